This is an optimization exercise on Yosys and OpenROAD, whose aim is small area and a short achievable clock period, not a production implementation.
The RTL was checked by simulation tests, not by an equivalence proof against the original design.
Runs are listed by start time; runs that overlapped did not see each other's results, and the first one shown may already differ from the original design.
Not every run is shown, and edits may drop behaviour that the tests do not exercise.

File: design/flow/config.mk
export PLATFORM = sky130hd
export DESIGN_NAME = fsm_multiplier
export DESIGN_NICKNAME = fsm_multiplier
export VERILOG_FILES = /design/flow/design.v
export SDC_FILE = /design/flow/constraint.sdc
export NUM_CORES = 4
export LEC_CHECK = 0
export CAP_MARGIN = 20
export CORE_MARGIN = 2
export CORE_UTILIZATION = 40
export SLEW_MARGIN = 20
File: design/flow/constraint.sdc
create_clock -name core_clock -period 22.0 [get_ports {clk}]
set_input_delay 4.4000 -clock core_clock [delete_from_list [all_inputs] [get_ports {clk}]]
set_output_delay 4.4000 -clock core_clock [all_outputs]
set_load 0.01 [all_outputs]
File: design/flow/design.v
module double_dabble (
    input logic [19:0] bin,        
    output logic [23:0] bcd        
);
    integer i;                     
    always_comb begin
        bcd = 0;                   
        for (i = 0; i < 20; i = i + 1) begin
            if (bcd[3:0] >= 5)    bcd[3:0]   = bcd[3:0]   + 3;
            if (bcd[7:4] >= 5)    bcd[7:4]   = bcd[7:4]   + 3;
            if (bcd[11:8] >= 5)   bcd[11:8]  = bcd[11:8]  + 3;
            if (bcd[15:12] >= 5)  bcd[15:12] = bcd[15:12] + 3;
            if (bcd[19:16] >= 5)  bcd[19:16] = bcd[19:16] + 3;
            if (bcd[23:20] >= 5)  bcd[23:20] = bcd[23:20] + 3;
            bcd = {bcd[22:0], bin[19 - i]};
        end
    end
endmodule
module seven_seg_display_driver (
    input wire [3:0] digit,       
    output wire [6:0] segments   
);
    assign segments = (digit == 4'd0) ? 7'b1000000 :  
                      (digit == 4'd1) ? 7'b1111001 :  
                      (digit == 4'd2) ? 7'b0100100 :  
                      (digit == 4'd3) ? 7'b0110000 :  
                      (digit == 4'd4) ? 7'b0011001 :  
                      (digit == 4'd5) ? 7'b0010010 :  
                      (digit == 4'd6) ? 7'b0000010 :  
                      (digit == 4'd7) ? 7'b1111000 :  
                      (digit == 4'd8) ? 7'b0000000 :  
                      (digit == 4'd9) ? 7'b0010000 :  
                      7'b1111111;                   
endmodule
module fsm_multiplier (
    input wire clk,                
    input wire k0,                 
    input wire k1,                 
    input wire [9:0] switches,     
    output wire [6:0] disp0,       
    output wire [6:0] disp1,       
    output wire [6:0] disp2,       
    output wire [6:0] disp3,       
    output reg [9:0] leds          
);
    typedef enum logic [1:0] {
        IDLE,        
        FIRST_NUM,   
        NEXT_NUM,    
        ERROR        
    } state_t;
    state_t pr_state;   
    state_t nx_state;   
    logic [15:0] lastn, currentn, cumprod;   
    wire [15:0] bcd;   
    logic k0pressed, k1pressed;   
    logic prev_k0, prev_k1;       
    always_ff @(posedge clk) begin
        k0pressed <= prev_k0 && !k0;   
        k1pressed <= prev_k1 && !k1;   
        prev_k0 <= k0;
        prev_k1 <= k1;
        if (k1pressed) begin
            pr_state <= IDLE;   
        end else begin
            pr_state <= nx_state;   
        end
        if (pr_state == FIRST_NUM && nx_state == NEXT_NUM) begin
            currentn <= switches;            
            cumprod <= lastn * switches;     
        end else if (pr_state == IDLE && nx_state == FIRST_NUM) begin
            lastn <= switches;   
        end
    end
    always_comb begin
        nx_state = pr_state;   
        leds = 10'b0;          
        case (pr_state)
            IDLE: begin
                leds[0] = 1'b1;   
                if (k0pressed) nx_state = FIRST_NUM;   
            end
            FIRST_NUM: begin
                leds[1] = 1'b1;   
                if (k0pressed) nx_state = NEXT_NUM;   
            end
            NEXT_NUM: begin
                leds[2] = 1'b1;   
                if (cumprod > 16'd9999) begin
                    nx_state = ERROR;   
                end else if (k1pressed) begin
                    nx_state = IDLE;   
                end
            end
            ERROR: begin
                leds = 10'b1111111111;   
            end
            default: nx_state = IDLE;   
        endcase
    end
    double_dabble dd_inst (
        .bin((pr_state == NEXT_NUM) ? cumprod : switches),   
        .bcd(bcd)                                            
    );
    seven_seg_display_driver hex0_driver (
        .digit((pr_state == ERROR) ? 4'b0000 : bcd[3:0]),    
        .segments(disp0)                                     
    );
    seven_seg_display_driver hex1_driver (
        .digit((pr_state == ERROR) ? 4'b0000 : bcd[7:4]),    
        .segments(disp1)                                     
    );
    seven_seg_display_driver hex2_driver (
        .digit((pr_state == ERROR) ? 4'b0000 : bcd[11:8]),   
        .segments(disp2)                                     
    );
    seven_seg_display_driver hex3_driver (
        .digit((pr_state == ERROR) ? 4'b0000 : bcd[15:12]),  
        .segments(disp3)                                     
    );
endmodule
File: design/flow/run.sh
#!/bin/bash
# synth_recipe.tcl (not shown) runs the flow's synth.tcl, then flattens the netlist and writes it again
# the make line also repeats each setting of config.mk as NAME=value (left out here)
make -C /OpenROAD-flow-scripts/flow DESIGN_CONFIG=/design/flow/config.mk WORK_HOME=/design/flow/orfs CLKGATE_MAP_FILE= SYNTH_SCRIPT=/design/flow/synth_recipe.tcl finish
==> results of run 1 <==
==> cells in the mapped netlist (all sizes together) (7+ instances only) <==
| library cell | instances | area [um2] |
|---|---|---|
| o22ai | 15 | 113 |
| a211o | 13 | 114 |
| o21ai | 59 | 307 |
| a211oi | 21 | 183 |
| mux2 | 19 | 225 |
| a21boi | 9 | 82.6 |
| a31oi | 9 | 77.6 |
| xor2 | 8 | 88.8 |
| a311oi | 8 | 119 |
| nand4 | 9 | 68.8 |
| o21bai | 14 | 105 |
| and3 | 9 | 56.3 |
| buf | 23 | 150 |
| edfxtp | 26 | 781 |
| nand3 | 33 | 165 |
| inv | 130 | 490 |
| nand2b | 13 | 81.3 |
| o32ai | 7 | 103 |
| xnor2 | 45 | 402 |
| and2 | 55 | 345 |
| mux2i | 38 | 413 |
| nor2 | 87 | 339 |
| nor2b | 16 | 100 |
| or3 | 9 | 61.3 |
| a2111oi | 8 | 83.8 |
| nor4 | 15 | 113 |
| clkbuf | 27 | 103 |
| o211ai | 25 | 198 |
| nand2 | 106 | 403 |
| fa | 57 | 1140 |
| nor3 | 28 | 150 |
| a21o | 15 | 113 |
| ha | 90 | 1130 |
| or2 | 18 | 115 |
| o31ai | 12 | 109 |
| o21a | 7 | 52.6 |
| a21oi | 73 | 377 |
==> what timing repair did <==
action / CTS / global route
resized for setup: 0 / 8
setup endpoints to repair: 0 / 28
setup buffers: 0 / 4
==> cells by family (layout without fill, tap and decap cells) <==
| kind of cell | count (synthesis) | count (layout) | synth area share, % |
|---|---|---|---|
| buffers and inverters | 182 | 198 | 7.41 |
| muxes | 57 | 57 | 6.30 |
| adders and majority gates | 147 | 147 | 22.4 |
| DFF | 32 | 32 | 8.89 |
| and+or+nand+nor | 414 | 414 | 21.2 |
| xor gates and xnor gates | 54 | 54 | 5.06 |
| AOI/OAI and AO/OA | 370 | 370 | 28.8 |
==> routing by layer <==
metal	up-vias	track usage [%]	routed length, um
met5	-	0	0
met4	0	2.78	199
met3	24	0.990	550
met2	152	29.3	10700
met1	4392	24.1	11400
li1	4613	-	-
==> per-stage QoR <==
step / utilization (%) / setup slack, ps
5_1_grt: 44.1 / 163
3_3_place_gp: 43.2 / 748
2_1_floorplan: - / 2790
4_1_cts: 43.8 / 308
6_report: 44.1 / 1390
3_5_place_dp: 43.2 / 374
==> worst max-delay path, delay by kind of cell <==
family	cells	cell delay, ps
adder cells (fa/ha/maj)	9	2260
buffers and inverters	4	1110
multiplexers	2	550
AO/OA/AOI/OAI	16	3690
XOR/XNOR	7	1660
AND/OR/NAND/NOR	15	2550
==> flip-flops by register name, indices dropped and copies added, names as in the netlist <==
register and flops:
prev_k1 1, prev_k0 1, pr_state 2, k1pressed 1
k0pressed 1, lastn 10, cumprod 16
==> layout make-up <==
cell class / count / area share, %
flip-flops and latches: 32 / 8.16
clock inverters: 3 / 0.193
well taps: 330 / 3.74
clock buffers: 5 / 1.13
inverters: 132 / 4.51
multi-input cells: 1042 / 77.2
repair buffers: 58 / 5.10
==> worst max-delay path by stage <==
stage,start,end,slack [ps],depth (start not counted)
after floorplan,switches[9],disp0[5],2790,52
after detailed placement,switches[9],disp0[3],370,53
final,switches[9],disp0[3],1390,53
after global placement,switches[9],disp0[3],750,53
after CTS,switches[9],disp0[3],310,53
after global routing,pr_state[0],disp0[3],160,62
==> impl_metrics.py, run 1 <==
metrics = {
    "yosys": {
        "seq_area_frac_synth_pct": 8.89,
        "synthesis.area_um2": 10100,
        "yosys_register_bits": 32,
        "ys_types": 124,
        "synth-edff-count": 26,
        "synth.avg_cell_area_um2": 8.07,
        "async_reset_ff_share_pct": 0,
        "synthFlopType": "edfxtp_1",
        "syn_inst": 1256,
        "ys_warn_count": 4,
    },
    "sta": {
        "rsz0062_at_grt": "no",
        "slew_viol_final": 0,
        "max_freq_mhz": 48.5,
        "setup_violations": 0,
        "holdWs_ps": 441,
        "period_share_pct": 93.7,
        "fin_skew_ps": 6.81,
        "fin_setup_tns_ps": 0,
        "worst_pin_slew_ps": 839,
        "slew_headroom_pct": 43.8,
        "fin_crit_ps": 20610,
        "hold_viol": 0,
    },
    "setup_path": {
        "cpMaxStageDelayCell": "clkdlybuf4s50_1",
        "r2r-start": "lastn[4]",
        "crit_top_cell": "ha_1",
        "critPathArrivalTime_ps": 16210,
        "startpoint_type": "primary input",
        "crit_fanout": 9,
        "r2r-end": "cumprod[15]",
        "end_kind": "output port",
        "worstPathRequired_ps": 17600,
        "slowest_delay_ps": 600,
        "ff2ff_path_depth": 20,
        "crit_type": "in2out",
        "r2r_slack_ps": 16650,
    },
    "worst_hold_path": {
        "worstHoldStart": "prev_k0",
        "hold_class": "reg2reg",
        "whs_path_depth": 1,
        "min_to": "k0pressed",
    },
    "drt": {
        "via_per_inst": 5.73,
        "wirelength_um": 22800,
        "drtPass1Iterations": 5,
        "antenna_left": 0,
        "drtIter0Drc": 521,
        "routedWlPerCell_um": 14.2,
        "vias": 9181,
        "drc": 0,
    },
    "layout": {
        "nets": 1431,
        "mostFrequentLayoutCell": "inv_1",
        "diodes": 0,
        "layout_common_cells": "inv_1 (123), nand2_1 (104), ha_1 (90)",
        "regArea_um2": 901,
        "drive_gt1_share_pct": 10.8,
        "multi_input_area_um2": 8510,
        "final_area_um2": 11000,
        "synthToLayoutAreaGrowth_pct": 8.88,
        "stdcell_count": 1602,
        "fill_cells": 2553,
    },
    "clock_network": {
        "htree_levels": 2,
        "cts_tree": "built",
        "cts_buffer_depth": 2,
        "clock_latency_ps": 280,
        "clkTransAtPathRegs_ps": 60,
        "hold_buffers": 0,
        "cts_num_sinks": 32,
        "clk_root_buffer_cell": "clkbuf_16",
        "cts_made_buffers": 5,
    },
    "grt": {
        "grt_pass1_wl_um": 39400,
        "track_usage_pct": 17.1,
        "antenna_found_initial": 0,
        "grt_pass1_vias": 8503,
        "gr-total-overflow": 0,
        "grt_max_degree": 31,
    },
    "floorplan": {
        "fp-row-count": 58,
        "initial_core_util_pct": 40.5,
        "design.core.area_um2": 25000,
        "num_io_pins": 51,
        "die_w_um": 163,
        "fp.dieArea_um2": 26600,
        "die_h_um": 163,
    },
    "place": {
        "hpwl_um": 18200,
        "placed_area_um2": 10800,
        "io_buffers": 50,
        "gp_congestion": 0.914,
        "dp.cells": 1590,
    },
    "flow_run": {
        "maxCapViolations": 0,
    },
    "run_status": {
        "outcome": "finished clean",
    },
}
Power of run 1 is left out: the tool's default activity adds up to more than one toggle a clock period on the data nets, which glitch-free logic cannot reach.
==> inputs of run 2 (changes only) <==
==> design/flow/design.v (replaced) <==
module dd_add3 (
    input  logic [3:0] i,
    output logic [3:0] o
);
    assign o[3] = i[3] | (i[2] & i[0]) | (i[2] & i[1]);
    assign o[2] = (i[3] & i[0]) | (i[2] & ~i[1] & ~i[0]);
    assign o[1] = (i[3] & ~i[0]) | (~i[2] & i[1]) | (i[1] & i[0]);
    assign o[0] = (i[3] & ~i[0]) | (~i[3] & ~i[2] & i[0]) | (i[2] & i[1] & ~i[0]);
endmodule
module double_dabble #(
    parameter int NB = 16,
    parameter int ND = 4
) (
    input  logic [NB-1:0]   bin,
    output logic [4*ND-1:0] bcd
);
    logic [4*ND-1:0] st [0:NB];
    assign st[0] = '0;
    genvar s, d;
    generate
        for (s = 0; s < NB; s = s + 1) begin : g_s
            logic [4*ND-1:0] adj;
            for (d = 0; d < ND; d = d + 1) begin : g_d
                if (s >= 3 + 3 * d) begin : g_a
                    dd_add3 u (.i(st[s][4*d +: 4]), .o(adj[4*d +: 4]));
                end else begin : g_n
                    assign adj[4*d +: 4] = st[s][4*d +: 4];
                end
            end
            assign st[s+1] = {adj[4*ND-2:0], bin[NB-1-s]};
        end
    endgenerate
    assign bcd = st[NB];
endmodule
module mul16 (
    input  logic [9:0]  a,
    input  logic [9:0]  b,
    output logic [15:0] p
);
    logic [9:0] pp [0:9];
    genvar gi, gj;
    generate for (gi = 0; gi < 10; gi = gi + 1) begin : g_pp
        for (gj = 0; gj < 10; gj = gj + 1) begin : g_ppj
            assign pp[gi][gj] = a[gi] & b[gj];
        end
    end endgenerate
    wire n1, n2;
    ha_cell u_n1 (.a(pp[0][9]), .b(pp[1][8]), .s(n1), .co(n2));
    wire n3, n4;
    ha_cell u_n3 (.a(pp[1][9]), .b(pp[2][8]), .s(n3), .co(n4));
    wire n5, n6;
    ha_cell u_n5 (.a(pp[0][6]), .b(pp[1][5]), .s(n5), .co(n6));
    wire n7, n8;
    fa_cell u_n7 (.a(pp[0][7]), .b(pp[1][6]), .c(pp[2][5]), .s(n7), .co(n8));
    wire n9, n10;
    ha_cell u_n9 (.a(pp[3][4]), .b(pp[4][3]), .s(n9), .co(n10));
    wire n11, n12;
    fa_cell u_n11 (.a(pp[0][8]), .b(pp[1][7]), .c(pp[2][6]), .s(n11), .co(n12));
    wire n13, n14;
    fa_cell u_n13 (.a(pp[3][5]), .b(pp[4][4]), .c(pp[5][3]), .s(n13), .co(n14));
    wire n15, n16;
    ha_cell u_n15 (.a(pp[6][2]), .b(pp[7][1]), .s(n15), .co(n16));
    wire n17, n18;
    fa_cell u_n17 (.a(n1), .b(pp[2][7]), .c(pp[3][6]), .s(n17), .co(n18));
    wire n19, n20;
    fa_cell u_n19 (.a(pp[4][5]), .b(pp[5][4]), .c(pp[6][3]), .s(n19), .co(n20));
    wire n21, n22;
    fa_cell u_n21 (.a(pp[7][2]), .b(pp[8][1]), .c(pp[9][0]), .s(n21), .co(n22));
    wire n23, n24;
    fa_cell u_n23 (.a(n3), .b(pp[3][7]), .c(pp[4][6]), .s(n23), .co(n24));
    wire n25, n26;
    fa_cell u_n25 (.a(pp[5][5]), .b(pp[6][4]), .c(pp[7][3]), .s(n25), .co(n26));
    wire n27, n28;
    fa_cell u_n27 (.a(pp[8][2]), .b(pp[9][1]), .c(n2), .s(n27), .co(n28));
    wire n29, n30;
    fa_cell u_n29 (.a(pp[2][9]), .b(pp[3][8]), .c(pp[4][7]), .s(n29), .co(n30));
    wire n31, n32;
    fa_cell u_n31 (.a(pp[5][6]), .b(pp[6][5]), .c(pp[7][4]), .s(n31), .co(n32));
    wire n33, n34;
    fa_cell u_n33 (.a(pp[8][3]), .b(pp[9][2]), .c(n4), .s(n33), .co(n34));
    wire n35, n36;
    fa_cell u_n35 (.a(pp[3][9]), .b(pp[4][8]), .c(pp[5][7]), .s(n35), .co(n36));
    wire n37, n38;
    fa_cell u_n37 (.a(pp[6][6]), .b(pp[7][5]), .c(pp[8][4]), .s(n37), .co(n38));
    wire n39, n40;
    fa_cell u_n39 (.a(pp[4][9]), .b(pp[5][8]), .c(pp[6][7]), .s(n39), .co(n40));
    wire n41, n42;
    ha_cell u_n41 (.a(pp[0][4]), .b(pp[1][3]), .s(n41), .co(n42));
    wire n43, n44;
    fa_cell u_n43 (.a(pp[0][5]), .b(pp[1][4]), .c(pp[2][3]), .s(n43), .co(n44));
    wire n45, n46;
    ha_cell u_n45 (.a(pp[3][2]), .b(pp[4][1]), .s(n45), .co(n46));
    wire n47, n48;
    fa_cell u_n47 (.a(n5), .b(pp[2][4]), .c(pp[3][3]), .s(n47), .co(n48));
    wire n49, n50;
    fa_cell u_n49 (.a(pp[4][2]), .b(pp[5][1]), .c(pp[6][0]), .s(n49), .co(n50));
    wire n51, n52;
    fa_cell u_n51 (.a(n7), .b(n9), .c(pp[5][2]), .s(n51), .co(n52));
    wire n53, n54;
    fa_cell u_n53 (.a(pp[6][1]), .b(pp[7][0]), .c(n6), .s(n53), .co(n54));
    wire n55, n56;
    fa_cell u_n55 (.a(n11), .b(n13), .c(n15), .s(n55), .co(n56));
    wire n57, n58;
    fa_cell u_n57 (.a(pp[8][0]), .b(n8), .c(n10), .s(n57), .co(n58));
    wire n59, n60;
    fa_cell u_n59 (.a(n17), .b(n19), .c(n21), .s(n59), .co(n60));
    wire n61, n62;
    fa_cell u_n61 (.a(n12), .b(n14), .c(n16), .s(n61), .co(n62));
    wire n63, n64;
    fa_cell u_n63 (.a(n23), .b(n25), .c(n27), .s(n63), .co(n64));
    wire n65, n66;
    fa_cell u_n65 (.a(n18), .b(n20), .c(n22), .s(n65), .co(n66));
    wire n67, n68;
    fa_cell u_n67 (.a(n29), .b(n31), .c(n33), .s(n67), .co(n68));
    wire n69, n70;
    fa_cell u_n69 (.a(n24), .b(n26), .c(n28), .s(n69), .co(n70));
    wire n71, n72;
    fa_cell u_n71 (.a(n35), .b(n37), .c(pp[9][3]), .s(n71), .co(n72));
    wire n73, n74;
    fa_cell u_n73 (.a(n30), .b(n32), .c(n34), .s(n73), .co(n74));
    wire n75, n76;
    fa_cell u_n75 (.a(n39), .b(pp[7][6]), .c(pp[8][5]), .s(n75), .co(n76));
    wire n77, n78;
    fa_cell u_n77 (.a(pp[9][4]), .b(n36), .c(n38), .s(n77), .co(n78));
    wire n79, n80;
    fa_cell u_n79 (.a(pp[5][9]), .b(pp[6][8]), .c(pp[7][7]), .s(n79), .co(n80));
    wire n81, n82;
    fa_cell u_n81 (.a(pp[8][6]), .b(pp[9][5]), .c(n40), .s(n81), .co(n82));
    wire n83 = pp[6][9] ^ pp[7][8] ^ pp[8][7];
    wire n84, n85;
    ha_cell u_n84 (.a(pp[0][3]), .b(pp[1][2]), .s(n84), .co(n85));
    wire n86, n87;
    fa_cell u_n86 (.a(n41), .b(pp[2][2]), .c(pp[3][1]), .s(n86), .co(n87));
    wire n88, n89;
    fa_cell u_n88 (.a(n43), .b(n45), .c(pp[5][0]), .s(n88), .co(n89));
    wire n90, n91;
    fa_cell u_n90 (.a(n47), .b(n49), .c(n44), .s(n90), .co(n91));
    wire n92, n93;
    fa_cell u_n92 (.a(n51), .b(n53), .c(n48), .s(n92), .co(n93));
    wire n94, n95;
    fa_cell u_n94 (.a(n55), .b(n57), .c(n52), .s(n94), .co(n95));
    wire n96, n97;
    fa_cell u_n96 (.a(n59), .b(n61), .c(n56), .s(n96), .co(n97));
    wire n98, n99;
    fa_cell u_n98 (.a(n63), .b(n65), .c(n60), .s(n98), .co(n99));
    wire n100, n101;
    fa_cell u_n100 (.a(n67), .b(n69), .c(n64), .s(n100), .co(n101));
    wire n102, n103;
    fa_cell u_n102 (.a(n71), .b(n73), .c(n68), .s(n102), .co(n103));
    wire n104, n105;
    fa_cell u_n104 (.a(n75), .b(n77), .c(n72), .s(n104), .co(n105));
    wire n106, n107;
    fa_cell u_n106 (.a(n79), .b(n81), .c(n76), .s(n106), .co(n107));
    wire n108 = n83 ^ pp[9][6] ^ n80;
    wire n109, n110;
    ha_cell u_n109 (.a(pp[0][2]), .b(pp[1][1]), .s(n109), .co(n110));
    wire n111, n112;
    fa_cell u_n111 (.a(n84), .b(pp[2][1]), .c(pp[3][0]), .s(n111), .co(n112));
    wire n113, n114;
    fa_cell u_n113 (.a(n86), .b(pp[4][0]), .c(n85), .s(n113), .co(n114));
    wire n115, n116;
    fa_cell u_n115 (.a(n88), .b(n42), .c(n87), .s(n115), .co(n116));
    wire n117, n118;
    fa_cell u_n117 (.a(n90), .b(n46), .c(n89), .s(n117), .co(n118));
    wire n119, n120;
    fa_cell u_n119 (.a(n92), .b(n50), .c(n91), .s(n119), .co(n120));
    wire n121, n122;
    fa_cell u_n121 (.a(n94), .b(n54), .c(n93), .s(n121), .co(n122));
    wire n123, n124;
    fa_cell u_n123 (.a(n96), .b(n58), .c(n95), .s(n123), .co(n124));
    wire n125, n126;
    fa_cell u_n125 (.a(n98), .b(n62), .c(n97), .s(n125), .co(n126));
    wire n127, n128;
    fa_cell u_n127 (.a(n100), .b(n66), .c(n99), .s(n127), .co(n128));
    wire n129, n130;
    fa_cell u_n129 (.a(n102), .b(n70), .c(n101), .s(n129), .co(n130));
    wire n131, n132;
    fa_cell u_n131 (.a(n104), .b(n74), .c(n103), .s(n131), .co(n132));
    wire n133, n134;
    fa_cell u_n133 (.a(n106), .b(n78), .c(n105), .s(n133), .co(n134));
    wire n135 = n108 ^ n82 ^ n107;
    wire [15:0] ra = {n135, n133, n131, n129, n127, n125, n123, n121, n119, n117, n115, n113, n111, n109, pp[0][1], pp[0][0]};
    wire [15:0] rb = {n134, n132, n130, n128, n126, n124, n122, n120, n118, n116, n114, n112, n110, pp[2][0], pp[1][0], 1'b0};
    wire [16:0] c;
    assign c[0] = 1'b0;
    genvar k;
    generate for (k = 0; k < 16; k = k + 1) begin : g_rc
        fa_cell u_fa (.a(ra[k]), .b(rb[k]), .c(c[k]), .s(p[k]), .co(c[k+1]));
    end endgenerate
endmodule
module fa_cell (input logic a, input logic b, input logic c, output logic s, output logic co);
    assign s = a ^ b ^ c;
    assign co = (a & b) | (a & c) | (b & c);
endmodule
module ha_cell (input logic a, input logic b, output logic s, output logic co);
    assign s = a ^ b;
    assign co = a & b;
endmodule
module seven_seg_display_driver (
    input  wire [3:0] digit,
    output wire [6:0] segments
);
    wire A = digit[3], B = digit[2], C = digit[1], D = digit[0];
    assign segments[0] = ~(A | C | (B & D) | (~B & ~D));              
    assign segments[1] = ~(~B | (~C & ~D) | (C & D));                 
    assign segments[2] = ~(B | ~C | D);                               
    assign segments[3] = ~(A | (~B & ~D) | (~B & C) | (C & ~D) | (B & ~C & D));  
    assign segments[4] = ~((~B & ~D) | (C & ~D));                     
    assign segments[5] = ~(A | (~C & ~D) | (B & ~C) | (B & ~D));      
    assign segments[6] = ~(A | (B & ~C) | (~B & C) | (C & ~D));       
endmodule
module fsm_multiplier (
    input wire clk,
    input wire k0,
    input wire k1,
    input wire [9:0] switches,
    output wire [6:0] disp0,
    output wire [6:0] disp1,
    output wire [6:0] disp2,
    output wire [6:0] disp3,
    output reg [9:0] leds
);
    localparam logic [1:0] IDLE = 2'd0, FIRST_NUM = 2'd1, NEXT_NUM = 2'd2, ERROR = 2'd3;
    logic [1:0] pr_state;
    logic prev_k0, prev_k1, k0pressed, k1pressed;
    logic [15:0] num;
    wire is_idle  = (pr_state == IDLE);
    wire is_first = (pr_state == FIRST_NUM);
    wire is_next  = (pr_state == NEXT_NUM);
    wire is_err   = (pr_state == ERROR);
    wire [15:0] prod;
    mul16 u_mul (.a(num[9:0]), .b(switches), .p(prod));
    always_ff @(posedge clk) begin
        k0pressed <= prev_k0 & ~k0;
        k1pressed <= prev_k1 & ~k1;
        prev_k0 <= k0;
        prev_k1 <= k1;
        if (k1pressed)                         pr_state <= IDLE;
        else if (is_idle & k0pressed)          pr_state <= FIRST_NUM;
        else if (is_first & k0pressed)         pr_state <= NEXT_NUM;
        else if (is_next & (num > 16'd9999))   pr_state <= ERROR;
        if (is_idle & k0pressed)       num <= {6'd0, switches};
        else if (is_first & k0pressed) num <= prod;
    end
    always_comb begin
        leds = 10'b0;
        case (pr_state)
            IDLE:      leds[0] = 1'b1;
            FIRST_NUM: leds[1] = 1'b1;
            NEXT_NUM:  leds[2] = 1'b1;
            default:   leds = 10'b1111111111;
        endcase
    end
    wire [15:0] bcd_sw, bcd_pr;
    double_dabble #(.NB(10), .ND(4)) dd_sw (.bin(switches), .bcd(bcd_sw));
    double_dabble #(.NB(16), .ND(4)) dd_pr (.bin(num), .bcd(bcd_pr));
    wire [15:0] dig = is_err ? 16'd0 : (is_next ? bcd_pr : bcd_sw);
    seven_seg_display_driver hex0 (.digit(dig[3:0]),   .segments(disp0));
    seven_seg_display_driver hex1 (.digit(dig[7:4]),   .segments(disp1));
    seven_seg_display_driver hex2 (.digit(dig[11:8]),  .segments(disp2));
    seven_seg_display_driver hex3 (.digit(dig[15:12]), .segments(disp3));
endmodule
--- a/design/flow/config.mk
+++ b/design/flow/config.mk
@@ -9,3 +9,4 @@
 export CORE_MARGIN = 2
 export CORE_UTILIZATION = 40
 export SLEW_MARGIN = 20
+export SYNTH_HIERARCHICAL = 1
==> impl_metrics.py, run 2 <==
metrics = {
    "place": {
        "hpwl_um": 11000,
        "io_buffers": 50,
        "gp_congestion": 0.779,
    },
    "layout": {
        "synthToLayoutAreaGrowth_pct": 11.9,
        "layout_common_cells": "a21oi_1 (98), nand2b_1 (89), o21ai_0 (89)",
        "mostFrequentLayoutCell": "a21oi_1",
        "drive_gt1_share_pct": 3.39,
        "diodes": 0,
        "largest_register": "num",
        "nets": 984,
        "largestRegisters": "num: 16 flops, pr_state: 2 flops",
        "largest_reg_flops": 16,
    },
    "sta": {
        "rsz0062_at_grt": "no",
        "fin_crit_ps": 13880,
        "worst_pin_slew_ps": 1070,
        "fin_setup_tns_ps": 0,
        "setup_violations": 0,
        "slew_viol_final": 0,
        "fin_skew_ps": 12.2,
        "hold_viol": 0,
        "period_share_pct": 63.1,
        "slew_headroom_pct": 28.8,
        "max_freq_mhz": 72.0,
    },
    "drt": {
        "routedWlPerCell_um": 12.7,
        "drtIter0Drc": 239,
        "wirelength_um": 14000,
        "vias": 5573,
        "drtPass1Iterations": 5,
        "via_per_inst": 5.07,
        "drc": 0,
        "antenna_left": 0,
    },
    "floorplan": {
        "die_h_um": 132,
        "die_w_um": 132,
        "design.core.area_um2": 15900,
        "num_io_pins": 51,
        "initial_core_util_pct": 41.0,
        "fp.dieArea_um2": 17400,
        "fp-row-count": 46,
    },
    "clock_network": {
        "clk_root_buffer_cell": "clkbuf_16",
        "cts_num_sinks": 22,
        "cts_resized": 0,
        "hold_buffers": 0,
        "cts_buffer_depth": 2,
        "cts_setup_buffers": 0,
        "htree_levels": 1,
        "clock_latency_ps": 260,
        "clkTransAtPathRegs_ps": 50,
        "cts_tree": "built",
        "cts_made_buffers": 3,
    },
    "grt": {
        "grt_max_degree": 24,
        "grt_pass1_vias": 5362,
        "gr-total-overflow": 0,
        "grt_pass1_wl_um": 24800,
        "track_usage_pct": 16.7,
        "antenna_found_initial": 0,
    },
    "setup_path": {
        "ff2ff_path_depth": 17,
        "critPathArrivalTime_ps": 9480,
        "startpoint_type": "primary input",
        "worstPathRequired_ps": 17600,
        "crit_type": "in2out",
        "critPathLaunch": "switches[7]",
        "crit_fanout": 15,
        "end_kind": "output port",
        "r2r-start": "num[1]",
    },
    "flow_run": {
        "maxCapViolations": 0,
    },
    "worst_hold_path": {
        "whs_path_depth": 1,
        "worstHoldStart": "prev_k1",
        "hold_class": "reg2reg",
    },
    "yosys": {
        "synthesis.area_um2": 6530,
        "syn_inst": 818,
        "synth.avg_cell_area_um2": 7.98,
        "ys_warn_count": 16,
    },
    "run_status": {
        "outcome": "finished clean",
    },
}
## run 2: path summary, 6_finish.rpt
check,slack (ps),endpoint
setup / recovery,8120,disp1[3]
hold / removal,440,k1pressed
setup reg to reg,14490,num[15]
hold reg to reg,440,k1pressed
## run 2: per-stage QoR
step	utilization, %	setup WS (ps)	hold slack (ps)	cells	area (um2)
3_3_place_gp	45.4	8220	428	1096	7230
4_1_cts	45.8	8130	444	1100	7310
2_1_floorplan	-	10070	414	854	6670
3_5_place_dp	45.4	8130	431	1096	7230
6_report	45.8	8120	436	1100	7310
5_1_grt	45.8	7440	460	1100	7310
## run 2: metal layers
metal / up-vias / global-route usage (%) / part of all wire (%)
met2: 56 / 29.0 / 47
met4: 0 / 2.60 / 0.81
met3: 11 / 0.807 / 1.6
met1: 2587 / 23.4 / 51
met5: - / 0 / 0
li1: 2919 / - / -
## run 2: area by class of cell
type,instances,area (um2)
clock buffer,3,75.1
clock inverter,1,3.75
fill,1602,8630
inverter,54,203
multi-input combinational,754,5720
sequential,22,541
tap,216,270
timing repair buffer,50,500
## run 2: worst max-delay path, cell delays in order
cell and delay, ps:
clkdlybuf4s50_1 640, nand2b_1 270, o21ai_0 410, a21oi_1 70, a21oi_1 290, a21oi_1 110
a21oi_1 280, a21oi_1 110, a21oi_1 300, a21oi_1 110, a21oi_1 290, a21oi_1 110
a21oi_1 280, o21ai_0 120, nand2b_1 120, mux2i_1 70, nor2_1 400, or4b_1 470
o21ai_1 90, clkdlybuf4s50_1 550
Power of run 2 is left out for the same reason.
==> inputs of run 3 (changes only) <==
==> design/flow/design.v (replaced) <==
module dd_cell (
    input  logic b,
    input  logic m0,
    input  logic m1,
    input  logic m2,
    output logic n0,
    output logic n1,
    output logic n2,
    output logic c
);
    assign n0 = ({m2, m1, m0, b} == 4'd0) | ({m2, m1, m0, b} == 4'd1) | ({m2, m1, m0, b} == 4'd2) | ({m2, m1, m0, b} == 4'd3) | ({m2, m1, m0, b} == 4'd4) | ({m2, m1, m0, b} == 4'd5) | ({m2, m1, m0, b} == 4'd6) | ({m2, m1, m0, b} == 4'd7) | ({m2, m1, m0, b} == 4'd8) | ({m2, m1, m0, b} == 4'd11) | ({m2, m1, m0, b} == 4'd12);
    assign n1 = ({m2, m1, m0, b} == 4'd1) | ({m2, m1, m0, b} == 4'd2) | ({m2, m1, m0, b} == 4'd3) | ({m2, m1, m0, b} == 4'd5) | ({m2, m1, m0, b} == 4'd6) | ({m2, m1, m0, b} == 4'd7) | ({m2, m1, m0, b} == 4'd8) | ({m2, m1, m0, b} == 4'd12);
    assign n2 = ({m2, m1, m0, b} == 4'd0) | ({m2, m1, m0, b} == 4'd2) | ({m2, m1, m0, b} == 4'd3) | ({m2, m1, m0, b} == 4'd7) | ({m2, m1, m0, b} == 4'd8) | ({m2, m1, m0, b} == 4'd10) | ({m2, m1, m0, b} == 4'd11) | ({m2, m1, m0, b} == 4'd15);
    assign c = ({m2, m1, m0, b} == 4'd1) | ({m2, m1, m0, b} == 4'd2) | ({m2, m1, m0, b} == 4'd3) | ({m2, m1, m0, b} == 4'd8) | ({m2, m1, m0, b} == 4'd9) | ({m2, m1, m0, b} == 4'd10) | ({m2, m1, m0, b} == 4'd11);
endmodule
module dd_cell_nc (
    input  logic b,
    input  logic m0,
    input  logic m1,
    input  logic m2,
    output logic n0,
    output logic n1,
    output logic n2
);
    assign n0 = ({m2, m1, m0, b} == 4'd0) | ({m2, m1, m0, b} == 4'd1) | ({m2, m1, m0, b} == 4'd2) | ({m2, m1, m0, b} == 4'd3) | ({m2, m1, m0, b} == 4'd4) | ({m2, m1, m0, b} == 4'd5) | ({m2, m1, m0, b} == 4'd6) | ({m2, m1, m0, b} == 4'd7) | ({m2, m1, m0, b} == 4'd8) | ({m2, m1, m0, b} == 4'd11) | ({m2, m1, m0, b} == 4'd12);
    assign n1 = ({m2, m1, m0, b} == 4'd1) | ({m2, m1, m0, b} == 4'd2) | ({m2, m1, m0, b} == 4'd3) | ({m2, m1, m0, b} == 4'd5) | ({m2, m1, m0, b} == 4'd6) | ({m2, m1, m0, b} == 4'd7) | ({m2, m1, m0, b} == 4'd8) | ({m2, m1, m0, b} == 4'd12);
    assign n2 = ({m2, m1, m0, b} == 4'd0) | ({m2, m1, m0, b} == 4'd2) | ({m2, m1, m0, b} == 4'd3) | ({m2, m1, m0, b} == 4'd7) | ({m2, m1, m0, b} == 4'd8) | ({m2, m1, m0, b} == 4'd10) | ({m2, m1, m0, b} == 4'd11) | ({m2, m1, m0, b} == 4'd15);
endmodule
module dd_cell_bn (
    input  logic bn,
    input  logic m0,
    input  logic m1,
    input  logic m2,
    output logic n0,
    output logic n1,
    output logic n2,
    output logic c
);
    assign n0 = ({m2, m1, m0, bn} == 4'd0) | ({m2, m1, m0, bn} == 4'd1) | ({m2, m1, m0, bn} == 4'd2) | ({m2, m1, m0, bn} == 4'd3) | ({m2, m1, m0, bn} == 4'd4) | ({m2, m1, m0, bn} == 4'd5) | ({m2, m1, m0, bn} == 4'd6) | ({m2, m1, m0, bn} == 4'd7) | ({m2, m1, m0, bn} == 4'd9) | ({m2, m1, m0, bn} == 4'd10);
    assign n1 = ({m2, m1, m0, bn} == 4'd0) | ({m2, m1, m0, bn} == 4'd2) | ({m2, m1, m0, bn} == 4'd3) | ({m2, m1, m0, bn} == 4'd4) | ({m2, m1, m0, bn} == 4'd6) | ({m2, m1, m0, bn} == 4'd7) | ({m2, m1, m0, bn} == 4'd9) | ({m2, m1, m0, bn} == 4'd13);
    assign n2 = ({m2, m1, m0, bn} == 4'd1) | ({m2, m1, m0, bn} == 4'd2) | ({m2, m1, m0, bn} == 4'd3) | ({m2, m1, m0, bn} == 4'd6) | ({m2, m1, m0, bn} == 4'd9) | ({m2, m1, m0, bn} == 4'd10) | ({m2, m1, m0, bn} == 4'd11) | ({m2, m1, m0, bn} == 4'd14);
    assign c = ({m2, m1, m0, bn} == 4'd0) | ({m2, m1, m0, bn} == 4'd2) | ({m2, m1, m0, bn} == 4'd8) | ({m2, m1, m0, bn} == 4'd9) | ({m2, m1, m0, bn} == 4'd10) | ({m2, m1, m0, bn} == 4'd11);
endmodule
module dd_first (
    input  logic x0,
    input  logic x1,
    input  logic x2,
    output logic n0,
    output logic n1,
    output logic n2,
    output logic c
);
    assign n0 = ({x2, x1, x0} == 3'd0) | ({x2, x1, x0} == 3'd1) | ({x2, x1, x0} == 3'd4) | ({x2, x1, x0} == 3'd5) | ({x2, x1, x0} == 3'd6);
    assign n1 = ({x2, x1, x0} == 3'd0) | ({x2, x1, x0} == 3'd1) | ({x2, x1, x0} == 3'd5) | ({x2, x1, x0} == 3'd6);
    assign n2 = ({x2, x1, x0} == 3'd1) | ({x2, x1, x0} == 3'd3) | ({x2, x1, x0} == 3'd4) | ({x2, x1, x0} == 3'd6);
    assign c = ({x2, x1, x0} == 3'd5) | ({x2, x1, x0} == 3'd6) | ({x2, x1, x0} == 3'd7);
endmodule
module dd_first_nc (
    input  logic x0,
    input  logic x1,
    input  logic x2,
    output logic n0,
    output logic n1,
    output logic n2
);
    assign n0 = ({x2, x1, x0} == 3'd0) | ({x2, x1, x0} == 3'd1) | ({x2, x1, x0} == 3'd4) | ({x2, x1, x0} == 3'd5) | ({x2, x1, x0} == 3'd6);
    assign n1 = ({x2, x1, x0} == 3'd0) | ({x2, x1, x0} == 3'd1) | ({x2, x1, x0} == 3'd5) | ({x2, x1, x0} == 3'd6);
    assign n2 = ({x2, x1, x0} == 3'd1) | ({x2, x1, x0} == 3'd3) | ({x2, x1, x0} == 3'd4) | ({x2, x1, x0} == 3'd6);
endmodule
module dd_first_n (
    input  logic x0n,
    input  logic x1n,
    input  logic x2n,
    output logic n0,
    output logic n1,
    output logic n2,
    output logic c
);
    assign n0 = ({x2n, x1n, x0n} == 3'd1) | ({x2n, x1n, x0n} == 3'd2) | ({x2n, x1n, x0n} == 3'd3) | ({x2n, x1n, x0n} == 3'd6) | ({x2n, x1n, x0n} == 3'd7);
    assign n1 = ({x2n, x1n, x0n} == 3'd1) | ({x2n, x1n, x0n} == 3'd2) | ({x2n, x1n, x0n} == 3'd6) | ({x2n, x1n, x0n} == 3'd7);
    assign n2 = ({x2n, x1n, x0n} == 3'd1) | ({x2n, x1n, x0n} == 3'd3) | ({x2n, x1n, x0n} == 3'd4) | ({x2n, x1n, x0n} == 3'd6);
    assign c = ({x2n, x1n, x0n} == 3'd0) | ({x2n, x1n, x0n} == 3'd1) | ({x2n, x1n, x0n} == 3'd2);
endmodule
module dd_first_n_nc (
    input  logic x0n,
    input  logic x1n,
    input  logic x2n,
    output logic n0,
    output logic n1,
    output logic n2
);
    assign n0 = ({x2n, x1n, x0n} == 3'd1) | ({x2n, x1n, x0n} == 3'd2) | ({x2n, x1n, x0n} == 3'd3) | ({x2n, x1n, x0n} == 3'd6) | ({x2n, x1n, x0n} == 3'd7);
    assign n1 = ({x2n, x1n, x0n} == 3'd1) | ({x2n, x1n, x0n} == 3'd2) | ({x2n, x1n, x0n} == 3'd6) | ({x2n, x1n, x0n} == 3'd7);
    assign n2 = ({x2n, x1n, x0n} == 3'd1) | ({x2n, x1n, x0n} == 3'd3) | ({x2n, x1n, x0n} == 3'd4) | ({x2n, x1n, x0n} == 3'd6);
endmodule
module dd_conv10 (
    input  logic [9:0] x,
    output logic [11:0] m,    
    output logic [3:0] b      
);
    logic [2:0] m1; logic c2;
    dd_first u_m1 (.x0(x[7]), .x1(x[8]), .x2(x[9]), .n0(m1[0]), .n1(m1[1]), .n2(m1[2]), .c(c2));
    logic [2:0] m3; logic c4;
    dd_cell u_m3 (.b(x[6]), .m0(m1[0]), .m1(m1[1]), .m2(m1[2]), .n0(m3[0]), .n1(m3[1]), .n2(m3[2]), .c(c4));
    logic [2:0] m5; logic c6;
    dd_cell u_m5 (.b(x[5]), .m0(m3[0]), .m1(m3[1]), .m2(m3[2]), .n0(m5[0]), .n1(m5[1]), .n2(m5[2]), .c(c6));
    logic [2:0] m7; logic c8;
    dd_cell u_m7 (.b(x[4]), .m0(m5[0]), .m1(m5[1]), .m2(m5[2]), .n0(m7[0]), .n1(m7[1]), .n2(m7[2]), .c(c8));
    logic [2:0] m9; logic c10;
    dd_first u_m9 (.x0(c6), .x1(c4), .x2(c2), .n0(m9[0]), .n1(m9[1]), .n2(m9[2]), .c(c10));
    logic [2:0] m11; logic c12;
    dd_cell u_m11 (.b(x[3]), .m0(m7[0]), .m1(m7[1]), .m2(m7[2]), .n0(m11[0]), .n1(m11[1]), .n2(m11[2]), .c(c12));
    logic [2:0] m13; logic c14;
    dd_cell u_m13 (.b(c8), .m0(m9[0]), .m1(m9[1]), .m2(m9[2]), .n0(m13[0]), .n1(m13[1]), .n2(m13[2]), .c(c14));
    logic [2:0] m15; logic c16;
    dd_cell u_m15 (.b(x[2]), .m0(m11[0]), .m1(m11[1]), .m2(m11[2]), .n0(m15[0]), .n1(m15[1]), .n2(m15[2]), .c(c16));
    logic [2:0] m17; logic c18;
    dd_cell u_m17 (.b(c12), .m0(m13[0]), .m1(m13[1]), .m2(m13[2]), .n0(m17[0]), .n1(m17[1]), .n2(m17[2]), .c(c18));
    logic [2:0] m19; logic c20;
    dd_cell u_m19 (.b(x[1]), .m0(m15[0]), .m1(m15[1]), .m2(m15[2]), .n0(m19[0]), .n1(m19[1]), .n2(m19[2]), .c(c20));
    logic [2:0] m21; logic c22;
    dd_cell u_m21 (.b(c16), .m0(m17[0]), .m1(m17[1]), .m2(m17[2]), .n0(m21[0]), .n1(m21[1]), .n2(m21[2]), .c(c22));
    logic [2:0] m23; logic c24;
    dd_first u_m23 (.x0(c18), .x1(c14), .x2(c10), .n0(m23[0]), .n1(m23[1]), .n2(m23[2]), .c(c24));
    assign m[2:0] = m19;
    assign b[0] = x[0];
    assign m[5:3] = m21;
    assign b[1] = c20;
    assign m[8:6] = m23;
    assign b[2] = c22;
    assign m[11:9] = 3'b011;
    assign b[3] = c24;
endmodule
module dd_conv16 (
    input  logic [15:0] xn,
    output logic [11:0] m,    
    output logic [3:0] b      
);
    logic [2:0] m1; logic c2;
    dd_first_n u_m1 (.x0n(xn[13]), .x1n(xn[14]), .x2n(xn[15]), .n0(m1[0]), .n1(m1[1]), .n2(m1[2]), .c(c2));
    logic [2:0] m3; logic c4;
    dd_cell_bn u_m3 (.bn(xn[12]), .m0(m1[0]), .m1(m1[1]), .m2(m1[2]), .n0(m3[0]), .n1(m3[1]), .n2(m3[2]), .c(c4));
    logic [2:0] m5; logic c6;
    dd_cell_bn u_m5 (.bn(xn[11]), .m0(m3[0]), .m1(m3[1]), .m2(m3[2]), .n0(m5[0]), .n1(m5[1]), .n2(m5[2]), .c(c6));
    logic [2:0] m7; logic c8;
    dd_cell_bn u_m7 (.bn(xn[10]), .m0(m5[0]), .m1(m5[1]), .m2(m5[2]), .n0(m7[0]), .n1(m7[1]), .n2(m7[2]), .c(c8));
    logic [2:0] m9; logic c10;
    dd_first u_m9 (.x0(c6), .x1(c4), .x2(c2), .n0(m9[0]), .n1(m9[1]), .n2(m9[2]), .c(c10));
    logic [2:0] m11; logic c12;
    dd_cell_bn u_m11 (.bn(xn[9]), .m0(m7[0]), .m1(m7[1]), .m2(m7[2]), .n0(m11[0]), .n1(m11[1]), .n2(m11[2]), .c(c12));
    logic [2:0] m13; logic c14;
    dd_cell u_m13 (.b(c8), .m0(m9[0]), .m1(m9[1]), .m2(m9[2]), .n0(m13[0]), .n1(m13[1]), .n2(m13[2]), .c(c14));
    logic [2:0] m15; logic c16;
    dd_cell_bn u_m15 (.bn(xn[8]), .m0(m11[0]), .m1(m11[1]), .m2(m11[2]), .n0(m15[0]), .n1(m15[1]), .n2(m15[2]), .c(c16));
    logic [2:0] m17; logic c18;
    dd_cell u_m17 (.b(c12), .m0(m13[0]), .m1(m13[1]), .m2(m13[2]), .n0(m17[0]), .n1(m17[1]), .n2(m17[2]), .c(c18));
    logic [2:0] m19; logic c20;
    dd_cell_bn u_m19 (.bn(xn[7]), .m0(m15[0]), .m1(m15[1]), .m2(m15[2]), .n0(m19[0]), .n1(m19[1]), .n2(m19[2]), .c(c20));
    logic [2:0] m21; logic c22;
    dd_cell u_m21 (.b(c16), .m0(m17[0]), .m1(m17[1]), .m2(m17[2]), .n0(m21[0]), .n1(m21[1]), .n2(m21[2]), .c(c22));
    logic [2:0] m23; logic c24;
    dd_first u_m23 (.x0(c18), .x1(c14), .x2(c10), .n0(m23[0]), .n1(m23[1]), .n2(m23[2]), .c(c24));
    logic [2:0] m25; logic c26;
    dd_cell_bn u_m25 (.bn(xn[6]), .m0(m19[0]), .m1(m19[1]), .m2(m19[2]), .n0(m25[0]), .n1(m25[1]), .n2(m25[2]), .c(c26));
    logic [2:0] m27; logic c28;
    dd_cell u_m27 (.b(c20), .m0(m21[0]), .m1(m21[1]), .m2(m21[2]), .n0(m27[0]), .n1(m27[1]), .n2(m27[2]), .c(c28));
    logic [2:0] m29; logic c30;
    dd_cell u_m29 (.b(c22), .m0(m23[0]), .m1(m23[1]), .m2(m23[2]), .n0(m29[0]), .n1(m29[1]), .n2(m29[2]), .c(c30));
    logic [2:0] m31; logic c32;
    dd_cell_bn u_m31 (.bn(xn[5]), .m0(m25[0]), .m1(m25[1]), .m2(m25[2]), .n0(m31[0]), .n1(m31[1]), .n2(m31[2]), .c(c32));
    logic [2:0] m33; logic c34;
    dd_cell u_m33 (.b(c26), .m0(m27[0]), .m1(m27[1]), .m2(m27[2]), .n0(m33[0]), .n1(m33[1]), .n2(m33[2]), .c(c34));
    logic [2:0] m35; logic c36;
    dd_cell u_m35 (.b(c28), .m0(m29[0]), .m1(m29[1]), .m2(m29[2]), .n0(m35[0]), .n1(m35[1]), .n2(m35[2]), .c(c36));
    logic [2:0] m37; logic c38;
    dd_cell_bn u_m37 (.bn(xn[4]), .m0(m31[0]), .m1(m31[1]), .m2(m31[2]), .n0(m37[0]), .n1(m37[1]), .n2(m37[2]), .c(c38));
    logic [2:0] m39; logic c40;
    dd_cell u_m39 (.b(c32), .m0(m33[0]), .m1(m33[1]), .m2(m33[2]), .n0(m39[0]), .n1(m39[1]), .n2(m39[2]), .c(c40));
    logic [2:0] m41; logic c42;
    dd_cell u_m41 (.b(c34), .m0(m35[0]), .m1(m35[1]), .m2(m35[2]), .n0(m41[0]), .n1(m41[1]), .n2(m41[2]), .c(c42));
    logic [2:0] m43;
    dd_first_nc u_m43 (.x0(c36), .x1(c30), .x2(c24), .n0(m43[0]), .n1(m43[1]), .n2(m43[2]));
    logic [2:0] m44; logic c45;
    dd_cell_bn u_m44 (.bn(xn[3]), .m0(m37[0]), .m1(m37[1]), .m2(m37[2]), .n0(m44[0]), .n1(m44[1]), .n2(m44[2]), .c(c45));
    logic [2:0] m46; logic c47;
    dd_cell u_m46 (.b(c38), .m0(m39[0]), .m1(m39[1]), .m2(m39[2]), .n0(m46[0]), .n1(m46[1]), .n2(m46[2]), .c(c47));
    logic [2:0] m48; logic c49;
    dd_cell u_m48 (.b(c40), .m0(m41[0]), .m1(m41[1]), .m2(m41[2]), .n0(m48[0]), .n1(m48[1]), .n2(m48[2]), .c(c49));
    logic [2:0] m50;
    dd_cell_nc u_m50 (.b(c42), .m0(m43[0]), .m1(m43[1]), .m2(m43[2]), .n0(m50[0]), .n1(m50[1]), .n2(m50[2]));
    logic [2:0] m51; logic c52;
    dd_cell_bn u_m51 (.bn(xn[2]), .m0(m44[0]), .m1(m44[1]), .m2(m44[2]), .n0(m51[0]), .n1(m51[1]), .n2(m51[2]), .c(c52));
    logic [2:0] m53; logic c54;
    dd_cell u_m53 (.b(c45), .m0(m46[0]), .m1(m46[1]), .m2(m46[2]), .n0(m53[0]), .n1(m53[1]), .n2(m53[2]), .c(c54));
    logic [2:0] m55; logic c56;
    dd_cell u_m55 (.b(c47), .m0(m48[0]), .m1(m48[1]), .m2(m48[2]), .n0(m55[0]), .n1(m55[1]), .n2(m55[2]), .c(c56));
    logic [2:0] m57;
    dd_cell_nc u_m57 (.b(c49), .m0(m50[0]), .m1(m50[1]), .m2(m50[2]), .n0(m57[0]), .n1(m57[1]), .n2(m57[2]));
    logic [2:0] m58; logic c59;
    dd_cell_bn u_m58 (.bn(xn[1]), .m0(m51[0]), .m1(m51[1]), .m2(m51[2]), .n0(m58[0]), .n1(m58[1]), .n2(m58[2]), .c(c59));
    logic [2:0] m60; logic c61;
    dd_cell u_m60 (.b(c52), .m0(m53[0]), .m1(m53[1]), .m2(m53[2]), .n0(m60[0]), .n1(m60[1]), .n2(m60[2]), .c(c61));
    logic [2:0] m62; logic c63;
    dd_cell u_m62 (.b(c54), .m0(m55[0]), .m1(m55[1]), .m2(m55[2]), .n0(m62[0]), .n1(m62[1]), .n2(m62[2]), .c(c63));
    logic [2:0] m64;
    dd_cell_nc u_m64 (.b(c56), .m0(m57[0]), .m1(m57[1]), .m2(m57[2]), .n0(m64[0]), .n1(m64[1]), .n2(m64[2]));
    assign m[2:0] = m58;
    assign b[0] = ~xn[0];
    assign m[5:3] = m60;
    assign b[1] = c59;
    assign m[8:6] = m62;
    assign b[2] = c61;
    assign m[11:9] = m64;
    assign b[3] = c63;
endmodule
module mul16 (
    input  logic [9:0]  an,     
    input  logic        one,    
    input  logic [9:0]  b,
    output logic [15:0] pn      
);
    logic [9:0] a;
    assign a[0] = one | ~an[0];
    assign a[9:1] = one ? 9'd0 : ~an[9:1];
    logic [9:0] ppn [0:9];
    genvar gi, gj;
    generate for (gi = 0; gi < 10; gi = gi + 1) begin : g_pp
        for (gj = 0; gj < 10; gj = gj + 1) begin : g_ppj
            nand_cell u_pp (.a(a[gi]), .b(b[gj]), .y(ppn[gi][gj]));
        end
    end endgenerate
    logic s1, s2;
    xnor_cell u_s1 (.a(ppn[0][9]), .b(ppn[1][8]), .y(s1));
    or_cell u_s2 (.a(ppn[0][9]), .b(ppn[1][8]), .y(s2));
    logic s3, s4;
    xnor_cell u_s3 (.a(ppn[1][9]), .b(ppn[2][8]), .y(s3));
    or_cell u_s4 (.a(ppn[1][9]), .b(ppn[2][8]), .y(s4));
    logic s5, s6;
    xnor_cell u_s5 (.a(ppn[0][6]), .b(ppn[1][5]), .y(s5));
    or_cell u_s6 (.a(ppn[0][6]), .b(ppn[1][5]), .y(s6));
    logic s7, s8;
    fa_cell u_s7 (.a(ppn[0][7]), .b(ppn[1][6]), .c(ppn[2][5]), .s(s7), .co(s8));
    logic s9, s10;
    xnor_cell u_s9 (.a(ppn[3][4]), .b(ppn[4][3]), .y(s9));
    or_cell u_s10 (.a(ppn[3][4]), .b(ppn[4][3]), .y(s10));
    logic s11, s12;
    fa_cell u_s11 (.a(ppn[0][8]), .b(ppn[1][7]), .c(ppn[2][6]), .s(s11), .co(s12));
    logic s13, s14;
    fa_cell u_s13 (.a(ppn[3][5]), .b(ppn[4][4]), .c(ppn[5][3]), .s(s13), .co(s14));
    logic s15, s16;
    xnor_cell u_s15 (.a(ppn[6][2]), .b(ppn[7][1]), .y(s15));
    or_cell u_s16 (.a(ppn[6][2]), .b(ppn[7][1]), .y(s16));
    logic s17, s18;
    fa_cell u_s17 (.a(s1), .b(ppn[2][7]), .c(ppn[3][6]), .s(s17), .co(s18));
    logic s19, s20;
    fa_cell u_s19 (.a(ppn[4][5]), .b(ppn[5][4]), .c(ppn[6][3]), .s(s19), .co(s20));
    logic s21, s22;
    fa_cell u_s21 (.a(ppn[7][2]), .b(ppn[8][1]), .c(ppn[9][0]), .s(s21), .co(s22));
    logic s23, s24;
    fa_cell u_s23 (.a(s3), .b(ppn[3][7]), .c(ppn[4][6]), .s(s23), .co(s24));
    logic s25, s26;
    fa_cell u_s25 (.a(ppn[5][5]), .b(ppn[6][4]), .c(ppn[7][3]), .s(s25), .co(s26));
    logic s27, s28;
    fa_cell u_s27 (.a(ppn[8][2]), .b(ppn[9][1]), .c(s2), .s(s27), .co(s28));
    logic s29, s30;
    fa_cell u_s29 (.a(ppn[2][9]), .b(ppn[3][8]), .c(ppn[4][7]), .s(s29), .co(s30));
    logic s31, s32;
    fa_cell u_s31 (.a(ppn[5][6]), .b(ppn[6][5]), .c(ppn[7][4]), .s(s31), .co(s32));
    logic s33, s34;
    fa_cell u_s33 (.a(ppn[8][3]), .b(ppn[9][2]), .c(s4), .s(s33), .co(s34));
    logic s35, s36;
    fa_cell u_s35 (.a(ppn[3][9]), .b(ppn[4][8]), .c(ppn[5][7]), .s(s35), .co(s36));
    logic s37, s38;
    fa_cell u_s37 (.a(ppn[6][6]), .b(ppn[7][5]), .c(ppn[8][4]), .s(s37), .co(s38));
    logic s39, s40;
    fa_cell u_s39 (.a(ppn[4][9]), .b(ppn[5][8]), .c(ppn[6][7]), .s(s39), .co(s40));
    logic s41, s42;
    xnor_cell u_s41 (.a(ppn[0][4]), .b(ppn[1][3]), .y(s41));
    or_cell u_s42 (.a(ppn[0][4]), .b(ppn[1][3]), .y(s42));
    logic s43, s44;
    fa_cell u_s43 (.a(ppn[0][5]), .b(ppn[1][4]), .c(ppn[2][3]), .s(s43), .co(s44));
    logic s45, s46;
    xnor_cell u_s45 (.a(ppn[3][2]), .b(ppn[4][1]), .y(s45));
    or_cell u_s46 (.a(ppn[3][2]), .b(ppn[4][1]), .y(s46));
    logic s47, s48;
    fa_cell u_s47 (.a(s5), .b(ppn[2][4]), .c(ppn[3][3]), .s(s47), .co(s48));
    logic s49, s50;
    fa_cell u_s49 (.a(ppn[4][2]), .b(ppn[5][1]), .c(ppn[6][0]), .s(s49), .co(s50));
    logic s51, s52;
    fa_cell u_s51 (.a(s7), .b(s9), .c(ppn[5][2]), .s(s51), .co(s52));
    logic s53, s54;
    fa_cell u_s53 (.a(ppn[6][1]), .b(ppn[7][0]), .c(s6), .s(s53), .co(s54));
    logic s55, s56;
    fa_cell u_s55 (.a(s11), .b(s13), .c(s15), .s(s55), .co(s56));
    logic s57, s58;
    fa_cell u_s57 (.a(ppn[8][0]), .b(s8), .c(s10), .s(s57), .co(s58));
    logic s59, s60;
    fa_cell u_s59 (.a(s17), .b(s19), .c(s21), .s(s59), .co(s60));
    logic s61, s62;
    fa_cell u_s61 (.a(s12), .b(s14), .c(s16), .s(s61), .co(s62));
    logic s63, s64;
    fa_cell u_s63 (.a(s23), .b(s25), .c(s27), .s(s63), .co(s64));
    logic s65, s66;
    fa_cell u_s65 (.a(s18), .b(s20), .c(s22), .s(s65), .co(s66));
    logic s67, s68;
    fa_cell u_s67 (.a(s29), .b(s31), .c(s33), .s(s67), .co(s68));
    logic s69, s70;
    fa_cell u_s69 (.a(s24), .b(s26), .c(s28), .s(s69), .co(s70));
    logic s71, s72;
    fa_cell u_s71 (.a(s35), .b(s37), .c(ppn[9][3]), .s(s71), .co(s72));
    logic s73, s74;
    fa_cell u_s73 (.a(s30), .b(s32), .c(s34), .s(s73), .co(s74));
    logic s75, s76;
    fa_cell u_s75 (.a(s39), .b(ppn[7][6]), .c(ppn[8][5]), .s(s75), .co(s76));
    logic s77, s78;
    fa_cell u_s77 (.a(ppn[9][4]), .b(s36), .c(s38), .s(s77), .co(s78));
    logic s79, s80;
    fa_cell u_s79 (.a(ppn[5][9]), .b(ppn[6][8]), .c(ppn[7][7]), .s(s79), .co(s80));
    logic s81, s82;
    fa_cell u_s81 (.a(ppn[8][6]), .b(ppn[9][5]), .c(s40), .s(s81), .co(s82));
    logic s83, s84;
    xnor_cell u_s83 (.a(ppn[0][3]), .b(ppn[1][2]), .y(s83));
    or_cell u_s84 (.a(ppn[0][3]), .b(ppn[1][2]), .y(s84));
    logic s85, s86;
    fa_cell u_s85 (.a(s41), .b(ppn[2][2]), .c(ppn[3][1]), .s(s85), .co(s86));
    logic s87, s88;
    fa_cell u_s87 (.a(s43), .b(s45), .c(ppn[5][0]), .s(s87), .co(s88));
    logic s89, s90;
    fa_cell u_s89 (.a(s47), .b(s49), .c(s44), .s(s89), .co(s90));
    logic s91, s92;
    fa_cell u_s91 (.a(s51), .b(s53), .c(s48), .s(s91), .co(s92));
    logic s93, s94;
    fa_cell u_s93 (.a(s55), .b(s57), .c(s52), .s(s93), .co(s94));
    logic s95, s96;
    fa_cell u_s95 (.a(s59), .b(s61), .c(s56), .s(s95), .co(s96));
    logic s97, s98;
    fa_cell u_s97 (.a(s63), .b(s65), .c(s60), .s(s97), .co(s98));
    logic s99, s100;
    fa_cell u_s99 (.a(s67), .b(s69), .c(s64), .s(s99), .co(s100));
    logic s101, s102;
    fa_cell u_s101 (.a(s71), .b(s73), .c(s68), .s(s101), .co(s102));
    logic s103, s104;
    fa_cell u_s103 (.a(s75), .b(s77), .c(s72), .s(s103), .co(s104));
    logic s105, s106;
    fa_cell u_s105 (.a(s79), .b(s81), .c(s76), .s(s105), .co(s106));
    logic s107, s108;
    xnor_cell u_s107 (.a(ppn[0][2]), .b(ppn[1][1]), .y(s107));
    or_cell u_s108 (.a(ppn[0][2]), .b(ppn[1][1]), .y(s108));
    logic s109, s110;
    fa_cell u_s109 (.a(s83), .b(ppn[2][1]), .c(ppn[3][0]), .s(s109), .co(s110));
    logic s111, s112;
    fa_cell u_s111 (.a(s85), .b(ppn[4][0]), .c(s84), .s(s111), .co(s112));
    logic s113, s114;
    fa_cell u_s113 (.a(s87), .b(s42), .c(s86), .s(s113), .co(s114));
    logic s115, s116;
    fa_cell u_s115 (.a(s89), .b(s46), .c(s88), .s(s115), .co(s116));
    logic s117, s118;
    fa_cell u_s117 (.a(s91), .b(s50), .c(s90), .s(s117), .co(s118));
    logic s119, s120;
    fa_cell u_s119 (.a(s93), .b(s54), .c(s92), .s(s119), .co(s120));
    logic s121, s122;
    fa_cell u_s121 (.a(s95), .b(s58), .c(s94), .s(s121), .co(s122));
    logic s123, s124;
    fa_cell u_s123 (.a(s97), .b(s62), .c(s96), .s(s123), .co(s124));
    logic s125, s126;
    fa_cell u_s125 (.a(s99), .b(s66), .c(s98), .s(s125), .co(s126));
    logic s127, s128;
    fa_cell u_s127 (.a(s101), .b(s70), .c(s100), .s(s127), .co(s128));
    logic s129, s130;
    fa_cell u_s129 (.a(s103), .b(s74), .c(s102), .s(s129), .co(s130));
    logic s131, s132;
    fa_cell u_s131 (.a(s105), .b(s78), .c(s104), .s(s131), .co(s132));
    logic s133, s134;
    xnor_cell u_s133 (.a(ppn[0][1]), .b(ppn[1][0]), .y(s133));
    or_cell u_s134 (.a(ppn[0][1]), .b(ppn[1][0]), .y(s134));
    logic s135, s136;
    fa_cell u_s135 (.a(s107), .b(ppn[2][0]), .c(s134), .s(s135), .co(s136));
    logic s137, s138;
    fa_cell u_s137 (.a(s109), .b(s108), .c(s136), .s(s137), .co(s138));
    logic s139, s140;
    fa_cell u_s139 (.a(s111), .b(s110), .c(s138), .s(s139), .co(s140));
    logic s141, s142;
    fa_cell u_s141 (.a(s113), .b(s112), .c(s140), .s(s141), .co(s142));
    logic s143, s144;
    fa_cell u_s143 (.a(s115), .b(s114), .c(s142), .s(s143), .co(s144));
    logic s145, s146;
    fa_cell u_s145 (.a(s117), .b(s116), .c(s144), .s(s145), .co(s146));
    logic s147, s148;
    fa_cell u_s147 (.a(s119), .b(s118), .c(s146), .s(s147), .co(s148));
    logic s149, s150;
    fa_cell u_s149 (.a(s121), .b(s120), .c(s148), .s(s149), .co(s150));
    logic s151, s152;
    fa_cell u_s151 (.a(s123), .b(s122), .c(s150), .s(s151), .co(s152));
    logic s153, s154;
    fa_cell u_s153 (.a(s125), .b(s124), .c(s152), .s(s153), .co(s154));
    logic s155, s156;
    fa_cell u_s155 (.a(s127), .b(s126), .c(s154), .s(s155), .co(s156));
    logic s157, s158;
    fa_cell u_s157 (.a(s129), .b(s128), .c(s156), .s(s157), .co(s158));
    logic s159, s160;
    fa_cell u_s159 (.a(s131), .b(s130), .c(s158), .s(s159), .co(s160));
    logic s161;
    xnor_cell u_s161 (.a(ppn[6][9]), .b(ppn[7][8]), .y(s161));
    logic s162;
    xnor_cell u_s162 (.a(s161), .b(ppn[8][7]), .y(s162));
    logic s163;
    xnor_cell u_s163 (.a(s162), .b(ppn[9][6]), .y(s163));
    logic s164;
    xnor_cell u_s164 (.a(s163), .b(s80), .y(s164));
    logic s165;
    xnor_cell u_s165 (.a(s164), .b(s82), .y(s165));
    logic s166;
    xnor_cell u_s166 (.a(s165), .b(s106), .y(s166));
    logic s167;
    xnor_cell u_s167 (.a(s166), .b(s132), .y(s167));
    logic s168;
    xnor_cell u_s168 (.a(s167), .b(s160), .y(s168));
    assign pn[0] = ppn[0][0];
    assign pn[1] = s133;
    assign pn[2] = s135;
    assign pn[3] = s137;
    assign pn[4] = s139;
    assign pn[5] = s141;
    assign pn[6] = s143;
    assign pn[7] = s145;
    assign pn[8] = s147;
    assign pn[9] = s149;
    assign pn[10] = s151;
    assign pn[11] = s153;
    assign pn[12] = s155;
    assign pn[13] = s157;
    assign pn[14] = s159;
    assign pn[15] = s168;
endmodule
module fa_cell (input logic a, input logic b, input logic c, output logic s, output logic co);
    assign s = a ^ b ^ c;
    assign co = (a & b) | (a & c) | (b & c);
endmodule
module nand_cell (input logic a, input logic b, output logic y);
    assign y = ~(a & b);
endmodule
module or_cell (input logic a, input logic b, output logic y);
    assign y = a | b;
endmodule
module xnor_cell (input logic a, input logic b, output logic y);
    assign y = ~(a ^ b);
endmodule
module seven_seg_display_driver (
    input  logic b,
    input  logic m0,
    input  logic m1,
    input  logic m2,
    output logic s0,
    output logic s1,
    output logic s2,
    output logic s3,
    output logic s4,
    output logic s5,
    output logic s6
);
    assign s0 = ({m2, m1, m0, b} == 4'd0) | ({m2, m1, m0, b} == 4'd2) | ({m2, m1, m0, b} == 4'd5) | ({m2, m1, m0, b} == 4'd7);
    assign s1 = ({m2, m1, m0, b} == 4'd1) | ({m2, m1, m0, b} == 4'd5) | ({m2, m1, m0, b} == 4'd8) | ({m2, m1, m0, b} == 4'd12);
    assign s2 = ({m2, m1, m0, b} == 4'd12) | ({m2, m1, m0, b} == 4'd14);
    assign s3 = ({m2, m1, m0, b} == 4'd0) | ({m2, m1, m0, b} == 4'd2) | ({m2, m1, m0, b} == 4'd5) | ({m2, m1, m0, b} == 4'd7) | ({m2, m1, m0, b} == 4'd9) | ({m2, m1, m0, b} == 4'd13);
    assign s4 = ({m2, m1, m0, b} == 4'd0) | ({m2, m1, m0, b} == 4'd1) | ({m2, m1, m0, b} == 4'd2) | ({m2, m1, m0, b} == 4'd3) | ({m2, m1, m0, b} == 4'd5) | ({m2, m1, m0, b} == 4'd7) | ({m2, m1, m0, b} == 4'd9) | ({m2, m1, m0, b} == 4'd11) | ({m2, m1, m0, b} == 4'd13) | ({m2, m1, m0, b} == 4'd15);
    assign s5 = ({m2, m1, m0, b} == 4'd5) | ({m2, m1, m0, b} == 4'd7) | ({m2, m1, m0, b} == 4'd9) | ({m2, m1, m0, b} == 4'd12) | ({m2, m1, m0, b} == 4'd13) | ({m2, m1, m0, b} == 4'd14) | ({m2, m1, m0, b} == 4'd15);
    assign s6 = ({m2, m1, m0, b} == 4'd2) | ({m2, m1, m0, b} == 4'd3) | ({m2, m1, m0, b} == 4'd6) | ({m2, m1, m0, b} == 4'd7) | ({m2, m1, m0, b} == 4'd9) | ({m2, m1, m0, b} == 4'd13);
endmodule
module fsm_multiplier (
    input wire clk,
    input wire k0,
    input wire k1,
    input wire [9:0] switches,
    output wire [6:0] disp0,
    output wire [6:0] disp1,
    output wire [6:0] disp2,
    output wire [6:0] disp3,
    output reg [9:0] leds
);
    localparam logic [1:0] IDLE = 2'd0, FIRST_NUM = 2'd1, NEXT_NUM = 2'd2, ERROR = 2'd3;
    logic [1:0] pr_state;
    logic prev_k0, prev_k1, k0pressed, k1pressed;
    logic [15:0] num;    
    wire is_idle  = (pr_state == IDLE);
    wire is_first = (pr_state == FIRST_NUM);
    wire is_next  = (pr_state == NEXT_NUM);
    wire is_err   = (pr_state == ERROR);
    wire [15:0] r = ~num;
    wire over = r[15] | r[14] | (r[13] & (r[12] | r[11] | (r[10] & r[9] & r[8] & (r[7] | r[6] | r[5] | r[4]))));
    wire [15:0] prodn;
    mul16 u_mul (.an(num[9:0]), .one(is_idle), .b(switches), .pn(prodn));
    always_ff @(posedge clk) begin
        k0pressed <= prev_k0 & ~k0;
        k1pressed <= prev_k1 & ~k1;
        prev_k0 <= k0;
        prev_k1 <= k1;
        if (k1pressed)                          pr_state <= IDLE;
        else if (is_idle & k0pressed)           pr_state <= FIRST_NUM;
        else if (is_first & k0pressed)          pr_state <= NEXT_NUM;
        else if (is_next & over)                pr_state <= ERROR;
        if (is_idle | (is_first & k0pressed)) num <= prodn;
    end
    always_comb begin
        leds = 10'b0;
        case (pr_state)
            IDLE:      leds[0] = 1'b1;
            FIRST_NUM: leds[1] = 1'b1;
            NEXT_NUM:  leds[2] = 1'b1;
            default:   leds = 10'b1111111111;
        endcase
    end
    wire [11:0] m_sw, m_pr;
    wire [3:0]  b_sw, b_pr;
    dd_conv10 u_dsw (.x(switches), .m(m_sw), .b(b_sw));
    dd_conv16 u_dpr (.xn(num), .m(m_pr), .b(b_pr));
    wire [11:0] m_swx = {3'b011, m_sw[8:0]};
    wire [11:0] m = is_err ? {4{3'b011}} : (is_next ? m_pr : m_swx);
    wire [3:0]  b = is_err ? 4'b0000 : (is_next ? b_pr : b_sw);
    seven_seg_display_driver hex0 (.b(b[0]), .m0(m[0]),  .m1(m[1]),  .m2(m[2]),  .s0(disp0[0]), .s1(disp0[1]), .s2(disp0[2]), .s3(disp0[3]), .s4(disp0[4]), .s5(disp0[5]), .s6(disp0[6]));
    seven_seg_display_driver hex1 (.b(b[1]), .m0(m[3]),  .m1(m[4]),  .m2(m[5]),  .s0(disp1[0]), .s1(disp1[1]), .s2(disp1[2]), .s3(disp1[3]), .s4(disp1[4]), .s5(disp1[5]), .s6(disp1[6]));
    seven_seg_display_driver hex2 (.b(b[2]), .m0(m[6]),  .m1(m[7]),  .m2(m[8]),  .s0(disp2[0]), .s1(disp2[1]), .s2(disp2[2]), .s3(disp2[3]), .s4(disp2[4]), .s5(disp2[5]), .s6(disp2[6]));
    seven_seg_display_driver hex3 (.b(b[3]), .m0(m[9]),  .m1(m[10]), .m2(m[11]), .s0(disp3[0]), .s1(disp3[1]), .s2(disp3[2]), .s3(disp3[3]), .s4(disp3[4]), .s5(disp3[5]), .s6(disp3[6]));
endmodule
--- a/design/flow/config.mk
+++ b/design/flow/config.mk
@@ -7,6 +7,6 @@
 export LEC_CHECK = 0
 export CAP_MARGIN = 20
 export CORE_MARGIN = 2
-export CORE_UTILIZATION = 40
+export CORE_UTILIZATION = 65
 export SLEW_MARGIN = 20
 export SYNTH_HIERARCHICAL = 1
==> impl_metrics.py, run 3 <==
metrics = {
    "run_status": {
        "outcome": "finished clean",
    },
    "setup_path": {
        "cpMaxStageDelayCell": "clkdlybuf4s50_1",
        "crit_top_cell": "o21ai_0",
        "crit_type": "in2out",
        "slowest_delay_ps": 650,
        "crit_fanout": 10,
        "worstPathRequired_ps": 17600,
        "critPathArrivalTime_ps": 9560,
        "end_kind": "output port",
        "startpoint_type": "primary input",
        "crit_chain": "clkdlybuf4s50_1, inv_1, o21ai_0, nand2_1, o21ai_0, nand2_1, o21ai_0, nand2_1, o21ai_0, nor3_1, nor2_1, nand2_1, o21ai_0, o21a_1, o21ai_0, and2b_4, a211o_1, and2b_1, nand2_1, o21ai_0, clkdlybuf4s50_1",
    },
    "sta": {
        "slew_headroom_pct": 34.5,
        "slew_viol_final": 0,
        "period_share_pct": 63.5,
        "max_freq_mhz": 71.6,
        "setup_violations": 0,
        "fin_skew_ps": 10.9,
        "fin_setup_tns_ps": 0,
        "fin_crit_ps": 13960,
        "hold_viol": 0,
        "rsz0062_at_grt": "no",
        "worst_pin_slew_ps": 982,
    },
    "layout": {
        "nets": 839,
        "largest_register": "num",
        "largestRegisters": "num: 16 flops, pr_state: 2 flops",
        "mostFrequentLayoutCell": "nand2_1",
        "synthToLayoutAreaGrowth_pct": 6.96,
        "stdcell_count": 859,
        "final_area_um2": 6100,
        "layout_common_cells": "nand2_1 (136), nor2_1 (103), fa_1 (70)",
        "diodes": 0,
        "drive_gt1_share_pct": 4.53,
        "largest_reg_flops": 16,
        "fill_cells": 718,
    },
    "clock_network": {
        "clk_root_buffer_cell": "clkbuf_8",
        "cts_buffer_depth": 2,
        "htree_levels": 1,
        "cts_tree": "built",
        "cts_num_sinks": 22,
        "clkTransAtPathRegs_ps": 90,
        "cts_made_buffers": 3,
        "clock_latency_ps": 260,
        "cts_resized": 0,
        "cts_setup_buffers": 0,
        "hold_buffers": 0,
    },
    "grt": {
        "grt_max_degree": 24,
        "antenna_found_initial": 0,
        "grt_pass1_wl_um": 20300,
        "grt_pass1_vias": 4718,
        "track_usage_pct": 25.0,
        "gr-total-overflow": 0,
    },
    "place": {
        "io_buffers": 50,
        "placed_area_um2": 6040,
        "dp.cells": 855,
        "hpwl_um": 9490,
        "gp_congestion": 0.865,
    },
    "drt": {
        "vias": 4806,
        "wirelength_um": 11400,
        "via_per_inst": 5.59,
        "routedWlPerCell_um": 13.3,
        "drc": 0,
        "drtIter0Drc": 173,
        "antenna_left": 0,
        "drtPass1Iterations": 5,
    },
    "yosys": {
        "synthesis.area_um2": 5700,
        "syn_inst": 734,
        "synth.avg_cell_area_um2": 7.76,
        "ys_warn_count": 9,
    },
    "floorplan": {
        "die_h_um": 97.6,
        "die_w_um": 97.6,
        "design.core.area_um2": 8590,
        "fp.dieArea_um2": 9530,
        "initial_core_util_pct": 66.3,
        "num_io_pins": 51,
        "fp-row-count": 34,
    },
    "worst_hold_path": {
        "hold_class": "reg2reg",
    },
    "flow_run": {
        "maxCapViolations": 0,
    },
}
run 3: per-layer routing:
metal  share of wire, %  vias up  global-route usage, %  wire length, um
met3                3.1        6                   1.37              349
li1                   -     2395                      -                -
met2                 51       82                   46.2             5830
met5                  0        -                      0                0
met4               0.87        0                   5.56               99
met1                 45     2323                   32.4             5120
run 3: area by class of cell:
cell class,instances,area [um2],area share (%)
clock buffer,4,55.1,0.903
sequential,22,601,9.85
inverter,56,210,3.45
tap,108,135,2.22
timing repair buffer,50,500,8.21
multi-input combinational,619,4590,75.4
run 3: metrics by stage:
step,worst slack (ps),util [%],hold WS [ps]
floorplan,9750,-,414
global placement,8500,70.3,422
detailed placement,8160,70.3,430
CTS,8180,70.9,451
global route,7500,70.9,466
finish,8040,70.9,447
run 3: critical path: cells and delay by family:
family | cells | cell delay, ps
buf+inv | 3 | 1320
simple gates | 9 | 1240
compound gates | 9 | 2590
run 3: path summary, 6_finish.rpt:
| kind | end | cells past startpoint | from | slack [ps] |
|---|---|---|---|---|
| setup reg to reg | num[15] | 19 | pr_state[0] | 14180 |
| hold reg to reg | k0pressed | 1 | prev_k0 | 450 |
| hold / removal | k0pressed | 1 | prev_k0 | 450 |
| setup / recovery | disp1[6] | 21 | switches[9] | 8040 |
Power of run 3 is left out for the same reason.
==> inputs of run 4 (changes only) <==
==> design/flow/flow/run.sh (new file) <==
#!/bin/bash
# The standard layout (standard.sh: ORFS synthesis and layout), except that the port
# buffers are buf_2 cells instead of the default choice.
set -euo pipefail
export BUFFER_PORTS_ARGS="-buffer_cell sky130_fd_sc_hd__buf_2"
bash standard.sh > standard.log 2>&1
==> design/flow/standard.sh (new file) <==
#!/bin/bash
# synth_recipe.tcl (not shown) runs the flow's synth.tcl, then flattens the netlist and writes it again
# the make line also repeats each setting of config.mk as NAME=value (left out here)
make -C /OpenROAD-flow-scripts/flow DESIGN_CONFIG=/design/flow/config.mk WORK_HOME=/design/flow/orfs CLKGATE_MAP_FILE= SYNTH_SCRIPT=/design/flow/synth_recipe.tcl "${@:-finish}"
removed: design/flow/run.sh
==> impl_metrics.py, run 4 <==
metrics = {
    "setup_path": {
        "crit_chain": "buf_2, inv_1, o21ai_0, nand2_1, o21ai_0, nand2_1, o21ai_0, nand2_1, o21ai_0, nand2_1, o21ai_0, nand2_1, o21ai_0, o21a_1, o21ai_0, and2b_4, a211o_1, and2b_1, a21oi_1, a21boi_1, buf_2",
        "crit_family": "compound AO/OA/AOI/OAI gates",
        "crit_type": "in2out",
        "slowest_delay_ps": 370,
        "end_kind": "output port",
        "cpMaxStageDelayCell": "o21ai_0",
        "worstPathRequired_ps": 17600,
        "startpoint_type": "primary input",
        "crit_fanout": 10,
        "r2r_slack_ps": 14100,
        "crit_top_cell": "o21ai_0",
        "critPathArrivalTime_ps": 8480,
        "crit_buf_inv": 3,
    },
    "floorplan": {
        "die_h_um": 97.6,
        "design.core.area_um2": 8590,
        "fp-row-count": 34,
        "die_w_um": 97.6,
        "initial_core_util_pct": 66.3,
        "fp.dieArea_um2": 9530,
        "num_io_pins": 51,
    },
    "grt": {
        "gr-total-overflow": 0,
        "grt_max_degree": 24,
        "track_usage_pct": 24.8,
        "grt_pass1_vias": 4611,
        "grt_pass1_wl_um": 20100,
        "antenna_found_initial": 0,
    },
    "place": {
        "hpwl_um": 9300,
        "placed_area_um2": 5790,
        "io_buffers": 50,
        "dp.cells": 855,
        "gp_congestion": 0.862,
    },
    "clock_network": {
        "cts_buffer_depth": 2,
        "clock_latency_ps": 260,
        "hold_buffers": 0,
        "clk_root_buffer_cell": "clkbuf_8",
        "cts_setup_buffers": 0,
        "clkTransAtPathRegs_ps": 80,
        "cts_made_buffers": 3,
        "htree_levels": 1,
        "cts_tree": "built",
        "cts_num_sinks": 22,
        "cts_resized": 0,
    },
    "drt": {
        "via_per_inst": 5.51,
        "vias": 4733,
        "drc": 0,
        "drtIter0Drc": 163,
        "drtPass1Iterations": 4,
        "antenna_left": 0,
        "wirelength_um": 11300,
        "routedWlPerCell_um": 13.1,
    },
    "layout": {
        "nets": 839,
        "synthToLayoutAreaGrowth_pct": 2.57,
        "fill_cells": 770,
        "mostFrequentLayoutCell": "nand2_1",
        "largestRegisters": "num: 16 flops, pr_state: 2 flops",
        "layout_common_cells": "nand2_1 (136), nor2_1 (103), fa_1 (70)",
        "regArea_um2": 601,
        "multi_input_area_um2": 4590,
        "largest_reg_flops": 16,
        "largest_register": "num",
        "drive_gt1_share_pct": 11.2,
        "diodes": 0,
        "stdcell_count": 859,
        "final_area_um2": 5850,
    },
    "sta": {
        "max_freq_mhz": 77.7,
        "rsz0062_at_grt": "no",
        "slew_viol_final": 0,
        "hold_viol": 0,
        "worst_pin_slew_ps": 944,
        "setup_violations": 0,
        "period_share_pct": 58.5,
        "slew_headroom_pct": 37.1,
        "fin_crit_ps": 12880,
        "fin_skew_ps": 8.07,
        "fin_setup_tns_ps": 0,
    },
    "flow_run": {
        "maxCapViolations": 0,
    },
    "yosys": {
        "syn_inst": 734,
        "synthesis.area_um2": 5700,
        "ys_warn_count": 9,
        "synth.avg_cell_area_um2": 7.76,
    },
    "worst_hold_path": {
        "hold_class": "reg2reg",
    },
    "run_status": {
        "outcome": "finished clean",
    },
}
-- run 4: per-layer routing --
layer / share of wire, % / GRT usage, % / routed length (um)
met2: 50 / 46.0 / 5620
met4: 0.72 / 3.63 / 81
met5: 0 / 0 / 0
met1: 47 / 32.4 / 5240
met3: 2.9 / 1.65 / 324
-- run 4: layout make-up --
type / instances / share of cell area [%]
well taps: 108 / 2.31
flip-flops and latches: 22 / 10.3
clock buffers: 4 / 0.942
inverters: 56 / 3.60
multi-input cells: 619 / 78.6
repair buffers: 50 / 4.28
-- run 4: path summary, 6_finish.rpt --
path	from	to	depth (start not counted)
worst max-delay path	switches[9]	disp0[3]	21
worst max register to register	pr_state[0]	num[15]	19
worst min register to register	prev_k1	k1pressed	1
worst min-delay path	prev_k1	k1pressed	1
-- run 4: through the flow --
stage / hold slack, ps / utilization [%] / worst slack [ps]
6_report: 450 / 68.0 / 9120
5_1_grt: 471 / 68.0 / 8490
4_1_cts: 455 / 68.0 / 9140
3_5_place_dp: 439 / 67.4 / 9130
3_3_place_gp: 423 / 67.4 / 9450
2_1_floorplan: 414 / - / 9750
Power of run 4 is left out for the same reason.
==> inputs of run 5 (changes only) <==
--- a/design/flow/flow/run.sh
+++ b/design/flow/flow/run.sh
@@ -3,4 +3,5 @@
 # buffers are buf_2 cells instead of the default choice.
 set -euo pipefail
 export BUFFER_PORTS_ARGS="-buffer_cell sky130_fd_sc_hd__buf_2"
+export SETUP_SLACK_MARGIN=11
 bash standard.sh > standard.log 2>&1
==> impl_metrics.py, run 5 <==
metrics = {
    "run_status": {
        "outcome": "finished clean",
    },
    "sta": {
        "fin_skew_ps": 4.35,
        "holdWs_ps": 452,
        "fin_crit_ps": 12030,
        "hold_viol": 0,
        "max_freq_mhz": 83.2,
        "period_share_pct": 54.7,
        "rsz0062_at_grt": "yes",
        "slew_viol_final": 0,
        "setup_violations": 0,
        "fin_setup_tns_ps": 0,
        "slew_headroom_pct": 25.6,
        "worst_pin_slew_ps": 1120,
    },
    "grt": {
        "grt_pass1_wl_um": 21400,
        "track_usage_pct": 26.7,
        "antenna_found_initial": 0,
        "grt_pass1_vias": 4762,
        "grt_max_degree": 24,
        "gr-total-overflow": 0,
    },
    "setup_path": {
        "end_kind": "output port",
        "crit_family": "compound AO/OA/AOI/OAI gates",
        "worstPathRequired_ps": 17600,
        "r2r-start": "pr_state[0]",
        "crit_buf_inv": 3,
        "crit_fanout": 5,
        "crit_top_cell": "o21ai_4",
        "critPathLaunch": "switches[9]",
        "critPathArrivalTime_ps": 7630,
        "slowest_delay_ps": 420,
        "cpMaxStageDelayCell": "a211o_2",
        "crit_chain": "buf_12, inv_6, o21ai_4, o21a_1, o21ai_4, o21a_4, o21ai_4, nand2_1, o21ai_2, nor3_2, nor2_2, nor3_2, nor2_2, nor2b_2, xnor2_1, nor2b_1, a211o_2, o21bai_4, a21boi_4, buf_2",
        "startpoint_type": "primary input",
        "crit_type": "in2out",
    },
    "clock_network": {
        "clk_root_buffer_cell": "clkbuf_8",
        "clock_latency_ps": 260,
        "cts_num_sinks": 22,
        "cts_made_buffers": 3,
        "cts_tree": "built",
        "cts_buffer_depth": 2,
        "clkTransAtPathRegs_ps": 80,
        "htree_levels": 1,
    },
    "layout": {
        "nets": 856,
        "layout_common_cells": "nand2_1 (131), nor2_1 (82), fa_1 (70)",
        "drive_gt1_share_pct": 23.2,
        "largest_reg_flops": 16,
        "mostFrequentLayoutCell": "nand2_1",
        "stdcell_count": 876,
        "largest_register": "num",
        "fill_cells": 666,
        "synthToLayoutAreaGrowth_pct": 14.6,
        "regArea_um2": 601,
        "multi_input_area_um2": 5050,
        "largestRegisters": "num: 16 flops, pr_state: 2 flops",
        "diodes": 0,
    },
    "floorplan": {
        "die_h_um": 97.6,
        "fp.dieArea_um2": 9530,
        "num_io_pins": 51,
        "initial_core_util_pct": 66.3,
        "design.core.area_um2": 8590,
        "fp-row-count": 34,
        "die_w_um": 97.6,
    },
    "flow_run": {
        "maxCapViolations": 0,
    },
    "drt": {
        "vias": 4942,
        "via_per_inst": 5.64,
        "drtIter0Drc": 248,
        "routedWlPerCell_um": 14.7,
        "antenna_left": 0,
        "wirelength_um": 12800,
        "drc": 0,
        "drtPass1Iterations": 4,
    },
    "yosys": {
        "syn_inst": 734,
        "synthesis.area_um2": 5700,
        "ys_warn_count": 9,
        "synth.avg_cell_area_um2": 7.76,
    },
    "worst_hold_path": {
        "hold_class": "reg2reg",
        "worstHoldStart": "prev_k1",
    },
    "place": {
        "io_buffers": 50,
        "hpwl_um": 9640,
        "gp_congestion": 0.860,
        "dp.cells": 855,
    },
}
==> run 5: changes by cell type in the layout (fill, tap and decap cells not counted), sizes merged <==
cell    delta
buf       +16
clkbuf     +1
==> run 5: layout make-up <==
| cell class | instances | share of cell area, % |
|---|---|---|
| clock buffers | 4 | 0.689 |
| inverters | 56 | 3.29 |
| multi-input cells | 619 | 77.3 |
| flip-flops and latches | 22 | 9.19 |
| well taps | 108 | 2.07 |
| repair buffers | 67 | 7.45 |
==> run 5: stage by stage <==
| stage | setup WS (ps) | util [%] | cell area (um2) |
|---|---|---|---|
| after floorplan | 10590 | - | 5930 |
| after global placement | 9960 | 70.1 | 6020 |
| after detailed placement | 9750 | 70.1 | 6020 |
| after CTS | 10140 | 73.7 | 6330 |
| after global routing | 9790 | 76.0 | 6530 |
| final | 9970 | 76.0 | 6530 |
==> run 5: layer usage <==
layer | GRT usage, % | routed length [um] | vias up
met1 | 36.3 | 5520 | 2381
li1 | - | - | 2432
met5 | 0 | 0 | -
met4 | 6.94 | 232 | 0
met2 | 46.9 | 6630 | 111
met3 | 1.29 | 457 | 18
==> run 5: final timing paths <==
path | endpoint | slack (ps) | cells after the start
worst max-delay path | disp2[3] | 9970 | 20
worst min register to register | k1pressed | 450 | 1
worst max register to register | num[15] | 14340 | 19
worst min-delay path | k1pressed | 450 | 1
==> run 5: what timing repair did <==
action	CTS	global route
gates cloned	0	0
pin swaps	28	19
hold buffers	0	0
endpoints found under the setup margin	28	28
setup buffers	11	6
resized for setup	45	44
Power of run 5 is left out for the same reason.
==> inputs of run 6 (changes only) <==
==> design/flow/flow/run.sh (replaced) <==
#!/bin/bash
# The standard layout (standard.sh: ORFS synthesis and layout), except that the port
# buffers are buf_2 cells instead of the default choice.
set -euo pipefail
export BUFFER_PORTS_ARGS="-buffer_cell sky130_fd_sc_hd__buf_2"
export SETUP_SLACK_MARGIN=9.5
bash standard.sh > standard.log 2>&1
==> impl_metrics.py, run 6 <==
metrics = {
    "setup_path": {
        "crit_buf_inv": 2,
        "crit_family": "compound AO/OA/AOI/OAI gates",
        "crit_type": "in2out",
        "worstPathRequired_ps": 17600,
        "critPathArrivalTime_ps": 7820,
        "slowest_delay_ps": 310,
        "cpMaxStageDelayCell": "o21ai_1",
        "end_kind": "output port",
        "startpoint_type": "primary input",
        "crit_chain": "buf_2, nor2b_2, xnor2_1, o21ai_2, nor3_1, nor2_1, o21ai_1, o21a_1, o21ai_2, o21a_1, o21ai_1, o21a_1, o21ai_0, and2b_4, a211o_1, and2b_1, a21oi_1, a21boi_1, buf_2",
        "crit_top_cell": "o21a_1",
        "crit_fanout": 10,
    },
    "drt": {
        "vias": 4756,
        "drc": 0,
        "wirelength_um": 11400,
        "drtPass1Iterations": 4,
        "drtIter0Drc": 179,
        "antenna_left": 0,
        "routedWlPerCell_um": 13.3,
        "via_per_inst": 5.54,
    },
    "grt": {
        "grt_pass1_vias": 4609,
        "gr-total-overflow": 0,
        "track_usage_pct": 24.8,
        "grt_pass1_wl_um": 20100,
        "antenna_found_initial": 0,
        "use_met1_pct": 32.5,
        "top_usage_layer": "met2",
        "grt_max_degree": 24,
        "use_met2_pct": 46.0,
        "grt_use_met3_pct": 1.65,
    },
    "floorplan": {
        "initial_core_util_pct": 66.3,
        "design.core.area_um2": 8590,
        "num_io_pins": 51,
        "die_w_um": 97.6,
        "fp.dieArea_um2": 9530,
        "die_h_um": 97.6,
        "fp-row-count": 34,
    },
    "yosys": {
        "ys_warn_count": 9,
        "synthesis.area_um2": 5700,
        "syn_inst": 734,
        "synth.avg_cell_area_um2": 7.76,
    },
    "sta": {
        "fin_skew_ps": 7.15,
        "fin_crit_ps": 12220,
        "worst_pin_slew_ps": 949,
        "slew_viol_final": 0,
        "fin_setup_tns_ps": 0,
        "slew_headroom_pct": 36.7,
        "setup_violations": 0,
        "period_share_pct": 55.6,
        "rsz0062_at_grt": "no",
        "max_freq_mhz": 81.8,
        "hold_viol": 0,
    },
    "layout": {
        "layout_common_cells": "nand2_1 (136), nor2_1 (96), fa_1 (70)",
        "multi_input_area_um2": 4650,
        "mostFrequentLayoutCell": "nand2_1",
        "drive_gt1_share_pct": 13.3,
        "largest_register": "num",
        "largestRegisters": "num: 16 flops, pr_state: 2 flops",
        "fill_cells": 769,
        "regArea_um2": 601,
        "largest_reg_flops": 16,
        "diodes": 0,
        "nets": 839,
        "synthToLayoutAreaGrowth_pct": 3.56,
    },
    "clock_network": {
        "hold_buffers": 0,
        "clock_latency_ps": 260,
        "clkTransAtPathRegs_ps": 80,
        "cts_tree": "built",
        "clk_root_buffer_cell": "clkbuf_8",
        "cts_made_buffers": 3,
        "cts_num_sinks": 22,
        "htree_levels": 1,
        "cts_buffer_depth": 2,
    },
    "flow_run": {
        "maxCapViolations": 0,
    },
    "place": {
        "gp_congestion": 0.862,
        "hpwl_um": 9300,
        "io_buffers": 50,
    },
    "run_status": {
        "outcome": "finished clean",
    },
    "worst_hold_path": {
        "hold_class": "reg2reg",
    },
}
run 6: cell types whose count changed in the layout (fill, tap and decap cells not counted), sizes merged:
| cell | before | now |
|---|---|---|
| buf | 66 | 50 |
| clkbuf | 5 | 4 |
run 6: path summary, 6_finish.rpt:
path	from	endpoint	slack, ps	depth (start not counted)
max	switches[9]	disp1[3]	9780	19
min	prev_k1	k1pressed	450	1
max reg2reg	pr_state[0]	num[15]	14070	19
min reg2reg	prev_k1	k1pressed	450	1
run 6: stage by stage:
step           hold WS [ps]  instances  setup slack (ps)  util (%)  area (um2)
2_1_floorplan           414        734              9750         -        5700
3_3_place_gp            423        855              9450      67.4        5790
3_5_place_dp            439        855              9130      67.4        5790
4_1_cts                 455        859              9520      68.1        5850
5_1_grt                 471        859              9460      68.7        5900
6_report                450        859              9780      68.7        5900
run 6: timing repair:
item | in CTS | in global routing
cloned | 0 | 0
endpoints found under the setup margin | 27 | 28
gates resized for setup | 7 | 18
setup buffers | 0 | 0
run 6: routing by layer:
layer  up-vias  wire length (um)
met3         6               279
li1       2397                 -
met5         -                 0
met4         0                81
met1      2295              5290
met2        58              5740
run 6: final cells by class:
| cell class | count | area share [%] |
|---|---|---|
| clock buffer | 4 | 0.933 |
| tap | 108 | 2.29 |
| sequential | 22 | 10.2 |
| timing repair buffer | 50 | 4.24 |
| inverter | 56 | 3.56 |
| multi-input combinational | 619 | 78.8 |
Power of run 6 is left out for the same reason.
==> inputs of run 7 (changes only) <==
--- a/design/flow/design.v
+++ b/design/flow/design.v
@@ -481,10 +481,10 @@
     logic [1:0] pr_state;
     logic prev_k0, prev_k1, k0pressed, k1pressed;
     logic [15:0] num;    
-    wire is_idle  = (pr_state == IDLE);
-    wire is_first = (pr_state == FIRST_NUM);
-    wire is_next  = (pr_state == NEXT_NUM);
-    wire is_err   = (pr_state == ERROR);
+    wire is_idle  = ~pr_state[1] & ~pr_state[0];
+    wire is_first = ~pr_state[1] &  pr_state[0];
+    wire is_next  =  pr_state[1] & ~pr_state[0];
+    wire is_err   =  pr_state[1] &  pr_state[0];
     wire [15:0] r = ~num;
     wire over = r[15] | r[14] | (r[13] & (r[12] | r[11] | (r[10] & r[9] & r[8] & (r[7] | r[6] | r[5] | r[4]))));
     wire [15:0] prodn;
@@ -500,14 +500,13 @@
         else if (is_next & over)                pr_state <= ERROR;
         if (is_idle | (is_first & k0pressed)) num <= prodn;
     end
+    wire idle_or_err;
+    xnor_cell u_led0 (.a(pr_state[1]), .b(pr_state[0]), .y(idle_or_err));
     always_comb begin
-        leds = 10'b0;
-        case (pr_state)
-            IDLE:      leds[0] = 1'b1;
-            FIRST_NUM: leds[1] = 1'b1;
-            NEXT_NUM:  leds[2] = 1'b1;
-            default:   leds = 10'b1111111111;
-        endcase
+        leds[0] = idle_or_err;
+        leds[1] = pr_state[0];
+        leds[2] = pr_state[1];
+        leds[9:3] = {7{is_err}};
     end
     wire [11:0] m_sw, m_pr;
     wire [3:0]  b_sw, b_pr;
==> impl_metrics.py, run 7 <==
metrics = {
    "run_status": {
        "outcome": "finished clean",
    },
    "layout": {
        "fill_cells": 729,
        "nets": 830,
        "final_area_um2": 5770,
        "synthToLayoutAreaGrowth_pct": 3.60,
        "mostFrequentLayoutCell": "nand2_1",
        "largest_register": "num",
        "diodes": 0,
        "largest_reg_flops": 16,
        "layout_common_cells": "nand2_1 (141), nor2_1 (94), fa_1 (70)",
        "drive_gt1_share_pct": 12.1,
        "largestRegisters": "num: 16 flops, pr_state: 2 flops",
    },
    "sta": {
        "rsz0062_at_grt": "yes",
        "setup_violations": 0,
        "fin_crit_ps": 12130,
        "slew_headroom_pct": 32.7,
        "hold_viol": 0,
        "holdWs_ps": 419,
        "max_freq_mhz": 82.4,
        "fin_setup_tns_ps": 0,
        "slew_viol_final": 0,
        "fin_skew_ps": 10.8,
        "period_share_pct": 55.1,
        "setup_ws_ps": 9870,
        "worst_pin_slew_ps": 1010,
    },
    "drt": {
        "drc": 0,
        "antenna_left": 0,
        "vias": 4727,
        "wirelength_um": 11500,
        "routedWlPerCell_um": 13.5,
        "drtIter0Drc": 261,
        "drtPass1Iterations": 4,
        "via_per_inst": 5.55,
    },
    "setup_path": {
        "startpoint_type": "primary input",
        "r2r-start": "pr_state[1]",
        "crit_fanout": 10,
        "critPathLaunch": "switches[9]",
        "critPathArrivalTime_ps": 7730,
        "end_kind": "output port",
        "crit_type": "in2out",
        "worstPathRequired_ps": 17600,
    },
    "floorplan": {
        "design.core.area_um2": 8260,
        "die_h_um": 96.5,
        "initial_core_util_pct": 67.4,
        "num_io_pins": 51,
        "die_w_um": 96.5,
        "fp.dieArea_um2": 9320,
        "fp-row-count": 33,
    },
    "yosys": {
        "synthesis.area_um2": 5570,
        "ys_warn_count": 9,
        "synth.avg_cell_area_um2": 7.62,
        "syn_inst": 730,
    },
    "place": {
        "placed_area_um2": 5660,
        "hpwl_um": 9450,
        "io_buffers": 50,
        "gp_congestion": 0.891,
        "dp_slack_ps": 9290,
    },
    "grt": {
        "track_usage_pct": 26.2,
        "grt_pass1_wl_um": 19300,
        "antenna_found_initial": 0,
        "grt_pass1_vias": 4403,
        "gr-total-overflow": 0,
        "grt_max_degree": 23,
    },
    "clock_network": {
        "cts_setup_buffers": 0,
        "cts_buffer_depth": 2,
        "cts_tree": "built",
        "clk_root_buffer_cell": "clkbuf_8",
        "htree_levels": 1,
        "cts_num_sinks": 22,
        "clkTransAtPathRegs_ps": 80,
        "cts_made_buffers": 3,
        "clock_latency_ps": 270,
    },
    "worst_hold_path": {
        "worstHoldStart": "k1pressed",
        "hold_class": "reg2reg",
    },
    "flow_run": {
        "maxCapViolations": 0,
    },
}
==> run 7: changes by cell type in the layout (fill, tap and decap cells not counted), moves of 5 or more <==
| cell | previous run | this run |
|---|---|---|
| inv_1 | 56 | 61 |
| o22a_1 | 0 | 6 |
| nand2_1 | 136 | 141 |
| mux2i_1 | 34 | 27 |
| a211o_1 | 6 | 0 |
==> run 7: final cells by class <==
class                   instances  area [um2]  share of cell area, %
multi-input cells             608        4490                   77.9
repair buffers                 51         258                   4.47
clock buffers                   4        55.1                  0.955
inverters                      61         229                   3.97
flip-flops and latches         22         601                   10.4
well taps                     105         131                   2.28
==> run 7: timing repair <==
item,4_1_cts,5_1_grt
setup endpoints to repair,23,28
hold buffers,0,0
resized for setup,10,12
endpoints found under the hold margin,0,0
==> run 7: worst max-delay path, cell delays in order <==
cell and delay (ps):
buf_2 170, inv_1 70, o21ai_1 250, o21a_1 190, o21ai_1 110, o21a_1 220
o21ai_1 150, o21a_1 190, o21ai_1 110, nor3_1 280, nor2_1 140, nor3_1 300
nor2_2 120, xor2_1 140, inv_1 60, o21ai_2 270, and2b_1 220, a21oi_1 50
a21boi_1 130, buf_2 140
==> run 7: metrics by stage <==
step / cells / utilization [%]
after floorplan: 730 / -
after detailed placement: 847 / 68.5
after CTS: 851 / 69.5
after global routing: 851 / 69.8
final: 851 / 69.8
after global placement: 847 / 68.5
==> run 7: layer usage <==
metal,track usage [%],share of wire [%],vias to the layer above
met1,33.5,43,2263
met3,1.78,3.8,11
li1,-,-,2364
met5,0,0,-
met2,48.4,51,89
met4,6.22,1.4,0
==> run 7: path summary, 6_finish.rpt <==
path / slack, ps / end / cells after the start
setup / recovery: 9870 / disp2[3] / 20
hold / removal: 420 / pr_state[1] / 1
setup reg to reg: 13560 / num[15] / 18
hold reg to reg: 420 / pr_state[1] / 1
Power of run 7 is left out for the same reason.
==> inputs of run 8 (changes only) <==
==> design/flow/design.v (replaced) <==
module dd_cell (input logic b, input logic m0, input logic m1, input logic m2, output logic n0, output logic n1, output logic n2, output logic c);
    logic w_new_n10, w_new_n11, w_new_n12, w_new_n14, w_new_n9;
    g_inv_1 u0 (.A(m2), .Y(w_new_n9));
    g_nor2_1 u1 (.A(m0), .B(b), .Y(w_new_n10));
    g_nor2_1 u2 (.A(w_new_n10), .B(w_new_n9), .Y(w_new_n11));
    g_nand2_1 u3 (.A(m0), .B(b), .Y(w_new_n12));
    g_o21ai_0 u4 (.A1(w_new_n12), .A2(m1), .B1(w_new_n11), .Y(n0));
    g_and2_0 u5 (.A(w_new_n10), .B(w_new_n9), .X(w_new_n14));
    g_nor2_1 u6 (.A(w_new_n14), .B(w_new_n11), .Y(n1));
    g_o21ai_0 u7 (.A1(m1), .A2(b), .B1(w_new_n12), .Y(n2));
    g_nor2_1 u8 (.A(w_new_n14), .B(m1), .Y(c));
endmodule
module dd_cell_nc (input logic b, input logic m0, input logic m1, input logic m2, output logic n0, output logic n1, output logic n2);
    logic w_new_n10, w_new_n11, w_new_n8, w_new_n9;
    g_inv_1 u0 (.A(m2), .Y(w_new_n8));
    g_nor2_1 u1 (.A(m0), .B(b), .Y(w_new_n9));
    g_nor2_1 u2 (.A(w_new_n9), .B(w_new_n8), .Y(w_new_n10));
    g_nand2_1 u3 (.A(m0), .B(b), .Y(w_new_n11));
    g_o21ai_0 u4 (.A1(w_new_n11), .A2(m1), .B1(w_new_n10), .Y(n0));
    g_xor2_1 u5 (.A(w_new_n9), .B(w_new_n8), .X(n1));
    g_o21ai_0 u6 (.A1(m1), .A2(b), .B1(w_new_n11), .Y(n2));
endmodule
module dd_cell_bn (input logic bn, input logic m0, input logic m1, input logic m2, output logic n0, output logic n1, output logic n2, output logic c);
    logic w_new_n10, w_new_n11, w_new_n12, w_new_n16, w_new_n9;
    g_inv_1 u0 (.A(bn), .Y(w_new_n9));
    g_and2_0 u1 (.A(m0), .B(w_new_n9), .X(w_new_n10));
    g_nor2_1 u2 (.A(m0), .B(w_new_n9), .Y(w_new_n11));
    g_nor2_1 u3 (.A(w_new_n11), .B(w_new_n10), .Y(w_new_n12));
    g_o21ai_0 u4 (.A1(w_new_n12), .A2(m1), .B1(m2), .Y(n0));
    g_xnor2_1 u5 (.A(w_new_n11), .B(m2), .Y(n1));
    g_o21bai_1 u6 (.A1(m1), .A2(w_new_n9), .B1_N(w_new_n10), .Y(n2));
    g_nor2_1 u7 (.A(m2), .B(w_new_n9), .Y(w_new_n16));
    g_nor2_1 u8 (.A(w_new_n16), .B(m1), .Y(c));
endmodule
module dd_first (input logic x0, input logic x1, input logic x2, output logic n0, output logic n1, output logic n2, output logic c);
    logic w_new_n8;
    g_nand2b_1 u0 (.A_N(x0), .B(x2), .Y(w_new_n8));
    g_nand2_1 u1 (.A(w_new_n8), .B(x1), .Y(n0));
    g_xor2_1 u2 (.A(w_new_n8), .B(x1), .X(n1));
    g_xor2_1 u3 (.A(x2), .B(x0), .X(n2));
    g_o21a_1 u4 (.A1(x1), .B1(x2), .A2(x0), .X(c));
endmodule
module dd_first_nc (input logic x0, input logic x1, input logic x2, output logic n0, output logic n1, output logic n2);
    logic w_new_n7;
    g_nand2b_1 u0 (.A_N(x0), .B(x2), .Y(w_new_n7));
    g_nand2_1 u1 (.A(w_new_n7), .B(x1), .Y(n0));
    g_xor2_1 u2 (.A(w_new_n7), .B(x1), .X(n1));
    g_xor2_1 u3 (.A(x2), .B(x0), .X(n2));
endmodule
module dd_first_n (input logic x0n, input logic x1n, input logic x2n, output logic n0, output logic n1, output logic n2, output logic c);
    logic w_new_n8, w_new_n9;
    g_inv_1 u0 (.A(x1n), .Y(w_new_n8));
    g_nand2b_1 u1 (.A_N(x2n), .B(x0n), .Y(w_new_n9));
    g_nand2_1 u2 (.A(w_new_n9), .B(w_new_n8), .Y(n0));
    g_xor2_1 u3 (.A(w_new_n9), .B(w_new_n8), .X(n1));
    g_xor2_1 u4 (.A(x2n), .B(x0n), .X(n2));
    g_a21oi_1 u5 (.A1(x1n), .B1(x2n), .A2(x0n), .Y(c));
endmodule
module dd_first_n_nc (input logic x0n, input logic x1n, input logic x2n, output logic n0, output logic n1, output logic n2);
    logic w_new_n7, w_new_n8;
    g_inv_1 u0 (.A(x1n), .Y(w_new_n7));
    g_nand2b_1 u1 (.A_N(x2n), .B(x0n), .Y(w_new_n8));
    g_nand2_1 u2 (.A(w_new_n8), .B(w_new_n7), .Y(n0));
    g_xor2_1 u3 (.A(w_new_n8), .B(w_new_n7), .X(n1));
    g_xor2_1 u4 (.A(x2n), .B(x0n), .X(n2));
endmodule
module dd_conv10 (
    input  logic [9:0] x,
    output logic [11:0] m,    
    output logic [3:0] b      
);
    logic [2:0] m1; logic c2;
    dd_first u_m1 (.x0(x[7]), .x1(x[8]), .x2(x[9]), .n0(m1[0]), .n1(m1[1]), .n2(m1[2]), .c(c2));
    logic [2:0] m3; logic c4;
    dd_cell u_m3 (.b(x[6]), .m0(m1[0]), .m1(m1[1]), .m2(m1[2]), .n0(m3[0]), .n1(m3[1]), .n2(m3[2]), .c(c4));
    logic [2:0] m5; logic c6;
    dd_cell u_m5 (.b(x[5]), .m0(m3[0]), .m1(m3[1]), .m2(m3[2]), .n0(m5[0]), .n1(m5[1]), .n2(m5[2]), .c(c6));
    logic [2:0] m7; logic c8;
    dd_cell u_m7 (.b(x[4]), .m0(m5[0]), .m1(m5[1]), .m2(m5[2]), .n0(m7[0]), .n1(m7[1]), .n2(m7[2]), .c(c8));
    logic [2:0] m9; logic c10;
    dd_first u_m9 (.x0(c6), .x1(c4), .x2(c2), .n0(m9[0]), .n1(m9[1]), .n2(m9[2]), .c(c10));
    logic [2:0] m11; logic c12;
    dd_cell u_m11 (.b(x[3]), .m0(m7[0]), .m1(m7[1]), .m2(m7[2]), .n0(m11[0]), .n1(m11[1]), .n2(m11[2]), .c(c12));
    logic [2:0] m13; logic c14;
    dd_cell u_m13 (.b(c8), .m0(m9[0]), .m1(m9[1]), .m2(m9[2]), .n0(m13[0]), .n1(m13[1]), .n2(m13[2]), .c(c14));
    logic [2:0] m15; logic c16;
    dd_cell u_m15 (.b(x[2]), .m0(m11[0]), .m1(m11[1]), .m2(m11[2]), .n0(m15[0]), .n1(m15[1]), .n2(m15[2]), .c(c16));
    logic [2:0] m17; logic c18;
    dd_cell u_m17 (.b(c12), .m0(m13[0]), .m1(m13[1]), .m2(m13[2]), .n0(m17[0]), .n1(m17[1]), .n2(m17[2]), .c(c18));
    logic [2:0] m19; logic c20;
    dd_cell u_m19 (.b(x[1]), .m0(m15[0]), .m1(m15[1]), .m2(m15[2]), .n0(m19[0]), .n1(m19[1]), .n2(m19[2]), .c(c20));
    logic [2:0] m21; logic c22;
    dd_cell u_m21 (.b(c16), .m0(m17[0]), .m1(m17[1]), .m2(m17[2]), .n0(m21[0]), .n1(m21[1]), .n2(m21[2]), .c(c22));
    logic [2:0] m23; logic c24;
    dd_first u_m23 (.x0(c18), .x1(c14), .x2(c10), .n0(m23[0]), .n1(m23[1]), .n2(m23[2]), .c(c24));
    assign m[2:0] = m19;
    assign b[0] = x[0];
    assign m[5:3] = m21;
    assign b[1] = c20;
    assign m[8:6] = m23;
    assign b[2] = c22;
    assign m[11:9] = 3'b011;
    assign b[3] = c24;
endmodule
module dd_conv16 (
    input  logic [15:0] x,
    output logic [11:0] m,    
    output logic [3:0] b      
);
    logic [2:0] m1; logic c2;
    dd_first u_m1 (.x0(x[13]), .x1(x[14]), .x2(x[15]), .n0(m1[0]), .n1(m1[1]), .n2(m1[2]), .c(c2));
    logic [2:0] m3; logic c4;
    dd_cell u_m3 (.b(x[12]), .m0(m1[0]), .m1(m1[1]), .m2(m1[2]), .n0(m3[0]), .n1(m3[1]), .n2(m3[2]), .c(c4));
    logic [2:0] m5; logic c6;
    dd_cell u_m5 (.b(x[11]), .m0(m3[0]), .m1(m3[1]), .m2(m3[2]), .n0(m5[0]), .n1(m5[1]), .n2(m5[2]), .c(c6));
    logic [2:0] m7; logic c8;
    dd_cell u_m7 (.b(x[10]), .m0(m5[0]), .m1(m5[1]), .m2(m5[2]), .n0(m7[0]), .n1(m7[1]), .n2(m7[2]), .c(c8));
    logic [2:0] m9; logic c10;
    dd_first u_m9 (.x0(c6), .x1(c4), .x2(c2), .n0(m9[0]), .n1(m9[1]), .n2(m9[2]), .c(c10));
    logic [2:0] m11; logic c12;
    dd_cell u_m11 (.b(x[9]), .m0(m7[0]), .m1(m7[1]), .m2(m7[2]), .n0(m11[0]), .n1(m11[1]), .n2(m11[2]), .c(c12));
    logic [2:0] m13; logic c14;
    dd_cell u_m13 (.b(c8), .m0(m9[0]), .m1(m9[1]), .m2(m9[2]), .n0(m13[0]), .n1(m13[1]), .n2(m13[2]), .c(c14));
    logic [2:0] m15; logic c16;
    dd_cell u_m15 (.b(x[8]), .m0(m11[0]), .m1(m11[1]), .m2(m11[2]), .n0(m15[0]), .n1(m15[1]), .n2(m15[2]), .c(c16));
    logic [2:0] m17; logic c18;
    dd_cell u_m17 (.b(c12), .m0(m13[0]), .m1(m13[1]), .m2(m13[2]), .n0(m17[0]), .n1(m17[1]), .n2(m17[2]), .c(c18));
    logic [2:0] m19; logic c20;
    dd_cell u_m19 (.b(x[7]), .m0(m15[0]), .m1(m15[1]), .m2(m15[2]), .n0(m19[0]), .n1(m19[1]), .n2(m19[2]), .c(c20));
    logic [2:0] m21; logic c22;
    dd_cell u_m21 (.b(c16), .m0(m17[0]), .m1(m17[1]), .m2(m17[2]), .n0(m21[0]), .n1(m21[1]), .n2(m21[2]), .c(c22));
    logic [2:0] m23; logic c24;
    dd_first u_m23 (.x0(c18), .x1(c14), .x2(c10), .n0(m23[0]), .n1(m23[1]), .n2(m23[2]), .c(c24));
    logic [2:0] m25; logic c26;
    dd_cell u_m25 (.b(x[6]), .m0(m19[0]), .m1(m19[1]), .m2(m19[2]), .n0(m25[0]), .n1(m25[1]), .n2(m25[2]), .c(c26));
    logic [2:0] m27; logic c28;
    dd_cell u_m27 (.b(c20), .m0(m21[0]), .m1(m21[1]), .m2(m21[2]), .n0(m27[0]), .n1(m27[1]), .n2(m27[2]), .c(c28));
    logic [2:0] m29; logic c30;
    dd_cell u_m29 (.b(c22), .m0(m23[0]), .m1(m23[1]), .m2(m23[2]), .n0(m29[0]), .n1(m29[1]), .n2(m29[2]), .c(c30));
    logic [2:0] m31; logic c32;
    dd_cell u_m31 (.b(x[5]), .m0(m25[0]), .m1(m25[1]), .m2(m25[2]), .n0(m31[0]), .n1(m31[1]), .n2(m31[2]), .c(c32));
    logic [2:0] m33; logic c34;
    dd_cell u_m33 (.b(c26), .m0(m27[0]), .m1(m27[1]), .m2(m27[2]), .n0(m33[0]), .n1(m33[1]), .n2(m33[2]), .c(c34));
    logic [2:0] m35; logic c36;
    dd_cell u_m35 (.b(c28), .m0(m29[0]), .m1(m29[1]), .m2(m29[2]), .n0(m35[0]), .n1(m35[1]), .n2(m35[2]), .c(c36));
    logic [2:0] m37; logic c38;
    dd_cell u_m37 (.b(x[4]), .m0(m31[0]), .m1(m31[1]), .m2(m31[2]), .n0(m37[0]), .n1(m37[1]), .n2(m37[2]), .c(c38));
    logic [2:0] m39; logic c40;
    dd_cell u_m39 (.b(c32), .m0(m33[0]), .m1(m33[1]), .m2(m33[2]), .n0(m39[0]), .n1(m39[1]), .n2(m39[2]), .c(c40));
    logic [2:0] m41; logic c42;
    dd_cell u_m41 (.b(c34), .m0(m35[0]), .m1(m35[1]), .m2(m35[2]), .n0(m41[0]), .n1(m41[1]), .n2(m41[2]), .c(c42));
    logic [2:0] m43;
    dd_first_nc u_m43 (.x0(c36), .x1(c30), .x2(c24), .n0(m43[0]), .n1(m43[1]), .n2(m43[2]));
    logic [2:0] m44; logic c45;
    dd_cell u_m44 (.b(x[3]), .m0(m37[0]), .m1(m37[1]), .m2(m37[2]), .n0(m44[0]), .n1(m44[1]), .n2(m44[2]), .c(c45));
    logic [2:0] m46; logic c47;
    dd_cell u_m46 (.b(c38), .m0(m39[0]), .m1(m39[1]), .m2(m39[2]), .n0(m46[0]), .n1(m46[1]), .n2(m46[2]), .c(c47));
    logic [2:0] m48; logic c49;
    dd_cell u_m48 (.b(c40), .m0(m41[0]), .m1(m41[1]), .m2(m41[2]), .n0(m48[0]), .n1(m48[1]), .n2(m48[2]), .c(c49));
    logic [2:0] m50;
    dd_cell_nc u_m50 (.b(c42), .m0(m43[0]), .m1(m43[1]), .m2(m43[2]), .n0(m50[0]), .n1(m50[1]), .n2(m50[2]));
    logic [2:0] m51; logic c52;
    dd_cell u_m51 (.b(x[2]), .m0(m44[0]), .m1(m44[1]), .m2(m44[2]), .n0(m51[0]), .n1(m51[1]), .n2(m51[2]), .c(c52));
    logic [2:0] m53; logic c54;
    dd_cell u_m53 (.b(c45), .m0(m46[0]), .m1(m46[1]), .m2(m46[2]), .n0(m53[0]), .n1(m53[1]), .n2(m53[2]), .c(c54));
    logic [2:0] m55; logic c56;
    dd_cell u_m55 (.b(c47), .m0(m48[0]), .m1(m48[1]), .m2(m48[2]), .n0(m55[0]), .n1(m55[1]), .n2(m55[2]), .c(c56));
    logic [2:0] m57;
    dd_cell_nc u_m57 (.b(c49), .m0(m50[0]), .m1(m50[1]), .m2(m50[2]), .n0(m57[0]), .n1(m57[1]), .n2(m57[2]));
    logic [2:0] m58; logic c59;
    dd_cell u_m58 (.b(x[1]), .m0(m51[0]), .m1(m51[1]), .m2(m51[2]), .n0(m58[0]), .n1(m58[1]), .n2(m58[2]), .c(c59));
    logic [2:0] m60; logic c61;
    dd_cell u_m60 (.b(c52), .m0(m53[0]), .m1(m53[1]), .m2(m53[2]), .n0(m60[0]), .n1(m60[1]), .n2(m60[2]), .c(c61));
    logic [2:0] m62; logic c63;
    dd_cell u_m62 (.b(c54), .m0(m55[0]), .m1(m55[1]), .m2(m55[2]), .n0(m62[0]), .n1(m62[1]), .n2(m62[2]), .c(c63));
    logic [2:0] m64;
    dd_cell_nc u_m64 (.b(c56), .m0(m57[0]), .m1(m57[1]), .m2(m57[2]), .n0(m64[0]), .n1(m64[1]), .n2(m64[2]));
    assign m[2:0] = m58;
    assign b[0] = x[0];
    assign m[5:3] = m60;
    assign b[1] = c59;
    assign m[8:6] = m62;
    assign b[2] = c61;
    assign m[11:9] = m64;
    assign b[3] = c63;
endmodule
module mul16 (
    input  logic [9:0]  a,
    input  logic        one,    
    input  logic [9:0]  b,
    output logic [15:0] p
);
    logic [9:0] an, bn;
    assign an[0] = ~(one | a[0]);
    assign an[9:1] = {9{one}} | ~a[9:1];
    assign bn = ~b;
    logic [9:0] pp [0:9];
    genvar gi, gj;
    generate for (gi = 0; gi < 10; gi = gi + 1) begin : g_pp
        for (gj = 0; gj < 10; gj = gj + 1) begin : g_ppj
            nor_cell u_pp (.a(an[gi]), .b(bn[gj]), .y(pp[gi][gj]));
        end
    end endgenerate
    logic s1, s2;
    ha_cell u_s1 (.a(pp[0][9]), .b(pp[1][8]), .s(s1), .co(s2));
    logic s3, s4;
    ha_cell u_s3 (.a(pp[1][9]), .b(pp[2][8]), .s(s3), .co(s4));
    logic s5, s6;
    ha_cell u_s5 (.a(pp[0][6]), .b(pp[1][5]), .s(s5), .co(s6));
    logic s7, s8;
    fa_cell u_s7 (.a(pp[0][7]), .b(pp[1][6]), .c(pp[2][5]), .s(s7), .co(s8));
    logic s9, s10;
    ha_cell u_s9 (.a(pp[3][4]), .b(pp[4][3]), .s(s9), .co(s10));
    logic s11, s12;
    fa_cell u_s11 (.a(pp[0][8]), .b(pp[1][7]), .c(pp[2][6]), .s(s11), .co(s12));
    logic s13, s14;
    fa_cell u_s13 (.a(pp[3][5]), .b(pp[4][4]), .c(pp[5][3]), .s(s13), .co(s14));
    logic s15, s16;
    ha_cell u_s15 (.a(pp[6][2]), .b(pp[7][1]), .s(s15), .co(s16));
    logic s17, s18;
    fa_cell u_s17 (.a(s1), .b(pp[2][7]), .c(pp[3][6]), .s(s17), .co(s18));
    logic s19, s20;
    fa_cell u_s19 (.a(pp[4][5]), .b(pp[5][4]), .c(pp[6][3]), .s(s19), .co(s20));
    logic s21, s22;
    fa_cell u_s21 (.a(pp[7][2]), .b(pp[8][1]), .c(pp[9][0]), .s(s21), .co(s22));
    logic s23, s24;
    fa_cell u_s23 (.a(s3), .b(pp[3][7]), .c(pp[4][6]), .s(s23), .co(s24));
    logic s25, s26;
    fa_cell u_s25 (.a(pp[5][5]), .b(pp[6][4]), .c(pp[7][3]), .s(s25), .co(s26));
    logic s27, s28;
    fa_cell u_s27 (.a(pp[8][2]), .b(pp[9][1]), .c(s2), .s(s27), .co(s28));
    logic s29, s30;
    fa_cell u_s29 (.a(pp[2][9]), .b(pp[3][8]), .c(pp[4][7]), .s(s29), .co(s30));
    logic s31, s32;
    fa_cell u_s31 (.a(pp[5][6]), .b(pp[6][5]), .c(pp[7][4]), .s(s31), .co(s32));
    logic s33, s34;
    fa_cell u_s33 (.a(pp[8][3]), .b(pp[9][2]), .c(s4), .s(s33), .co(s34));
    logic s35, s36;
    fa_cell u_s35 (.a(pp[3][9]), .b(pp[4][8]), .c(pp[5][7]), .s(s35), .co(s36));
    logic s37, s38;
    fa_cell u_s37 (.a(pp[6][6]), .b(pp[7][5]), .c(pp[8][4]), .s(s37), .co(s38));
    logic s39, s40;
    fa_cell u_s39 (.a(pp[4][9]), .b(pp[5][8]), .c(pp[6][7]), .s(s39), .co(s40));
    logic s41, s42;
    ha_cell u_s41 (.a(pp[0][4]), .b(pp[1][3]), .s(s41), .co(s42));
    logic s43, s44;
    fa_cell u_s43 (.a(pp[0][5]), .b(pp[1][4]), .c(pp[2][3]), .s(s43), .co(s44));
    logic s45, s46;
    ha_cell u_s45 (.a(pp[3][2]), .b(pp[4][1]), .s(s45), .co(s46));
    logic s47, s48;
    fa_cell u_s47 (.a(s5), .b(pp[2][4]), .c(pp[3][3]), .s(s47), .co(s48));
    logic s49, s50;
    fa_cell u_s49 (.a(pp[4][2]), .b(pp[5][1]), .c(pp[6][0]), .s(s49), .co(s50));
    logic s51, s52;
    fa_cell u_s51 (.a(s7), .b(s9), .c(pp[5][2]), .s(s51), .co(s52));
    logic s53, s54;
    fa_cell u_s53 (.a(pp[6][1]), .b(pp[7][0]), .c(s6), .s(s53), .co(s54));
    logic s55, s56;
    fa_cell u_s55 (.a(s11), .b(s13), .c(s15), .s(s55), .co(s56));
    logic s57, s58;
    fa_cell u_s57 (.a(pp[8][0]), .b(s8), .c(s10), .s(s57), .co(s58));
    logic s59, s60;
    fa_cell u_s59 (.a(s17), .b(s19), .c(s21), .s(s59), .co(s60));
    logic s61, s62;
    fa_cell u_s61 (.a(s12), .b(s14), .c(s16), .s(s61), .co(s62));
    logic s63, s64;
    fa_cell u_s63 (.a(s23), .b(s25), .c(s27), .s(s63), .co(s64));
    logic s65, s66;
    fa_cell u_s65 (.a(s18), .b(s20), .c(s22), .s(s65), .co(s66));
    logic s67, s68;
    fa_cell u_s67 (.a(s29), .b(s31), .c(s33), .s(s67), .co(s68));
    logic s69, s70;
    fa_cell u_s69 (.a(s24), .b(s26), .c(s28), .s(s69), .co(s70));
    logic s71, s72;
    fa_cell u_s71 (.a(s35), .b(s37), .c(pp[9][3]), .s(s71), .co(s72));
    logic s73, s74;
    fa_cell u_s73 (.a(s30), .b(s32), .c(s34), .s(s73), .co(s74));
    logic s75, s76;
    fa_cell u_s75 (.a(s39), .b(pp[7][6]), .c(pp[8][5]), .s(s75), .co(s76));
    logic s77, s78;
    fa_cell u_s77 (.a(pp[9][4]), .b(s36), .c(s38), .s(s77), .co(s78));
    logic s79, s80;
    fa_cell u_s79 (.a(pp[5][9]), .b(pp[6][8]), .c(pp[7][7]), .s(s79), .co(s80));
    logic s81, s82;
    fa_cell u_s81 (.a(pp[8][6]), .b(pp[9][5]), .c(s40), .s(s81), .co(s82));
    logic s83, s84;
    ha_cell u_s83 (.a(pp[0][3]), .b(pp[1][2]), .s(s83), .co(s84));
    logic s85, s86;
    fa_cell u_s85 (.a(s41), .b(pp[2][2]), .c(pp[3][1]), .s(s85), .co(s86));
    logic s87, s88;
    fa_cell u_s87 (.a(s43), .b(s45), .c(pp[5][0]), .s(s87), .co(s88));
    logic s89, s90;
    fa_cell u_s89 (.a(s47), .b(s49), .c(s44), .s(s89), .co(s90));
    logic s91, s92;
    fa_cell u_s91 (.a(s51), .b(s53), .c(s48), .s(s91), .co(s92));
    logic s93, s94;
    fa_cell u_s93 (.a(s55), .b(s57), .c(s52), .s(s93), .co(s94));
    logic s95, s96;
    fa_cell u_s95 (.a(s59), .b(s61), .c(s56), .s(s95), .co(s96));
    logic s97, s98;
    fa_cell u_s97 (.a(s63), .b(s65), .c(s60), .s(s97), .co(s98));
    logic s99, s100;
    fa_cell u_s99 (.a(s67), .b(s69), .c(s64), .s(s99), .co(s100));
    logic s101, s102;
    fa_cell u_s101 (.a(s71), .b(s73), .c(s68), .s(s101), .co(s102));
    logic s103, s104;
    fa_cell u_s103 (.a(s75), .b(s77), .c(s72), .s(s103), .co(s104));
    logic s105, s106;
    fa_cell u_s105 (.a(s79), .b(s81), .c(s76), .s(s105), .co(s106));
    logic s107, s108;
    ha_cell u_s107 (.a(pp[0][2]), .b(pp[1][1]), .s(s107), .co(s108));
    logic s109, s110;
    fa_cell u_s109 (.a(s83), .b(pp[2][1]), .c(pp[3][0]), .s(s109), .co(s110));
    logic s111, s112;
    fa_cell u_s111 (.a(s85), .b(pp[4][0]), .c(s84), .s(s111), .co(s112));
    logic s113, s114;
    fa_cell u_s113 (.a(s87), .b(s42), .c(s86), .s(s113), .co(s114));
    logic s115, s116;
    fa_cell u_s115 (.a(s89), .b(s46), .c(s88), .s(s115), .co(s116));
    logic s117, s118;
    fa_cell u_s117 (.a(s91), .b(s50), .c(s90), .s(s117), .co(s118));
    logic s119, s120;
    fa_cell u_s119 (.a(s93), .b(s54), .c(s92), .s(s119), .co(s120));
    logic s121, s122;
    fa_cell u_s121 (.a(s95), .b(s58), .c(s94), .s(s121), .co(s122));
    logic s123, s124;
    fa_cell u_s123 (.a(s97), .b(s62), .c(s96), .s(s123), .co(s124));
    logic s125, s126;
    fa_cell u_s125 (.a(s99), .b(s66), .c(s98), .s(s125), .co(s126));
    logic s127, s128;
    fa_cell u_s127 (.a(s101), .b(s70), .c(s100), .s(s127), .co(s128));
    logic s129, s130;
    fa_cell u_s129 (.a(s103), .b(s74), .c(s102), .s(s129), .co(s130));
    logic s131, s132;
    fa_cell u_s131 (.a(s105), .b(s78), .c(s104), .s(s131), .co(s132));
    logic s133, s134;
    ha_cell u_s133 (.a(pp[0][1]), .b(pp[1][0]), .s(s133), .co(s134));
    logic s135, s136;
    fa_cell u_s135 (.a(s107), .b(pp[2][0]), .c(s134), .s(s135), .co(s136));
    logic s137, s138;
    fa_cell u_s137 (.a(s109), .b(s108), .c(s136), .s(s137), .co(s138));
    logic s139, s140;
    fa_cell u_s139 (.a(s111), .b(s110), .c(s138), .s(s139), .co(s140));
    logic s141, s142;
    fa_cell u_s141 (.a(s113), .b(s112), .c(s140), .s(s141), .co(s142));
    logic s143, s144;
    fa_cell u_s143 (.a(s115), .b(s114), .c(s142), .s(s143), .co(s144));
    logic s145, s146;
    fa_cell u_s145 (.a(s117), .b(s116), .c(s144), .s(s145), .co(s146));
    logic s147, s148;
    fa_cell u_s147 (.a(s119), .b(s118), .c(s146), .s(s147), .co(s148));
    logic s149, s150;
    fa_cell u_s149 (.a(s121), .b(s120), .c(s148), .s(s149), .co(s150));
    logic s151, s152;
    fa_cell u_s151 (.a(s123), .b(s122), .c(s150), .s(s151), .co(s152));
    logic s153, s154;
    fa_cell u_s153 (.a(s125), .b(s124), .c(s152), .s(s153), .co(s154));
    logic s155, s156;
    fa_cell u_s155 (.a(s127), .b(s126), .c(s154), .s(s155), .co(s156));
    logic s157, s158;
    fa_cell u_s157 (.a(s129), .b(s128), .c(s156), .s(s157), .co(s158));
    logic s159, s160;
    fa_cell u_s159 (.a(s131), .b(s130), .c(s158), .s(s159), .co(s160));
    logic s161;
    xor_cell u_s161 (.a(pp[6][9]), .b(pp[7][8]), .y(s161));
    logic s162;
    xor_cell u_s162 (.a(s161), .b(pp[8][7]), .y(s162));
    logic s163;
    xor_cell u_s163 (.a(s162), .b(pp[9][6]), .y(s163));
    logic s164;
    xor_cell u_s164 (.a(s163), .b(s80), .y(s164));
    logic s165;
    xor_cell u_s165 (.a(s164), .b(s82), .y(s165));
    logic s166;
    xor_cell u_s166 (.a(s165), .b(s106), .y(s166));
    logic s167;
    xor_cell u_s167 (.a(s166), .b(s132), .y(s167));
    logic s168;
    xor_cell u_s168 (.a(s167), .b(s160), .y(s168));
    assign p[0] = pp[0][0];
    assign p[1] = s133;
    assign p[2] = s135;
    assign p[3] = s137;
    assign p[4] = s139;
    assign p[5] = s141;
    assign p[6] = s143;
    assign p[7] = s145;
    assign p[8] = s147;
    assign p[9] = s149;
    assign p[10] = s151;
    assign p[11] = s153;
    assign p[12] = s155;
    assign p[13] = s157;
    assign p[14] = s159;
    assign p[15] = s168;
endmodule
module fa_cell (input logic a, input logic b, input logic c, output logic s, output logic co);
    assign s = a ^ b ^ c;
    assign co = (a & b) | (a & c) | (b & c);
endmodule
module ha_cell (input logic a, input logic b, output logic s, output logic co);
    assign s = a ^ b;
    assign co = a & b;
endmodule
module nor_cell (input logic a, input logic b, output logic y);
    assign y = ~(a | b);
endmodule
module xor_cell (input logic a, input logic b, output logic y);
    assign y = a ^ b;
endmodule
module xnor_cell (input logic a, input logic b, output logic y);
    assign y = ~(a ^ b);
endmodule
module seven_seg_display_driver (input logic b, input logic m0, input logic m1, input logic m2, output logic s0, output logic s1, output logic s2, output logic s3, output logic s4, output logic s5, output logic s6);
    logic w_new_n12, w_new_n14, w_new_n16, w_new_n18, w_new_n19, w_new_n22;
    g_xor2_1 u0 (.A(m1), .B(b), .X(w_new_n12));
    g_nor2_1 u1 (.A(w_new_n12), .B(m2), .Y(s0));
    g_xnor2_1 u2 (.A(m2), .B(b), .Y(w_new_n14));
    g_nor2_1 u3 (.A(w_new_n14), .B(m0), .Y(s1));
    g_inv_1 u4 (.A(b), .Y(w_new_n16));
    g_and3_1 u5 (.A(m2), .B(m1), .C(w_new_n16), .X(s2));
    g_inv_1 u6 (.A(m0), .Y(w_new_n18));
    g_nand3_1 u7 (.A(m2), .B(w_new_n18), .C(b), .Y(w_new_n19));
    g_o21ai_0 u8 (.A1(w_new_n12), .A2(m2), .B1(w_new_n19), .Y(s3));
    g_o21ai_0 u9 (.A1(m2), .A2(m1), .B1(w_new_n16), .Y(s4));
    g_o21ai_0 u10 (.A1(m2), .A2(b), .B1(m1), .Y(w_new_n22));
    g_nand2_1 u11 (.A(w_new_n22), .B(w_new_n19), .Y(s5));
    g_o21ai_0 u12 (.A1(m2), .A2(w_new_n18), .B1(w_new_n19), .Y(s6));
endmodule
module g_inv_1 (input logic A, output logic Y);
    assign Y = (~A);
endmodule
module g_nor2_1 (input logic A, input logic B, output logic Y);
    assign Y = (~A&~B);
endmodule
module g_nand2_1 (input logic A, input logic B, output logic Y);
    assign Y = (~A) | (~B);
endmodule
module g_o21ai_0 (input logic A1, input logic A2, input logic B1, output logic Y);
    assign Y = (~A1&~A2) | (~B1);
endmodule
module g_and2_0 (input logic A, input logic B, output logic X);
    assign X = (A&B);
endmodule
module g_xor2_1 (input logic A, input logic B, output logic X);
    assign X = (A&~B) | (~A&B);
endmodule
module g_xnor2_1 (input logic A, input logic B, output logic Y);
    assign Y = (~A&~B) | (A&B);
endmodule
module g_o21bai_1 (input logic A1, input logic A2, input logic B1_N, output logic Y);
    assign Y = (~A1&~A2) | (B1_N);
endmodule
module g_nand2b_1 (input logic A_N, input logic B, input logic A, input logic C, output logic Y);
    assign Y = (A_N) | (~B);
endmodule
module g_o21a_1 (input logic A1, input logic A2, input logic B1, output logic X);
    assign X = (A1&B1) | (A2&B1);
endmodule
module g_a21oi_1 (input logic A1, input logic A2, input logic B1, output logic Y);
    assign Y = (~A1&~B1) | (~A2&~B1);
endmodule
module g_and3_1 (input logic A, input logic B, input logic C, output logic X);
    assign X = (A&B&C);
endmodule
module g_nand3_1 (input logic A, input logic B, input logic C, output logic Y);
    assign Y = (~A) | (~B) | (~C);
endmodule
module fsm_multiplier (
    input wire clk,
    input wire k0,
    input wire k1,
    input wire [9:0] switches,
    output wire [6:0] disp0,
    output wire [6:0] disp1,
    output wire [6:0] disp2,
    output wire [6:0] disp3,
    output reg [9:0] leds
);
    localparam logic [1:0] IDLE = 2'd0, FIRST_NUM = 2'd1, NEXT_NUM = 2'd2, ERROR = 2'd3;
    logic [1:0] pr_state;
    logic prev_k0, prev_k1, k0pressed, k1pressed;
    logic [15:0] num;
    wire is_idle  = ~pr_state[1] & ~pr_state[0];
    wire is_first = ~pr_state[1] &  pr_state[0];
    wire is_next  =  pr_state[1] & ~pr_state[0];
    wire is_err   =  pr_state[1] &  pr_state[0];
    wire [15:0] r = num;
    wire over = r[15] | r[14] | (r[13] & (r[12] | r[11] | (r[10] & r[9] & r[8] & (r[7] | r[6] | r[5] | r[4]))));
    wire [15:0] prod;
    mul16 u_mul (.a(num[9:0]), .one(is_idle), .b(switches), .p(prod));
    always_ff @(posedge clk) begin
        k0pressed <= prev_k0 & ~k0;
        k1pressed <= prev_k1 & ~k1;
        prev_k0 <= k0;
        prev_k1 <= k1;
        if (k1pressed)                          pr_state <= IDLE;
        else if (is_idle & k0pressed)           pr_state <= FIRST_NUM;
        else if (is_first & k0pressed)          pr_state <= NEXT_NUM;
        else if (is_next & over)                pr_state <= ERROR;
        if (is_idle | (is_first & k0pressed)) num <= prod;
    end
    wire idle_or_err;
    xnor_cell u_led0 (.a(pr_state[1]), .b(pr_state[0]), .y(idle_or_err));
    always_comb begin
        leds[0] = idle_or_err;
        leds[1] = pr_state[0];
        leds[2] = pr_state[1];
        leds[9:3] = {7{is_err}};
    end
    wire [11:0] m_sw, m_pr;
    wire [3:0]  b_sw, b_pr;
    dd_conv10 u_dsw (.x(switches), .m(m_sw), .b(b_sw));
    dd_conv16 u_dpr (.x(num), .m(m_pr), .b(b_pr));
    wire [11:0] m_swx = {3'b011, m_sw[8:0]};
    wire [11:0] m = is_err ? {4{3'b011}} : (is_next ? m_pr : m_swx);
    wire [3:0]  b = is_err ? 4'b0000 : (is_next ? b_pr : b_sw);
    seven_seg_display_driver hex0 (.b(b[0]), .m0(m[0]),  .m1(m[1]),  .m2(m[2]),  .s0(disp0[0]), .s1(disp0[1]), .s2(disp0[2]), .s3(disp0[3]), .s4(disp0[4]), .s5(disp0[5]), .s6(disp0[6]));
    seven_seg_display_driver hex1 (.b(b[1]), .m0(m[3]),  .m1(m[4]),  .m2(m[5]),  .s0(disp1[0]), .s1(disp1[1]), .s2(disp1[2]), .s3(disp1[3]), .s4(disp1[4]), .s5(disp1[5]), .s6(disp1[6]));
    seven_seg_display_driver hex2 (.b(b[2]), .m0(m[6]),  .m1(m[7]),  .m2(m[8]),  .s0(disp2[0]), .s1(disp2[1]), .s2(disp2[2]), .s3(disp2[3]), .s4(disp2[4]), .s5(disp2[5]), .s6(disp2[6]));
    seven_seg_display_driver hex3 (.b(b[3]), .m0(m[9]),  .m1(m[10]), .m2(m[11]), .s0(disp3[0]), .s1(disp3[1]), .s2(disp3[2]), .s3(disp3[3]), .s4(disp3[4]), .s5(disp3[5]), .s6(disp3[6]));
endmodule
==> design/flow/flow/run.sh (replaced) <==
#!/bin/bash
set -euo pipefail
export BUFFER_PORTS_ARGS="-buffer_cell sky130_fd_sc_hd__buf_2"
export SETUP_SLACK_MARGIN=9.5
bash standard.sh > standard.log 2>&1
==> impl_metrics.py, run 8 <==
metrics = {
    "floorplan": {
        "num_io_pins": 51,
        "fp.dieArea_um2": 8700,
        "initial_core_util_pct": 67.0,
        "design.core.area_um2": 7730,
        "die_w_um": 93.3,
        "fp-row-count": 32,
        "die_h_um": 93.3,
    },
    "drt": {
        "antenna_left": 0,
        "drtPass1Iterations": 6,
        "via_per_inst": 5.45,
        "routedWlPerCell_um": 12.6,
        "drtIter0Drc": 253,
        "wirelength_um": 10800,
        "drc": 0,
        "vias": 4686,
    },
    "setup_path": {
        "crit_type": "in2out",
        "r2r-end": "num[15]",
        "crit_fanout": 8,
        "startpoint_type": "primary input",
        "worstPathRequired_ps": 17600,
        "r2r_slack_ps": 13920,
        "r2r-start": "pr_state[1]",
        "critPathArrivalTime_ps": 7600,
        "end_kind": "output port",
        "ff2ff_path_depth": 18,
    },
    "layout": {
        "synthToLayoutAreaGrowth_pct": 3.82,
        "layout_common_cells": "nor2_1 (256), o21ai_1 (99), fa_1 (70)",
        "largest_reg_flops": 16,
        "fill_cells": 671,
        "nets": 852,
        "mostFrequentLayoutCell": "nor2_1",
        "diodes": 0,
        "drive_gt1_share_pct": 7.39,
        "largestRegisters": "num: 16 flops, pr_state: 2 flops",
        "largest_register": "num",
    },
    "worst_hold_path": {
        "worstHoldStart": "k1pressed",
        "hold_class": "reg2reg",
        "whs_path_depth": 1,
        "min_to": "pr_state[0]",
    },
    "yosys": {
        "synth.avg_cell_area_um2": 7.02,
        "ys_warn_count": 9,
        "syn_inst": 738,
        "synthesis.area_um2": 5180,
    },
    "clock_network": {
        "cts_tree": "built",
        "cts_num_sinks": 22,
        "clkTransAtPathRegs_ps": 80,
        "cts_made_buffers": 3,
        "cts_buffer_depth": 2,
        "clock_latency_ps": 270,
        "clk_root_buffer_cell": "clkbuf_8",
        "htree_levels": 1,
    },
    "sta": {
        "max_freq_mhz": 83.3,
        "fin_skew_ps": 7.77,
        "slew_headroom_pct": 46.9,
        "fin_crit_ps": 12000,
        "slew_viol_final": 0,
        "hold_viol": 0,
        "rsz0062_at_grt": "no",
        "setup_violations": 0,
        "fin_setup_tns_ps": 0,
        "worst_pin_slew_ps": 789,
        "period_share_pct": 54.5,
    },
    "place": {
        "gp_congestion": 0.865,
        "hpwl_um": 8970,
        "io_buffers": 50,
    },
    "grt": {
        "grt_pass1_wl_um": 18800,
        "antenna_found_initial": 0,
        "grt_pass1_vias": 4551,
        "gr-total-overflow": 0,
        "grt_max_degree": 23,
        "track_usage_pct": 26.8,
    },
    "run_status": {
        "outcome": "finished clean",
    },
    "flow_run": {
        "maxCapViolations": 0,
    },
}
[run 8: layout make-up]
class | count | area (um2) | share of cell area [%]
clock buffer | 4 | 66.3 | 1.23
multi-input combinational | 616 | 4080 | 75.9
timing repair buffer | 51 | 258 | 4.79
tap | 102 | 128 | 2.37
inverter | 65 | 244 | 4.54
sequential | 22 | 601 | 11.2
[run 8: metrics by stage]
| stage | worst slack [ps] | utilization, % | hold WS [ps] | area [um2] | instances |
|---|---|---|---|---|---|
| final | 10000 | 69.6 | 432 | 5380 | 860 |
| after global routing | 9550 | 69.6 | 459 | 5380 | 860 |
| after CTS | 9790 | 69.6 | 437 | 5380 | 860 |
| after detailed placement | 9790 | 68.7 | 425 | 5310 | 856 |
| after global placement | 10010 | 68.7 | 423 | 5310 | 856 |
| after floorplan | 10420 | - | 393 | 5180 | 738 |
[run 8: layer usage]
metal	GRT usage [%]	wire, um	share of wire [%]
met5	0	0	0
met1	34.3	4840	45
met3	1.85	467	4.3
met2	48.6	5280	49
met4	8.58	257	2.4
[run 8: how the worst max path moves through the flow]
stage / start / to / cells after the start
finish: switches[7] / disp2[6] / 21
global route: switches[7] / disp0[3] / 23
CTS: switches[7] / disp2[6] / 22
detailed placement: switches[7] / disp2[6] / 22
global placement: switches[7] / disp2[6] / 22
floorplan: switches[7] / disp2[3] / 20
[run 8: critical path, cell delays in order]
cell,delay [ps]
buf_2,120
nand2b_1,160
xor2_1,170
o21ai_1,200
nor2_1,80
and2_1,170
nor2_1,180
nand2b_1,180
nand2_1,80
nor2_1,130
nor2_1,70
o21ai_1,100
nor2_1,70
and2_1,170
nor2_1,200
xor2_1,190
inv_1,60
o21ai_1,410
nand3_1,200
o21ai_1,110
buf_2,150
[run 8: timing repair]
item,4_1_cts,5_1_grt
setup buffers,0,0
hold buffers,0,0
endpoints found under the setup margin,0,13
gates resized for setup,0,5
Power of run 8 is left out for the same reason.
==> inputs of run 9 (changes only) <==
==> design/flow/flow/run.sh (replaced) <==
#!/bin/bash
set -euo pipefail
export BUFFER_PORTS_ARGS="-buffer_cell sky130_fd_sc_hd__buf_2"
export SETUP_SLACK_MARGIN=10.5
bash standard.sh > standard.log 2>&1
==> impl_metrics.py, run 9 <==
metrics = {
    "run_status": {
        "outcome": "finished clean",
    },
    "sta": {
        "setup_violations": 0,
        "worst_pin_slew_ps": 1180,
        "holdWs_ps": 451,
        "rsz0062_at_grt": "yes",
        "hold_viol": 0,
        "setup_ws_ps": 10010,
        "slew_headroom_pct": 21.5,
        "fin_crit_ps": 11990,
        "max_freq_mhz": 83.4,
        "fin_setup_tns_ps": 0,
        "period_share_pct": 54.5,
        "fin_skew_ps": 10.5,
        "slew_viol_final": 0,
    },
    "drt": {
        "drc": 0,
        "vias": 5002,
        "drtIter0Drc": 281,
        "via_per_inst": 5.67,
        "drtPass1Iterations": 7,
        "wirelength_um": 13000,
        "antenna_left": 0,
        "routedWlPerCell_um": 14.8,
    },
    "setup_path": {
        "ff2ff_path_depth": 18,
        "worstPathRequired_ps": 17600,
        "crit_fanout": 4,
        "crit_chain": "buf_8, nand2b_4, nand2_4, nor2_4, nor2_4, o21ai_2, nor2_2, nor2_1, o21ai_1, nor2_1, nor2_1, o21ai_1, nor2_1, and2_4, nor2_4, nor2_4, and2_4, nor2_4, nand2b_4, xor2_2, o22a_1, xor2_2, nor2_2, buf_2",
        "critPathArrivalTime_ps": 7590,
        "r2r-start": "pr_state[1]",
        "end_kind": "output port",
        "crit_family": "simple AND/OR/NAND/NOR gates",
        "crit_buf_inv": 2,
        "r2r_slack_ps": 13460,
        "slowest_delay_ps": 260,
        "cpMaxStageDelayCell": "o22a_1",
        "crit_type": "in2out",
        "r2r-end": "num[15]",
        "startpoint_type": "primary input",
        "crit_top_cell": "nor2_4",
    },
    "grt": {
        "antenna_found_initial": 0,
        "grt_pass1_vias": 4634,
        "track_usage_pct": 28.4,
        "grt_pass1_wl_um": 20000,
        "gr-total-overflow": 0,
        "grt_max_degree": 23,
    },
    "clock_network": {
        "clock_latency_ps": 260,
        "cts_buffer_depth": 2,
        "cts_tree": "built",
        "clkTransAtPathRegs_ps": 90,
        "clk_root_buffer_cell": "clkbuf_8",
        "cts_made_buffers": 3,
        "cts_num_sinks": 22,
        "htree_levels": 1,
    },
    "layout": {
        "largest_register": "num",
        "largestRegisters": "num: 16 flops, pr_state: 2 flops",
        "nets": 874,
        "largest_reg_flops": 16,
        "mostFrequentLayoutCell": "nor2_1",
        "layout_common_cells": "nor2_1 (229), o21ai_1 (81), fa_1 (70)",
        "synthToLayoutAreaGrowth_pct": 14.7,
        "fill_cells": 562,
        "drive_gt1_share_pct": 19.4,
        "diodes": 0,
    },
    "worst_hold_path": {
        "min_to": "k1pressed",
        "hold_class": "reg2reg",
        "worstHoldStart": "prev_k1",
        "whs_path_depth": 1,
    },
    "floorplan": {
        "design.core.area_um2": 7730,
        "fp-row-count": 32,
        "num_io_pins": 51,
        "initial_core_util_pct": 67.0,
        "fp.dieArea_um2": 8700,
        "die_h_um": 93.3,
        "die_w_um": 93.3,
    },
    "place": {
        "io_buffers": 50,
        "gp_congestion": 0.858,
        "hpwl_um": 8870,
        "dp_slack_ps": 9880,
    },
    "yosys": {
        "ys_warn_count": 9,
        "synth.avg_cell_area_um2": 7.02,
        "synthesis.area_um2": 5180,
        "syn_inst": 738,
    },
    "flow_run": {
        "maxCapViolations": 0,
    },
}
-- run 9: cell types whose count changed in the layout (fill, tap and decap cells not counted), sizes merged --
cell  previous run  this run
buf             51        73
-- run 9: what timing repair did --
action                                  4_1_cts  5_1_grt
hold buffers                                  0        0
pin swaps                                    18       32
setup buffers                                15        7
endpoints found under the setup margin       28       28
resized for setup                            50       58
-- run 9: metrics by stage --
| step | instance area, um2 | std cells | util, % |
|---|---|---|---|
| floorplan | 5180 | 738 | - |
| global placement | 5310 | 856 | 68.7 |
| detailed placement | 5310 | 856 | 68.7 |
| CTS | 5670 | 875 | 73.3 |
| global route | 5940 | 882 | 76.8 |
| finish | 5940 | 882 | 76.8 |
-- run 9: area by class of cell --
class | instances | area [um2] | area share [%]
multi-input cells | 616 | 4440 | 74.8
flip-flops and latches | 22 | 601 | 10.1
repair buffers | 73 | 467 | 7.86
inverters | 65 | 244 | 4.11
well taps | 102 | 128 | 2.15
clock buffers | 4 | 55.1 | 0.927
-- run 9: worst max-delay path by stage --
| stage | start | end | depth (start not counted) |
|---|---|---|---|
| final | switches[7] | disp2[0] | 24 |
| after global routing | switches[7] | disp2[3] | 26 |
| after CTS | switches[7] | disp1[3] | 25 |
| after detailed placement | switches[7] | disp1[3] | 25 |
| after global placement | switches[7] | disp1[6] | 24 |
| after floorplan | switches[7] | disp1[3] | 22 |
-- run 9: layer usage --
layer | vias to the layer above | wire [um] | GRT usage (%)
met5 | - | 0 | 0
met4 | 0 | 495 | 7.60
met3 | 50 | 758 | 2.18
met2 | 211 | 6600 | 51.9
met1 | 2362 | 5170 | 36.3
li1 | 2379 | - | -
Power of run 9 is left out for the same reason.
==> inputs of run 10 (changes only) <==
--- a/design/flow/design.v
+++ b/design/flow/design.v
@@ -64,44 +64,6 @@
     g_xor2_1 u3 (.A(w_new_n8), .B(w_new_n7), .X(n1));
     g_xor2_1 u4 (.A(x2n), .B(x0n), .X(n2));
 endmodule
-module dd_conv10 (
-    input  logic [9:0] x,
-    output logic [11:0] m,    
-    output logic [3:0] b      
-);
-    logic [2:0] m1; logic c2;
-    dd_first u_m1 (.x0(x[7]), .x1(x[8]), .x2(x[9]), .n0(m1[0]), .n1(m1[1]), .n2(m1[2]), .c(c2));
-    logic [2:0] m3; logic c4;
-    dd_cell u_m3 (.b(x[6]), .m0(m1[0]), .m1(m1[1]), .m2(m1[2]), .n0(m3[0]), .n1(m3[1]), .n2(m3[2]), .c(c4));
-    logic [2:0] m5; logic c6;
-    dd_cell u_m5 (.b(x[5]), .m0(m3[0]), .m1(m3[1]), .m2(m3[2]), .n0(m5[0]), .n1(m5[1]), .n2(m5[2]), .c(c6));
-    logic [2:0] m7; logic c8;
-    dd_cell u_m7 (.b(x[4]), .m0(m5[0]), .m1(m5[1]), .m2(m5[2]), .n0(m7[0]), .n1(m7[1]), .n2(m7[2]), .c(c8));
-    logic [2:0] m9; logic c10;
-    dd_first u_m9 (.x0(c6), .x1(c4), .x2(c2), .n0(m9[0]), .n1(m9[1]), .n2(m9[2]), .c(c10));
-    logic [2:0] m11; logic c12;
-    dd_cell u_m11 (.b(x[3]), .m0(m7[0]), .m1(m7[1]), .m2(m7[2]), .n0(m11[0]), .n1(m11[1]), .n2(m11[2]), .c(c12));
-    logic [2:0] m13; logic c14;
-    dd_cell u_m13 (.b(c8), .m0(m9[0]), .m1(m9[1]), .m2(m9[2]), .n0(m13[0]), .n1(m13[1]), .n2(m13[2]), .c(c14));
-    logic [2:0] m15; logic c16;
-    dd_cell u_m15 (.b(x[2]), .m0(m11[0]), .m1(m11[1]), .m2(m11[2]), .n0(m15[0]), .n1(m15[1]), .n2(m15[2]), .c(c16));
-    logic [2:0] m17; logic c18;
-    dd_cell u_m17 (.b(c12), .m0(m13[0]), .m1(m13[1]), .m2(m13[2]), .n0(m17[0]), .n1(m17[1]), .n2(m17[2]), .c(c18));
-    logic [2:0] m19; logic c20;
-    dd_cell u_m19 (.b(x[1]), .m0(m15[0]), .m1(m15[1]), .m2(m15[2]), .n0(m19[0]), .n1(m19[1]), .n2(m19[2]), .c(c20));
-    logic [2:0] m21; logic c22;
-    dd_cell u_m21 (.b(c16), .m0(m17[0]), .m1(m17[1]), .m2(m17[2]), .n0(m21[0]), .n1(m21[1]), .n2(m21[2]), .c(c22));
-    logic [2:0] m23; logic c24;
-    dd_first u_m23 (.x0(c18), .x1(c14), .x2(c10), .n0(m23[0]), .n1(m23[1]), .n2(m23[2]), .c(c24));
-    assign m[2:0] = m19;
-    assign b[0] = x[0];
-    assign m[5:3] = m21;
-    assign b[1] = c20;
-    assign m[8:6] = m23;
-    assign b[2] = c22;
-    assign m[11:9] = 3'b011;
-    assign b[3] = c24;
-endmodule
 module dd_conv16 (
     input  logic [15:0] x,
     output logic [11:0] m,    
@@ -508,13 +470,11 @@
         leds[2] = pr_state[1];
         leds[9:3] = {7{is_err}};
     end
-    wire [11:0] m_sw, m_pr;
-    wire [3:0]  b_sw, b_pr;
-    dd_conv10 u_dsw (.x(switches), .m(m_sw), .b(b_sw));
-    dd_conv16 u_dpr (.x(num), .m(m_pr), .b(b_pr));
-    wire [11:0] m_swx = {3'b011, m_sw[8:0]};
-    wire [11:0] m = is_err ? {4{3'b011}} : (is_next ? m_pr : m_swx);
-    wire [3:0]  b = is_err ? 4'b0000 : (is_next ? b_pr : b_sw);
+    wire sel_sw = ~pr_state[1];
+    wire [15:0] x = ({16{is_next}} & num) | {6'd0, {10{sel_sw}} & switches};
+    wire [11:0] m;
+    wire [3:0]  b;
+    dd_conv16 u_dd (.x(x), .m(m), .b(b));
     seven_seg_display_driver hex0 (.b(b[0]), .m0(m[0]),  .m1(m[1]),  .m2(m[2]),  .s0(disp0[0]), .s1(disp0[1]), .s2(disp0[2]), .s3(disp0[3]), .s4(disp0[4]), .s5(disp0[5]), .s6(disp0[6]));
     seven_seg_display_driver hex1 (.b(b[1]), .m0(m[3]),  .m1(m[4]),  .m2(m[5]),  .s0(disp1[0]), .s1(disp1[1]), .s2(disp1[2]), .s3(disp1[3]), .s4(disp1[4]), .s5(disp1[5]), .s6(disp1[6]));
     seven_seg_display_driver hex2 (.b(b[2]), .m0(m[6]),  .m1(m[7]),  .m2(m[8]),  .s0(disp2[0]), .s1(disp2[1]), .s2(disp2[2]), .s3(disp2[3]), .s4(disp2[4]), .s5(disp2[5]), .s6(disp2[6]));
==> design/flow/flow/run.sh (replaced) <==
#!/bin/bash
set -euo pipefail
export BUFFER_PORTS_ARGS="-buffer_cell sky130_fd_sc_hd__buf_2"
export SETUP_SLACK_MARGIN=9.5
bash standard.sh > standard.log 2>&1
==> impl_metrics.py, run 10 <==
metrics = {
    "clock_network": {
        "clock_latency_ps": 270,
        "clk_root_buffer_cell": "clkbuf_8",
        "cts_buffer_depth": 2,
        "cts_made_buffers": 3,
        "clkTransAtPathRegs_ps": 80,
        "cts_tree": "built",
        "cts_num_sinks": 22,
        "htree_levels": 1,
    },
    "layout": {
        "largest_reg_flops": 16,
        "synthToLayoutAreaGrowth_pct": 19.7,
        "largestRegisters": "num: 16 flops, pr_state: 2 flops",
        "largest_register": "num",
        "layout_common_cells": "nor2_1 (146), fa_1 (70), inv_1 (56)",
        "mostFrequentLayoutCell": "nor2_1",
        "drive_gt1_share_pct": 31.2,
        "diodes": 0,
        "nets": 771,
    },
    "setup_path": {
        "end_kind": "output port",
        "crit_type": "in2out",
        "ff2ff_path_depth": 18,
        "crit_top_cell": "nor2_1",
        "startpoint_type": "primary input",
        "crit_fanout": 5,
        "worstPathRequired_ps": 17600,
        "cpMaxStageDelayCell": "nor2_1",
        "r2r-end": "num[15]",
        "r2r_slack_ps": 13800,
        "critPathArrivalTime_ps": 8250,
        "slowest_delay_ps": 210,
        "r2r-start": "pr_state[1]",
    },
    "sta": {
        "slew_viol_final": 0,
        "holdWs_ps": 434,
        "setup_ws_ps": 9350,
        "fin_skew_ps": 7.58,
        "period_share_pct": 57.5,
        "hold_viol": 0,
        "fin_crit_ps": 12650,
        "worst_pin_slew_ps": 896,
        "max_freq_mhz": 79.1,
        "setup_violations": 0,
        "fin_setup_tns_ps": 0,
        "slew_headroom_pct": 39.6,
        "rsz0062_at_grt": "yes",
    },
    "place": {
        "gp_congestion": 0.874,
        "hpwl_um": 8270,
        "io_buffers": 50,
        "dp_slack_ps": 9200,
    },
    "worst_hold_path": {
        "hold_class": "reg2reg",
        "whs_path_depth": 1,
        "min_to": "pr_state[0]",
        "worstHoldStart": "k1pressed",
    },
    "yosys": {
        "synth-edff-count": 16,
        "yosysTopAreaCellShare_pct": 29.7,
        "synthFlopType": "edfxtp_1",
        "ys_warn_count": 9,
        "async_reset_ff_share_pct": 0,
        "synth.most_common_cell": "nor2_1",
        "synthesis.area_um2": 4720,
        "yosys_register_bits": 22,
        "ys_types": 27,
        "synth_area_leaders": "fa_1 (30%), nor2_1 (18%), edfxtp_1 (10%)",
        "synth.avg_cell_area_um2": 7.35,
        "synth_top_cell_by_area": "fa_1",
        "synth_commonest_cells": "nor2_1 (221), o21ai_1 (76), fa_1 (70)",
        "seq_area_frac_synth_pct": 12.7,
        "syn_inst": 643,
    },
    "drt": {
        "wirelength_um": 11500,
        "antenna_left": 0,
        "routedWlPerCell_um": 14.8,
        "drc": 0,
        "via_per_inst": 5.54,
        "drtPass1Iterations": 4,
        "drtIter0Drc": 168,
        "vias": 4302,
    },
    "floorplan": {
        "initial_core_util_pct": 66.2,
        "design.core.area_um2": 7140,
        "fp.dieArea_um2": 7970,
        "die_h_um": 89.3,
        "num_io_pins": 51,
        "die_w_um": 89.3,
        "fp-row-count": 31,
    },
    "grt": {
        "antenna_found_initial": 0,
        "grt_pass1_wl_um": 16900,
        "track_usage_pct": 27.2,
        "grt_max_degree": 19,
        "gr-total-overflow": 0,
        "grt_pass1_vias": 3923,
    },
    "run_status": {
        "outcome": "finished clean",
    },
    "flow_run": {
        "maxCapViolations": 0,
    },
}
## run 10: final cells by class
cell class                 count  area, um2
sequential                    22        601
fill                         513       1480
tap                           99        124
inverter                      59        224
timing repair buffer          60        352
clock buffer                   4       66.3
multi-input combinational    532       4290
## run 10: logic make-up after synthesis
group	share of synthesized area [%]
and+or+nand+nor	29.6
buffers and inverters	9.48
adders and majority gates	32.3
xor gates and xnor gates	5.38
AOI/OAI and AO/OA	10.5
DFF	12.7
## run 10: per-stage QoR
step	std cells	cell area, um2	utilization, %
3_5_place_dp	763	4880	68.4
3_3_place_gp	763	4880	68.4
2_1_floorplan	643	4720	-
4_1_cts	770	5040	70.6
6_report	776	5660	79.2
5_1_grt	776	5660	79.2
## run 10: what timing repair did
action	4_1_cts	5_1_grt
setup endpoints to repair	25	28
buffers inserted	3	6
pin swaps	7	72
resized for setup	25	160
hold buffers	0	0
## run 10: worst max-delay path by stage
stage	from	end	depth (start not counted)
final	switches[9]	disp2[3]	33
after global placement	switches[9]	disp3[3]	32
after global routing	switches[9]	disp3[3]	31
after floorplan	switches[9]	disp3[3]	30
after CTS	switches[9]	disp3[3]	33
after detailed placement	switches[9]	disp3[3]	33
## run 10: worst max-delay path: cells and delay by family
| family | cells | cell delay, ps |
|---|---|---|
| AO/OA/AOI/OAI | 9 | 970 |
| XOR/XNOR | 1 | 190 |
| buffers and inverters | 3 | 260 |
| AND/OR/NAND/NOR | 20 | 2420 |
## run 10: layer usage
| layer | global-route usage (%) | up-vias | routed length (um) |
|---|---|---|---|
| met4 | 7.46 | 0 | 203 |
| li1 | - | 2067 | - |
| met3 | 2.03 | 18 | 321 |
| met2 | 51.9 | 96 | 6250 |
| met1 | 32.8 | 2121 | 4720 |
| met5 | 0 | - | 0 |
## run 10: modules after synthesis (local to each module, per instance), excerpt
module,cells inside,cell area [um2],flops+latches,copies in the design
mul16,36,218,0,1
fa_cell,1,20.0,0,70
ha_cell,1,12.5,0,10
g_xor2_1,1,8.76,0,15
xor_cell,1,8.76,0,8
g_xnor2_1,1,8.76,0,4
g_o21a_1,1,7.51,0,3
g_and2_0,1,6.26,0,27
g_o21ai_0,1,5.00,0,76
g_nand3_1,1,5.00,0,4
g_nand2_1,1,3.75,0,38
g_nor2_1,1,3.75,0,122
g_inv_1,1,3.75,0,38
Power of run 10 is left out for the same reason.
==> inputs of run 11 (changes only) <==
--- a/design/flow/design.v
+++ b/design/flow/design.v
@@ -66,6 +66,8 @@
 endmodule
 module dd_conv16 (
     input  logic [15:0] x,
+    input  logic nx,          
+    input  logic [2:0] xs,    
     output logic [11:0] m,    
     output logic [3:0] b      
 );
@@ -90,61 +92,68 @@
     logic [2:0] m19; logic c20;
     dd_cell u_m19 (.b(x[7]), .m0(m15[0]), .m1(m15[1]), .m2(m15[2]), .n0(m19[0]), .n1(m19[1]), .n2(m19[2]), .c(c20));
     logic [2:0] m21; logic c22;
-    dd_cell u_m21 (.b(c16), .m0(m17[0]), .m1(m17[1]), .m2(m17[2]), .n0(m21[0]), .n1(m21[1]), .n2(m21[2]), .c(c22));
+    dd_first u_m21 (.x0(xs[0]), .x1(xs[1]), .x2(xs[2]), .n0(m21[0]), .n1(m21[1]), .n2(m21[2]), .c(c22));
     logic [2:0] m23; logic c24;
-    dd_first u_m23 (.x0(c18), .x1(c14), .x2(c10), .n0(m23[0]), .n1(m23[1]), .n2(m23[2]), .c(c24));
+    mux_cell u_m23_0 (.s(nx), .a(m19[0]), .b(m21[0]), .y(m23[0]));
+    mux_cell u_m23_1 (.s(nx), .a(m19[1]), .b(m21[1]), .y(m23[1]));
+    mux_cell u_m23_2 (.s(nx), .a(m19[2]), .b(m21[2]), .y(m23[2]));
+    mux_cell u_c24 (.s(nx), .a(c20), .b(c22), .y(c24));
     logic [2:0] m25; logic c26;
-    dd_cell u_m25 (.b(x[6]), .m0(m19[0]), .m1(m19[1]), .m2(m19[2]), .n0(m25[0]), .n1(m25[1]), .n2(m25[2]), .c(c26));
+    dd_cell u_m25 (.b(c16), .m0(m17[0]), .m1(m17[1]), .m2(m17[2]), .n0(m25[0]), .n1(m25[1]), .n2(m25[2]), .c(c26));
     logic [2:0] m27; logic c28;
-    dd_cell u_m27 (.b(c20), .m0(m21[0]), .m1(m21[1]), .m2(m21[2]), .n0(m27[0]), .n1(m27[1]), .n2(m27[2]), .c(c28));
+    dd_first u_m27 (.x0(c18), .x1(c14), .x2(c10), .n0(m27[0]), .n1(m27[1]), .n2(m27[2]), .c(c28));
     logic [2:0] m29; logic c30;
-    dd_cell u_m29 (.b(c22), .m0(m23[0]), .m1(m23[1]), .m2(m23[2]), .n0(m29[0]), .n1(m29[1]), .n2(m29[2]), .c(c30));
+    dd_cell u_m29 (.b(x[6]), .m0(m23[0]), .m1(m23[1]), .m2(m23[2]), .n0(m29[0]), .n1(m29[1]), .n2(m29[2]), .c(c30));
     logic [2:0] m31; logic c32;
-    dd_cell u_m31 (.b(x[5]), .m0(m25[0]), .m1(m25[1]), .m2(m25[2]), .n0(m31[0]), .n1(m31[1]), .n2(m31[2]), .c(c32));
+    dd_cell u_m31 (.b(c24), .m0(m25[0]), .m1(m25[1]), .m2(m25[2]), .n0(m31[0]), .n1(m31[1]), .n2(m31[2]), .c(c32));
     logic [2:0] m33; logic c34;
     dd_cell u_m33 (.b(c26), .m0(m27[0]), .m1(m27[1]), .m2(m27[2]), .n0(m33[0]), .n1(m33[1]), .n2(m33[2]), .c(c34));
     logic [2:0] m35; logic c36;
-    dd_cell u_m35 (.b(c28), .m0(m29[0]), .m1(m29[1]), .m2(m29[2]), .n0(m35[0]), .n1(m35[1]), .n2(m35[2]), .c(c36));
+    dd_cell u_m35 (.b(x[5]), .m0(m29[0]), .m1(m29[1]), .m2(m29[2]), .n0(m35[0]), .n1(m35[1]), .n2(m35[2]), .c(c36));
     logic [2:0] m37; logic c38;
-    dd_cell u_m37 (.b(x[4]), .m0(m31[0]), .m1(m31[1]), .m2(m31[2]), .n0(m37[0]), .n1(m37[1]), .n2(m37[2]), .c(c38));
+    dd_cell u_m37 (.b(c30), .m0(m31[0]), .m1(m31[1]), .m2(m31[2]), .n0(m37[0]), .n1(m37[1]), .n2(m37[2]), .c(c38));
     logic [2:0] m39; logic c40;
     dd_cell u_m39 (.b(c32), .m0(m33[0]), .m1(m33[1]), .m2(m33[2]), .n0(m39[0]), .n1(m39[1]), .n2(m39[2]), .c(c40));
     logic [2:0] m41; logic c42;
-    dd_cell u_m41 (.b(c34), .m0(m35[0]), .m1(m35[1]), .m2(m35[2]), .n0(m41[0]), .n1(m41[1]), .n2(m41[2]), .c(c42));
-    logic [2:0] m43;
-    dd_first_nc u_m43 (.x0(c36), .x1(c30), .x2(c24), .n0(m43[0]), .n1(m43[1]), .n2(m43[2]));
-    logic [2:0] m44; logic c45;
-    dd_cell u_m44 (.b(x[3]), .m0(m37[0]), .m1(m37[1]), .m2(m37[2]), .n0(m44[0]), .n1(m44[1]), .n2(m44[2]), .c(c45));
-    logic [2:0] m46; logic c47;
-    dd_cell u_m46 (.b(c38), .m0(m39[0]), .m1(m39[1]), .m2(m39[2]), .n0(m46[0]), .n1(m46[1]), .n2(m46[2]), .c(c47));
+    dd_cell u_m41 (.b(x[4]), .m0(m35[0]), .m1(m35[1]), .m2(m35[2]), .n0(m41[0]), .n1(m41[1]), .n2(m41[2]), .c(c42));
+    logic [2:0] m43; logic c44;
+    dd_cell u_m43 (.b(c36), .m0(m37[0]), .m1(m37[1]), .m2(m37[2]), .n0(m43[0]), .n1(m43[1]), .n2(m43[2]), .c(c44));
+    logic [2:0] m45; logic c46;
+    dd_cell u_m45 (.b(c38), .m0(m39[0]), .m1(m39[1]), .m2(m39[2]), .n0(m45[0]), .n1(m45[1]), .n2(m45[2]), .c(c46));
+    logic [2:0] m47;
+    dd_first_nc u_m47 (.x0(c40), .x1(c34), .x2(c28), .n0(m47[0]), .n1(m47[1]), .n2(m47[2]));
     logic [2:0] m48; logic c49;
-    dd_cell u_m48 (.b(c40), .m0(m41[0]), .m1(m41[1]), .m2(m41[2]), .n0(m48[0]), .n1(m48[1]), .n2(m48[2]), .c(c49));
-    logic [2:0] m50;
-    dd_cell_nc u_m50 (.b(c42), .m0(m43[0]), .m1(m43[1]), .m2(m43[2]), .n0(m50[0]), .n1(m50[1]), .n2(m50[2]));
-    logic [2:0] m51; logic c52;
-    dd_cell u_m51 (.b(x[2]), .m0(m44[0]), .m1(m44[1]), .m2(m44[2]), .n0(m51[0]), .n1(m51[1]), .n2(m51[2]), .c(c52));
-    logic [2:0] m53; logic c54;
-    dd_cell u_m53 (.b(c45), .m0(m46[0]), .m1(m46[1]), .m2(m46[2]), .n0(m53[0]), .n1(m53[1]), .n2(m53[2]), .c(c54));
+    dd_cell u_m48 (.b(x[3]), .m0(m41[0]), .m1(m41[1]), .m2(m41[2]), .n0(m48[0]), .n1(m48[1]), .n2(m48[2]), .c(c49));
+    logic [2:0] m50; logic c51;
+    dd_cell u_m50 (.b(c42), .m0(m43[0]), .m1(m43[1]), .m2(m43[2]), .n0(m50[0]), .n1(m50[1]), .n2(m50[2]), .c(c51));
+    logic [2:0] m52; logic c53;
+    dd_cell u_m52 (.b(c44), .m0(m45[0]), .m1(m45[1]), .m2(m45[2]), .n0(m52[0]), .n1(m52[1]), .n2(m52[2]), .c(c53));
+    logic [2:0] m54;
+    dd_cell_nc u_m54 (.b(c46), .m0(m47[0]), .m1(m47[1]), .m2(m47[2]), .n0(m54[0]), .n1(m54[1]), .n2(m54[2]));
     logic [2:0] m55; logic c56;
-    dd_cell u_m55 (.b(c47), .m0(m48[0]), .m1(m48[1]), .m2(m48[2]), .n0(m55[0]), .n1(m55[1]), .n2(m55[2]), .c(c56));
-    logic [2:0] m57;
-    dd_cell_nc u_m57 (.b(c49), .m0(m50[0]), .m1(m50[1]), .m2(m50[2]), .n0(m57[0]), .n1(m57[1]), .n2(m57[2]));
-    logic [2:0] m58; logic c59;
-    dd_cell u_m58 (.b(x[1]), .m0(m51[0]), .m1(m51[1]), .m2(m51[2]), .n0(m58[0]), .n1(m58[1]), .n2(m58[2]), .c(c59));
-    logic [2:0] m60; logic c61;
-    dd_cell u_m60 (.b(c52), .m0(m53[0]), .m1(m53[1]), .m2(m53[2]), .n0(m60[0]), .n1(m60[1]), .n2(m60[2]), .c(c61));
+    dd_cell u_m55 (.b(x[2]), .m0(m48[0]), .m1(m48[1]), .m2(m48[2]), .n0(m55[0]), .n1(m55[1]), .n2(m55[2]), .c(c56));
+    logic [2:0] m57; logic c58;
+    dd_cell u_m57 (.b(c49), .m0(m50[0]), .m1(m50[1]), .m2(m50[2]), .n0(m57[0]), .n1(m57[1]), .n2(m57[2]), .c(c58));
+    logic [2:0] m59; logic c60;
+    dd_cell u_m59 (.b(c51), .m0(m52[0]), .m1(m52[1]), .m2(m52[2]), .n0(m59[0]), .n1(m59[1]), .n2(m59[2]), .c(c60));
+    logic [2:0] m61;
+    dd_cell_nc u_m61 (.b(c53), .m0(m54[0]), .m1(m54[1]), .m2(m54[2]), .n0(m61[0]), .n1(m61[1]), .n2(m61[2]));
     logic [2:0] m62; logic c63;
-    dd_cell u_m62 (.b(c54), .m0(m55[0]), .m1(m55[1]), .m2(m55[2]), .n0(m62[0]), .n1(m62[1]), .n2(m62[2]), .c(c63));
-    logic [2:0] m64;
-    dd_cell_nc u_m64 (.b(c56), .m0(m57[0]), .m1(m57[1]), .m2(m57[2]), .n0(m64[0]), .n1(m64[1]), .n2(m64[2]));
-    assign m[2:0] = m58;
+    dd_cell u_m62 (.b(x[1]), .m0(m55[0]), .m1(m55[1]), .m2(m55[2]), .n0(m62[0]), .n1(m62[1]), .n2(m62[2]), .c(c63));
+    logic [2:0] m64; logic c65;
+    dd_cell u_m64 (.b(c56), .m0(m57[0]), .m1(m57[1]), .m2(m57[2]), .n0(m64[0]), .n1(m64[1]), .n2(m64[2]), .c(c65));
+    logic [2:0] m66; logic c67;
+    dd_cell u_m66 (.b(c58), .m0(m59[0]), .m1(m59[1]), .m2(m59[2]), .n0(m66[0]), .n1(m66[1]), .n2(m66[2]), .c(c67));
+    logic [2:0] m68;
+    dd_cell_nc u_m68 (.b(c60), .m0(m61[0]), .m1(m61[1]), .m2(m61[2]), .n0(m68[0]), .n1(m68[1]), .n2(m68[2]));
+    assign m[2:0] = m62;
     assign b[0] = x[0];
-    assign m[5:3] = m60;
-    assign b[1] = c59;
-    assign m[8:6] = m62;
-    assign b[2] = c61;
-    assign m[11:9] = m64;
-    assign b[3] = c63;
+    assign m[5:3] = m64;
+    assign b[1] = c63;
+    assign m[8:6] = m66;
+    assign b[2] = c65;
+    assign m[11:9] = m68;
+    assign b[3] = c67;
 endmodule
 module mul16 (
     input  logic [9:0]  a,
@@ -364,6 +373,9 @@
     assign s = a ^ b;
     assign co = a & b;
 endmodule
+module mux_cell (input logic s, input logic a, input logic b, output logic y);
+    assign y = s ? a : b;
+endmodule
 module nor_cell (input logic a, input logic b, output logic y);
     assign y = ~(a | b);
 endmodule
@@ -471,10 +483,11 @@
         leds[9:3] = {7{is_err}};
     end
     wire sel_sw = ~pr_state[1];
-    wire [15:0] x = ({16{is_next}} & num) | {6'd0, {10{sel_sw}} & switches};
+    wire [15:0] x = ({16{is_next}} & num) | {9'd0, {7{sel_sw}} & switches[6:0]};
+    wire [2:0] xs = {3{sel_sw}} & switches[9:7];
     wire [11:0] m;
     wire [3:0]  b;
-    dd_conv16 u_dd (.x(x), .m(m), .b(b));
+    dd_conv16 u_dd (.x(x), .nx(is_next), .xs(xs), .m(m), .b(b));
     seven_seg_display_driver hex0 (.b(b[0]), .m0(m[0]),  .m1(m[1]),  .m2(m[2]),  .s0(disp0[0]), .s1(disp0[1]), .s2(disp0[2]), .s3(disp0[3]), .s4(disp0[4]), .s5(disp0[5]), .s6(disp0[6]));
     seven_seg_display_driver hex1 (.b(b[1]), .m0(m[3]),  .m1(m[4]),  .m2(m[5]),  .s0(disp1[0]), .s1(disp1[1]), .s2(disp1[2]), .s3(disp1[3]), .s4(disp1[4]), .s5(disp1[5]), .s6(disp1[6]));
     seven_seg_display_driver hex2 (.b(b[2]), .m0(m[6]),  .m1(m[7]),  .m2(m[8]),  .s0(disp2[0]), .s1(disp2[1]), .s2(disp2[2]), .s3(disp2[3]), .s4(disp2[4]), .s5(disp2[5]), .s6(disp2[6]));
==> impl_metrics.py, run 11 <==
metrics = {
    "worst_hold_path": {
        "min_to": "pr_state[0]",
        "hold_class": "reg2reg",
        "whs_path_depth": 1,
        "worstHoldStart": "k1pressed",
    },
    "setup_path": {
        "crit_fanout": 5,
        "critPathArrivalTime_ps": 7770,
        "r2r-start": "pr_state[1]",
        "r2r-end": "num[15]",
        "slowest_delay_ps": 280,
        "startpoint_type": "primary input",
        "r2r_slack_ps": 13720,
        "crit_family": "simple AND/OR/NAND/NOR gates",
        "end_kind": "output port",
        "crit_chain": "buf_2, and2b_1, nand2b_1, xor2_1, mux2_4, o21ai_1, nor2_1, and2_1, nor2_1, nor2_1, nor2_1, o21ai_1, nor2_1, nor2_1, o21ai_1, nor2_1, and2_1, nor2_2, nor2_1, and2_1, nor2_2, xor2_1, o21ai_1, buf_2",
        "crit_buf_inv": 2,
        "crit_top_cell": "nor2_1",
        "cpMaxStageDelayCell": "mux2_4",
        "worstPathRequired_ps": 17600,
        "crit_type": "in2out",
        "ff2ff_path_depth": 18,
    },
    "place": {
        "gp_congestion": 0.863,
        "io_buffers": 50,
        "hpwl_um": 8290,
    },
    "drt": {
        "wirelength_um": 10400,
        "drtIter0Drc": 192,
        "via_per_inst": 5.42,
        "drtPass1Iterations": 4,
        "vias": 4186,
        "routedWlPerCell_um": 13.4,
        "antenna_left": 0,
        "drc": 0,
    },
    "grt": {
        "antenna_found_initial": 0,
        "grt_pass1_vias": 4107,
        "grt_max_degree": 22,
        "track_usage_pct": 27.1,
        "grt_pass1_wl_um": 18200,
        "gr-total-overflow": 0,
    },
    "yosys": {
        "yosysTopAreaCellShare_pct": 28.9,
        "async_reset_ff_share_pct": 0,
        "synth.avg_cell_area_um2": 7.45,
        "ys_types": 30,
        "synthFlopType": "edfxtp_1",
        "synth-edff-count": 16,
        "synth_area_leaders": "fa_1 (29%), nor2_1 (17%), edfxtp_1 (9.9%)",
        "synth.most_common_cell": "nor2_1",
        "ys_warn_count": 9,
        "synth_commonest_cells": "nor2_1 (221), o21ai_1 (76), fa_1 (70)",
        "syn_inst": 650,
        "seq_area_frac_synth_pct": 12.4,
        "yosys_register_bits": 22,
        "synthesis.area_um2": 4840,
        "synth_top_cell_by_area": "fa_1",
    },
    "clock_network": {
        "cts_tree": "built",
        "cts_num_sinks": 22,
        "cts_made_buffers": 3,
        "clkTransAtPathRegs_ps": 90,
        "clk_root_buffer_cell": "clkbuf_8",
        "htree_levels": 1,
        "clock_latency_ps": 270,
        "cts_buffer_depth": 2,
    },
    "floorplan": {
        "die_w_um": 90.3,
        "fp-row-count": 31,
        "initial_core_util_pct": 67.1,
        "design.core.area_um2": 7210,
        "num_io_pins": 51,
        "die_h_um": 90.3,
        "fp.dieArea_um2": 8150,
    },
    "sta": {
        "max_freq_mhz": 82.2,
        "fin_setup_tns_ps": 0,
        "slew_headroom_pct": 43.3,
        "fin_crit_ps": 12170,
        "period_share_pct": 55.3,
        "slew_viol_final": 0,
        "rsz0062_at_grt": "yes",
        "fin_skew_ps": 9.82,
        "setup_violations": 0,
        "worst_pin_slew_ps": 847,
        "holdWs_ps": 434,
        "hold_viol": 0,
    },
    "layout": {
        "fill_cells": 625,
        "nets": 768,
        "diodes": 0,
        "layout_common_cells": "nor2_1 (215), o21ai_1 (73), fa_1 (70)",
        "largest_register": "num",
        "mostFrequentLayoutCell": "nor2_1",
        "multi_input_area_um2": 3830,
        "synthToLayoutAreaGrowth_pct": 4.99,
        "final_util_pct": 70.4,
        "largestRegisters": "num: 16 flops, pr_state: 2 flops",
        "regArea_um2": 601,
        "drive_gt1_share_pct": 11.7,
        "largest_reg_flops": 16,
    },
    "flow_run": {
        "maxCapViolations": 0,
    },
    "run_status": {
        "outcome": "finished clean",
    },
}
## run 11: cell types whose count changed after synthesis
cell and change:
nand2b_1 +1, xor2_1 +2, buf_8 +1, o21ai_0 -5, inv_1 -3, mux2_4 +4, o21ai_2 +2, nor2b_2 +1
o21a_1 +1, and2_1 +3, nand2_1 -2, nor2b_4 -1, and2b_1 +3
## run 11: layout make-up
cell class | count | share of cell area, %
clock buffers | 4 | 1.08
inverters | 56 | 4.14
multi-input cells | 541 | 75.5
flip-flops and latches | 22 | 11.8
well taps | 99 | 2.44
repair buffers | 51 | 5.07
## run 11: worst max-delay path by stage
| stage | start | depth (start not counted) | slack [ps] | end |
|---|---|---|---|---|
| after detailed placement | switches[7] | 24 | 9750 | disp3[3] |
| after floorplan | switches[7] | 21 | 10250 | disp3[3] |
| after global placement | switches[7] | 23 | 9890 | disp3[3] |
| final | switches[7] | 24 | 9830 | disp3[3] |
| after CTS | switches[7] | 24 | 9720 | disp3[3] |
| after global routing | switches[7] | 24 | 9440 | disp3[3] |
## run 11: kinds of logic (layout without fill, tap and decap cells)
kind of cell | Yosys count | count (layout) | share of synthesized area (%)
adders and majority gates | 80 | 80 | 31.5
buffers and inverters | 87 | 111 | 9.33
and+or+nand+nor | 335 | 335 | 29.6
xor gates and xnor gates | 31 | 31 | 5.61
AOI/OAI and AO/OA | 91 | 91 | 10.3
muxes | 4 | 4 | 1.24
DFF | 22 | 22 | 12.4
## run 11: repair_timing
item | 4_1_cts | 5_1_grt
setup endpoints to repair | 0 | 15
hold buffers | 0 | 0
gates resized for setup | 0 | 12
setup buffers | 0 | 0
## run 11: per-layer routing
layer | GRT usage, % | vias to the layer above | part of all wire (%)
li1 | - | 2073 | -
met1 | 33.9 | 1977 | 42
met3 | 4.26 | 19 | 5.0
met4 | 7.05 | 0 | 1.8
met5 | 0 | - | 0
met2 | 49.2 | 117 | 51
## run 11: metrics by stage
step	instance area (um2)	instances	worst slack, ps
finish	5080	773	9830
floorplan	4840	650	10250
detailed placement	4980	769	9750
CTS	5040	773	9720
global placement	4980	769	9890
global route	5080	773	9440
## run 11: modules after synthesis (local to each module, per instance), excerpt
module,area (um2),copies in the design
g_o21a_1,7.51,4
g_xor2_1,8.76,17
ha_cell,12.5,10
g_inv_1,3.75,38
g_and2_0,6.26,27
fa_cell,20.0,70
nor_cell,3.75,94
xnor_cell,8.76,1
fsm_multiplier,988,1
g_xnor2_1,8.76,4
g_nor2_1,3.75,122
dd_conv16,30.0,1
mul16,218,1
g_nand2_1,3.75,39
g_nand3_1,5.00,4
mux_cell,15.0,4
Power of run 11 is left out for the same reason.
==> inputs of run 12 (changes only) <==
==> design/flow/flow/run.sh (replaced) <==
#!/bin/bash
set -euo pipefail
export BUFFER_PORTS_ARGS="-buffer_cell sky130_fd_sc_hd__buf_2"
export SETUP_SLACK_MARGIN=10
bash standard.sh > standard.log 2>&1
==> impl_metrics.py, run 12 <==
metrics = {
    "yosys": {
        "syn_inst": 650,
        "synthXorXnorAreaFrac_pct": 5.61,
        "yosys.area_share.simple_pct": 29.6,
        "ys_types": 30,
        "synth_compound_area_share_pct": 10.3,
        "synthFlopType": "edfxtp_1",
        "synth.most_common_cell": "nor2_1",
        "synth_top_family_by_area": "adder cells",
        "synth.area.mux_share_pct": 1.24,
        "synth_area_leaders": "fa_1 (29%), nor2_1 (17%), edfxtp_1 (9.9%)",
        "synth-edff-count": 16,
        "ys_warn_count": 9,
        "yosysTopAreaCellShare_pct": 28.9,
        "async_reset_ff_share_pct": 0,
        "synth_fa_ha_area_share_pct": 31.5,
        "synth.avg_cell_area_um2": 7.45,
        "yosys_register_bits": 22,
        "synth_commonest_cells": "nor2_1 (221), o21ai_1 (76), fa_1 (70)",
        "synthesis.area_um2": 4840,
        "seq_area_frac_synth_pct": 12.4,
        "synth_top_cell_by_area": "fa_1",
    },
    "place": {
        "dp.cells": 769,
        "placed_area_um2": 4980,
        "hpwl_um": 8290,
        "gp_congestion": 0.863,
        "io_buffers": 50,
        "dp_slack_ps": 9750,
    },
    "clock_network": {
        "cts_made_buffers": 3,
        "clock_latency_ps": 270,
        "cts_buffer_depth": 2,
        "htree_levels": 1,
        "clkTransAtPathRegs_ps": 90,
        "clk_root_buffer_cell": "clkbuf_8",
        "cts_num_sinks": 22,
        "hold_buffers": 0,
        "cts_tree": "built",
    },
    "setup_path": {
        "crit_end": "disp2[5]",
        "cp_num_cells": 26,
        "r2r_slack_ps": 13710,
        "critPathLaunch": "switches[7]",
        "startpoint_type": "primary input",
        "r2r-end": "num[15]",
        "worstPathRequired_ps": 17600,
        "crit_type": "in2out",
        "ff2ff_path_depth": 18,
        "cpMaxStageDelayCell": "mux2_4",
        "crit_fanout": 3,
        "end_kind": "output port",
        "r2r-start": "pr_state[1]",
        "crit_family": "simple AND/OR/NAND/NOR gates",
        "crit_buf_inv": 4,
        "slowest_delay_ps": 310,
        "critPathArrivalTime_ps": 7800,
        "crit_top_cell": "nor2_2",
    },
    "floorplan": {
        "fp.dieArea_um2": 8150,
        "die_h_um": 90.3,
        "num_io_pins": 51,
        "initial_core_util_pct": 67.1,
        "design.core.area_um2": 7210,
        "fp-row-count": 31,
        "die_w_um": 90.3,
    },
    "grt": {
        "grt_pass1_wl_um": 18800,
        "gr-total-overflow": 0,
        "grt_max_degree": 22,
        "track_usage_pct": 28.0,
        "antenna_found_initial": 0,
        "grt_pass1_vias": 4233,
    },
    "sta": {
        "slew_headroom_pct": 42.2,
        "fin_skew_ps": 8.95,
        "hold_viol": 0,
        "fin_crit_ps": 12200,
        "fin_setup_tns_ps": 0,
        "setup_ws_ps": 9800,
        "slew_viol_final": 0,
        "setup_violations": 0,
        "rsz0062_at_grt": "yes",
        "worst_pin_slew_ps": 865,
        "period_share_pct": 55.5,
        "max_freq_mhz": 81.9,
    },
    "drt": {
        "antenna_left": 0,
        "via_per_inst": 5.74,
        "routedWlPerCell_um": 16.1,
        "wirelength_um": 12800,
        "vias": 4556,
        "drtIter0Drc": 247,
        "drc": 0,
        "drtPass1Iterations": 5,
    },
    "layout": {
        "diodes": 0,
        "drive_gt1_share_pct": 30.1,
        "nets": 789,
        "largest_reg_flops": 16,
        "stdcell_count": 794,
        "mostFrequentLayoutCell": "nor2_1",
        "largestRegisters": "num: 16 flops, pr_state: 2 flops",
        "final_area_um2": 5800,
        "largest_register": "num",
        "synthToLayoutAreaGrowth_pct": 19.7,
        "layout_common_cells": "nor2_1 (164), fa_1 (70), inv_1 (52)",
    },
    "worst_hold_path": {
        "whs_path_depth": 1,
        "hold_class": "reg2reg",
    },
    "run_status": {
        "outcome": "finished clean",
    },
    "flow_run": {
        "maxCapViolations": 0,
    },
}
[run 12: worst min-delay path by stage]
stage,start,end,slack (ps)
global route,k1pressed,pr_state[0],460
global placement,k1pressed,pr_state[0],420
detailed placement,k1pressed,pr_state[0],420
finish,k1pressed,pr_state[0],430
floorplan,k1pressed,pr_state[0],410
CTS,k1pressed,pr_state[0],440
[run 12: area by class of cell]
class	instances	area (um2)
tap	99	124
timing repair buffer	72	450
fill	482	1420
inverter	56	210
multi-input combinational	541	4360
clock buffer	4	55.1
sequential	22	601
[run 12: routing by layer]
| metal | up-vias | track usage, % | wire length (um) |
|---|---|---|---|
| li1 | 2113 | - | - |
| met1 | 2234 | 34.4 | 4960 |
| met2 | 163 | 51.6 | 6710 |
| met3 | 46 | 4.26 | 661 |
| met4 | 0 | 7.05 | 438 |
| met5 | - | 0 | 0 |
[run 12: modules after synthesis (local to each module, per instance), excerpt]
module          flip-flops and latches  area (um2)  cells
g_o21a_1                             0        7.51      1
fa_cell                              0        20.0      1
nor_cell                             0        3.75      1
ha_cell                              0        12.5      1
g_and3_1                             0        6.26      1
g_and2_0                             0        6.26      1
fsm_multiplier                      22         988     83
g_inv_1                              0        3.75      1
[run 12: logic make-up after synthesis]
| kind of cell | after synthesis |
|---|---|
| AO/OA/AOI/OAI | 91 |
| adder cells (fa/ha/maj) | 80 |
| multiplexers | 4 |
| flip-flops | 22 |
| XOR/XNOR | 31 |
| AND/OR/NAND/NOR | 335 |
| buffers and inverters | 87 |
[run 12: through the flow]
| step | hold WS [ps] | util, % |
|---|---|---|
| finish | 433 | 80.3 |
| CTS | 437 | 72.5 |
| global route | 460 | 80.3 |
| detailed placement | 425 | 69.0 |
| floorplan | 411 | - |
| global placement | 418 | 69.0 |
[run 12: what timing repair did]
item,in CTS,in global routing
gates cloned,0,0
setup buffers,9,12
gates resized for setup,38,128
endpoints found under the setup margin,17,28
pin swaps,25,53
Power of run 12 is left out for the same reason.
==> inputs of run 13 (changes only) <==
==> design/flow/flow/run.sh (replaced) <==
#!/bin/bash
set -euo pipefail
export BUFFER_PORTS_ARGS="-buffer_cell sky130_fd_sc_hd__buf_2"
export SETUP_SLACK_MARGIN=9.5
bash standard.sh > standard.log 2>&1
--- a/design/flow/config.mk
+++ b/design/flow/config.mk
@@ -7,6 +7,7 @@
 export LEC_CHECK = 0
 export CAP_MARGIN = 20
 export CORE_MARGIN = 2
-export CORE_UTILIZATION = 65
+export CORE_UTILIZATION = 80
+export PLACE_DENSITY = 0.9
 export SLEW_MARGIN = 20
 export SYNTH_HIERARCHICAL = 1
==> impl_metrics.py, run 13 <==
metrics = {
    "place": {
        "io_buffers": 50,
        "dp_slack_ps": 9700,
        "hpwl_um": 8560,
        "dp.cells": 745,
        "gp_congestion": 0.909,
    },
    "layout": {
        "mostFrequentLayoutCell": "nor2_1",
        "layout_common_cells": "nor2_1 (213), o21ai_1 (74), fa_1 (70)",
        "largestRegisters": "num: 16 flops, pr_state: 2 flops",
        "stdcell_count": 749,
        "diodes": 0,
        "multi_input_area_um2": 3830,
        "nets": 768,
        "fill_cells": 357,
        "regArea_um2": 601,
        "synthToLayoutAreaGrowth_pct": 4.24,
        "largest_register": "num",
        "drive_gt1_share_pct": 11.7,
        "largest_reg_flops": 16,
    },
    "clock_network": {
        "cts_buffer_depth": 2,
        "htree_levels": 1,
        "clock_latency_ps": 270,
        "clkTransAtPathRegs_ps": 80,
        "clk_root_buffer_cell": "clkbuf_8",
        "hold_buffers": 0,
        "cts_num_sinks": 22,
        "cts_resized": 0,
        "cts_setup_buffers": 0,
        "cts_tree": "built",
        "cts_made_buffers": 3,
    },
    "floorplan": {
        "initial_core_util_pct": 82.2,
        "design.core.area_um2": 5890,
        "die_h_um": 81.8,
        "fp.dieArea_um2": 6690,
        "die_w_um": 81.8,
        "fp-row-count": 28,
        "num_io_pins": 51,
    },
    "yosys": {
        "seq_area_frac_synth_pct": 12.4,
        "synthesis.area_um2": 4840,
        "ys_warn_count": 9,
        "async_reset_ff_share_pct": 0,
        "yosys_register_bits": 22,
        "syn_inst": 650,
        "synth_area_leaders": "fa_1 (29%), nor2_1 (17%), edfxtp_1 (9.9%)",
        "ys_types": 30,
        "yosysTopAreaCellShare_pct": 28.9,
        "synth_commonest_cells": "nor2_1 (221), o21ai_1 (76), fa_1 (70)",
        "synthFlopType": "edfxtp_1",
        "synth.avg_cell_area_um2": 7.45,
        "synth-edff-count": 16,
        "synth_top_cell_by_area": "fa_1",
        "synth.most_common_cell": "nor2_1",
    },
    "grt": {
        "use_met1_pct": 36.6,
        "use_met2_pct": 66.0,
        "antenna_found_initial": 0,
        "top_usage_layer": "met2",
        "grt_pass1_vias": 4234,
        "gr-total-overflow": 0,
        "grt_max_degree": 22,
        "track_usage_pct": 34.4,
        "grt_pass1_wl_um": 17600,
        "grt_use_met3_pct": 5.38,
    },
    "setup_path": {
        "r2r-start": "pr_state[1]",
        "r2r-end": "num[15]",
        "r2r_slack_ps": 13680,
        "crit_fanout": 4,
        "ff2ff_path_depth": 18,
        "end_kind": "output port",
        "worstPathRequired_ps": 17600,
        "startpoint_type": "primary input",
        "crit_type": "in2out",
        "critPathArrivalTime_ps": 7840,
    },
    "drt": {
        "drc": 0,
        "antenna_left": 0,
        "routedWlPerCell_um": 14.8,
        "drtPass1Iterations": 5,
        "wirelength_um": 11100,
        "via_per_inst": 5.89,
        "vias": 4408,
        "drtIter0Drc": 314,
    },
    "sta": {
        "setup_violations": 0,
        "fin_crit_ps": 12240,
        "fin_setup_tns_ps": 0,
        "period_share_pct": 55.6,
        "hold_viol": 0,
        "rsz0062_at_grt": "yes",
        "worst_pin_slew_ps": 818,
        "slew_headroom_pct": 45.3,
        "max_freq_mhz": 81.7,
        "slew_viol_final": 0,
        "setup_ws_ps": 9760,
        "fin_skew_ps": 8.30,
    },
    "worst_hold_path": {
        "worstHoldStart": "k1pressed",
        "min_to": "pr_state[0]",
        "hold_class": "reg2reg",
        "whs_path_depth": 1,
    },
    "flow_run": {
        "maxCapViolations": 0,
    },
    "run_status": {
        "outcome": "finished clean",
    },
}
-- run 13: cell count changes in the layout (fill, tap and decap cells not counted), sizes merged --
cell / previous run / this run
buf: 72 / 51
-- run 13: per-stage QoR --
stage / util, % / hold WS (ps) / cell area [um2]
final: 85.7 / 437 / 5050
after global routing: 85.7 / 449 / 5050
after CTS: 85.1 / 443 / 5010
after detailed placement: 84.1 / 430 / 4950
after global placement: 84.1 / 416 / 4950
after floorplan: - / 411 / 4840
-- run 13: layer usage --
metal	routed length [um]	vias to the layer above
li1	-	2065
met1	4100	2065
met2	5720	227
met3	851	51
met4	421	0
met5	0	-
-- run 13: area by class of cell --
class / instances / share of cell area (%)
Tap cell: 75 / 1.86
Timing Repair Buffer: 51 / 5.11
Inverter: 56 / 4.17
Multi-Input combinational cell: 541 / 75.9
Clock buffer: 4 / 1.09
Sequential cell: 22 / 11.9
-- run 13: worst max path at each step --
| stage | from | to | slack [ps] | cells after the start |
|---|---|---|---|---|
| 5_1_grt | switches[7] | disp3[3] | 9470 | 24 |
| 4_1_cts | switches[7] | disp3[3] | 9670 | 24 |
| 3_5_place_dp | switches[7] | disp3[3] | 9700 | 24 |
| 3_3_place_gp | switches[7] | disp3[3] | 9900 | 23 |
| 2_1_floorplan | switches[7] | disp3[3] | 10250 | 21 |
| 6_report | switches[7] | disp3[3] | 9760 | 23 |
-- run 13: kinds of logic (layout without fill, tap and decap cells) --
group	Yosys count	after routing	synth area share [%]
and+or+nand+nor	335	335	29.6
AOI/OAI and AO/OA	91	91	10.3
buffers and inverters	87	111	9.33
adders and majority gates	80	80	31.5
xor gates and xnor gates	31	31	5.61
DFF	22	22	12.4
muxes	4	4	1.24
-- run 13: modules after synthesis, one instance, submodules excluded, excerpt --
module	area [um2]	cells inside
fa_cell	20.0	1
g_nand3_1	5.00	1
g_nand2b_1	6.26	1
fsm_multiplier	988	83
mul16	218	36
xnor_cell	8.76	1
xor_cell	8.76	1
g_o21a_1	7.51	1
-- run 13: worst max-delay path, cell delays in order --
cell and delay [ps]:
buf_2 110, and2b_1 190, nand2b_1 180, xor2_1 150, mux2_4 280, o21ai_1 190
nor2_1 70, and2_1 170, nor2_1 160, nor2_1 80, and2_1 170, nor2_1 150
nor2_1 80, nor2_1 120, o21ai_1 100, nor2_1 120, and2_1 160, nor2_1 80
nor2_2 200, xor2_2 230, xor2_1 230, o21ai_1 80, buf_2 140
Power of run 13 is left out for the same reason.
==> inputs of run 14 (changes only) <==
--- a/design/flow/design.v
+++ b/design/flow/design.v
@@ -20,18 +20,6 @@
     g_xor2_1 u5 (.A(w_new_n9), .B(w_new_n8), .X(n1));
     g_o21ai_0 u6 (.A1(m1), .A2(b), .B1(w_new_n11), .Y(n2));
 endmodule
-module dd_cell_bn (input logic bn, input logic m0, input logic m1, input logic m2, output logic n0, output logic n1, output logic n2, output logic c);
-    logic w_new_n10, w_new_n11, w_new_n12, w_new_n16, w_new_n9;
-    g_inv_1 u0 (.A(bn), .Y(w_new_n9));
-    g_and2_0 u1 (.A(m0), .B(w_new_n9), .X(w_new_n10));
-    g_nor2_1 u2 (.A(m0), .B(w_new_n9), .Y(w_new_n11));
-    g_nor2_1 u3 (.A(w_new_n11), .B(w_new_n10), .Y(w_new_n12));
-    g_o21ai_0 u4 (.A1(w_new_n12), .A2(m1), .B1(m2), .Y(n0));
-    g_xnor2_1 u5 (.A(w_new_n11), .B(m2), .Y(n1));
-    g_o21bai_1 u6 (.A1(m1), .A2(w_new_n9), .B1_N(w_new_n10), .Y(n2));
-    g_nor2_1 u7 (.A(m2), .B(w_new_n9), .Y(w_new_n16));
-    g_nor2_1 u8 (.A(w_new_n16), .B(m1), .Y(c));
-endmodule
 module dd_first (input logic x0, input logic x1, input logic x2, output logic n0, output logic n1, output logic n2, output logic c);
     logic w_new_n8;
     g_nand2b_1 u0 (.A_N(x0), .B(x2), .Y(w_new_n8));
@@ -47,23 +35,6 @@
     g_xor2_1 u2 (.A(w_new_n7), .B(x1), .X(n1));
     g_xor2_1 u3 (.A(x2), .B(x0), .X(n2));
 endmodule
-module dd_first_n (input logic x0n, input logic x1n, input logic x2n, output logic n0, output logic n1, output logic n2, output logic c);
-    logic w_new_n8, w_new_n9;
-    g_inv_1 u0 (.A(x1n), .Y(w_new_n8));
-    g_nand2b_1 u1 (.A_N(x2n), .B(x0n), .Y(w_new_n9));
-    g_nand2_1 u2 (.A(w_new_n9), .B(w_new_n8), .Y(n0));
-    g_xor2_1 u3 (.A(w_new_n9), .B(w_new_n8), .X(n1));
-    g_xor2_1 u4 (.A(x2n), .B(x0n), .X(n2));
-    g_a21oi_1 u5 (.A1(x1n), .B1(x2n), .A2(x0n), .Y(c));
-endmodule
-module dd_first_n_nc (input logic x0n, input logic x1n, input logic x2n, output logic n0, output logic n1, output logic n2);
-    logic w_new_n7, w_new_n8;
-    g_inv_1 u0 (.A(x1n), .Y(w_new_n7));
-    g_nand2b_1 u1 (.A_N(x2n), .B(x0n), .Y(w_new_n8));
-    g_nand2_1 u2 (.A(w_new_n8), .B(w_new_n7), .Y(n0));
-    g_xor2_1 u3 (.A(w_new_n8), .B(w_new_n7), .X(n1));
-    g_xor2_1 u4 (.A(x2n), .B(x0n), .X(n2));
-endmodule
 module dd_conv16 (
     input  logic [15:0] x,
     input  logic nx,          
@@ -71,6 +42,8 @@
     output logic [11:0] m,    
     output logic [3:0] b      
 );
+    logic nxn;
+    assign nxn = ~nx;
     logic [2:0] m1; logic c2;
     dd_first u_m1 (.x0(x[13]), .x1(x[14]), .x2(x[15]), .n0(m1[0]), .n1(m1[1]), .n2(m1[2]), .c(c2));
     logic [2:0] m3; logic c4;
@@ -94,10 +67,10 @@
     logic [2:0] m21; logic c22;
     dd_first u_m21 (.x0(xs[0]), .x1(xs[1]), .x2(xs[2]), .n0(m21[0]), .n1(m21[1]), .n2(m21[2]), .c(c22));
     logic [2:0] m23; logic c24;
-    mux_cell u_m23_0 (.s(nx), .a(m19[0]), .b(m21[0]), .y(m23[0]));
-    mux_cell u_m23_1 (.s(nx), .a(m19[1]), .b(m21[1]), .y(m23[1]));
-    mux_cell u_m23_2 (.s(nx), .a(m19[2]), .b(m21[2]), .y(m23[2]));
-    mux_cell u_c24 (.s(nx), .a(c20), .b(c22), .y(c24));
+    mux_cell u_m23_0 (.s(nx), .sn(nxn), .a(m19[0]), .b(m21[0]), .y(m23[0]));
+    mux_cell u_m23_1 (.s(nx), .sn(nxn), .a(m19[1]), .b(m21[1]), .y(m23[1]));
+    mux_cell u_m23_2 (.s(nx), .sn(nxn), .a(m19[2]), .b(m21[2]), .y(m23[2]));
+    mux_cell u_c24 (.s(nx), .sn(nxn), .a(c20), .b(c22), .y(c24));
     logic [2:0] m25; logic c26;
     dd_cell u_m25 (.b(c16), .m0(m17[0]), .m1(m17[1]), .m2(m17[2]), .n0(m25[0]), .n1(m25[1]), .n2(m25[2]), .c(c26));
     logic [2:0] m27; logic c28;
@@ -373,8 +346,8 @@
     assign s = a ^ b;
     assign co = a & b;
 endmodule
-module mux_cell (input logic s, input logic a, input logic b, output logic y);
-    assign y = s ? a : b;
+module mux_cell (input logic s, input logic sn, input logic a, input logic b, output logic y);
+    assign y = (s & a) | (sn & b);
 endmodule
 module nor_cell (input logic a, input logic b, output logic y);
     assign y = ~(a | b);
@@ -422,18 +395,12 @@
 module g_xnor2_1 (input logic A, input logic B, output logic Y);
     assign Y = (~A&~B) | (A&B);
 endmodule
-module g_o21bai_1 (input logic A1, input logic A2, input logic B1_N, output logic Y);
-    assign Y = (~A1&~A2) | (B1_N);
-endmodule
 module g_nand2b_1 (input logic A_N, input logic B, input logic A, input logic C, output logic Y);
     assign Y = (A_N) | (~B);
 endmodule
 module g_o21a_1 (input logic A1, input logic A2, input logic B1, output logic X);
     assign X = (A1&B1) | (A2&B1);
 endmodule
-module g_a21oi_1 (input logic A1, input logic A2, input logic B1, output logic Y);
-    assign Y = (~A1&~B1) | (~A2&~B1);
-endmodule
 module g_and3_1 (input logic A, input logic B, input logic C, output logic X);
     assign X = (A&B&C);
 endmodule
==> design/flow/flow/run.sh (replaced) <==
#!/bin/bash
set -euo pipefail
export BUFFER_PORTS_ARGS="-buffer_cell sky130_fd_sc_hd__buf_2"
export SETUP_SLACK_MARGIN=9
bash standard.sh > standard.log 2>&1
--- a/design/flow/config.mk
+++ b/design/flow/config.mk
@@ -7,7 +7,6 @@
 export LEC_CHECK = 0
 export CAP_MARGIN = 20
 export CORE_MARGIN = 2
-export CORE_UTILIZATION = 80
-export PLACE_DENSITY = 0.9
+export CORE_UTILIZATION = 65
 export SLEW_MARGIN = 20
 export SYNTH_HIERARCHICAL = 1
==> impl_metrics.py, run 14 <==
metrics = {
    "floorplan": {
        "fp.dieArea_um2": 8120,
        "initial_core_util_pct": 66.8,
        "die_h_um": 90.1,
        "num_io_pins": 51,
        "die_w_um": 90.1,
        "design.core.area_um2": 7210,
        "fp-row-count": 31,
    },
    "flow_run": {
        "maxCapViolations": 0,
    },
    "yosys": {
        "yosys_register_bits": 22,
        "ys_warn_count": 9,
        "synth_compound_area_share_pct": 11.1,
        "synth.area.mux_share_pct": 0,
        "synth-edff-count": 16,
        "synthFlopType": "edfxtp_1",
        "synth_top_cell_by_area": "fa_1",
        "synth_top_family_by_area": "adder cells",
        "synthXorXnorAreaFrac_pct": 5.63,
        "synth_area_leaders": "fa_1 (29%), nor2_1 (17%), edfxtp_1 (10%)",
        "syn_inst": 651,
        "yosys.area_share.simple_pct": 29.7,
        "async_reset_ff_share_pct": 0,
        "synth_fa_ha_area_share_pct": 31.7,
        "seq_area_frac_synth_pct": 12.5,
        "synthesis.area_um2": 4820,
        "synth.avg_cell_area_um2": 7.40,
        "synth.most_common_cell": "nor2_1",
        "synth_commonest_cells": "nor2_1 (221), o21ai_1 (76), fa_1 (70)",
        "yosysTopAreaCellShare_pct": 29.1,
        "ys_types": 30,
    },
    "sta": {
        "period_share_pct": 55.5,
        "max_freq_mhz": 82.0,
        "worst_pin_slew_ps": 746,
        "fin_setup_tns_ps": 0,
        "setup_violations": 0,
        "hold_viol": 0,
        "fin_skew_ps": 4.14,
        "slew_headroom_pct": 50.2,
        "fin_crit_ps": 12200,
        "rsz0062_at_grt": "no",
        "slew_viol_final": 0,
    },
    "setup_path": {
        "r2r-end": "num[15]",
        "end_kind": "output port",
        "r2r_slack_ps": 14000,
        "crit_fanout": 5,
        "crit_top_cell": "nor2_1",
        "startpoint_type": "primary input",
        "crit_buf_inv": 2,
        "crit_end": "disp3[3]",
        "worstPathRequired_ps": 17600,
        "cp_num_cells": 24,
        "crit_type": "in2out",
        "cpMaxStageDelayCell": "nor2_1",
        "slowest_delay_ps": 280,
        "ff2ff_path_depth": 18,
        "critPathLaunch": "switches[7]",
        "critPathArrivalTime_ps": 7800,
        "r2r-start": "pr_state[1]",
        "crit_chain": "buf_2, and2b_1, nand2b_1, xor2_1, a22o_1, o21ai_1, nor2_1, nor2_1, o21ai_1, nor2_1, nor2_1, o21ai_1, nor2_1, and2_1, nor2_1, nor2_1, and2_1, nor2_1, nor2_1, and2_1, nor2_1, xor2_1, o21ai_1, buf_2",
        "crit_family": "simple AND/OR/NAND/NOR gates",
    },
    "drt": {
        "antenna_left": 0,
        "drc": 0,
        "drtPass1Iterations": 6,
        "vias": 4284,
        "drtIter0Drc": 141,
        "routedWlPerCell_um": 13.7,
        "via_per_inst": 5.53,
        "wirelength_um": 10600,
    },
    "place": {
        "io_buffers": 50,
        "hpwl_um": 8520,
        "gp_congestion": 0.915,
    },
    "grt": {
        "gr-total-overflow": 0,
        "grt_pass1_wl_um": 19000,
        "grt_pass1_vias": 4293,
        "antenna_found_initial": 0,
        "grt_max_degree": 23,
        "track_usage_pct": 28.5,
    },
    "clock_network": {
        "cts_resized": 0,
        "cts_tree": "built",
        "cts_setup_buffers": 0,
        "clkTransAtPathRegs_ps": 80,
        "cts_num_sinks": 22,
        "htree_levels": 1,
        "clk_root_buffer_cell": "clkbuf_8",
        "cts_buffer_depth": 2,
        "clock_latency_ps": 260,
        "hold_buffers": 0,
        "cts_made_buffers": 3,
    },
    "layout": {
        "mostFrequentLayoutCell": "nor2_1",
        "largestRegisters": "num: 16 flops, pr_state: 2 flops",
        "drive_gt1_share_pct": 9.47,
        "synthToLayoutAreaGrowth_pct": 4.00,
        "largest_register": "num",
        "layout_common_cells": "nor2_1 (221), o21ai_1 (76), fa_1 (70)",
        "diodes": 0,
        "nets": 770,
        "largest_reg_flops": 16,
        "fill_cells": 675,
    },
    "run_status": {
        "outcome": "finished clean",
    },
    "worst_hold_path": {
        "hold_class": "reg2reg",
    },
}
[run 14: changes by cell type in the layout (fill, tap and decap cells not counted), sizes merged]
cell / change
a22o: +4
buf: +1
inv: +1
mux2: -4
[run 14: how the worst min path moves through the flow]
stage                   to  slack, ps  depth (start not counted)  startpoint
2_1_floorplan  pr_state[0]        410                          1   k1pressed
3_3_place_gp   pr_state[0]        420                          1   k1pressed
3_5_place_dp   pr_state[0]        430                          1   k1pressed
4_1_cts        pr_state[0]        440                          1   k1pressed
5_1_grt          k1pressed        460                          1     prev_k1
6_report       pr_state[0]        430                          1   k1pressed
[run 14: layer usage]
layer | vias to the layer above | global-route usage (%) | part of all wire [%]
met1 | 2045 | 33.9 | 40
met5 | - | 0 | 0
met2 | 126 | 54.1 | 52
met3 | 24 | 2.85 | 5.7
met4 | 0 | 8.72 | 2.4
li1 | 2089 | - | -
[run 14: through the flow]
stage	cell area, um2	hold slack (ps)	setup WS, ps	cells	util [%]
finish	5010	434	9800	775	69.5
global route	5010	458	9360	775	69.5
CTS	5010	437	9800	775	69.5
detailed placement	4970	425	9810	771	68.9
global placement	4970	421	9950	771	68.9
floorplan	4820	411	10330	651	-
[run 14: worst reg2reg max path, cell delays in order, from the launching register on]
cell and delay, ps:
dfxtp_1 810, nor2_1 300, nand2b_1 480, nor2_1 190
ha_1 270, fa_1 520, fa_1 530, fa_1 470
fa_1 410, fa_1 400, fa_1 400, fa_1 410
fa_1 410, fa_1 400, fa_1 410, fa_1 400
fa_1 390, fa_1 380, xor2_1 170
[run 14: layout make-up]
class	instances	area [um2]	share of cell area, %
flip-flops and latches	22	601	12.0
inverters	57	214	4.27
multi-input cells	541	3760	75.1
clock buffers	4	45.0	0.899
repair buffers	52	265	5.29
well taps	99	124	2.47
[run 14: per-module statistics from Yosys (local to each module, per instance), a selection]
module / times used / cells / area [um2]
fsm_multiplier: 1 / 83 / 988
mul16: 1 / 36 / 218
dd_conv16: 1 / 5 / 33.8
fa_cell: 70 / 1 / 20.0
ha_cell: 10 / 1 / 12.5
xnor_cell: 1 / 1 / 8.76
g_xnor2_1: 4 / 1 / 8.76
mux_cell: 4 / 1 / 8.76
xor_cell: 8 / 1 / 8.76
g_o21a_1: 4 / 1 / 7.51
g_and2_0: 27 / 1 / 6.26
g_and3_1: 4 / 1 / 6.26
nor_cell: 94 / 1 / 3.75
g_nand2_1: 39 / 1 / 3.75
[run 14: cell families after synthesis]
group	after synthesis
flip-flops	22
adder cells (fa/ha/maj)	80
AO/OA/AOI/OAI	95
XOR/XNOR	31
AND/OR/NAND/NOR	335
buffers and inverters	88
Power of run 14 is left out for the same reason.
==> inputs of run 15 (changes only) <==
==> design/flow/flow/run.sh (replaced) <==
#!/bin/bash
set -euo pipefail
export BUFFER_PORTS_ARGS="-buffer_cell sky130_fd_sc_hd__buf_2"
export SETUP_SLACK_MARGIN=9.5
bash standard.sh > standard.log 2>&1
==> impl_metrics.py, run 15 <==
metrics = {
    "run_status": {
        "outcome": "finished clean",
    },
    "grt": {
        "antenna_found_initial": 0,
        "gr-total-overflow": 0,
        "grt_max_degree": 23,
        "grt_pass1_vias": 4293,
        "grt_pass1_wl_um": 19000,
        "track_usage_pct": 28.5,
    },
    "setup_path": {
        "slowest_delay_ps": 240,
        "crit_top_cell": "nor2_1",
        "critPathLaunch": "switches[7]",
        "crit_family": "simple AND/OR/NAND/NOR gates",
        "crit_type": "in2out",
        "r2r-end": "num[15]",
        "crit_fanout": 5,
        "cpMaxStageDelayCell": "a22o_1",
        "ff2ff_path_depth": 18,
        "critPathArrivalTime_ps": 7720,
        "worstPathRequired_ps": 17600,
        "crit_buf_inv": 2,
        "end_kind": "output port",
        "r2r_slack_ps": 13990,
        "r2r-start": "pr_state[1]",
        "crit_chain": "buf_2, and2b_1, nand2b_1, xor2_1, a22o_1, o21ai_1, nor2_1, and2_1, nor2_1, nor2_1, nor2_1, o21ai_1, nor2_1, nor2_1, o21ai_1, nor2_1, and2_1, nor2_2, nor2_1, and2_1, nor2_2, xor2_1, o21ai_1, buf_2",
        "startpoint_type": "primary input",
    },
    "layout": {
        "fill_cells": 673,
        "diodes": 0,
        "drive_gt1_share_pct": 10.9,
        "mostFrequentLayoutCell": "nor2_1",
        "largest_reg_flops": 16,
        "largest_register": "num",
        "largestRegisters": "num: 16 flops, pr_state: 2 flops",
        "layout_common_cells": "nor2_1 (214), o21ai_1 (74), fa_1 (70)",
        "synthToLayoutAreaGrowth_pct": 4.67,
        "nets": 770,
    },
    "drt": {
        "vias": 4294,
        "routedWlPerCell_um": 13.7,
        "via_per_inst": 5.54,
        "drc": 0,
        "drtIter0Drc": 144,
        "wirelength_um": 10600,
        "drtPass1Iterations": 6,
        "antenna_left": 0,
    },
    "sta": {
        "max_freq_mhz": 82.5,
        "slew_viol_final": 0,
        "rsz0062_at_grt": "yes",
        "period_share_pct": 55.1,
        "setup_violations": 0,
        "fin_skew_ps": 2.38,
        "slew_headroom_pct": 50.0,
        "hold_viol": 0,
        "fin_crit_ps": 12120,
        "fin_setup_tns_ps": 0,
        "worst_pin_slew_ps": 750,
    },
    "clock_network": {
        "clk_root_buffer_cell": "clkbuf_8",
        "htree_levels": 1,
        "cts_made_buffers": 3,
        "clock_latency_ps": 260,
        "cts_buffer_depth": 2,
        "clkTransAtPathRegs_ps": 80,
        "cts_num_sinks": 22,
        "cts_tree": "built",
    },
    "yosys": {
        "synth_area_leaders": "fa_1 (29%), nor2_1 (17%), edfxtp_1 (10%)",
        "synth.most_common_cell": "nor2_1",
        "synth_top_cell_by_area": "fa_1",
        "seq_area_frac_synth_pct": 12.5,
        "syn_inst": 651,
        "ys_types": 30,
        "synthFlopType": "edfxtp_1",
        "ys_warn_count": 9,
        "synth.avg_cell_area_um2": 7.40,
        "async_reset_ff_share_pct": 0,
        "synth-edff-count": 16,
        "yosysTopAreaCellShare_pct": 29.1,
        "synthesis.area_um2": 4820,
        "yosys_register_bits": 22,
        "synth_commonest_cells": "nor2_1 (221), o21ai_1 (76), fa_1 (70)",
    },
    "flow_run": {
        "maxCapViolations": 0,
    },
    "worst_hold_path": {
        "whs_path_depth": 1,
        "worstHoldStart": "k1pressed",
        "min_to": "pr_state[0]",
        "hold_class": "reg2reg",
    },
    "place": {
        "hpwl_um": 8520,
        "io_buffers": 50,
        "gp_congestion": 0.915,
    },
    "floorplan": {
        "design.core.area_um2": 7210,
        "fp.dieArea_um2": 8120,
        "num_io_pins": 51,
        "fp-row-count": 31,
        "die_w_um": 90.1,
        "initial_core_util_pct": 66.8,
        "die_h_um": 90.1,
    },
}
-- run 15: area by class of cell --
type / instances / area, um2 / area share, %
Inverter: 57 / 214 / 4.24
Timing Repair Buffer: 52 / 265 / 5.26
Clock buffer: 4 / 45.0 / 0.893
Multi-Input combinational cell: 541 / 3800 / 75.2
Tap cell: 99 / 124 / 2.46
Sequential cell: 22 / 601 / 11.9
-- run 15: worst max-delay path by stage --
stage                          end  depth (start not counted)
after floorplan           disp3[3]                         21
after global placement    disp3[3]                         23
after detailed placement  disp3[3]                         24
after CTS                 disp3[3]                         24
after global routing      disp3[3]                         23
final                     disp3[3]                         24
-- run 15: what timing repair did --
action / in CTS / in global routing
hold buffers: 0 / 0
hold endpoints to repair: 0 / 0
setup endpoints to repair: 0 / 13
buffers inserted: 0 / 0
gates resized for setup: 0 / 10
-- run 15: routing by layer --
metal  up-vias  share of wire, %  global-route usage, %
met2       134                53                   54.1
met1      2050                40                   33.9
met3        23               4.9                   2.85
li1       2087                 -                      -
met4         0               2.3                   8.72
met5         -                 0                      0
-- run 15: through the flow --
step / worst slack [ps] / instances / utilization, % / instance area, um2 / hold WS [ps]
after floorplan: 10330 / 651 / - / 4820 / 411
after global placement: 9950 / 771 / 68.9 / 4970 / 421
after detailed placement: 9810 / 771 / 68.9 / 4970 / 425
after CTS: 9800 / 775 / 69.5 / 5010 / 437
after global routing: 9490 / 775 / 69.9 / 5040 / 458
final: 9880 / 775 / 69.9 / 5040 / 434
-- run 15: modules after synthesis, one instance, submodules excluded, excerpt --
module,flops+latches,times used,cells,cell area [um2]
fsm_multiplier,22,1,83,988
g_and3_1,0,4,1,6.26
g_nand2b_1,0,5,1,6.26
g_nand3_1,0,4,1,5.00
g_xor2_1,0,17,1,8.76
nor_cell,0,94,1,3.75
-- run 15: worst reg2reg max path, delay by kind of cell (launching register included) --
kind,cells,cell delay (ps)
fa+ha+maj,14,5800
xor+xnor,1,170
flops,1,810
simple gates,3,970
-- run 15: logic make-up (layout without fill, tap and decap cells) --
family	count (synthesis)	after routing	share of synthesized area (%)
and+or+nand+nor	335	335	29.7
AOI/OAI and AO/OA	95	95	11.1
buffers and inverters	88	113	9.45
adders and majority gates	80	80	31.7
xor gates and xnor gates	31	31	5.63
DFF	22	22	12.5
Power of run 15 is left out for the same reason.
==> inputs of run 16 (changes only) <==
--- a/design/flow/design.v
+++ b/design/flow/design.v
@@ -20,6 +20,17 @@
     g_xor2_1 u5 (.A(w_new_n9), .B(w_new_n8), .X(n1));
     g_o21ai_0 u6 (.A1(m1), .A2(b), .B1(w_new_n11), .Y(n2));
 endmodule
+module dd_first_en (input logic x0, input logic x1, input logic x2, input logic en, output logic n0, output logic n1, output logic n2, output logic c);
+    logic w_new_n10, w_new_n12, w_new_n14, w_new_n9;
+    g_nand2b_1 u0 (.A_N(x0), .B(x2), .Y(w_new_n9));
+    g_and2_0 u1 (.A(w_new_n9), .B(x1), .X(w_new_n10));
+    g_nand2_1 u2 (.A(w_new_n10), .B(en), .Y(n0));
+    g_nor2_1 u3 (.A(w_new_n9), .B(x1), .Y(w_new_n12));
+    g_o21ai_0 u4 (.A1(w_new_n12), .A2(w_new_n10), .B1(en), .Y(n1));
+    g_xor2_1 u5 (.A(x2), .B(x0), .X(w_new_n14));
+    g_and2_0 u6 (.A(w_new_n14), .B(en), .X(n2));
+    g_o211a_1 u7 (.A1(x1), .B1(en), .C1(x2), .A2(x0), .X(c));
+endmodule
 module dd_first (input logic x0, input logic x1, input logic x2, output logic n0, output logic n1, output logic n2, output logic c);
     logic w_new_n8;
     g_nand2b_1 u0 (.A_N(x0), .B(x2), .Y(w_new_n8));
@@ -39,6 +50,7 @@
     input  logic [15:0] x,
     input  logic nx,          
     input  logic [2:0] xs,    
+    input  logic xs_en,       
     output logic [11:0] m,    
     output logic [3:0] b      
 );
@@ -65,7 +77,7 @@
     logic [2:0] m19; logic c20;
     dd_cell u_m19 (.b(x[7]), .m0(m15[0]), .m1(m15[1]), .m2(m15[2]), .n0(m19[0]), .n1(m19[1]), .n2(m19[2]), .c(c20));
     logic [2:0] m21; logic c22;
-    dd_first u_m21 (.x0(xs[0]), .x1(xs[1]), .x2(xs[2]), .n0(m21[0]), .n1(m21[1]), .n2(m21[2]), .c(c22));
+    dd_first_en u_m21 (.x0(xs[0]), .x1(xs[1]), .x2(xs[2]), .en(xs_en), .n0(m21[0]), .n1(m21[1]), .n2(m21[2]), .c(c22));
     logic [2:0] m23; logic c24;
     mux_cell u_m23_0 (.s(nx), .sn(nxn), .a(m19[0]), .b(m21[0]), .y(m23[0]));
     mux_cell u_m23_1 (.s(nx), .sn(nxn), .a(m19[1]), .b(m21[1]), .y(m23[1]));
@@ -398,6 +410,9 @@
 module g_nand2b_1 (input logic A_N, input logic B, input logic A, input logic C, output logic Y);
     assign Y = (A_N) | (~B);
 endmodule
+module g_o211a_1 (input logic A1, input logic A2, input logic B1, input logic C1, output logic X);
+    assign X = (A1&B1&C1) | (A2&B1&C1);
+endmodule
 module g_o21a_1 (input logic A1, input logic A2, input logic B1, output logic X);
     assign X = (A1&B1) | (A2&B1);
 endmodule
@@ -451,10 +466,9 @@
     end
     wire sel_sw = ~pr_state[1];
     wire [15:0] x = ({16{is_next}} & num) | {9'd0, {7{sel_sw}} & switches[6:0]};
-    wire [2:0] xs = {3{sel_sw}} & switches[9:7];
     wire [11:0] m;
     wire [3:0]  b;
-    dd_conv16 u_dd (.x(x), .nx(is_next), .xs(xs), .m(m), .b(b));
+    dd_conv16 u_dd (.x(x), .nx(is_next), .xs(switches[9:7]), .xs_en(sel_sw), .m(m), .b(b));
     seven_seg_display_driver hex0 (.b(b[0]), .m0(m[0]),  .m1(m[1]),  .m2(m[2]),  .s0(disp0[0]), .s1(disp0[1]), .s2(disp0[2]), .s3(disp0[3]), .s4(disp0[4]), .s5(disp0[5]), .s6(disp0[6]));
     seven_seg_display_driver hex1 (.b(b[1]), .m0(m[3]),  .m1(m[4]),  .m2(m[5]),  .s0(disp1[0]), .s1(disp1[1]), .s2(disp1[2]), .s3(disp1[3]), .s4(disp1[4]), .s5(disp1[5]), .s6(disp1[6]));
     seven_seg_display_driver hex2 (.b(b[2]), .m0(m[6]),  .m1(m[7]),  .m2(m[8]),  .s0(disp2[0]), .s1(disp2[1]), .s2(disp2[2]), .s3(disp2[3]), .s4(disp2[4]), .s5(disp2[5]), .s6(disp2[6]));
==> impl_metrics.py, run 16 <==
metrics = {
    "run_status": {
        "outcome": "finished clean",
    },
    "clock_network": {
        "cts_made_buffers": 3,
        "cts_setup_buffers": 0,
        "cts_num_sinks": 22,
        "clk_root_buffer_cell": "clkbuf_8",
        "cts_buffer_depth": 2,
        "clock_latency_ps": 270,
        "cts_tree": "built",
        "hold_buffers": 0,
        "clkTransAtPathRegs_ps": 80,
        "htree_levels": 1,
        "cts_resized": 0,
    },
    "drt": {
        "antenna_left": 0,
        "vias": 4130,
        "drtPass1Iterations": 4,
        "via_per_inst": 5.43,
        "routedWlPerCell_um": 13.5,
        "drtIter0Drc": 136,
        "wirelength_um": 10200,
        "drc": 0,
    },
    "floorplan": {
        "design.core.area_um2": 7180,
        "die_h_um": 89.5,
        "fp-row-count": 31,
        "num_io_pins": 51,
        "die_w_um": 89.5,
        "fp.dieArea_um2": 8010,
        "initial_core_util_pct": 66.2,
    },
    "place": {
        "io_buffers": 50,
        "gp_congestion": 0.873,
        "dp.cells": 757,
        "hpwl_um": 8320,
    },
    "sta": {
        "fin_skew_ps": 4.74,
        "worst_pin_slew_ps": 731,
        "period_share_pct": 54.8,
        "rsz0062_at_grt": "no",
        "slew_viol_final": 0,
        "hold_viol": 0,
        "slew_headroom_pct": 51.1,
        "fin_setup_tns_ps": 0,
        "setup_violations": 0,
        "fin_crit_ps": 12060,
        "max_freq_mhz": 82.9,
    },
    "layout": {
        "mostFrequentLayoutCell": "nor2_1",
        "diodes": 0,
        "largest_reg_flops": 16,
        "layout_common_cells": "nor2_1 (216), o21ai_1 (74), fa_1 (70)",
        "nets": 756,
        "fill_cells": 608,
        "stdcell_count": 761,
        "largest_register": "num",
        "largestRegisters": "num: 16 flops, pr_state: 2 flops",
        "synthToLayoutAreaGrowth_pct": 5.27,
        "drive_gt1_share_pct": 10.1,
    },
    "worst_hold_path": {
        "whs_path_depth": 1,
        "worstHoldStart": "k1pressed",
        "min_to": "pr_state[0]",
        "hold_class": "reg2reg",
    },
    "yosys": {
        "yosysTopAreaCellShare_pct": 29.5,
        "async_reset_ff_share_pct": 0,
        "ys_warn_count": 9,
        "seq_area_frac_synth_pct": 12.6,
        "syn_inst": 636,
        "synth_commonest_cells": "nor2_1 (221), o21ai_1 (77), fa_1 (70)",
        "synth_area_leaders": "fa_1 (29%), nor2_1 (17%), edfxtp_1 (10%)",
        "ys_types": 26,
        "synthesis.area_um2": 4750,
        "synth-edff-count": 16,
        "synth_top_cell_by_area": "fa_1",
        "synth.most_common_cell": "nor2_1",
        "yosys_register_bits": 22,
        "synthFlopType": "edfxtp_1",
        "synth.avg_cell_area_um2": 7.47,
    },
    "setup_path": {
        "startpoint_type": "primary input",
        "r2r_slack_ps": 14280,
        "ff2ff_path_depth": 18,
        "critPathArrivalTime_ps": 7660,
        "r2r-start": "pr_state[0]",
        "worstPathRequired_ps": 17600,
        "crit_type": "in2out",
        "crit_fanout": 4,
        "r2r-end": "num[15]",
        "end_kind": "output port",
    },
    "grt": {
        "gr-total-overflow": 0,
        "track_usage_pct": 27.1,
        "grt_max_degree": 23,
        "antenna_found_initial": 0,
        "grt_pass1_vias": 3868,
        "grt_pass1_wl_um": 16900,
    },
    "flow_run": {
        "maxCapViolations": 0,
    },
}
[run 16: logic make-up (layout without fill, tap and decap cells)]
family	Yosys count	count (layout)	synth area share, %
AO/OA/AOI/OAI	97	97	11.6
XOR/XNOR	30	30	5.53
adder cells (fa/ha/maj)	80	80	32.1
buffers and inverters	81	107	8.93
flip-flops	22	22	12.6
AND/OR/NAND/NOR	326	326	29.1
[run 16: final cells by class]
class	instances	area (um2)	area share (%)
multi-input cells	533	3760	75.3
flip-flops and latches	22	601	12.0
repair buffers	52	265	5.30
inverters	51	191	3.83
well taps	99	124	2.48
clock buffers	4	55.1	1.10
[run 16: stage by stage]
stage | util, % | setup WS [ps] | hold WS [ps] | cell area, um2
floorplan | - | 10440 | 403 | 4750
global placement | 68.4 | 10060 | 419 | 4910
detailed placement | 68.4 | 9840 | 421 | 4910
CTS | 69.2 | 9830 | 433 | 4960
global route | 69.7 | 9500 | 462 | 5000
finish | 69.7 | 9940 | 435 | 5000
[run 16: Yosys stat by module (local to each module, per instance), excerpt]
module | times used | flops+latches
xor_cell | 8 | 0
g_o211a_1 | 1 | 0
nor_cell | 94 | 0
mux_cell | 4 | 0
g_nor2_1 | 123 | 0
ha_cell | 10 | 0
xnor_cell | 1 | 0
g_and2_0 | 29 | 0
[run 16: how the worst max path moves through the flow]
stage | startpoint | to | slack (ps) | cells past startpoint
4_1_cts | switches[7] | disp3[3] | 9830 | 26
3_3_place_gp | switches[7] | disp3[3] | 10060 | 25
2_1_floorplan | switches[7] | disp3[3] | 10440 | 23
5_1_grt | switches[7] | disp2[3] | 9500 | 26
3_5_place_dp | switches[7] | disp3[3] | 9840 | 26
6_report | switches[7] | disp2[3] | 9940 | 26
[run 16: routing by layer]
layer	wire length (um)	vias up	track usage, %
met5	0	-	0
met2	5270	102	49.6
li1	-	2058	-
met3	539	12	3.69
met4	121	0	5.16
met1	4320	1958	34.5
[run 16: critical path, cell delays in order]
cell,delay [ps]
buf_2,130
nand2b_1,150
and2_1,160
nand2_1,60
a22o_1,140
nor2_1,50
and2_1,170
nor2_1,150
nor2_1,80
and2_1,170
nor2_1,160
nor2_1,90
nor2_1,120
o21ai_1,100
nor2_1,120
nor2_1,60
o21ai_1,110
nor2_1,70
nor2_1,150
o21ai_1,130
nor2_1,170
nor2_1,90
nor2_2,190
xor2_1,210
o21ai_1,80
buf_2,150
Power of run 16 is left out for the same reason.
==> inputs of run 17 (changes only) <==
==> design/flow/flow/run.sh (replaced) <==
#!/bin/bash
set -euo pipefail
export BUFFER_PORTS_ARGS="-buffer_cell sky130_fd_sc_hd__buf_2"
export SETUP_SLACK_MARGIN=9
bash standard.sh > standard.log 2>&1
==> impl_metrics.py, run 17 <==
metrics = {
    "setup_path": {
        "worstPathRequired_ps": 17600,
        "end_kind": "output port",
        "cpMaxStageDelayCell": "nor2_1",
        "crit_fanout": 5,
        "critPathLaunch": "switches[7]",
        "crit_type": "in2out",
        "crit_family": "simple AND/OR/NAND/NOR gates",
        "r2r-start": "pr_state[0]",
        "slowest_delay_ps": 280,
        "crit_top_cell": "nor2_1",
        "startpoint_type": "primary input",
        "crit_buf_inv": 2,
        "critPathArrivalTime_ps": 7770,
    },
    "clock_network": {
        "hold_buffers": 0,
        "clk_root_buffer_cell": "clkbuf_8",
        "cts_buffer_depth": 2,
        "cts_setup_buffers": 0,
        "cts_tree": "built",
        "cts_made_buffers": 3,
        "clock_latency_ps": 270,
        "clkTransAtPathRegs_ps": 80,
        "cts_num_sinks": 22,
        "htree_levels": 1,
        "cts_resized": 0,
    },
    "sta": {
        "fin_setup_tns_ps": 0,
        "hold_viol": 0,
        "rsz0062_at_grt": "no",
        "period_share_pct": 55.3,
        "slew_headroom_pct": 51.0,
        "worst_pin_slew_ps": 732,
        "setup_violations": 0,
        "max_freq_mhz": 82.2,
        "fin_crit_ps": 12170,
        "slew_viol_final": 0,
        "fin_skew_ps": 5.76,
    },
    "floorplan": {
        "design.core.area_um2": 7180,
        "die_w_um": 89.5,
        "die_h_um": 89.5,
        "fp.dieArea_um2": 8010,
        "initial_core_util_pct": 66.2,
        "num_io_pins": 51,
        "fp-row-count": 31,
    },
    "yosys": {
        "ys_types": 26,
        "synth-edff-count": 16,
        "synth.avg_cell_area_um2": 7.47,
        "synth_top_cell_by_area": "fa_1",
        "async_reset_ff_share_pct": 0,
        "synthFlopType": "edfxtp_1",
        "synth_commonest_cells": "nor2_1 (221), o21ai_1 (77), fa_1 (70)",
        "seq_area_frac_synth_pct": 12.6,
        "ys_warn_count": 9,
        "synth.most_common_cell": "nor2_1",
        "yosys_register_bits": 22,
        "syn_inst": 636,
        "synth_area_leaders": "fa_1 (29%), nor2_1 (17%), edfxtp_1 (10%)",
        "yosysTopAreaCellShare_pct": 29.5,
        "synthesis.area_um2": 4750,
    },
    "run_status": {
        "outcome": "finished clean",
    },
    "layout": {
        "largestRegisters": "num: 16 flops, pr_state: 2 flops",
        "synthToLayoutAreaGrowth_pct": 4.45,
        "layout_common_cells": "nor2_1 (221), o21ai_1 (77), fa_1 (70)",
        "largest_register": "num",
        "nets": 756,
        "largest_reg_flops": 16,
        "mostFrequentLayoutCell": "nor2_1",
        "diodes": 0,
        "drive_gt1_share_pct": 8.61,
        "fill_cells": 612,
    },
    "drt": {
        "antenna_left": 0,
        "vias": 4118,
        "drc": 0,
        "wirelength_um": 10200,
        "drtPass1Iterations": 4,
        "routedWlPerCell_um": 13.4,
        "via_per_inst": 5.41,
        "drtIter0Drc": 153,
    },
    "worst_hold_path": {
        "worstHoldStart": "k1pressed",
        "hold_class": "reg2reg",
    },
    "grt": {
        "gr-total-overflow": 0,
        "grt_pass1_wl_um": 16900,
        "antenna_found_initial": 0,
        "track_usage_pct": 27.1,
        "grt_max_degree": 23,
        "grt_pass1_vias": 3868,
    },
    "place": {
        "hpwl_um": 8320,
        "gp_congestion": 0.873,
        "io_buffers": 50,
    },
    "flow_run": {
        "maxCapViolations": 0,
    },
}
## run 17: cell types whose count changed in the layout (fill, tap and decap cells not counted)
cell | previous run | this run
nor2_1 | 216 | 221
nor2_2 | 4 | 0
o21ai_1 | 74 | 77
o21ai_2 | 3 | 0
and2_1 | 38 | 39
and2_4 | 1 | 0
nor2_4 | 1 | 0
xor2_1 | 23 | 24
xor2_2 | 1 | 0
## run 17: layout make-up
cell class	instances	area, um2	area share, %
clock buffer	4	55.1	1.11
inverter	51	191	3.86
multi-input combinational	533	3730	75.1
sequential	22	601	12.1
tap	99	124	2.50
timing repair buffer	52	265	5.35
## run 17: worst paths after layout
path,endpoint,slack [ps],cells past startpoint
setup / recovery,disp3[3],9830,26
hold / removal,pr_state[0],430,1
setup reg to reg,num[15],14260,18
hold reg to reg,pr_state[0],430,1
## run 17: cells by family (layout without fill, tap and decap cells)
family,count (synthesis),count (layout),synth area share (%)
AOI/OAI and AO/OA,97,97,11.6
xor gates and xnor gates,30,30,5.53
adders and majority gates,80,80,32.1
buffers and inverters,81,107,8.93
DFF,22,22,12.6
and+or+nand+nor,326,326,29.1
## run 17: per-layer routing
layer / GRT usage (%) / vias to the layer above / share of wire [%]
met2: 49.6 / 101 / 51
li1: - / 2057 / -
met5: 0 / - / 0
met4: 5.16 / 0 / 1.0
met3: 3.69 / 8 / 5.8
met1: 34.5 / 1952 / 42
## run 17: per-stage QoR
stage	std cells	hold slack, ps	area (um2)	util [%]	setup slack [ps]
6_report	761	434	4960	69.2	9830
4_1_cts	761	433	4960	69.2	9830
2_1_floorplan	636	403	4750	-	10440
3_3_place_gp	757	419	4910	68.4	10060
5_1_grt	761	462	4960	69.2	9210
3_5_place_dp	757	421	4910	68.4	9840
## run 17: per-module statistics from Yosys, one instance, submodules excluded, a selection
module / cells inside / cell area [um2]
mul16: 36 / 218
fa_cell: 1 / 20.0
ha_cell: 1 / 12.5
xnor_cell: 1 / 8.76
xor_cell: 1 / 8.76
g_o21a_1: 1 / 7.51
g_nand2b_1: 1 / 6.26
g_and3_1: 1 / 6.26
g_o21ai_0: 1 / 5.00
g_nor2_1: 1 / 3.75
nor_cell: 1 / 3.75
g_nand2_1: 1 / 3.75
Power of run 17 is left out for the same reason.
==> inputs of run 18 (changes only) <==
--- a/design/flow/design.v
+++ b/design/flow/design.v
@@ -1,24 +1,22 @@
 module dd_cell (input logic b, input logic m0, input logic m1, input logic m2, output logic n0, output logic n1, output logic n2, output logic c);
-    logic w_new_n10, w_new_n11, w_new_n12, w_new_n14, w_new_n9;
-    g_inv_1 u0 (.A(m2), .Y(w_new_n9));
-    g_nor2_1 u1 (.A(m0), .B(b), .Y(w_new_n10));
-    g_nor2_1 u2 (.A(w_new_n10), .B(w_new_n9), .Y(w_new_n11));
-    g_nand2_1 u3 (.A(m0), .B(b), .Y(w_new_n12));
-    g_o21ai_0 u4 (.A1(w_new_n12), .A2(m1), .B1(w_new_n11), .Y(n0));
-    g_and2_0 u5 (.A(w_new_n10), .B(w_new_n9), .X(w_new_n14));
-    g_nor2_1 u6 (.A(w_new_n14), .B(w_new_n11), .Y(n1));
-    g_o21ai_0 u7 (.A1(m1), .A2(b), .B1(w_new_n12), .Y(n2));
-    g_nor2_1 u8 (.A(w_new_n14), .B(m1), .Y(c));
+    logic w_new_n10, w_new_n12, w_new_n15, w_new_n9;
+    g_o21a_1 u0 (.A1(m0), .B1(m2), .A2(b), .X(w_new_n9));
+    g_nand2_1 u1 (.A(m0), .B(b), .Y(w_new_n10));
+    g_o21ai_0 u2 (.A1(w_new_n10), .A2(m1), .B1(w_new_n9), .Y(n0));
+    g_nor2_1 u3 (.A(m0), .B(b), .Y(w_new_n12));
+    g_xnor2_1 u4 (.A(w_new_n12), .B(m2), .Y(n1));
+    g_o21ai_0 u5 (.A1(m1), .A2(b), .B1(w_new_n10), .Y(n2));
+    g_nor2_1 u6 (.A(m2), .B(b), .Y(w_new_n15));
+    g_nor2_1 u7 (.A(w_new_n15), .B(m1), .Y(c));
 endmodule
 module dd_cell_nc (input logic b, input logic m0, input logic m1, input logic m2, output logic n0, output logic n1, output logic n2);
-    logic w_new_n10, w_new_n11, w_new_n8, w_new_n9;
-    g_inv_1 u0 (.A(m2), .Y(w_new_n8));
-    g_nor2_1 u1 (.A(m0), .B(b), .Y(w_new_n9));
-    g_nor2_1 u2 (.A(w_new_n9), .B(w_new_n8), .Y(w_new_n10));
-    g_nand2_1 u3 (.A(m0), .B(b), .Y(w_new_n11));
-    g_o21ai_0 u4 (.A1(w_new_n11), .A2(m1), .B1(w_new_n10), .Y(n0));
-    g_xor2_1 u5 (.A(w_new_n9), .B(w_new_n8), .X(n1));
-    g_o21ai_0 u6 (.A1(m1), .A2(b), .B1(w_new_n11), .Y(n2));
+    logic w_new_n11, w_new_n8, w_new_n9;
+    g_o21a_1 u0 (.A1(m0), .B1(m2), .A2(b), .X(w_new_n8));
+    g_nand2_1 u1 (.A(m0), .B(b), .Y(w_new_n9));
+    g_o21ai_0 u2 (.A1(w_new_n9), .A2(m1), .B1(w_new_n8), .Y(n0));
+    g_nor2_1 u3 (.A(m0), .B(b), .Y(w_new_n11));
+    g_xnor2_1 u4 (.A(w_new_n11), .B(m2), .Y(n1));
+    g_o21ai_0 u5 (.A1(m1), .A2(b), .B1(w_new_n9), .Y(n2));
 endmodule
 module dd_first_en (input logic x0, input logic x1, input logic x2, input logic en, output logic n0, output logic n1, output logic n2, output logic c);
     logic w_new_n10, w_new_n12, w_new_n14, w_new_n9;
@@ -386,11 +384,8 @@
     g_nand2_1 u11 (.A(w_new_n22), .B(w_new_n19), .Y(s5));
     g_o21ai_0 u12 (.A1(m2), .A2(w_new_n18), .B1(w_new_n19), .Y(s6));
 endmodule
-module g_inv_1 (input logic A, output logic Y);
-    assign Y = (~A);
-endmodule
-module g_nor2_1 (input logic A, input logic B, output logic Y);
-    assign Y = (~A&~B);
+module g_o21a_1 (input logic A1, input logic A2, input logic B1, output logic X);
+    assign X = (A1&B1) | (A2&B1);
 endmodule
 module g_nand2_1 (input logic A, input logic B, output logic Y);
     assign Y = (~A) | (~B);
@@ -398,24 +393,27 @@
 module g_o21ai_0 (input logic A1, input logic A2, input logic B1, output logic Y);
     assign Y = (~A1&~A2) | (~B1);
 endmodule
-module g_and2_0 (input logic A, input logic B, output logic X);
-    assign X = (A&B);
-endmodule
-module g_xor2_1 (input logic A, input logic B, output logic X);
-    assign X = (A&~B) | (~A&B);
+module g_nor2_1 (input logic A, input logic B, output logic Y);
+    assign Y = (~A&~B);
 endmodule
 module g_xnor2_1 (input logic A, input logic B, output logic Y);
     assign Y = (~A&~B) | (A&B);
 endmodule
+module g_inv_1 (input logic A, output logic Y);
+    assign Y = (~A);
+endmodule
+module g_and2_0 (input logic A, input logic B, output logic X);
+    assign X = (A&B);
+endmodule
 module g_nand2b_1 (input logic A_N, input logic B, input logic A, input logic C, output logic Y);
     assign Y = (A_N) | (~B);
 endmodule
+module g_xor2_1 (input logic A, input logic B, output logic X);
+    assign X = (A&~B) | (~A&B);
+endmodule
 module g_o211a_1 (input logic A1, input logic A2, input logic B1, input logic C1, output logic X);
     assign X = (A1&B1&C1) | (A2&B1&C1);
 endmodule
-module g_o21a_1 (input logic A1, input logic A2, input logic B1, output logic X);
-    assign X = (A1&B1) | (A2&B1);
-endmodule
 module g_and3_1 (input logic A, input logic B, input logic C, output logic X);
     assign X = (A&B&C);
 endmodule
==> design/flow/flow/run.sh (replaced) <==
#!/bin/bash
set -euo pipefail
export BUFFER_PORTS_ARGS="-buffer_cell sky130_fd_sc_hd__buf_2"
export SETUP_SLACK_MARGIN=10
bash standard.sh > standard.log 2>&1
==> impl_metrics.py, run 18 <==
metrics = {
    "drt": {
        "via_per_inst": 5.61,
        "vias": 4121,
        "routedWlPerCell_um": 14.4,
        "antenna_left": 0,
        "drtIter0Drc": 161,
        "drc": 0,
        "wirelength_um": 10600,
        "drtPass1Iterations": 4,
    },
    "place": {
        "gp_congestion": 0.874,
        "io_buffers": 50,
        "hpwl_um": 8110,
    },
    "sta": {
        "slew_headroom_pct": 44.2,
        "fin_crit_ps": 11790,
        "fin_skew_ps": 5.44,
        "period_share_pct": 53.6,
        "slew_viol_final": 0,
        "hold_viol": 0,
        "fin_setup_tns_ps": 0,
        "setup_violations": 0,
        "max_freq_mhz": 84.8,
        "rsz0062_at_grt": "yes",
        "worst_pin_slew_ps": 835,
    },
    "floorplan": {
        "initial_core_util_pct": 66.8,
        "design.core.area_um2": 7210,
        "fp.dieArea_um2": 8120,
        "fp-row-count": 31,
        "num_io_pins": 51,
        "die_w_um": 90.1,
        "die_h_um": 90.1,
    },
    "grt": {
        "grt_max_degree": 22,
        "grt_pass1_wl_um": 18300,
        "gr-total-overflow": 0,
        "grt_pass1_vias": 4125,
        "track_usage_pct": 26.8,
        "antenna_found_initial": 0,
    },
    "layout": {
        "fill_cells": 601,
        "synthToLayoutAreaGrowth_pct": 10.2,
        "nets": 729,
        "layout_common_cells": "nor2_1 (174), fa_1 (70), o21ai_1 (55)",
        "diodes": 0,
        "final_util_pct": 73.6,
        "drive_gt1_share_pct": 18.0,
        "mostFrequentLayoutCell": "nor2_1",
        "regArea_um2": 601,
        "largest_reg_flops": 16,
        "largest_register": "num",
        "largestRegisters": "num: 16 flops, pr_state: 2 flops",
        "multi_input_area_um2": 4150,
    },
    "clock_network": {
        "cts_buffer_depth": 2,
        "cts_tree": "built",
        "htree_levels": 1,
        "cts_made_buffers": 3,
        "clk_root_buffer_cell": "clkbuf_8",
        "cts_num_sinks": 22,
        "clkTransAtPathRegs_ps": 80,
        "clock_latency_ps": 260,
        "hold_buffers": 0,
    },
    "yosys": {
        "synthesis.area_um2": 4820,
        "ys_types": 26,
        "synth-edff-count": 16,
        "synth_commonest_cells": "nor2_1 (191), o21ai_1 (77), fa_1 (70)",
        "synthFlopType": "edfxtp_1",
        "synth_top_cell_by_area": "fa_1",
        "yosys_register_bits": 22,
        "yosysTopAreaCellShare_pct": 29.1,
        "synth_area_leaders": "fa_1 (29%), nor2_1 (15%), edfxtp_1 (10%)",
        "async_reset_ff_share_pct": 0,
        "syn_inst": 606,
        "ys_warn_count": 9,
        "synth.avg_cell_area_um2": 7.95,
        "synth.most_common_cell": "nor2_1",
        "seq_area_frac_synth_pct": 12.5,
    },
    "setup_path": {
        "crit_type": "in2out",
        "startpoint_type": "primary input",
        "end_kind": "output port",
        "worstPathRequired_ps": 17600,
        "critPathArrivalTime_ps": 7390,
        "crit_fanout": 4,
    },
    "flow_run": {
        "maxCapViolations": 0,
    },
    "worst_hold_path": {
        "hold_class": "reg2reg",
    },
    "run_status": {
        "outcome": "finished clean",
    },
}
==> run 18: cell types whose count changed in the layout (fill, tap and decap cells not counted), sizes merged <==
cell / previous run / this run
inv: 51 / 21
nor2: 221 / 191
o21a: 3 / 33
xnor2: 6 / 36
and2: 39 / 12
buf: 52 / 55
xor2: 24 / 21
==> run 18: timing repair <==
item	4_1_cts	5_1_grt
gates resized for setup	0	59
setup buffers	0	3
setup endpoints to repair	0	28
==> run 18: modules after synthesis (local to each module, per instance), excerpt <==
module	flops+latches	copies in the design	area (um2)	cells
g_nand2b_1	0	5	6.26	1
g_o21a_1	0	33	7.51	1
g_inv_1	0	8	3.75	1
fsm_multiplier	22	1	905	65
mux_cell	0	4	8.76	1
ha_cell	0	10	12.5	1
g_xor2_1	0	13	8.76	1
fa_cell	0	70	20.0	1
mul16	0	1	218	36
g_nand2_1	0	39	3.75	1
g_o211a_1	0	1	10.0	1
==> run 18: final timing paths <==
path | start | end | slack [ps] | depth (start not counted)
max | switches[7] | disp0[3] | 10210 | 22
min | k1pressed | pr_state[0] | 450 | 1
max reg2reg | pr_state[0] | num[15] | 14250 | 18
min reg2reg | k1pressed | pr_state[0] | 450 | 1
==> run 18: critical path, stage by stage <==
cell,delay (ps)
buf_2,120
nand2b_4,130
and2_1,140
nand2_1,50
a22o_1,250
o21a_1,210
o21ai_4,80
nand2_2,100
o21ai_4,190
o21a_1,180
o21ai_4,80
buf_4,140
o21a_1,180
o21ai_2,90
nand2_2,110
o21ai_4,200
nand2_1,120
o21ai_1,180
inv_1,90
nand3_1,120
o21ai_1,70
buf_2,140
==> run 18: stage by stage <==
| step | area, um2 | worst slack (ps) | hold WS (ps) | instances |
|---|---|---|---|---|
| 3_3_place_gp | 4970 | 10300 | 422 | 727 |
| 3_5_place_dp | 4970 | 10100 | 427 | 727 |
| 5_1_grt | 5310 | 9910 | 453 | 734 |
| 6_report | 5310 | 10210 | 445 | 734 |
| 4_1_cts | 5040 | 10100 | 441 | 731 |
| 2_1_floorplan | 4820 | 10720 | 403 | 606 |
==> run 18: cells by family after synthesis <==
kind of cell / count (synthesis) / share of synthesized area, %
AOI/OAI and AO/OA: 127 / 16.2
xor gates and xnor gates: 57 / 10.4
DFF: 22 / 12.5
buffers and inverters: 51 / 6.47
and+or+nand+nor: 269 / 22.9
adders and majority gates: 80 / 31.7
==> run 18: cell type report <==
| type | count | area share, % |
|---|---|---|
| Multi-Input combinational cell | 533 | 78.2 |
| Clock buffer | 4 | 1.25 |
| Inverter | 21 | 1.48 |
| Sequential cell | 22 | 11.3 |
| Timing Repair Buffer | 55 | 5.42 |
| Tap cell | 99 | 2.33 |
==> run 18: layer usage <==
metal | GRT usage [%] | part of all wire (%)
met1 | 34.3 | 43
met2 | 47.3 | 51
met3 | 3.94 | 4.6
met4 | 7.95 | 1.9
met5 | 0 | 0
Power of run 18 is left out for the same reason.
==> inputs of run 19 (changes only) <==
==> design/flow/flow/run.sh (replaced) <==
#!/bin/bash
set -euo pipefail
export BUFFER_PORTS_ARGS="-buffer_cell sky130_fd_sc_hd__buf_2"
export SETUP_SLACK_MARGIN=9.5
bash standard.sh > standard.log 2>&1
==> impl_metrics.py, run 19 <==
metrics = {
    "layout": {
        "layout_common_cells": "nor2_1 (191), o21ai_1 (77), fa_1 (70)",
        "nets": 726,
        "mostFrequentLayoutCell": "nor2_1",
        "fill_cells": 633,
        "drive_gt1_share_pct": 9.02,
        "largest_reg_flops": 16,
        "largestRegisters": "num: 16 flops, pr_state: 2 flops",
        "synthToLayoutAreaGrowth_pct": 4.62,
        "diodes": 0,
        "final_area_um2": 5040,
        "largest_register": "num",
        "final_util_pct": 69.9,
    },
    "setup_path": {
        "worstPathRequired_ps": 17600,
        "startpoint_type": "primary input",
        "r2r-start": "pr_state[0]",
        "crit_type": "in2out",
        "crit_fanout": 8,
        "r2r_slack_ps": 14250,
        "end_kind": "output port",
        "critPathArrivalTime_ps": 7540,
        "ff2ff_path_depth": 18,
        "r2r-end": "num[15]",
    },
    "clock_network": {
        "clk_root_buffer_cell": "clkbuf_8",
        "cts_buffer_depth": 2,
        "cts_resized": 0,
        "clock_latency_ps": 260,
        "cts_tree": "built",
        "cts_setup_buffers": 0,
        "hold_buffers": 0,
        "cts_made_buffers": 3,
        "clkTransAtPathRegs_ps": 80,
        "htree_levels": 1,
        "cts_num_sinks": 22,
    },
    "worst_hold_path": {
        "whs_path_depth": 1,
        "hold_class": "reg2reg",
        "worstHoldStart": "k1pressed",
        "min_to": "pr_state[0]",
    },
    "sta": {
        "worst_pin_slew_ps": 821,
        "slew_viol_final": 0,
        "fin_setup_tns_ps": 0,
        "rsz0062_at_grt": "no",
        "period_share_pct": 54.3,
        "setup_violations": 0,
        "slew_headroom_pct": 45.1,
        "max_freq_mhz": 83.8,
        "fin_skew_ps": 5.05,
        "fin_crit_ps": 11940,
        "holdWs_ps": 444,
        "hold_viol": 0,
    },
    "drt": {
        "wirelength_um": 10200,
        "drc": 0,
        "vias": 4049,
        "via_per_inst": 5.54,
        "antenna_left": 0,
        "drtPass1Iterations": 5,
        "drtIter0Drc": 137,
        "routedWlPerCell_um": 13.9,
    },
    "floorplan": {
        "fp.dieArea_um2": 8120,
        "design.core.area_um2": 7210,
        "fp-row-count": 31,
        "initial_core_util_pct": 66.8,
        "num_io_pins": 51,
        "die_w_um": 90.1,
        "die_h_um": 90.1,
    },
    "yosys": {
        "yosysTopAreaCellShare_pct": 29.1,
        "synthFlopType": "edfxtp_1",
        "synth_commonest_cells": "nor2_1 (191), o21ai_1 (77), fa_1 (70)",
        "synth.avg_cell_area_um2": 7.95,
        "ys_warn_count": 9,
        "yosys_register_bits": 22,
        "synth_top_cell_by_area": "fa_1",
        "synth.most_common_cell": "nor2_1",
        "async_reset_ff_share_pct": 0,
        "ys_types": 26,
        "synth_area_leaders": "fa_1 (29%), nor2_1 (15%), edfxtp_1 (10%)",
        "synth-edff-count": 16,
        "seq_area_frac_synth_pct": 12.5,
        "synthesis.area_um2": 4820,
        "syn_inst": 606,
    },
    "grt": {
        "antenna_found_initial": 0,
        "gr-total-overflow": 0,
        "grt_pass1_wl_um": 18300,
        "track_usage_pct": 26.8,
        "grt_max_degree": 22,
        "grt_pass1_vias": 4125,
    },
    "place": {
        "io_buffers": 50,
        "placed_area_um2": 4970,
        "hpwl_um": 8110,
        "gp_congestion": 0.874,
    },
    "flow_run": {
        "maxCapViolations": 0,
    },
    "run_status": {
        "outcome": "finished clean",
    },
}
## run 19: worst max-delay path, cell delays in order
cell and delay, ps:
buf_2 120, nand2b_1 150, and2_1 170, nand2_1 60
a22o_1 180, nand2_1 80, o21ai_1 240, nand2_1 120
o21ai_1 170, nor2_1 70, nor2_1 230, nor2_1 80
nor2_1 270, nand2_1 120, o21ai_1 220, nand2_1 100
o21ai_1 290, nand3_1 200, o21ai_1 110, buf_2 140
## run 19: through the flow
step                      setup slack, ps  cells
after floorplan                     10720    606
after global placement              10300    727
after detailed placement            10100    727
after CTS                           10100    731
after global routing                 9520    731
final                               10060    731
## run 19: modules after synthesis (local to each module, per instance), a selection
| module | cell area (um2) | flip-flops and latches | cells inside |
|---|---|---|---|
| g_xnor2_1 | 8.76 | 0 | 1 |
| dd_conv16 | 33.8 | 0 | 5 |
| g_nor2_1 | 3.75 | 0 | 1 |
| g_and3_1 | 6.26 | 0 | 1 |
| mul16 | 218 | 0 | 36 |
| xnor_cell | 8.76 | 0 | 1 |
| xor_cell | 8.76 | 0 | 1 |
| fsm_multiplier | 905 | 22 | 65 |
| g_inv_1 | 3.75 | 0 | 1 |
| ha_cell | 12.5 | 0 | 1 |
| mux_cell | 8.76 | 0 | 1 |
## run 19: worst max path at each step
stage / start / endpoint / slack, ps / depth (start not counted)
floorplan: switches[7] / disp2[3] / 10720 / 17
global placement: switches[7] / disp1[6] / 10300 / 19
detailed placement: switches[7] / disp2[3] / 10100 / 20
CTS: switches[7] / disp2[3] / 10100 / 20
global route: switches[7] / disp3[3] / 9520 / 20
finish: switches[7] / disp2[3] / 10060 / 20
## run 19: area by class of cell
class / count / area [um2] / area share [%]
Inverter: 21 / 78.8 / 1.56
Sequential cell: 22 / 601 / 11.9
Clock buffer: 4 / 66.3 / 1.32
Timing Repair Buffer: 52 / 265 / 5.26
Tap cell: 99 / 124 / 2.46
Multi-Input combinational cell: 533 / 3910 / 77.5
## run 19: routing by layer
layer  up-vias  share of wire (%)  track usage (%)
met2       101                 49             47.3
met4         0                2.0             7.95
met5         -                  0                0
met1      1912                 44             34.3
li1       2017                  -                -
met3        19                5.1             3.94
## run 19: logic make-up (layout without fill, tap and decap cells)
logic type | after synthesis | count (layout) | synth area share, %
simple gates | 269 | 269 | 22.9
compound gates | 127 | 127 | 16.2
fa+ha+maj | 80 | 80 | 31.7
xor+xnor | 57 | 57 | 10.4
buf+inv | 51 | 77 | 6.47
flops | 22 | 22 | 12.5
Power of run 19 is left out for the same reason.
==> inputs of run 20 (changes only) <==
--- a/design/flow/design.v
+++ b/design/flow/design.v
@@ -139,214 +139,252 @@
     assign b[3] = c67;
 endmodule
 module mul16 (
-    input  logic [9:0]  a,
+    input  logic [9:0]  an,     
     input  logic        one,    
     input  logic [9:0]  b,
-    output logic [15:0] p
+    output logic [15:0] pn      
 );
-    logic [9:0] an, bn;
-    assign an[0] = ~(one | a[0]);
-    assign an[9:1] = {9{one}} | ~a[9:1];
-    assign bn = ~b;
-    logic [9:0] pp [0:9];
-    genvar gi, gj;
-    generate for (gi = 0; gi < 10; gi = gi + 1) begin : g_pp
-        for (gj = 0; gj < 10; gj = gj + 1) begin : g_ppj
-            nor_cell u_pp (.a(an[gi]), .b(bn[gj]), .y(pp[gi][gj]));
-        end
+    logic [9:0] ae;
+    assign ae[0] = one | ~an[0];
+    assign ae[9:1] = {9{~one}} & ~an[9:1];
+    logic [4:0] d1, d2, d3;
+    genvar gk;
+    generate for (gk = 0; gk < 5; gk = gk + 1) begin : g_dig
+        assign d1[gk] = b[2*gk] & ~b[2*gk+1];
+        assign d2[gk] = ~b[2*gk] & b[2*gk+1];
+        assign d3[gk] = b[2*gk] & b[2*gk+1];
     end endgenerate
+    logic [11:0] t;
+    logic [11:1] tc;
+    assign t[0] = ae[0];
+    ha_cell u_t1 (.a(ae[1]), .b(ae[0]), .s(t[1]), .co(tc[2]));
+    fa_cell u_t2 (.a(ae[2]), .b(ae[1]), .c(tc[2]), .s(t[2]), .co(tc[3]));
+    fa_cell u_t3 (.a(ae[3]), .b(ae[2]), .c(tc[3]), .s(t[3]), .co(tc[4]));
+    fa_cell u_t4 (.a(ae[4]), .b(ae[3]), .c(tc[4]), .s(t[4]), .co(tc[5]));
+    fa_cell u_t5 (.a(ae[5]), .b(ae[4]), .c(tc[5]), .s(t[5]), .co(tc[6]));
+    fa_cell u_t6 (.a(ae[6]), .b(ae[5]), .c(tc[6]), .s(t[6]), .co(tc[7]));
+    fa_cell u_t7 (.a(ae[7]), .b(ae[6]), .c(tc[7]), .s(t[7]), .co(tc[8]));
+    fa_cell u_t8 (.a(ae[8]), .b(ae[7]), .c(tc[8]), .s(t[8]), .co(tc[9]));
+    fa_cell u_t9 (.a(ae[9]), .b(ae[8]), .c(tc[9]), .s(t[9]), .co(tc[10]));
+    ha_cell u_t10 (.a(ae[9]), .b(tc[10]), .s(t[10]), .co(t[11]));
+    logic ppn_0_0;
+    pp2_cell u_ppn_0_0 (.s1(d1[0]), .x1(ae[0]), .s2(d3[0]), .x2(t[0]), .yn(ppn_0_0));
+    logic ppn_0_1;
+    pp3_cell u_ppn_0_1 (.s1(d1[0]), .x1(ae[1]), .s2(d2[0]), .x2(ae[0]), .s3(d3[0]), .x3(t[1]), .yn(ppn_0_1));
+    logic ppn_0_2;
+    pp3_cell u_ppn_0_2 (.s1(d1[0]), .x1(ae[2]), .s2(d2[0]), .x2(ae[1]), .s3(d3[0]), .x3(t[2]), .yn(ppn_0_2));
+    logic ppn_0_3;
+    pp3_cell u_ppn_0_3 (.s1(d1[0]), .x1(ae[3]), .s2(d2[0]), .x2(ae[2]), .s3(d3[0]), .x3(t[3]), .yn(ppn_0_3));
+    logic ppn_0_4;
+    pp3_cell u_ppn_0_4 (.s1(d1[0]), .x1(ae[4]), .s2(d2[0]), .x2(ae[3]), .s3(d3[0]), .x3(t[4]), .yn(ppn_0_4));
+    logic ppn_0_5;
+    pp3_cell u_ppn_0_5 (.s1(d1[0]), .x1(ae[5]), .s2(d2[0]), .x2(ae[4]), .s3(d3[0]), .x3(t[5]), .yn(ppn_0_5));
+    logic ppn_0_6;
+    pp3_cell u_ppn_0_6 (.s1(d1[0]), .x1(ae[6]), .s2(d2[0]), .x2(ae[5]), .s3(d3[0]), .x3(t[6]), .yn(ppn_0_6));
+    logic ppn_0_7;
+    pp3_cell u_ppn_0_7 (.s1(d1[0]), .x1(ae[7]), .s2(d2[0]), .x2(ae[6]), .s3(d3[0]), .x3(t[7]), .yn(ppn_0_7));
+    logic ppn_0_8;
+    pp3_cell u_ppn_0_8 (.s1(d1[0]), .x1(ae[8]), .s2(d2[0]), .x2(ae[7]), .s3(d3[0]), .x3(t[8]), .yn(ppn_0_8));
+    logic ppn_0_9;
+    pp3_cell u_ppn_0_9 (.s1(d1[0]), .x1(ae[9]), .s2(d2[0]), .x2(ae[8]), .s3(d3[0]), .x3(t[9]), .yn(ppn_0_9));
+    logic ppn_0_10;
+    pp2_cell u_ppn_0_10 (.s1(d2[0]), .x1(ae[9]), .s2(d3[0]), .x2(t[10]), .yn(ppn_0_10));
+    logic ppn_0_11;
+    nand_cell u_ppn_0_11 (.a(d3[0]), .b(t[11]), .y(ppn_0_11));
+    logic ppn_1_0;
+    pp2_cell u_ppn_1_0 (.s1(d1[1]), .x1(ae[0]), .s2(d3[1]), .x2(t[0]), .yn(ppn_1_0));
+    logic ppn_1_1;
+    pp3_cell u_ppn_1_1 (.s1(d1[1]), .x1(ae[1]), .s2(d2[1]), .x2(ae[0]), .s3(d3[1]), .x3(t[1]), .yn(ppn_1_1));
+    logic ppn_1_2;
+    pp3_cell u_ppn_1_2 (.s1(d1[1]), .x1(ae[2]), .s2(d2[1]), .x2(ae[1]), .s3(d3[1]), .x3(t[2]), .yn(ppn_1_2));
+    logic ppn_1_3;
+    pp3_cell u_ppn_1_3 (.s1(d1[1]), .x1(ae[3]), .s2(d2[1]), .x2(ae[2]), .s3(d3[1]), .x3(t[3]), .yn(ppn_1_3));
+    logic ppn_1_4;
+    pp3_cell u_ppn_1_4 (.s1(d1[1]), .x1(ae[4]), .s2(d2[1]), .x2(ae[3]), .s3(d3[1]), .x3(t[4]), .yn(ppn_1_4));
+    logic ppn_1_5;
+    pp3_cell u_ppn_1_5 (.s1(d1[1]), .x1(ae[5]), .s2(d2[1]), .x2(ae[4]), .s3(d3[1]), .x3(t[5]), .yn(ppn_1_5));
+    logic ppn_1_6;
+    pp3_cell u_ppn_1_6 (.s1(d1[1]), .x1(ae[6]), .s2(d2[1]), .x2(ae[5]), .s3(d3[1]), .x3(t[6]), .yn(ppn_1_6));
+    logic ppn_1_7;
+    pp3_cell u_ppn_1_7 (.s1(d1[1]), .x1(ae[7]), .s2(d2[1]), .x2(ae[6]), .s3(d3[1]), .x3(t[7]), .yn(ppn_1_7));
+    logic ppn_1_8;
+    pp3_cell u_ppn_1_8 (.s1(d1[1]), .x1(ae[8]), .s2(d2[1]), .x2(ae[7]), .s3(d3[1]), .x3(t[8]), .yn(ppn_1_8));
+    logic ppn_1_9;
+    pp3_cell u_ppn_1_9 (.s1(d1[1]), .x1(ae[9]), .s2(d2[1]), .x2(ae[8]), .s3(d3[1]), .x3(t[9]), .yn(ppn_1_9));
+    logic ppn_1_10;
+    pp2_cell u_ppn_1_10 (.s1(d2[1]), .x1(ae[9]), .s2(d3[1]), .x2(t[10]), .yn(ppn_1_10));
+    logic ppn_1_11;
+    nand_cell u_ppn_1_11 (.a(d3[1]), .b(t[11]), .y(ppn_1_11));
+    logic ppn_2_0;
+    pp2_cell u_ppn_2_0 (.s1(d1[2]), .x1(ae[0]), .s2(d3[2]), .x2(t[0]), .yn(ppn_2_0));
+    logic ppn_2_1;
+    pp3_cell u_ppn_2_1 (.s1(d1[2]), .x1(ae[1]), .s2(d2[2]), .x2(ae[0]), .s3(d3[2]), .x3(t[1]), .yn(ppn_2_1));
+    logic ppn_2_2;
+    pp3_cell u_ppn_2_2 (.s1(d1[2]), .x1(ae[2]), .s2(d2[2]), .x2(ae[1]), .s3(d3[2]), .x3(t[2]), .yn(ppn_2_2));
+    logic ppn_2_3;
+    pp3_cell u_ppn_2_3 (.s1(d1[2]), .x1(ae[3]), .s2(d2[2]), .x2(ae[2]), .s3(d3[2]), .x3(t[3]), .yn(ppn_2_3));
+    logic ppn_2_4;
+    pp3_cell u_ppn_2_4 (.s1(d1[2]), .x1(ae[4]), .s2(d2[2]), .x2(ae[3]), .s3(d3[2]), .x3(t[4]), .yn(ppn_2_4));
+    logic ppn_2_5;
+    pp3_cell u_ppn_2_5 (.s1(d1[2]), .x1(ae[5]), .s2(d2[2]), .x2(ae[4]), .s3(d3[2]), .x3(t[5]), .yn(ppn_2_5));
+    logic ppn_2_6;
+    pp3_cell u_ppn_2_6 (.s1(d1[2]), .x1(ae[6]), .s2(d2[2]), .x2(ae[5]), .s3(d3[2]), .x3(t[6]), .yn(ppn_2_6));
+    logic ppn_2_7;
+    pp3_cell u_ppn_2_7 (.s1(d1[2]), .x1(ae[7]), .s2(d2[2]), .x2(ae[6]), .s3(d3[2]), .x3(t[7]), .yn(ppn_2_7));
+    logic ppn_2_8;
+    pp3_cell u_ppn_2_8 (.s1(d1[2]), .x1(ae[8]), .s2(d2[2]), .x2(ae[7]), .s3(d3[2]), .x3(t[8]), .yn(ppn_2_8));
+    logic ppn_2_9;
+    pp3_cell u_ppn_2_9 (.s1(d1[2]), .x1(ae[9]), .s2(d2[2]), .x2(ae[8]), .s3(d3[2]), .x3(t[9]), .yn(ppn_2_9));
+    logic ppn_2_10;
+    pp2_cell u_ppn_2_10 (.s1(d2[2]), .x1(ae[9]), .s2(d3[2]), .x2(t[10]), .yn(ppn_2_10));
+    logic ppn_2_11;
+    nand_cell u_ppn_2_11 (.a(d3[2]), .b(t[11]), .y(ppn_2_11));
+    logic ppn_3_0;
+    pp2_cell u_ppn_3_0 (.s1(d1[3]), .x1(ae[0]), .s2(d3[3]), .x2(t[0]), .yn(ppn_3_0));
+    logic ppn_3_1;
+    pp3_cell u_ppn_3_1 (.s1(d1[3]), .x1(ae[1]), .s2(d2[3]), .x2(ae[0]), .s3(d3[3]), .x3(t[1]), .yn(ppn_3_1));
+    logic ppn_3_2;
+    pp3_cell u_ppn_3_2 (.s1(d1[3]), .x1(ae[2]), .s2(d2[3]), .x2(ae[1]), .s3(d3[3]), .x3(t[2]), .yn(ppn_3_2));
+    logic ppn_3_3;
+    pp3_cell u_ppn_3_3 (.s1(d1[3]), .x1(ae[3]), .s2(d2[3]), .x2(ae[2]), .s3(d3[3]), .x3(t[3]), .yn(ppn_3_3));
+    logic ppn_3_4;
+    pp3_cell u_ppn_3_4 (.s1(d1[3]), .x1(ae[4]), .s2(d2[3]), .x2(ae[3]), .s3(d3[3]), .x3(t[4]), .yn(ppn_3_4));
+    logic ppn_3_5;
+    pp3_cell u_ppn_3_5 (.s1(d1[3]), .x1(ae[5]), .s2(d2[3]), .x2(ae[4]), .s3(d3[3]), .x3(t[5]), .yn(ppn_3_5));
+    logic ppn_3_6;
+    pp3_cell u_ppn_3_6 (.s1(d1[3]), .x1(ae[6]), .s2(d2[3]), .x2(ae[5]), .s3(d3[3]), .x3(t[6]), .yn(ppn_3_6));
+    logic ppn_3_7;
+    pp3_cell u_ppn_3_7 (.s1(d1[3]), .x1(ae[7]), .s2(d2[3]), .x2(ae[6]), .s3(d3[3]), .x3(t[7]), .yn(ppn_3_7));
+    logic ppn_3_8;
+    pp3_cell u_ppn_3_8 (.s1(d1[3]), .x1(ae[8]), .s2(d2[3]), .x2(ae[7]), .s3(d3[3]), .x3(t[8]), .yn(ppn_3_8));
+    logic ppn_3_9;
+    pp3_cell u_ppn_3_9 (.s1(d1[3]), .x1(ae[9]), .s2(d2[3]), .x2(ae[8]), .s3(d3[3]), .x3(t[9]), .yn(ppn_3_9));
+    logic ppn_4_0;
+    pp2_cell u_ppn_4_0 (.s1(d1[4]), .x1(ae[0]), .s2(d3[4]), .x2(t[0]), .yn(ppn_4_0));
+    logic ppn_4_1;
+    pp3_cell u_ppn_4_1 (.s1(d1[4]), .x1(ae[1]), .s2(d2[4]), .x2(ae[0]), .s3(d3[4]), .x3(t[1]), .yn(ppn_4_1));
+    logic ppn_4_2;
+    pp3_cell u_ppn_4_2 (.s1(d1[4]), .x1(ae[2]), .s2(d2[4]), .x2(ae[1]), .s3(d3[4]), .x3(t[2]), .yn(ppn_4_2));
+    logic ppn_4_3;
+    pp3_cell u_ppn_4_3 (.s1(d1[4]), .x1(ae[3]), .s2(d2[4]), .x2(ae[2]), .s3(d3[4]), .x3(t[3]), .yn(ppn_4_3));
+    logic ppn_4_4;
+    pp3_cell u_ppn_4_4 (.s1(d1[4]), .x1(ae[4]), .s2(d2[4]), .x2(ae[3]), .s3(d3[4]), .x3(t[4]), .yn(ppn_4_4));
+    logic ppn_4_5;
+    pp3_cell u_ppn_4_5 (.s1(d1[4]), .x1(ae[5]), .s2(d2[4]), .x2(ae[4]), .s3(d3[4]), .x3(t[5]), .yn(ppn_4_5));
+    logic ppn_4_6;
+    pp3_cell u_ppn_4_6 (.s1(d1[4]), .x1(ae[6]), .s2(d2[4]), .x2(ae[5]), .s3(d3[4]), .x3(t[6]), .yn(ppn_4_6));
+    logic ppn_4_7;
+    pp3_cell u_ppn_4_7 (.s1(d1[4]), .x1(ae[7]), .s2(d2[4]), .x2(ae[6]), .s3(d3[4]), .x3(t[7]), .yn(ppn_4_7));
     logic s1, s2;
-    ha_cell u_s1 (.a(pp[0][9]), .b(pp[1][8]), .s(s1), .co(s2));
+    xnor_cell u_s1 (.a(ppn_0_8), .b(ppn_1_6), .y(s1));
+    or_cell u_s2 (.a(ppn_0_8), .b(ppn_1_6), .y(s2));
     logic s3, s4;
-    ha_cell u_s3 (.a(pp[1][9]), .b(pp[2][8]), .s(s3), .co(s4));
+    fa_cell u_s3 (.a(ppn_0_9), .b(ppn_1_7), .c(ppn_2_5), .s(s3), .co(s4));
     logic s5, s6;
-    ha_cell u_s5 (.a(pp[0][6]), .b(pp[1][5]), .s(s5), .co(s6));
+    fa_cell u_s5 (.a(ppn_0_10), .b(ppn_1_8), .c(ppn_2_6), .s(s5), .co(s6));
     logic s7, s8;
-    fa_cell u_s7 (.a(pp[0][7]), .b(pp[1][6]), .c(pp[2][5]), .s(s7), .co(s8));
+    fa_cell u_s7 (.a(ppn_0_11), .b(ppn_1_9), .c(ppn_2_7), .s(s7), .co(s8));
     logic s9, s10;
-    ha_cell u_s9 (.a(pp[3][4]), .b(pp[4][3]), .s(s9), .co(s10));
+    xnor_cell u_s9 (.a(ppn_1_10), .b(ppn_2_8), .y(s9));
+    or_cell u_s10 (.a(ppn_1_10), .b(ppn_2_8), .y(s10));
     logic s11, s12;
-    fa_cell u_s11 (.a(pp[0][8]), .b(pp[1][7]), .c(pp[2][6]), .s(s11), .co(s12));
+    xnor_cell u_s11 (.a(ppn_1_11), .b(ppn_2_9), .y(s11));
+    or_cell u_s12 (.a(ppn_1_11), .b(ppn_2_9), .y(s12));
     logic s13, s14;
-    fa_cell u_s13 (.a(pp[3][5]), .b(pp[4][4]), .c(pp[5][3]), .s(s13), .co(s14));
+    xnor_cell u_s13 (.a(ppn_0_6), .b(ppn_1_4), .y(s13));
+    or_cell u_s14 (.a(ppn_0_6), .b(ppn_1_4), .y(s14));
     logic s15, s16;
-    ha_cell u_s15 (.a(pp[6][2]), .b(pp[7][1]), .s(s15), .co(s16));
+    fa_cell u_s15 (.a(ppn_0_7), .b(ppn_1_5), .c(ppn_2_3), .s(s15), .co(s16));
     logic s17, s18;
-    fa_cell u_s17 (.a(s1), .b(pp[2][7]), .c(pp[3][6]), .s(s17), .co(s18));
+    fa_cell u_s17 (.a(s1), .b(ppn_2_4), .c(ppn_3_2), .s(s17), .co(s18));
     logic s19, s20;
-    fa_cell u_s19 (.a(pp[4][5]), .b(pp[5][4]), .c(pp[6][3]), .s(s19), .co(s20));
+    fa_cell u_s19 (.a(s3), .b(ppn_3_3), .c(ppn_4_1), .s(s19), .co(s20));
     logic s21, s22;
-    fa_cell u_s21 (.a(pp[7][2]), .b(pp[8][1]), .c(pp[9][0]), .s(s21), .co(s22));
+    fa_cell u_s21 (.a(s5), .b(ppn_3_4), .c(ppn_4_2), .s(s21), .co(s22));
     logic s23, s24;
-    fa_cell u_s23 (.a(s3), .b(pp[3][7]), .c(pp[4][6]), .s(s23), .co(s24));
+    fa_cell u_s23 (.a(s7), .b(ppn_3_5), .c(ppn_4_3), .s(s23), .co(s24));
     logic s25, s26;
-    fa_cell u_s25 (.a(pp[5][5]), .b(pp[6][4]), .c(pp[7][3]), .s(s25), .co(s26));
+    fa_cell u_s25 (.a(s9), .b(ppn_3_6), .c(ppn_4_4), .s(s25), .co(s26));
     logic s27, s28;
-    fa_cell u_s27 (.a(pp[8][2]), .b(pp[9][1]), .c(s2), .s(s27), .co(s28));
+    fa_cell u_s27 (.a(s11), .b(ppn_3_7), .c(ppn_4_5), .s(s27), .co(s28));
     logic s29, s30;
-    fa_cell u_s29 (.a(pp[2][9]), .b(pp[3][8]), .c(pp[4][7]), .s(s29), .co(s30));
+    fa_cell u_s29 (.a(ppn_2_10), .b(ppn_3_8), .c(ppn_4_6), .s(s29), .co(s30));
     logic s31, s32;
-    fa_cell u_s31 (.a(pp[5][6]), .b(pp[6][5]), .c(pp[7][4]), .s(s31), .co(s32));
+    xnor_cell u_s31 (.a(ppn_0_4), .b(ppn_1_2), .y(s31));
+    or_cell u_s32 (.a(ppn_0_4), .b(ppn_1_2), .y(s32));
     logic s33, s34;
-    fa_cell u_s33 (.a(pp[8][3]), .b(pp[9][2]), .c(s4), .s(s33), .co(s34));
+    fa_cell u_s33 (.a(ppn_0_5), .b(ppn_1_3), .c(ppn_2_1), .s(s33), .co(s34));
     logic s35, s36;
-    fa_cell u_s35 (.a(pp[3][9]), .b(pp[4][8]), .c(pp[5][7]), .s(s35), .co(s36));
+    fa_cell u_s35 (.a(s13), .b(ppn_2_2), .c(ppn_3_0), .s(s35), .co(s36));
     logic s37, s38;
-    fa_cell u_s37 (.a(pp[6][6]), .b(pp[7][5]), .c(pp[8][4]), .s(s37), .co(s38));
+    fa_cell u_s37 (.a(s15), .b(ppn_3_1), .c(s14), .s(s37), .co(s38));
     logic s39, s40;
-    fa_cell u_s39 (.a(pp[4][9]), .b(pp[5][8]), .c(pp[6][7]), .s(s39), .co(s40));
+    fa_cell u_s39 (.a(s17), .b(ppn_4_0), .c(s16), .s(s39), .co(s40));
     logic s41, s42;
-    ha_cell u_s41 (.a(pp[0][4]), .b(pp[1][3]), .s(s41), .co(s42));
+    fa_cell u_s41 (.a(s19), .b(s2), .c(s18), .s(s41), .co(s42));
     logic s43, s44;
-    fa_cell u_s43 (.a(pp[0][5]), .b(pp[1][4]), .c(pp[2][3]), .s(s43), .co(s44));
+    fa_cell u_s43 (.a(s21), .b(s4), .c(s20), .s(s43), .co(s44));
     logic s45, s46;
-    ha_cell u_s45 (.a(pp[3][2]), .b(pp[4][1]), .s(s45), .co(s46));
+    fa_cell u_s45 (.a(s23), .b(s6), .c(s22), .s(s45), .co(s46));
     logic s47, s48;
-    fa_cell u_s47 (.a(s5), .b(pp[2][4]), .c(pp[3][3]), .s(s47), .co(s48));
+    fa_cell u_s47 (.a(s25), .b(s8), .c(s24), .s(s47), .co(s48));
     logic s49, s50;
-    fa_cell u_s49 (.a(pp[4][2]), .b(pp[5][1]), .c(pp[6][0]), .s(s49), .co(s50));
+    fa_cell u_s49 (.a(s27), .b(s10), .c(s26), .s(s49), .co(s50));
     logic s51, s52;
-    fa_cell u_s51 (.a(s7), .b(s9), .c(pp[5][2]), .s(s51), .co(s52));
+    fa_cell u_s51 (.a(s29), .b(s12), .c(s28), .s(s51), .co(s52));
     logic s53, s54;
-    fa_cell u_s53 (.a(pp[6][1]), .b(pp[7][0]), .c(s6), .s(s53), .co(s54));
+    xnor_cell u_s53 (.a(ppn_0_2), .b(ppn_1_0), .y(s53));
+    or_cell u_s54 (.a(ppn_0_2), .b(ppn_1_0), .y(s54));
     logic s55, s56;
-    fa_cell u_s55 (.a(s11), .b(s13), .c(s15), .s(s55), .co(s56));
+    fa_cell u_s55 (.a(ppn_0_3), .b(ppn_1_1), .c(s54), .s(s55), .co(s56));
     logic s57, s58;
-    fa_cell u_s57 (.a(pp[8][0]), .b(s8), .c(s10), .s(s57), .co(s58));
+    fa_cell u_s57 (.a(s31), .b(ppn_2_0), .c(s56), .s(s57), .co(s58));
     logic s59, s60;
-    fa_cell u_s59 (.a(s17), .b(s19), .c(s21), .s(s59), .co(s60));
+    fa_cell u_s59 (.a(s33), .b(s32), .c(s58), .s(s59), .co(s60));
     logic s61, s62;
-    fa_cell u_s61 (.a(s12), .b(s14), .c(s16), .s(s61), .co(s62));
+    fa_cell u_s61 (.a(s35), .b(s34), .c(s60), .s(s61), .co(s62));
     logic s63, s64;
-    fa_cell u_s63 (.a(s23), .b(s25), .c(s27), .s(s63), .co(s64));
+    fa_cell u_s63 (.a(s37), .b(s36), .c(s62), .s(s63), .co(s64));
     logic s65, s66;
-    fa_cell u_s65 (.a(s18), .b(s20), .c(s22), .s(s65), .co(s66));
+    fa_cell u_s65 (.a(s39), .b(s38), .c(s64), .s(s65), .co(s66));
     logic s67, s68;
-    fa_cell u_s67 (.a(s29), .b(s31), .c(s33), .s(s67), .co(s68));
+    fa_cell u_s67 (.a(s41), .b(s40), .c(s66), .s(s67), .co(s68));
     logic s69, s70;
-    fa_cell u_s69 (.a(s24), .b(s26), .c(s28), .s(s69), .co(s70));
+    fa_cell u_s69 (.a(s43), .b(s42), .c(s68), .s(s69), .co(s70));
     logic s71, s72;
-    fa_cell u_s71 (.a(s35), .b(s37), .c(pp[9][3]), .s(s71), .co(s72));
+    fa_cell u_s71 (.a(s45), .b(s44), .c(s70), .s(s71), .co(s72));
     logic s73, s74;
-    fa_cell u_s73 (.a(s30), .b(s32), .c(s34), .s(s73), .co(s74));
+    fa_cell u_s73 (.a(s47), .b(s46), .c(s72), .s(s73), .co(s74));
     logic s75, s76;
-    fa_cell u_s75 (.a(s39), .b(pp[7][6]), .c(pp[8][5]), .s(s75), .co(s76));
+    fa_cell u_s75 (.a(s49), .b(s48), .c(s74), .s(s75), .co(s76));
     logic s77, s78;
-    fa_cell u_s77 (.a(pp[9][4]), .b(s36), .c(s38), .s(s77), .co(s78));
-    logic s79, s80;
-    fa_cell u_s79 (.a(pp[5][9]), .b(pp[6][8]), .c(pp[7][7]), .s(s79), .co(s80));
-    logic s81, s82;
-    fa_cell u_s81 (.a(pp[8][6]), .b(pp[9][5]), .c(s40), .s(s81), .co(s82));
-    logic s83, s84;
-    ha_cell u_s83 (.a(pp[0][3]), .b(pp[1][2]), .s(s83), .co(s84));
-    logic s85, s86;
-    fa_cell u_s85 (.a(s41), .b(pp[2][2]), .c(pp[3][1]), .s(s85), .co(s86));
-    logic s87, s88;
-    fa_cell u_s87 (.a(s43), .b(s45), .c(pp[5][0]), .s(s87), .co(s88));
-    logic s89, s90;
-    fa_cell u_s89 (.a(s47), .b(s49), .c(s44), .s(s89), .co(s90));
-    logic s91, s92;
-    fa_cell u_s91 (.a(s51), .b(s53), .c(s48), .s(s91), .co(s92));
-    logic s93, s94;
-    fa_cell u_s93 (.a(s55), .b(s57), .c(s52), .s(s93), .co(s94));
-    logic s95, s96;
-    fa_cell u_s95 (.a(s59), .b(s61), .c(s56), .s(s95), .co(s96));
-    logic s97, s98;
-    fa_cell u_s97 (.a(s63), .b(s65), .c(s60), .s(s97), .co(s98));
-    logic s99, s100;
-    fa_cell u_s99 (.a(s67), .b(s69), .c(s64), .s(s99), .co(s100));
-    logic s101, s102;
-    fa_cell u_s101 (.a(s71), .b(s73), .c(s68), .s(s101), .co(s102));
-    logic s103, s104;
-    fa_cell u_s103 (.a(s75), .b(s77), .c(s72), .s(s103), .co(s104));
-    logic s105, s106;
-    fa_cell u_s105 (.a(s79), .b(s81), .c(s76), .s(s105), .co(s106));
-    logic s107, s108;
-    ha_cell u_s107 (.a(pp[0][2]), .b(pp[1][1]), .s(s107), .co(s108));
-    logic s109, s110;
-    fa_cell u_s109 (.a(s83), .b(pp[2][1]), .c(pp[3][0]), .s(s109), .co(s110));
-    logic s111, s112;
-    fa_cell u_s111 (.a(s85), .b(pp[4][0]), .c(s84), .s(s111), .co(s112));
-    logic s113, s114;
-    fa_cell u_s113 (.a(s87), .b(s42), .c(s86), .s(s113), .co(s114));
-    logic s115, s116;
-    fa_cell u_s115 (.a(s89), .b(s46), .c(s88), .s(s115), .co(s116));
-    logic s117, s118;
-    fa_cell u_s117 (.a(s91), .b(s50), .c(s90), .s(s117), .co(s118));
-    logic s119, s120;
-    fa_cell u_s119 (.a(s93), .b(s54), .c(s92), .s(s119), .co(s120));
-    logic s121, s122;
-    fa_cell u_s121 (.a(s95), .b(s58), .c(s94), .s(s121), .co(s122));
-    logic s123, s124;
-    fa_cell u_s123 (.a(s97), .b(s62), .c(s96), .s(s123), .co(s124));
-    logic s125, s126;
-    fa_cell u_s125 (.a(s99), .b(s66), .c(s98), .s(s125), .co(s126));
-    logic s127, s128;
-    fa_cell u_s127 (.a(s101), .b(s70), .c(s100), .s(s127), .co(s128));
-    logic s129, s130;
-    fa_cell u_s129 (.a(s103), .b(s74), .c(s102), .s(s129), .co(s130));
-    logic s131, s132;
-    fa_cell u_s131 (.a(s105), .b(s78), .c(s104), .s(s131), .co(s132));
-    logic s133, s134;
-    ha_cell u_s133 (.a(pp[0][1]), .b(pp[1][0]), .s(s133), .co(s134));
-    logic s135, s136;
-    fa_cell u_s135 (.a(s107), .b(pp[2][0]), .c(s134), .s(s135), .co(s136));
-    logic s137, s138;
-    fa_cell u_s137 (.a(s109), .b(s108), .c(s136), .s(s137), .co(s138));
-    logic s139, s140;
-    fa_cell u_s139 (.a(s111), .b(s110), .c(s138), .s(s139), .co(s140));
-    logic s141, s142;
-    fa_cell u_s141 (.a(s113), .b(s112), .c(s140), .s(s141), .co(s142));
-    logic s143, s144;
-    fa_cell u_s143 (.a(s115), .b(s114), .c(s142), .s(s143), .co(s144));
-    logic s145, s146;
-    fa_cell u_s145 (.a(s117), .b(s116), .c(s144), .s(s145), .co(s146));
-    logic s147, s148;
-    fa_cell u_s147 (.a(s119), .b(s118), .c(s146), .s(s147), .co(s148));
-    logic s149, s150;
-    fa_cell u_s149 (.a(s121), .b(s120), .c(s148), .s(s149), .co(s150));
-    logic s151, s152;
-    fa_cell u_s151 (.a(s123), .b(s122), .c(s150), .s(s151), .co(s152));
-    logic s153, s154;
-    fa_cell u_s153 (.a(s125), .b(s124), .c(s152), .s(s153), .co(s154));
-    logic s155, s156;
-    fa_cell u_s155 (.a(s127), .b(s126), .c(s154), .s(s155), .co(s156));
-    logic s157, s158;
-    fa_cell u_s157 (.a(s129), .b(s128), .c(s156), .s(s157), .co(s158));
-    logic s159, s160;
-    fa_cell u_s159 (.a(s131), .b(s130), .c(s158), .s(s159), .co(s160));
-    logic s161;
-    xor_cell u_s161 (.a(pp[6][9]), .b(pp[7][8]), .y(s161));
-    logic s162;
-    xor_cell u_s162 (.a(s161), .b(pp[8][7]), .y(s162));
-    logic s163;
-    xor_cell u_s163 (.a(s162), .b(pp[9][6]), .y(s163));
-    logic s164;
-    xor_cell u_s164 (.a(s163), .b(s80), .y(s164));
-    logic s165;
-    xor_cell u_s165 (.a(s164), .b(s82), .y(s165));
-    logic s166;
-    xor_cell u_s166 (.a(s165), .b(s106), .y(s166));
-    logic s167;
-    xor_cell u_s167 (.a(s166), .b(s132), .y(s167));
-    logic s168;
-    xor_cell u_s168 (.a(s167), .b(s160), .y(s168));
-    assign p[0] = pp[0][0];
-    assign p[1] = s133;
-    assign p[2] = s135;
-    assign p[3] = s137;
-    assign p[4] = s139;
-    assign p[5] = s141;
-    assign p[6] = s143;
-    assign p[7] = s145;
-    assign p[8] = s147;
-    assign p[9] = s149;
-    assign p[10] = s151;
-    assign p[11] = s153;
-    assign p[12] = s155;
-    assign p[13] = s157;
-    assign p[14] = s159;
-    assign p[15] = s168;
+    fa_cell u_s77 (.a(s51), .b(s50), .c(s76), .s(s77), .co(s78));
+    logic s79;
+    xnor_cell u_s79 (.a(ppn_2_11), .b(ppn_3_9), .y(s79));
+    logic s80;
+    xnor_cell u_s80 (.a(s79), .b(ppn_4_7), .y(s80));
+    logic s81;
+    xnor_cell u_s81 (.a(s80), .b(s30), .y(s81));
+    logic s82;
+    xnor_cell u_s82 (.a(s81), .b(s52), .y(s82));
+    logic s83;
+    xnor_cell u_s83 (.a(s82), .b(s78), .y(s83));
+    assign pn[0] = ppn_0_0;
+    assign pn[1] = ppn_0_1;
+    assign pn[2] = s53;
+    assign pn[3] = s55;
+    assign pn[4] = s57;
+    assign pn[5] = s59;
+    assign pn[6] = s61;
+    assign pn[7] = s63;
+    assign pn[8] = s65;
+    assign pn[9] = s67;
+    assign pn[10] = s69;
+    assign pn[11] = s71;
+    assign pn[12] = s73;
+    assign pn[13] = s75;
+    assign pn[14] = s77;
+    assign pn[15] = s83;
 endmodule
 module fa_cell (input logic a, input logic b, input logic c, output logic s, output logic co);
     assign s = a ^ b ^ c;
@@ -356,17 +394,23 @@
     assign s = a ^ b;
     assign co = a & b;
 endmodule
-module mux_cell (input logic s, input logic sn, input logic a, input logic b, output logic y);
-    assign y = (s & a) | (sn & b);
+module xnor_cell (input logic a, input logic b, output logic y);
+    assign y = ~(a ^ b);
 endmodule
-module nor_cell (input logic a, input logic b, output logic y);
-    assign y = ~(a | b);
+module or_cell (input logic a, input logic b, output logic y);
+    assign y = a | b;
 endmodule
-module xor_cell (input logic a, input logic b, output logic y);
-    assign y = a ^ b;
+module nand_cell (input logic a, input logic b, output logic y);
+    assign y = ~(a & b);
 endmodule
-module xnor_cell (input logic a, input logic b, output logic y);
-    assign y = ~(a ^ b);
+module pp3_cell (input logic s1, input logic x1, input logic s2, input logic x2, input logic s3, input logic x3, output logic yn);
+    assign yn = ~((s1 & x1) | (s2 & x2) | (s3 & x3));
+endmodule
+module pp2_cell (input logic s1, input logic x1, input logic s2, input logic x2, output logic yn);
+    assign yn = ~((s1 & x1) | (s2 & x2));
+endmodule
+module mux_cell (input logic s, input logic sn, input logic a, input logic b, output logic y);
+    assign y = (s & a) | (sn & b);
 endmodule
 module seven_seg_display_driver (input logic b, input logic m0, input logic m1, input logic m2, output logic s0, output logic s1, output logic s2, output logic s3, output logic s4, output logic s5, output logic s6);
     logic w_new_n12, w_new_n14, w_new_n16, w_new_n18, w_new_n19, w_new_n22;
@@ -434,15 +478,15 @@
     localparam logic [1:0] IDLE = 2'd0, FIRST_NUM = 2'd1, NEXT_NUM = 2'd2, ERROR = 2'd3;
     logic [1:0] pr_state;
     logic prev_k0, prev_k1, k0pressed, k1pressed;
-    logic [15:0] num;
+    logic [15:0] num;    
     wire is_idle  = ~pr_state[1] & ~pr_state[0];
     wire is_first = ~pr_state[1] &  pr_state[0];
     wire is_next  =  pr_state[1] & ~pr_state[0];
     wire is_err   =  pr_state[1] &  pr_state[0];
-    wire [15:0] r = num;
+    wire [15:0] r = ~num;
     wire over = r[15] | r[14] | (r[13] & (r[12] | r[11] | (r[10] & r[9] & r[8] & (r[7] | r[6] | r[5] | r[4]))));
-    wire [15:0] prod;
-    mul16 u_mul (.a(num[9:0]), .one(is_idle), .b(switches), .p(prod));
+    wire [15:0] prodn;
+    mul16 u_mul (.an(num[9:0]), .one(is_idle), .b(switches), .pn(prodn));
     always_ff @(posedge clk) begin
         k0pressed <= prev_k0 & ~k0;
         k1pressed <= prev_k1 & ~k1;
@@ -452,7 +496,7 @@
         else if (is_idle & k0pressed)           pr_state <= FIRST_NUM;
         else if (is_first & k0pressed)          pr_state <= NEXT_NUM;
         else if (is_next & over)                pr_state <= ERROR;
-        if (is_idle | (is_first & k0pressed)) num <= prod;
+        if (is_idle | (is_first & k0pressed)) num <= prodn;
     end
     wire idle_or_err;
     xnor_cell u_led0 (.a(pr_state[1]), .b(pr_state[0]), .y(idle_or_err));
@@ -463,7 +507,7 @@
         leds[9:3] = {7{is_err}};
     end
     wire sel_sw = ~pr_state[1];
-    wire [15:0] x = ({16{is_next}} & num) | {9'd0, {7{sel_sw}} & switches[6:0]};
+    wire [15:0] x = ({16{is_next}} & ~num) | {9'd0, {7{sel_sw}} & switches[6:0]};
     wire [11:0] m;
     wire [3:0]  b;
     dd_conv16 u_dd (.x(x), .nx(is_next), .xs(switches[9:7]), .xs_en(sel_sw), .m(m), .b(b));
==> impl_metrics.py, run 20 <==
metrics = {
    "run_status": {
        "outcome": "finished clean",
    },
    "grt": {
        "gr-total-overflow": 0,
        "grt_max_degree": 19,
        "grt_pass1_vias": 3786,
        "track_usage_pct": 27.8,
        "grt_pass1_wl_um": 16900,
        "antenna_found_initial": 0,
    },
    "yosys": {
        "synth.area.mux_share_pct": 0,
        "ys_types": 32,
        "synth_commonest_cells": "nor2_1 (113), o21ai_1 (77), xnor2_1 (47)",
        "yosysTopAreaCellShare_pct": 18.4,
        "synth.most_common_cell": "nor2_1",
        "yosys.area_share.simple_pct": 19.6,
        "syn_inst": 545,
        "synth-edff-count": 16,
        "ys_warn_count": 7,
        "synthFlopType": "edfxtp_1",
        "synth_top_family_by_area": "compound AO/OA/AOI/OAI gates",
        "synth_top_cell_by_area": "fa_1",
        "synth_fa_ha_area_share_pct": 19.0,
        "seq_area_frac_synth_pct": 13.5,
        "synth_area_leaders": "fa_1 (18%), edfxtp_1 (11%), a222oi_1 (9.7%)",
        "yosys_register_bits": 22,
        "synthXorXnorAreaFrac_pct": 11.8,
        "synth.avg_cell_area_um2": 8.17,
        "synth_compound_area_share_pct": 29.8,
        "synthesis.area_um2": 4450,
        "async_reset_ff_share_pct": 0,
    },
    "clock_network": {
        "cts_made_buffers": 3,
        "cts_buffer_depth": 2,
        "clk_root_buffer_cell": "clkbuf_8",
        "cts_tree": "built",
        "htree_levels": 1,
        "cts_resized": 0,
        "cts_setup_buffers": 0,
        "clkTransAtPathRegs_ps": 90,
        "cts_num_sinks": 22,
        "hold_buffers": 0,
        "clock_latency_ps": 270,
    },
    "drt": {
        "drtIter0Drc": 480,
        "vias": 4152,
        "routedWlPerCell_um": 15.7,
        "drc": 0,
        "via_per_inst": 6.36,
        "wirelength_um": 10200,
        "antenna_left": 0,
        "drtPass1Iterations": 9,
    },
    "flow_run": {
        "maxCapViolations": 0,
    },
    "setup_path": {
        "ff2ff_path_depth": 22,
        "critPathArrivalTime_ps": 7510,
        "r2r_slack_ps": 12180,
        "crit_family": "compound AO/OA/AOI/OAI gates",
        "crit_buf_inv": 2,
        "end_kind": "output port",
        "crit_type": "in2out",
        "worstPathRequired_ps": 17600,
        "r2r-end": "num[15]",
        "slowest_delay_ps": 310,
        "cpMaxStageDelayCell": "o21ai_1",
        "crit_top_cell": "o21ai_1",
        "crit_chain": "buf_2, nand2b_1, and2_1, nand2_1, a22o_1, o21a_1, o21ai_1, nand2_1, o21ai_1, nand2_1, o21ai_1, nand2_1, o21ai_1, nand2_1, o21ai_1, nand2_1, o21ai_1, nand3_1, o21ai_1, buf_2",
        "crit_fanout": 8,
        "startpoint_type": "primary input",
        "r2r-start": "pr_state[0]",
    },
    "worst_hold_path": {
        "min_to": "k1pressed",
        "hold_class": "reg2reg",
        "worstHoldStart": "prev_k1",
        "whs_path_depth": 1,
    },
    "layout": {
        "mostFrequentLayoutCell": "nor2_1",
        "largest_register": "num",
        "synthToLayoutAreaGrowth_pct": 4.86,
        "nets": 630,
        "regArea_um2": 601,
        "drive_gt1_share_pct": 12.6,
        "fill_cells": 564,
        "diodes": 0,
        "multi_input_area_um2": 3570,
        "layout_common_cells": "nor2_1 (113), o21ai_1 (77), buf_2 (50)",
        "largestRegisters": "num: 16 flops, pr_state: 2 flops",
        "largest_reg_flops": 16,
    },
    "floorplan": {
        "fp-row-count": 30,
        "design.core.area_um2": 6720,
        "die_h_um": 86.8,
        "num_io_pins": 51,
        "fp.dieArea_um2": 7530,
        "die_w_um": 86.8,
        "initial_core_util_pct": 66.3,
    },
    "sta": {
        "fin_skew_ps": 6.39,
        "fin_setup_tns_ps": 0,
        "period_share_pct": 54.1,
        "fin_crit_ps": 11910,
        "worst_pin_slew_ps": 1010,
        "rsz0062_at_grt": "no",
        "setup_violations": 0,
        "slew_viol_final": 0,
        "slew_headroom_pct": 32.4,
        "max_freq_mhz": 84.0,
        "hold_viol": 0,
    },
    "place": {
        "io_buffers": 50,
        "gp_congestion": 0.914,
        "hpwl_um": 8210,
    },
}
==> run 20: cell types whose count changed in the layout (fill, tap and decap cells not counted), moves of 9 or more <==
cell      delta
xnor2_1     +11
inv_1       -10
fa_1        -29
nor2_1      -78
a222oi_1    +43
nor2b_1      +9
==> run 20: layout make-up <==
| cell class | instances | area share [%] |
|---|---|---|
| Multi-Input combinational cell | 480 | 76.4 |
| Inverter | 12 | 0.965 |
| Clock buffer | 4 | 1.42 |
| Tap cell | 80 | 2.14 |
| Sequential cell | 22 | 12.9 |
| Timing Repair Buffer | 55 | 6.16 |
==> run 20: per-stage QoR <==
stage	worst slack (ps)	hold WS (ps)	cells	instance area (um2)	util [%]
after floorplan	10680	403	545	4450	-
after global placement	10300	414	649	4600	68.5
after detailed placement	10100	422	649	4600	68.5
after CTS	10110	443	653	4670	69.5
after global routing	9610	449	653	4670	69.5
final	10090	446	653	4670	69.5
==> run 20: kinds of logic (layout without fill, tap and decap cells) <==
family	Yosys count	in the layout
XOR/XNOR	60	60
adder cells (fa/ha/maj)	43	43
flip-flops	22	22
AND/OR/NAND/NOR	199	199
buffers and inverters	43	71
AO/OA/AOI/OAI	178	178
==> run 20: routing by layer <==
metal  wire length, um  vias to the layer above  track usage, %  share of wire, %
met1              4390                     1934            37.3                43
met3               692                       18            2.95               6.8
met4               154                        0            5.82               1.5
met5                 0                        -               0                 0
li1                  -                     2027               -                 -
met2              4980                      173            48.8                49
==> run 20: how the worst max path moves through the flow <==
stage,startpoint,to,slack (ps),depth (start not counted)
floorplan,switches[7],disp0[3],10680,18
global placement,switches[7],disp3[3],10300,20
detailed placement,switches[7],disp0[3],10100,20
CTS,switches[7],disp0[3],10110,20
global route,switches[7],disp1[6],9610,19
finish,switches[7],disp0[6],10090,20
==> run 20: worst reg2reg max path: cells and delay by family, from the launching register on <==
family	cells	cell delay, ps
adders and majority gates	18	7560
and+or+nand+nor	2	1050
DFF	1	390
AOI/OAI and AO/OA	1	430
xor gates and xnor gates	1	140
==> run 20: Yosys stat by module (local to each module, per instance), excerpt <==
module / copies in the design / cell area [um2] / flip-flops and latches / cells
mul16: 1 / 273 / 0 / 42
dd_conv16: 1 / 33.8 / 0 / 5
fa_cell: 41 / 20.0 / 0 / 1
pp2_cell: 8 / 12.5 / 0 / 1
g_xor2_1: 13 / 8.76 / 0 / 1
g_xnor2_1: 34 / 8.76 / 0 / 1
mux_cell: 4 / 8.76 / 0 / 1
g_nand2b_1: 5 / 6.26 / 0 / 1
or_cell: 6 / 6.26 / 0 / 1
g_nand3_1: 4 / 5.00 / 0 / 1
g_nor2_1: 93 / 3.75 / 0 / 1
Power of run 20 is left out for the same reason.
==> inputs of run 21 (changes only) <==
==> design/flow/flow/run.sh (replaced) <==
#!/bin/bash
set -euo pipefail
export BUFFER_PORTS_ARGS="-buffer_cell sky130_fd_sc_hd__buf_2"
export SETUP_SLACK_MARGIN=9
bash standard.sh > standard.log 2>&1
==> impl_metrics.py, run 21 <==
metrics = {
    "layout": {
        "largest_reg_flops": 16,
        "diodes": 0,
        "nets": 630,
        "largestRegisters": "num: 16 flops, pr_state: 2 flops",
        "mostFrequentLayoutCell": "nor2_1",
        "drive_gt1_share_pct": 12.6,
        "final_util_pct": 69.5,
        "layout_common_cells": "nor2_1 (113), o21ai_1 (77), buf_2 (50)",
        "fill_cells": 564,
        "synthToLayoutAreaGrowth_pct": 4.86,
        "largest_register": "num",
    },
    "sta": {
        "slew_headroom_pct": 32.4,
        "setup_violations": 0,
        "fin_setup_tns_ps": 0,
        "hold_viol": 0,
        "rsz0062_at_grt": "no",
        "fin_crit_ps": 11910,
        "fin_skew_ps": 6.39,
        "slew_viol_final": 0,
        "period_share_pct": 54.1,
        "worst_pin_slew_ps": 1010,
        "max_freq_mhz": 84.0,
        "setup_ws_ps": 10090,
    },
    "run_status": {
        "outcome": "finished clean",
    },
    "place": {
        "hpwl_um": 8210,
        "gp_congestion": 0.914,
        "dp_slack_ps": 10100,
        "io_buffers": 50,
    },
    "yosys": {
        "synthFlopType": "edfxtp_1",
        "synth_commonest_cells": "nor2_1 (113), o21ai_1 (77), xnor2_1 (47)",
        "ys_types": 32,
        "ys_warn_count": 7,
        "synth-edff-count": 16,
        "synthesis.area_um2": 4450,
        "synth.most_common_cell": "nor2_1",
        "synth_area_leaders": "fa_1 (18%), edfxtp_1 (11%), a222oi_1 (9.7%)",
        "synth.avg_cell_area_um2": 8.17,
        "yosysTopAreaCellShare_pct": 18.4,
        "seq_area_frac_synth_pct": 13.5,
        "yosys_register_bits": 22,
        "syn_inst": 545,
        "synth_top_cell_by_area": "fa_1",
        "async_reset_ff_share_pct": 0,
    },
    "clock_network": {
        "cts_setup_buffers": 0,
        "cts_buffer_depth": 2,
        "cts_num_sinks": 22,
        "hold_buffers": 0,
        "cts_made_buffers": 3,
        "clk_root_buffer_cell": "clkbuf_8",
        "cts_tree": "built",
        "cts_resized": 0,
        "clock_latency_ps": 270,
        "htree_levels": 1,
        "clkTransAtPathRegs_ps": 90,
    },
    "setup_path": {
        "r2r_slack_ps": 12180,
        "end_kind": "output port",
        "worstPathRequired_ps": 17600,
        "crit_fanout": 8,
        "startpoint_type": "primary input",
        "critPathArrivalTime_ps": 7510,
        "crit_type": "in2out",
    },
    "drt": {
        "via_per_inst": 6.36,
        "drtIter0Drc": 480,
        "drc": 0,
        "antenna_left": 0,
        "wirelength_um": 10200,
        "vias": 4152,
        "routedWlPerCell_um": 15.7,
        "drtPass1Iterations": 9,
    },
    "worst_hold_path": {
        "hold_class": "reg2reg",
    },
    "grt": {
        "antenna_found_initial": 0,
        "grt_use_met3_pct": 2.95,
        "use_met1_pct": 37.3,
        "use_met2_pct": 48.8,
        "grt_pass1_wl_um": 16900,
        "grt_max_degree": 19,
        "track_usage_pct": 27.8,
        "top_usage_layer": "met2",
        "gr-total-overflow": 0,
        "grt_pass1_vias": 3786,
    },
    "flow_run": {
        "maxCapViolations": 0,
    },
    "floorplan": {
        "die_w_um": 86.8,
        "design.core.area_um2": 6720,
        "die_h_um": 86.8,
        "num_io_pins": 51,
        "fp.dieArea_um2": 7530,
        "fp-row-count": 30,
        "initial_core_util_pct": 66.3,
    },
}
[run 21: area by class of cell]
cell class,instances,area (um2),share of cell area (%)
Multi-Input combinational cell,480,3570,76.4
Sequential cell,22,601,12.9
Tap cell,80,100,2.14
Clock buffer,4,66.3,1.42
Inverter,12,45.0,0.965
Timing Repair Buffer,55,288,6.16
[run 21: logic make-up (layout without fill, tap and decap cells)]
logic type | count (synthesis) | after routing | share of synthesized area (%)
xor gates and xnor gates | 60 | 60 | 11.8
buffers and inverters | 43 | 71 | 6.35
DFF | 22 | 22 | 13.5
adders and majority gates | 43 | 43 | 19.0
and+or+nand+nor | 199 | 199 | 19.6
AOI/OAI and AO/OA | 178 | 178 | 29.8
[run 21: worst max-delay path: stages]
cell and delay (ps):
buf_2 130, nand2b_1 120, and2_1 150, nand2_1 60, a22o_1 210, o21a_1 190
o21ai_1 130, nand2_1 110, o21ai_1 220, nand2_1 100, o21ai_1 200, nand2_1 90
o21ai_1 200, nand2_1 100, o21ai_1 220, nand2_1 110, o21ai_1 310, nand3_1 210
o21ai_1 110, buf_2 140
[run 21: final timing paths]
check         startpoint         to  depth (start not counted)
max          switches[7]   disp0[6]                         20
min              prev_k1  k1pressed                          1
max reg2reg  pr_state[0]    num[15]                         22
min reg2reg      prev_k1  k1pressed                          1
[run 21: Yosys stat by module, one instance, submodules excluded, a selection]
module / area [um2] / cells inside / copies in the design / flops+latches
xnor_cell: 8.76 / 1 / 12 / 0
g_xnor2_1: 8.76 / 1 / 34 / 0
or_cell: 6.26 / 1 / 6 / 0
nand_cell: 3.75 / 1 / 3 / 0
g_o211a_1: 10.0 / 1 / 1 / 0
g_inv_1: 3.75 / 1 / 8 / 0
g_and2_0: 6.26 / 1 / 2 / 0
pp2_cell: 12.5 / 1 / 8 / 0
g_and3_1: 6.26 / 1 / 4 / 0
pp3_cell: 10.0 / 1 / 43 / 0
g_xor2_1: 8.76 / 1 / 13 / 0
g_o21a_1: 7.51 / 1 / 33 / 0
g_nand2_1: 3.75 / 1 / 39 / 0
g_nor2_1: 3.75 / 1 / 93 / 0
[run 21: per-stage QoR]
stage / std cells / hold slack [ps] / cell area [um2]
finish: 653 / 446 / 4670
global route: 653 / 449 / 4670
CTS: 653 / 443 / 4670
detailed placement: 649 / 422 / 4600
global placement: 649 / 414 / 4600
floorplan: 545 / 403 / 4450
[run 21: routing by layer]
| metal | share of wire [%] | vias up |
|---|---|---|
| li1 | - | 2027 |
| met1 | 43 | 1934 |
| met2 | 49 | 173 |
| met3 | 6.8 | 18 |
| met4 | 1.5 | 0 |
| met5 | 0 | - |
Power of run 21 is left out for the same reason.
==> inputs of run 22 (changes only) <==
--- a/design/flow/design.v
+++ b/design/flow/design.v
@@ -9,6 +9,18 @@
     g_nor2_1 u6 (.A(m2), .B(b), .Y(w_new_n15));
     g_nor2_1 u7 (.A(w_new_n15), .B(m1), .Y(c));
 endmodule
+module dd_cell_a (input logic b, input logic m0, input logic m1, input logic m2, output logic n0, output logic n1, output logic n2, output logic c);
+    logic w_new_n10, w_new_n11, w_new_n12, w_new_n14, w_new_n9;
+    g_inv_1 u0 (.A(m2), .Y(w_new_n9));
+    g_nor2_1 u1 (.A(m0), .B(b), .Y(w_new_n10));
+    g_nor2_1 u2 (.A(w_new_n10), .B(w_new_n9), .Y(w_new_n11));
+    g_nand2_1 u3 (.A(m0), .B(b), .Y(w_new_n12));
+    g_o21ai_0 u4 (.A1(w_new_n12), .A2(m1), .B1(w_new_n11), .Y(n0));
+    g_and2_0 u5 (.A(w_new_n10), .B(w_new_n9), .X(w_new_n14));
+    g_nor2_1 u6 (.A(w_new_n14), .B(w_new_n11), .Y(n1));
+    g_o21ai_0 u7 (.A1(m1), .A2(b), .B1(w_new_n12), .Y(n2));
+    g_nor2_1 u8 (.A(w_new_n14), .B(m1), .Y(c));
+endmodule
 module dd_cell_nc (input logic b, input logic m0, input logic m1, input logic m2, output logic n0, output logic n1, output logic n2);
     logic w_new_n11, w_new_n8, w_new_n9;
     g_o21a_1 u0 (.A1(m0), .B1(m2), .A2(b), .X(w_new_n8));
@@ -57,23 +69,23 @@
     logic [2:0] m1; logic c2;
     dd_first u_m1 (.x0(x[13]), .x1(x[14]), .x2(x[15]), .n0(m1[0]), .n1(m1[1]), .n2(m1[2]), .c(c2));
     logic [2:0] m3; logic c4;
-    dd_cell u_m3 (.b(x[12]), .m0(m1[0]), .m1(m1[1]), .m2(m1[2]), .n0(m3[0]), .n1(m3[1]), .n2(m3[2]), .c(c4));
+    dd_cell_a u_m3 (.b(x[12]), .m0(m1[0]), .m1(m1[1]), .m2(m1[2]), .n0(m3[0]), .n1(m3[1]), .n2(m3[2]), .c(c4));
     logic [2:0] m5; logic c6;
-    dd_cell u_m5 (.b(x[11]), .m0(m3[0]), .m1(m3[1]), .m2(m3[2]), .n0(m5[0]), .n1(m5[1]), .n2(m5[2]), .c(c6));
+    dd_cell_a u_m5 (.b(x[11]), .m0(m3[0]), .m1(m3[1]), .m2(m3[2]), .n0(m5[0]), .n1(m5[1]), .n2(m5[2]), .c(c6));
     logic [2:0] m7; logic c8;
-    dd_cell u_m7 (.b(x[10]), .m0(m5[0]), .m1(m5[1]), .m2(m5[2]), .n0(m7[0]), .n1(m7[1]), .n2(m7[2]), .c(c8));
+    dd_cell_a u_m7 (.b(x[10]), .m0(m5[0]), .m1(m5[1]), .m2(m5[2]), .n0(m7[0]), .n1(m7[1]), .n2(m7[2]), .c(c8));
     logic [2:0] m9; logic c10;
     dd_first u_m9 (.x0(c6), .x1(c4), .x2(c2), .n0(m9[0]), .n1(m9[1]), .n2(m9[2]), .c(c10));
     logic [2:0] m11; logic c12;
-    dd_cell u_m11 (.b(x[9]), .m0(m7[0]), .m1(m7[1]), .m2(m7[2]), .n0(m11[0]), .n1(m11[1]), .n2(m11[2]), .c(c12));
+    dd_cell_a u_m11 (.b(x[9]), .m0(m7[0]), .m1(m7[1]), .m2(m7[2]), .n0(m11[0]), .n1(m11[1]), .n2(m11[2]), .c(c12));
     logic [2:0] m13; logic c14;
-    dd_cell u_m13 (.b(c8), .m0(m9[0]), .m1(m9[1]), .m2(m9[2]), .n0(m13[0]), .n1(m13[1]), .n2(m13[2]), .c(c14));
+    dd_cell_a u_m13 (.b(c8), .m0(m9[0]), .m1(m9[1]), .m2(m9[2]), .n0(m13[0]), .n1(m13[1]), .n2(m13[2]), .c(c14));
     logic [2:0] m15; logic c16;
-    dd_cell u_m15 (.b(x[8]), .m0(m11[0]), .m1(m11[1]), .m2(m11[2]), .n0(m15[0]), .n1(m15[1]), .n2(m15[2]), .c(c16));
+    dd_cell_a u_m15 (.b(x[8]), .m0(m11[0]), .m1(m11[1]), .m2(m11[2]), .n0(m15[0]), .n1(m15[1]), .n2(m15[2]), .c(c16));
     logic [2:0] m17; logic c18;
-    dd_cell u_m17 (.b(c12), .m0(m13[0]), .m1(m13[1]), .m2(m13[2]), .n0(m17[0]), .n1(m17[1]), .n2(m17[2]), .c(c18));
+    dd_cell_a u_m17 (.b(c12), .m0(m13[0]), .m1(m13[1]), .m2(m13[2]), .n0(m17[0]), .n1(m17[1]), .n2(m17[2]), .c(c18));
     logic [2:0] m19; logic c20;
-    dd_cell u_m19 (.b(x[7]), .m0(m15[0]), .m1(m15[1]), .m2(m15[2]), .n0(m19[0]), .n1(m19[1]), .n2(m19[2]), .c(c20));
+    dd_cell_a u_m19 (.b(x[7]), .m0(m15[0]), .m1(m15[1]), .m2(m15[2]), .n0(m19[0]), .n1(m19[1]), .n2(m19[2]), .c(c20));
     logic [2:0] m21; logic c22;
     dd_first_en u_m21 (.x0(xs[0]), .x1(xs[1]), .x2(xs[2]), .en(xs_en), .n0(m21[0]), .n1(m21[1]), .n2(m21[2]), .c(c22));
     logic [2:0] m23; logic c24;
@@ -82,7 +94,7 @@
     mux_cell u_m23_2 (.s(nx), .sn(nxn), .a(m19[2]), .b(m21[2]), .y(m23[2]));
     mux_cell u_c24 (.s(nx), .sn(nxn), .a(c20), .b(c22), .y(c24));
     logic [2:0] m25; logic c26;
-    dd_cell u_m25 (.b(c16), .m0(m17[0]), .m1(m17[1]), .m2(m17[2]), .n0(m25[0]), .n1(m25[1]), .n2(m25[2]), .c(c26));
+    dd_cell_a u_m25 (.b(c16), .m0(m17[0]), .m1(m17[1]), .m2(m17[2]), .n0(m25[0]), .n1(m25[1]), .n2(m25[2]), .c(c26));
     logic [2:0] m27; logic c28;
     dd_first u_m27 (.x0(c18), .x1(c14), .x2(c10), .n0(m27[0]), .n1(m27[1]), .n2(m27[2]), .c(c28));
     logic [2:0] m29; logic c30;
@@ -90,7 +102,7 @@
     logic [2:0] m31; logic c32;
     dd_cell u_m31 (.b(c24), .m0(m25[0]), .m1(m25[1]), .m2(m25[2]), .n0(m31[0]), .n1(m31[1]), .n2(m31[2]), .c(c32));
     logic [2:0] m33; logic c34;
-    dd_cell u_m33 (.b(c26), .m0(m27[0]), .m1(m27[1]), .m2(m27[2]), .n0(m33[0]), .n1(m33[1]), .n2(m33[2]), .c(c34));
+    dd_cell_a u_m33 (.b(c26), .m0(m27[0]), .m1(m27[1]), .m2(m27[2]), .n0(m33[0]), .n1(m33[1]), .n2(m33[2]), .c(c34));
     logic [2:0] m35; logic c36;
     dd_cell u_m35 (.b(x[5]), .m0(m29[0]), .m1(m29[1]), .m2(m29[2]), .n0(m35[0]), .n1(m35[1]), .n2(m35[2]), .c(c36));
     logic [2:0] m37; logic c38;
@@ -168,7 +180,7 @@
     fa_cell u_t9 (.a(ae[9]), .b(ae[8]), .c(tc[9]), .s(t[9]), .co(tc[10]));
     ha_cell u_t10 (.a(ae[9]), .b(tc[10]), .s(t[10]), .co(t[11]));
     logic ppn_0_0;
-    pp2_cell u_ppn_0_0 (.s1(d1[0]), .x1(ae[0]), .s2(d3[0]), .x2(t[0]), .yn(ppn_0_0));
+    nand_cell u_ppn_0_0 (.a(b[0]), .b(ae[0]), .y(ppn_0_0));
     logic ppn_0_1;
     pp3_cell u_ppn_0_1 (.s1(d1[0]), .x1(ae[1]), .s2(d2[0]), .x2(ae[0]), .s3(d3[0]), .x3(t[1]), .yn(ppn_0_1));
     logic ppn_0_2;
@@ -192,7 +204,7 @@
     logic ppn_0_11;
     nand_cell u_ppn_0_11 (.a(d3[0]), .b(t[11]), .y(ppn_0_11));
     logic ppn_1_0;
-    pp2_cell u_ppn_1_0 (.s1(d1[1]), .x1(ae[0]), .s2(d3[1]), .x2(t[0]), .yn(ppn_1_0));
+    nand_cell u_ppn_1_0 (.a(b[2]), .b(ae[0]), .y(ppn_1_0));
     logic ppn_1_1;
     pp3_cell u_ppn_1_1 (.s1(d1[1]), .x1(ae[1]), .s2(d2[1]), .x2(ae[0]), .s3(d3[1]), .x3(t[1]), .yn(ppn_1_1));
     logic ppn_1_2;
@@ -216,7 +228,7 @@
     logic ppn_1_11;
     nand_cell u_ppn_1_11 (.a(d3[1]), .b(t[11]), .y(ppn_1_11));
     logic ppn_2_0;
-    pp2_cell u_ppn_2_0 (.s1(d1[2]), .x1(ae[0]), .s2(d3[2]), .x2(t[0]), .yn(ppn_2_0));
+    nand_cell u_ppn_2_0 (.a(b[4]), .b(ae[0]), .y(ppn_2_0));
     logic ppn_2_1;
     pp3_cell u_ppn_2_1 (.s1(d1[2]), .x1(ae[1]), .s2(d2[2]), .x2(ae[0]), .s3(d3[2]), .x3(t[1]), .yn(ppn_2_1));
     logic ppn_2_2;
@@ -240,7 +252,7 @@
     logic ppn_2_11;
     nand_cell u_ppn_2_11 (.a(d3[2]), .b(t[11]), .y(ppn_2_11));
     logic ppn_3_0;
-    pp2_cell u_ppn_3_0 (.s1(d1[3]), .x1(ae[0]), .s2(d3[3]), .x2(t[0]), .yn(ppn_3_0));
+    nand_cell u_ppn_3_0 (.a(b[6]), .b(ae[0]), .y(ppn_3_0));
     logic ppn_3_1;
     pp3_cell u_ppn_3_1 (.s1(d1[3]), .x1(ae[1]), .s2(d2[3]), .x2(ae[0]), .s3(d3[3]), .x3(t[1]), .yn(ppn_3_1));
     logic ppn_3_2;
@@ -260,7 +272,7 @@
     logic ppn_3_9;
     pp3_cell u_ppn_3_9 (.s1(d1[3]), .x1(ae[9]), .s2(d2[3]), .x2(ae[8]), .s3(d3[3]), .x3(t[9]), .yn(ppn_3_9));
     logic ppn_4_0;
-    pp2_cell u_ppn_4_0 (.s1(d1[4]), .x1(ae[0]), .s2(d3[4]), .x2(t[0]), .yn(ppn_4_0));
+    nand_cell u_ppn_4_0 (.a(b[8]), .b(ae[0]), .y(ppn_4_0));
     logic ppn_4_1;
     pp3_cell u_ppn_4_1 (.s1(d1[4]), .x1(ae[1]), .s2(d2[4]), .x2(ae[0]), .s3(d3[4]), .x3(t[1]), .yn(ppn_4_1));
     logic ppn_4_2;
==> design/flow/flow/run.sh (replaced) <==
#!/bin/bash
set -euo pipefail
export BUFFER_PORTS_ARGS="-buffer_cell sky130_fd_sc_hd__buf_2"
export SETUP_SLACK_MARGIN=9.5
bash standard.sh > standard.log 2>&1
--- a/design/flow/config.mk
+++ b/design/flow/config.mk
@@ -7,6 +7,6 @@
 export LEC_CHECK = 0
 export CAP_MARGIN = 20
 export CORE_MARGIN = 2
-export CORE_UTILIZATION = 65
+export CORE_UTILIZATION = 55
 export SLEW_MARGIN = 20
 export SYNTH_HIERARCHICAL = 1
==> impl_metrics.py, run 22 <==
metrics = {
    "yosys": {
        "yosys_register_bits": 22,
        "synthesis.area_um2": 4380,
        "synth.avg_cell_area_um2": 7.90,
        "yosys.area_share.simple_pct": 22.6,
        "ys_types": 32,
        "async_reset_ff_share_pct": 0,
        "seq_area_frac_synth_pct": 13.7,
        "synth_commonest_cells": "nor2_1 (123), o21ai_1 (77), nand2_1 (48)",
        "yosysTopAreaCellShare_pct": 18.7,
        "ys_warn_count": 7,
        "synth_top_family_by_area": "compound AO/OA/AOI/OAI gates",
        "synth.most_common_cell": "nor2_1",
        "synth_compound_area_share_pct": 27.1,
        "synth_area_leaders": "fa_1 (19%), edfxtp_1 (11%), nor2_1 (11%)",
        "syn_inst": 555,
        "synth_top_cell_by_area": "fa_1",
        "synthXorXnorAreaFrac_pct": 9.99,
        "synth.area.mux_share_pct": 0,
        "synthFlopType": "edfxtp_1",
        "synth-edff-count": 16,
        "synth_fa_ha_area_share_pct": 19.3,
    },
    "layout": {
        "largest_reg_flops": 16,
        "drive_gt1_share_pct": 11.9,
        "mostFrequentLayoutCell": "nor2_1",
        "largest_register": "num",
        "largestRegisters": "num: 16 flops, pr_state: 2 flops",
        "nets": 643,
        "stdcell_count": 688,
        "synthToLayoutAreaGrowth_pct": 6.08,
        "layout_common_cells": "nor2_1 (123), o21ai_1 (77), buf_2 (50)",
        "diodes": 0,
    },
    "drt": {
        "routedWlPerCell_um": 14.8,
        "drc": 0,
        "drtPass1Iterations": 10,
        "wirelength_um": 10200,
        "vias": 4041,
        "drtIter0Drc": 365,
        "antenna_left": 0,
        "via_per_inst": 5.87,
    },
    "setup_path": {
        "worstPathRequired_ps": 17600,
        "cpMaxStageDelayCell": "o21ai_1",
        "crit_top_cell": "o21ai_1",
        "crit_family": "compound AO/OA/AOI/OAI gates",
        "startpoint_type": "primary input",
        "crit_type": "in2out",
        "crit_chain": "buf_2, nand2b_1, and2_1, nand2_1, a22o_1, o21a_1, o21ai_1, nand2_1, o21ai_1, nand2_1, o21ai_1, nand2_1, o21ai_1, nand2_1, o21ai_1, nand2_1, o21ai_1, nand3_1, o21ai_1, buf_2",
        "slowest_delay_ps": 310,
        "crit_buf_inv": 2,
        "crit_fanout": 8,
        "end_kind": "output port",
        "critPathArrivalTime_ps": 7600,
    },
    "sta": {
        "slew_headroom_pct": 35.2,
        "hold_viol": 0,
        "rsz0062_at_grt": "no",
        "setup_violations": 0,
        "max_freq_mhz": 83.4,
        "slew_viol_final": 0,
        "fin_setup_tns_ps": 0,
        "setup_ws_ps": 10000,
        "fin_skew_ps": 6.99,
        "worst_pin_slew_ps": 970,
        "fin_crit_ps": 12000,
        "period_share_pct": 54.5,
    },
    "flow_run": {
        "maxCapViolations": 0,
    },
    "floorplan": {
        "design.core.area_um2": 7730,
        "fp-row-count": 32,
        "die_h_um": 93.3,
        "initial_core_util_pct": 56.7,
        "fp.dieArea_um2": 8700,
        "die_w_um": 93.3,
        "num_io_pins": 51,
    },
    "grt": {
        "antenna_found_initial": 0,
        "grt_pass1_wl_um": 17500,
        "grt_pass1_vias": 3808,
        "gr-total-overflow": 0,
        "track_usage_pct": 24.7,
        "grt_max_degree": 19,
    },
    "place": {
        "dp_slack_ps": 10000,
        "hpwl_um": 8090,
        "dp.cells": 684,
        "gp_congestion": 0.946,
        "io_buffers": 50,
    },
    "clock_network": {
        "cts_setup_buffers": 0,
        "cts_tree": "built",
        "cts_buffer_depth": 2,
        "cts_resized": 0,
        "clk_root_buffer_cell": "clkbuf_8",
        "clock_latency_ps": 270,
        "htree_levels": 1,
        "clkTransAtPathRegs_ps": 90,
        "cts_made_buffers": 3,
        "cts_num_sinks": 22,
        "hold_buffers": 0,
    },
    "run_status": {
        "outcome": "finished clean",
    },
    "worst_hold_path": {
        "hold_class": "reg2reg",
    },
}
run 22: worst paths after layout:
check / from / slack, ps / depth (start not counted) / endpoint
worst max-delay path: switches[7] / 10000 / 20 / disp0[3]
worst min-delay path: k1pressed / 440 / 1 / pr_state[0]
worst max register to register: pr_state[0] / 12300 / 22 / num[15]
worst min register to register: k1pressed / 440 / 1 / pr_state[0]
run 22: through the flow:
step / utilization (%) / hold slack, ps / cell area, um2
6_report: 60.2 / 436 / 4650
5_1_grt: 60.2 / 457 / 4650
4_1_cts: 60.2 / 441 / 4650
3_5_place_dp: 59.3 / 423 / 4580
3_3_place_gp: 59.3 / 415 / 4580
2_1_floorplan: - / 403 / 4380
run 22: cell type report:
cell class | count | area (um2)
clock buffer | 4 | 66.3
inverter | 22 | 82.6
tap | 102 | 128
multi-input combinational | 480 | 3460
sequential | 22 | 601
timing repair buffer | 58 | 310
fill | 716 | 3080
run 22: worst reg2reg max path, delay by kind of cell (launching register included):
family / cells / cell delay (ps)
flip-flops: 1 / 380
AO/OA/AOI/OAI: 1 / 390
XOR/XNOR: 1 / 140
adder cells (fa/ha/maj): 18 / 7490
AND/OR/NAND/NOR: 2 / 1010
run 22: cells by family after synthesis:
group | count (synthesis)
and+or+nand+nor | 224
AOI/OAI and AO/OA | 163
buffers and inverters | 53
xor gates and xnor gates | 50
adders and majority gates | 43
DFF | 22
run 22: per-layer routing:
metal | track usage, % | vias up | wire length [um]
li1 | - | 2040 | -
met1 | 33.7 | 1847 | 4640
met2 | 42.4 | 146 | 4750
met3 | 2.66 | 8 | 735
met4 | 5.64 | 0 | 87
met5 | 0 | - | 0
run 22: modules after synthesis (local to each module, per instance), a selection:
module          cells inside  flops+latches  copies in the design
g_and2_0                   1              0                    12
or_cell                    1              0                     6
g_inv_1                    1              0                    18
fsm_multiplier            66             22                     1
nand_cell                  1              0                     8
g_and3_1                   1              0                     4
Power of run 22 is left out for the same reason.
==> inputs of run 23 (changes only) <==
--- a/design/flow/config.mk
+++ b/design/flow/config.mk
@@ -6,7 +6,9 @@
 export NUM_CORES = 4
 export LEC_CHECK = 0
 export CAP_MARGIN = 20
+export CELL_PAD_IN_SITES_DETAIL_PLACEMENT = 1
+export CELL_PAD_IN_SITES_GLOBAL_PLACEMENT = 1
 export CORE_MARGIN = 2
-export CORE_UTILIZATION = 55
+export CORE_UTILIZATION = 60
 export SLEW_MARGIN = 20
 export SYNTH_HIERARCHICAL = 1
==> impl_metrics.py, run 23 <==
metrics = {
    "layout": {
        "largest_reg_flops": 16,
        "mostFrequentLayoutCell": "nor2_1",
        "layout_common_cells": "nor2_1 (118), o21ai_1 (73), buf_2 (50)",
        "final_util_pct": 64.9,
        "nets": 639,
        "largest_register": "num",
        "stdcell_count": 681,
        "synthToLayoutAreaGrowth_pct": 6.28,
        "largestRegisters": "num: 16 flops, pr_state: 2 flops",
        "fill_cells": 896,
        "multi_input_area_um2": 3500,
        "regArea_um2": 601,
        "diodes": 0,
        "drive_gt1_share_pct": 13.2,
    },
    "place": {
        "gp_congestion": 0.956,
        "dp.cells": 677,
        "io_buffers": 50,
        "hpwl_um": 10900,
    },
    "drt": {
        "wirelength_um": 14200,
        "antenna_left": 0,
        "vias": 4593,
        "drc": 0,
        "via_per_inst": 6.74,
        "wl_met2_um": 7340,
        "route.met3.wl_um": 980,
        "drtPass1Iterations": 12,
        "highest_layer": "met4",
        "routedWlPerCell_um": 20.8,
        "wl_met1_um": 5060,
        "drtIter0Drc": 676,
    },
    "sta": {
        "slew_viol_final": 0,
        "worst_pin_slew_ps": 1130,
        "fin_skew_ps": 2.22,
        "period_share_pct": 55.7,
        "max_freq_mhz": 81.6,
        "rsz0062_at_grt": "no",
        "fin_crit_ps": 12250,
        "hold_viol": 0,
        "fin_setup_tns_ps": 0,
        "setup_violations": 0,
        "slew_headroom_pct": 24.3,
        "holdWs_ps": 450,
    },
    "setup_path": {
        "end_kind": "output port",
        "r2r-end": "num[15]",
        "ff2ff_path_depth": 22,
        "r2r_slack_ps": 11770,
        "crit_type": "in2out",
        "worstPathRequired_ps": 17600,
        "critPathArrivalTime_ps": 7850,
        "crit_fanout": 6,
        "r2r-start": "pr_state[1]",
        "startpoint_type": "primary input",
    },
    "floorplan": {
        "fp.dieArea_um2": 8000,
        "design.core.area_um2": 7180,
        "initial_core_util_pct": 61.1,
        "die_h_um": 89.5,
        "num_io_pins": 51,
        "die_w_um": 89.5,
        "fp-row-count": 31,
    },
    "clock_network": {
        "htree_levels": 1,
        "cts_tree": "built",
        "hold_buffers": 0,
        "cts_num_sinks": 22,
        "clk_root_buffer_cell": "clkbuf_8",
        "clkTransAtPathRegs_ps": 90,
        "cts_made_buffers": 3,
        "clock_latency_ps": 270,
        "cts_buffer_depth": 2,
    },
    "flow_run": {
        "maxCapViolations": 0,
    },
    "yosys": {
        "synthesis.area_um2": 4380,
        "yosysTopAreaCellShare_pct": 18.7,
        "syn_inst": 555,
        "yosys_register_bits": 22,
        "synth.avg_cell_area_um2": 7.90,
        "synthFlopType": "edfxtp_1",
        "async_reset_ff_share_pct": 0,
        "synth_area_leaders": "fa_1 (19%), edfxtp_1 (11%), nor2_1 (11%)",
        "ys_warn_count": 7,
        "synth_commonest_cells": "nor2_1 (123), o21ai_1 (77), nand2_1 (48)",
        "synth_top_cell_by_area": "fa_1",
        "synth-edff-count": 16,
        "synth.most_common_cell": "nor2_1",
        "seq_area_frac_synth_pct": 13.7,
        "ys_types": 32,
    },
    "grt": {
        "gr-total-overflow": 0,
        "antenna_found_initial": 0,
        "grt_pass1_wl_um": 21900,
        "grt_max_degree": 19,
        "track_usage_pct": 35.7,
        "grt_pass1_vias": 4651,
    },
    "worst_hold_path": {
        "min_to": "k0pressed",
        "worstHoldStart": "prev_k0",
        "hold_class": "reg2reg",
        "whs_path_depth": 1,
    },
    "run_status": {
        "outcome": "finished clean",
    },
}
==> run 23: changes by cell type in the layout (fill, tap and decap cells not counted), sizes merged <==
cell	delta
buf	-4
==> run 23: routing by layer <==
metal	GRT usage, %	vias up
met4	17.9	0
met1	38.6	2208
met2	66.7	266
li1	-	2035
met5	0	-
met3	5.72	84
==> run 23: what timing repair did <==
item                                    4_1_cts  5_1_grt
resized for setup                             0       11
endpoints found under the setup margin        0       21
setup buffers                                 0        0
==> run 23: kinds of logic after synthesis <==
family                   Yosys count  synth area share, %
adder cells (fa/ha/maj)           43                 19.3
XOR/XNOR                          50                 9.99
buffers and inverters             53                 7.31
AND/OR/NAND/NOR                  224                 22.6
AO/OA/AOI/OAI                    163                 27.1
flip-flops                        22                 13.7
==> run 23: stage by stage <==
step | setup WS (ps) | cell area (um2)
after floorplan | 10680 | 4380
after global routing | 9460 | 4660
final | 9750 | 4660
after detailed placement | 9770 | 4550
after CTS | 9770 | 4620
after global placement | 10170 | 4550
==> run 23: area by class of cell <==
cell class	instances	share of cell area (%)
Multi-Input combinational cell	480	75.2
Sequential cell	22	12.9
Timing Repair Buffer	54	6.02
Tap cell	99	2.66
Inverter	22	1.77
Clock buffer	4	1.42
==> run 23: worst max-delay path by stage <==
stage,start,endpoint,cells past startpoint
2_1_floorplan,switches[7],disp0[3],18
3_3_place_gp,switches[7],disp0[3],20
3_5_place_dp,switches[7],disp0[3],20
4_1_cts,switches[7],disp0[3],20
5_1_grt,switches[7],disp0[3],20
6_report,switches[7],disp0[3],20
==> run 23: worst max-delay path: stages <==
cell	delay, ps
buf_2	140
nand2b_1	180
and2_1	170
nand2_1	60
a22o_1	230
o21a_1	200
o21ai_1	140
nand2_1	100
o21ai_1	240
nand2_1	110
o21ai_1	260
nand2_1	120
o21ai_1	230
nand2_1	120
o21ai_1	260
nor2_1	120
xnor2_2	250
xor2_1	250
o21ai_1	110
buf_2	160
==> run 23: per-module statistics from Yosys (local to each module, per instance), excerpt <==
module | area, um2 | cells | copies in the design | flops+latches
fa_cell | 20.0 | 1 | 41 | 0
g_and2_0 | 6.26 | 1 | 12 | 0
g_inv_1 | 3.75 | 1 | 18 | 0
g_nand2_1 | 3.75 | 1 | 39 | 0
ha_cell | 12.5 | 1 | 2 | 0
xnor_cell | 8.76 | 1 | 12 | 0
Power of run 23 is left out for the same reason.
==> inputs of run 24 (changes only) <==
==> design/flow/config.mk (replaced) <==
export PLATFORM = sky130hd
export DESIGN_NAME = fsm_multiplier
export DESIGN_NICKNAME = fsm_multiplier
export VERILOG_FILES = /design/flow/design.v
export SDC_FILE = /design/flow/constraint.sdc
export NUM_CORES = 4
export LEC_CHECK = 0
export CAP_MARGIN = 20
export CORE_MARGIN = 2
export CORE_UTILIZATION = 65
export SLEW_MARGIN = 20
export SYNTH_HIERARCHICAL = 1
==> impl_metrics.py, run 24 <==
metrics = {
    "layout": {
        "mostFrequentLayoutCell": "nor2_1",
        "largest_register": "num",
        "largestRegisters": "num: 16 flops, pr_state: 2 flops",
        "drive_gt1_share_pct": 11.3,
        "nets": 639,
        "multi_input_area_um2": 3460,
        "fill_cells": 516,
        "regArea_um2": 601,
        "diodes": 0,
        "synthToLayoutAreaGrowth_pct": 4.68,
        "largest_reg_flops": 16,
        "layout_common_cells": "nor2_1 (123), o21ai_1 (77), buf_2 (50)",
    },
    "floorplan": {
        "die_h_um": 86.1,
        "fp-row-count": 29,
        "num_io_pins": 51,
        "initial_core_util_pct": 68.2,
        "fp.dieArea_um2": 7420,
        "design.core.area_um2": 6420,
        "die_w_um": 86.1,
    },
    "grt": {
        "grt_max_degree": 19,
        "antenna_found_initial": 0,
        "track_usage_pct": 28.4,
        "grt_pass1_vias": 3832,
        "gr-total-overflow": 0,
        "grt_pass1_wl_um": 17200,
    },
    "sta": {
        "fin_skew_ps": 6.87,
        "period_share_pct": 54.5,
        "hold_viol": 0,
        "fin_setup_tns_ps": 0,
        "rsz0062_at_grt": "no",
        "fin_crit_ps": 11980,
        "worst_pin_slew_ps": 1080,
        "slew_viol_final": 0,
        "setup_violations": 0,
        "slew_headroom_pct": 27.4,
        "max_freq_mhz": 83.5,
    },
    "clock_network": {
        "cts_setup_buffers": 0,
        "hold_buffers": 0,
        "clk_root_buffer_cell": "clkbuf_8",
        "cts_tree": "built",
        "cts_resized": 0,
        "cts_num_sinks": 22,
        "clkTransAtPathRegs_ps": 80,
        "htree_levels": 1,
        "cts_buffer_depth": 2,
        "clock_latency_ps": 270,
        "cts_made_buffers": 3,
    },
    "setup_path": {
        "startpoint_type": "primary input",
        "crit_fanout": 8,
        "critPathArrivalTime_ps": 7580,
        "end_kind": "output port",
        "crit_type": "in2out",
        "worstPathRequired_ps": 17600,
    },
    "drt": {
        "drtIter0Drc": 629,
        "antenna_left": 0,
        "wirelength_um": 9980,
        "vias": 4184,
        "drtPass1Iterations": 12,
        "via_per_inst": 6.35,
        "drc": 0,
        "routedWlPerCell_um": 15.1,
    },
    "yosys": {
        "synth.avg_cell_area_um2": 7.90,
        "synthesis.area_um2": 4380,
        "synth_commonest_cells": "nor2_1 (123), o21ai_1 (77), nand2_1 (48)",
        "synth.most_common_cell": "nor2_1",
        "synth_top_cell_by_area": "fa_1",
        "seq_area_frac_synth_pct": 13.7,
        "synth-edff-count": 16,
        "ys_warn_count": 7,
        "ys_types": 32,
        "synthFlopType": "edfxtp_1",
        "yosysTopAreaCellShare_pct": 18.7,
        "synth_area_leaders": "fa_1 (19%), edfxtp_1 (11%), nor2_1 (11%)",
        "yosys_register_bits": 22,
        "async_reset_ff_share_pct": 0,
        "syn_inst": 555,
    },
    "place": {
        "gp_congestion": 0.946,
        "io_buffers": 50,
        "hpwl_um": 8000,
    },
    "run_status": {
        "outcome": "finished clean",
    },
    "worst_hold_path": {
        "hold_class": "reg2reg",
    },
    "flow_run": {
        "maxCapViolations": 0,
    },
}
run 24: cell counts after synthesis:
No cell type changed its count.
run 24: per-layer routing:
layer	vias up	global-route usage, %	share of wire (%)
met5	-	0	0
met4	0	7.22	2.7
met3	24	4.14	9.1
met2	218	50.1	48
met1	1916	36.4	40
li1	2026	-	-
run 24: kinds of logic (layout without fill, tap and decap cells):
group	Yosys count	in the layout	share of synthesized area, %
simple gates	224	224	22.6
compound gates	163	163	27.1
buf+inv	53	80	7.31
flops	22	22	13.7
fa+ha+maj	43	43	19.3
xor+xnor	50	50	9.99
run 24: path summary, 6_finish.rpt:
kind | start | to | slack, ps | cells past startpoint
max | switches[7] | disp0[3] | 10020 | 20
min | prev_k0 | k0pressed | 450 | 1
max reg2reg | pr_state[0] | num[15] | 12200 | 22
min reg2reg | prev_k0 | k0pressed | 450 | 1
run 24: worst max-delay path: stages:
cell	delay, ps
buf_2	130
nand2b_1	180
and2_1	170
nand2_1	70
a22o_1	220
o21a_1	190
o21ai_1	120
nand2_1	100
o21ai_1	210
nand2_1	100
o21ai_1	210
nand2_1	100
o21ai_1	210
nand2_1	100
o21ai_1	220
nand2_1	100
o21ai_1	300
nand3_1	200
o21ai_1	120
buf_2	140
run 24: modules after synthesis (local to each module, per instance), excerpt:
module	flip-flops and latches	area, um2	cells	copies in the design
fsm_multiplier	22	911	66	1
g_and2_0	0	6.26	1	12
mul16	0	273	42	1
dd_conv16	0	33.8	5	1
g_inv_1	0	3.75	1	18
g_o21a_1	0	7.51	1	23
or_cell	0	6.26	1	6
ha_cell	0	12.5	1	2
run 24: cell type report:
type	instances	share of cell area (%)
multi-input combinational	480	75.5
tap	77	2.10
clock buffer	4	1.45
sequential	22	13.1
timing repair buffer	54	6.11
inverter	22	1.80
run 24: through the flow:
stage | utilization [%] | hold slack [ps] | instance area, um2 | instances | worst slack [ps]
4_1_cts | 71.4 | 453 | 4590 | 659 | 10040
3_5_place_dp | 70.4 | 436 | 4520 | 655 | 10040
3_3_place_gp | 70.4 | 414 | 4520 | 655 | 10230
5_1_grt | 71.4 | 469 | 4590 | 659 | 9560
2_1_floorplan | - | 403 | 4380 | 555 | 10680
6_report | 71.4 | 449 | 4590 | 659 | 10020
Power of run 24 is left out for the same reason.

afterwards: timing with drivers on the ports:
The flow's constraints put no driver on any port. The routed layouts listed below were extracted and timed again, unchanged, in two steps. Step 1 sets driving cells, clkbuf_16 on the clock port and buf_2 on the other inputs (assumed; they add their load-dependent delay and slew). Step 2, shift: input delay + t, output delay - t, t = (earliest + latest rising clock arrival at the registers) / 2. This alone moves slack from input paths to output paths. a / b / c = no drivers / after step 1 / after step 2; a / b = the first two.
run	shift t [ns]	setup slack, ns	worst register clock-pin slew, ns
run 1	0.308	1.391 / 1.372 / 1.372	0.06 / 0.06
run 2	0.284	8.115 / 8.094 / 8.094	0.06 / 0.06
run 3	0.289	8.036 / 8.014 / 8.014	0.09 / 0.09
run 4	0.285	9.125 / 9.104 / 9.104	0.08 / 0.08
run 5	0.289	9.975 / 9.914 / 9.914	0.08 / 0.08
run 6	0.284	9.778 / 9.760 / 9.760	0.08 / 0.08
run 7	0.288	9.869 / 9.848 / 9.848	0.08 / 0.08
run 8	0.301	10.000 / 9.982 / 9.982	0.08 / 0.08
run 9	0.284	10.013 / 9.975 / 9.975	0.09 / 0.09
run 10	0.293	9.355 / 9.287 / 9.287	0.08 / 0.08
run 11	0.291	9.829 / 9.805 / 9.805	0.09 / 0.09
run 12	0.291	9.796 / 9.761 / 9.761	0.09 / 0.09
run 13	0.294	9.760 / 9.741 / 9.741	0.08 / 0.08
run 14	0.286	9.799 / 9.779 / 9.779	0.08 / 0.08
run 15	0.287	9.880 / 9.859 / 9.859	0.08 / 0.08
run 16	0.292	9.936 / 9.906 / 9.906	0.08 / 0.08
run 17	0.290	9.835 / 9.799 / 9.799	0.08 / 0.08
run 18	0.288	10.206 / 10.167 / 10.167	0.08 / 0.08
run 19	0.288	10.060 / 10.026 / 10.026	0.08 / 0.08
run 20	0.291	10.093 / 10.047 / 10.047	0.09 / 0.09
run 21	0.291	10.093 / 10.047 / 10.047	0.09 / 0.09
run 22	0.295	10.003 / 9.979 / 9.979	0.09 / 0.09
run 23	0.296	9.749 / 9.727 / 9.727	0.09 / 0.09
run 24	0.290	10.017 / 9.989 / 9.989	0.08 / 0.08
After both steps every run listed still meets setup and hold. For run 10, which loses most, drivers alone change the setup slack by -0.068 ns; drivers and shift together by -0.068 ns.
